From an optimization exercise on the open Yosys and OpenROAD flow, aimed at small area and a short achievable clock period; shortcuts taken in it are not production practice. The RTL was checked by simulation tests, not by an equivalence proof against the original design. The runs stand in the order in which they began. Some may have run side by side, so a run need not build on the results above it, and the first need not be the original design. Not every run is shown, and edits may drop behaviour that the tests do not exercise. No activity file was given, so power comes from the tool's default toggle rates.

**flow/run.sh**
```bash
#!/bin/bash
# synth_recipe.tcl (not shown) runs the flow's synth.tcl, then flattens the netlist and writes it again
# the make line also repeats each setting of config.mk as NAME=value (left out here)
make -C /OpenROAD-flow-scripts/flow DESIGN_CONFIG=/design/flow/config.mk WORK_HOME=/design/flow/orfs CLKGATE_MAP_FILE= SYNTH_SCRIPT=/design/flow/synth_recipe.tcl finish
```
**flow/config.mk**
```make
export PLATFORM = sky130hd
export DESIGN_NAME = fir_filter
export DESIGN_NICKNAME = fir_filter
export VERILOG_FILES = /design/flow/design.v
export SDC_FILE = /design/flow/constraint.sdc
export NUM_CORES = 4
export LEC_CHECK = 0
export CAP_MARGIN = 20
export CORE_MARGIN = 2
export CORE_UTILIZATION = 40
export SLEW_MARGIN = 20
```
**flow/constraint.sdc**
```tcl
create_clock -name core_clock -period 13.0 [get_ports {clk}]
set_input_delay 2.6000 -clock core_clock [delete_from_list [all_inputs] [get_ports {clk}]]
set_output_delay 2.6000 -clock core_clock [all_outputs]
set_load 0.01 [all_outputs]
```
**flow/design.v**
```verilog
`timescale 1ns / 1ps
module fir_filter
#(
    parameter NUM_ELEMENTS = 7
)
(
    input clk,
    input rst,
    input [ 7 : 0 ] weight_data,
    input [ 2 : 0 ] weight_idx,
    input weight_valid,
    output weight_ready,
    input [ 7 : 0 ] input_data,
    input input_valid,
    output input_ready,
    output [ 15 : 0 ] output_data,
    input output_ready,
    output output_valid
);
    assign weight_ready = 1;
    assign input_ready = 1;
    assign output_valid = 1;
    reg [7:0] weights [NUM_ELEMENTS-1:0];
    reg [7:0] values [NUM_ELEMENTS-1:0];
    integer i;
    always@(posedge clk)begin
        if (rst)begin
            for (i = 0; i< NUM_ELEMENTS; i = i+1)
                weights[i] = 0;
        end else if (weight_valid)
            weights[weight_idx] = weight_data;
        for (i = NUM_ELEMENTS-1; i> 0; i=i-1)begin
            values[i] <= rst?0:values[i-1];
        end
        values[0] <= rst?0:input_data;
    end
    wire [15:0] intermediate_sums [NUM_ELEMENTS-1:0];
    assign output_data = intermediate_sums[NUM_ELEMENTS-1];  
    generate
        genvar j;
        for (j = 0; j<NUM_ELEMENTS; j=j+1)begin:summation
            assign intermediate_sums[j] = (j?intermediate_sums[j-1]:0) + values[j]*weights[j];
        end
    endgenerate
endmodule
```
==> impl_metrics.csv, run 1 <==
group,metric,value,unit
clocking,cts_root_buf,"clkbuf_16",
synth,synth-edff-count,48,
worst_setup_path,path_max_fanout,9,
worst_setup_path,path_class,"flop to primary output",
status,status,"complete, no violations",
finish,fin_nets,2510,
clocking,clk_pin_slew,90,ps
die,dieArea,48500,sq um
synth,ys_seq_elements,112,
worst_setup_path,endpoint_kind,"primary output",
sta,tightest_slew,916,ps
route,route.vias.total,11736,
sta,setup_viol,0,
route,drt-total-wl,44.0,mm
power,worst_ir_drop_vdd,374,uV
sta,post-route-min-period,10710,ps
grt,grt_pass1_wl,72.6,mm
worst_setup_path,slowest_delay,700,ps
flow_run,maxCapViolCount,0,
die,dieWidth,220,microns
synth,syn_area,18700,sq um
route,ant_nets,0,
power,leakagePower,0.0101,uW
grt,gr-total-overflow,0,
worst_setup_path,crit_path_start_kind,"flop",
route,viasPerCell,4.67,
finish,n_fill_cell,4533,
power,power,1770,uW
finish,final-seq-area,2720,sq um
finish,design_area,20000,sq um
sta,skew,9.70,ps
die,dieHeight,220,microns
clocking,post_cts_resized,0,
sta,rsz0062_at_grt,"no",
placement,placed_cell_area,19700,sq um
grt,antenna_found_initial,0,
synth,yosys_warnings,2,
clocking,htree_levels,3,
route,drtPass1Iterations,5,
grt,grt_pass1_vias,12920,
route,routedWlPerCell,17.5,microns
die,io_pins,43,
sta,hold_violations,0,
worst_setup_path,cpMaxStageDelayCell,"dfxtp_1",
worst_setup_path,crit_top_cell,"fa_1",
worst_setup_path,cp.arrival,8110,ps
clocking,numCtsBuffers,9,
synth,synth_cells,1875,
sta,fmax,0.0934,GHz
synth,postSynthAreaPerCell,9.98,sq um
sta,drv_slew,0,
hold_path,hold_class,"flop to flop",
finish,antennaDiodeCount,0,
finish,area_growth,7.17,%
die,rows,79,
finish,multi_input_area,14000,sq um
clocking,clock_sinks,112,
placement,io_buffers,37,
worst_setup_path,r2r_setup_slack,11670,ps
synth,synthArstFlopShare,0,
clocking,clk_path_buf_depth,2,
sta,whs,608,ps
placement,place.gp.congestion,0.853,
route,drt_iter0_markers,608,
clocking,cts_tree,"done",
finish,drive_above_1_share,0.0115,
grt,grtUsageTotal,0.200,
power,p_per_area,88.1,nW/um^2
synth,yosysSeqAreaShare,0.146,
die,start_util,0.404,
clocking,clock_latency,380,ps
sta,period_share,0.824,
clocking,post_cts_buffers,0,
route,drc,0,
clocking,cts_hold_buf,0,
synth,ys_types,32,
placement,dp_hpwl,38.3,mm
sta,slew_headroom,0.389,
grt,grt_max_degree,72,
die,fp.coreArea,46400,sq um
worst_setup_path,crit_required,10400,ps
synth,yosys_most_used_dff,"dfxtp_1",
sta,fin_setup_tns,0,ps
critical path, delay by kind of cell (launching register included):
family,cells,cell delay [ps]
fa+ha+maj,10,4930
compound gates,6,880
buf+inv,8,950
xor+xnor,1,130
simple gates,1,150
flops,1,700
routing by layer:
layer  up-vias  share of wire  track usage
met3        42          0.027       0.0165
li1       5446              -            -
met2       158           0.50        0.350
met1      6090           0.44        0.261
met5         -              0            0
met4         0          0.033       0.0676
final timing paths:
check	from	endpoint	cells after the start
hold reg to reg	values[1][4]	values[2][4]	1
setup / recovery	values[0][5]	output_data[15]	26
hold / removal	values[1][4]	values[2][4]	1
setup reg to reg	values[0][5]	values[1][5]	1
synth_stat cells, types with 2 or more instances:
| master | n | area (sq um) |
|---|---|---|
| dfxtp_1 | 64 | 1280 |
| o21ai_0 | 2 | 10.0 |
| a21o_1 | 6 | 45.0 |
| clkbuf_1 | 19 | 71.3 |
| nor2_1 | 42 | 158 |
| nand2b_1 | 6 | 37.5 |
| a21oi_1 | 10 | 50.1 |
| xor2_1 | 3 | 26.3 |
| buf_4 | 3 | 22.5 |
| o21a_1 | 2 | 15.0 |
| o21ai_1 | 2 | 10.0 |
| and3_1 | 2 | 12.5 |
| buf_2 | 2 | 10.0 |
| edfxtp_1 | 48 | 1440 |
| nor2b_1 | 61 | 382 |
| fa_1 | 401 | 8030 |
| inv_1 | 503 | 1890 |
| nand2_1 | 168 | 631 |
| ha_1 | 183 | 2290 |
| xnor2_1 | 28 | 245 |
| and2_1 | 302 | 1890 |
| mux2i_1 | 8 | 80.1 |
cell usage in the layout (no fill, tap or decap):
cell type,count
a311oi_2,1
clkbuf_1,1
clkinvlp_4,2
mux2i_1,8
buf_2,1
clkinv_4,1
o21a_1,2
nor3_1,1
nand3_1,1
a31oi_1,1
ha_1,183
and3_1,2
a31o_1,1
fa_1,401
and2_1,302
edfxtp_1,48
xor2_1,3
inv_1,503
o41ai_2,1
conb_1,3
nor2b_1,61
a21oi_1,10
clkdlybuf4s50_1,36
a21oi_2,1
inv_8,2
a21o_1,6
xnor2_1,28
or2_2,1
o21ai_0,2
o21ai_1,2
dfxtp_1,64
nand2b_1,6
bufinv_16,1
a31o_2,1
clkbuf_16,9
nor2_1,42
nand2_1,168
buf_4,1
stage by stage:
step,utilization,std cells,setup slack (ps)
final,0.432,2514,2290
after detailed placement,0.426,2498,2640
after global placement,0.426,2498,2720
after floorplan,-,1877,3720
after global routing,0.432,2514,1880
after CTS,0.432,2514,2260
power by group:
group / switching, uW / total (uW) / leakage (uW) / internal (uW)
clock network: 157 / 311 / 0.000143 / 154
registers: 38.9 / 420 / 0.000981 / 381
logic: 527 / 1040 / 0.00894 / 509
total: 723 / 1770 / 0.0101 / 1040
cells by family after synthesis:
kind of cell | synth area share
adder cells (fa/ha/maj) | 0.552
AND/OR/NAND/NOR | 0.167
buffers and inverters | 0.106
flip-flops | 0.146
XOR/XNOR | 0.0145
AO/OA/AOI/OAI | 0.0104
multiplexers | 0.00428
other | 0.000200
final cells by class:
class                           count  area share
Clock inverter                      6     0.00381
Tap cell                          607      0.0379
Multi-Input combinational cell   1238       0.698
Inverter                          503      0.0942
Clock buffer                       10      0.0114
Sequential cell                   112       0.136
Timing Repair Buffer               38      0.0186
sequential cells by signal, indices dropped and copies added, names as in the netlist:
signal   flops
weights     56
values      56
==> run 2, diff against run 1 <==
==> flow/design.v (replaced) <==
module fir_filter
#(
    parameter NUM_ELEMENTS = 7
)
(
    input clk,
    input rst,
    input [ 7 : 0 ] weight_data,
    input [ 2 : 0 ] weight_idx,
    input weight_valid,
    output weight_ready,
    input [ 7 : 0 ] input_data,
    input input_valid,
    output input_ready,
    output [ 15 : 0 ] output_data,
    input output_ready,
    output output_valid
);
    assign weight_ready = 1;
    assign input_ready = 1;
    assign output_valid = 1;
    reg [7:0] w0;
    reg [7:0] w1;
    reg [7:0] w2;
    reg [7:0] w3;
    reg [7:0] w4;
    reg [7:0] w5;
    reg [7:0] w6;
    reg [7:0] v0;
    reg [7:0] v1;
    reg [7:0] v2;
    reg [7:0] v3;
    reg [7:0] v4;
    reg [7:0] v5;
    wire [7:0] wn0;
    wsel ws0 (.rst(rst), .we(weight_valid && weight_idx == 3'd0), .wd(weight_data), .w(w0), .wn(wn0));
    wire [7:0] wn1;
    wsel ws1 (.rst(rst), .we(weight_valid && weight_idx == 3'd1), .wd(weight_data), .w(w1), .wn(wn1));
    wire [7:0] wn2;
    wsel ws2 (.rst(rst), .we(weight_valid && weight_idx == 3'd2), .wd(weight_data), .w(w2), .wn(wn2));
    wire [7:0] wn3;
    wsel ws3 (.rst(rst), .we(weight_valid && weight_idx == 3'd3), .wd(weight_data), .w(w3), .wn(wn3));
    wire [7:0] wn4;
    wsel ws4 (.rst(rst), .we(weight_valid && weight_idx == 3'd4), .wd(weight_data), .w(w4), .wn(wn4));
    wire [7:0] wn5;
    wsel ws5 (.rst(rst), .we(weight_valid && weight_idx == 3'd5), .wd(weight_data), .w(w5), .wn(wn5));
    wire [7:0] wn6;
    wsel ws6 (.rst(rst), .we(weight_valid && weight_idx == 3'd6), .wd(weight_data), .w(w6), .wn(wn6));
    always @(posedge clk) begin
        w0 <= wn0;
        w1 <= wn1;
        w2 <= wn2;
        w3 <= wn3;
        w4 <= wn4;
        w5 <= wn5;
        w6 <= wn6;
        v0 <= rst ? 8'd0 : input_data;
        v1 <= rst ? 8'd0 : v0;
        v2 <= rst ? 8'd0 : v1;
        v3 <= rst ? 8'd0 : v2;
        v4 <= rst ? 8'd0 : v3;
        v5 <= rst ? 8'd0 : v4;
    end
    wire p0_0_0 = ~(wn0[0] & input_data[0]);
    wire p0_0_1 = ~(wn0[0] & input_data[1]);
    wire p0_0_2 = ~(wn0[0] & input_data[2]);
    wire p0_0_3 = ~(wn0[0] & input_data[3]);
    wire p0_0_4 = ~(wn0[0] & input_data[4]);
    wire p0_0_5 = ~(wn0[0] & input_data[5]);
    wire p0_0_6 = ~(wn0[0] & input_data[6]);
    wire p0_0_7 = ~(wn0[0] & input_data[7]);
    wire p0_1_0 = ~(wn0[1] & input_data[0]);
    wire p0_1_1 = ~(wn0[1] & input_data[1]);
    wire p0_1_2 = ~(wn0[1] & input_data[2]);
    wire p0_1_3 = ~(wn0[1] & input_data[3]);
    wire p0_1_4 = ~(wn0[1] & input_data[4]);
    wire p0_1_5 = ~(wn0[1] & input_data[5]);
    wire p0_1_6 = ~(wn0[1] & input_data[6]);
    wire p0_1_7 = ~(wn0[1] & input_data[7]);
    wire p0_2_0 = ~(wn0[2] & input_data[0]);
    wire p0_2_1 = ~(wn0[2] & input_data[1]);
    wire p0_2_2 = ~(wn0[2] & input_data[2]);
    wire p0_2_3 = ~(wn0[2] & input_data[3]);
    wire p0_2_4 = ~(wn0[2] & input_data[4]);
    wire p0_2_5 = ~(wn0[2] & input_data[5]);
    wire p0_2_6 = ~(wn0[2] & input_data[6]);
    wire p0_2_7 = ~(wn0[2] & input_data[7]);
    wire p0_3_0 = ~(wn0[3] & input_data[0]);
    wire p0_3_1 = ~(wn0[3] & input_data[1]);
    wire p0_3_2 = ~(wn0[3] & input_data[2]);
    wire p0_3_3 = ~(wn0[3] & input_data[3]);
    wire p0_3_4 = ~(wn0[3] & input_data[4]);
    wire p0_3_5 = ~(wn0[3] & input_data[5]);
    wire p0_3_6 = ~(wn0[3] & input_data[6]);
    wire p0_3_7 = ~(wn0[3] & input_data[7]);
    wire p0_4_0 = ~(wn0[4] & input_data[0]);
    wire p0_4_1 = ~(wn0[4] & input_data[1]);
    wire p0_4_2 = ~(wn0[4] & input_data[2]);
    wire p0_4_3 = ~(wn0[4] & input_data[3]);
    wire p0_4_4 = ~(wn0[4] & input_data[4]);
    wire p0_4_5 = ~(wn0[4] & input_data[5]);
    wire p0_4_6 = ~(wn0[4] & input_data[6]);
    wire p0_4_7 = ~(wn0[4] & input_data[7]);
    wire p0_5_0 = ~(wn0[5] & input_data[0]);
    wire p0_5_1 = ~(wn0[5] & input_data[1]);
    wire p0_5_2 = ~(wn0[5] & input_data[2]);
    wire p0_5_3 = ~(wn0[5] & input_data[3]);
    wire p0_5_4 = ~(wn0[5] & input_data[4]);
    wire p0_5_5 = ~(wn0[5] & input_data[5]);
    wire p0_5_6 = ~(wn0[5] & input_data[6]);
    wire p0_5_7 = ~(wn0[5] & input_data[7]);
    wire p0_6_0 = ~(wn0[6] & input_data[0]);
    wire p0_6_1 = ~(wn0[6] & input_data[1]);
    wire p0_6_2 = ~(wn0[6] & input_data[2]);
    wire p0_6_3 = ~(wn0[6] & input_data[3]);
    wire p0_6_4 = ~(wn0[6] & input_data[4]);
    wire p0_6_5 = ~(wn0[6] & input_data[5]);
    wire p0_6_6 = ~(wn0[6] & input_data[6]);
    wire p0_6_7 = ~(wn0[6] & input_data[7]);
    wire p0_7_0 = ~(wn0[7] & input_data[0]);
    wire p0_7_1 = ~(wn0[7] & input_data[1]);
    wire p0_7_2 = ~(wn0[7] & input_data[2]);
    wire p0_7_3 = ~(wn0[7] & input_data[3]);
    wire p0_7_4 = ~(wn0[7] & input_data[4]);
    wire p0_7_5 = ~(wn0[7] & input_data[5]);
    wire p0_7_6 = ~(wn0[7] & input_data[6]);
    wire p0_7_7 = ~(wn0[7] & input_data[7]);
    wire p1_0_0 = ~(wn1[0] & v0[0]);
    wire p1_0_1 = ~(wn1[0] & v0[1]);
    wire p1_0_2 = ~(wn1[0] & v0[2]);
    wire p1_0_3 = ~(wn1[0] & v0[3]);
    wire p1_0_4 = ~(wn1[0] & v0[4]);
    wire p1_0_5 = ~(wn1[0] & v0[5]);
    wire p1_0_6 = ~(wn1[0] & v0[6]);
    wire p1_0_7 = ~(wn1[0] & v0[7]);
    wire p1_1_0 = ~(wn1[1] & v0[0]);
    wire p1_1_1 = ~(wn1[1] & v0[1]);
    wire p1_1_2 = ~(wn1[1] & v0[2]);
    wire p1_1_3 = ~(wn1[1] & v0[3]);
    wire p1_1_4 = ~(wn1[1] & v0[4]);
    wire p1_1_5 = ~(wn1[1] & v0[5]);
    wire p1_1_6 = ~(wn1[1] & v0[6]);
    wire p1_1_7 = ~(wn1[1] & v0[7]);
    wire p1_2_0 = ~(wn1[2] & v0[0]);
    wire p1_2_1 = ~(wn1[2] & v0[1]);
    wire p1_2_2 = ~(wn1[2] & v0[2]);
    wire p1_2_3 = ~(wn1[2] & v0[3]);
    wire p1_2_4 = ~(wn1[2] & v0[4]);
    wire p1_2_5 = ~(wn1[2] & v0[5]);
    wire p1_2_6 = ~(wn1[2] & v0[6]);
    wire p1_2_7 = ~(wn1[2] & v0[7]);
    wire p1_3_0 = ~(wn1[3] & v0[0]);
    wire p1_3_1 = ~(wn1[3] & v0[1]);
    wire p1_3_2 = ~(wn1[3] & v0[2]);
    wire p1_3_3 = ~(wn1[3] & v0[3]);
    wire p1_3_4 = ~(wn1[3] & v0[4]);
    wire p1_3_5 = ~(wn1[3] & v0[5]);
    wire p1_3_6 = ~(wn1[3] & v0[6]);
    wire p1_3_7 = ~(wn1[3] & v0[7]);
    wire p1_4_0 = ~(wn1[4] & v0[0]);
    wire p1_4_1 = ~(wn1[4] & v0[1]);
    wire p1_4_2 = ~(wn1[4] & v0[2]);
    wire p1_4_3 = ~(wn1[4] & v0[3]);
    wire p1_4_4 = ~(wn1[4] & v0[4]);
    wire p1_4_5 = ~(wn1[4] & v0[5]);
    wire p1_4_6 = ~(wn1[4] & v0[6]);
    wire p1_4_7 = ~(wn1[4] & v0[7]);
    wire p1_5_0 = ~(wn1[5] & v0[0]);
    wire p1_5_1 = ~(wn1[5] & v0[1]);
    wire p1_5_2 = ~(wn1[5] & v0[2]);
    wire p1_5_3 = ~(wn1[5] & v0[3]);
    wire p1_5_4 = ~(wn1[5] & v0[4]);
    wire p1_5_5 = ~(wn1[5] & v0[5]);
    wire p1_5_6 = ~(wn1[5] & v0[6]);
    wire p1_5_7 = ~(wn1[5] & v0[7]);
    wire p1_6_0 = ~(wn1[6] & v0[0]);
    wire p1_6_1 = ~(wn1[6] & v0[1]);
    wire p1_6_2 = ~(wn1[6] & v0[2]);
    wire p1_6_3 = ~(wn1[6] & v0[3]);
    wire p1_6_4 = ~(wn1[6] & v0[4]);
    wire p1_6_5 = ~(wn1[6] & v0[5]);
    wire p1_6_6 = ~(wn1[6] & v0[6]);
    wire p1_6_7 = ~(wn1[6] & v0[7]);
    wire p1_7_0 = ~(wn1[7] & v0[0]);
    wire p1_7_1 = ~(wn1[7] & v0[1]);
    wire p1_7_2 = ~(wn1[7] & v0[2]);
    wire p1_7_3 = ~(wn1[7] & v0[3]);
    wire p1_7_4 = ~(wn1[7] & v0[4]);
    wire p1_7_5 = ~(wn1[7] & v0[5]);
    wire p1_7_6 = ~(wn1[7] & v0[6]);
    wire p1_7_7 = ~(wn1[7] & v0[7]);
    wire p2_0_0 = ~(wn2[0] & v1[0]);
    wire p2_0_1 = ~(wn2[0] & v1[1]);
    wire p2_0_2 = ~(wn2[0] & v1[2]);
    wire p2_0_3 = ~(wn2[0] & v1[3]);
    wire p2_0_4 = ~(wn2[0] & v1[4]);
    wire p2_0_5 = ~(wn2[0] & v1[5]);
    wire p2_0_6 = ~(wn2[0] & v1[6]);
    wire p2_0_7 = ~(wn2[0] & v1[7]);
    wire p2_1_0 = ~(wn2[1] & v1[0]);
    wire p2_1_1 = ~(wn2[1] & v1[1]);
    wire p2_1_2 = ~(wn2[1] & v1[2]);
    wire p2_1_3 = ~(wn2[1] & v1[3]);
    wire p2_1_4 = ~(wn2[1] & v1[4]);
    wire p2_1_5 = ~(wn2[1] & v1[5]);
    wire p2_1_6 = ~(wn2[1] & v1[6]);
    wire p2_1_7 = ~(wn2[1] & v1[7]);
    wire p2_2_0 = ~(wn2[2] & v1[0]);
    wire p2_2_1 = ~(wn2[2] & v1[1]);
    wire p2_2_2 = ~(wn2[2] & v1[2]);
    wire p2_2_3 = ~(wn2[2] & v1[3]);
    wire p2_2_4 = ~(wn2[2] & v1[4]);
    wire p2_2_5 = ~(wn2[2] & v1[5]);
    wire p2_2_6 = ~(wn2[2] & v1[6]);
    wire p2_2_7 = ~(wn2[2] & v1[7]);
    wire p2_3_0 = ~(wn2[3] & v1[0]);
    wire p2_3_1 = ~(wn2[3] & v1[1]);
    wire p2_3_2 = ~(wn2[3] & v1[2]);
    wire p2_3_3 = ~(wn2[3] & v1[3]);
    wire p2_3_4 = ~(wn2[3] & v1[4]);
    wire p2_3_5 = ~(wn2[3] & v1[5]);
    wire p2_3_6 = ~(wn2[3] & v1[6]);
    wire p2_3_7 = ~(wn2[3] & v1[7]);
    wire p2_4_0 = ~(wn2[4] & v1[0]);
    wire p2_4_1 = ~(wn2[4] & v1[1]);
    wire p2_4_2 = ~(wn2[4] & v1[2]);
    wire p2_4_3 = ~(wn2[4] & v1[3]);
    wire p2_4_4 = ~(wn2[4] & v1[4]);
    wire p2_4_5 = ~(wn2[4] & v1[5]);
    wire p2_4_6 = ~(wn2[4] & v1[6]);
    wire p2_4_7 = ~(wn2[4] & v1[7]);
    wire p2_5_0 = ~(wn2[5] & v1[0]);
    wire p2_5_1 = ~(wn2[5] & v1[1]);
    wire p2_5_2 = ~(wn2[5] & v1[2]);
    wire p2_5_3 = ~(wn2[5] & v1[3]);
    wire p2_5_4 = ~(wn2[5] & v1[4]);
    wire p2_5_5 = ~(wn2[5] & v1[5]);
    wire p2_5_6 = ~(wn2[5] & v1[6]);
    wire p2_5_7 = ~(wn2[5] & v1[7]);
    wire p2_6_0 = ~(wn2[6] & v1[0]);
    wire p2_6_1 = ~(wn2[6] & v1[1]);
    wire p2_6_2 = ~(wn2[6] & v1[2]);
    wire p2_6_3 = ~(wn2[6] & v1[3]);
    wire p2_6_4 = ~(wn2[6] & v1[4]);
    wire p2_6_5 = ~(wn2[6] & v1[5]);
    wire p2_6_6 = ~(wn2[6] & v1[6]);
    wire p2_6_7 = ~(wn2[6] & v1[7]);
    wire p2_7_0 = ~(wn2[7] & v1[0]);
    wire p2_7_1 = ~(wn2[7] & v1[1]);
    wire p2_7_2 = ~(wn2[7] & v1[2]);
    wire p2_7_3 = ~(wn2[7] & v1[3]);
    wire p2_7_4 = ~(wn2[7] & v1[4]);
    wire p2_7_5 = ~(wn2[7] & v1[5]);
    wire p2_7_6 = ~(wn2[7] & v1[6]);
    wire p2_7_7 = ~(wn2[7] & v1[7]);
    wire p3_0_0 = ~(wn3[0] & v2[0]);
    wire p3_0_1 = ~(wn3[0] & v2[1]);
    wire p3_0_2 = ~(wn3[0] & v2[2]);
    wire p3_0_3 = ~(wn3[0] & v2[3]);
    wire p3_0_4 = ~(wn3[0] & v2[4]);
    wire p3_0_5 = ~(wn3[0] & v2[5]);
    wire p3_0_6 = ~(wn3[0] & v2[6]);
    wire p3_0_7 = ~(wn3[0] & v2[7]);
    wire p3_1_0 = ~(wn3[1] & v2[0]);
    wire p3_1_1 = ~(wn3[1] & v2[1]);
    wire p3_1_2 = ~(wn3[1] & v2[2]);
    wire p3_1_3 = ~(wn3[1] & v2[3]);
    wire p3_1_4 = ~(wn3[1] & v2[4]);
    wire p3_1_5 = ~(wn3[1] & v2[5]);
    wire p3_1_6 = ~(wn3[1] & v2[6]);
    wire p3_1_7 = ~(wn3[1] & v2[7]);
    wire p3_2_0 = ~(wn3[2] & v2[0]);
    wire p3_2_1 = ~(wn3[2] & v2[1]);
    wire p3_2_2 = ~(wn3[2] & v2[2]);
    wire p3_2_3 = ~(wn3[2] & v2[3]);
    wire p3_2_4 = ~(wn3[2] & v2[4]);
    wire p3_2_5 = ~(wn3[2] & v2[5]);
    wire p3_2_6 = ~(wn3[2] & v2[6]);
    wire p3_2_7 = ~(wn3[2] & v2[7]);
    wire p3_3_0 = ~(wn3[3] & v2[0]);
    wire p3_3_1 = ~(wn3[3] & v2[1]);
    wire p3_3_2 = ~(wn3[3] & v2[2]);
    wire p3_3_3 = ~(wn3[3] & v2[3]);
    wire p3_3_4 = ~(wn3[3] & v2[4]);
    wire p3_3_5 = ~(wn3[3] & v2[5]);
    wire p3_3_6 = ~(wn3[3] & v2[6]);
    wire p3_3_7 = ~(wn3[3] & v2[7]);
    wire p3_4_0 = ~(wn3[4] & v2[0]);
    wire p3_4_1 = ~(wn3[4] & v2[1]);
    wire p3_4_2 = ~(wn3[4] & v2[2]);
    wire p3_4_3 = ~(wn3[4] & v2[3]);
    wire p3_4_4 = ~(wn3[4] & v2[4]);
    wire p3_4_5 = ~(wn3[4] & v2[5]);
    wire p3_4_6 = ~(wn3[4] & v2[6]);
    wire p3_4_7 = ~(wn3[4] & v2[7]);
    wire p3_5_0 = ~(wn3[5] & v2[0]);
    wire p3_5_1 = ~(wn3[5] & v2[1]);
    wire p3_5_2 = ~(wn3[5] & v2[2]);
    wire p3_5_3 = ~(wn3[5] & v2[3]);
    wire p3_5_4 = ~(wn3[5] & v2[4]);
    wire p3_5_5 = ~(wn3[5] & v2[5]);
    wire p3_5_6 = ~(wn3[5] & v2[6]);
    wire p3_5_7 = ~(wn3[5] & v2[7]);
    wire p3_6_0 = ~(wn3[6] & v2[0]);
    wire p3_6_1 = ~(wn3[6] & v2[1]);
    wire p3_6_2 = ~(wn3[6] & v2[2]);
    wire p3_6_3 = ~(wn3[6] & v2[3]);
    wire p3_6_4 = ~(wn3[6] & v2[4]);
    wire p3_6_5 = ~(wn3[6] & v2[5]);
    wire p3_6_6 = ~(wn3[6] & v2[6]);
    wire p3_6_7 = ~(wn3[6] & v2[7]);
    wire p3_7_0 = ~(wn3[7] & v2[0]);
    wire p3_7_1 = ~(wn3[7] & v2[1]);
    wire p3_7_2 = ~(wn3[7] & v2[2]);
    wire p3_7_3 = ~(wn3[7] & v2[3]);
    wire p3_7_4 = ~(wn3[7] & v2[4]);
    wire p3_7_5 = ~(wn3[7] & v2[5]);
    wire p3_7_6 = ~(wn3[7] & v2[6]);
    wire p3_7_7 = ~(wn3[7] & v2[7]);
    wire p4_0_0 = ~(wn4[0] & v3[0]);
    wire p4_0_1 = ~(wn4[0] & v3[1]);
    wire p4_0_2 = ~(wn4[0] & v3[2]);
    wire p4_0_3 = ~(wn4[0] & v3[3]);
    wire p4_0_4 = ~(wn4[0] & v3[4]);
    wire p4_0_5 = ~(wn4[0] & v3[5]);
    wire p4_0_6 = ~(wn4[0] & v3[6]);
    wire p4_0_7 = ~(wn4[0] & v3[7]);
    wire p4_1_0 = ~(wn4[1] & v3[0]);
    wire p4_1_1 = ~(wn4[1] & v3[1]);
    wire p4_1_2 = ~(wn4[1] & v3[2]);
    wire p4_1_3 = ~(wn4[1] & v3[3]);
    wire p4_1_4 = ~(wn4[1] & v3[4]);
    wire p4_1_5 = ~(wn4[1] & v3[5]);
    wire p4_1_6 = ~(wn4[1] & v3[6]);
    wire p4_1_7 = ~(wn4[1] & v3[7]);
    wire p4_2_0 = ~(wn4[2] & v3[0]);
    wire p4_2_1 = ~(wn4[2] & v3[1]);
    wire p4_2_2 = ~(wn4[2] & v3[2]);
    wire p4_2_3 = ~(wn4[2] & v3[3]);
    wire p4_2_4 = ~(wn4[2] & v3[4]);
    wire p4_2_5 = ~(wn4[2] & v3[5]);
    wire p4_2_6 = ~(wn4[2] & v3[6]);
    wire p4_2_7 = ~(wn4[2] & v3[7]);
    wire p4_3_0 = ~(wn4[3] & v3[0]);
    wire p4_3_1 = ~(wn4[3] & v3[1]);
    wire p4_3_2 = ~(wn4[3] & v3[2]);
    wire p4_3_3 = ~(wn4[3] & v3[3]);
    wire p4_3_4 = ~(wn4[3] & v3[4]);
    wire p4_3_5 = ~(wn4[3] & v3[5]);
    wire p4_3_6 = ~(wn4[3] & v3[6]);
    wire p4_3_7 = ~(wn4[3] & v3[7]);
    wire p4_4_0 = ~(wn4[4] & v3[0]);
    wire p4_4_1 = ~(wn4[4] & v3[1]);
    wire p4_4_2 = ~(wn4[4] & v3[2]);
    wire p4_4_3 = ~(wn4[4] & v3[3]);
    wire p4_4_4 = ~(wn4[4] & v3[4]);
    wire p4_4_5 = ~(wn4[4] & v3[5]);
    wire p4_4_6 = ~(wn4[4] & v3[6]);
    wire p4_4_7 = ~(wn4[4] & v3[7]);
    wire p4_5_0 = ~(wn4[5] & v3[0]);
    wire p4_5_1 = ~(wn4[5] & v3[1]);
    wire p4_5_2 = ~(wn4[5] & v3[2]);
    wire p4_5_3 = ~(wn4[5] & v3[3]);
    wire p4_5_4 = ~(wn4[5] & v3[4]);
    wire p4_5_5 = ~(wn4[5] & v3[5]);
    wire p4_5_6 = ~(wn4[5] & v3[6]);
    wire p4_5_7 = ~(wn4[5] & v3[7]);
    wire p4_6_0 = ~(wn4[6] & v3[0]);
    wire p4_6_1 = ~(wn4[6] & v3[1]);
    wire p4_6_2 = ~(wn4[6] & v3[2]);
    wire p4_6_3 = ~(wn4[6] & v3[3]);
    wire p4_6_4 = ~(wn4[6] & v3[4]);
    wire p4_6_5 = ~(wn4[6] & v3[5]);
    wire p4_6_6 = ~(wn4[6] & v3[6]);
    wire p4_6_7 = ~(wn4[6] & v3[7]);
    wire p4_7_0 = ~(wn4[7] & v3[0]);
    wire p4_7_1 = ~(wn4[7] & v3[1]);
    wire p4_7_2 = ~(wn4[7] & v3[2]);
    wire p4_7_3 = ~(wn4[7] & v3[3]);
    wire p4_7_4 = ~(wn4[7] & v3[4]);
    wire p4_7_5 = ~(wn4[7] & v3[5]);
    wire p4_7_6 = ~(wn4[7] & v3[6]);
    wire p4_7_7 = ~(wn4[7] & v3[7]);
    wire p5_0_0 = ~(wn5[0] & v4[0]);
    wire p5_0_1 = ~(wn5[0] & v4[1]);
    wire p5_0_2 = ~(wn5[0] & v4[2]);
    wire p5_0_3 = ~(wn5[0] & v4[3]);
    wire p5_0_4 = ~(wn5[0] & v4[4]);
    wire p5_0_5 = ~(wn5[0] & v4[5]);
    wire p5_0_6 = ~(wn5[0] & v4[6]);
    wire p5_0_7 = ~(wn5[0] & v4[7]);
    wire p5_1_0 = ~(wn5[1] & v4[0]);
    wire p5_1_1 = ~(wn5[1] & v4[1]);
    wire p5_1_2 = ~(wn5[1] & v4[2]);
    wire p5_1_3 = ~(wn5[1] & v4[3]);
    wire p5_1_4 = ~(wn5[1] & v4[4]);
    wire p5_1_5 = ~(wn5[1] & v4[5]);
    wire p5_1_6 = ~(wn5[1] & v4[6]);
    wire p5_1_7 = ~(wn5[1] & v4[7]);
    wire p5_2_0 = ~(wn5[2] & v4[0]);
    wire p5_2_1 = ~(wn5[2] & v4[1]);
    wire p5_2_2 = ~(wn5[2] & v4[2]);
    wire p5_2_3 = ~(wn5[2] & v4[3]);
    wire p5_2_4 = ~(wn5[2] & v4[4]);
    wire p5_2_5 = ~(wn5[2] & v4[5]);
    wire p5_2_6 = ~(wn5[2] & v4[6]);
    wire p5_2_7 = ~(wn5[2] & v4[7]);
    wire p5_3_0 = ~(wn5[3] & v4[0]);
    wire p5_3_1 = ~(wn5[3] & v4[1]);
    wire p5_3_2 = ~(wn5[3] & v4[2]);
    wire p5_3_3 = ~(wn5[3] & v4[3]);
    wire p5_3_4 = ~(wn5[3] & v4[4]);
    wire p5_3_5 = ~(wn5[3] & v4[5]);
    wire p5_3_6 = ~(wn5[3] & v4[6]);
    wire p5_3_7 = ~(wn5[3] & v4[7]);
    wire p5_4_0 = ~(wn5[4] & v4[0]);
    wire p5_4_1 = ~(wn5[4] & v4[1]);
    wire p5_4_2 = ~(wn5[4] & v4[2]);
    wire p5_4_3 = ~(wn5[4] & v4[3]);
    wire p5_4_4 = ~(wn5[4] & v4[4]);
    wire p5_4_5 = ~(wn5[4] & v4[5]);
    wire p5_4_6 = ~(wn5[4] & v4[6]);
    wire p5_4_7 = ~(wn5[4] & v4[7]);
    wire p5_5_0 = ~(wn5[5] & v4[0]);
    wire p5_5_1 = ~(wn5[5] & v4[1]);
    wire p5_5_2 = ~(wn5[5] & v4[2]);
    wire p5_5_3 = ~(wn5[5] & v4[3]);
    wire p5_5_4 = ~(wn5[5] & v4[4]);
    wire p5_5_5 = ~(wn5[5] & v4[5]);
    wire p5_5_6 = ~(wn5[5] & v4[6]);
    wire p5_5_7 = ~(wn5[5] & v4[7]);
    wire p5_6_0 = ~(wn5[6] & v4[0]);
    wire p5_6_1 = ~(wn5[6] & v4[1]);
    wire p5_6_2 = ~(wn5[6] & v4[2]);
    wire p5_6_3 = ~(wn5[6] & v4[3]);
    wire p5_6_4 = ~(wn5[6] & v4[4]);
    wire p5_6_5 = ~(wn5[6] & v4[5]);
    wire p5_6_6 = ~(wn5[6] & v4[6]);
    wire p5_6_7 = ~(wn5[6] & v4[7]);
    wire p5_7_0 = ~(wn5[7] & v4[0]);
    wire p5_7_1 = ~(wn5[7] & v4[1]);
    wire p5_7_2 = ~(wn5[7] & v4[2]);
    wire p5_7_3 = ~(wn5[7] & v4[3]);
    wire p5_7_4 = ~(wn5[7] & v4[4]);
    wire p5_7_5 = ~(wn5[7] & v4[5]);
    wire p5_7_6 = ~(wn5[7] & v4[6]);
    wire p5_7_7 = ~(wn5[7] & v4[7]);
    wire p6_0_0 = ~(wn6[0] & v5[0]);
    wire p6_0_1 = ~(wn6[0] & v5[1]);
    wire p6_0_2 = ~(wn6[0] & v5[2]);
    wire p6_0_3 = ~(wn6[0] & v5[3]);
    wire p6_0_4 = ~(wn6[0] & v5[4]);
    wire p6_0_5 = ~(wn6[0] & v5[5]);
    wire p6_0_6 = ~(wn6[0] & v5[6]);
    wire p6_0_7 = ~(wn6[0] & v5[7]);
    wire p6_1_0 = ~(wn6[1] & v5[0]);
    wire p6_1_1 = ~(wn6[1] & v5[1]);
    wire p6_1_2 = ~(wn6[1] & v5[2]);
    wire p6_1_3 = ~(wn6[1] & v5[3]);
    wire p6_1_4 = ~(wn6[1] & v5[4]);
    wire p6_1_5 = ~(wn6[1] & v5[5]);
    wire p6_1_6 = ~(wn6[1] & v5[6]);
    wire p6_1_7 = ~(wn6[1] & v5[7]);
    wire p6_2_0 = ~(wn6[2] & v5[0]);
    wire p6_2_1 = ~(wn6[2] & v5[1]);
    wire p6_2_2 = ~(wn6[2] & v5[2]);
    wire p6_2_3 = ~(wn6[2] & v5[3]);
    wire p6_2_4 = ~(wn6[2] & v5[4]);
    wire p6_2_5 = ~(wn6[2] & v5[5]);
    wire p6_2_6 = ~(wn6[2] & v5[6]);
    wire p6_2_7 = ~(wn6[2] & v5[7]);
    wire p6_3_0 = ~(wn6[3] & v5[0]);
    wire p6_3_1 = ~(wn6[3] & v5[1]);
    wire p6_3_2 = ~(wn6[3] & v5[2]);
    wire p6_3_3 = ~(wn6[3] & v5[3]);
    wire p6_3_4 = ~(wn6[3] & v5[4]);
    wire p6_3_5 = ~(wn6[3] & v5[5]);
    wire p6_3_6 = ~(wn6[3] & v5[6]);
    wire p6_3_7 = ~(wn6[3] & v5[7]);
    wire p6_4_0 = ~(wn6[4] & v5[0]);
    wire p6_4_1 = ~(wn6[4] & v5[1]);
    wire p6_4_2 = ~(wn6[4] & v5[2]);
    wire p6_4_3 = ~(wn6[4] & v5[3]);
    wire p6_4_4 = ~(wn6[4] & v5[4]);
    wire p6_4_5 = ~(wn6[4] & v5[5]);
    wire p6_4_6 = ~(wn6[4] & v5[6]);
    wire p6_4_7 = ~(wn6[4] & v5[7]);
    wire p6_5_0 = ~(wn6[5] & v5[0]);
    wire p6_5_1 = ~(wn6[5] & v5[1]);
    wire p6_5_2 = ~(wn6[5] & v5[2]);
    wire p6_5_3 = ~(wn6[5] & v5[3]);
    wire p6_5_4 = ~(wn6[5] & v5[4]);
    wire p6_5_5 = ~(wn6[5] & v5[5]);
    wire p6_5_6 = ~(wn6[5] & v5[6]);
    wire p6_5_7 = ~(wn6[5] & v5[7]);
    wire p6_6_0 = ~(wn6[6] & v5[0]);
    wire p6_6_1 = ~(wn6[6] & v5[1]);
    wire p6_6_2 = ~(wn6[6] & v5[2]);
    wire p6_6_3 = ~(wn6[6] & v5[3]);
    wire p6_6_4 = ~(wn6[6] & v5[4]);
    wire p6_6_5 = ~(wn6[6] & v5[5]);
    wire p6_6_6 = ~(wn6[6] & v5[6]);
    wire p6_6_7 = ~(wn6[6] & v5[7]);
    wire p6_7_0 = ~(wn6[7] & v5[0]);
    wire p6_7_1 = ~(wn6[7] & v5[1]);
    wire p6_7_2 = ~(wn6[7] & v5[2]);
    wire p6_7_3 = ~(wn6[7] & v5[3]);
    wire p6_7_4 = ~(wn6[7] & v5[4]);
    wire p6_7_5 = ~(wn6[7] & v5[5]);
    wire p6_7_6 = ~(wn6[7] & v5[6]);
    wire p6_7_7 = ~(wn6[7] & v5[7]);
    wire s1, c2;
    ha us1 (.a(1'b1), .b(p0_0_5), .s(s1), .co(c2));
    wire s3, c4;
    fa us3 (.a(1'b1), .b(p0_0_6), .c(p0_1_5), .s(s3), .co(c4));
    wire s5, c6;
    fa us5 (.a(p0_2_4), .b(p0_3_3), .c(p0_4_2), .s(s5), .co(c6));
    wire s7, c8;
    fa us7 (.a(p0_5_1), .b(p0_6_0), .c(p1_0_6), .s(s7), .co(c8));
    wire s9, c10;
    fa us9 (.a(p1_1_5), .b(p1_2_4), .c(p1_3_3), .s(s9), .co(c10));
    wire s11, c12;
    ha us11 (.a(p1_4_2), .b(p1_5_1), .s(s11), .co(c12));
    wire s13, c14;
    fa us13 (.a(1'b1), .b(p0_0_7), .c(p0_1_6), .s(s13), .co(c14));
    wire s15, c16;
    fa us15 (.a(p0_2_5), .b(p0_3_4), .c(p0_4_3), .s(s15), .co(c16));
    wire s17, c18;
    fa us17 (.a(p0_5_2), .b(p0_6_1), .c(p0_7_0), .s(s17), .co(c18));
    wire s19, c20;
    fa us19 (.a(p1_0_7), .b(p1_1_6), .c(p1_2_5), .s(s19), .co(c20));
    wire s21, c22;
    fa us21 (.a(p1_3_4), .b(p1_4_3), .c(p1_5_2), .s(s21), .co(c22));
    wire s23, c24;
    fa us23 (.a(p1_6_1), .b(p1_7_0), .c(p2_0_7), .s(s23), .co(c24));
    wire s25, c26;
    fa us25 (.a(p2_1_6), .b(p2_2_5), .c(p2_3_4), .s(s25), .co(c26));
    wire s27, c28;
    fa us27 (.a(p2_4_3), .b(p2_5_2), .c(p2_6_1), .s(s27), .co(c28));
    wire s29, c30;
    fa us29 (.a(p2_7_0), .b(p3_0_7), .c(p3_1_6), .s(s29), .co(c30));
    wire s31, c32;
    fa us31 (.a(p3_2_5), .b(p3_3_4), .c(p3_4_3), .s(s31), .co(c32));
    wire s33, c34;
    fa us33 (.a(1'b1), .b(p0_1_7), .c(p0_2_6), .s(s33), .co(c34));
    wire s35, c36;
    fa us35 (.a(p0_3_5), .b(p0_4_4), .c(p0_5_3), .s(s35), .co(c36));
    wire s37, c38;
    fa us37 (.a(p0_6_2), .b(p0_7_1), .c(p1_1_7), .s(s37), .co(c38));
    wire s39, c40;
    fa us39 (.a(p1_2_6), .b(p1_3_5), .c(p1_4_4), .s(s39), .co(c40));
    wire s41, c42;
    fa us41 (.a(p1_5_3), .b(p1_6_2), .c(p1_7_1), .s(s41), .co(c42));
    wire s43, c44;
    fa us43 (.a(p2_1_7), .b(p2_2_6), .c(p2_3_5), .s(s43), .co(c44));
    wire s45, c46;
    fa us45 (.a(p2_4_4), .b(p2_5_3), .c(p2_6_2), .s(s45), .co(c46));
    wire s47, c48;
    fa us47 (.a(p2_7_1), .b(p3_1_7), .c(p3_2_6), .s(s47), .co(c48));
    wire s49, c50;
    fa us49 (.a(p3_3_5), .b(p3_4_4), .c(p3_5_3), .s(s49), .co(c50));
    wire s51, c52;
    fa us51 (.a(p0_2_7), .b(p0_3_6), .c(p0_4_5), .s(s51), .co(c52));
    wire s53, c54;
    fa us53 (.a(p0_5_4), .b(p0_6_3), .c(p0_7_2), .s(s53), .co(c54));
    wire s55, c56;
    fa us55 (.a(p1_2_7), .b(p1_3_6), .c(p1_4_5), .s(s55), .co(c56));
    wire s57, c58;
    fa us57 (.a(p1_5_4), .b(p1_6_3), .c(p1_7_2), .s(s57), .co(c58));
    wire s59, c60;
    ha us59 (.a(p2_2_7), .b(p2_3_6), .s(s59), .co(c60));
    wire s61, c62;
    ha us61 (.a(1'b1), .b(p0_0_3), .s(s61), .co(c62));
    wire s63, c64;
    fa us63 (.a(1'b1), .b(p0_0_4), .c(p0_1_3), .s(s63), .co(c64));
    wire s65, c66;
    fa us65 (.a(p0_2_2), .b(p0_3_1), .c(p0_4_0), .s(s65), .co(c66));
    wire s67, c68;
    fa us67 (.a(p1_0_4), .b(p1_1_3), .c(p1_2_2), .s(s67), .co(c68));
    wire s69, c70;
    fa us69 (.a(p1_3_1), .b(p1_4_0), .c(p2_0_4), .s(s69), .co(c70));
    wire s71, c72;
    ha us71 (.a(p2_1_3), .b(p2_2_2), .s(s71), .co(c72));
    wire s73, c74;
    fa us73 (.a(p0_1_4), .b(p0_2_3), .c(p0_3_2), .s(s73), .co(c74));
    wire s75, c76;
    fa us75 (.a(p0_4_1), .b(p0_5_0), .c(p1_0_5), .s(s75), .co(c76));
    wire s77, c78;
    fa us77 (.a(p1_1_4), .b(p1_2_3), .c(p1_3_2), .s(s77), .co(c78));
    wire s79, c80;
    fa us79 (.a(p1_4_1), .b(p1_5_0), .c(p2_0_5), .s(s79), .co(c80));
    wire s81, c82;
    fa us81 (.a(p2_1_4), .b(p2_2_3), .c(p2_3_2), .s(s81), .co(c82));
    wire s83, c84;
    fa us83 (.a(p2_4_1), .b(p2_5_0), .c(p3_0_5), .s(s83), .co(c84));
    wire s85, c86;
    fa us85 (.a(p3_1_4), .b(p3_2_3), .c(p3_3_2), .s(s85), .co(c86));
    wire s87, c88;
    fa us87 (.a(p3_4_1), .b(p3_5_0), .c(p4_0_5), .s(s87), .co(c88));
    wire s89, c90;
    fa us89 (.a(p4_1_4), .b(p4_2_3), .c(p4_3_2), .s(s89), .co(c90));
    wire s91, c92;
    ha us91 (.a(p4_4_1), .b(p4_5_0), .s(s91), .co(c92));
    wire s93, c94;
    fa us93 (.a(p1_6_0), .b(p2_0_6), .c(p2_1_5), .s(s93), .co(c94));
    wire s95, c96;
    fa us95 (.a(p2_2_4), .b(p2_3_3), .c(p2_4_2), .s(s95), .co(c96));
    wire s97, c98;
    fa us97 (.a(p2_5_1), .b(p2_6_0), .c(p3_0_6), .s(s97), .co(c98));
    wire s99, c100;
    fa us99 (.a(p3_1_5), .b(p3_2_4), .c(p3_3_3), .s(s99), .co(c100));
    wire s101, c102;
    fa us101 (.a(p3_4_2), .b(p3_5_1), .c(p3_6_0), .s(s101), .co(c102));
    wire s103, c104;
    fa us103 (.a(p4_0_6), .b(p4_1_5), .c(p4_2_4), .s(s103), .co(c104));
    wire s105, c106;
    fa us105 (.a(p4_3_3), .b(p4_4_2), .c(p4_5_1), .s(s105), .co(c106));
    wire s107, c108;
    fa us107 (.a(p4_6_0), .b(p5_0_6), .c(p5_1_5), .s(s107), .co(c108));
    wire s109, c110;
    fa us109 (.a(p5_2_4), .b(p5_3_3), .c(p5_4_2), .s(s109), .co(c110));
    wire s111, c112;
    fa us111 (.a(p5_5_1), .b(p5_6_0), .c(p6_0_6), .s(s111), .co(c112));
    wire s113, c114;
    fa us113 (.a(p6_1_5), .b(p6_2_4), .c(p6_3_3), .s(s113), .co(c114));
    wire s115, c116;
    fa us115 (.a(p6_4_2), .b(p6_5_1), .c(p6_6_0), .s(s115), .co(c116));
    wire s117, c118;
    fa us117 (.a(p3_5_2), .b(p3_6_1), .c(p3_7_0), .s(s117), .co(c118));
    wire s119, c120;
    fa us119 (.a(p4_0_7), .b(p4_1_6), .c(p4_2_5), .s(s119), .co(c120));
    wire s121, c122;
    fa us121 (.a(p4_3_4), .b(p4_4_3), .c(p4_5_2), .s(s121), .co(c122));
    wire s123, c124;
    fa us123 (.a(p4_6_1), .b(p4_7_0), .c(p5_0_7), .s(s123), .co(c124));
    wire s125, c126;
    fa us125 (.a(p5_1_6), .b(p5_2_5), .c(p5_3_4), .s(s125), .co(c126));
    wire s127, c128;
    fa us127 (.a(p5_4_3), .b(p5_5_2), .c(p5_6_1), .s(s127), .co(c128));
    wire s129, c130;
    fa us129 (.a(p5_7_0), .b(p6_0_7), .c(p6_1_6), .s(s129), .co(c130));
    wire s131, c132;
    fa us131 (.a(p6_2_5), .b(p6_3_4), .c(p6_4_3), .s(s131), .co(c132));
    wire s133, c134;
    fa us133 (.a(p6_5_2), .b(p6_6_1), .c(p6_7_0), .s(s133), .co(c134));
    wire s135, c136;
    fa us135 (.a(c12), .b(c4), .c(c6), .s(s135), .co(c136));
    wire s137, c138;
    fa us137 (.a(c8), .b(c10), .c(s13), .s(s137), .co(c138));
    wire s139, c140;
    fa us139 (.a(s15), .b(s17), .c(s19), .s(s139), .co(c140));
    wire s141, c142;
    fa us141 (.a(s21), .b(s23), .c(s25), .s(s141), .co(c142));
    wire s143, c144;
    fa us143 (.a(p3_6_2), .b(p3_7_1), .c(p4_1_7), .s(s143), .co(c144));
    wire s145, c146;
    fa us145 (.a(p4_2_6), .b(p4_3_5), .c(p4_4_4), .s(s145), .co(c146));
    wire s147, c148;
    fa us147 (.a(p4_5_3), .b(p4_6_2), .c(p4_7_1), .s(s147), .co(c148));
    wire s149, c150;
    fa us149 (.a(p5_1_7), .b(p5_2_6), .c(p5_3_5), .s(s149), .co(c150));
    wire s151, c152;
    fa us151 (.a(p5_4_4), .b(p5_5_3), .c(p5_6_2), .s(s151), .co(c152));
    wire s153, c154;
    fa us153 (.a(p5_7_1), .b(p6_1_7), .c(p6_2_6), .s(s153), .co(c154));
    wire s155, c156;
    fa us155 (.a(p6_3_5), .b(p6_4_4), .c(p6_5_3), .s(s155), .co(c156));
    wire s157, c158;
    fa us157 (.a(p6_6_2), .b(p6_7_1), .c(c14), .s(s157), .co(c158));
    wire s159, c160;
    fa us159 (.a(c16), .b(c18), .c(c20), .s(s159), .co(c160));
    wire s161, c162;
    fa us161 (.a(c22), .b(c24), .c(c26), .s(s161), .co(c162));
    wire s163, c164;
    fa us163 (.a(c28), .b(c30), .c(c32), .s(s163), .co(c164));
    wire s165, c166;
    fa us165 (.a(s33), .b(s35), .c(s37), .s(s165), .co(c166));
    wire s167, c168;
    fa us167 (.a(s39), .b(s41), .c(s43), .s(s167), .co(c168));
    wire s169, c170;
    ha us169 (.a(s45), .b(s47), .s(s169), .co(c170));
    wire s171, c172;
    fa us171 (.a(p2_4_5), .b(p2_5_4), .c(p2_6_3), .s(s171), .co(c172));
    wire s173, c174;
    fa us173 (.a(p2_7_2), .b(p3_2_7), .c(p3_3_6), .s(s173), .co(c174));
    wire s175, c176;
    fa us175 (.a(p3_4_5), .b(p3_5_4), .c(p3_6_3), .s(s175), .co(c176));
    wire s177, c178;
    fa us177 (.a(p3_7_2), .b(p4_2_7), .c(p4_3_6), .s(s177), .co(c178));
    wire s179, c180;
    fa us179 (.a(p4_4_5), .b(p4_5_4), .c(p4_6_3), .s(s179), .co(c180));
    wire s181, c182;
    fa us181 (.a(p4_7_2), .b(p5_2_7), .c(p5_3_6), .s(s181), .co(c182));
    wire s183, c184;
    fa us183 (.a(p5_4_5), .b(p5_5_4), .c(p5_6_3), .s(s183), .co(c184));
    wire s185, c186;
    fa us185 (.a(p5_7_2), .b(p6_2_7), .c(p6_3_6), .s(s185), .co(c186));
    wire s187, c188;
    fa us187 (.a(p6_4_5), .b(p6_5_4), .c(p6_6_3), .s(s187), .co(c188));
    wire s189, c190;
    fa us189 (.a(p6_7_2), .b(s59), .c(c34), .s(s189), .co(c190));
    wire s191, c192;
    fa us191 (.a(c36), .b(c38), .c(c40), .s(s191), .co(c192));
    wire s193, c194;
    fa us193 (.a(c42), .b(c44), .c(c46), .s(s193), .co(c194));
    wire s195, c196;
    fa us195 (.a(c48), .b(c50), .c(s51), .s(s195), .co(c196));
    wire s197, c198;
    fa us197 (.a(s53), .b(s55), .c(s57), .s(s197), .co(c198));
    wire s199, c200;
    fa us199 (.a(1'b1), .b(p0_3_7), .c(p0_4_6), .s(s199), .co(c200));
    wire s201, c202;
    fa us201 (.a(p0_5_5), .b(p0_6_4), .c(p0_7_3), .s(s201), .co(c202));
    wire s203, c204;
    fa us203 (.a(p1_3_7), .b(p1_4_6), .c(p1_5_5), .s(s203), .co(c204));
    wire s205, c206;
    fa us205 (.a(p1_6_4), .b(p1_7_3), .c(p2_3_7), .s(s205), .co(c206));
    wire s207, c208;
    fa us207 (.a(p2_4_6), .b(p2_5_5), .c(p2_6_4), .s(s207), .co(c208));
    wire s209, c210;
    fa us209 (.a(p2_7_3), .b(p3_3_7), .c(p3_4_6), .s(s209), .co(c210));
    wire s211, c212;
    fa us211 (.a(p3_5_5), .b(p3_6_4), .c(p3_7_3), .s(s211), .co(c212));
    wire s213, c214;
    fa us213 (.a(p4_3_7), .b(p4_4_6), .c(p4_5_5), .s(s213), .co(c214));
    wire s215, c216;
    fa us215 (.a(p4_6_4), .b(p4_7_3), .c(p5_3_7), .s(s215), .co(c216));
    wire s217, c218;
    fa us217 (.a(p5_4_6), .b(p5_5_5), .c(p5_6_4), .s(s217), .co(c218));
    wire s219, c220;
    fa us219 (.a(p5_7_3), .b(p6_3_7), .c(p6_4_6), .s(s219), .co(c220));
    wire s221, c222;
    fa us221 (.a(p6_5_5), .b(p6_6_4), .c(p6_7_3), .s(s221), .co(c222));
    wire s223, c224;
    fa us223 (.a(c60), .b(c52), .c(c54), .s(s223), .co(c224));
    wire s225, c226;
    ha us225 (.a(c56), .b(c58), .s(s225), .co(c226));
    wire s227, c228;
    fa us227 (.a(1'b1), .b(p0_4_7), .c(p0_5_6), .s(s227), .co(c228));
    wire s229, c230;
    fa us229 (.a(p0_6_5), .b(p0_7_4), .c(p1_4_7), .s(s229), .co(c230));
    wire s231, c232;
    fa us231 (.a(p1_5_6), .b(p1_6_5), .c(p1_7_4), .s(s231), .co(c232));
    wire s233, c234;
    fa us233 (.a(p2_4_7), .b(p2_5_6), .c(p2_6_5), .s(s233), .co(c234));
    wire s235, c236;
    fa us235 (.a(p2_7_4), .b(p3_4_7), .c(p3_5_6), .s(s235), .co(c236));
    wire s237, c238;
    fa us237 (.a(p3_6_5), .b(p3_7_4), .c(p4_4_7), .s(s237), .co(c238));
    wire s239, c240;
    fa us239 (.a(p4_5_6), .b(p4_6_5), .c(p4_7_4), .s(s239), .co(c240));
    wire s241, c242;
    ha us241 (.a(p5_4_7), .b(p5_5_6), .s(s241), .co(c242));
    wire s243, c244;
    ha us243 (.a(p0_5_7), .b(p0_6_6), .s(s243), .co(c244));
    wire s245, c246;
    fa us245 (.a(p0_0_2), .b(p0_1_1), .c(p0_2_0), .s(s245), .co(c246));
    wire s247, c248;
    fa us247 (.a(p0_1_2), .b(p0_2_1), .c(p0_3_0), .s(s247), .co(c248));
    wire s249, c250;
    fa us249 (.a(p1_0_3), .b(p1_1_2), .c(p1_2_1), .s(s249), .co(c250));
    wire s251, c252;
    fa us251 (.a(p1_3_0), .b(p2_0_3), .c(p2_1_2), .s(s251), .co(c252));
    wire s253, c254;
    fa us253 (.a(p2_2_1), .b(p2_3_0), .c(p3_0_3), .s(s253), .co(c254));
    wire s255, c256;
    fa us255 (.a(p3_1_2), .b(p3_2_1), .c(p3_3_0), .s(s255), .co(c256));
    wire s257, c258;
    fa us257 (.a(p2_3_1), .b(p2_4_0), .c(p3_0_4), .s(s257), .co(c258));
    wire s259, c260;
    fa us259 (.a(p3_1_3), .b(p3_2_2), .c(p3_3_1), .s(s259), .co(c260));
    wire s261, c262;
    fa us261 (.a(p3_4_0), .b(p4_0_4), .c(p4_1_3), .s(s261), .co(c262));
    wire s263, c264;
    fa us263 (.a(p4_2_2), .b(p4_3_1), .c(p4_4_0), .s(s263), .co(c264));
    wire s265, c266;
    fa us265 (.a(p5_0_4), .b(p5_1_3), .c(p5_2_2), .s(s265), .co(c266));
    wire s267, c268;
    fa us267 (.a(p5_3_1), .b(p5_4_0), .c(p6_0_4), .s(s267), .co(c268));
    wire s269, c270;
    fa us269 (.a(p6_1_3), .b(p6_2_2), .c(p6_3_1), .s(s269), .co(c270));
    wire s271, c272;
    fa us271 (.a(p5_0_5), .b(p5_1_4), .c(p5_2_3), .s(s271), .co(c272));
    wire s273, c274;
    fa us273 (.a(p5_3_2), .b(p5_4_1), .c(p5_5_0), .s(s273), .co(c274));
    wire s275, c276;
    fa us275 (.a(p6_0_5), .b(p6_1_4), .c(p6_2_3), .s(s275), .co(c276));
    wire s277, c278;
    fa us277 (.a(p6_3_2), .b(p6_4_1), .c(p6_5_0), .s(s277), .co(c278));
    wire s279, c280;
    fa us279 (.a(c72), .b(s91), .c(s1), .s(s279), .co(c280));
    wire s281, c282;
    fa us281 (.a(c64), .b(c66), .c(c68), .s(s281), .co(c282));
    wire s283, c284;
    fa us283 (.a(c70), .b(s73), .c(s75), .s(s283), .co(c284));
    wire s285, c286;
    fa us285 (.a(s77), .b(s79), .c(s81), .s(s285), .co(c286));
    wire s287, c288;
    fa us287 (.a(c92), .b(c2), .c(s11), .s(s287), .co(c288));
    wire s289, c290;
    fa us289 (.a(c74), .b(c76), .c(c78), .s(s289), .co(c290));
    wire s291, c292;
    fa us291 (.a(c80), .b(c82), .c(c84), .s(s291), .co(c292));
    wire s293, c294;
    fa us293 (.a(c86), .b(c88), .c(c90), .s(s293), .co(c294));
    wire s295, c296;
    fa us295 (.a(s93), .b(s95), .c(s97), .s(s295), .co(c296));
    wire s297, c298;
    fa us297 (.a(s99), .b(s101), .c(s103), .s(s297), .co(c298));
    wire s299, c300;
    fa us299 (.a(s105), .b(s107), .c(s109), .s(s299), .co(c300));
    wire s301, c302;
    fa us301 (.a(s111), .b(s113), .c(s115), .s(s301), .co(c302));
    wire s303, c304;
    ha us303 (.a(s3), .b(s5), .s(s303), .co(c304));
    wire s305, c306;
    fa us305 (.a(c94), .b(c96), .c(c98), .s(s305), .co(c306));
    wire s307, c308;
    fa us307 (.a(c100), .b(c102), .c(c104), .s(s307), .co(c308));
    wire s309, c310;
    fa us309 (.a(c106), .b(c108), .c(c110), .s(s309), .co(c310));
    wire s311, c312;
    fa us311 (.a(c112), .b(c114), .c(c116), .s(s311), .co(c312));
    wire s313, c314;
    fa us313 (.a(s117), .b(s119), .c(s121), .s(s313), .co(c314));
    wire s315, c316;
    fa us315 (.a(s123), .b(s125), .c(s127), .s(s315), .co(c316));
    wire s317, c318;
    fa us317 (.a(s129), .b(s131), .c(s133), .s(s317), .co(c318));
    wire s319, c320;
    fa us319 (.a(s27), .b(s29), .c(s31), .s(s319), .co(c320));
    wire s321, c322;
    fa us321 (.a(s135), .b(s137), .c(s139), .s(s321), .co(c322));
    wire s323, c324;
    fa us323 (.a(c118), .b(c120), .c(c122), .s(s323), .co(c324));
    wire s325, c326;
    fa us325 (.a(c124), .b(c126), .c(c128), .s(s325), .co(c326));
    wire s327, c328;
    fa us327 (.a(c130), .b(c132), .c(c134), .s(s327), .co(c328));
    wire s329, c330;
    fa us329 (.a(s143), .b(s145), .c(s147), .s(s329), .co(c330));
    wire s331, c332;
    fa us331 (.a(s149), .b(s151), .c(s153), .s(s331), .co(c332));
    wire s333, c334;
    fa us333 (.a(s155), .b(s49), .c(c136), .s(s333), .co(c334));
    wire s335, c336;
    fa us335 (.a(s169), .b(c138), .c(c140), .s(s335), .co(c336));
    wire s337, c338;
    fa us337 (.a(c142), .b(s157), .c(s159), .s(s337), .co(c338));
    wire s339, c340;
    fa us339 (.a(s161), .b(s163), .c(s165), .s(s339), .co(c340));
    wire s341, c342;
    fa us341 (.a(c144), .b(c146), .c(c148), .s(s341), .co(c342));
    wire s343, c344;
    fa us343 (.a(c150), .b(c152), .c(c154), .s(s343), .co(c344));
    wire s345, c346;
    fa us345 (.a(c156), .b(s171), .c(s173), .s(s345), .co(c346));
    wire s347, c348;
    fa us347 (.a(s175), .b(s177), .c(s179), .s(s347), .co(c348));
    wire s349, c350;
    fa us349 (.a(s181), .b(s183), .c(s185), .s(s349), .co(c350));
    wire s351, c352;
    fa us351 (.a(s187), .b(c170), .c(c158), .s(s351), .co(c352));
    wire s353, c354;
    fa us353 (.a(c160), .b(c162), .c(c164), .s(s353), .co(c354));
    wire s355, c356;
    fa us355 (.a(c166), .b(c168), .c(s189), .s(s355), .co(c356));
    wire s357, c358;
    fa us357 (.a(s191), .b(s193), .c(s195), .s(s357), .co(c358));
    wire s359, c360;
    fa us359 (.a(c172), .b(c174), .c(c176), .s(s359), .co(c360));
    wire s361, c362;
    fa us361 (.a(c178), .b(c180), .c(c182), .s(s361), .co(c362));
    wire s363, c364;
    fa us363 (.a(c184), .b(c186), .c(c188), .s(s363), .co(c364));
    wire s365, c366;
    fa us365 (.a(s199), .b(s201), .c(s203), .s(s365), .co(c366));
    wire s367, c368;
    fa us367 (.a(s205), .b(s207), .c(s209), .s(s367), .co(c368));
    wire s369, c370;
    fa us369 (.a(s211), .b(s213), .c(s215), .s(s369), .co(c370));
    wire s371, c372;
    fa us371 (.a(s217), .b(s219), .c(s221), .s(s371), .co(c372));
    wire s373, c374;
    fa us373 (.a(s225), .b(c190), .c(c192), .s(s373), .co(c374));
    wire s375, c376;
    fa us375 (.a(c194), .b(c196), .c(c198), .s(s375), .co(c376));
    wire s377, c378;
    fa us377 (.a(p5_6_5), .b(p5_7_4), .c(p6_4_7), .s(s377), .co(c378));
    wire s379, c380;
    fa us379 (.a(p6_5_6), .b(p6_6_5), .c(p6_7_4), .s(s379), .co(c380));
    wire s381, c382;
    fa us381 (.a(s241), .b(c200), .c(c202), .s(s381), .co(c382));
    wire s383, c384;
    fa us383 (.a(c204), .b(c206), .c(c208), .s(s383), .co(c384));
    wire s385, c386;
    fa us385 (.a(c210), .b(c212), .c(c214), .s(s385), .co(c386));
    wire s387, c388;
    fa us387 (.a(c216), .b(c218), .c(c220), .s(s387), .co(c388));
    wire s389, c390;
    fa us389 (.a(c222), .b(s227), .c(s229), .s(s389), .co(c390));
    wire s391, c392;
    fa us391 (.a(s231), .b(s233), .c(s235), .s(s391), .co(c392));
    wire s393, c394;
    fa us393 (.a(s237), .b(s239), .c(c226), .s(s393), .co(c394));
    wire s395, c396;
    fa us395 (.a(p0_7_5), .b(p1_5_7), .c(p1_6_6), .s(s395), .co(c396));
    wire s397, c398;
    fa us397 (.a(p1_7_5), .b(p2_5_7), .c(p2_6_6), .s(s397), .co(c398));
    wire s399, c400;
    fa us399 (.a(p2_7_5), .b(p3_5_7), .c(p3_6_6), .s(s399), .co(c400));
    wire s401, c402;
    fa us401 (.a(p3_7_5), .b(p4_5_7), .c(p4_6_6), .s(s401), .co(c402));
    wire s403, c404;
    fa us403 (.a(p4_7_5), .b(p5_5_7), .c(p5_6_6), .s(s403), .co(c404));
    wire s405, c406;
    fa us405 (.a(p5_7_5), .b(p6_5_7), .c(p6_6_6), .s(s405), .co(c406));
    wire s407, c408;
    fa us407 (.a(p6_7_5), .b(c242), .c(s243), .s(s407), .co(c408));
    wire s409, c410;
    fa us409 (.a(c228), .b(c230), .c(c232), .s(s409), .co(c410));
    wire s411, c412;
    fa us411 (.a(c234), .b(c236), .c(c238), .s(s411), .co(c412));
    wire s413, c414;
    fa us413 (.a(p0_6_7), .b(p0_7_6), .c(p1_6_7), .s(s413), .co(c414));
    wire s415, c416;
    fa us415 (.a(p1_7_6), .b(p2_6_7), .c(p2_7_6), .s(s415), .co(c416));
    wire s417, c418;
    ha us417 (.a(p3_6_7), .b(p3_7_6), .s(s417), .co(c418));
    wire s419, c420;
    ha us419 (.a(p0_0_1), .b(p0_1_0), .s(s419), .co(c420));
    wire s421, c422;
    fa us421 (.a(p1_0_2), .b(p1_1_1), .c(p1_2_0), .s(s421), .co(c422));
    wire s423, c424;
    fa us423 (.a(p2_0_2), .b(p2_1_1), .c(p2_2_0), .s(s423), .co(c424));
    wire s425, c426;
    fa us425 (.a(p3_0_2), .b(p3_1_1), .c(p3_2_0), .s(s425), .co(c426));
    wire s427, c428;
    ha us427 (.a(p4_0_2), .b(p4_1_1), .s(s427), .co(c428));
    wire s429, c430;
    fa us429 (.a(p4_0_3), .b(p4_1_2), .c(p4_2_1), .s(s429), .co(c430));
    wire s431, c432;
    fa us431 (.a(p4_3_0), .b(p5_0_3), .c(p5_1_2), .s(s431), .co(c432));
    wire s433, c434;
    fa us433 (.a(p5_2_1), .b(p5_3_0), .c(p6_0_3), .s(s433), .co(c434));
    wire s435, c436;
    fa us435 (.a(p6_1_2), .b(p6_2_1), .c(p6_3_0), .s(s435), .co(c436));
    wire s437, c438;
    fa us437 (.a(s61), .b(c246), .c(s247), .s(s437), .co(c438));
    wire s439, c440;
    fa us439 (.a(p6_4_0), .b(c62), .c(s71), .s(s439), .co(c440));
    wire s441, c442;
    fa us441 (.a(c248), .b(c250), .c(c252), .s(s441), .co(c442));
    wire s443, c444;
    fa us443 (.a(c254), .b(c256), .c(s257), .s(s443), .co(c444));
    wire s445, c446;
    fa us445 (.a(s259), .b(s261), .c(s263), .s(s445), .co(c446));
    wire s447, c448;
    fa us447 (.a(s265), .b(s267), .c(s269), .s(s447), .co(c448));
    wire s449, c450;
    ha us449 (.a(s63), .b(s65), .s(s449), .co(c450));
    wire s451, c452;
    fa us451 (.a(c258), .b(c260), .c(c262), .s(s451), .co(c452));
    wire s453, c454;
    fa us453 (.a(c264), .b(c266), .c(c268), .s(s453), .co(c454));
    wire s455, c456;
    fa us455 (.a(c270), .b(s271), .c(s273), .s(s455), .co(c456));
    wire s457, c458;
    fa us457 (.a(s275), .b(s277), .c(s83), .s(s457), .co(c458));
    wire s459, c460;
    fa us459 (.a(s85), .b(s87), .c(s89), .s(s459), .co(c460));
    wire s461, c462;
    fa us461 (.a(s279), .b(s281), .c(s283), .s(s461), .co(c462));
    wire s463, c464;
    fa us463 (.a(c272), .b(c274), .c(c276), .s(s463), .co(c464));
    wire s465, c466;
    fa us465 (.a(c278), .b(s7), .c(s9), .s(s465), .co(c466));
    wire s467, c468;
    fa us467 (.a(c280), .b(c282), .c(s303), .s(s467), .co(c468));
    wire s469, c470;
    fa us469 (.a(s287), .b(c284), .c(c286), .s(s469), .co(c470));
    wire s471, c472;
    fa us471 (.a(s289), .b(s291), .c(s293), .s(s471), .co(c472));
    wire s473, c474;
    fa us473 (.a(s295), .b(s297), .c(s299), .s(s473), .co(c474));
    wire s475, c476;
    fa us475 (.a(c288), .b(c304), .c(c290), .s(s475), .co(c476));
    wire s477, c478;
    fa us477 (.a(c292), .b(c294), .c(c296), .s(s477), .co(c478));
    wire s479, c480;
    fa us479 (.a(c298), .b(c300), .c(c302), .s(s479), .co(c480));
    wire s481, c482;
    fa us481 (.a(s305), .b(s307), .c(s309), .s(s481), .co(c482));
    wire s483, c484;
    fa us483 (.a(s311), .b(s313), .c(s315), .s(s483), .co(c484));
    wire s485, c486;
    fa us485 (.a(s317), .b(s319), .c(s141), .s(s485), .co(c486));
    wire s487, c488;
    fa us487 (.a(c306), .b(c308), .c(c310), .s(s487), .co(c488));
    wire s489, c490;
    fa us489 (.a(c312), .b(c314), .c(c316), .s(s489), .co(c490));
    wire s491, c492;
    fa us491 (.a(c318), .b(c320), .c(s323), .s(s491), .co(c492));
    wire s493, c494;
    fa us493 (.a(s325), .b(s327), .c(s329), .s(s493), .co(c494));
    wire s495, c496;
    fa us495 (.a(s331), .b(s167), .c(s333), .s(s495), .co(c496));
    wire s497, c498;
    fa us497 (.a(c322), .b(s335), .c(s337), .s(s497), .co(c498));
    wire s499, c500;
    fa us499 (.a(c324), .b(c326), .c(c328), .s(s499), .co(c500));
    wire s501, c502;
    fa us501 (.a(c330), .b(c332), .c(s341), .s(s501), .co(c502));
    wire s503, c504;
    fa us503 (.a(s343), .b(s345), .c(s347), .s(s503), .co(c504));
    wire s505, c506;
    fa us505 (.a(s349), .b(s197), .c(c334), .s(s505), .co(c506));
    wire s507, c508;
    fa us507 (.a(c336), .b(c338), .c(s351), .s(s507), .co(c508));
    wire s509, c510;
    fa us509 (.a(s353), .b(c340), .c(s355), .s(s509), .co(c510));
    wire s511, c512;
    fa us511 (.a(c342), .b(c344), .c(c346), .s(s511), .co(c512));
    wire s513, c514;
    fa us513 (.a(c348), .b(c350), .c(s359), .s(s513), .co(c514));
    wire s515, c516;
    fa us515 (.a(s361), .b(s363), .c(s223), .s(s515), .co(c516));
    wire s517, c518;
    fa us517 (.a(s365), .b(s367), .c(s369), .s(s517), .co(c518));
    wire s519, c520;
    fa us519 (.a(s371), .b(c352), .c(c354), .s(s519), .co(c520));
    wire s521, c522;
    fa us521 (.a(c356), .b(s373), .c(c358), .s(s521), .co(c522));
    wire s523, c524;
    fa us523 (.a(s377), .b(s379), .c(c360), .s(s523), .co(c524));
    wire s525, c526;
    fa us525 (.a(c362), .b(c364), .c(c224), .s(s525), .co(c526));
    wire s527, c528;
    fa us527 (.a(c366), .b(c368), .c(c370), .s(s527), .co(c528));
    wire s529, c530;
    fa us529 (.a(c372), .b(s381), .c(s383), .s(s529), .co(c530));
    wire s531, c532;
    fa us531 (.a(s385), .b(s387), .c(s389), .s(s531), .co(c532));
    wire s533, c534;
    fa us533 (.a(s391), .b(s393), .c(c374), .s(s533), .co(c534));
    wire s535, c536;
    fa us535 (.a(c378), .b(c380), .c(c240), .s(s535), .co(c536));
    wire s537, c538;
    fa us537 (.a(s395), .b(s397), .c(s399), .s(s537), .co(c538));
    wire s539, c540;
    fa us539 (.a(s401), .b(s403), .c(s405), .s(s539), .co(c540));
    wire s541, c542;
    fa us541 (.a(c382), .b(c384), .c(c386), .s(s541), .co(c542));
    wire s543, c544;
    fa us543 (.a(c388), .b(s407), .c(c390), .s(s543), .co(c544));
    wire s545, c546;
    fa us545 (.a(c392), .b(s409), .c(s411), .s(s545), .co(c546));
    wire s547, c548;
    fa us547 (.a(p4_6_7), .b(p4_7_6), .c(p5_6_7), .s(s547), .co(c548));
    wire s549, c550;
    fa us549 (.a(p5_7_6), .b(p6_6_7), .c(p6_7_6), .s(s549), .co(c550));
    wire s551, c552;
    fa us551 (.a(c244), .b(s417), .c(c396), .s(s551), .co(c552));
    wire s553, c554;
    fa us553 (.a(c398), .b(c400), .c(c402), .s(s553), .co(c554));
    wire s555, c556;
    fa us555 (.a(c404), .b(c406), .c(s413), .s(s555), .co(c556));
    wire s557, c558;
    fa us557 (.a(s415), .b(c408), .c(c410), .s(s557), .co(c558));
    wire s559, c560;
    fa us559 (.a(p0_7_7), .b(p1_7_7), .c(p2_7_7), .s(s559), .co(c560));
    wire s561, c562;
    ha us561 (.a(p3_7_7), .b(p4_7_7), .s(s561), .co(c562));
    wire s563, c564;
    fa us563 (.a(p1_0_1), .b(p1_1_0), .c(p2_0_1), .s(s563), .co(c564));
    wire s565, c566;
    fa us565 (.a(p2_1_0), .b(p3_0_1), .c(p3_1_0), .s(s565), .co(c566));
    wire s567, c568;
    fa us567 (.a(p4_2_0), .b(p5_0_2), .c(p5_1_1), .s(s567), .co(c568));
    wire s569, c570;
    fa us569 (.a(p5_2_0), .b(p6_0_2), .c(p6_1_1), .s(s569), .co(c570));
    wire s571, c572;
    fa us571 (.a(p6_2_0), .b(c420), .c(s427), .s(s571), .co(c572));
    wire s573, c574;
    fa us573 (.a(c428), .b(c422), .c(c424), .s(s573), .co(c574));
    wire s575, c576;
    fa us575 (.a(c426), .b(s429), .c(s431), .s(s575), .co(c576));
    wire s577, c578;
    fa us577 (.a(s433), .b(s435), .c(s249), .s(s577), .co(c578));
    wire s579, c580;
    ha us579 (.a(s251), .b(s253), .s(s579), .co(c580));
    wire s581, c582;
    fa us581 (.a(c430), .b(c432), .c(c434), .s(s581), .co(c582));
    wire s583, c584;
    fa us583 (.a(c436), .b(s67), .c(s69), .s(s583), .co(c584));
    wire s585, c586;
    fa us585 (.a(s449), .b(s439), .c(c438), .s(s585), .co(c586));
    wire s587, c588;
    fa us587 (.a(s441), .b(s443), .c(s445), .s(s587), .co(c588));
    wire s589, c590;
    fa us589 (.a(c440), .b(c450), .c(c442), .s(s589), .co(c590));
    wire s591, c592;
    fa us591 (.a(c444), .b(c446), .c(c448), .s(s591), .co(c592));
    wire s593, c594;
    fa us593 (.a(s451), .b(s453), .c(s455), .s(s593), .co(c594));
    wire s595, c596;
    fa us595 (.a(s457), .b(s459), .c(s285), .s(s595), .co(c596));
    wire s597, c598;
    fa us597 (.a(c452), .b(c454), .c(c456), .s(s597), .co(c598));
    wire s599, c600;
    fa us599 (.a(c458), .b(c460), .c(s463), .s(s599), .co(c600));
    wire s601, c602;
    fa us601 (.a(s465), .b(s301), .c(s467), .s(s601), .co(c602));
    wire s603, c604;
    fa us603 (.a(c462), .b(s469), .c(s471), .s(s603), .co(c604));
    wire s605, c606;
    fa us605 (.a(c464), .b(c466), .c(c468), .s(s605), .co(c606));
    wire s607, c608;
    fa us607 (.a(c470), .b(c472), .c(s475), .s(s607), .co(c608));
    wire s609, c610;
    fa us609 (.a(c474), .b(s477), .c(s479), .s(s609), .co(c610));
    wire s611, c612;
    fa us611 (.a(s481), .b(s483), .c(s485), .s(s611), .co(c612));
    wire s613, c614;
    fa us613 (.a(c476), .b(c478), .c(c480), .s(s613), .co(c614));
    wire s615, c616;
    fa us615 (.a(c482), .b(s487), .c(c484), .s(s615), .co(c616));
    wire s617, c618;
    fa us617 (.a(c486), .b(s489), .c(s491), .s(s617), .co(c618));
    wire s619, c620;
    fa us619 (.a(s493), .b(s339), .c(s495), .s(s619), .co(c620));
    wire s621, c622;
    fa us621 (.a(c488), .b(c490), .c(c492), .s(s621), .co(c622));
    wire s623, c624;
    fa us623 (.a(s499), .b(c494), .c(s501), .s(s623), .co(c624));
    wire s625, c626;
    fa us625 (.a(s503), .b(s357), .c(c496), .s(s625), .co(c626));
    wire s627, c628;
    fa us627 (.a(s505), .b(c498), .c(s507), .s(s627), .co(c628));
    wire s629, c630;
    fa us629 (.a(c500), .b(c502), .c(c504), .s(s629), .co(c630));
    wire s631, c632;
    fa us631 (.a(s511), .b(s513), .c(s515), .s(s631), .co(c632));
    wire s633, c634;
    fa us633 (.a(s375), .b(s517), .c(c506), .s(s633), .co(c634));
    wire s635, c636;
    fa us635 (.a(c508), .b(s519), .c(c510), .s(s635), .co(c636));
    wire s637, c638;
    fa us637 (.a(c512), .b(c514), .c(c516), .s(s637), .co(c638));
    wire s639, c640;
    fa us639 (.a(s523), .b(s525), .c(c376), .s(s639), .co(c640));
    wire s641, c642;
    fa us641 (.a(c518), .b(s527), .c(s529), .s(s641), .co(c642));
    wire s643, c644;
    fa us643 (.a(s531), .b(c520), .c(s533), .s(s643), .co(c644));
    wire s645, c646;
    fa us645 (.a(s535), .b(s537), .c(s539), .s(s645), .co(c646));
    wire s647, c648;
    fa us647 (.a(c394), .b(c524), .c(c526), .s(s647), .co(c648));
    wire s649, c650;
    fa us649 (.a(c528), .b(c530), .c(s541), .s(s649), .co(c650));
    wire s651, c652;
    fa us651 (.a(c532), .b(s543), .c(s545), .s(s651), .co(c652));
    wire s653, c654;
    fa us653 (.a(s547), .b(s549), .c(c536), .s(s653), .co(c654));
    wire s655, c656;
    fa us655 (.a(c412), .b(c538), .c(c540), .s(s655), .co(c656));
    wire s657, c658;
    fa us657 (.a(s551), .b(s553), .c(s555), .s(s657), .co(c658));
    wire s659, c660;
    fa us659 (.a(c542), .b(c544), .c(c546), .s(s659), .co(c660));
    wire s661, c662;
    fa us661 (.a(p5_7_7), .b(p6_7_7), .c(c418), .s(s661), .co(c662));
    wire s663, c664;
    fa us663 (.a(s561), .b(c548), .c(c550), .s(s663), .co(c664));
    wire s665, c666;
    fa us665 (.a(c414), .b(c416), .c(s559), .s(s665), .co(c666));
    wire s667, c668;
    fa us667 (.a(c552), .b(c554), .c(c556), .s(s667), .co(c668));
    wire s669, c670;
    ha us669 (.a(p0_0_0), .b(p1_0_0), .s(s669), .co(c670));
    wire s671, c672;
    fa us671 (.a(p4_0_1), .b(p4_1_0), .c(p5_0_1), .s(s671), .co(c672));
    wire s673, c674;
    fa us673 (.a(p5_1_0), .b(p6_0_1), .c(p6_1_0), .s(s673), .co(c674));
    wire s675, c676;
    fa us675 (.a(c564), .b(c566), .c(s567), .s(s675), .co(c676));
    wire s677, c678;
    fa us677 (.a(s569), .b(s421), .c(s423), .s(s677), .co(c678));
    wire s679, c680;
    ha us679 (.a(s425), .b(s245), .s(s679), .co(c680));
    wire s681, c682;
    fa us681 (.a(c568), .b(c570), .c(s255), .s(s681), .co(c682));
    wire s683, c684;
    fa us683 (.a(c572), .b(s579), .c(s573), .s(s683), .co(c684));
    wire s685, c686;
    fa us685 (.a(s575), .b(s577), .c(s437), .s(s685), .co(c686));
    wire s687, c688;
    fa us687 (.a(c580), .b(c574), .c(c576), .s(s687), .co(c688));
    wire s689, c690;
    fa us689 (.a(c578), .b(s581), .c(s583), .s(s689), .co(c690));
    wire s691, c692;
    fa us691 (.a(s447), .b(s585), .c(s587), .s(s691), .co(c692));
    wire s693, c694;
    fa us693 (.a(c582), .b(c584), .c(c586), .s(s693), .co(c694));
    wire s695, c696;
    fa us695 (.a(s589), .b(c588), .c(s591), .s(s695), .co(c696));
    wire s697, c698;
    fa us697 (.a(s593), .b(s595), .c(s461), .s(s697), .co(c698));
    wire s699, c700;
    fa us699 (.a(c590), .b(c592), .c(c594), .s(s699), .co(c700));
    wire s701, c702;
    fa us701 (.a(c596), .b(s597), .c(s599), .s(s701), .co(c702));
    wire s703, c704;
    fa us703 (.a(s473), .b(s601), .c(s603), .s(s703), .co(c704));
    wire s705, c706;
    fa us705 (.a(c598), .b(c600), .c(s321), .s(s705), .co(c706));
    wire s707, c708;
    fa us707 (.a(c602), .b(s605), .c(c604), .s(s707), .co(c708));
    wire s709, c710;
    fa us709 (.a(s607), .b(s609), .c(s611), .s(s709), .co(c710));
    wire s711, c712;
    fa us711 (.a(c606), .b(c608), .c(c610), .s(s711), .co(c712));
    wire s713, c714;
    fa us713 (.a(s613), .b(c612), .c(s615), .s(s713), .co(c714));
    wire s715, c716;
    fa us715 (.a(s617), .b(s497), .c(s619), .s(s715), .co(c716));
    wire s717, c718;
    fa us717 (.a(c614), .b(c616), .c(c618), .s(s717), .co(c718));
    wire s719, c720;
    fa us719 (.a(s621), .b(s623), .c(s509), .s(s719), .co(c720));
    wire s721, c722;
    fa us721 (.a(c620), .b(s625), .c(s627), .s(s721), .co(c722));
    wire s723, c724;
    fa us723 (.a(c622), .b(c624), .c(s629), .s(s723), .co(c724));
    wire s725, c726;
    fa us725 (.a(s631), .b(s521), .c(c626), .s(s725), .co(c726));
    wire s727, c728;
    fa us727 (.a(s633), .b(c628), .c(s635), .s(s727), .co(c728));
    wire s729, c730;
    fa us729 (.a(c630), .b(c632), .c(s637), .s(s729), .co(c730));
    wire s731, c732;
    fa us731 (.a(s639), .b(c522), .c(s641), .s(s731), .co(c732));
    wire s733, c734;
    fa us733 (.a(c634), .b(c636), .c(s643), .s(s733), .co(c734));
    wire s735, c736;
    fa us735 (.a(s645), .b(c534), .c(c638), .s(s735), .co(c736));
    wire s737, c738;
    fa us737 (.a(c640), .b(s647), .c(c642), .s(s737), .co(c738));
    wire s739, c740;
    fa us739 (.a(s649), .b(s651), .c(c644), .s(s739), .co(c740));
    wire s741, c742;
    fa us741 (.a(s653), .b(s557), .c(c646), .s(s741), .co(c742));
    wire s743, c744;
    fa us743 (.a(s655), .b(s657), .c(c648), .s(s743), .co(c744));
    wire s745, c746;
    fa us745 (.a(c650), .b(c652), .c(s659), .s(s745), .co(c746));
    wire s747, c748;
    fa us747 (.a(s661), .b(s663), .c(s665), .s(s747), .co(c748));
    wire s749, c750;
    fa us749 (.a(c654), .b(c558), .c(c656), .s(s749), .co(c750));
    wire s751, c752;
    fa us751 (.a(c658), .b(s667), .c(c660), .s(s751), .co(c752));
    wire s753, c754;
    fa us753 (.a(c562), .b(c560), .c(c662), .s(s753), .co(c754));
    wire s755, c756;
    ha us755 (.a(c664), .b(c666), .s(s755), .co(c756));
    wire s757, c758;
    fa us757 (.a(q0), .b(q1), .c(q2), .s(s757), .co(c758));
    wire s759, c760;
    fa us759 (.a(q6), .b(q7), .c(q8), .s(s759), .co(c760));
    wire s761, c762;
    ha us761 (.a(q9), .b(q10), .s(s761), .co(c762));
    wire s763, c764;
    fa us763 (.a(q12), .b(q13), .c(q14), .s(s763), .co(c764));
    wire s765, c766;
    fa us765 (.a(q15), .b(q16), .c(q17), .s(s765), .co(c766));
    wire s767, c768;
    fa us767 (.a(q18), .b(q19), .c(q20), .s(s767), .co(c768));
    wire s769, c770;
    fa us769 (.a(q21), .b(q22), .c(q23), .s(s769), .co(c770));
    wire s771, c772;
    fa us771 (.a(q24), .b(q25), .c(q26), .s(s771), .co(c772));
    wire s773, c774;
    fa us773 (.a(q27), .b(q28), .c(q29), .s(s773), .co(c774));
    wire s775, c776;
    fa us775 (.a(q30), .b(q31), .c(q32), .s(s775), .co(c776));
    wire s777, c778;
    fa us777 (.a(q33), .b(q34), .c(q35), .s(s777), .co(c778));
    wire s779, c780;
    fa us779 (.a(q36), .b(q37), .c(q38), .s(s779), .co(c780));
    wire s781, c782;
    fa us781 (.a(q39), .b(q40), .c(q41), .s(s781), .co(c782));
    wire s783, c784;
    fa us783 (.a(q42), .b(q43), .c(q44), .s(s783), .co(c784));
    wire s785, c786;
    fa us785 (.a(q45), .b(q46), .c(q47), .s(s785), .co(c786));
    wire s787, c788;
    fa us787 (.a(q48), .b(q49), .c(q50), .s(s787), .co(c788));
    wire s789, c790;
    fa us789 (.a(q51), .b(q52), .c(q53), .s(s789), .co(c790));
    wire s791, c792;
    fa us791 (.a(q54), .b(q55), .c(q56), .s(s791), .co(c792));
    wire s793, c794;
    fa us793 (.a(q57), .b(q58), .c(q59), .s(s793), .co(c794));
    wire s795, c796;
    fa us795 (.a(q60), .b(q61), .c(q62), .s(s795), .co(c796));
    wire s797, c798;
    fa us797 (.a(q63), .b(q64), .c(q65), .s(s797), .co(c798));
    wire s799, c800;
    fa us799 (.a(q66), .b(q67), .c(q68), .s(s799), .co(c800));
    wire s801, c802;
    fa us801 (.a(q69), .b(q70), .c(q71), .s(s801), .co(c802));
    wire s803, c804;
    fa us803 (.a(q72), .b(q73), .c(q74), .s(s803), .co(c804));
    wire s805, c806;
    fa us805 (.a(q75), .b(q76), .c(q77), .s(s805), .co(c806));
    wire s807, c808;
    fa us807 (.a(q78), .b(q79), .c(q80), .s(s807), .co(c808));
    wire s809, c810;
    fa us809 (.a(q81), .b(q82), .c(q83), .s(s809), .co(c810));
    wire s811, c812;
    fa us811 (.a(q84), .b(q85), .c(q86), .s(s811), .co(c812));
    wire s813, c814;
    fa us813 (.a(q87), .b(q88), .c(q89), .s(s813), .co(c814));
    wire s815, c816;
    fa us815 (.a(q90), .b(q91), .c(q92), .s(s815), .co(c816));
    wire s817, c818;
    fa us817 (.a(q93), .b(q94), .c(q95), .s(s817), .co(c818));
    wire s819, c820;
    ha us819 (.a(q3), .b(q4), .s(s819), .co(c820));
    wire s821, c822;
    fa us821 (.a(q11), .b(s761), .c(c758), .s(s821), .co(c822));
    wire s823, c824;
    fa us823 (.a(c762), .b(c760), .c(s763), .s(s823), .co(c824));
    wire s825, c826;
    fa us825 (.a(c764), .b(c766), .c(s767), .s(s825), .co(c826));
    wire s827, c828;
    fa us827 (.a(c768), .b(c770), .c(s771), .s(s827), .co(c828));
    wire s829, c830;
    fa us829 (.a(c772), .b(c774), .c(s775), .s(s829), .co(c830));
    wire s831, c832;
    fa us831 (.a(c776), .b(c778), .c(s779), .s(s831), .co(c832));
    wire s833, c834;
    fa us833 (.a(c780), .b(c782), .c(s783), .s(s833), .co(c834));
    wire s835, c836;
    fa us835 (.a(c784), .b(c786), .c(s787), .s(s835), .co(c836));
    wire s837, c838;
    fa us837 (.a(c788), .b(c790), .c(s791), .s(s837), .co(c838));
    wire s839, c840;
    fa us839 (.a(c792), .b(c794), .c(s795), .s(s839), .co(c840));
    wire s841, c842;
    fa us841 (.a(c796), .b(c798), .c(s799), .s(s841), .co(c842));
    wire s843, c844;
    fa us843 (.a(c800), .b(c802), .c(s803), .s(s843), .co(c844));
    wire s845, c846;
    fa us845 (.a(c804), .b(c806), .c(s807), .s(s845), .co(c846));
    wire s847, c848;
    fa us847 (.a(c808), .b(c810), .c(s811), .s(s847), .co(c848));
    wire s849, c850;
    fa us849 (.a(c812), .b(c814), .c(s815), .s(s849), .co(c850));
    wire s851, c852;
    ha us851 (.a(q5), .b(s819), .s(s851), .co(c852));
    wire s853, c854;
    fa us853 (.a(c820), .b(s759), .c(s821), .s(s853), .co(c854));
    wire s855, c856;
    fa us855 (.a(s765), .b(c822), .c(s823), .s(s855), .co(c856));
    wire s857, c858;
    fa us857 (.a(s769), .b(c824), .c(s825), .s(s857), .co(c858));
    wire s859, c860;
    fa us859 (.a(s773), .b(c826), .c(s827), .s(s859), .co(c860));
    wire s861, c862;
    fa us861 (.a(s777), .b(c828), .c(s829), .s(s861), .co(c862));
    wire s863, c864;
    fa us863 (.a(s781), .b(c830), .c(s831), .s(s863), .co(c864));
    wire s865, c866;
    fa us865 (.a(s785), .b(c832), .c(s833), .s(s865), .co(c866));
    wire s867, c868;
    fa us867 (.a(s789), .b(c834), .c(s835), .s(s867), .co(c868));
    wire s869, c870;
    fa us869 (.a(s793), .b(c836), .c(s837), .s(s869), .co(c870));
    wire s871, c872;
    fa us871 (.a(s797), .b(c838), .c(s839), .s(s871), .co(c872));
    wire s873, c874;
    fa us873 (.a(s801), .b(c840), .c(s841), .s(s873), .co(c874));
    wire s875, c876;
    fa us875 (.a(s805), .b(c842), .c(s843), .s(s875), .co(c876));
    wire s877, c878;
    fa us877 (.a(s809), .b(c844), .c(s845), .s(s877), .co(c878));
    wire s879, c880;
    fa us879 (.a(s813), .b(c846), .c(s847), .s(s879), .co(c880));
    wire s881, c882;
    fa us881 (.a(s817), .b(c848), .c(s849), .s(s881), .co(c882));
    reg q0, q1, q2, q3, q4, q5, q6, q7, q8, q9, q10, q11, q12, q13, q14, q15, q16, q17, q18, q19, q20, q21, q22, q23, q24, q25, q26, q27, q28, q29, q30, q31, q32, q33, q34, q35, q36, q37, q38, q39, q40, q41, q42, q43, q44, q45, q46, q47, q48, q49, q50, q51, q52, q53, q54, q55, q56, q57, q58, q59, q60, q61, q62, q63, q64, q65, q66, q67, q68, q69, q70, q71, q72, q73, q74, q75, q76, q77, q78, q79, q80, q81, q82, q83, q84, q85, q86, q87, q88, q89, q90, q91, q92, q93, q94, q95;
    always @(posedge clk) begin
        q0 <= s669;
        q1 <= p2_0_0;
        q2 <= p3_0_0;
        q3 <= p4_0_0;
        q4 <= p5_0_0;
        q5 <= p6_0_0;
        q6 <= c670;
        q7 <= s671;
        q8 <= s673;
        q9 <= s419;
        q10 <= s563;
        q11 <= s565;
        q12 <= c672;
        q13 <= c674;
        q14 <= s675;
        q15 <= s677;
        q16 <= s679;
        q17 <= s571;
        q18 <= c676;
        q19 <= c678;
        q20 <= c680;
        q21 <= s681;
        q22 <= s683;
        q23 <= s685;
        q24 <= c682;
        q25 <= c684;
        q26 <= c686;
        q27 <= s687;
        q28 <= s689;
        q29 <= s691;
        q30 <= c688;
        q31 <= c690;
        q32 <= c692;
        q33 <= s693;
        q34 <= s695;
        q35 <= s697;
        q36 <= c694;
        q37 <= c696;
        q38 <= c698;
        q39 <= s699;
        q40 <= s701;
        q41 <= s703;
        q42 <= c700;
        q43 <= c702;
        q44 <= c704;
        q45 <= s705;
        q46 <= s707;
        q47 <= s709;
        q48 <= c706;
        q49 <= c708;
        q50 <= c710;
        q51 <= s711;
        q52 <= s713;
        q53 <= s715;
        q54 <= c712;
        q55 <= c714;
        q56 <= c716;
        q57 <= s717;
        q58 <= s719;
        q59 <= s721;
        q60 <= c718;
        q61 <= c720;
        q62 <= c722;
        q63 <= s723;
        q64 <= s725;
        q65 <= s727;
        q66 <= c724;
        q67 <= c726;
        q68 <= c728;
        q69 <= s729;
        q70 <= s731;
        q71 <= s733;
        q72 <= c730;
        q73 <= c732;
        q74 <= c734;
        q75 <= s735;
        q76 <= s737;
        q77 <= s739;
        q78 <= c736;
        q79 <= c738;
        q80 <= c740;
        q81 <= s741;
        q82 <= s743;
        q83 <= s745;
        q84 <= c742;
        q85 <= c744;
        q86 <= c746;
        q87 <= s747;
        q88 <= s749;
        q89 <= s751;
        q90 <= c748;
        q91 <= c750;
        q92 <= c752;
        q93 <= s753;
        q94 <= s755;
        q95 <= c668;
    end
    wire [15:0] ra = {c880, c878, c876, c874, c872, c870, c868, c866, c864, c862, c860, c858, c856, c854, c852, s851};
    wire [15:0] rb = {s881, s879, s877, s875, s873, s871, s869, s867, s865, s863, s861, s859, s857, s855, s853, s757};
    wire [15:0] sum;
    cpa16 add (.a(ra), .b(rb), .s(sum));
    assign output_data = ~sum;
endmodule
module fa (input a, input b, input c, output s, output co);
    assign s = a ^ b ^ c;
    assign co = (a & b) | (a & c) | (b & c);
endmodule
module cpa16 (input [15:0] a, input [15:0] b, output [15:0] s);
    wire [15:0] p = a ^ b;
    wire [15:0] g0 = a & b, p0 = p;
    wire [15:0] g1, p1, g2, p2, g3, p3, g4, p4;
    genvar i;
    generate for (i = 0; i < 16; i = i + 1) begin : pf
        if (i % 2 == 1) begin
            assign g1[i] = g0[i] | (p0[i] & g0[i-1]);
            assign p1[i] = p0[i] & p0[i-1];
        end else begin
            assign g1[i] = g0[i]; assign p1[i] = p0[i];
        end
        if (i % 4 >= 2) begin
            assign g2[i] = g1[i] | (p1[i] & g1[i - i % 4 + 1]);
            assign p2[i] = p1[i] & p1[i - i % 4 + 1];
        end else begin
            assign g2[i] = g1[i]; assign p2[i] = p1[i];
        end
        if (i % 8 >= 4) begin
            assign g3[i] = g2[i] | (p2[i] & g2[i - i % 8 + 3]);
            assign p3[i] = p2[i] & p2[i - i % 8 + 3];
        end else begin
            assign g3[i] = g2[i]; assign p3[i] = p2[i];
        end
        if (i % 16 >= 8) begin
            assign g4[i] = g3[i] | (p3[i] & g3[7]);
            assign p4[i] = p3[i] & p3[7];
        end else begin
            assign g4[i] = g3[i]; assign p4[i] = p3[i];
        end
    end endgenerate
    assign s = p ^ {g4[14:0], 1'b0};
endmodule
module wsel (input rst, input we, input [7:0] wd, input [7:0] w, output [7:0] wn);
    assign wn = rst ? 8'd0 : (we ? wd : w);
endmodule
module ha (input a, input b, output s, output co);
    assign s = a ^ b;
    assign co = a & b;
endmodule
module fac (input a, input b, output s, output co);
    assign s = ~(a ^ b);
    assign co = a | b;
endmodule
--- a/flow/config.mk
+++ b/flow/config.mk
@@ -9,3 +9,5 @@
 export CORE_MARGIN = 2
 export CORE_UTILIZATION = 40
 export SLEW_MARGIN = 20
+export SYNTH_HIERARCHICAL = 1
+export SYNTH_MINIMUM_KEEP_SIZE = 0
==> run 2 against run 1 <==
Net effect:
- still clean
- die area is 10% lower
- sequential power is 57% higher
- flip-flop and latch count is 88 higher
- register-to-register slack worse by 3200 ps
- highest routed layer unchanged
==> impl_metrics.csv, run 2 <==
group,metric,value,unit
grt,grt_pass1_vias,11903,
status,status,"complete, no violations",
route,routedWlPerCell,23.7,microns
power,combPwrFrac,0.340,
sta,slew_headroom,0.259,
synth,synth_cells,1484,
sta,setup_viol,0,
synth,ys_top_cells_by_area,"fa_1, dfxtp_1, nand2_1, mux2i_1, ha_1",
worst_setup_path,path_max_fanout,3,
flow_run,maxCapViolCount,0,
worst_setup_path,crit_path_start_kind,"flop",
power,leakagePower,0.00429,uW
worst_setup_path,path_class,"flop to primary output",
synth,ys_seq_elements,200,
worst_setup_path,r2r-end,"q65",
die,start_util,0.403,
sta,hold_violations,0,
synth,syn_area,16800,sq um
synth,yosys_warnings,7,
power,worst_ir_drop_vdd,89.1,uV
worst_setup_path,worst-path-stages,13,
worst_setup_path,crit_buf_inv,2,
finish,n_fill_cell,3951,
placement,io_buffers,37,
placement,dp_hpwl,38.1,mm
clocking,post_cts_buffers,0,
clocking,cts_hold_buf,0,
power,p_per_area,102,nW/um^2
route,drt_iter0_markers,951,
route,ant_nets,0,
hold_path,hold_class,"flop to flop",
worst_setup_path,cp-endpoint,"output_data[9]",
power,power,1840,uW
worst_setup_path,crit_top_cell,"fa_1",
worst_setup_path,rr_worst_depth,9,
clocking,clk_pin_slew,80,ps
worst_setup_path,r2r-start,"w1[6]",
power,clockPowerShare,0.302,
route,route.vias.total,10569,
die,dieArea,43700,sq um
worst_setup_path,crit_chain,"fa_1, fa_1, fa_1, fa_1, a211oi_1, o21ai_0, and2_1, o21ai_0, nand2b_1, fa_1, xor2_1, inv_1, clkdlybuf4s50_1",
clocking,cts_root_buf,"clkbuf_16",
route,drtPass1Iterations,6,
route,drc,0,
synth,synth-edff-count,0,
power,swShare,0.329,
synth,synth_common_cells,"nand2_1, fa_1, dfxtp_1",
sta,rsz0062_at_grt,"no",
worst_setup_path,r2r_setup_slack,8460,ps
power,seq_power_share,0.358,
route,drt-total-wl,47.1,mm
die,fp.coreArea,41700,sq um
clocking,numCtsBuffers,17,
sta,period_share,0.584,
clocking,post_cts_resized,0,
placement,place.gp.congestion,0.939,
clocking,clock_sinks,200,
sta,fmax,0.132,GHz
synth,synth_most_common_cell,"nand2_1",
finish,final_common_cell,"nand2_1",
synth,yosysTopAreaCell,"fa_1",
grt,gr-total-overflow,0,
worst_setup_path,cpMaxStageDelayCell,"fa_1",
die,dieWidth,209,microns
clocking,cts_tree,"done",
sta,fin_ws,5400,ps
sta,skew,15.2,ps
sta,tightest_slew,1110,ps
sta,drv_slew,0,
placement,pre_cts_slack,5110,ps
worst_setup_path,cp.arrival,5000,ps
die,dieHeight,209,microns
grt,antenna_found_initial,1,
worst_setup_path,crit_required,10400,ps
placement,placed_cells,1952,
worst_setup_path,startpoint,"q0",
synth,synthArstFlopShare,0,
clocking,clk_path_buf_depth,2,
sta,fin_setup_tns,0,ps
finish,mostFrequentLayoutCells,"nand2_1, fa_1, dfxtp_1, nor2_1, mux2i_1",
finish,area_growth,7.10,%
grt,grt_max_degree,63,
die,io_pins,43,
synth,postSynthAreaPerCell,11.3,sq um
clocking,htree_levels,4,
synth,yosys.area.top_type_share,0.503,
power,internal_power,1230,uW
route,viasPerCell,5.32,
synth,yosys_most_used_dff,"dfxtp_1",
finish,drive_above_1_share,0.0408,
sta,post-route-min-period,7600,ps
synth,yosysSeqAreaShare,0.238,
die,rows,75,
synth,ys_types,38,
finish,fin_nets,1915,
worst_setup_path,endpoint_kind,"primary output",
worst_setup_path,crit_family,"adder cells",
clocking,clock_latency,460,ps
worst_setup_path,slowest_delay,530,ps
power,power_switching,605,uW
grt,grt_pass1_wl,74.0,mm
grt,grtUsageTotal,0.233,
finish,fin_cells,1985,
## run 2: per-module statistics from Yosys, one instance, submodules excluded
module	copies in the design	flops+latches	cells inside
wsel	7	0	18
cpa16	1	0	77
ha	23	0	1
fir_filter	1	200	840
fa	418	0	1
## run 2: cell type report
cell class / instances / area [sq um] / area share
inverters: 26 / 97.6 / 0.00542
well taps: 539 / 674 / 0.0375
clock buffers: 18 / 439 / 0.0244
multi-input cells: 1134 / 12100 / 0.674
flip-flops and latches: 200 / 4000 / 0.222
clock inverters: 14 / 160 / 0.00890
repair buffers: 53 / 488 / 0.0271
diodes: 1 / 2.50 / 0.000139
## run 2: kinds of logic after synthesis
kind of cell               Yosys count  share of synthesized area
DFF                                200                      0.238
buffers and inverters              160                     0.0429
and+or+nand+nor                    574                      0.139
AOI/OAI and AO/OA                   25                     0.0108
adders and majority gates          459                      0.530
xor gates and xnor gates             9                    0.00469
other                                1                   0.000223
muxes                               56                     0.0334
## run 2: per-layer routing
layer / global-route usage / vias to the layer above / part of all wire
li1: - / 4352 / -
met1: 0.292 / 5571 / 0.38
met2: 0.390 / 534 / 0.49
met3: 0.0502 / 112 / 0.085
met4: 0.105 / 0 / 0.048
met5: 0 / - / 0
## run 2: metrics by stage
step	util	hold slack [ps]	cell area, sq um
3_5_place_dp	0.417	506	17400
4_1_cts	0.432	526	18000
3_3_place_gp	0.417	496	17400
6_report	0.432	524	18000
2_1_floorplan	-	472	16800
5_1_grt	0.432	555	18000
## run 2: worst min path at each step
stage,from,to,slack [ps],cells past startpoint
after floorplan,w0[0],w0[0],470,2
after global placement,w6[1],w6[1],500,2
after detailed placement,w6[0],w6[0],510,2
after CTS,w5[1],w5[1],530,2
after global routing,w6[0],w6[0],560,2
final,w5[1],w5[1],520,2
## run 2: power groups by stage
| stage | combinational, uW | sequential, uW | clock, uW |
|---|---|---|---|
| detailed placement | 644 | 672 | 0 |
| finish | 626 | 658 | 555 |
| global route | 706 | 660 | 591 |
| CTS | 646 | 657 | 569 |
| floorplan | 378 | 657 | 0 |
| global placement | 637 | 671 | 0 |
## run 2: worst min-delay path, cell delays in order (launching register included)
cell     delay [ps]
dfxtp_1         310
mux2i_1          60
nor2_1          110
==> run 3: too many edits to list; what changed since run 2 <==
flow/design.v: 1546 -> 1485 lines; modules unchanged: 3
  fir_filter: edited, 1498 -> 1441 lines, shown in part
  wmux: new, 3 lines
  removed: wsel, fac
==> module fir_filter, changes in run 3, first 32 of 1507 lines <==
@@ -32,20 +32,21 @@
     reg [7:0] v3;
     reg [7:0] v4;
     reg [7:0] v5;
+    wire [7:0] wdr = rst ? 8'd0 : weight_data;
     wire [7:0] wn0;
-    wsel ws0 (.rst(rst), .we(weight_valid && weight_idx == 3'd0), .wd(weight_data), .w(w0), .wn(wn0));
+    wmux m0 (.s(rst | (weight_valid && weight_idx == 3'd0)), .a(w0), .b(wdr), .y(wn0));
     wire [7:0] wn1;
-    wsel ws1 (.rst(rst), .we(weight_valid && weight_idx == 3'd1), .wd(weight_data), .w(w1), .wn(wn1));
+    wmux m1 (.s(rst | (weight_valid && weight_idx == 3'd1)), .a(w1), .b(wdr), .y(wn1));
     wire [7:0] wn2;
-    wsel ws2 (.rst(rst), .we(weight_valid && weight_idx == 3'd2), .wd(weight_data), .w(w2), .wn(wn2));
+    wmux m2 (.s(rst | (weight_valid && weight_idx == 3'd2)), .a(w2), .b(wdr), .y(wn2));
     wire [7:0] wn3;
-    wsel ws3 (.rst(rst), .we(weight_valid && weight_idx == 3'd3), .wd(weight_data), .w(w3), .wn(wn3));
+    wmux m3 (.s(rst | (weight_valid && weight_idx == 3'd3)), .a(w3), .b(wdr), .y(wn3));
     wire [7:0] wn4;
-    wsel ws4 (.rst(rst), .we(weight_valid && weight_idx == 3'd4), .wd(weight_data), .w(w4), .wn(wn4));
+    wmux m4 (.s(rst | (weight_valid && weight_idx == 3'd4)), .a(w4), .b(wdr), .y(wn4));
     wire [7:0] wn5;
-    wsel ws5 (.rst(rst), .we(weight_valid && weight_idx == 3'd5), .wd(weight_data), .w(w5), .wn(wn5));
+    wmux m5 (.s(rst | (weight_valid && weight_idx == 3'd5)), .a(w5), .b(wdr), .y(wn5));
     wire [7:0] wn6;
-    wsel ws6 (.rst(rst), .we(weight_valid && weight_idx == 3'd6), .wd(weight_data), .w(w6), .wn(wn6));
+    wmux m6 (.s(rst | (weight_valid && weight_idx == 3'd6)), .a(w6), .b(wdr), .y(wn6));
     always @(posedge clk) begin
         w0 <= wn0;
         w1 <= wn1;
@@ -510,988 +511,930 @@
     wire p6_7_6 = ~(wn6[7] & v5[6]);
     wire p6_7_7 = ~(wn6[7] & v5[7]);
==> module wmux as of run 3 <==
module wmux (input s, input [7:0] a, input [7:0] b, output [7:0] y);
    assign y = s ? b : a;
endmodule
removed: flow/run.sh
==> flow/flow/run.sh (new file) <==
#!/bin/bash
# Standard layout, with stronger port buffers and timing repair aimed past the clock period.
set -euo pipefail
export BUFFER_PORTS_ARGS="-buffer_cell ${PORTBUF:-sky130_fd_sc_hd__buf_2}"
export SETUP_SLACK_MARGIN=${MARGIN:-6.5}
bash standard.sh > standard.log 2>&1
==> flow/standard.sh (new file) <==
#!/bin/bash
# synth_recipe.tcl (not shown) runs the flow's synth.tcl, then flattens the netlist and writes it again
# the make line also repeats each setting of config.mk as NAME=value (left out here)
make -C /OpenROAD-flow-scripts/flow DESIGN_CONFIG=/design/flow/config.mk WORK_HOME=/design/flow/orfs CLKGATE_MAP_FILE= SYNTH_SCRIPT=/design/flow/synth_recipe.tcl "${@:-finish}"
==> run 3 against run 2 <==
Net effect:
- still clean
- clock skew is 3.0 ps higher
- core utilization rose by 1.0 points
- count of clock-buffer cells in the layout is 1 lower
- highest routed layer unchanged
==> impl_metrics.csv, run 3 <==
group,metric,value,unit
die,rows,73,
worst_setup_path,endpoint_kind,"flop",
power,leakagePower,0.00451,uW
placement,place.gp.congestion,0.992,
synth,ys_seq_elements,156,
clocking,cts_root_buf,"clkbuf_16",
die,io_pins,43,
grt,grt_max_degree,32,
sta,fin_setup_tns,0,ps
synth,yosysTopAreaCell,"fa_1",
hold_path,hold_path_end,"q36",
worst_setup_path,path_class,"input pin to flop",
route,ant_nets,0,
power,p_per_area,166,nW/um^2
grt,antenna_found_initial,0,
finish,fin_nets,1820,
finish,drive_above_1_share,0.181,
sta,fmax,0.153,GHz
route,route.vias.total,10007,
worst_setup_path,cp.arrival,6860,ps
synth,yosys_warnings,7,
worst_setup_path,slowest_delay,610,ps
worst_setup_path,r2r-start,"v3[4]",
sta,setup_viol,0,
clocking,clk_path_buf_depth,2,
synth,ys_top_cells_by_area,"fa_1, dfxtp_1, nand2_1, mux2_4, nor2b_1",
grt,grt_pass1_vias,11392,
sta,tightest_slew,718,ps
worst_setup_path,crit_chain,"clkbuf_4, buf_16, a31o_4, buf_4, mux2_4, nand2_1, fa_1, fa_1, fa_2, fa_2, fa_1, fa_1",
grt,grt_pass1_wl,70.9,mm
synth,yosys.area.top_type_share,0.535,
sta,post-route-min-period,6540,ps
die,fp.coreArea,39500,sq um
grt,gr-total-overflow,0,
grt,grtUsageTotal,0.238,
finish,antennaDiodeCount,0,
synth,postSynthAreaPerCell,11.5,sq um
synth,syn_area,15900,sq um
sta,rsz0062_at_grt,"yes",
route,drt_iter0_markers,808,
route,drtPass1Iterations,5,
hold_path,hold_class,"flop to flop",
clocking,clk_pin_slew,70,ps
die,dieHeight,204,microns
finish,final_common_cell,"nand2_1",
worst_setup_path,crit_path_start_kind,"input pin",
worst_setup_path,r2r_setup_slack,8860,ps
sta,period_share,0.503,
placement,io_buffers,37,
power,power,2910,uW
worst_setup_path,cpMaxStageDelayCell,"fa_2",
sta,drv_slew,0,
placement,dp_hpwl,36.4,mm
worst_setup_path,r2r-end,"q8",
hold_path,hold_start,"v5[4]",
clocking,htree_levels,4,
clocking,cts_tree,"done",
synth,synth_most_common_cell,"nand2_1",
clocking,numCtsBuffers,17,
synth,synth_common_cells,"nand2_1, fa_1, dfxtp_1",
sta,whs,541,ps
worst_setup_path,rr_worst_depth,7,
route,drc,0,
route,viasPerCell,5.32,
sta,slew_headroom,0.520,
status,status,"complete, no violations",
sta,skew,18.1,ps
sta,hold_violations,0,
worst_setup_path,crit_required,13320,ps
synth,yosysSeqAreaShare,0.196,
synth,yosys_most_used_dff,"dfxtp_1",
die,dieArea,41500,sq um
die,start_util,0.403,
finish,area_growth,9.68,%
sta,fin_ws,6460,ps
worst_setup_path,crit_top_cell,"fa_1",
flow_run,maxCapViolCount,0,
hold_path,holdPathStages,1,
clocking,clock_latency,450,ps
power,worst_ir_drop_vdd,128,uV
route,drt-total-wl,46.5,mm
clocking,cts_hold_buf,0,
synth,synthArstFlopShare,0,
finish,mostFrequentLayoutCells,"nand2_1, fa_1, dfxtp_1, fa_2, mux2_4",
worst_setup_path,path_max_fanout,15,
clocking,clock_sinks,156,
synth,synth_cells,1385,
die,dieWidth,204,microns
synth,ys_types,38,
placement,pre_cts_slack,5270,ps
synth,synth-edff-count,0,
route,routedWlPerCell,24.7,microns
run 3: cell types whose count changed after synthesis, moves of 8 or more:
cell / change
buf_2: -21
mux2i_1: -56
dfxtp_1: -44
nor2_1: -55
buf_1: +33
ha_1: -11
nor2b_1: +8
clkbuf_1: -15
mux2_4: +56
run 3: worst max path at each step:
stage	slack [ps]	startpoint	to
after floorplan	6340	rst	q15
final	6460	rst	q35
after detailed placement	5270	rst	q35
after global routing	6390	rst	q35
after global placement	5310	rst	q24
after CTS	6490	rst	q35
run 3: timing repair:
action	4_1_cts	5_1_grt
cloned	2	1
resized for setup	23	10
endpoints found under the setup margin	41	22
setup buffers	1	13
pin swaps	1	0
run 3: per-layer routing:
| metal | global-route usage | up-vias | wire length, microns |
|---|---|---|---|
| met4 | 0.0871 | 0 | 1930 |
| met1 | 0.303 | 5337 | 18500 |
| met2 | 0.389 | 499 | 21800 |
| li1 | - | 4058 | - |
| met5 | 0 | - | 0 |
| met3 | 0.0673 | 113 | 4290 |
run 3: metrics by stage:
step | cells | utilization | instance area, sq um
after floorplan | 1399 | - | 16500
after global placement | 1833 | 0.417 | 16500
after detailed placement | 1833 | 0.417 | 16500
after CTS | 1868 | 0.437 | 17300
after global routing | 1882 | 0.442 | 17500
final | 1882 | 0.442 | 17500
run 3: cells by family after synthesis:
group / count (synthesis) / share of synthesized area
AND/OR/NAND/NOR: 523 / 0.134
AO/OA/AOI/OAI: 32 / 0.0150
multiplexers: 56 / 0.0527
other: 2 / 0.000471
adder cells (fa/ha/maj): 452 / 0.555
buffers and inverters: 155 / 0.0417
flip-flops: 156 / 0.196
XOR/XNOR: 9 / 0.00494
run 3: where the power goes:
| part | switching, uW | internal, uW | total, uW | leakage (uW) |
|---|---|---|---|---|
| logic | 1010 | 782 | 1790 | 0.00293 |
| clock network | 252 | 279 | 531 | 0.000300 |
| registers | 38.1 | 549 | 587 | 0.00129 |
run 3: Yosys stat by module (local to each module, per instance):
module	cells	copies in the design
fir_filter	811	1
cpa16	77	1
wmux	9	7
fa	1	422
ha	1	12
run 3: critical path: cells and delay by family:
| kind | cells | cell delay [ps] |
|---|---|---|
| multiplexers | 1 | 350 |
| AND/OR/NAND/NOR | 1 | 120 |
| AO/OA/AOI/OAI | 1 | 270 |
| buffers and inverters | 3 | 520 |
| adder cells (fa/ha/maj) | 6 | 3000 |
run 3: area by class of cell:
| cell class | count | area (sq um) |
|---|---|---|
| fill | 3663 | 22100 |
| multi-input combinational | 1089 | 12600 |
| sequential | 156 | 3120 |
| tap | 525 | 657 |
| clock buffer | 17 | 425 |
| timing repair buffer | 54 | 423 |
| clock inverter | 15 | 199 |
| inverter | 26 | 97.6 |
==> run 4, diff against run 3 <==
--- a/flow/design.v
+++ b/flow/design.v
@@ -537,7 +537,7 @@
     wire s25, c26;
     fa us25 (.a(p6_0_2), .b(p6_1_1), .c(p6_2_0), .s(s25), .co(c26));
     wire s27, c28;
-    fa us27 (.a(1'b1), .b(p0_0_3), .c(p0_1_2), .s(s27), .co(c28));
+    fa1 us27 (.a(p0_0_3), .b(p0_1_2), .s(s27), .co(c28));
     wire s29, c30;
     fa us29 (.a(p0_2_1), .b(p0_3_0), .c(p1_0_3), .s(s29), .co(c30));
     wire s31, c32;
@@ -555,7 +555,7 @@
     wire s43, c44;
     fa us43 (.a(p5_3_0), .b(p6_0_3), .c(p6_1_2), .s(s43), .co(c44));
     wire s45, c46;
-    fa us45 (.a(1'b1), .b(p0_0_4), .c(p0_1_3), .s(s45), .co(c46));
+    fa1 us45 (.a(p0_0_4), .b(p0_1_3), .s(s45), .co(c46));
     wire s47, c48;
     fa us47 (.a(p0_2_2), .b(p0_3_1), .c(p0_4_0), .s(s47), .co(c48));
     wire s49, c50;
@@ -579,7 +579,7 @@
     wire s67, c68;
     fa us67 (.a(p6_2_2), .b(p6_3_1), .c(p6_4_0), .s(s67), .co(c68));
     wire s69, c70;
-    fa us69 (.a(1'b1), .b(p0_0_5), .c(p0_1_4), .s(s69), .co(c70));
+    fa1 us69 (.a(p0_0_5), .b(p0_1_4), .s(s69), .co(c70));
     wire s71, c72;
     fa us71 (.a(p0_2_3), .b(p0_3_2), .c(p0_4_1), .s(s71), .co(c72));
     wire s73, c74;
@@ -607,7 +607,7 @@
     wire s95, c96;
     fa us95 (.a(p6_2_3), .b(p6_3_2), .c(p6_4_1), .s(s95), .co(c96));
     wire s97, c98;
-    fa us97 (.a(1'b1), .b(p0_0_6), .c(p0_1_5), .s(s97), .co(c98));
+    fa1 us97 (.a(p0_0_6), .b(p0_1_5), .s(s97), .co(c98));
     wire s99, c100;
     fa us99 (.a(p0_2_4), .b(p0_3_3), .c(p0_4_2), .s(s99), .co(c100));
     wire s101, c102;
@@ -639,7 +639,7 @@
     wire s127, c128;
     fa us127 (.a(p6_2_4), .b(p6_3_3), .c(p6_4_2), .s(s127), .co(c128));
     wire s129, c130;
-    fa us129 (.a(1'b1), .b(p0_0_7), .c(p0_1_6), .s(s129), .co(c130));
+    fa1 us129 (.a(p0_0_7), .b(p0_1_6), .s(s129), .co(c130));
     wire s131, c132;
     fa us131 (.a(p0_2_5), .b(p0_3_4), .c(p0_4_3), .s(s131), .co(c132));
     wire s133, c134;
@@ -677,7 +677,7 @@
     wire s165, c166;
     fa us165 (.a(p6_5_2), .b(p6_6_1), .c(p6_7_0), .s(s165), .co(c166));
     wire s167, c168;
-    fa us167 (.a(1'b1), .b(p0_1_7), .c(p0_2_6), .s(s167), .co(c168));
+    fa1 us167 (.a(p0_1_7), .b(p0_2_6), .s(s167), .co(c168));
     wire s169, c170;
     fa us169 (.a(p0_3_5), .b(p0_4_4), .c(p0_5_3), .s(s169), .co(c170));
     wire s171, c172;
@@ -737,7 +737,7 @@
     wire s225, c226;
     fa us225 (.a(p6_5_4), .b(p6_6_3), .c(p6_7_2), .s(s225), .co(c226));
     wire s227, c228;
-    fa us227 (.a(1'b1), .b(p0_3_7), .c(p0_4_6), .s(s227), .co(c228));
+    fa1 us227 (.a(p0_3_7), .b(p0_4_6), .s(s227), .co(c228));
     wire s229, c230;
     fa us229 (.a(p0_5_5), .b(p0_6_4), .c(p0_7_3), .s(s229), .co(c230));
     wire s231, c232;
@@ -761,7 +761,7 @@
     wire s249, c250;
     fa us249 (.a(p6_5_5), .b(p6_6_4), .c(p6_7_3), .s(s249), .co(c250));
     wire s251, c252;
-    fa us251 (.a(1'b1), .b(p0_4_7), .c(p0_5_6), .s(s251), .co(c252));
+    fa1 us251 (.a(p0_4_7), .b(p0_5_6), .s(s251), .co(c252));
     wire s253, c254;
     fa us253 (.a(p0_6_5), .b(p0_7_4), .c(p1_4_7), .s(s253), .co(c254));
     wire s255, c256;
@@ -1433,10 +1433,8 @@
     fa us865 (.a(c840), .b(s841), .c(q49), .s(s865), .co(c866));
     wire s867, c868;
     fa us867 (.a(c842), .b(s843), .c(q51), .s(s867), .co(c868));
-    wire [15:0] ra = {c866, c864, c862, c860, c858, c856, c854, c852, c850, c848, c846, s845, q3, q2, q1, q0};
-    wire [15:0] rb = {s867, s865, s863, s861, s859, s857, s855, s853, s851, s849, s847, q6, 1'b0, 1'b0, 1'b0, 1'b0};
     wire [15:0] sum;
-    cpa16 add (.a(ra), .b(rb), .s(sum));
+    cpa add (.x({s867, s865, s863, s861, s859, s857, s855, s853, s851, s849, s847, q6, c866, c864, c862, c860, c858, c856, c854, c852, c850, c848, c846, s845, q3, q2, q1, q0}), .s(sum));
     assign output_data = ~sum;
 endmodule
 module fa (input a, input b, input c, output s, output co);
@@ -1447,10 +1445,16 @@
     assign s = a ^ b;
     assign co = a & b;
 endmodule
+module fa1 (input a, input b, output s, output co);
+    assign s = ~(a ^ b);
+    assign co = a | b;
+endmodule
 module wmux (input s, input [7:0] a, input [7:0] b, output [7:0] y);
     assign y = s ? b : a;
 endmodule
-module cpa16 (input [15:0] a, input [15:0] b, output [15:0] s);
+module cpa (input [27:0] x, output [15:0] s);
+    wire [15:0] a = {x[15], x[14], x[13], x[12], x[11], x[10], x[9], x[8], x[7], x[6], x[5], x[4], x[3], x[2], x[1], x[0]};
+    wire [15:0] b = {x[27], x[26], x[25], x[24], x[23], x[22], x[21], x[20], x[19], x[18], x[17], x[16], 1'b0, 1'b0, 1'b0, 1'b0};
     wire [15:0] p = a ^ b;
     wire [15:0] g0 = a & b, p0 = p;
     wire [15:0] g1, p1, g2, p2, g3, p3, g4, p4;
==> run 4 against run 3 <==
Net effect:
- clock power about the same
- synthesized cell count up 0.14%
- flip-flop and latch count unchanged
- critical path depth unchanged
- combinational power down 17%
- sequential share of layout area down 0.27 points
- maximum frequency down 0.11%
- area after synthesis down 0.78%
- clock skew down 6.1 ps
- core utilization up 1.5 points
- non-clock buffer count up 19
- global-route usage down 0.22 points
==> impl_metrics.csv, run 4 <==
group,metric,value,unit
worst_setup_path,path_max_fanout,10,
synth,yosysTopAreaCell,"fa_1",
worst_setup_path,crit_top_cell,"fa_1",
grt,met2_usage,0.380,
clocking,clock_latency,450,ps
route,route.vias.total,10362,
grt,gr-total-overflow,0,
power,leakagePower,0.00477,uW
synth,synth_cells,1387,
synth,yosysSeqAreaShare,0.197,
grt,grt_pass1_vias,11019,
worst_setup_path,slowest_delay,600,ps
power,p_per_area,146,nW/um^2
synth,synth_common_cells,"nand2_1, fa_1, dfxtp_1",
sta,slew_headroom,0.574,
grt,grtUsageMet1,0.314,
die,fp.coreArea,38800,sq um
synth,yosys_warnings,7,
synth,syn_area,15800,sq um
worst_setup_path,endpoint_kind,"flop",
synth,synthMuxAreaShare,0.0532,
grt,grtUsageTotal,0.236,
placement,dp_hpwl,36.6,mm
die,rows,72,
synth,synth-compound-area-share,0.0112,
die,io_pins,43,
placement,place.gp.congestion,0.919,
flow_run,maxCapViolCount,0,
synth,synth-edff-count,0,
worst_setup_path,crit_chain,"clkbuf_4, buf_12, buf_4, nor2b_4, mux2_4, nand2_1, fa_1, fa_1, fa_1, fa_1, fa_1, fa_1",
finish,mostFrequentLayoutCells,"nand2_1, fa_1, dfxtp_1, fa_2, mux2_4",
sta,period_share,0.504,
sta,setup_viol,0,
sta,rsz0062_at_grt,"yes",
sta,tightest_slew,638,ps
synth,yosys.area_share.adder,0.551,
finish,drive_above_1_share,0.226,
sta,skew,12.0,ps
synth,synth_xor_area_frac,0.00498,
grt,met3_usage,0.0610,
grt,grt_max_degree,33,
synth,postSynthAreaPerCell,11.4,sq um
sta,fmax,0.153,GHz
worst_setup_path,cpMaxStageDelayCell,"fa_1",
sta,hold_violations,0,
synth,ys_top_cells_by_area,"fa_1, dfxtp_1, nand2_1, mux2_4, ha_1",
finish,n_fill_cell,3499,
synth,synthSimpleGateAreaFrac,0.131,
route,ant_nets,0,
synth,ys_seq_elements,156,
synth,ys_types,31,
route,viasPerCell,5.46,
finish,antennaDiodeCount,0,
clocking,htree_levels,4,
status,status,"complete, no violations",
worst_setup_path,crit_required,13330,ps
power,worst_ir_drop_vdd,108,uV
finish,final_common_cell,"nand2_1",
sta,fin_ws,6450,ps
die,dieArea,41200,sq um
placement,pre_cts_slack,5270,ps
sta,drv_slew,0,
worst_setup_path,cp.arrival,6870,ps
clocking,cts_root_buf,"clkbuf_16",
worst_setup_path,crit_path_start_kind,"input pin",
worst_setup_path,path_class,"input pin to flop",
synth,synth_most_common_cell,"nand2_1",
route,drt-total-wl,51.2,mm
synth,synth_top_family_by_area,"adder cells",
route,drtPass1Iterations,6,
hold_path,hold_class,"flop to flop",
clocking,clk_pin_slew,70,ps
route,routedWlPerCell,27.0,microns
synth,yosys_most_used_dff,"dfxtp_1",
clocking,cts_tree,"done",
sta,post-route-min-period,6550,ps
clocking,numCtsBuffers,17,
grt,grt_pass1_wl,69.7,mm
finish,fin_nets,1839,
placement,io_buffers,37,
route,drc,0,
synth,synthArstFlopShare,0,
synth,yosys.area.top_type_share,0.528,
grt,grt-busiest-layer,"met2",
grt,antenna_found_initial,1,
finish,area_growth,12.2,%
clocking,clock_sinks,156,
clocking,cts_hold_buf,0,
die,dieHeight,203,microns
sta,fin_setup_tns,0,ps
die,start_util,0.407,
route,drt_iter0_markers,1125,
clocking,clk_path_buf_depth,2,
die,dieWidth,203,microns
run 4: worst paths after layout:
kind              startpoint   to  slack, ps  cells past startpoint
setup / recovery         rst  q15       6450                     12
hold reg to reg        v5[4]  q36        570                      1
hold / removal         v5[4]  q36        570                      1
setup reg to reg       v3[4]   q8       8970                      7
run 4: area by class of cell:
type / count / area (sq um) / share of cell area
Multi-Input combinational cell: 1068 / 12600 / 0.708
Sequential cell: 156 / 3120 / 0.176
Tap cell: 518 / 648 / 0.0365
Timing Repair Buffer: 73 / 618 / 0.0348
Clock buffer: 17 / 425 / 0.0240
Inverter: 52 / 195 / 0.0110
Clock inverter: 14 / 171 / 0.00966
run 4: kinds of logic after synthesis:
logic type                 count (synthesis)
AOI/OAI and AO/OA                         21
xor gates and xnor gates                   9
adders and majority gates                447
buffers and inverters                    185
DFF                                      156
muxes                                     56
other                                      1
and+or+nand+nor                          512
run 4: modules after synthesis, one instance, submodules excluded:
module / area, sq um / flip-flops and latches
fir_filter: 5790 / 156
cpa: 448 / 0
ha: 12.5 / 0
fa1: 27.5 / 0
fa: 20.0 / 0
wmux: 131 / 0
run 4: per-stage QoR:
step                      instance area (sq um)  cells  hold WS (ps)  power [uW]   util
after floorplan                           16300   1389           444        1570      -
after global placement                    16300   1812           544        2020  0.420
after detailed placement                  16300   1812           552        2040  0.420
after CTS                                 17000   1844           561        2570  0.438
after global routing                      17700   1898           588        2820  0.457
final                                     17700   1898           565        2590  0.457
run 4: timing repair:
item                                    in CTS  in global routing
pin swaps                                    1                 26
endpoints found under the setup margin      40                 16
gates resized for setup                     19                 63
setup buffers                                0                 32
hold endpoints to repair                     0                  0
gates cloned                                 1                 22
run 4: worst max-delay path: cells and delay by family:
kind                       cells  cell delay (ps)
adders and majority gates      6             3050
buffers and inverters          3              520
muxes                          1              310
and+or+nand+nor                2              360
run 4: routing by layer:
metal	share of wire	vias up
li1	-	4112
met1	0.39	5451
met2	0.46	663
met3	0.12	134
met4	0.041	2
met5	0.00025	-
run 4: report_power, final:
part	switching [uW]	internal (uW)	total (uW)
Combinational	842	641	1480
Clock	237	290	528
Sequential	37.8	542	580
==> run 5, diff against run 4 <==
==> flow/design.v (replaced) <==
module fir_filter
#(
    parameter NUM_ELEMENTS = 7
)
(
    input clk,
    input rst,
    input [ 7 : 0 ] weight_data,
    input [ 2 : 0 ] weight_idx,
    input weight_valid,
    output weight_ready,
    input [ 7 : 0 ] input_data,
    input input_valid,
    output input_ready,
    output [ 15 : 0 ] output_data,
    input output_ready,
    output output_valid
);
    assign weight_ready = 1;
    assign input_ready = 1;
    assign output_valid = 1;
    reg [7:0] w0;
    reg [7:0] w1;
    reg [7:0] w2;
    reg [7:0] w3;
    reg [7:0] w4;
    reg [7:0] w5;
    reg [7:0] w6;
    reg [7:0] v0;
    reg [7:0] v1;
    reg [7:0] v2;
    reg [7:0] v3;
    reg [7:0] v4;
    reg [7:0] v5;
    wire [7:0] wdr = rst ? 8'd0 : weight_data;
    wire [7:0] wn0;
    wmux m0 (.s(rst | (weight_valid && weight_idx == 3'd0)), .a(w0), .b(wdr), .y(wn0));
    wire [7:0] wn1;
    wmux m1 (.s(rst | (weight_valid && weight_idx == 3'd1)), .a(w1), .b(wdr), .y(wn1));
    wire [7:0] wn2;
    wmux m2 (.s(rst | (weight_valid && weight_idx == 3'd2)), .a(w2), .b(wdr), .y(wn2));
    wire [7:0] wn3;
    wmux m3 (.s(rst | (weight_valid && weight_idx == 3'd3)), .a(w3), .b(wdr), .y(wn3));
    wire [7:0] wn4;
    wmux m4 (.s(rst | (weight_valid && weight_idx == 3'd4)), .a(w4), .b(wdr), .y(wn4));
    wire [7:0] wn5;
    wmux m5 (.s(rst | (weight_valid && weight_idx == 3'd5)), .a(w5), .b(wdr), .y(wn5));
    wire [7:0] wn6;
    wmux m6 (.s(rst | (weight_valid && weight_idx == 3'd6)), .a(w6), .b(wdr), .y(wn6));
    always @(posedge clk) begin
        w0 <= wn0;
        w1 <= wn1;
        w2 <= wn2;
        w3 <= wn3;
        w4 <= wn4;
        w5 <= wn5;
        w6 <= wn6;
        v0 <= rst ? 8'd0 : input_data;
        v1 <= rst ? 8'd0 : v0;
        v2 <= rst ? 8'd0 : v1;
        v3 <= rst ? 8'd0 : v2;
        v4 <= rst ? 8'd0 : v3;
        v5 <= rst ? 8'd0 : v4;
    end
    wire p0_0_0 = ~(wn0[0] & input_data[0]);
    wire p0_0_1 = ~(wn0[0] & input_data[1]);
    wire p0_0_2 = ~(wn0[0] & input_data[2]);
    wire p0_0_3 = ~(wn0[0] & input_data[3]);
    wire p0_0_4 = ~(wn0[0] & input_data[4]);
    wire p0_0_5 = ~(wn0[0] & input_data[5]);
    wire p0_0_6 = ~(wn0[0] & input_data[6]);
    wire p0_0_7 = ~(wn0[0] & input_data[7]);
    wire p0_1_0 = ~(wn0[1] & input_data[0]);
    wire p0_1_1 = ~(wn0[1] & input_data[1]);
    wire p0_1_2 = ~(wn0[1] & input_data[2]);
    wire p0_1_3 = ~(wn0[1] & input_data[3]);
    wire p0_1_4 = ~(wn0[1] & input_data[4]);
    wire p0_1_5 = ~(wn0[1] & input_data[5]);
    wire p0_1_6 = ~(wn0[1] & input_data[6]);
    wire p0_1_7 = ~(wn0[1] & input_data[7]);
    wire p0_2_0 = ~(wn0[2] & input_data[0]);
    wire p0_2_1 = ~(wn0[2] & input_data[1]);
    wire p0_2_2 = ~(wn0[2] & input_data[2]);
    wire p0_2_3 = ~(wn0[2] & input_data[3]);
    wire p0_2_4 = ~(wn0[2] & input_data[4]);
    wire p0_2_5 = ~(wn0[2] & input_data[5]);
    wire p0_2_6 = ~(wn0[2] & input_data[6]);
    wire p0_2_7 = ~(wn0[2] & input_data[7]);
    wire p0_3_0 = ~(wn0[3] & input_data[0]);
    wire p0_3_1 = ~(wn0[3] & input_data[1]);
    wire p0_3_2 = ~(wn0[3] & input_data[2]);
    wire p0_3_3 = ~(wn0[3] & input_data[3]);
    wire p0_3_4 = ~(wn0[3] & input_data[4]);
    wire p0_3_5 = ~(wn0[3] & input_data[5]);
    wire p0_3_6 = ~(wn0[3] & input_data[6]);
    wire p0_3_7 = ~(wn0[3] & input_data[7]);
    wire p0_4_0 = ~(wn0[4] & input_data[0]);
    wire p0_4_1 = ~(wn0[4] & input_data[1]);
    wire p0_4_2 = ~(wn0[4] & input_data[2]);
    wire p0_4_3 = ~(wn0[4] & input_data[3]);
    wire p0_4_4 = ~(wn0[4] & input_data[4]);
    wire p0_4_5 = ~(wn0[4] & input_data[5]);
    wire p0_4_6 = ~(wn0[4] & input_data[6]);
    wire p0_4_7 = ~(wn0[4] & input_data[7]);
    wire p0_5_0 = ~(wn0[5] & input_data[0]);
    wire p0_5_1 = ~(wn0[5] & input_data[1]);
    wire p0_5_2 = ~(wn0[5] & input_data[2]);
    wire p0_5_3 = ~(wn0[5] & input_data[3]);
    wire p0_5_4 = ~(wn0[5] & input_data[4]);
    wire p0_5_5 = ~(wn0[5] & input_data[5]);
    wire p0_5_6 = ~(wn0[5] & input_data[6]);
    wire p0_5_7 = ~(wn0[5] & input_data[7]);
    wire p0_6_0 = ~(wn0[6] & input_data[0]);
    wire p0_6_1 = ~(wn0[6] & input_data[1]);
    wire p0_6_2 = ~(wn0[6] & input_data[2]);
    wire p0_6_3 = ~(wn0[6] & input_data[3]);
    wire p0_6_4 = ~(wn0[6] & input_data[4]);
    wire p0_6_5 = ~(wn0[6] & input_data[5]);
    wire p0_6_6 = ~(wn0[6] & input_data[6]);
    wire p0_6_7 = ~(wn0[6] & input_data[7]);
    wire p0_7_0 = ~(wn0[7] & input_data[0]);
    wire p0_7_1 = ~(wn0[7] & input_data[1]);
    wire p0_7_2 = ~(wn0[7] & input_data[2]);
    wire p0_7_3 = ~(wn0[7] & input_data[3]);
    wire p0_7_4 = ~(wn0[7] & input_data[4]);
    wire p0_7_5 = ~(wn0[7] & input_data[5]);
    wire p0_7_6 = ~(wn0[7] & input_data[6]);
    wire p0_7_7 = ~(wn0[7] & input_data[7]);
    wire [9:0] x1;
    assign x1[0] = v0[0];
    wire s1, c2;
    ha us1 (.a(v0[1]), .b(v0[0]), .s(s1), .co(c2));
    assign x1[1] = s1;
    wire s3, c4;
    fa us3 (.a(v0[2]), .b(v0[1]), .c(c2), .s(s3), .co(c4));
    assign x1[2] = s3;
    wire s5, c6;
    fa us5 (.a(v0[3]), .b(v0[2]), .c(c4), .s(s5), .co(c6));
    assign x1[3] = s5;
    wire s7, c8;
    fa us7 (.a(v0[4]), .b(v0[3]), .c(c6), .s(s7), .co(c8));
    assign x1[4] = s7;
    wire s9, c10;
    fa us9 (.a(v0[5]), .b(v0[4]), .c(c8), .s(s9), .co(c10));
    assign x1[5] = s9;
    wire s11, c12;
    fa us11 (.a(v0[6]), .b(v0[5]), .c(c10), .s(s11), .co(c12));
    assign x1[6] = s11;
    wire s13, c14;
    fa us13 (.a(v0[7]), .b(v0[6]), .c(c12), .s(s13), .co(c14));
    assign x1[7] = s13;
    wire s15, c16;
    ha us15 (.a(v0[7]), .b(c14), .s(s15), .co(c16));
    assign x1[8] = s15;
    assign x1[9] = c16;
    wire [2:0] d1_0;
    dec2 dd1_0 (.a(wn1[0]), .b(wn1[1]), .s(d1_0));
    wire p1_0_0 = ~(wn1[0] & v0[0]);
    wire p1_0_1;
    sel3 qp1_0_1 (.s(d1_0), .a({x1[1], v0[0], v0[1]}), .y(p1_0_1));
    wire p1_0_2;
    sel3 qp1_0_2 (.s(d1_0), .a({x1[2], v0[1], v0[2]}), .y(p1_0_2));
    wire p1_0_3;
    sel3 qp1_0_3 (.s(d1_0), .a({x1[3], v0[2], v0[3]}), .y(p1_0_3));
    wire p1_0_4;
    sel3 qp1_0_4 (.s(d1_0), .a({x1[4], v0[3], v0[4]}), .y(p1_0_4));
    wire p1_0_5;
    sel3 qp1_0_5 (.s(d1_0), .a({x1[5], v0[4], v0[5]}), .y(p1_0_5));
    wire p1_0_6;
    sel3 qp1_0_6 (.s(d1_0), .a({x1[6], v0[5], v0[6]}), .y(p1_0_6));
    wire p1_0_7;
    sel3 qp1_0_7 (.s(d1_0), .a({x1[7], v0[6], v0[7]}), .y(p1_0_7));
    wire p1_0_8;
    sel2 qp1_0_8 (.s(d1_0[2:1]), .a({x1[8], v0[7]}), .y(p1_0_8));
    wire p1_0_9 = ~(d1_0[2] & x1[9]);
    wire [2:0] d1_1;
    dec2 dd1_1 (.a(wn1[2]), .b(wn1[3]), .s(d1_1));
    wire p1_1_0 = ~(wn1[2] & v0[0]);
    wire p1_1_1;
    sel3 qp1_1_1 (.s(d1_1), .a({x1[1], v0[0], v0[1]}), .y(p1_1_1));
    wire p1_1_2;
    sel3 qp1_1_2 (.s(d1_1), .a({x1[2], v0[1], v0[2]}), .y(p1_1_2));
    wire p1_1_3;
    sel3 qp1_1_3 (.s(d1_1), .a({x1[3], v0[2], v0[3]}), .y(p1_1_3));
    wire p1_1_4;
    sel3 qp1_1_4 (.s(d1_1), .a({x1[4], v0[3], v0[4]}), .y(p1_1_4));
    wire p1_1_5;
    sel3 qp1_1_5 (.s(d1_1), .a({x1[5], v0[4], v0[5]}), .y(p1_1_5));
    wire p1_1_6;
    sel3 qp1_1_6 (.s(d1_1), .a({x1[6], v0[5], v0[6]}), .y(p1_1_6));
    wire p1_1_7;
    sel3 qp1_1_7 (.s(d1_1), .a({x1[7], v0[6], v0[7]}), .y(p1_1_7));
    wire p1_1_8;
    sel2 qp1_1_8 (.s(d1_1[2:1]), .a({x1[8], v0[7]}), .y(p1_1_8));
    wire p1_1_9 = ~(d1_1[2] & x1[9]);
    wire [2:0] d1_2;
    dec2 dd1_2 (.a(wn1[4]), .b(wn1[5]), .s(d1_2));
    wire p1_2_0 = ~(wn1[4] & v0[0]);
    wire p1_2_1;
    sel3 qp1_2_1 (.s(d1_2), .a({x1[1], v0[0], v0[1]}), .y(p1_2_1));
    wire p1_2_2;
    sel3 qp1_2_2 (.s(d1_2), .a({x1[2], v0[1], v0[2]}), .y(p1_2_2));
    wire p1_2_3;
    sel3 qp1_2_3 (.s(d1_2), .a({x1[3], v0[2], v0[3]}), .y(p1_2_3));
    wire p1_2_4;
    sel3 qp1_2_4 (.s(d1_2), .a({x1[4], v0[3], v0[4]}), .y(p1_2_4));
    wire p1_2_5;
    sel3 qp1_2_5 (.s(d1_2), .a({x1[5], v0[4], v0[5]}), .y(p1_2_5));
    wire p1_2_6;
    sel3 qp1_2_6 (.s(d1_2), .a({x1[6], v0[5], v0[6]}), .y(p1_2_6));
    wire p1_2_7;
    sel3 qp1_2_7 (.s(d1_2), .a({x1[7], v0[6], v0[7]}), .y(p1_2_7));
    wire p1_2_8;
    sel2 qp1_2_8 (.s(d1_2[2:1]), .a({x1[8], v0[7]}), .y(p1_2_8));
    wire p1_2_9 = ~(d1_2[2] & x1[9]);
    wire [2:0] d1_3;
    dec2 dd1_3 (.a(wn1[6]), .b(wn1[7]), .s(d1_3));
    wire p1_3_0 = ~(wn1[6] & v0[0]);
    wire p1_3_1;
    sel3 qp1_3_1 (.s(d1_3), .a({x1[1], v0[0], v0[1]}), .y(p1_3_1));
    wire p1_3_2;
    sel3 qp1_3_2 (.s(d1_3), .a({x1[2], v0[1], v0[2]}), .y(p1_3_2));
    wire p1_3_3;
    sel3 qp1_3_3 (.s(d1_3), .a({x1[3], v0[2], v0[3]}), .y(p1_3_3));
    wire p1_3_4;
    sel3 qp1_3_4 (.s(d1_3), .a({x1[4], v0[3], v0[4]}), .y(p1_3_4));
    wire p1_3_5;
    sel3 qp1_3_5 (.s(d1_3), .a({x1[5], v0[4], v0[5]}), .y(p1_3_5));
    wire p1_3_6;
    sel3 qp1_3_6 (.s(d1_3), .a({x1[6], v0[5], v0[6]}), .y(p1_3_6));
    wire p1_3_7;
    sel3 qp1_3_7 (.s(d1_3), .a({x1[7], v0[6], v0[7]}), .y(p1_3_7));
    wire p1_3_8;
    sel2 qp1_3_8 (.s(d1_3[2:1]), .a({x1[8], v0[7]}), .y(p1_3_8));
    wire p1_3_9 = ~(d1_3[2] & x1[9]);
    wire [9:0] x2;
    assign x2[0] = v1[0];
    wire s17, c18;
    ha us17 (.a(v1[1]), .b(v1[0]), .s(s17), .co(c18));
    assign x2[1] = s17;
    wire s19, c20;
    fa us19 (.a(v1[2]), .b(v1[1]), .c(c18), .s(s19), .co(c20));
    assign x2[2] = s19;
    wire s21, c22;
    fa us21 (.a(v1[3]), .b(v1[2]), .c(c20), .s(s21), .co(c22));
    assign x2[3] = s21;
    wire s23, c24;
    fa us23 (.a(v1[4]), .b(v1[3]), .c(c22), .s(s23), .co(c24));
    assign x2[4] = s23;
    wire s25, c26;
    fa us25 (.a(v1[5]), .b(v1[4]), .c(c24), .s(s25), .co(c26));
    assign x2[5] = s25;
    wire s27, c28;
    fa us27 (.a(v1[6]), .b(v1[5]), .c(c26), .s(s27), .co(c28));
    assign x2[6] = s27;
    wire s29, c30;
    fa us29 (.a(v1[7]), .b(v1[6]), .c(c28), .s(s29), .co(c30));
    assign x2[7] = s29;
    wire s31, c32;
    ha us31 (.a(v1[7]), .b(c30), .s(s31), .co(c32));
    assign x2[8] = s31;
    assign x2[9] = c32;
    wire [2:0] d2_0;
    dec2 dd2_0 (.a(wn2[0]), .b(wn2[1]), .s(d2_0));
    wire p2_0_0 = ~(wn2[0] & v1[0]);
    wire p2_0_1;
    sel3 qp2_0_1 (.s(d2_0), .a({x2[1], v1[0], v1[1]}), .y(p2_0_1));
    wire p2_0_2;
    sel3 qp2_0_2 (.s(d2_0), .a({x2[2], v1[1], v1[2]}), .y(p2_0_2));
    wire p2_0_3;
    sel3 qp2_0_3 (.s(d2_0), .a({x2[3], v1[2], v1[3]}), .y(p2_0_3));
    wire p2_0_4;
    sel3 qp2_0_4 (.s(d2_0), .a({x2[4], v1[3], v1[4]}), .y(p2_0_4));
    wire p2_0_5;
    sel3 qp2_0_5 (.s(d2_0), .a({x2[5], v1[4], v1[5]}), .y(p2_0_5));
    wire p2_0_6;
    sel3 qp2_0_6 (.s(d2_0), .a({x2[6], v1[5], v1[6]}), .y(p2_0_6));
    wire p2_0_7;
    sel3 qp2_0_7 (.s(d2_0), .a({x2[7], v1[6], v1[7]}), .y(p2_0_7));
    wire p2_0_8;
    sel2 qp2_0_8 (.s(d2_0[2:1]), .a({x2[8], v1[7]}), .y(p2_0_8));
    wire p2_0_9 = ~(d2_0[2] & x2[9]);
    wire [2:0] d2_1;
    dec2 dd2_1 (.a(wn2[2]), .b(wn2[3]), .s(d2_1));
    wire p2_1_0 = ~(wn2[2] & v1[0]);
    wire p2_1_1;
    sel3 qp2_1_1 (.s(d2_1), .a({x2[1], v1[0], v1[1]}), .y(p2_1_1));
    wire p2_1_2;
    sel3 qp2_1_2 (.s(d2_1), .a({x2[2], v1[1], v1[2]}), .y(p2_1_2));
    wire p2_1_3;
    sel3 qp2_1_3 (.s(d2_1), .a({x2[3], v1[2], v1[3]}), .y(p2_1_3));
    wire p2_1_4;
    sel3 qp2_1_4 (.s(d2_1), .a({x2[4], v1[3], v1[4]}), .y(p2_1_4));
    wire p2_1_5;
    sel3 qp2_1_5 (.s(d2_1), .a({x2[5], v1[4], v1[5]}), .y(p2_1_5));
    wire p2_1_6;
    sel3 qp2_1_6 (.s(d2_1), .a({x2[6], v1[5], v1[6]}), .y(p2_1_6));
    wire p2_1_7;
    sel3 qp2_1_7 (.s(d2_1), .a({x2[7], v1[6], v1[7]}), .y(p2_1_7));
    wire p2_1_8;
    sel2 qp2_1_8 (.s(d2_1[2:1]), .a({x2[8], v1[7]}), .y(p2_1_8));
    wire p2_1_9 = ~(d2_1[2] & x2[9]);
    wire [2:0] d2_2;
    dec2 dd2_2 (.a(wn2[4]), .b(wn2[5]), .s(d2_2));
    wire p2_2_0 = ~(wn2[4] & v1[0]);
    wire p2_2_1;
    sel3 qp2_2_1 (.s(d2_2), .a({x2[1], v1[0], v1[1]}), .y(p2_2_1));
    wire p2_2_2;
    sel3 qp2_2_2 (.s(d2_2), .a({x2[2], v1[1], v1[2]}), .y(p2_2_2));
    wire p2_2_3;
    sel3 qp2_2_3 (.s(d2_2), .a({x2[3], v1[2], v1[3]}), .y(p2_2_3));
    wire p2_2_4;
    sel3 qp2_2_4 (.s(d2_2), .a({x2[4], v1[3], v1[4]}), .y(p2_2_4));
    wire p2_2_5;
    sel3 qp2_2_5 (.s(d2_2), .a({x2[5], v1[4], v1[5]}), .y(p2_2_5));
    wire p2_2_6;
    sel3 qp2_2_6 (.s(d2_2), .a({x2[6], v1[5], v1[6]}), .y(p2_2_6));
    wire p2_2_7;
    sel3 qp2_2_7 (.s(d2_2), .a({x2[7], v1[6], v1[7]}), .y(p2_2_7));
    wire p2_2_8;
    sel2 qp2_2_8 (.s(d2_2[2:1]), .a({x2[8], v1[7]}), .y(p2_2_8));
    wire p2_2_9 = ~(d2_2[2] & x2[9]);
    wire [2:0] d2_3;
    dec2 dd2_3 (.a(wn2[6]), .b(wn2[7]), .s(d2_3));
    wire p2_3_0 = ~(wn2[6] & v1[0]);
    wire p2_3_1;
    sel3 qp2_3_1 (.s(d2_3), .a({x2[1], v1[0], v1[1]}), .y(p2_3_1));
    wire p2_3_2;
    sel3 qp2_3_2 (.s(d2_3), .a({x2[2], v1[1], v1[2]}), .y(p2_3_2));
    wire p2_3_3;
    sel3 qp2_3_3 (.s(d2_3), .a({x2[3], v1[2], v1[3]}), .y(p2_3_3));
    wire p2_3_4;
    sel3 qp2_3_4 (.s(d2_3), .a({x2[4], v1[3], v1[4]}), .y(p2_3_4));
    wire p2_3_5;
    sel3 qp2_3_5 (.s(d2_3), .a({x2[5], v1[4], v1[5]}), .y(p2_3_5));
    wire p2_3_6;
    sel3 qp2_3_6 (.s(d2_3), .a({x2[6], v1[5], v1[6]}), .y(p2_3_6));
    wire p2_3_7;
    sel3 qp2_3_7 (.s(d2_3), .a({x2[7], v1[6], v1[7]}), .y(p2_3_7));
    wire p2_3_8;
    sel2 qp2_3_8 (.s(d2_3[2:1]), .a({x2[8], v1[7]}), .y(p2_3_8));
    wire p2_3_9 = ~(d2_3[2] & x2[9]);
    wire [9:0] x3;
    assign x3[0] = v2[0];
    wire s33, c34;
    ha us33 (.a(v2[1]), .b(v2[0]), .s(s33), .co(c34));
    assign x3[1] = s33;
    wire s35, c36;
    fa us35 (.a(v2[2]), .b(v2[1]), .c(c34), .s(s35), .co(c36));
    assign x3[2] = s35;
    wire s37, c38;
    fa us37 (.a(v2[3]), .b(v2[2]), .c(c36), .s(s37), .co(c38));
    assign x3[3] = s37;
    wire s39, c40;
    fa us39 (.a(v2[4]), .b(v2[3]), .c(c38), .s(s39), .co(c40));
    assign x3[4] = s39;
    wire s41, c42;
    fa us41 (.a(v2[5]), .b(v2[4]), .c(c40), .s(s41), .co(c42));
    assign x3[5] = s41;
    wire s43, c44;
    fa us43 (.a(v2[6]), .b(v2[5]), .c(c42), .s(s43), .co(c44));
    assign x3[6] = s43;
    wire s45, c46;
    fa us45 (.a(v2[7]), .b(v2[6]), .c(c44), .s(s45), .co(c46));
    assign x3[7] = s45;
    wire s47, c48;
    ha us47 (.a(v2[7]), .b(c46), .s(s47), .co(c48));
    assign x3[8] = s47;
    assign x3[9] = c48;
    wire [2:0] d3_0;
    dec2 dd3_0 (.a(wn3[0]), .b(wn3[1]), .s(d3_0));
    wire p3_0_0 = ~(wn3[0] & v2[0]);
    wire p3_0_1;
    sel3 qp3_0_1 (.s(d3_0), .a({x3[1], v2[0], v2[1]}), .y(p3_0_1));
    wire p3_0_2;
    sel3 qp3_0_2 (.s(d3_0), .a({x3[2], v2[1], v2[2]}), .y(p3_0_2));
    wire p3_0_3;
    sel3 qp3_0_3 (.s(d3_0), .a({x3[3], v2[2], v2[3]}), .y(p3_0_3));
    wire p3_0_4;
    sel3 qp3_0_4 (.s(d3_0), .a({x3[4], v2[3], v2[4]}), .y(p3_0_4));
    wire p3_0_5;
    sel3 qp3_0_5 (.s(d3_0), .a({x3[5], v2[4], v2[5]}), .y(p3_0_5));
    wire p3_0_6;
    sel3 qp3_0_6 (.s(d3_0), .a({x3[6], v2[5], v2[6]}), .y(p3_0_6));
    wire p3_0_7;
    sel3 qp3_0_7 (.s(d3_0), .a({x3[7], v2[6], v2[7]}), .y(p3_0_7));
    wire p3_0_8;
    sel2 qp3_0_8 (.s(d3_0[2:1]), .a({x3[8], v2[7]}), .y(p3_0_8));
    wire p3_0_9 = ~(d3_0[2] & x3[9]);
    wire [2:0] d3_1;
    dec2 dd3_1 (.a(wn3[2]), .b(wn3[3]), .s(d3_1));
    wire p3_1_0 = ~(wn3[2] & v2[0]);
    wire p3_1_1;
    sel3 qp3_1_1 (.s(d3_1), .a({x3[1], v2[0], v2[1]}), .y(p3_1_1));
    wire p3_1_2;
    sel3 qp3_1_2 (.s(d3_1), .a({x3[2], v2[1], v2[2]}), .y(p3_1_2));
    wire p3_1_3;
    sel3 qp3_1_3 (.s(d3_1), .a({x3[3], v2[2], v2[3]}), .y(p3_1_3));
    wire p3_1_4;
    sel3 qp3_1_4 (.s(d3_1), .a({x3[4], v2[3], v2[4]}), .y(p3_1_4));
    wire p3_1_5;
    sel3 qp3_1_5 (.s(d3_1), .a({x3[5], v2[4], v2[5]}), .y(p3_1_5));
    wire p3_1_6;
    sel3 qp3_1_6 (.s(d3_1), .a({x3[6], v2[5], v2[6]}), .y(p3_1_6));
    wire p3_1_7;
    sel3 qp3_1_7 (.s(d3_1), .a({x3[7], v2[6], v2[7]}), .y(p3_1_7));
    wire p3_1_8;
    sel2 qp3_1_8 (.s(d3_1[2:1]), .a({x3[8], v2[7]}), .y(p3_1_8));
    wire p3_1_9 = ~(d3_1[2] & x3[9]);
    wire [2:0] d3_2;
    dec2 dd3_2 (.a(wn3[4]), .b(wn3[5]), .s(d3_2));
    wire p3_2_0 = ~(wn3[4] & v2[0]);
    wire p3_2_1;
    sel3 qp3_2_1 (.s(d3_2), .a({x3[1], v2[0], v2[1]}), .y(p3_2_1));
    wire p3_2_2;
    sel3 qp3_2_2 (.s(d3_2), .a({x3[2], v2[1], v2[2]}), .y(p3_2_2));
    wire p3_2_3;
    sel3 qp3_2_3 (.s(d3_2), .a({x3[3], v2[2], v2[3]}), .y(p3_2_3));
    wire p3_2_4;
    sel3 qp3_2_4 (.s(d3_2), .a({x3[4], v2[3], v2[4]}), .y(p3_2_4));
    wire p3_2_5;
    sel3 qp3_2_5 (.s(d3_2), .a({x3[5], v2[4], v2[5]}), .y(p3_2_5));
    wire p3_2_6;
    sel3 qp3_2_6 (.s(d3_2), .a({x3[6], v2[5], v2[6]}), .y(p3_2_6));
    wire p3_2_7;
    sel3 qp3_2_7 (.s(d3_2), .a({x3[7], v2[6], v2[7]}), .y(p3_2_7));
    wire p3_2_8;
    sel2 qp3_2_8 (.s(d3_2[2:1]), .a({x3[8], v2[7]}), .y(p3_2_8));
    wire p3_2_9 = ~(d3_2[2] & x3[9]);
    wire [2:0] d3_3;
    dec2 dd3_3 (.a(wn3[6]), .b(wn3[7]), .s(d3_3));
    wire p3_3_0 = ~(wn3[6] & v2[0]);
    wire p3_3_1;
    sel3 qp3_3_1 (.s(d3_3), .a({x3[1], v2[0], v2[1]}), .y(p3_3_1));
    wire p3_3_2;
    sel3 qp3_3_2 (.s(d3_3), .a({x3[2], v2[1], v2[2]}), .y(p3_3_2));
    wire p3_3_3;
    sel3 qp3_3_3 (.s(d3_3), .a({x3[3], v2[2], v2[3]}), .y(p3_3_3));
    wire p3_3_4;
    sel3 qp3_3_4 (.s(d3_3), .a({x3[4], v2[3], v2[4]}), .y(p3_3_4));
    wire p3_3_5;
    sel3 qp3_3_5 (.s(d3_3), .a({x3[5], v2[4], v2[5]}), .y(p3_3_5));
    wire p3_3_6;
    sel3 qp3_3_6 (.s(d3_3), .a({x3[6], v2[5], v2[6]}), .y(p3_3_6));
    wire p3_3_7;
    sel3 qp3_3_7 (.s(d3_3), .a({x3[7], v2[6], v2[7]}), .y(p3_3_7));
    wire p3_3_8;
    sel2 qp3_3_8 (.s(d3_3[2:1]), .a({x3[8], v2[7]}), .y(p3_3_8));
    wire p3_3_9 = ~(d3_3[2] & x3[9]);
    wire [9:0] x4;
    assign x4[0] = v3[0];
    wire s49, c50;
    ha us49 (.a(v3[1]), .b(v3[0]), .s(s49), .co(c50));
    assign x4[1] = s49;
    wire s51, c52;
    fa us51 (.a(v3[2]), .b(v3[1]), .c(c50), .s(s51), .co(c52));
    assign x4[2] = s51;
    wire s53, c54;
    fa us53 (.a(v3[3]), .b(v3[2]), .c(c52), .s(s53), .co(c54));
    assign x4[3] = s53;
    wire s55, c56;
    fa us55 (.a(v3[4]), .b(v3[3]), .c(c54), .s(s55), .co(c56));
    assign x4[4] = s55;
    wire s57, c58;
    fa us57 (.a(v3[5]), .b(v3[4]), .c(c56), .s(s57), .co(c58));
    assign x4[5] = s57;
    wire s59, c60;
    fa us59 (.a(v3[6]), .b(v3[5]), .c(c58), .s(s59), .co(c60));
    assign x4[6] = s59;
    wire s61, c62;
    fa us61 (.a(v3[7]), .b(v3[6]), .c(c60), .s(s61), .co(c62));
    assign x4[7] = s61;
    wire s63, c64;
    ha us63 (.a(v3[7]), .b(c62), .s(s63), .co(c64));
    assign x4[8] = s63;
    assign x4[9] = c64;
    wire [2:0] d4_0;
    dec2 dd4_0 (.a(wn4[0]), .b(wn4[1]), .s(d4_0));
    wire p4_0_0 = ~(wn4[0] & v3[0]);
    wire p4_0_1;
    sel3 qp4_0_1 (.s(d4_0), .a({x4[1], v3[0], v3[1]}), .y(p4_0_1));
    wire p4_0_2;
    sel3 qp4_0_2 (.s(d4_0), .a({x4[2], v3[1], v3[2]}), .y(p4_0_2));
    wire p4_0_3;
    sel3 qp4_0_3 (.s(d4_0), .a({x4[3], v3[2], v3[3]}), .y(p4_0_3));
    wire p4_0_4;
    sel3 qp4_0_4 (.s(d4_0), .a({x4[4], v3[3], v3[4]}), .y(p4_0_4));
    wire p4_0_5;
    sel3 qp4_0_5 (.s(d4_0), .a({x4[5], v3[4], v3[5]}), .y(p4_0_5));
    wire p4_0_6;
    sel3 qp4_0_6 (.s(d4_0), .a({x4[6], v3[5], v3[6]}), .y(p4_0_6));
    wire p4_0_7;
    sel3 qp4_0_7 (.s(d4_0), .a({x4[7], v3[6], v3[7]}), .y(p4_0_7));
    wire p4_0_8;
    sel2 qp4_0_8 (.s(d4_0[2:1]), .a({x4[8], v3[7]}), .y(p4_0_8));
    wire p4_0_9 = ~(d4_0[2] & x4[9]);
    wire [2:0] d4_1;
    dec2 dd4_1 (.a(wn4[2]), .b(wn4[3]), .s(d4_1));
    wire p4_1_0 = ~(wn4[2] & v3[0]);
    wire p4_1_1;
    sel3 qp4_1_1 (.s(d4_1), .a({x4[1], v3[0], v3[1]}), .y(p4_1_1));
    wire p4_1_2;
    sel3 qp4_1_2 (.s(d4_1), .a({x4[2], v3[1], v3[2]}), .y(p4_1_2));
    wire p4_1_3;
    sel3 qp4_1_3 (.s(d4_1), .a({x4[3], v3[2], v3[3]}), .y(p4_1_3));
    wire p4_1_4;
    sel3 qp4_1_4 (.s(d4_1), .a({x4[4], v3[3], v3[4]}), .y(p4_1_4));
    wire p4_1_5;
    sel3 qp4_1_5 (.s(d4_1), .a({x4[5], v3[4], v3[5]}), .y(p4_1_5));
    wire p4_1_6;
    sel3 qp4_1_6 (.s(d4_1), .a({x4[6], v3[5], v3[6]}), .y(p4_1_6));
    wire p4_1_7;
    sel3 qp4_1_7 (.s(d4_1), .a({x4[7], v3[6], v3[7]}), .y(p4_1_7));
    wire p4_1_8;
    sel2 qp4_1_8 (.s(d4_1[2:1]), .a({x4[8], v3[7]}), .y(p4_1_8));
    wire p4_1_9 = ~(d4_1[2] & x4[9]);
    wire [2:0] d4_2;
    dec2 dd4_2 (.a(wn4[4]), .b(wn4[5]), .s(d4_2));
    wire p4_2_0 = ~(wn4[4] & v3[0]);
    wire p4_2_1;
    sel3 qp4_2_1 (.s(d4_2), .a({x4[1], v3[0], v3[1]}), .y(p4_2_1));
    wire p4_2_2;
    sel3 qp4_2_2 (.s(d4_2), .a({x4[2], v3[1], v3[2]}), .y(p4_2_2));
    wire p4_2_3;
    sel3 qp4_2_3 (.s(d4_2), .a({x4[3], v3[2], v3[3]}), .y(p4_2_3));
    wire p4_2_4;
    sel3 qp4_2_4 (.s(d4_2), .a({x4[4], v3[3], v3[4]}), .y(p4_2_4));
    wire p4_2_5;
    sel3 qp4_2_5 (.s(d4_2), .a({x4[5], v3[4], v3[5]}), .y(p4_2_5));
    wire p4_2_6;
    sel3 qp4_2_6 (.s(d4_2), .a({x4[6], v3[5], v3[6]}), .y(p4_2_6));
    wire p4_2_7;
    sel3 qp4_2_7 (.s(d4_2), .a({x4[7], v3[6], v3[7]}), .y(p4_2_7));
    wire p4_2_8;
    sel2 qp4_2_8 (.s(d4_2[2:1]), .a({x4[8], v3[7]}), .y(p4_2_8));
    wire p4_2_9 = ~(d4_2[2] & x4[9]);
    wire [2:0] d4_3;
    dec2 dd4_3 (.a(wn4[6]), .b(wn4[7]), .s(d4_3));
    wire p4_3_0 = ~(wn4[6] & v3[0]);
    wire p4_3_1;
    sel3 qp4_3_1 (.s(d4_3), .a({x4[1], v3[0], v3[1]}), .y(p4_3_1));
    wire p4_3_2;
    sel3 qp4_3_2 (.s(d4_3), .a({x4[2], v3[1], v3[2]}), .y(p4_3_2));
    wire p4_3_3;
    sel3 qp4_3_3 (.s(d4_3), .a({x4[3], v3[2], v3[3]}), .y(p4_3_3));
    wire p4_3_4;
    sel3 qp4_3_4 (.s(d4_3), .a({x4[4], v3[3], v3[4]}), .y(p4_3_4));
    wire p4_3_5;
    sel3 qp4_3_5 (.s(d4_3), .a({x4[5], v3[4], v3[5]}), .y(p4_3_5));
    wire p4_3_6;
    sel3 qp4_3_6 (.s(d4_3), .a({x4[6], v3[5], v3[6]}), .y(p4_3_6));
    wire p4_3_7;
    sel3 qp4_3_7 (.s(d4_3), .a({x4[7], v3[6], v3[7]}), .y(p4_3_7));
    wire p4_3_8;
    sel2 qp4_3_8 (.s(d4_3[2:1]), .a({x4[8], v3[7]}), .y(p4_3_8));
    wire p4_3_9 = ~(d4_3[2] & x4[9]);
    wire [9:0] x5;
    assign x5[0] = v4[0];
    wire s65, c66;
    ha us65 (.a(v4[1]), .b(v4[0]), .s(s65), .co(c66));
    assign x5[1] = s65;
    wire s67, c68;
    fa us67 (.a(v4[2]), .b(v4[1]), .c(c66), .s(s67), .co(c68));
    assign x5[2] = s67;
    wire s69, c70;
    fa us69 (.a(v4[3]), .b(v4[2]), .c(c68), .s(s69), .co(c70));
    assign x5[3] = s69;
    wire s71, c72;
    fa us71 (.a(v4[4]), .b(v4[3]), .c(c70), .s(s71), .co(c72));
    assign x5[4] = s71;
    wire s73, c74;
    fa us73 (.a(v4[5]), .b(v4[4]), .c(c72), .s(s73), .co(c74));
    assign x5[5] = s73;
    wire s75, c76;
    fa us75 (.a(v4[6]), .b(v4[5]), .c(c74), .s(s75), .co(c76));
    assign x5[6] = s75;
    wire s77, c78;
    fa us77 (.a(v4[7]), .b(v4[6]), .c(c76), .s(s77), .co(c78));
    assign x5[7] = s77;
    wire s79, c80;
    ha us79 (.a(v4[7]), .b(c78), .s(s79), .co(c80));
    assign x5[8] = s79;
    assign x5[9] = c80;
    wire [2:0] d5_0;
    dec2 dd5_0 (.a(wn5[0]), .b(wn5[1]), .s(d5_0));
    wire p5_0_0 = ~(wn5[0] & v4[0]);
    wire p5_0_1;
    sel3 qp5_0_1 (.s(d5_0), .a({x5[1], v4[0], v4[1]}), .y(p5_0_1));
    wire p5_0_2;
    sel3 qp5_0_2 (.s(d5_0), .a({x5[2], v4[1], v4[2]}), .y(p5_0_2));
    wire p5_0_3;
    sel3 qp5_0_3 (.s(d5_0), .a({x5[3], v4[2], v4[3]}), .y(p5_0_3));
    wire p5_0_4;
    sel3 qp5_0_4 (.s(d5_0), .a({x5[4], v4[3], v4[4]}), .y(p5_0_4));
    wire p5_0_5;
    sel3 qp5_0_5 (.s(d5_0), .a({x5[5], v4[4], v4[5]}), .y(p5_0_5));
    wire p5_0_6;
    sel3 qp5_0_6 (.s(d5_0), .a({x5[6], v4[5], v4[6]}), .y(p5_0_6));
    wire p5_0_7;
    sel3 qp5_0_7 (.s(d5_0), .a({x5[7], v4[6], v4[7]}), .y(p5_0_7));
    wire p5_0_8;
    sel2 qp5_0_8 (.s(d5_0[2:1]), .a({x5[8], v4[7]}), .y(p5_0_8));
    wire p5_0_9 = ~(d5_0[2] & x5[9]);
    wire [2:0] d5_1;
    dec2 dd5_1 (.a(wn5[2]), .b(wn5[3]), .s(d5_1));
    wire p5_1_0 = ~(wn5[2] & v4[0]);
    wire p5_1_1;
    sel3 qp5_1_1 (.s(d5_1), .a({x5[1], v4[0], v4[1]}), .y(p5_1_1));
    wire p5_1_2;
    sel3 qp5_1_2 (.s(d5_1), .a({x5[2], v4[1], v4[2]}), .y(p5_1_2));
    wire p5_1_3;
    sel3 qp5_1_3 (.s(d5_1), .a({x5[3], v4[2], v4[3]}), .y(p5_1_3));
    wire p5_1_4;
    sel3 qp5_1_4 (.s(d5_1), .a({x5[4], v4[3], v4[4]}), .y(p5_1_4));
    wire p5_1_5;
    sel3 qp5_1_5 (.s(d5_1), .a({x5[5], v4[4], v4[5]}), .y(p5_1_5));
    wire p5_1_6;
    sel3 qp5_1_6 (.s(d5_1), .a({x5[6], v4[5], v4[6]}), .y(p5_1_6));
    wire p5_1_7;
    sel3 qp5_1_7 (.s(d5_1), .a({x5[7], v4[6], v4[7]}), .y(p5_1_7));
    wire p5_1_8;
    sel2 qp5_1_8 (.s(d5_1[2:1]), .a({x5[8], v4[7]}), .y(p5_1_8));
    wire p5_1_9 = ~(d5_1[2] & x5[9]);
    wire [2:0] d5_2;
    dec2 dd5_2 (.a(wn5[4]), .b(wn5[5]), .s(d5_2));
    wire p5_2_0 = ~(wn5[4] & v4[0]);
    wire p5_2_1;
    sel3 qp5_2_1 (.s(d5_2), .a({x5[1], v4[0], v4[1]}), .y(p5_2_1));
    wire p5_2_2;
    sel3 qp5_2_2 (.s(d5_2), .a({x5[2], v4[1], v4[2]}), .y(p5_2_2));
    wire p5_2_3;
    sel3 qp5_2_3 (.s(d5_2), .a({x5[3], v4[2], v4[3]}), .y(p5_2_3));
    wire p5_2_4;
    sel3 qp5_2_4 (.s(d5_2), .a({x5[4], v4[3], v4[4]}), .y(p5_2_4));
    wire p5_2_5;
    sel3 qp5_2_5 (.s(d5_2), .a({x5[5], v4[4], v4[5]}), .y(p5_2_5));
    wire p5_2_6;
    sel3 qp5_2_6 (.s(d5_2), .a({x5[6], v4[5], v4[6]}), .y(p5_2_6));
    wire p5_2_7;
    sel3 qp5_2_7 (.s(d5_2), .a({x5[7], v4[6], v4[7]}), .y(p5_2_7));
    wire p5_2_8;
    sel2 qp5_2_8 (.s(d5_2[2:1]), .a({x5[8], v4[7]}), .y(p5_2_8));
    wire p5_2_9 = ~(d5_2[2] & x5[9]);
    wire [2:0] d5_3;
    dec2 dd5_3 (.a(wn5[6]), .b(wn5[7]), .s(d5_3));
    wire p5_3_0 = ~(wn5[6] & v4[0]);
    wire p5_3_1;
    sel3 qp5_3_1 (.s(d5_3), .a({x5[1], v4[0], v4[1]}), .y(p5_3_1));
    wire p5_3_2;
    sel3 qp5_3_2 (.s(d5_3), .a({x5[2], v4[1], v4[2]}), .y(p5_3_2));
    wire p5_3_3;
    sel3 qp5_3_3 (.s(d5_3), .a({x5[3], v4[2], v4[3]}), .y(p5_3_3));
    wire p5_3_4;
    sel3 qp5_3_4 (.s(d5_3), .a({x5[4], v4[3], v4[4]}), .y(p5_3_4));
    wire p5_3_5;
    sel3 qp5_3_5 (.s(d5_3), .a({x5[5], v4[4], v4[5]}), .y(p5_3_5));
    wire p5_3_6;
    sel3 qp5_3_6 (.s(d5_3), .a({x5[6], v4[5], v4[6]}), .y(p5_3_6));
    wire p5_3_7;
    sel3 qp5_3_7 (.s(d5_3), .a({x5[7], v4[6], v4[7]}), .y(p5_3_7));
    wire p5_3_8;
    sel2 qp5_3_8 (.s(d5_3[2:1]), .a({x5[8], v4[7]}), .y(p5_3_8));
    wire p5_3_9 = ~(d5_3[2] & x5[9]);
    wire [9:0] x6;
    assign x6[0] = v5[0];
    wire s81, c82;
    ha us81 (.a(v5[1]), .b(v5[0]), .s(s81), .co(c82));
    assign x6[1] = s81;
    wire s83, c84;
    fa us83 (.a(v5[2]), .b(v5[1]), .c(c82), .s(s83), .co(c84));
    assign x6[2] = s83;
    wire s85, c86;
    fa us85 (.a(v5[3]), .b(v5[2]), .c(c84), .s(s85), .co(c86));
    assign x6[3] = s85;
    wire s87, c88;
    fa us87 (.a(v5[4]), .b(v5[3]), .c(c86), .s(s87), .co(c88));
    assign x6[4] = s87;
    wire s89, c90;
    fa us89 (.a(v5[5]), .b(v5[4]), .c(c88), .s(s89), .co(c90));
    assign x6[5] = s89;
    wire s91, c92;
    fa us91 (.a(v5[6]), .b(v5[5]), .c(c90), .s(s91), .co(c92));
    assign x6[6] = s91;
    wire s93, c94;
    fa us93 (.a(v5[7]), .b(v5[6]), .c(c92), .s(s93), .co(c94));
    assign x6[7] = s93;
    wire s95, c96;
    ha us95 (.a(v5[7]), .b(c94), .s(s95), .co(c96));
    assign x6[8] = s95;
    assign x6[9] = c96;
    wire [2:0] d6_0;
    dec2 dd6_0 (.a(wn6[0]), .b(wn6[1]), .s(d6_0));
    wire p6_0_0 = ~(wn6[0] & v5[0]);
    wire p6_0_1;
    sel3 qp6_0_1 (.s(d6_0), .a({x6[1], v5[0], v5[1]}), .y(p6_0_1));
    wire p6_0_2;
    sel3 qp6_0_2 (.s(d6_0), .a({x6[2], v5[1], v5[2]}), .y(p6_0_2));
    wire p6_0_3;
    sel3 qp6_0_3 (.s(d6_0), .a({x6[3], v5[2], v5[3]}), .y(p6_0_3));
    wire p6_0_4;
    sel3 qp6_0_4 (.s(d6_0), .a({x6[4], v5[3], v5[4]}), .y(p6_0_4));
    wire p6_0_5;
    sel3 qp6_0_5 (.s(d6_0), .a({x6[5], v5[4], v5[5]}), .y(p6_0_5));
    wire p6_0_6;
    sel3 qp6_0_6 (.s(d6_0), .a({x6[6], v5[5], v5[6]}), .y(p6_0_6));
    wire p6_0_7;
    sel3 qp6_0_7 (.s(d6_0), .a({x6[7], v5[6], v5[7]}), .y(p6_0_7));
    wire p6_0_8;
    sel2 qp6_0_8 (.s(d6_0[2:1]), .a({x6[8], v5[7]}), .y(p6_0_8));
    wire p6_0_9 = ~(d6_0[2] & x6[9]);
    wire [2:0] d6_1;
    dec2 dd6_1 (.a(wn6[2]), .b(wn6[3]), .s(d6_1));
    wire p6_1_0 = ~(wn6[2] & v5[0]);
    wire p6_1_1;
    sel3 qp6_1_1 (.s(d6_1), .a({x6[1], v5[0], v5[1]}), .y(p6_1_1));
    wire p6_1_2;
    sel3 qp6_1_2 (.s(d6_1), .a({x6[2], v5[1], v5[2]}), .y(p6_1_2));
    wire p6_1_3;
    sel3 qp6_1_3 (.s(d6_1), .a({x6[3], v5[2], v5[3]}), .y(p6_1_3));
    wire p6_1_4;
    sel3 qp6_1_4 (.s(d6_1), .a({x6[4], v5[3], v5[4]}), .y(p6_1_4));
    wire p6_1_5;
    sel3 qp6_1_5 (.s(d6_1), .a({x6[5], v5[4], v5[5]}), .y(p6_1_5));
    wire p6_1_6;
    sel3 qp6_1_6 (.s(d6_1), .a({x6[6], v5[5], v5[6]}), .y(p6_1_6));
    wire p6_1_7;
    sel3 qp6_1_7 (.s(d6_1), .a({x6[7], v5[6], v5[7]}), .y(p6_1_7));
    wire p6_1_8;
    sel2 qp6_1_8 (.s(d6_1[2:1]), .a({x6[8], v5[7]}), .y(p6_1_8));
    wire p6_1_9 = ~(d6_1[2] & x6[9]);
    wire [2:0] d6_2;
    dec2 dd6_2 (.a(wn6[4]), .b(wn6[5]), .s(d6_2));
    wire p6_2_0 = ~(wn6[4] & v5[0]);
    wire p6_2_1;
    sel3 qp6_2_1 (.s(d6_2), .a({x6[1], v5[0], v5[1]}), .y(p6_2_1));
    wire p6_2_2;
    sel3 qp6_2_2 (.s(d6_2), .a({x6[2], v5[1], v5[2]}), .y(p6_2_2));
    wire p6_2_3;
    sel3 qp6_2_3 (.s(d6_2), .a({x6[3], v5[2], v5[3]}), .y(p6_2_3));
    wire p6_2_4;
    sel3 qp6_2_4 (.s(d6_2), .a({x6[4], v5[3], v5[4]}), .y(p6_2_4));
    wire p6_2_5;
    sel3 qp6_2_5 (.s(d6_2), .a({x6[5], v5[4], v5[5]}), .y(p6_2_5));
    wire p6_2_6;
    sel3 qp6_2_6 (.s(d6_2), .a({x6[6], v5[5], v5[6]}), .y(p6_2_6));
    wire p6_2_7;
    sel3 qp6_2_7 (.s(d6_2), .a({x6[7], v5[6], v5[7]}), .y(p6_2_7));
    wire p6_2_8;
    sel2 qp6_2_8 (.s(d6_2[2:1]), .a({x6[8], v5[7]}), .y(p6_2_8));
    wire p6_2_9 = ~(d6_2[2] & x6[9]);
    wire [2:0] d6_3;
    dec2 dd6_3 (.a(wn6[6]), .b(wn6[7]), .s(d6_3));
    wire p6_3_0 = ~(wn6[6] & v5[0]);
    wire p6_3_1;
    sel3 qp6_3_1 (.s(d6_3), .a({x6[1], v5[0], v5[1]}), .y(p6_3_1));
    wire p6_3_2;
    sel3 qp6_3_2 (.s(d6_3), .a({x6[2], v5[1], v5[2]}), .y(p6_3_2));
    wire p6_3_3;
    sel3 qp6_3_3 (.s(d6_3), .a({x6[3], v5[2], v5[3]}), .y(p6_3_3));
    wire p6_3_4;
    sel3 qp6_3_4 (.s(d6_3), .a({x6[4], v5[3], v5[4]}), .y(p6_3_4));
    wire p6_3_5;
    sel3 qp6_3_5 (.s(d6_3), .a({x6[5], v5[4], v5[5]}), .y(p6_3_5));
    wire p6_3_6;
    sel3 qp6_3_6 (.s(d6_3), .a({x6[6], v5[5], v5[6]}), .y(p6_3_6));
    wire p6_3_7;
    sel3 qp6_3_7 (.s(d6_3), .a({x6[7], v5[6], v5[7]}), .y(p6_3_7));
    wire p6_3_8;
    sel2 qp6_3_8 (.s(d6_3[2:1]), .a({x6[8], v5[7]}), .y(p6_3_8));
    wire p6_3_9 = ~(d6_3[2] & x6[9]);
    wire s97, c98;
    fa us97 (.a(p0_0_0), .b(p1_0_0), .c(p2_0_0), .s(s97), .co(c98));
    wire s99, c100;
    fa us99 (.a(p3_0_0), .b(p4_0_0), .c(p5_0_0), .s(s99), .co(c100));
    wire s101, c102;
    fa us101 (.a(p0_0_1), .b(p0_1_0), .c(p1_0_1), .s(s101), .co(c102));
    wire s103, c104;
    fa us103 (.a(p2_0_1), .b(p3_0_1), .c(p4_0_1), .s(s103), .co(c104));
    wire s105, c106;
    fa1 us105 (.a(p0_0_2), .b(p0_1_1), .s(s105), .co(c106));
    wire s107, c108;
    fa us107 (.a(p0_2_0), .b(p1_0_2), .c(p1_1_0), .s(s107), .co(c108));
    wire s109, c110;
    fa us109 (.a(p2_0_2), .b(p2_1_0), .c(p3_0_2), .s(s109), .co(c110));
    wire s111, c112;
    fa us111 (.a(p3_1_0), .b(p4_0_2), .c(p4_1_0), .s(s111), .co(c112));
    wire s113, c114;
    fa us113 (.a(p5_0_2), .b(p5_1_0), .c(p6_0_2), .s(s113), .co(c114));
    wire s115, c116;
    fa1 us115 (.a(p0_0_3), .b(p0_1_2), .s(s115), .co(c116));
    wire s117, c118;
    fa us117 (.a(p0_2_1), .b(p0_3_0), .c(p1_0_3), .s(s117), .co(c118));
    wire s119, c120;
    fa us119 (.a(p1_1_1), .b(p2_0_3), .c(p2_1_1), .s(s119), .co(c120));
    wire s121, c122;
    fa us121 (.a(p3_0_3), .b(p3_1_1), .c(p4_0_3), .s(s121), .co(c122));
    wire s123, c124;
    fa us123 (.a(p4_1_1), .b(p5_0_3), .c(p5_1_1), .s(s123), .co(c124));
    wire s125, c126;
    fa1 us125 (.a(p0_0_4), .b(p0_1_3), .s(s125), .co(c126));
    wire s127, c128;
    fa us127 (.a(p0_2_2), .b(p0_3_1), .c(p0_4_0), .s(s127), .co(c128));
    wire s129, c130;
    fa us129 (.a(p1_0_4), .b(p1_1_2), .c(p1_2_0), .s(s129), .co(c130));
    wire s131, c132;
    fa us131 (.a(p2_0_4), .b(p2_1_2), .c(p2_2_0), .s(s131), .co(c132));
    wire s133, c134;
    fa us133 (.a(p3_0_4), .b(p3_1_2), .c(p3_2_0), .s(s133), .co(c134));
    wire s135, c136;
    fa us135 (.a(p4_0_4), .b(p4_1_2), .c(p4_2_0), .s(s135), .co(c136));
    wire s137, c138;
    fa us137 (.a(p5_0_4), .b(p5_1_2), .c(p5_2_0), .s(s137), .co(c138));
    wire s139, c140;
    fa us139 (.a(p6_0_4), .b(p6_1_2), .c(p6_2_0), .s(s139), .co(c140));
    wire s141, c142;
    fa1 us141 (.a(p0_0_5), .b(p0_1_4), .s(s141), .co(c142));
    wire s143, c144;
    fa us143 (.a(p0_2_3), .b(p0_3_2), .c(p0_4_1), .s(s143), .co(c144));
    wire s145, c146;
    fa us145 (.a(p0_5_0), .b(p1_0_5), .c(p1_1_3), .s(s145), .co(c146));
    wire s147, c148;
    fa us147 (.a(p1_2_1), .b(p2_0_5), .c(p2_1_3), .s(s147), .co(c148));
    wire s149, c150;
    fa us149 (.a(p2_2_1), .b(p3_0_5), .c(p3_1_3), .s(s149), .co(c150));
    wire s151, c152;
    fa us151 (.a(p3_2_1), .b(p4_0_5), .c(p4_1_3), .s(s151), .co(c152));
    wire s153, c154;
    fa us153 (.a(p4_2_1), .b(p5_0_5), .c(p5_1_3), .s(s153), .co(c154));
    wire s155, c156;
    fa us155 (.a(p5_2_1), .b(p6_0_5), .c(p6_1_3), .s(s155), .co(c156));
    wire s157, c158;
    fa1 us157 (.a(p0_0_6), .b(p0_1_5), .s(s157), .co(c158));
    wire s159, c160;
    fa us159 (.a(p0_2_4), .b(p0_3_3), .c(p0_4_2), .s(s159), .co(c160));
    wire s161, c162;
    fa us161 (.a(p0_5_1), .b(p0_6_0), .c(p1_0_6), .s(s161), .co(c162));
    wire s163, c164;
    fa us163 (.a(p1_1_4), .b(p1_2_2), .c(p1_3_0), .s(s163), .co(c164));
    wire s165, c166;
    fa us165 (.a(p2_0_6), .b(p2_1_4), .c(p2_2_2), .s(s165), .co(c166));
    wire s167, c168;
    fa us167 (.a(p2_3_0), .b(p3_0_6), .c(p3_1_4), .s(s167), .co(c168));
    wire s169, c170;
    fa us169 (.a(p3_2_2), .b(p3_3_0), .c(p4_0_6), .s(s169), .co(c170));
    wire s171, c172;
    fa us171 (.a(p4_1_4), .b(p4_2_2), .c(p4_3_0), .s(s171), .co(c172));
    wire s173, c174;
    fa us173 (.a(p5_0_6), .b(p5_1_4), .c(p5_2_2), .s(s173), .co(c174));
    wire s175, c176;
    fa us175 (.a(p5_3_0), .b(p6_0_6), .c(p6_1_4), .s(s175), .co(c176));
    wire s177, c178;
    fa1 us177 (.a(p0_0_7), .b(p0_1_6), .s(s177), .co(c178));
    wire s179, c180;
    fa us179 (.a(p0_2_5), .b(p0_3_4), .c(p0_4_3), .s(s179), .co(c180));
    wire s181, c182;
    fa us181 (.a(p0_5_2), .b(p0_6_1), .c(p0_7_0), .s(s181), .co(c182));
    wire s183, c184;
    fa us183 (.a(p1_0_7), .b(p1_1_5), .c(p1_2_3), .s(s183), .co(c184));
    wire s185, c186;
    fa us185 (.a(p1_3_1), .b(p2_0_7), .c(p2_1_5), .s(s185), .co(c186));
    wire s187, c188;
    fa us187 (.a(p2_2_3), .b(p2_3_1), .c(p3_0_7), .s(s187), .co(c188));
    wire s189, c190;
    fa us189 (.a(p3_1_5), .b(p3_2_3), .c(p3_3_1), .s(s189), .co(c190));
    wire s191, c192;
    fa us191 (.a(p4_0_7), .b(p4_1_5), .c(p4_2_3), .s(s191), .co(c192));
    wire s193, c194;
    fa us193 (.a(p4_3_1), .b(p5_0_7), .c(p5_1_5), .s(s193), .co(c194));
    wire s195, c196;
    fa us195 (.a(p5_2_3), .b(p5_3_1), .c(p6_0_7), .s(s195), .co(c196));
    wire s197, c198;
    fa us197 (.a(p6_1_5), .b(p6_2_3), .c(p6_3_1), .s(s197), .co(c198));
    wire s199, c200;
    fa1 us199 (.a(p0_1_7), .b(p0_2_6), .s(s199), .co(c200));
    wire s201, c202;
    fa us201 (.a(p0_3_5), .b(p0_4_4), .c(p0_5_3), .s(s201), .co(c202));
    wire s203, c204;
    fa us203 (.a(p0_6_2), .b(p0_7_1), .c(p1_0_8), .s(s203), .co(c204));
    wire s205, c206;
    fa us205 (.a(p1_1_6), .b(p1_2_4), .c(p1_3_2), .s(s205), .co(c206));
    wire s207, c208;
    fa us207 (.a(p2_0_8), .b(p2_1_6), .c(p2_2_4), .s(s207), .co(c208));
    wire s209, c210;
    fa us209 (.a(p2_3_2), .b(p3_0_8), .c(p3_1_6), .s(s209), .co(c210));
    wire s211, c212;
    fa us211 (.a(p3_2_4), .b(p3_3_2), .c(p4_0_8), .s(s211), .co(c212));
    wire s213, c214;
    fa us213 (.a(p4_1_6), .b(p4_2_4), .c(p4_3_2), .s(s213), .co(c214));
    wire s215, c216;
    fa us215 (.a(p5_0_8), .b(p5_1_6), .c(p5_2_4), .s(s215), .co(c216));
    wire s217, c218;
    fa us217 (.a(p5_3_2), .b(p6_0_8), .c(p6_1_6), .s(s217), .co(c218));
    wire s219, c220;
    fa1 us219 (.a(p0_2_7), .b(p0_3_6), .s(s219), .co(c220));
    wire s221, c222;
    fa us221 (.a(p0_4_5), .b(p0_5_4), .c(p0_6_3), .s(s221), .co(c222));
    wire s223, c224;
    fa us223 (.a(p0_7_2), .b(p1_0_9), .c(p1_1_7), .s(s223), .co(c224));
    wire s225, c226;
    fa us225 (.a(p1_2_5), .b(p1_3_3), .c(p2_0_9), .s(s225), .co(c226));
    wire s227, c228;
    fa us227 (.a(p2_1_7), .b(p2_2_5), .c(p2_3_3), .s(s227), .co(c228));
    wire s229, c230;
    fa us229 (.a(p3_0_9), .b(p3_1_7), .c(p3_2_5), .s(s229), .co(c230));
    wire s231, c232;
    fa us231 (.a(p3_3_3), .b(p4_0_9), .c(p4_1_7), .s(s231), .co(c232));
    wire s233, c234;
    fa us233 (.a(p4_2_5), .b(p4_3_3), .c(p5_0_9), .s(s233), .co(c234));
    wire s235, c236;
    fa us235 (.a(p5_1_7), .b(p5_2_5), .c(p5_3_3), .s(s235), .co(c236));
    wire s237, c238;
    fa us237 (.a(p6_0_9), .b(p6_1_7), .c(p6_2_5), .s(s237), .co(c238));
    wire s239, c240;
    fa us239 (.a(p0_3_7), .b(p0_4_6), .c(p0_5_5), .s(s239), .co(c240));
    wire s241, c242;
    fa us241 (.a(p0_6_4), .b(p0_7_3), .c(p1_1_8), .s(s241), .co(c242));
    wire s243, c244;
    fa us243 (.a(p1_2_6), .b(p1_3_4), .c(p2_1_8), .s(s243), .co(c244));
    wire s245, c246;
    fa us245 (.a(p2_2_6), .b(p2_3_4), .c(p3_1_8), .s(s245), .co(c246));
    wire s247, c248;
    fa us247 (.a(p3_2_6), .b(p3_3_4), .c(p4_1_8), .s(s247), .co(c248));
    wire s249, c250;
    fa us249 (.a(p4_2_6), .b(p4_3_4), .c(p5_1_8), .s(s249), .co(c250));
    wire s251, c252;
    fa us251 (.a(p5_2_6), .b(p5_3_4), .c(p6_1_8), .s(s251), .co(c252));
    wire s253, c254;
    fa1 us253 (.a(p0_4_7), .b(p0_5_6), .s(s253), .co(c254));
    wire s255, c256;
    fa us255 (.a(p0_6_5), .b(p0_7_4), .c(p1_1_9), .s(s255), .co(c256));
    wire s257, c258;
    fa us257 (.a(p1_2_7), .b(p1_3_5), .c(p2_1_9), .s(s257), .co(c258));
    wire s259, c260;
    fa us259 (.a(p2_2_7), .b(p2_3_5), .c(p3_1_9), .s(s259), .co(c260));
    wire s261, c262;
    fa us261 (.a(p3_2_7), .b(p3_3_5), .c(p4_1_9), .s(s261), .co(c262));
    wire s263, c264;
    fa us263 (.a(p4_2_7), .b(p4_3_5), .c(p5_1_9), .s(s263), .co(c264));
    wire s265, c266;
    fa us265 (.a(p5_2_7), .b(p5_3_5), .c(p6_1_9), .s(s265), .co(c266));
    wire s267, c268;
    fa us267 (.a(p0_5_7), .b(p0_6_6), .c(p0_7_5), .s(s267), .co(c268));
    wire s269, c270;
    fa us269 (.a(p1_2_8), .b(p1_3_6), .c(p2_2_8), .s(s269), .co(c270));
    wire s271, c272;
    fa us271 (.a(p2_3_6), .b(p3_2_8), .c(p3_3_6), .s(s271), .co(c272));
    wire s273, c274;
    fa us273 (.a(p4_2_8), .b(p4_3_6), .c(p5_2_8), .s(s273), .co(c274));
    wire s275, c276;
    fa us275 (.a(p5_3_6), .b(p6_2_8), .c(p6_3_6), .s(s275), .co(c276));
    wire s277, c278;
    fa us277 (.a(p0_6_7), .b(p0_7_6), .c(p1_2_9), .s(s277), .co(c278));
    wire s279, c280;
    fa us279 (.a(p1_3_7), .b(p2_2_9), .c(p2_3_7), .s(s279), .co(c280));
    wire s281, c282;
    fa us281 (.a(p3_2_9), .b(p3_3_7), .c(p4_2_9), .s(s281), .co(c282));
    wire s283, c284;
    fa us283 (.a(p4_3_7), .b(p5_2_9), .c(p5_3_7), .s(s283), .co(c284));
    wire s285, c286;
    fa us285 (.a(p0_7_7), .b(p1_3_8), .c(p2_3_8), .s(s285), .co(c286));
    wire s287, c288;
    fa us287 (.a(p3_3_8), .b(p4_3_8), .c(p5_3_8), .s(s287), .co(c288));
    wire s289, c290;
    fa us289 (.a(p1_3_9), .b(p2_3_9), .c(p3_3_9), .s(s289), .co(c290));
    wire s291, c292;
    fa us291 (.a(p4_3_9), .b(p5_3_9), .c(p6_3_9), .s(s291), .co(c292));
    wire s293, c294;
    fa us293 (.a(s97), .b(s99), .c(p6_0_0), .s(s293), .co(c294));
    wire s295, c296;
    fa us295 (.a(c98), .b(c100), .c(s101), .s(s295), .co(c296));
    wire s297, c298;
    fa us297 (.a(s103), .b(p5_0_1), .c(p6_0_1), .s(s297), .co(c298));
    wire s299, c300;
    fa us299 (.a(c102), .b(c104), .c(s105), .s(s299), .co(c300));
    wire s301, c302;
    fa us301 (.a(s107), .b(s109), .c(s111), .s(s301), .co(c302));
    wire s303, c304;
    fa us303 (.a(c106), .b(c108), .c(c110), .s(s303), .co(c304));
    wire s305, c306;
    fa us305 (.a(c112), .b(c114), .c(s115), .s(s305), .co(c306));
    wire s307, c308;
    fa us307 (.a(s117), .b(s119), .c(s121), .s(s307), .co(c308));
    wire s309, c310;
    fa us309 (.a(s123), .b(p6_0_3), .c(p6_1_1), .s(s309), .co(c310));
    wire s311, c312;
    fa us311 (.a(c116), .b(c118), .c(c120), .s(s311), .co(c312));
    wire s313, c314;
    fa us313 (.a(c122), .b(c124), .c(s125), .s(s313), .co(c314));
    wire s315, c316;
    fa us315 (.a(s127), .b(s129), .c(s131), .s(s315), .co(c316));
    wire s317, c318;
    fa us317 (.a(s133), .b(s135), .c(s137), .s(s317), .co(c318));
    wire s319, c320;
    fa us319 (.a(c126), .b(c128), .c(c130), .s(s319), .co(c320));
    wire s321, c322;
    fa us321 (.a(c132), .b(c134), .c(c136), .s(s321), .co(c322));
    wire s323, c324;
    fa us323 (.a(c138), .b(c140), .c(s141), .s(s323), .co(c324));
    wire s325, c326;
    fa us325 (.a(s143), .b(s145), .c(s147), .s(s325), .co(c326));
    wire s327, c328;
    fa us327 (.a(s149), .b(s151), .c(s153), .s(s327), .co(c328));
    wire s329, c330;
    fa us329 (.a(c142), .b(c144), .c(c146), .s(s329), .co(c330));
    wire s331, c332;
    fa us331 (.a(c148), .b(c150), .c(c152), .s(s331), .co(c332));
    wire s333, c334;
    fa us333 (.a(c154), .b(c156), .c(s157), .s(s333), .co(c334));
    wire s335, c336;
    fa us335 (.a(s159), .b(s161), .c(s163), .s(s335), .co(c336));
    wire s337, c338;
    fa us337 (.a(s165), .b(s167), .c(s169), .s(s337), .co(c338));
    wire s339, c340;
    fa us339 (.a(s171), .b(s173), .c(s175), .s(s339), .co(c340));
    wire s341, c342;
    fa us341 (.a(c158), .b(c160), .c(c162), .s(s341), .co(c342));
    wire s343, c344;
    fa us343 (.a(c164), .b(c166), .c(c168), .s(s343), .co(c344));
    wire s345, c346;
    fa us345 (.a(c170), .b(c172), .c(c174), .s(s345), .co(c346));
    wire s347, c348;
    fa us347 (.a(c176), .b(s177), .c(s179), .s(s347), .co(c348));
    wire s349, c350;
    fa us349 (.a(s181), .b(s183), .c(s185), .s(s349), .co(c350));
    wire s351, c352;
    fa us351 (.a(s187), .b(s189), .c(s191), .s(s351), .co(c352));
    wire s353, c354;
    fa us353 (.a(s193), .b(s195), .c(s197), .s(s353), .co(c354));
    wire s355, c356;
    fa us355 (.a(c178), .b(c180), .c(c182), .s(s355), .co(c356));
    wire s357, c358;
    fa us357 (.a(c184), .b(c186), .c(c188), .s(s357), .co(c358));
    wire s359, c360;
    fa us359 (.a(c190), .b(c192), .c(c194), .s(s359), .co(c360));
    wire s361, c362;
    fa us361 (.a(c196), .b(c198), .c(s199), .s(s361), .co(c362));
    wire s363, c364;
    fa us363 (.a(s201), .b(s203), .c(s205), .s(s363), .co(c364));
    wire s365, c366;
    fa us365 (.a(s207), .b(s209), .c(s211), .s(s365), .co(c366));
    wire s367, c368;
    fa us367 (.a(s213), .b(s215), .c(s217), .s(s367), .co(c368));
    wire s369, c370;
    fa us369 (.a(c200), .b(c202), .c(c204), .s(s369), .co(c370));
    wire s371, c372;
    fa us371 (.a(c206), .b(c208), .c(c210), .s(s371), .co(c372));
    wire s373, c374;
    fa us373 (.a(c212), .b(c214), .c(c216), .s(s373), .co(c374));
    wire s375, c376;
    fa us375 (.a(c218), .b(s219), .c(s221), .s(s375), .co(c376));
    wire s377, c378;
    fa us377 (.a(s223), .b(s225), .c(s227), .s(s377), .co(c378));
    wire s379, c380;
    fa us379 (.a(s229), .b(s231), .c(s233), .s(s379), .co(c380));
    wire s381, c382;
    fa us381 (.a(s235), .b(s237), .c(p6_3_3), .s(s381), .co(c382));
    wire s383, c384;
    fa us383 (.a(c220), .b(c222), .c(c224), .s(s383), .co(c384));
    wire s385, c386;
    fa us385 (.a(c226), .b(c228), .c(c230), .s(s385), .co(c386));
    wire s387, c388;
    fa us387 (.a(c232), .b(c234), .c(c236), .s(s387), .co(c388));
    wire s389, c390;
    fa us389 (.a(c238), .b(s239), .c(s241), .s(s389), .co(c390));
    wire s391, c392;
    fa us391 (.a(s243), .b(s245), .c(s247), .s(s391), .co(c392));
    wire s393, c394;
    fa us393 (.a(s249), .b(s251), .c(p6_2_6), .s(s393), .co(c394));
    wire s395, c396;
    fa us395 (.a(c240), .b(c242), .c(c244), .s(s395), .co(c396));
    wire s397, c398;
    fa us397 (.a(c246), .b(c248), .c(c250), .s(s397), .co(c398));
    wire s399, c400;
    fa us399 (.a(c252), .b(s253), .c(s255), .s(s399), .co(c400));
    wire s401, c402;
    fa us401 (.a(s257), .b(s259), .c(s261), .s(s401), .co(c402));
    wire s403, c404;
    fa us403 (.a(s263), .b(s265), .c(p6_2_7), .s(s403), .co(c404));
    wire s405, c406;
    fa us405 (.a(c254), .b(c256), .c(c258), .s(s405), .co(c406));
    wire s407, c408;
    fa us407 (.a(c260), .b(c262), .c(c264), .s(s407), .co(c408));
    wire s409, c410;
    fa us409 (.a(c266), .b(s267), .c(s269), .s(s409), .co(c410));
    wire s411, c412;
    fa us411 (.a(s271), .b(s273), .c(s275), .s(s411), .co(c412));
    wire s413, c414;
    fa us413 (.a(c268), .b(c270), .c(c272), .s(s413), .co(c414));
    wire s415, c416;
    fa us415 (.a(c274), .b(c276), .c(s277), .s(s415), .co(c416));
    wire s417, c418;
    fa us417 (.a(s279), .b(s281), .c(s283), .s(s417), .co(c418));
    wire s419, c420;
    fa us419 (.a(c278), .b(c280), .c(c282), .s(s419), .co(c420));
    wire s421, c422;
    fa us421 (.a(c284), .b(s285), .c(s287), .s(s421), .co(c422));
    wire s423, c424;
    fa us423 (.a(c286), .b(c288), .c(s289), .s(s423), .co(c424));
    wire s425, c426;
    fa us425 (.a(c294), .b(s295), .c(s297), .s(s425), .co(c426));
    wire s427, c428;
    fa us427 (.a(c296), .b(c298), .c(s299), .s(s427), .co(c428));
    wire s429, c430;
    fa us429 (.a(s301), .b(s113), .c(p6_1_0), .s(s429), .co(c430));
    wire s431, c432;
    fa us431 (.a(c300), .b(c302), .c(s303), .s(s431), .co(c432));
    wire s433, c434;
    fa us433 (.a(s305), .b(s307), .c(s309), .s(s433), .co(c434));
    wire s435, c436;
    fa us435 (.a(c304), .b(c306), .c(c308), .s(s435), .co(c436));
    wire s437, c438;
    fa us437 (.a(c310), .b(s311), .c(s313), .s(s437), .co(c438));
    wire s439, c440;
    fa us439 (.a(s315), .b(s317), .c(s139), .s(s439), .co(c440));
    wire s441, c442;
    fa us441 (.a(c312), .b(c314), .c(c316), .s(s441), .co(c442));
    wire s443, c444;
    fa us443 (.a(c318), .b(s319), .c(s321), .s(s443), .co(c444));
    wire s445, c446;
    fa us445 (.a(s323), .b(s325), .c(s327), .s(s445), .co(c446));
    wire s447, c448;
    fa us447 (.a(c320), .b(c322), .c(c324), .s(s447), .co(c448));
    wire s449, c450;
    fa us449 (.a(c326), .b(c328), .c(s329), .s(s449), .co(c450));
    wire s451, c452;
    fa us451 (.a(s331), .b(s333), .c(s335), .s(s451), .co(c452));
    wire s453, c454;
    fa us453 (.a(s337), .b(s339), .c(p6_2_2), .s(s453), .co(c454));
    wire s455, c456;
    fa us455 (.a(c330), .b(c332), .c(c334), .s(s455), .co(c456));
    wire s457, c458;
    fa us457 (.a(c336), .b(c338), .c(c340), .s(s457), .co(c458));
    wire s459, c460;
    fa us459 (.a(s341), .b(s343), .c(s345), .s(s459), .co(c460));
    wire s461, c462;
    fa us461 (.a(s347), .b(s349), .c(s351), .s(s461), .co(c462));
    wire s463, c464;
    fa us463 (.a(c342), .b(c344), .c(c346), .s(s463), .co(c464));
    wire s465, c466;
    fa us465 (.a(c348), .b(c350), .c(c352), .s(s465), .co(c466));
    wire s467, c468;
    fa us467 (.a(c354), .b(s355), .c(s357), .s(s467), .co(c468));
    wire s469, c470;
    fa us469 (.a(s359), .b(s361), .c(s363), .s(s469), .co(c470));
    wire s471, c472;
    fa us471 (.a(s365), .b(s367), .c(p6_2_4), .s(s471), .co(c472));
    wire s473, c474;
    fa us473 (.a(c356), .b(c358), .c(c360), .s(s473), .co(c474));
    wire s475, c476;
    fa us475 (.a(c362), .b(c364), .c(c366), .s(s475), .co(c476));
    wire s477, c478;
    fa us477 (.a(c368), .b(s369), .c(s371), .s(s477), .co(c478));
    wire s479, c480;
    fa us479 (.a(s373), .b(s375), .c(s377), .s(s479), .co(c480));
    wire s481, c482;
    fa us481 (.a(c370), .b(c372), .c(c374), .s(s481), .co(c482));
    wire s483, c484;
    fa us483 (.a(c376), .b(c378), .c(c380), .s(s483), .co(c484));
    wire s485, c486;
    fa us485 (.a(c382), .b(s383), .c(s385), .s(s485), .co(c486));
    wire s487, c488;
    fa us487 (.a(s387), .b(s389), .c(s391), .s(s487), .co(c488));
    wire s489, c490;
    fa us489 (.a(c384), .b(c386), .c(c388), .s(s489), .co(c490));
    wire s491, c492;
    fa us491 (.a(c390), .b(c392), .c(c394), .s(s491), .co(c492));
    wire s493, c494;
    fa us493 (.a(s395), .b(s397), .c(s399), .s(s493), .co(c494));
    wire s495, c496;
    fa us495 (.a(s401), .b(s403), .c(p6_3_5), .s(s495), .co(c496));
    wire s497, c498;
    fa us497 (.a(c396), .b(c398), .c(c400), .s(s497), .co(c498));
    wire s499, c500;
    fa us499 (.a(c402), .b(c404), .c(s405), .s(s499), .co(c500));
    wire s501, c502;
    fa us501 (.a(s407), .b(s409), .c(s411), .s(s501), .co(c502));
    wire s503, c504;
    fa us503 (.a(c406), .b(c408), .c(c410), .s(s503), .co(c504));
    wire s505, c506;
    fa us505 (.a(c412), .b(s413), .c(s415), .s(s505), .co(c506));
    wire s507, c508;
    fa us507 (.a(s417), .b(p6_2_9), .c(p6_3_7), .s(s507), .co(c508));
    wire s509, c510;
    fa us509 (.a(c414), .b(c416), .c(c418), .s(s509), .co(c510));
    wire s511, c512;
    fa us511 (.a(s419), .b(s421), .c(p6_3_8), .s(s511), .co(c512));
    wire s513, c514;
    fa us513 (.a(c420), .b(c422), .c(s423), .s(s513), .co(c514));
    wire s515, c516;
    fa us515 (.a(c426), .b(s427), .c(s429), .s(s515), .co(c516));
    wire s517, c518;
    fa us517 (.a(c428), .b(c430), .c(s431), .s(s517), .co(c518));
    wire s519, c520;
    fa us519 (.a(c432), .b(c434), .c(s435), .s(s519), .co(c520));
    wire s521, c522;
    fa us521 (.a(c436), .b(c438), .c(c440), .s(s521), .co(c522));
    wire s523, c524;
    fa us523 (.a(s441), .b(s443), .c(s445), .s(s523), .co(c524));
    wire s525, c526;
    fa us525 (.a(c442), .b(c444), .c(c446), .s(s525), .co(c526));
    wire s527, c528;
    fa us527 (.a(s447), .b(s449), .c(s451), .s(s527), .co(c528));
    wire s529, c530;
    fa us529 (.a(c448), .b(c450), .c(c452), .s(s529), .co(c530));
    wire s531, c532;
    fa us531 (.a(c454), .b(s455), .c(s457), .s(s531), .co(c532));
    wire s533, c534;
    fa us533 (.a(s459), .b(s461), .c(s353), .s(s533), .co(c534));
    wire s535, c536;
    fa us535 (.a(c456), .b(c458), .c(c460), .s(s535), .co(c536));
    wire s537, c538;
    fa us537 (.a(c462), .b(s463), .c(s465), .s(s537), .co(c538));
    wire s539, c540;
    fa us539 (.a(s467), .b(s469), .c(s471), .s(s539), .co(c540));
    wire s541, c542;
    fa us541 (.a(c464), .b(c466), .c(c468), .s(s541), .co(c542));
    wire s543, c544;
    fa us543 (.a(c470), .b(c472), .c(s473), .s(s543), .co(c544));
    wire s545, c546;
    fa us545 (.a(s475), .b(s477), .c(s479), .s(s545), .co(c546));
    wire s547, c548;
    fa us547 (.a(c474), .b(c476), .c(c478), .s(s547), .co(c548));
    wire s549, c550;
    fa us549 (.a(c480), .b(s481), .c(s483), .s(s549), .co(c550));
    wire s551, c552;
    fa us551 (.a(s485), .b(s487), .c(s393), .s(s551), .co(c552));
    wire s553, c554;
    fa us553 (.a(c482), .b(c484), .c(c486), .s(s553), .co(c554));
    wire s555, c556;
    fa us555 (.a(c488), .b(s489), .c(s491), .s(s555), .co(c556));
    wire s557, c558;
    fa us557 (.a(c490), .b(c492), .c(c494), .s(s557), .co(c558));
    wire s559, c560;
    fa us559 (.a(c496), .b(s497), .c(s499), .s(s559), .co(c560));
    wire s561, c562;
    fa us561 (.a(c498), .b(c500), .c(c502), .s(s561), .co(c562));
    wire s563, c564;
    fa us563 (.a(s503), .b(s505), .c(s507), .s(s563), .co(c564));
    wire s565, c566;
    fa us565 (.a(c504), .b(c506), .c(c508), .s(s565), .co(c566));
    wire s567, c568;
    fa us567 (.a(c510), .b(c512), .c(s513), .s(s567), .co(c568));
    wire s569, c570;
    fa us569 (.a(c516), .b(s517), .c(s433), .s(s569), .co(c570));
    wire s571, c572;
    fa us571 (.a(c518), .b(s519), .c(s437), .s(s571), .co(c572));
    wire s573, c574;
    fa us573 (.a(c520), .b(s521), .c(s523), .s(s573), .co(c574));
    wire s575, c576;
    fa us575 (.a(c522), .b(c524), .c(s525), .s(s575), .co(c576));
    wire s577, c578;
    fa us577 (.a(s527), .b(s453), .c(p6_3_0), .s(s577), .co(c578));
    wire s579, c580;
    fa us579 (.a(c526), .b(c528), .c(s529), .s(s579), .co(c580));
    wire s581, c582;
    fa us581 (.a(c530), .b(c532), .c(c534), .s(s581), .co(c582));
    wire s583, c584;
    fa us583 (.a(s535), .b(s537), .c(s539), .s(s583), .co(c584));
    wire s585, c586;
    fa us585 (.a(c536), .b(c538), .c(c540), .s(s585), .co(c586));
    wire s587, c588;
    fa us587 (.a(s541), .b(s543), .c(s545), .s(s587), .co(c588));
    wire s589, c590;
    fa us589 (.a(c542), .b(c544), .c(c546), .s(s589), .co(c590));
    wire s591, c592;
    fa us591 (.a(s547), .b(s549), .c(s551), .s(s591), .co(c592));
    wire s593, c594;
    fa us593 (.a(c548), .b(c550), .c(c552), .s(s593), .co(c594));
    wire s595, c596;
    fa us595 (.a(s553), .b(s555), .c(s493), .s(s595), .co(c596));
    wire s597, c598;
    fa us597 (.a(c554), .b(c556), .c(s557), .s(s597), .co(c598));
    wire s599, c600;
    fa us599 (.a(c558), .b(c560), .c(s561), .s(s599), .co(c600));
    wire s601, c602;
    fa us601 (.a(c562), .b(c564), .c(s565), .s(s601), .co(c602));
    wire s603, c604;
    fa us603 (.a(c566), .b(s567), .c(s291), .s(s603), .co(c604));
    reg q0, q1, q2, q3, q4, q5, q6, q7, q8, q9, q10, q11, q12, q13, q14, q15, q16, q17, q18, q19, q20, q21, q22, q23, q24, q25, q26, q27, q28, q29, q30, q31, q32, q33, q34, q35, q36, q37, q38, q39, q40, q41, q42, q43, q44, q45, q46, q47, q48, q49, q50, q51, q52;
    always @(posedge clk) begin
        q0 <= s293;
        q1 <= s425;
        q2 <= s515;
        q3 <= s569;
        q4 <= c570;
        q5 <= s571;
        q6 <= s439;
        q7 <= c572;
        q8 <= s573;
        q9 <= s155;
        q10 <= p6_2_1;
        q11 <= c574;
        q12 <= s575;
        q13 <= s577;
        q14 <= c576;
        q15 <= c578;
        q16 <= s579;
        q17 <= s531;
        q18 <= s533;
        q19 <= c580;
        q20 <= s581;
        q21 <= s583;
        q22 <= p6_3_2;
        q23 <= c582;
        q24 <= c584;
        q25 <= s585;
        q26 <= s587;
        q27 <= s379;
        q28 <= s381;
        q29 <= c586;
        q30 <= c588;
        q31 <= s589;
        q32 <= s591;
        q33 <= p6_3_4;
        q34 <= c590;
        q35 <= c592;
        q36 <= s593;
        q37 <= s595;
        q38 <= s495;
        q39 <= c594;
        q40 <= c596;
        q41 <= s597;
        q42 <= s559;
        q43 <= s501;
        q44 <= c598;
        q45 <= s599;
        q46 <= s563;
        q47 <= c600;
        q48 <= s601;
        q49 <= s509;
        q50 <= s511;
        q51 <= c602;
        q52 <= s603;
    end
    wire s605, c606;
    ha us605 (.a(q14), .b(q15), .s(s605), .co(c606));
    wire s607, c608;
    ha us607 (.a(q19), .b(q20), .s(s607), .co(c608));
    wire s609, c610;
    fa us609 (.a(q23), .b(q24), .c(q25), .s(s609), .co(c610));
    wire s611, c612;
    ha us611 (.a(q26), .b(q27), .s(s611), .co(c612));
    wire s613, c614;
    fa us613 (.a(q29), .b(q30), .c(q31), .s(s613), .co(c614));
    wire s615, c616;
    ha us615 (.a(q32), .b(q33), .s(s615), .co(c616));
    wire s617, c618;
    fa us617 (.a(q34), .b(q35), .c(q36), .s(s617), .co(c618));
    wire s619, c620;
    ha us619 (.a(q37), .b(q38), .s(s619), .co(c620));
    wire s621, c622;
    fa us621 (.a(q39), .b(q40), .c(q41), .s(s621), .co(c622));
    wire s623, c624;
    ha us623 (.a(q42), .b(q43), .s(s623), .co(c624));
    wire s625, c626;
    ha us625 (.a(q44), .b(q45), .s(s625), .co(c626));
    wire s627, c628;
    ha us627 (.a(q47), .b(q48), .s(s627), .co(c628));
    wire s629, c630;
    ha us629 (.a(q7), .b(q8), .s(s629), .co(c630));
    wire s631, c632;
    ha us631 (.a(q11), .b(q12), .s(s631), .co(c632));
    wire s633, c634;
    fa us633 (.a(s605), .b(q16), .c(q17), .s(s633), .co(c634));
    wire s635, c636;
    fa us635 (.a(c606), .b(s607), .c(q21), .s(s635), .co(c636));
    wire s637, c638;
    fa us637 (.a(c608), .b(s609), .c(s611), .s(s637), .co(c638));
    wire s639, c640;
    fa us639 (.a(c610), .b(c612), .c(s613), .s(s639), .co(c640));
    wire s641, c642;
    fa us641 (.a(c614), .b(c616), .c(s617), .s(s641), .co(c642));
    wire s643, c644;
    fa us643 (.a(c618), .b(c620), .c(s621), .s(s643), .co(c644));
    wire s645, c646;
    fa us645 (.a(c622), .b(c624), .c(s625), .s(s645), .co(c646));
    wire s647, c648;
    fa us647 (.a(c626), .b(s627), .c(q49), .s(s647), .co(c648));
    wire s649, c650;
    ha us649 (.a(c628), .b(q51), .s(s649), .co(c650));
    wire s651, c652;
    ha us651 (.a(q4), .b(q5), .s(s651), .co(c652));
    wire s653, c654;
    fa us653 (.a(s629), .b(q9), .c(q10), .s(s653), .co(c654));
    wire s655, c656;
    fa us655 (.a(c630), .b(s631), .c(q13), .s(s655), .co(c656));
    wire s657, c658;
    fa us657 (.a(c632), .b(s633), .c(q18), .s(s657), .co(c658));
    wire s659, c660;
    fa us659 (.a(c634), .b(s635), .c(q22), .s(s659), .co(c660));
    wire s661, c662;
    fa us661 (.a(c636), .b(s637), .c(q28), .s(s661), .co(c662));
    wire s663, c664;
    fa us663 (.a(c638), .b(s639), .c(s615), .s(s663), .co(c664));
    wire s665, c666;
    fa us665 (.a(c640), .b(s641), .c(s619), .s(s665), .co(c666));
    wire s667, c668;
    fa us667 (.a(c642), .b(s643), .c(s623), .s(s667), .co(c668));
    wire s669, c670;
    fa us669 (.a(c644), .b(s645), .c(q46), .s(s669), .co(c670));
    wire s671, c672;
    fa us671 (.a(c646), .b(s647), .c(q50), .s(s671), .co(c672));
    wire s673, c674;
    fa us673 (.a(c648), .b(s649), .c(q52), .s(s673), .co(c674));
    wire [15:0] sum;
    cpa add (.x({s673, s671, s669, s667, s665, s663, s661, s659, s657, s655, s653, q6, c672, c670, c668, c666, c664, c662, c660, c658, c656, c654, c652, s651, q3, q2, q1, q0}), .s(sum));
    assign output_data = ~sum;
endmodule
module fa (input a, input b, input c, output s, output co);
    assign s = a ^ b ^ c;
    assign co = (a & b) | (a & c) | (b & c);
endmodule
module ha (input a, input b, output s, output co);
    assign s = a ^ b;
    assign co = a & b;
endmodule
module fa1 (input a, input b, output s, output co);
    assign s = ~(a ^ b);
    assign co = a | b;
endmodule
module dec2 (input a, input b, output [2:0] s);
    assign s = {a & b, ~a & b, a & ~b};
endmodule
module sel3 (input [2:0] s, input [2:0] a, output y);
    assign y = ~((s[0] & a[0]) | (s[1] & a[1]) | (s[2] & a[2]));
endmodule
module sel2 (input [1:0] s, input [1:0] a, output y);
    assign y = ~((s[0] & a[0]) | (s[1] & a[1]));
endmodule
module wmux (input s, input [7:0] a, input [7:0] b, output [7:0] y);
    assign y = s ? b : a;
endmodule
module cpa (input [27:0] x, output [15:0] s);
    wire [15:0] a = {x[15], x[14], x[13], x[12], x[11], x[10], x[9], x[8], x[7], x[6], x[5], x[4], x[3], x[2], x[1], x[0]};
    wire [15:0] b = {x[27], x[26], x[25], x[24], x[23], x[22], x[21], x[20], x[19], x[18], x[17], x[16], 1'b0, 1'b0, 1'b0, 1'b0};
    wire [15:0] p = a ^ b;
    wire [15:0] g0 = a & b, p0 = p;
    wire [15:0] g1, p1, g2, p2, g3, p3, g4, p4;
    genvar i;
    generate for (i = 0; i < 16; i = i + 1) begin : pf
        if (i % 2 == 1) begin
            assign g1[i] = g0[i] | (p0[i] & g0[i-1]);
            assign p1[i] = p0[i] & p0[i-1];
        end else begin
            assign g1[i] = g0[i]; assign p1[i] = p0[i];
        end
        if (i % 4 >= 2) begin
            assign g2[i] = g1[i] | (p1[i] & g1[i - i % 4 + 1]);
            assign p2[i] = p1[i] & p1[i - i % 4 + 1];
        end else begin
            assign g2[i] = g1[i]; assign p2[i] = p1[i];
        end
        if (i % 8 >= 4) begin
            assign g3[i] = g2[i] | (p2[i] & g2[i - i % 8 + 3]);
            assign p3[i] = p2[i] & p2[i - i % 8 + 3];
        end else begin
            assign g3[i] = g2[i]; assign p3[i] = p2[i];
        end
        if (i % 16 >= 8) begin
            assign g4[i] = g3[i] | (p3[i] & g3[7]);
            assign p4[i] = p3[i] & p3[7];
        end else begin
            assign g4[i] = g3[i]; assign p4[i] = p3[i];
        end
    end endgenerate
    assign s = p ^ {g4[14:0], 1'b0};
endmodule
==> run 5 against run 4 <==
Net effect:
- critical path depth is 1 higher
- area after synthesis is 7.0% lower
- design area is 4.2% lower
- total power is 6.5% higher
- worst setup slack worse by 81 ps
- critical path type unchanged
- first-iteration DRC count is 110% higher
- critical endpoint is now q3
- sequential share of layout area is 0.89 points higher
==> impl_metrics.csv, run 5 <==
group,metric,value,unit
clocking,clk_path_buf_depth,2,
synth,yosys.area.top_type_share,0.418,
route,viasPerCell,6.16,
power,worst_ir_drop_vdd,235,uV
synth,synthArstFlopShare,0,
finish,drive_above_1_share,0.289,
synth,ys_top_cells_by_area,"fa_1, dfxtp_1, a222oi_1, mux2_4, ha_1",
synth,yosys_warnings,7,
worst_setup_path,crit_required,13320,ps
synth,yosysSeqAreaShare,0.214,
grt,grt_pass1_vias,11131,
sta,fin_setup_tns,0,ps
power,seq_power_share,0.211,
sta,fin_ws,6370,ps
die,start_util,0.404,
clocking,cts_root_buf,"clkbuf_16",
power,swShare,0.417,
grt,grt_pass1_wl,70.5,mm
power,leakagePower,0.00546,uW
sta,setup_viol,0,
route,route.vias.total,10455,
route,drt_iter0_markers,2343,
worst_setup_path,endpoint_kind,"flop",
route,routedWlPerCell,26.9,microns
route,drtPass1Iterations,13,
worst_setup_path,cp.arrival,6950,ps
grt,grt_max_degree,32,
sta,rsz0062_at_grt,"yes",
grt,gr-total-overflow,0,
worst_setup_path,path_max_fanout,8,
synth,ys_types,35,
synth,synth-edff-count,0,
sta,period_share,0.510,
clocking,clk_pin_slew,70,ps
finish,final_common_cell,"fa_1",
worst_setup_path,cpMaxStageDelayCell,"a222oi_1",
worst_setup_path,path_class,"input pin to flop",
die,fp.coreArea,36400,sq um
power,clockPowerShare,0.194,
synth,synth_most_common_cell,"fa_1",
worst_setup_path,crit_top_cell,"fa_2",
power,internal_power,1610,uW
sta,drv_slew,0,
sta,hold_violations,0,
worst_setup_path,crit_path_start_kind,"input pin",
route,drt-total-wl,45.7,mm
flow_run,maxCapViolCount,0,
finish,fin_nets,1590,
placement,placed_cell_area,15400,sq um
synth,syn_area,14700,sq um
status,status,"complete, no violations",
sta,slew_headroom,0.316,
sta,skew,13.5,ps
die,dieArea,38300,sq um
die,dieWidth,196,microns
finish,antennaDiodeCount,0,
grt,grtUsageTotal,0.250,
sta,fmax,0.151,GHz
synth,postSynthAreaPerCell,13.1,sq um
synth,yosysTopAreaCell,"fa_1",
placement,dp_hpwl,35.9,mm
clocking,cts_hold_buf,0,
finish,design_area,17000,sq um
placement,pre_cts_slack,5220,ps
clocking,numCtsBuffers,17,
die,dieHeight,196,microns
clocking,htree_levels,4,
sta,post-route-min-period,6630,ps
synth,ys_seq_elements,157,
clocking,clock_latency,450,ps
route,drc,0,
worst_setup_path,crit_chain,"buf_12, buf_16, buf_12, nor2b_1, buf_4, mux2_4, and2b_2, a222oi_1, fa_1, fa_2, fa_2, fa_2, fa_1",
worst_setup_path,slowest_delay,830,ps
hold_path,hold_class,"flop to flop",
finish,area_growth,15.6,%
synth,synth_common_cells,"fa_1, a222oi_1, dfxtp_1",
synth,yosys_most_used_dff,"dfxtp_1",
die,io_pins,43,
clocking,cts_tree,"done",
route,ant_nets,0,
power,p_per_area,162,nW/um^2
synth,synth_cells,1127,
grt,antenna_found_initial,0,
sta,whs,496,ps
sta,tightest_slew,1030,ps
worst_setup_path,crit_buf_inv,4,
power,combPwrFrac,0.595,
placement,io_buffers,37,
clocking,clock_sinks,157,
power,power_switching,1150,uW
placement,place.gp.congestion,0.953,
finish,mostFrequentLayoutCells,"fa_1, a222oi_1, dfxtp_1, nand2_1",
die,rows,70,
worst_setup_path,crit_family,"adder cells",
==> run 5: path summary, 6_finish.rpt <==
| kind | end | depth (start not counted) | slack, ps | start |
|---|---|---|---|---|
| setup / recovery | q3 | 13 | 6370 | rst |
| hold reg to reg | w2[0] | 1 | 500 | w2[0] |
| setup reg to reg | q48 | 13 | 6690 | v3[0] |
| hold / removal | w2[0] | 1 | 500 | w2[0] |
==> run 5: kinds of logic (layout without fill, tap and decap cells) <==
family | count (synthesis) | in the layout | share of synthesized area
DFF | 157 | 157 | 0.214
xor gates and xnor gates | 9 | 9 | 0.00536
adders and majority gates | 350 | 350 | 0.454
muxes | 56 | 56 | 0.0572
AOI/OAI and AO/OA | 213 | 213 | 0.147
and+or+nand+nor | 248 | 248 | 0.0924
other | 1 | 3 | 0.000255
buffers and inverters | 93 | 193 | 0.0301
==> run 5: power by group through the flow <==
stage	Sequential (uW)	Clock, uW	Combinational (uW)
after floorplan	584	0	1130
after global placement	592	0	1590
after detailed placement	593	0	1600
after CTS	582	549	1640
after global routing	590	565	1870
final	582	536	1640
==> run 5: area by class of cell <==
type | instances | area [sq um]
Fill cell | 3253 | 19400
Multi-Input combinational cell | 879 | 11500
Sequential cell | 157 | 3140
Timing Repair Buffer | 105 | 970
Tap cell | 468 | 586
Clock buffer | 17 | 425
Inverter | 56 | 210
Clock inverter | 15 | 186
==> run 5: per-stage QoR <==
step	instances	total power, uW	util
after floorplan	1129	1720	-
after global placement	1601	2180	0.422
after detailed placement	1601	2190	0.422
after CTS	1680	2770	0.459
after global routing	1697	3020	0.467
final	1697	2760	0.467
==> run 5: what timing repair did <==
| item | 4_1_cts | 5_1_grt |
|---|---|---|
| pin swaps | 54 | 106 |
| endpoints found under the setup margin | 40 | 35 |
| gates resized for setup | 68 | 60 |
| buffers inserted | 45 | 17 |
| cloned | 2 | 0 |
==> run 5: modules after synthesis, one instance, submodules excluded, a selection <==
module | cells inside | area, sq um | flip-flops and latches
fir_filter | 379 | 4190 | 157
cpa | 48 | 448 | 0
wmux | 9 | 131 | 0
dec2 | 3 | 22.5 | 0
fa | 1 | 20.0 | 0
sel2 | 1 | 12.5 | 0
ha | 1 | 12.5 | 0
sel3 | 1 | 10.0 | 0
==> run 5: layer usage <==
layer  vias up  track usage  wire length [microns]
met1      5419        0.340                  18400
met2       594        0.411                  21600
li1       4339            -                      -
met5         -            0                      0
met4         0       0.0903                   1880
met3       103       0.0361                   3720
==> run 6, diff against run 5 <==
--- a/flow/design.v
+++ b/flow/design.v
@@ -62,70 +62,88 @@
         v4 <= rst ? 8'd0 : v3;
         v5 <= rst ? 8'd0 : v4;
     end
+    wire [9:0] x0;
+    times3 m3_0 (.u(input_data), .t(x0));
+    wire [2:0] d0_0;
+    dec2 dd0_0 (.a(wn0[0]), .b(wn0[1]), .s(d0_0));
     wire p0_0_0 = ~(wn0[0] & input_data[0]);
-    wire p0_0_1 = ~(wn0[0] & input_data[1]);
-    wire p0_0_2 = ~(wn0[0] & input_data[2]);
-    wire p0_0_3 = ~(wn0[0] & input_data[3]);
-    wire p0_0_4 = ~(wn0[0] & input_data[4]);
-    wire p0_0_5 = ~(wn0[0] & input_data[5]);
-    wire p0_0_6 = ~(wn0[0] & input_data[6]);
-    wire p0_0_7 = ~(wn0[0] & input_data[7]);
-    wire p0_1_0 = ~(wn0[1] & input_data[0]);
-    wire p0_1_1 = ~(wn0[1] & input_data[1]);
-    wire p0_1_2 = ~(wn0[1] & input_data[2]);
-    wire p0_1_3 = ~(wn0[1] & input_data[3]);
-    wire p0_1_4 = ~(wn0[1] & input_data[4]);
-    wire p0_1_5 = ~(wn0[1] & input_data[5]);
-    wire p0_1_6 = ~(wn0[1] & input_data[6]);
-    wire p0_1_7 = ~(wn0[1] & input_data[7]);
-    wire p0_2_0 = ~(wn0[2] & input_data[0]);
-    wire p0_2_1 = ~(wn0[2] & input_data[1]);
-    wire p0_2_2 = ~(wn0[2] & input_data[2]);
-    wire p0_2_3 = ~(wn0[2] & input_data[3]);
-    wire p0_2_4 = ~(wn0[2] & input_data[4]);
-    wire p0_2_5 = ~(wn0[2] & input_data[5]);
-    wire p0_2_6 = ~(wn0[2] & input_data[6]);
-    wire p0_2_7 = ~(wn0[2] & input_data[7]);
-    wire p0_3_0 = ~(wn0[3] & input_data[0]);
-    wire p0_3_1 = ~(wn0[3] & input_data[1]);
-    wire p0_3_2 = ~(wn0[3] & input_data[2]);
-    wire p0_3_3 = ~(wn0[3] & input_data[3]);
-    wire p0_3_4 = ~(wn0[3] & input_data[4]);
-    wire p0_3_5 = ~(wn0[3] & input_data[5]);
-    wire p0_3_6 = ~(wn0[3] & input_data[6]);
-    wire p0_3_7 = ~(wn0[3] & input_data[7]);
-    wire p0_4_0 = ~(wn0[4] & input_data[0]);
-    wire p0_4_1 = ~(wn0[4] & input_data[1]);
-    wire p0_4_2 = ~(wn0[4] & input_data[2]);
-    wire p0_4_3 = ~(wn0[4] & input_data[3]);
-    wire p0_4_4 = ~(wn0[4] & input_data[4]);
-    wire p0_4_5 = ~(wn0[4] & input_data[5]);
-    wire p0_4_6 = ~(wn0[4] & input_data[6]);
-    wire p0_4_7 = ~(wn0[4] & input_data[7]);
-    wire p0_5_0 = ~(wn0[5] & input_data[0]);
-    wire p0_5_1 = ~(wn0[5] & input_data[1]);
-    wire p0_5_2 = ~(wn0[5] & input_data[2]);
-    wire p0_5_3 = ~(wn0[5] & input_data[3]);
-    wire p0_5_4 = ~(wn0[5] & input_data[4]);
-    wire p0_5_5 = ~(wn0[5] & input_data[5]);
-    wire p0_5_6 = ~(wn0[5] & input_data[6]);
-    wire p0_5_7 = ~(wn0[5] & input_data[7]);
-    wire p0_6_0 = ~(wn0[6] & input_data[0]);
-    wire p0_6_1 = ~(wn0[6] & input_data[1]);
-    wire p0_6_2 = ~(wn0[6] & input_data[2]);
-    wire p0_6_3 = ~(wn0[6] & input_data[3]);
-    wire p0_6_4 = ~(wn0[6] & input_data[4]);
-    wire p0_6_5 = ~(wn0[6] & input_data[5]);
-    wire p0_6_6 = ~(wn0[6] & input_data[6]);
-    wire p0_6_7 = ~(wn0[6] & input_data[7]);
-    wire p0_7_0 = ~(wn0[7] & input_data[0]);
-    wire p0_7_1 = ~(wn0[7] & input_data[1]);
-    wire p0_7_2 = ~(wn0[7] & input_data[2]);
-    wire p0_7_3 = ~(wn0[7] & input_data[3]);
-    wire p0_7_4 = ~(wn0[7] & input_data[4]);
-    wire p0_7_5 = ~(wn0[7] & input_data[5]);
-    wire p0_7_6 = ~(wn0[7] & input_data[6]);
-    wire p0_7_7 = ~(wn0[7] & input_data[7]);
+    wire p0_0_1;
+    sel3 qp0_0_1 (.s(d0_0), .a({x0[1], input_data[0], input_data[1]}), .y(p0_0_1));
+    wire p0_0_2;
+    sel3 qp0_0_2 (.s(d0_0), .a({x0[2], input_data[1], input_data[2]}), .y(p0_0_2));
+    wire p0_0_3;
+    sel3 qp0_0_3 (.s(d0_0), .a({x0[3], input_data[2], input_data[3]}), .y(p0_0_3));
+    wire p0_0_4;
+    sel3 qp0_0_4 (.s(d0_0), .a({x0[4], input_data[3], input_data[4]}), .y(p0_0_4));
+    wire p0_0_5;
+    sel3 qp0_0_5 (.s(d0_0), .a({x0[5], input_data[4], input_data[5]}), .y(p0_0_5));
+    wire p0_0_6;
+    sel3 qp0_0_6 (.s(d0_0), .a({x0[6], input_data[5], input_data[6]}), .y(p0_0_6));
+    wire p0_0_7;
+    sel3 qp0_0_7 (.s(d0_0), .a({x0[7], input_data[6], input_data[7]}), .y(p0_0_7));
+    wire p0_0_8;
+    sel2 qp0_0_8 (.s(d0_0[2:1]), .a({x0[8], input_data[7]}), .y(p0_0_8));
+    wire p0_0_9 = ~(d0_0[2] & x0[9]);
+    wire [2:0] d0_1;
+    dec2 dd0_1 (.a(wn0[2]), .b(wn0[3]), .s(d0_1));
+    wire p0_1_0 = ~(wn0[2] & input_data[0]);
+    wire p0_1_1;
+    sel3 qp0_1_1 (.s(d0_1), .a({x0[1], input_data[0], input_data[1]}), .y(p0_1_1));
+    wire p0_1_2;
+    sel3 qp0_1_2 (.s(d0_1), .a({x0[2], input_data[1], input_data[2]}), .y(p0_1_2));
+    wire p0_1_3;
+    sel3 qp0_1_3 (.s(d0_1), .a({x0[3], input_data[2], input_data[3]}), .y(p0_1_3));
+    wire p0_1_4;
+    sel3 qp0_1_4 (.s(d0_1), .a({x0[4], input_data[3], input_data[4]}), .y(p0_1_4));
+    wire p0_1_5;
+    sel3 qp0_1_5 (.s(d0_1), .a({x0[5], input_data[4], input_data[5]}), .y(p0_1_5));
+    wire p0_1_6;
+    sel3 qp0_1_6 (.s(d0_1), .a({x0[6], input_data[5], input_data[6]}), .y(p0_1_6));
+    wire p0_1_7;
+    sel3 qp0_1_7 (.s(d0_1), .a({x0[7], input_data[6], input_data[7]}), .y(p0_1_7));
+    wire p0_1_8;
+    sel2 qp0_1_8 (.s(d0_1[2:1]), .a({x0[8], input_data[7]}), .y(p0_1_8));
+    wire p0_1_9 = ~(d0_1[2] & x0[9]);
+    wire [2:0] d0_2;
+    dec2 dd0_2 (.a(wn0[4]), .b(wn0[5]), .s(d0_2));
+    wire p0_2_0 = ~(wn0[4] & input_data[0]);
+    wire p0_2_1;
+    sel3 qp0_2_1 (.s(d0_2), .a({x0[1], input_data[0], input_data[1]}), .y(p0_2_1));
+    wire p0_2_2;
+    sel3 qp0_2_2 (.s(d0_2), .a({x0[2], input_data[1], input_data[2]}), .y(p0_2_2));
+    wire p0_2_3;
+    sel3 qp0_2_3 (.s(d0_2), .a({x0[3], input_data[2], input_data[3]}), .y(p0_2_3));
+    wire p0_2_4;
+    sel3 qp0_2_4 (.s(d0_2), .a({x0[4], input_data[3], input_data[4]}), .y(p0_2_4));
+    wire p0_2_5;
+    sel3 qp0_2_5 (.s(d0_2), .a({x0[5], input_data[4], input_data[5]}), .y(p0_2_5));
+    wire p0_2_6;
+    sel3 qp0_2_6 (.s(d0_2), .a({x0[6], input_data[5], input_data[6]}), .y(p0_2_6));
+    wire p0_2_7;
+    sel3 qp0_2_7 (.s(d0_2), .a({x0[7], input_data[6], input_data[7]}), .y(p0_2_7));
+    wire p0_2_8;
+    sel2 qp0_2_8 (.s(d0_2[2:1]), .a({x0[8], input_data[7]}), .y(p0_2_8));
+    wire p0_2_9 = ~(d0_2[2] & x0[9]);
+    wire [2:0] d0_3;
+    dec2 dd0_3 (.a(wn0[6]), .b(wn0[7]), .s(d0_3));
+    wire p0_3_0 = ~(wn0[6] & input_data[0]);
+    wire p0_3_1;
+    sel3 qp0_3_1 (.s(d0_3), .a({x0[1], input_data[0], input_data[1]}), .y(p0_3_1));
+    wire p0_3_2;
+    sel3 qp0_3_2 (.s(d0_3), .a({x0[2], input_data[1], input_data[2]}), .y(p0_3_2));
+    wire p0_3_3;
+    sel3 qp0_3_3 (.s(d0_3), .a({x0[3], input_data[2], input_data[3]}), .y(p0_3_3));
+    wire p0_3_4;
+    sel3 qp0_3_4 (.s(d0_3), .a({x0[4], input_data[3], input_data[4]}), .y(p0_3_4));
+    wire p0_3_5;
+    sel3 qp0_3_5 (.s(d0_3), .a({x0[5], input_data[4], input_data[5]}), .y(p0_3_5));
+    wire p0_3_6;
+    sel3 qp0_3_6 (.s(d0_3), .a({x0[6], input_data[5], input_data[6]}), .y(p0_3_6));
+    wire p0_3_7;
+    sel3 qp0_3_7 (.s(d0_3), .a({x0[7], input_data[6], input_data[7]}), .y(p0_3_7));
+    wire p0_3_8;
+    sel2 qp0_3_8 (.s(d0_3[2:1]), .a({x0[8], input_data[7]}), .y(p0_3_8));
+    wire p0_3_9 = ~(d0_3[2] & x0[9]);
     wire [9:0] x1;
     assign x1[0] = v0[0];
     wire s1, c2;
@@ -773,638 +791,597 @@
     wire s99, c100;
     fa us99 (.a(p3_0_0), .b(p4_0_0), .c(p5_0_0), .s(s99), .co(c100));
     wire s101, c102;
-    fa us101 (.a(p0_0_1), .b(p0_1_0), .c(p1_0_1), .s(s101), .co(c102));
+    fa1 us101 (.a(p0_0_1), .b(p1_0_1), .s(s101), .co(c102));
     wire s103, c104;
     fa us103 (.a(p2_0_1), .b(p3_0_1), .c(p4_0_1), .s(s103), .co(c104));
     wire s105, c106;
-    fa1 us105 (.a(p0_0_2), .b(p0_1_1), .s(s105), .co(c106));
+    fa us105 (.a(p0_0_2), .b(p0_1_0), .c(p1_0_2), .s(s105), .co(c106));
     wire s107, c108;
-    fa us107 (.a(p0_2_0), .b(p1_0_2), .c(p1_1_0), .s(s107), .co(c108));
+    fa us107 (.a(p1_1_0), .b(p2_0_2), .c(p2_1_0), .s(s107), .co(c108));
     wire s109, c110;
-    fa us109 (.a(p2_0_2), .b(p2_1_0), .c(p3_0_2), .s(s109), .co(c110));
+    fa us109 (.a(p3_0_2), .b(p3_1_0), .c(p4_0_2), .s(s109), .co(c110));
     wire s111, c112;
-    fa us111 (.a(p3_1_0), .b(p4_0_2), .c(p4_1_0), .s(s111), .co(c112));
+    fa us111 (.a(p4_1_0), .b(p5_0_2), .c(p5_1_0), .s(s111), .co(c112));
     wire s113, c114;
-    fa us113 (.a(p5_0_2), .b(p5_1_0), .c(p6_0_2), .s(s113), .co(c114));
+    fa us113 (.a(p0_0_3), .b(p0_1_1), .c(p1_0_3), .s(s113), .co(c114));
     wire s115, c116;
-    fa1 us115 (.a(p0_0_3), .b(p0_1_2), .s(s115), .co(c116));
+    fa us115 (.a(p1_1_1), .b(p2_0_3), .c(p2_1_1), .s(s115), .co(c116));
     wire s117, c118;
-    fa us117 (.a(p0_2_1), .b(p0_3_0), .c(p1_0_3), .s(s117), .co(c118));
+    fa us117 (.a(p3_0_3), .b(p3_1_1), .c(p4_0_3), .s(s117), .co(c118));
     wire s119, c120;
-    fa us119 (.a(p1_1_1), .b(p2_0_3), .c(p2_1_1), .s(s119), .co(c120));
+    fa us119 (.a(p4_1_1), .b(p5_0_3), .c(p5_1_1), .s(s119), .co(c120));
     wire s121, c122;
-    fa us121 (.a(p3_0_3), .b(p3_1_1), .c(p4_0_3), .s(s121), .co(c122));
+    fa1 us121 (.a(p0_0_4), .b(p0_1_2), .s(s121), .co(c122));
     wire s123, c124;
-    fa us123 (.a(p4_1_1), .b(p5_0_3), .c(p5_1_1), .s(s123), .co(c124));
+    fa us123 (.a(p0_2_0), .b(p1_0_4), .c(p1_1_2), .s(s123), .co(c124));
     wire s125, c126;
-    fa1 us125 (.a(p0_0_4), .b(p0_1_3), .s(s125), .co(c126));
+    fa us125 (.a(p1_2_0), .b(p2_0_4), .c(p2_1_2), .s(s125), .co(c126));
     wire s127, c128;
-    fa us127 (.a(p0_2_2), .b(p0_3_1), .c(p0_4_0), .s(s127), .co(c128));
+    fa us127 (.a(p2_2_0), .b(p3_0_4), .c(p3_1_2), .s(s127), .co(c128));
     wire s129, c130;
-    fa us129 (.a(p1_0_4), .b(p1_1_2), .c(p1_2_0), .s(s129), .co(c130));
+    fa us129 (.a(p3_2_0), .b(p4_0_4), .c(p4_1_2), .s(s129), .co(c130));
     wire s131, c132;
-    fa us131 (.a(p2_0_4), .b(p2_1_2), .c(p2_2_0), .s(s131), .co(c132));
+    fa us131 (.a(p4_2_0), .b(p5_0_4), .c(p5_1_2), .s(s131), .co(c132));
     wire s133, c134;
-    fa us133 (.a(p3_0_4), .b(p3_1_2), .c(p3_2_0), .s(s133), .co(c134));
+    fa us133 (.a(p5_2_0), .b(p6_0_4), .c(p6_1_2), .s(s133), .co(c134));
     wire s135, c136;
-    fa us135 (.a(p4_0_4), .b(p4_1_2), .c(p4_2_0), .s(s135), .co(c136));
+    fa us135 (.a(p0_0_5), .b(p0_1_3), .c(p0_2_1), .s(s135), .co(c136));
     wire s137, c138;
-    fa us137 (.a(p5_0_4), .b(p5_1_2), .c(p5_2_0), .s(s137), .co(c138));
+    fa us137 (.a(p1_0_5), .b(p1_1_3), .c(p1_2_1), .s(s137), .co(c138));
     wire s139, c140;
-    fa us139 (.a(p6_0_4), .b(p6_1_2), .c(p6_2_0), .s(s139), .co(c140));
+    fa us139 (.a(p2_0_5), .b(p2_1_3), .c(p2_2_1), .s(s139), .co(c140));
     wire s141, c142;
-    fa1 us141 (.a(p0_0_5), .b(p0_1_4), .s(s141), .co(c142));
+    fa us141 (.a(p3_0_5), .b(p3_1_3), .c(p3_2_1), .s(s141), .co(c142));
     wire s143, c144;
-    fa us143 (.a(p0_2_3), .b(p0_3_2), .c(p0_4_1), .s(s143), .co(c144));
+    fa us143 (.a(p4_0_5), .b(p4_1_3), .c(p4_2_1), .s(s143), .co(c144));
     wire s145, c146;
-    fa us145 (.a(p0_5_0), .b(p1_0_5), .c(p1_1_3), .s(s145), .co(c146));
+    fa us145 (.a(p5_0_5), .b(p5_1_3), .c(p5_2_1), .s(s145), .co(c146));
     wire s147, c148;
-    fa us147 (.a(p1_2_1), .b(p2_0_5), .c(p2_1_3), .s(s147), .co(c148));
+    fa us147 (.a(p6_0_5), .b(p6_1_3), .c(p6_2_1), .s(s147), .co(c148));
     wire s149, c150;
-    fa us149 (.a(p2_2_1), .b(p3_0_5), .c(p3_1_3), .s(s149), .co(c150));
+    fa1 us149 (.a(p0_0_6), .b(p0_1_4), .s(s149), .co(c150));
     wire s151, c152;
-    fa us151 (.a(p3_2_1), .b(p4_0_5), .c(p4_1_3), .s(s151), .co(c152));
+    fa us151 (.a(p0_2_2), .b(p0_3_0), .c(p1_0_6), .s(s151), .co(c152));
     wire s153, c154;
-    fa us153 (.a(p4_2_1), .b(p5_0_5), .c(p5_1_3), .s(s153), .co(c154));
+    fa us153 (.a(p1_1_4), .b(p1_2_2), .c(p1_3_0), .s(s153), .co(c154));
     wire s155, c156;
-    fa us155 (.a(p5_2_1), .b(p6_0_5), .c(p6_1_3), .s(s155), .co(c156));
+    fa us155 (.a(p2_0_6), .b(p2_1_4), .c(p2_2_2), .s(s155), .co(c156));
     wire s157, c158;
-    fa1 us157 (.a(p0_0_6), .b(p0_1_5), .s(s157), .co(c158));
+    fa us157 (.a(p2_3_0), .b(p3_0_6), .c(p3_1_4), .s(s157), .co(c158));
     wire s159, c160;
-    fa us159 (.a(p0_2_4), .b(p0_3_3), .c(p0_4_2), .s(s159), .co(c160));
+    fa us159 (.a(p3_2_2), .b(p3_3_0), .c(p4_0_6), .s(s159), .co(c160));
     wire s161, c162;
-    fa us161 (.a(p0_5_1), .b(p0_6_0), .c(p1_0_6), .s(s161), .co(c162));
+    fa us161 (.a(p4_1_4), .b(p4_2_2), .c(p4_3_0), .s(s161), .co(c162));
     wire s163, c164;
-    fa us163 (.a(p1_1_4), .b(p1_2_2), .c(p1_3_0), .s(s163), .co(c164));
+    fa us163 (.a(p5_0_6), .b(p5_1_4), .c(p5_2_2), .s(s163), .co(c164));
     wire s165, c166;
-    fa us165 (.a(p2_0_6), .b(p2_1_4), .c(p2_2_2), .s(s165), .co(c166));
+    fa us165 (.a(p5_3_0), .b(p6_0_6), .c(p6_1_4), .s(s165), .co(c166));
     wire s167, c168;
-    fa us167 (.a(p2_3_0), .b(p3_0_6), .c(p3_1_4), .s(s167), .co(c168));
+    fa us167 (.a(p0_0_7), .b(p0_1_5), .c(p0_2_3), .s(s167), .co(c168));
     wire s169, c170;
-    fa us169 (.a(p3_2_2), .b(p3_3_0), .c(p4_0_6), .s(s169), .co(c170));
+    fa us169 (.a(p0_3_1), .b(p1_0_7), .c(p1_1_5), .s(s169), .co(c170));
     wire s171, c172;
-    fa us171 (.a(p4_1_4), .b(p4_2_2), .c(p4_3_0), .s(s171), .co(c172));
+    fa us171 (.a(p1_2_3), .b(p1_3_1), .c(p2_0_7), .s(s171), .co(c172));
     wire s173, c174;
-    fa us173 (.a(p5_0_6), .b(p5_1_4), .c(p5_2_2), .s(s173), .co(c174));
+    fa us173 (.a(p2_1_5), .b(p2_2_3), .c(p2_3_1), .s(s173), .co(c174));
     wire s175, c176;
-    fa us175 (.a(p5_3_0), .b(p6_0_6), .c(p6_1_4), .s(s175), .co(c176));
+    fa us175 (.a(p3_0_7), .b(p3_1_5), .c(p3_2_3), .s(s175), .co(c176));
     wire s177, c178;
-    fa1 us177 (.a(p0_0_7), .b(p0_1_6), .s(s177), .co(c178));
+    fa us177 (.a(p3_3_1), .b(p4_0_7), .c(p4_1_5), .s(s177), .co(c178));
     wire s179, c180;
-    fa us179 (.a(p0_2_5), .b(p0_3_4), .c(p0_4_3), .s(s179), .co(c180));
+    fa us179 (.a(p4_2_3), .b(p4_3_1), .c(p5_0_7), .s(s179), .co(c180));
     wire s181, c182;
-    fa us181 (.a(p0_5_2), .b(p0_6_1), .c(p0_7_0), .s(s181), .co(c182));
+    fa us181 (.a(p5_1_5), .b(p5_2_3), .c(p5_3_1), .s(s181), .co(c182));
     wire s183, c184;
-    fa us183 (.a(p1_0_7), .b(p1_1_5), .c(p1_2_3), .s(s183), .co(c184));
+    fa us183 (.a(p6_0_7), .b(p6_1_5), .c(p6_2_3), .s(s183), .co(c184));
     wire s185, c186;
-    fa us185 (.a(p1_3_1), .b(p2_0_7), .c(p2_1_5), .s(s185), .co(c186));
+    fa us185 (.a(p0_0_8), .b(p0_1_6), .c(p0_2_4), .s(s185), .co(c186));
     wire s187, c188;
-    fa us187 (.a(p2_2_3), .b(p2_3_1), .c(p3_0_7), .s(s187), .co(c188));
+    fa us187 (.a(p0_3_2), .b(p1_0_8), .c(p1_1_6), .s(s187), .co(c188));
     wire s189, c190;
-    fa us189 (.a(p3_1_5), .b(p3_2_3), .c(p3_3_1), .s(s189), .co(c190));
+    fa us189 (.a(p1_2_4), .b(p1_3_2), .c(p2_0_8), .s(s189), .co(c190));
     wire s191, c192;
-    fa us191 (.a(p4_0_7), .b(p4_1_5), .c(p4_2_3), .s(s191), .co(c192));
+    fa us191 (.a(p2_1_6), .b(p2_2_4), .c(p2_3_2), .s(s191), .co(c192));
     wire s193, c194;
-    fa us193 (.a(p4_3_1), .b(p5_0_7), .c(p5_1_5), .s(s193), .co(c194));
+    fa us193 (.a(p3_0_8), .b(p3_1_6), .c(p3_2_4), .s(s193), .co(c194));
     wire s195, c196;
-    fa us195 (.a(p5_2_3), .b(p5_3_1), .c(p6_0_7), .s(s195), .co(c196));
+    fa us195 (.a(p3_3_2), .b(p4_0_8), .c(p4_1_6), .s(s195), .co(c196));
     wire s197, c198;
-    fa us197 (.a(p6_1_5), .b(p6_2_3), .c(p6_3_1), .s(s197), .co(c198));
+    fa us197 (.a(p4_2_4), .b(p4_3_2), .c(p5_0_8), .s(s197), .co(c198));
     wire s199, c200;
-    fa1 us199 (.a(p0_1_7), .b(p0_2_6), .s(s199), .co(c200));
+    fa us199 (.a(p5_1_6), .b(p5_2_4), .c(p5_3_2), .s(s199), .co(c200));
     wire s201, c202;
-    fa us201 (.a(p0_3_5), .b(p0_4_4), .c(p0_5_3), .s(s201), .co(c202));
+    fa us201 (.a(p6_0_8), .b(p6_1_6), .c(p6_2_4), .s(s201), .co(c202));
     wire s203, c204;
-    fa us203 (.a(p0_6_2), .b(p0_7_1), .c(p1_0_8), .s(s203), .co(c204));
+    fa1 us203 (.a(p0_0_9), .b(p0_1_7), .s(s203), .co(c204));
     wire s205, c206;
-    fa us205 (.a(p1_1_6), .b(p1_2_4), .c(p1_3_2), .s(s205), .co(c206));
+    fa us205 (.a(p0_2_5), .b(p0_3_3), .c(p1_0_9), .s(s205), .co(c206));
     wire s207, c208;
-    fa us207 (.a(p2_0_8), .b(p2_1_6), .c(p2_2_4), .s(s207), .co(c208));
+    fa us207 (.a(p1_1_7), .b(p1_2_5), .c(p1_3_3), .s(s207), .co(c208));
     wire s209, c210;
-    fa us209 (.a(p2_3_2), .b(p3_0_8), .c(p3_1_6), .s(s209), .co(c210));
+    fa us209 (.a(p2_0_9), .b(p2_1_7), .c(p2_2_5), .s(s209), .co(c210));
     wire s211, c212;
-    fa us211 (.a(p3_2_4), .b(p3_3_2), .c(p4_0_8), .s(s211), .co(c212));
+    fa us211 (.a(p2_3_3), .b(p3_0_9), .c(p3_1_7), .s(s211), .co(c212));
     wire s213, c214;
-    fa us213 (.a(p4_1_6), .b(p4_2_4), .c(p4_3_2), .s(s213), .co(c214));
+    fa us213 (.a(p3_2_5), .b(p3_3_3), .c(p4_0_9), .s(s213), .co(c214));
     wire s215, c216;
-    fa us215 (.a(p5_0_8), .b(p5_1_6), .c(p5_2_4), .s(s215), .co(c216));
+    fa us215 (.a(p4_1_7), .b(p4_2_5), .c(p4_3_3), .s(s215), .co(c216));
     wire s217, c218;
-    fa us217 (.a(p5_3_2), .b(p6_0_8), .c(p6_1_6), .s(s217), .co(c218));
+    fa us217 (.a(p5_0_9), .b(p5_1_7), .c(p5_2_5), .s(s217), .co(c218));
     wire s219, c220;
-    fa1 us219 (.a(p0_2_7), .b(p0_3_6), .s(s219), .co(c220));
+    fa us219 (.a(p5_3_3), .b(p6_0_9), .c(p6_1_7), .s(s219), .co(c220));
     wire s221, c222;
-    fa us221 (.a(p0_4_5), .b(p0_5_4), .c(p0_6_3), .s(s221), .co(c222));
+    fa1 us221 (.a(p0_1_8), .b(p0_2_6), .s(s221), .co(c222));
     wire s223, c224;
-    fa us223 (.a(p0_7_2), .b(p1_0_9), .c(p1_1_7), .s(s223), .co(c224));
+    fa us223 (.a(p0_3_4), .b(p1_1_8), .c(p1_2_6), .s(s223), .co(c224));
     wire s225, c226;
-    fa us225 (.a(p1_2_5), .b(p1_3_3), .c(p2_0_9), .s(s225), .co(c226));
+    fa us225 (.a(p1_3_4), .b(p2_1_8), .c(p2_2_6), .s(s225), .co(c226));
     wire s227, c228;
-    fa us227 (.a(p2_1_7), .b(p2_2_5), .c(p2_3_3), .s(s227), .co(c228));
+    fa us227 (.a(p2_3_4), .b(p3_1_8), .c(p3_2_6), .s(s227), .co(c228));
     wire s229, c230;
-    fa us229 (.a(p3_0_9), .b(p3_1_7), .c(p3_2_5), .s(s229), .co(c230));
+    fa us229 (.a(p3_3_4), .b(p4_1_8), .c(p4_2_6), .s(s229), .co(c230));
     wire s231, c232;
-    fa us231 (.a(p3_3_3), .b(p4_0_9), .c(p4_1_7), .s(s231), .co(c232));
+    fa us231 (.a(p4_3_4), .b(p5_1_8), .c(p5_2_6), .s(s231), .co(c232));
     wire s233, c234;
-    fa us233 (.a(p4_2_5), .b(p4_3_3), .c(p5_0_9), .s(s233), .co(c234));
+    fa us233 (.a(p5_3_4), .b(p6_1_8), .c(p6_2_6), .s(s233), .co(c234));
     wire s235, c236;
-    fa us235 (.a(p5_1_7), .b(p5_2_5), .c(p5_3_3), .s(s235), .co(c236));
+    fa us235 (.a(p0_1_9), .b(p0_2_7), .c(p0_3_5), .s(s235), .co(c236));
     wire s237, c238;
-    fa us237 (.a(p6_0_9), .b(p6_1_7), .c(p6_2_5), .s(s237), .co(c238));
+    fa us237 (.a(p1_1_9), .b(p1_2_7), .c(p1_3_5), .s(s237), .co(c238));
     wire s239, c240;
-    fa us239 (.a(p0_3_7), .b(p0_4_6), .c(p0_5_5), .s(s239), .co(c240));
+    fa us239 (.a(p2_1_9), .b(p2_2_7), .c(p2_3_5), .s(s239), .co(c240));
     wire s241, c242;
-    fa us241 (.a(p0_6_4), .b(p0_7_3), .c(p1_1_8), .s(s241), .co(c242));
+    fa us241 (.a(p3_1_9), .b(p3_2_7), .c(p3_3_5), .s(s241), .co(c242));
     wire s243, c244;
-    fa us243 (.a(p1_2_6), .b(p1_3_4), .c(p2_1_8), .s(s243), .co(c244));
+    fa us243 (.a(p4_1_9), .b(p4_2_7), .c(p4_3_5), .s(s243), .co(c244));
     wire s245, c246;
-    fa us245 (.a(p2_2_6), .b(p2_3_4), .c(p3_1_8), .s(s245), .co(c246));
+    fa us245 (.a(p5_1_9), .b(p5_2_7), .c(p5_3_5), .s(s245), .co(c246));
     wire s247, c248;
-    fa us247 (.a(p3_2_6), .b(p3_3_4), .c(p4_1_8), .s(s247), .co(c248));
+    fa us247 (.a(p6_1_9), .b(p6_2_7), .c(p6_3_5), .s(s247), .co(c248));
     wire s249, c250;
-    fa us249 (.a(p4_2_6), .b(p4_3_4), .c(p5_1_8), .s(s249), .co(c250));
+    fa1 us249 (.a(p0_2_8), .b(p0_3_6), .s(s249), .co(c250));
     wire s251, c252;
-    fa us251 (.a(p5_2_6), .b(p5_3_4), .c(p6_1_8), .s(s251), .co(c252));
+    fa us251 (.a(p1_2_8), .b(p1_3_6), .c(p2_2_8), .s(s251), .co(c252));
     wire s253, c254;
-    fa1 us253 (.a(p0_4_7), .b(p0_5_6), .s(s253), .co(c254));
+    fa us253 (.a(p2_3_6), .b(p3_2_8), .c(p3_3_6), .s(s253), .co(c254));
     wire s255, c256;
-    fa us255 (.a(p0_6_5), .b(p0_7_4), .c(p1_1_9), .s(s255), .co(c256));
+    fa us255 (.a(p4_2_8), .b(p4_3_6), .c(p5_2_8), .s(s255), .co(c256));
     wire s257, c258;
-    fa us257 (.a(p1_2_7), .b(p1_3_5), .c(p2_1_9), .s(s257), .co(c258));
+    fa us257 (.a(p5_3_6), .b(p6_2_8), .c(p6_3_6), .s(s257), .co(c258));
     wire s259, c260;
-    fa us259 (.a(p2_2_7), .b(p2_3_5), .c(p3_1_9), .s(s259), .co(c260));
+    fa1 us259 (.a(p0_2_9), .b(p0_3_7), .s(s259), .co(c260));
     wire s261, c262;
-    fa us261 (.a(p3_2_7), .b(p3_3_5), .c(p4_1_9), .s(s261), .co(c262));
+    fa us261 (.a(p1_2_9), .b(p1_3_7), .c(p2_2_9), .s(s261), .co(c262));
     wire s263, c264;
-    fa us263 (.a(p4_2_7), .b(p4_3_5), .c(p5_1_9), .s(s263), .co(c264));
+    fa us263 (.a(p2_3_7), .b(p3_2_9), .c(p3_3_7), .s(s263), .co(c264));
     wire s265, c266;
-    fa us265 (.a(p5_2_7), .b(p5_3_5), .c(p6_1_9), .s(s265), .co(c266));
+    fa us265 (.a(p4_2_9), .b(p4_3_7), .c(p5_2_9), .s(s265), .co(c266));
     wire s267, c268;
-    fa us267 (.a(p0_5_7), .b(p0_6_6), .c(p0_7_5), .s(s267), .co(c268));
+    fa us267 (.a(p5_3_7), .b(p6_2_9), .c(p6_3_7), .s(s267), .co(c268));
     wire s269, c270;
-    fa us269 (.a(p1_2_8), .b(p1_3_6), .c(p2_2_8), .s(s269), .co(c270));
+    fa us269 (.a(p0_3_8), .b(p1_3_8), .c(p2_3_8), .s(s269), .co(c270));
     wire s271, c272;
-    fa us271 (.a(p2_3_6), .b(p3_2_8), .c(p3_3_6), .s(s271), .co(c272));
+    fa us271 (.a(p3_3_8), .b(p4_3_8), .c(p5_3_8), .s(s271), .co(c272));
     wire s273, c274;
-    fa us273 (.a(p4_2_8), .b(p4_3_6), .c(p5_2_8), .s(s273), .co(c274));
+    fa1 us273 (.a(p0_3_9), .b(p1_3_9), .s(s273), .co(c274));
     wire s275, c276;
-    fa us275 (.a(p5_3_6), .b(p6_2_8), .c(p6_3_6), .s(s275), .co(c276));
+    fa us275 (.a(p2_3_9), .b(p3_3_9), .c(p4_3_9), .s(s275), .co(c276));
     wire s277, c278;
-    fa us277 (.a(p0_6_7), .b(p0_7_6), .c(p1_2_9), .s(s277), .co(c278));
+    fa us277 (.a(s97), .b(s99), .c(p6_0_0), .s(s277), .co(c278));
     wire s279, c280;
-    fa us279 (.a(p1_3_7), .b(p2_2_9), .c(p2_3_7), .s(s279), .co(c280));
+    fa us279 (.a(c98), .b(c100), .c(s101), .s(s279), .co(c280));
     wire s281, c282;
-    fa us281 (.a(p3_2_9), .b(p3_3_7), .c(p4_2_9), .s(s281), .co(c282));
+    fa us281 (.a(s103), .b(p5_0_1), .c(p6_0_1), .s(s281), .co(c282));
     wire s283, c284;
-    fa us283 (.a(p4_3_7), .b(p5_2_9), .c(p5_3_7), .s(s283), .co(c284));
+    fa us283 (.a(c102), .b(c104), .c(s105), .s(s283), .co(c284));
     wire s285, c286;
-    fa us285 (.a(p0_7_7), .b(p1_3_8), .c(p2_3_8), .s(s285), .co(c286));
+    fa us285 (.a(s107), .b(s109), .c(s111), .s(s285), .co(c286));
     wire s287, c288;
-    fa us287 (.a(p3_3_8), .b(p4_3_8), .c(p5_3_8), .s(s287), .co(c288));
+    fa us287 (.a(c106), .b(c108), .c(c110), .s(s287), .co(c288));
     wire s289, c290;
-    fa us289 (.a(p1_3_9), .b(p2_3_9), .c(p3_3_9), .s(s289), .co(c290));
+    fa us289 (.a(c112), .b(s113), .c(s115), .s(s289), .co(c290));
     wire s291, c292;
-    fa us291 (.a(p4_3_9), .b(p5_3_9), .c(p6_3_9), .s(s291), .co(c292));
+    fa us291 (.a(s117), .b(s119), .c(p6_0_3), .s(s291), .co(c292));
     wire s293, c294;
-    fa us293 (.a(s97), .b(s99), .c(p6_0_0), .s(s293), .co(c294));
+    fa us293 (.a(c114), .b(c116), .c(c118), .s(s293), .co(c294));
     wire s295, c296;
-    fa us295 (.a(c98), .b(c100), .c(s101), .s(s295), .co(c296));
+    fa us295 (.a(c120), .b(s121), .c(s123), .s(s295), .co(c296));
     wire s297, c298;
-    fa us297 (.a(s103), .b(p5_0_1), .c(p6_0_1), .s(s297), .co(c298));
+    fa us297 (.a(s125), .b(s127), .c(s129), .s(s297), .co(c298));
     wire s299, c300;
-    fa us299 (.a(c102), .b(c104), .c(s105), .s(s299), .co(c300));
+    fa us299 (.a(s131), .b(s133), .c(p6_2_0), .s(s299), .co(c300));
     wire s301, c302;
-    fa us301 (.a(s107), .b(s109), .c(s111), .s(s301), .co(c302));
+    fa us301 (.a(c122), .b(c124), .c(c126), .s(s301), .co(c302));
     wire s303, c304;
-    fa us303 (.a(c106), .b(c108), .c(c110), .s(s303), .co(c304));
+    fa us303 (.a(c128), .b(c130), .c(c132), .s(s303), .co(c304));
     wire s305, c306;
-    fa us305 (.a(c112), .b(c114), .c(s115), .s(s305), .co(c306));
+    fa us305 (.a(c134), .b(s135), .c(s137), .s(s305), .co(c306));
     wire s307, c308;
-    fa us307 (.a(s117), .b(s119), .c(s121), .s(s307), .co(c308));
+    fa us307 (.a(s139), .b(s141), .c(s143), .s(s307), .co(c308));
     wire s309, c310;
-    fa us309 (.a(s123), .b(p6_0_3), .c(p6_1_1), .s(s309), .co(c310));
+    fa us309 (.a(c136), .b(c138), .c(c140), .s(s309), .co(c310));
     wire s311, c312;
-    fa us311 (.a(c116), .b(c118), .c(c120), .s(s311), .co(c312));
+    fa us311 (.a(c142), .b(c144), .c(c146), .s(s311), .co(c312));
     wire s313, c314;
-    fa us313 (.a(c122), .b(c124), .c(s125), .s(s313), .co(c314));
+    fa us313 (.a(c148), .b(s149), .c(s151), .s(s313), .co(c314));
     wire s315, c316;
-    fa us315 (.a(s127), .b(s129), .c(s131), .s(s315), .co(c316));
+    fa us315 (.a(s153), .b(s155), .c(s157), .s(s315), .co(c316));
     wire s317, c318;
-    fa us317 (.a(s133), .b(s135), .c(s137), .s(s317), .co(c318));
+    fa us317 (.a(s159), .b(s161), .c(s163), .s(s317), .co(c318));
     wire s319, c320;
-    fa us319 (.a(c126), .b(c128), .c(c130), .s(s319), .co(c320));
+    fa us319 (.a(s165), .b(p6_2_2), .c(p6_3_0), .s(s319), .co(c320));
     wire s321, c322;
-    fa us321 (.a(c132), .b(c134), .c(c136), .s(s321), .co(c322));
+    fa us321 (.a(c150), .b(c152), .c(c154), .s(s321), .co(c322));
     wire s323, c324;
-    fa us323 (.a(c138), .b(c140), .c(s141), .s(s323), .co(c324));
+    fa us323 (.a(c156), .b(c158), .c(c160), .s(s323), .co(c324));
     wire s325, c326;
-    fa us325 (.a(s143), .b(s145), .c(s147), .s(s325), .co(c326));
+    fa us325 (.a(c162), .b(c164), .c(c166), .s(s325), .co(c326));
     wire s327, c328;
-    fa us327 (.a(s149), .b(s151), .c(s153), .s(s327), .co(c328));
+    fa us327 (.a(s167), .b(s169), .c(s171), .s(s327), .co(c328));
     wire s329, c330;
-    fa us329 (.a(c142), .b(c144), .c(c146), .s(s329), .co(c330));
+    fa us329 (.a(s173), .b(s175), .c(s177), .s(s329), .co(c330));
     wire s331, c332;
-    fa us331 (.a(c148), .b(c150), .c(c152), .s(s331), .co(c332));
+    fa us331 (.a(s179), .b(s181), .c(s183), .s(s331), .co(c332));
     wire s333, c334;
-    fa us333 (.a(c154), .b(c156), .c(s157), .s(s333), .co(c334));
+    fa us333 (.a(c168), .b(c170), .c(c172), .s(s333), .co(c334));
     wire s335, c336;
-    fa us335 (.a(s159), .b(s161), .c(s163), .s(s335), .co(c336));
+    fa us335 (.a(c174), .b(c176), .c(c178), .s(s335), .co(c336));
     wire s337, c338;
-    fa us337 (.a(s165), .b(s167), .c(s169), .s(s337), .co(c338));
+    fa us337 (.a(c180), .b(c182), .c(c184), .s(s337), .co(c338));
     wire s339, c340;
-    fa us339 (.a(s171), .b(s173), .c(s175), .s(s339), .co(c340));
+    fa us339 (.a(s185), .b(s187), .c(s189), .s(s339), .co(c340));
     wire s341, c342;
-    fa us341 (.a(c158), .b(c160), .c(c162), .s(s341), .co(c342));
+    fa us341 (.a(s191), .b(s193), .c(s195), .s(s341), .co(c342));
     wire s343, c344;
-    fa us343 (.a(c164), .b(c166), .c(c168), .s(s343), .co(c344));
+    fa us343 (.a(s197), .b(s199), .c(s201), .s(s343), .co(c344));
     wire s345, c346;
-    fa us345 (.a(c170), .b(c172), .c(c174), .s(s345), .co(c346));
+    fa us345 (.a(c186), .b(c188), .c(c190), .s(s345), .co(c346));
     wire s347, c348;
-    fa us347 (.a(c176), .b(s177), .c(s179), .s(s347), .co(c348));
+    fa us347 (.a(c192), .b(c194), .c(c196), .s(s347), .co(c348));
     wire s349, c350;
-    fa us349 (.a(s181), .b(s183), .c(s185), .s(s349), .co(c350));
+    fa us349 (.a(c198), .b(c200), .c(c202), .s(s349), .co(c350));
     wire s351, c352;
-    fa us351 (.a(s187), .b(s189), .c(s191), .s(s351), .co(c352));
+    fa us351 (.a(s203), .b(s205), .c(s207), .s(s351), .co(c352));
     wire s353, c354;
-    fa us353 (.a(s193), .b(s195), .c(s197), .s(s353), .co(c354));
+    fa us353 (.a(s209), .b(s211), .c(s213), .s(s353), .co(c354));
     wire s355, c356;
-    fa us355 (.a(c178), .b(c180), .c(c182), .s(s355), .co(c356));
+    fa us355 (.a(s215), .b(s217), .c(s219), .s(s355), .co(c356));
     wire s357, c358;
-    fa us357 (.a(c184), .b(c186), .c(c188), .s(s357), .co(c358));
+    fa us357 (.a(c204), .b(c206), .c(c208), .s(s357), .co(c358));
     wire s359, c360;
-    fa us359 (.a(c190), .b(c192), .c(c194), .s(s359), .co(c360));
+    fa us359 (.a(c210), .b(c212), .c(c214), .s(s359), .co(c360));
     wire s361, c362;
-    fa us361 (.a(c196), .b(c198), .c(s199), .s(s361), .co(c362));
+    fa us361 (.a(c216), .b(c218), .c(c220), .s(s361), .co(c362));
     wire s363, c364;
-    fa us363 (.a(s201), .b(s203), .c(s205), .s(s363), .co(c364));
+    fa us363 (.a(s221), .b(s223), .c(s225), .s(s363), .co(c364));
     wire s365, c366;
-    fa us365 (.a(s207), .b(s209), .c(s211), .s(s365), .co(c366));
+    fa us365 (.a(s227), .b(s229), .c(s231), .s(s365), .co(c366));
     wire s367, c368;
-    fa us367 (.a(s213), .b(s215), .c(s217), .s(s367), .co(c368));
+    fa us367 (.a(c222), .b(c224), .c(c226), .s(s367), .co(c368));
     wire s369, c370;
-    fa us369 (.a(c200), .b(c202), .c(c204), .s(s369), .co(c370));
+    fa us369 (.a(c228), .b(c230), .c(c232), .s(s369), .co(c370));
     wire s371, c372;
-    fa us371 (.a(c206), .b(c208), .c(c210), .s(s371), .co(c372));
+    fa us371 (.a(c234), .b(s235), .c(s237), .s(s371), .co(c372));
     wire s373, c374;
-    fa us373 (.a(c212), .b(c214), .c(c216), .s(s373), .co(c374));
+    fa us373 (.a(s239), .b(s241), .c(s243), .s(s373), .co(c374));
     wire s375, c376;
-    fa us375 (.a(c218), .b(s219), .c(s221), .s(s375), .co(c376));
+    fa us375 (.a(c236), .b(c238), .c(c240), .s(s375), .co(c376));
     wire s377, c378;
-    fa us377 (.a(s223), .b(s225), .c(s227), .s(s377), .co(c378));
+    fa us377 (.a(c242), .b(c244), .c(c246), .s(s377), .co(c378));
     wire s379, c380;
-    fa us379 (.a(s229), .b(s231), .c(s233), .s(s379), .co(c380));
+    fa us379 (.a(c248), .b(s249), .c(s251), .s(s379), .co(c380));
     wire s381, c382;
-    fa us381 (.a(s235), .b(s237), .c(p6_3_3), .s(s381), .co(c382));
+    fa us381 (.a(s253), .b(s255), .c(s257), .s(s381), .co(c382));
     wire s383, c384;
-    fa us383 (.a(c220), .b(c222), .c(c224), .s(s383), .co(c384));
+    fa us383 (.a(c250), .b(c252), .c(c254), .s(s383), .co(c384));
     wire s385, c386;
-    fa us385 (.a(c226), .b(c228), .c(c230), .s(s385), .co(c386));
+    fa us385 (.a(c256), .b(c258), .c(s259), .s(s385), .co(c386));
     wire s387, c388;
-    fa us387 (.a(c232), .b(c234), .c(c236), .s(s387), .co(c388));
+    fa us387 (.a(s261), .b(s263), .c(s265), .s(s387), .co(c388));
     wire s389, c390;
-    fa us389 (.a(c238), .b(s239), .c(s241), .s(s389), .co(c390));
+    fa us389 (.a(c260), .b(c262), .c(c264), .s(s389), .co(c390));
     wire s391, c392;
-    fa us391 (.a(s243), .b(s245), .c(s247), .s(s391), .co(c392));
+    fa us391 (.a(c266), .b(c268), .c(s269), .s(s391), .co(c392));
     wire s393, c394;
-    fa us393 (.a(s249), .b(s251), .c(p6_2_6), .s(s393), .co(c394));
+    fa us393 (.a(c270), .b(c272), .c(s273), .s(s393), .co(c394));
     wire s395, c396;
-    fa us395 (.a(c240), .b(c242), .c(c244), .s(s395), .co(c396));
+    fa us395 (.a(s275), .b(p5_3_9), .c(p6_3_9), .s(s395), .co(c396));
     wire s397, c398;
-    fa us397 (.a(c246), .b(c248), .c(c250), .s(s397), .co(c398));
+    fa us397 (.a(c278), .b(s279), .c(s281), .s(s397), .co(c398));
     wire s399, c400;
-    fa us399 (.a(c252), .b(s253), .c(s255), .s(s399), .co(c400));
+    fa us399 (.a(c280), .b(c282), .c(s283), .s(s399), .co(c400));
     wire s401, c402;
-    fa us401 (.a(s257), .b(s259), .c(s261), .s(s401), .co(c402));
+    fa us401 (.a(s285), .b(p6_0_2), .c(p6_1_0), .s(s401), .co(c402));
     wire s403, c404;
-    fa us403 (.a(s263), .b(s265), .c(p6_2_7), .s(s403), .co(c404));
+    fa us403 (.a(c284), .b(c286), .c(s287), .s(s403), .co(c404));
     wire s405, c406;
-    fa us405 (.a(c254), .b(c256), .c(c258), .s(s405), .co(c406));
+    fa us405 (.a(s289), .b(s291), .c(p6_1_1), .s(s405), .co(c406));
     wire s407, c408;
-    fa us407 (.a(c260), .b(c262), .c(c264), .s(s407), .co(c408));
+    fa us407 (.a(c288), .b(c290), .c(c292), .s(s407), .co(c408));
     wire s409, c410;
-    fa us409 (.a(c266), .b(s267), .c(s269), .s(s409), .co(c410));
+    fa us409 (.a(s293), .b(s295), .c(s297), .s(s409), .co(c410));
     wire s411, c412;
-    fa us411 (.a(s271), .b(s273), .c(s275), .s(s411), .co(c412));
+    fa us411 (.a(c294), .b(c296), .c(c298), .s(s411), .co(c412));
     wire s413, c414;
-    fa us413 (.a(c268), .b(c270), .c(c272), .s(s413), .co(c414));
+    fa us413 (.a(c300), .b(s301), .c(s303), .s(s413), .co(c414));
     wire s415, c416;
-    fa us415 (.a(c274), .b(c276), .c(s277), .s(s415), .co(c416));
+    fa us415 (.a(s305), .b(s307), .c(s145), .s(s415), .co(c416));
     wire s417, c418;
-    fa us417 (.a(s279), .b(s281), .c(s283), .s(s417), .co(c418));
+    fa us417 (.a(c302), .b(c304), .c(c306), .s(s417), .co(c418));
     wire s419, c420;
-    fa us419 (.a(c278), .b(c280), .c(c282), .s(s419), .co(c420));
+    fa us419 (.a(c308), .b(s309), .c(s311), .s(s419), .co(c420));
     wire s421, c422;
-    fa us421 (.a(c284), .b(s285), .c(s287), .s(s421), .co(c422));
+    fa us421 (.a(s313), .b(s315), .c(s317), .s(s421), .co(c422));
     wire s423, c424;
-    fa us423 (.a(c286), .b(c288), .c(s289), .s(s423), .co(c424));
+    fa us423 (.a(c310), .b(c312), .c(c314), .s(s423), .co(c424));
     wire s425, c426;
-    fa us425 (.a(c294), .b(s295), .c(s297), .s(s425), .co(c426));
+    fa us425 (.a(c316), .b(c318), .c(c320), .s(s425), .co(c426));
     wire s427, c428;
-    fa us427 (.a(c296), .b(c298), .c(s299), .s(s427), .co(c428));
+    fa us427 (.a(s321), .b(s323), .c(s325), .s(s427), .co(c428));
     wire s429, c430;
-    fa us429 (.a(s301), .b(s113), .c(p6_1_0), .s(s429), .co(c430));
+    fa us429 (.a(s327), .b(s329), .c(s331), .s(s429), .co(c430));
     wire s431, c432;
-    fa us431 (.a(c300), .b(c302), .c(s303), .s(s431), .co(c432));
+    fa us431 (.a(c322), .b(c324), .c(c326), .s(s431), .co(c432));
     wire s433, c434;
-    fa us433 (.a(s305), .b(s307), .c(s309), .s(s433), .co(c434));
+    fa us433 (.a(c328), .b(c330), .c(c332), .s(s433), .co(c434));
     wire s435, c436;
-    fa us435 (.a(c304), .b(c306), .c(c308), .s(s435), .co(c436));
+    fa us435 (.a(s333), .b(s335), .c(s337), .s(s435), .co(c436));
     wire s437, c438;
-    fa us437 (.a(c310), .b(s311), .c(s313), .s(s437), .co(c438));
+    fa us437 (.a(s339), .b(s341), .c(s343), .s(s437), .co(c438));
     wire s439, c440;
-    fa us439 (.a(s315), .b(s317), .c(s139), .s(s439), .co(c440));
+    fa us439 (.a(c334), .b(c336), .c(c338), .s(s439), .co(c440));
     wire s441, c442;
-    fa us441 (.a(c312), .b(c314), .c(c316), .s(s441), .co(c442));
+    fa us441 (.a(c340), .b(c342), .c(c344), .s(s441), .co(c442));
     wire s443, c444;
-    fa us443 (.a(c318), .b(s319), .c(s321), .s(s443), .co(c444));
+    fa us443 (.a(s345), .b(s347), .c(s349), .s(s443), .co(c444));
     wire s445, c446;
-    fa us445 (.a(s323), .b(s325), .c(s327), .s(s445), .co(c446));
+    fa us445 (.a(s351), .b(s353), .c(s355), .s(s445), .co(c446));
     wire s447, c448;
-    fa us447 (.a(c320), .b(c322), .c(c324), .s(s447), .co(c448));
+    fa us447 (.a(c346), .b(c348), .c(c350), .s(s447), .co(c448));
     wire s449, c450;
-    fa us449 (.a(c326), .b(c328), .c(s329), .s(s449), .co(c450));
+    fa us449 (.a(c352), .b(c354), .c(c356), .s(s449), .co(c450));
     wire s451, c452;
-    fa us451 (.a(s331), .b(s333), .c(s335), .s(s451), .co(c452));
+    fa us451 (.a(s357), .b(s359), .c(s361), .s(s451), .co(c452));
     wire s453, c454;
-    fa us453 (.a(s337), .b(s339), .c(p6_2_2), .s(s453), .co(c454));
+    fa us453 (.a(s363), .b(s365), .c(s233), .s(s453), .co(c454));
     wire s455, c456;
-    fa us455 (.a(c330), .b(c332), .c(c334), .s(s455), .co(c456));
+    fa us455 (.a(c358), .b(c360), .c(c362), .s(s455), .co(c456));
     wire s457, c458;
-    fa us457 (.a(c336), .b(c338), .c(c340), .s(s457), .co(c458));
+    fa us457 (.a(c364), .b(c366), .c(s367), .s(s457), .co(c458));
     wire s459, c460;
-    fa us459 (.a(s341), .b(s343), .c(s345), .s(s459), .co(c460));
+    fa us459 (.a(s369), .b(s371), .c(s373), .s(s459), .co(c460));
     wire s461, c462;
-    fa us461 (.a(s347), .b(s349), .c(s351), .s(s461), .co(c462));
+    fa us461 (.a(c368), .b(c370), .c(c372), .s(s461), .co(c462));
     wire s463, c464;
-    fa us463 (.a(c342), .b(c344), .c(c346), .s(s463), .co(c464));
+    fa us463 (.a(c374), .b(s375), .c(s377), .s(s463), .co(c464));
     wire s465, c466;
-    fa us465 (.a(c348), .b(c350), .c(c352), .s(s465), .co(c466));
+    fa us465 (.a(c376), .b(c378), .c(c380), .s(s465), .co(c466));
     wire s467, c468;
-    fa us467 (.a(c354), .b(s355), .c(s357), .s(s467), .co(c468));
+    fa us467 (.a(c382), .b(s383), .c(s385), .s(s467), .co(c468));
     wire s469, c470;
-    fa us469 (.a(s359), .b(s361), .c(s363), .s(s469), .co(c470));
+    fa us469 (.a(c384), .b(c386), .c(c388), .s(s469), .co(c470));
     wire s471, c472;
-    fa us471 (.a(s365), .b(s367), .c(p6_2_4), .s(s471), .co(c472));
+    fa us471 (.a(s389), .b(s391), .c(s271), .s(s471), .co(c472));
     wire s473, c474;
-    fa us473 (.a(c356), .b(c358), .c(c360), .s(s473), .co(c474));
+    fa us473 (.a(c390), .b(c392), .c(s393), .s(s473), .co(c474));
     wire s475, c476;
-    fa us475 (.a(c362), .b(c364), .c(c366), .s(s475), .co(c476));
+    fa us475 (.a(c398), .b(s399), .c(s401), .s(s475), .co(c476));
     wire s477, c478;
-    fa us477 (.a(c368), .b(s369), .c(s371), .s(s477), .co(c478));
+    fa us477 (.a(c400), .b(c402), .c(s403), .s(s477), .co(c478));
     wire s479, c480;
-    fa us479 (.a(s373), .b(s375), .c(s377), .s(s479), .co(c480));
+    fa us479 (.a(c404), .b(c406), .c(s407), .s(s479), .co(c480));
     wire s481, c482;
-    fa us481 (.a(c370), .b(c372), .c(c374), .s(s481), .co(c482));
+    fa us481 (.a(c408), .b(c410), .c(s411), .s(s481), .co(c482));
     wire s483, c484;
-    fa us483 (.a(c376), .b(c378), .c(c380), .s(s483), .co(c484));
+    fa us483 (.a(s413), .b(s415), .c(s147), .s(s483), .co(c484));
     wire s485, c486;
-    fa us485 (.a(c382), .b(s383), .c(s385), .s(s485), .co(c486));
+    fa us485 (.a(c412), .b(c414), .c(c416), .s(s485), .co(c486));
     wire s487, c488;
-    fa us487 (.a(s387), .b(s389), .c(s391), .s(s487), .co(c488));
+    fa us487 (.a(s417), .b(s419), .c(s421), .s(s487), .co(c488));
     wire s489, c490;
-    fa us489 (.a(c384), .b(c386), .c(c388), .s(s489), .co(c490));
+    fa us489 (.a(c418), .b(c420), .c(c422), .s(s489), .co(c490));
     wire s491, c492;
-    fa us491 (.a(c390), .b(c392), .c(c394), .s(s491), .co(c492));
+    fa us491 (.a(s423), .b(s425), .c(s427), .s(s491), .co(c492));
     wire s493, c494;
-    fa us493 (.a(s395), .b(s397), .c(s399), .s(s493), .co(c494));
+    fa us493 (.a(c424), .b(c426), .c(c428), .s(s493), .co(c494));
     wire s495, c496;
-    fa us495 (.a(s401), .b(s403), .c(p6_3_5), .s(s495), .co(c496));
+    fa us495 (.a(c430), .b(s431), .c(s433), .s(s495), .co(c496));
     wire s497, c498;
-    fa us497 (.a(c396), .b(c398), .c(c400), .s(s497), .co(c498));
+    fa us497 (.a(s435), .b(s437), .c(p6_3_2), .s(s497), .co(c498));
     wire s499, c500;
-    fa us499 (.a(c402), .b(c404), .c(s405), .s(s499), .co(c500));
+    fa us499 (.a(c432), .b(c434), .c(c436), .s(s499), .co(c500));
     wire s501, c502;
-    fa us501 (.a(s407), .b(s409), .c(s411), .s(s501), .co(c502));
+    fa us501 (.a(c438), .b(s439), .c(s441), .s(s501), .co(c502));
     wire s503, c504;
-    fa us503 (.a(c406), .b(c408), .c(c410), .s(s503), .co(c504));
+    fa us503 (.a(s443), .b(s445), .c(p6_2_5), .s(s503), .co(c504));
     wire s505, c506;
-    fa us505 (.a(c412), .b(s413), .c(s415), .s(s505), .co(c506));
+    fa us505 (.a(c440), .b(c442), .c(c444), .s(s505), .co(c506));
     wire s507, c508;
-    fa us507 (.a(s417), .b(p6_2_9), .c(p6_3_7), .s(s507), .co(c508));
+    fa us507 (.a(c446), .b(s447), .c(s449), .s(s507), .co(c508));
     wire s509, c510;
-    fa us509 (.a(c414), .b(c416), .c(c418), .s(s509), .co(c510));
+    fa us509 (.a(s451), .b(s453), .c(p6_3_4), .s(s509), .co(c510));
     wire s511, c512;
-    fa us511 (.a(s419), .b(s421), .c(p6_3_8), .s(s511), .co(c512));
+    fa us511 (.a(c448), .b(c450), .c(c452), .s(s511), .co(c512));
     wire s513, c514;
-    fa us513 (.a(c420), .b(c422), .c(s423), .s(s513), .co(c514));
+    fa us513 (.a(c454), .b(s455), .c(s457), .s(s513), .co(c514));
     wire s515, c516;
-    fa us515 (.a(c426), .b(s427), .c(s429), .s(s515), .co(c516));
+    fa us515 (.a(s459), .b(s245), .c(s247), .s(s515), .co(c516));
     wire s517, c518;
-    fa us517 (.a(c428), .b(c430), .c(s431), .s(s517), .co(c518));
+    fa us517 (.a(c456), .b(c458), .c(c460), .s(s517), .co(c518));
     wire s519, c520;
-    fa us519 (.a(c432), .b(c434), .c(s435), .s(s519), .co(c520));
+    fa us519 (.a(s461), .b(s463), .c(s379), .s(s519), .co(c520));
     wire s521, c522;
-    fa us521 (.a(c436), .b(c438), .c(c440), .s(s521), .co(c522));
+    fa us521 (.a(c462), .b(c464), .c(s465), .s(s521), .co(c522));
     wire s523, c524;
-    fa us523 (.a(s441), .b(s443), .c(s445), .s(s523), .co(c524));
+    fa us523 (.a(s467), .b(s387), .c(s267), .s(s523), .co(c524));
     wire s525, c526;
-    fa us525 (.a(c442), .b(c444), .c(c446), .s(s525), .co(c526));
+    fa us525 (.a(c466), .b(c468), .c(s469), .s(s525), .co(c526));
     wire s527, c528;
-    fa us527 (.a(s447), .b(s449), .c(s451), .s(s527), .co(c528));
+    fa us527 (.a(c470), .b(c472), .c(s473), .s(s527), .co(c528));
+    reg q0, q1, q2, q3, q4, q5, q6, q7, q8, q9, q10, q11, q12, q13, q14, q15, q16, q17, q18, q19, q20, q21, q22, q23, q24, q25, q26, q27, q28, q29, q30, q31, q32, q33, q34, q35, q36, q37, q38, q39, q40, q41, q42, q43, q44, q45, q46, q47, q48, q49, q50, q51, q52, q53, q54, q55, q56, q57, q58, q59, q60, q61, q62, q63, q64, q65;
+    always @(posedge clk) begin
+        q0 <= s277;
+        q1 <= s397;
+        q2 <= s475;
+        q3 <= c476;
+        q4 <= s477;
+        q5 <= s405;
+        q6 <= c478;
+        q7 <= s479;
+        q8 <= s409;
+        q9 <= s299;
+        q10 <= c480;
+        q11 <= s481;
+        q12 <= s483;
+        q13 <= c482;
+        q14 <= c484;
+        q15 <= s485;
+        q16 <= s487;
+        q17 <= s319;
+        q18 <= c486;
+        q19 <= c488;
+        q20 <= s489;
+        q21 <= s491;
+        q22 <= s429;
+        q23 <= p6_3_1;
+        q24 <= c490;
+        q25 <= c492;
+        q26 <= s493;
+        q27 <= s495;
+        q28 <= s497;
+        q29 <= c494;
+        q30 <= c496;
+        q31 <= c498;
+        q32 <= s499;
+        q33 <= s501;
+        q34 <= s503;
+        q35 <= p6_3_3;
+        q36 <= c500;
+        q37 <= c502;
+        q38 <= c504;
+        q39 <= s505;
+        q40 <= s507;
+        q41 <= s509;
+        q42 <= c506;
+        q43 <= c508;
+        q44 <= c510;
+        q45 <= s511;
+        q46 <= s513;
+        q47 <= s515;
+        q48 <= c512;
+        q49 <= c514;
+        q50 <= c516;
+        q51 <= s517;
+        q52 <= s519;
+        q53 <= s381;
+        q54 <= c518;
+        q55 <= c520;
+        q56 <= s521;
+        q57 <= s523;
+        q58 <= c522;
+        q59 <= c524;
+        q60 <= s525;
+        q61 <= s471;
+        q62 <= p6_3_8;
+        q63 <= c526;
+        q64 <= s527;
+        q65 <= s395;
+    end
     wire s529, c530;
-    fa us529 (.a(c448), .b(c450), .c(c452), .s(s529), .co(c530));
+    ha us529 (.a(q29), .b(q30), .s(s529), .co(c530));
     wire s531, c532;
-    fa us531 (.a(c454), .b(s455), .c(s457), .s(s531), .co(c532));
+    ha us531 (.a(q36), .b(q37), .s(s531), .co(c532));
     wire s533, c534;
-    fa us533 (.a(s459), .b(s461), .c(s353), .s(s533), .co(c534));
+    ha us533 (.a(q42), .b(q43), .s(s533), .co(c534));
     wire s535, c536;
-    fa us535 (.a(c456), .b(c458), .c(c460), .s(s535), .co(c536));
+    ha us535 (.a(q48), .b(q49), .s(s535), .co(c536));
     wire s537, c538;
-    fa us537 (.a(c462), .b(s463), .c(s465), .s(s537), .co(c538));
+    ha us537 (.a(q13), .b(q14), .s(s537), .co(c538));
     wire s539, c540;
-    fa us539 (.a(s467), .b(s469), .c(s471), .s(s539), .co(c540));
+    fa us539 (.a(q18), .b(q19), .c(q20), .s(s539), .co(c540));
     wire s541, c542;
-    fa us541 (.a(c464), .b(c466), .c(c468), .s(s541), .co(c542));
+    ha us541 (.a(q21), .b(q22), .s(s541), .co(c542));
     wire s543, c544;
-    fa us543 (.a(c470), .b(c472), .c(s473), .s(s543), .co(c544));
+    fa us543 (.a(q24), .b(q25), .c(q26), .s(s543), .co(c544));
     wire s545, c546;
-    fa us545 (.a(s475), .b(s477), .c(s479), .s(s545), .co(c546));
+    ha us545 (.a(q27), .b(q28), .s(s545), .co(c546));
     wire s547, c548;
-    fa us547 (.a(c474), .b(c476), .c(c478), .s(s547), .co(c548));
+    fa us547 (.a(s529), .b(q31), .c(q32), .s(s547), .co(c548));
     wire s549, c550;
-    fa us549 (.a(c480), .b(s481), .c(s483), .s(s549), .co(c550));
+    fa us549 (.a(q33), .b(q34), .c(q35), .s(s549), .co(c550));
     wire s551, c552;
-    fa us551 (.a(s485), .b(s487), .c(s393), .s(s551), .co(c552));
+    fa us551 (.a(c530), .b(s531), .c(q38), .s(s551), .co(c552));
     wire s553, c554;
-    fa us553 (.a(c482), .b(c484), .c(c486), .s(s553), .co(c554));
+    fa us553 (.a(q39), .b(q40), .c(q41), .s(s553), .co(c554));
     wire s555, c556;
-    fa us555 (.a(c488), .b(s489), .c(s491), .s(s555), .co(c556));
+    fa us555 (.a(c532), .b(s533), .c(q44), .s(s555), .co(c556));
     wire s557, c558;
-    fa us557 (.a(c490), .b(c492), .c(c494), .s(s557), .co(c558));
+    fa us557 (.a(q45), .b(q46), .c(q47), .s(s557), .co(c558));
     wire s559, c560;
-    fa us559 (.a(c496), .b(s497), .c(s499), .s(s559), .co(c560));
+    fa us559 (.a(c534), .b(s535), .c(q50), .s(s559), .co(c560));
     wire s561, c562;
-    fa us561 (.a(c498), .b(c500), .c(c502), .s(s561), .co(c562));
+    fa us561 (.a(q51), .b(q52), .c(q53), .s(s561), .co(c562));
     wire s563, c564;
-    fa us563 (.a(s503), .b(s505), .c(s507), .s(s563), .co(c564));
+    fa us563 (.a(c536), .b(q54), .c(q55), .s(s563), .co(c564));
     wire s565, c566;
-    fa us565 (.a(c504), .b(c506), .c(c508), .s(s565), .co(c566));
+    ha us565 (.a(q56), .b(q57), .s(s565), .co(c566));
     wire s567, c568;
-    fa us567 (.a(c510), .b(c512), .c(s513), .s(s567), .co(c568));
+    fa us567 (.a(q58), .b(q59), .c(q60), .s(s567), .co(c568));
     wire s569, c570;
-    fa us569 (.a(c516), .b(s517), .c(s433), .s(s569), .co(c570));
+    ha us569 (.a(q61), .b(q62), .s(s569), .co(c570));
     wire s571, c572;
-    fa us571 (.a(c518), .b(s519), .c(s437), .s(s571), .co(c572));
+    ha us571 (.a(q63), .b(q64), .s(s571), .co(c572));
     wire s573, c574;
-    fa us573 (.a(c520), .b(s521), .c(s523), .s(s573), .co(c574));
+    ha us573 (.a(q6), .b(q7), .s(s573), .co(c574));
     wire s575, c576;
-    fa us575 (.a(c522), .b(c524), .c(s525), .s(s575), .co(c576));
+    ha us575 (.a(q10), .b(q11), .s(s575), .co(c576));
     wire s577, c578;
-    fa us577 (.a(s527), .b(s453), .c(p6_3_0), .s(s577), .co(c578));
+    fa us577 (.a(s537), .b(q15), .c(q16), .s(s577), .co(c578));
     wire s579, c580;
-    fa us579 (.a(c526), .b(c528), .c(s529), .s(s579), .co(c580));
+    fa us579 (.a(c538), .b(s539), .c(s541), .s(s579), .co(c580));
     wire s581, c582;
-    fa us581 (.a(c530), .b(c532), .c(c534), .s(s581), .co(c582));
+    fa us581 (.a(c540), .b(c542), .c(s543), .s(s581), .co(c582));
     wire s583, c584;
-    fa us583 (.a(s535), .b(s537), .c(s539), .s(s583), .co(c584));
+    fa us583 (.a(c544), .b(c546), .c(s547), .s(s583), .co(c584));
     wire s585, c586;
-    fa us585 (.a(c536), .b(c538), .c(c540), .s(s585), .co(c586));
+    fa us585 (.a(c548), .b(c550), .c(s551), .s(s585), .co(c586));
     wire s587, c588;
-    fa us587 (.a(s541), .b(s543), .c(s545), .s(s587), .co(c588));
+    fa us587 (.a(c552), .b(c554), .c(s555), .s(s587), .co(c588));
     wire s589, c590;
-    fa us589 (.a(c542), .b(c544), .c(c546), .s(s589), .co(c590));
+    fa us589 (.a(c556), .b(c558), .c(s559), .s(s589), .co(c590));
     wire s591, c592;
-    fa us591 (.a(s547), .b(s549), .c(s551), .s(s591), .co(c592));
+    fa us591 (.a(c560), .b(c562), .c(s563), .s(s591), .co(c592));
     wire s593, c594;
-    fa us593 (.a(c548), .b(c550), .c(c552), .s(s593), .co(c594));
+    fa us593 (.a(c564), .b(c566), .c(s567), .s(s593), .co(c594));
     wire s595, c596;
-    fa us595 (.a(s553), .b(s555), .c(s493), .s(s595), .co(c596));
+    fa us595 (.a(c568), .b(c570), .c(s571), .s(s595), .co(c596));
     wire s597, c598;
-    fa us597 (.a(c554), .b(c556), .c(s557), .s(s597), .co(c598));
+    ha us597 (.a(q3), .b(q4), .s(s597), .co(c598));
     wire s599, c600;
-    fa us599 (.a(c558), .b(c560), .c(s561), .s(s599), .co(c600));
+    fa us599 (.a(s573), .b(q8), .c(q9), .s(s599), .co(c600));
     wire s601, c602;
-    fa us601 (.a(c562), .b(c564), .c(s565), .s(s601), .co(c602));
+    fa us601 (.a(c574), .b(s575), .c(q12), .s(s601), .co(c602));
     wire s603, c604;
-    fa us603 (.a(c566), .b(s567), .c(s291), .s(s603), .co(c604));
-    reg q0, q1, q2, q3, q4, q5, q6, q7, q8, q9, q10, q11, q12, q13, q14, q15, q16, q17, q18, q19, q20, q21, q22, q23, q24, q25, q26, q27, q28, q29, q30, q31, q32, q33, q34, q35, q36, q37, q38, q39, q40, q41, q42, q43, q44, q45, q46, q47, q48, q49, q50, q51, q52;
-    always @(posedge clk) begin
-        q0 <= s293;
-        q1 <= s425;
-        q2 <= s515;
-        q3 <= s569;
-        q4 <= c570;
-        q5 <= s571;
-        q6 <= s439;
-        q7 <= c572;
-        q8 <= s573;
-        q9 <= s155;
-        q10 <= p6_2_1;
-        q11 <= c574;
-        q12 <= s575;
-        q13 <= s577;
-        q14 <= c576;
-        q15 <= c578;
-        q16 <= s579;
-        q17 <= s531;
-        q18 <= s533;
-        q19 <= c580;
-        q20 <= s581;
-        q21 <= s583;
-        q22 <= p6_3_2;
-        q23 <= c582;
-        q24 <= c584;
-        q25 <= s585;
-        q26 <= s587;
-        q27 <= s379;
-        q28 <= s381;
-        q29 <= c586;
-        q30 <= c588;
-        q31 <= s589;
-        q32 <= s591;
-        q33 <= p6_3_4;
-        q34 <= c590;
-        q35 <= c592;
-        q36 <= s593;
-        q37 <= s595;
-        q38 <= s495;
-        q39 <= c594;
-        q40 <= c596;
-        q41 <= s597;
-        q42 <= s559;
-        q43 <= s501;
-        q44 <= c598;
-        q45 <= s599;
-        q46 <= s563;
-        q47 <= c600;
-        q48 <= s601;
-        q49 <= s509;
-        q50 <= s511;
-        q51 <= c602;
-        q52 <= s603;
-    end
+    fa us603 (.a(c576), .b(s577), .c(q17), .s(s603), .co(c604));
     wire s605, c606;
-    ha us605 (.a(q14), .b(q15), .s(s605), .co(c606));
+    fa us605 (.a(c578), .b(s579), .c(q23), .s(s605), .co(c606));
     wire s607, c608;
-    ha us607 (.a(q19), .b(q20), .s(s607), .co(c608));
+    fa us607 (.a(c580), .b(s581), .c(s545), .s(s607), .co(c608));
     wire s609, c610;
-    fa us609 (.a(q23), .b(q24), .c(q25), .s(s609), .co(c610));
+    fa us609 (.a(c582), .b(s583), .c(s549), .s(s609), .co(c610));
     wire s611, c612;
-    ha us611 (.a(q26), .b(q27), .s(s611), .co(c612));
+    fa us611 (.a(c584), .b(s585), .c(s553), .s(s611), .co(c612));
     wire s613, c614;
-    fa us613 (.a(q29), .b(q30), .c(q31), .s(s613), .co(c614));
+    fa us613 (.a(c586), .b(s587), .c(s557), .s(s613), .co(c614));
     wire s615, c616;
-    ha us615 (.a(q32), .b(q33), .s(s615), .co(c616));
+    fa us615 (.a(c588), .b(s589), .c(s561), .s(s615), .co(c616));
     wire s617, c618;
-    fa us617 (.a(q34), .b(q35), .c(q36), .s(s617), .co(c618));
+    fa us617 (.a(c590), .b(s591), .c(s565), .s(s617), .co(c618));
     wire s619, c620;
-    ha us619 (.a(q37), .b(q38), .s(s619), .co(c620));
+    fa us619 (.a(c592), .b(s593), .c(s569), .s(s619), .co(c620));
     wire s621, c622;
-    fa us621 (.a(q39), .b(q40), .c(q41), .s(s621), .co(c622));
-    wire s623, c624;
-    ha us623 (.a(q42), .b(q43), .s(s623), .co(c624));
-    wire s625, c626;
-    ha us625 (.a(q44), .b(q45), .s(s625), .co(c626));
-    wire s627, c628;
-    ha us627 (.a(q47), .b(q48), .s(s627), .co(c628));
-    wire s629, c630;
-    ha us629 (.a(q7), .b(q8), .s(s629), .co(c630));
-    wire s631, c632;
-    ha us631 (.a(q11), .b(q12), .s(s631), .co(c632));
-    wire s633, c634;
-    fa us633 (.a(s605), .b(q16), .c(q17), .s(s633), .co(c634));
-    wire s635, c636;
-    fa us635 (.a(c606), .b(s607), .c(q21), .s(s635), .co(c636));
-    wire s637, c638;
-    fa us637 (.a(c608), .b(s609), .c(s611), .s(s637), .co(c638));
-    wire s639, c640;
-    fa us639 (.a(c610), .b(c612), .c(s613), .s(s639), .co(c640));
-    wire s641, c642;
-    fa us641 (.a(c614), .b(c616), .c(s617), .s(s641), .co(c642));
-    wire s643, c644;
-    fa us643 (.a(c618), .b(c620), .c(s621), .s(s643), .co(c644));
-    wire s645, c646;
-    fa us645 (.a(c622), .b(c624), .c(s625), .s(s645), .co(c646));
-    wire s647, c648;
-    fa us647 (.a(c626), .b(s627), .c(q49), .s(s647), .co(c648));
-    wire s649, c650;
-    ha us649 (.a(c628), .b(q51), .s(s649), .co(c650));
-    wire s651, c652;
-    ha us651 (.a(q4), .b(q5), .s(s651), .co(c652));
-    wire s653, c654;
-    fa us653 (.a(s629), .b(q9), .c(q10), .s(s653), .co(c654));
-    wire s655, c656;
-    fa us655 (.a(c630), .b(s631), .c(q13), .s(s655), .co(c656));
-    wire s657, c658;
-    fa us657 (.a(c632), .b(s633), .c(q18), .s(s657), .co(c658));
-    wire s659, c660;
-    fa us659 (.a(c634), .b(s635), .c(q22), .s(s659), .co(c660));
-    wire s661, c662;
-    fa us661 (.a(c636), .b(s637), .c(q28), .s(s661), .co(c662));
-    wire s663, c664;
-    fa us663 (.a(c638), .b(s639), .c(s615), .s(s663), .co(c664));
-    wire s665, c666;
-    fa us665 (.a(c640), .b(s641), .c(s619), .s(s665), .co(c666));
-    wire s667, c668;
-    fa us667 (.a(c642), .b(s643), .c(s623), .s(s667), .co(c668));
-    wire s669, c670;
-    fa us669 (.a(c644), .b(s645), .c(q46), .s(s669), .co(c670));
-    wire s671, c672;
-    fa us671 (.a(c646), .b(s647), .c(q50), .s(s671), .co(c672));
-    wire s673, c674;
-    fa us673 (.a(c648), .b(s649), .c(q52), .s(s673), .co(c674));
-    wire [15:0] sum;
-    cpa add (.x({s673, s671, s669, s667, s665, s663, s661, s659, s657, s655, s653, q6, c672, c670, c668, c666, c664, c662, c660, c658, c656, c654, c652, s651, q3, q2, q1, q0}), .s(sum));
-    assign output_data = ~sum;
+    fa us621 (.a(c594), .b(s595), .c(q65), .s(s621), .co(c622));
+    cpa add (.x({s621, s619, s617, s615, s613, s611, s609, s607, s605, s603, s601, s599, q5, c620, c618, c616, c614, c612, c610, c608, c606, c604, c602, c600, c598, s597, q2, q1, q0}), .s(output_data));
 endmodule
 module fa (input a, input b, input c, output s, output co);
     assign s = a ^ b ^ c;
@@ -1430,9 +1407,48 @@
 module wmux (input s, input [7:0] a, input [7:0] b, output [7:0] y);
     assign y = s ? b : a;
 endmodule
-module cpa (input [27:0] x, output [15:0] s);
+module times3 (input [7:0] u, output [9:0] t);
+    wire [9:0] a = {2'b00, u};
+    wire [9:0] b = {1'b0, u, 1'b0};
+    wire [9:0] s;
+    assign t = s;
+    wire [9:0] p = a ^ b;
+    wire [9:0] g = a & b;
+    wire g0_1 = g[1] | (p[1] & g[0]);
+    wire p0_1 = p[1] & p[0];
+    wire g0_3 = g[3] | (p[3] & g[2]);
+    wire p0_3 = p[3] & p[2];
+    wire g0_5 = g[5] | (p[5] & g[4]);
+    wire p0_5 = p[5] & p[4];
+    wire g0_7 = g[7] | (p[7] & g[6]);
+    wire p0_7 = p[7] & p[6];
+    wire g0_9 = g[9] | (p[9] & g[8]);
+    wire p0_9 = p[9] & p[8];
+    wire g1_2 = g[2] | (p[2] & g0_1);
+    wire p1_2 = p[2] & p0_1;
+    wire g1_3 = g0_3 | (p0_3 & g0_1);
+    wire p1_3 = p0_3 & p0_1;
+    wire g1_6 = g[6] | (p[6] & g0_5);
+    wire p1_6 = p[6] & p0_5;
+    wire g1_7 = g0_7 | (p0_7 & g0_5);
+    wire p1_7 = p0_7 & p0_5;
+    wire g2_4 = g[4] | (p[4] & g1_3);
+    wire p2_4 = p[4] & p1_3;
+    wire g2_5 = g0_5 | (p0_5 & g1_3);
+    wire p2_5 = p0_5 & p1_3;
+    wire g2_6 = g1_6 | (p1_6 & g1_3);
+    wire p2_6 = p1_6 & p1_3;
+    wire g2_7 = g1_7 | (p1_7 & g1_3);
+    wire p2_7 = p1_7 & p1_3;
+    wire g3_8 = g[8] | (p[8] & g2_7);
+    wire p3_8 = p[8] & p2_7;
+    wire g3_9 = g0_9 | (p0_9 & g2_7);
+    wire p3_9 = p0_9 & p2_7;
+    assign s = p ^ {g3_8, g2_7, g2_6, g2_5, g2_4, g1_3, g1_2, g0_1, g[0], 1'b0};
+endmodule
+module cpa (input [28:0] x, output [15:0] s);
     wire [15:0] a = {x[15], x[14], x[13], x[12], x[11], x[10], x[9], x[8], x[7], x[6], x[5], x[4], x[3], x[2], x[1], x[0]};
-    wire [15:0] b = {x[27], x[26], x[25], x[24], x[23], x[22], x[21], x[20], x[19], x[18], x[17], x[16], 1'b0, 1'b0, 1'b0, 1'b0};
+    wire [15:0] b = {x[28], x[27], x[26], x[25], x[24], x[23], x[22], x[21], x[20], x[19], x[18], x[17], x[16], 1'b0, 1'b0, 1'b0};
     wire [15:0] p = a ^ b;
     wire [15:0] g0 = a & b, p0 = p;
     wire [15:0] g1, p1, g2, p2, g3, p3, g4, p4;
@@ -1463,5 +1479,5 @@
             assign g4[i] = g3[i]; assign p4[i] = p3[i];
         end
     end endgenerate
-    assign s = p ^ {g4[14:0], 1'b0};
+    assign s = ~(p ^ {g4[14:0], 1'b0});
 endmodule
--- a/flow/config.mk
+++ b/flow/config.mk
@@ -8,6 +8,7 @@
 export CAP_MARGIN = 20
 export CORE_MARGIN = 2
 export CORE_UTILIZATION = 40
+export CTS_BUF_LIST = sky130_fd_sc_hd__clkbuf_4 sky130_fd_sc_hd__clkbuf_8
 export SLEW_MARGIN = 20
 export SYNTH_HIERARCHICAL = 1
 export SYNTH_MINIMUM_KEEP_SIZE = 0
==> run 6 against run 5 <==
Net effect:
- hold slack lost 2.5 ps
- first-iteration DRC count is 0.90% lower
- design area fell by 3.7%
- largest cell class unchanged
- critical endpoint is now output_data[15]
- still clean on timing, DRC and antenna
- clock power down 19%
- area after synthesis is 1.7% higher
==> impl_metrics.csv, run 6 <==
group,metric,value,unit
synth,syn_area,15000,sq um
worst_setup_path,rr_worst_depth,12,
clocking,cts_tree,"done",
sta,fmax,0.156,GHz
power,leakagePower,0.00512,uW
worst_setup_path,r2r-start,"v1[1]",
sta,drv_slew,0,
route,drt_iter0_markers,2322,
synth,yosys_warnings,7,
sta,skew,23.1,ps
synth,postSynthAreaPerCell,13.2,sq um
die,dieArea,39000,sq um
hold_path,hold_class,"flop to flop",
grt,grt_pass1_wl,69.6,mm
die,dieWidth,197,microns
finish,final_common_cell,"fa_1",
finish,antennaDiodeCount,0,
clocking,cts_hold_buf,0,
placement,place.gp.congestion,0.963,
die,dieHeight,197,microns
status,status,"complete, no violations",
worst_setup_path,crit_buf_inv,2,
route,routedWlPerCell,27.5,microns
placement,dp_hpwl,36.8,mm
power,p_per_area,198,nW/um^2
worst_setup_path,r2r-end,"q34",
placement,placed_cells,1624,
worst_setup_path,crit_chain,"ha_1, fa_1, fa_1, fa_1, ha_4, inv_1, or3_1, o32ai_2, nor2_1, buf_2",
finish,drive_above_1_share,0.221,
clocking,htree_levels,4,
grt,grt_pass1_vias,10949,
clocking,clock_latency,500,ps
die,start_util,0.408,
power,power,3240,uW
flow_run,maxCapViolCount,0,
sta,fin_ws,6570,ps
worst_setup_path,crit_required,10400,ps
hold_path,hold_path_end,"w0[3]",
finish,fin_nets,1538,
placement,io_buffers,37,
sta,setup_viol,0,
hold_path,holdPathStages,1,
worst_setup_path,crit_family,"adder cells",
route,viasPerCell,6.37,
die,io_pins,43,
grt,antenna_found_initial,0,
sta,slew_headroom,0.424,
clocking,cts_root_buf,"clkbuf_8",
clocking,clk_path_buf_depth,2,
clocking,clk_pin_slew,100,ps
die,fp.coreArea,36700,sq um
worst_setup_path,cpMaxStageDelayCell,"fa_1",
grt,gr-total-overflow,0,
placement,pre_cts_slack,5360,ps
worst_setup_path,path_class,"flop to primary output",
sta,post-route-min-period,6430,ps
finish,area_growth,9.48,%
route,route.vias.total,10569,
finish,fin_cells,1660,
die,rows,70,
clocking,numCtsBuffers,17,
worst_setup_path,crit_path_start_kind,"flop",
worst_setup_path,startpoint,"q48",
sta,rsz0062_at_grt,"yes",
worst_setup_path,cp.arrival,3830,ps
hold_path,hold_start,"w0[3]",
grt,grtUsageTotal,0.243,
worst_setup_path,slowest_delay,530,ps
power,worst_ir_drop_vdd,335,uV
grt,grt_max_degree,57,
route,drt-total-wl,45.7,mm
worst_setup_path,r2r_setup_slack,7130,ps
worst_setup_path,endpoint_kind,"primary output",
sta,period_share,0.494,
sta,hold_violations,0,
sta,tightest_slew,860,ps
synth,synth_cells,1130,
route,drtPass1Iterations,14,
clocking,clock_sinks,170,
sta,fin_setup_tns,0,ps
worst_setup_path,path_max_fanout,5,
route,ant_nets,0,
finish,mostFrequentLayoutCells,"fa_1, a222oi_1, dfxtp_1, nor2b_1, nand2_1",
route,drc,0,
worst_setup_path,crit_top_cell,"fa_1",
==> run 6: final cells by class <==
type | instances | area, sq um
Fill cell | 3321 | 20300
Multi-Input combinational cell | 897 | 11500
Sequential cell | 170 | 3410
Tap cell | 468 | 586
Timing Repair Buffer | 46 | 285
Clock buffer | 18 | 248
Clock inverter | 14 | 203
Inverter | 47 | 176
==> run 6: per-layer routing <==
layer,vias to the layer above,wire [microns],global-route usage
li1,4477,-,-
met1,5427,18300,0.320
met2,591,21700,0.399
met3,74,4400,0.0603
met4,0,1230,0.0643
met5,-,0,0
==> run 6: stage by stage <==
stage                     hold slack, ps   util  instance area (sq um)
after floorplan                      459      -                  15000
after global routing                 505  0.446                  16400
final                                494  0.446                  16400
after CTS                            496  0.441                  16200
after global placement               466  0.426                  15600
after detailed placement             471  0.426                  15600
==> run 6: where the power goes <==
group / switching, uW / internal (uW)
logic: 1190 / 993
clock network: 231 / 204
registers: 36.9 / 588
total: 1460 / 1780
==> run 6: what timing repair did <==
| item | 4_1_cts | 5_1_grt |
|---|---|---|
| pin swaps | 10 | 12 |
| setup endpoints to repair | 61 | 37 |
| resized for setup | 26 | 29 |
| cloned | 0 | 1 |
| buffers inserted | 2 | 1 |
==> run 6: worst max path at each step <==
stage	endpoint	slack [ps]	depth (start not counted)
after global placement	q21	5400	10
after detailed placement	q41	5360	10
after floorplan	q12	6740	10
after CTS	output_data[15]	6500	10
after global routing	output_data[15]	6390	10
final	output_data[15]	6570	10
==> run 7, diff against run 6 <==
--- a/flow/design.v
+++ b/flow/design.v
@@ -1288,100 +1288,100 @@
         q65 <= s395;
     end
     wire s529, c530;
-    ha us529 (.a(q29), .b(q30), .s(s529), .co(c530));
+    fa us529 (.a(q3), .b(q4), .c(q5), .s(s529), .co(c530));
     wire s531, c532;
-    ha us531 (.a(q36), .b(q37), .s(s531), .co(c532));
+    fa us531 (.a(q6), .b(q7), .c(q8), .s(s531), .co(c532));
     wire s533, c534;
-    ha us533 (.a(q42), .b(q43), .s(s533), .co(c534));
+    fa us533 (.a(q10), .b(q11), .c(q12), .s(s533), .co(c534));
     wire s535, c536;
-    ha us535 (.a(q48), .b(q49), .s(s535), .co(c536));
+    fa us535 (.a(q13), .b(q14), .c(q15), .s(s535), .co(c536));
     wire s537, c538;
-    ha us537 (.a(q13), .b(q14), .s(s537), .co(c538));
+    fa us537 (.a(q18), .b(q19), .c(q20), .s(s537), .co(c538));
     wire s539, c540;
-    fa us539 (.a(q18), .b(q19), .c(q20), .s(s539), .co(c540));
+    fa us539 (.a(q21), .b(q22), .c(q23), .s(s539), .co(c540));
     wire s541, c542;
-    ha us541 (.a(q21), .b(q22), .s(s541), .co(c542));
+    fa us541 (.a(q24), .b(q25), .c(q26), .s(s541), .co(c542));
     wire s543, c544;
-    fa us543 (.a(q24), .b(q25), .c(q26), .s(s543), .co(c544));
+    fa us543 (.a(q29), .b(q30), .c(q31), .s(s543), .co(c544));
     wire s545, c546;
-    ha us545 (.a(q27), .b(q28), .s(s545), .co(c546));
+    fa us545 (.a(q32), .b(q33), .c(q34), .s(s545), .co(c546));
     wire s547, c548;
-    fa us547 (.a(s529), .b(q31), .c(q32), .s(s547), .co(c548));
+    fa us547 (.a(q36), .b(q37), .c(q38), .s(s547), .co(c548));
     wire s549, c550;
-    fa us549 (.a(q33), .b(q34), .c(q35), .s(s549), .co(c550));
+    fa us549 (.a(q39), .b(q40), .c(q41), .s(s549), .co(c550));
     wire s551, c552;
-    fa us551 (.a(c530), .b(s531), .c(q38), .s(s551), .co(c552));
+    fa us551 (.a(q42), .b(q43), .c(q44), .s(s551), .co(c552));
     wire s553, c554;
-    fa us553 (.a(q39), .b(q40), .c(q41), .s(s553), .co(c554));
+    fa us553 (.a(q45), .b(q46), .c(q47), .s(s553), .co(c554));
     wire s555, c556;
-    fa us555 (.a(c532), .b(s533), .c(q44), .s(s555), .co(c556));
+    fa us555 (.a(q48), .b(q49), .c(q50), .s(s555), .co(c556));
     wire s557, c558;
-    fa us557 (.a(q45), .b(q46), .c(q47), .s(s557), .co(c558));
+    fa us557 (.a(q51), .b(q52), .c(q53), .s(s557), .co(c558));
     wire s559, c560;
-    fa us559 (.a(c534), .b(s535), .c(q50), .s(s559), .co(c560));
+    fa us559 (.a(q54), .b(q55), .c(q56), .s(s559), .co(c560));
     wire s561, c562;
-    fa us561 (.a(q51), .b(q52), .c(q53), .s(s561), .co(c562));
+    fa us561 (.a(q58), .b(q59), .c(q60), .s(s561), .co(c562));
     wire s563, c564;
-    fa us563 (.a(c536), .b(q54), .c(q55), .s(s563), .co(c564));
+    fa us563 (.a(q63), .b(q64), .c(q65), .s(s563), .co(c564));
     wire s565, c566;
-    ha us565 (.a(q56), .b(q57), .s(s565), .co(c566));
+    fa us565 (.a(c530), .b(s531), .c(q9), .s(s565), .co(c566));
     wire s567, c568;
-    fa us567 (.a(q58), .b(q59), .c(q60), .s(s567), .co(c568));
+    fa us567 (.a(c534), .b(s535), .c(q16), .s(s567), .co(c568));
     wire s569, c570;
-    ha us569 (.a(q61), .b(q62), .s(s569), .co(c570));
+    fa us569 (.a(c536), .b(s537), .c(s539), .s(s569), .co(c570));
     wire s571, c572;
-    ha us571 (.a(q63), .b(q64), .s(s571), .co(c572));
+    fa us571 (.a(c538), .b(c540), .c(s541), .s(s571), .co(c572));
     wire s573, c574;
-    ha us573 (.a(q6), .b(q7), .s(s573), .co(c574));
+    fa us573 (.a(c542), .b(s543), .c(s545), .s(s573), .co(c574));
     wire s575, c576;
-    ha us575 (.a(q10), .b(q11), .s(s575), .co(c576));
+    fa us575 (.a(c544), .b(c546), .c(s547), .s(s575), .co(c576));
     wire s577, c578;
-    fa us577 (.a(s537), .b(q15), .c(q16), .s(s577), .co(c578));
+    fa us577 (.a(c548), .b(c550), .c(s551), .s(s577), .co(c578));
     wire s579, c580;
-    fa us579 (.a(c538), .b(s539), .c(s541), .s(s579), .co(c580));
+    fa us579 (.a(c552), .b(c554), .c(s555), .s(s579), .co(c580));
     wire s581, c582;
-    fa us581 (.a(c540), .b(c542), .c(s543), .s(s581), .co(c582));
+    fa us581 (.a(c556), .b(c558), .c(s559), .s(s581), .co(c582));
     wire s583, c584;
-    fa us583 (.a(c544), .b(c546), .c(s547), .s(s583), .co(c584));
+    fa us583 (.a(c560), .b(s561), .c(q61), .s(s583), .co(c584));
     wire s585, c586;
-    fa us585 (.a(c548), .b(c550), .c(s551), .s(s585), .co(c586));
+    fa us585 (.a(c566), .b(c532), .c(s533), .s(s585), .co(c586));
     wire s587, c588;
-    fa us587 (.a(c552), .b(c554), .c(s555), .s(s587), .co(c588));
+    fa us587 (.a(c570), .b(s571), .c(q27), .s(s587), .co(c588));
     wire s589, c590;
-    fa us589 (.a(c556), .b(c558), .c(s559), .s(s589), .co(c590));
+    fa us589 (.a(c572), .b(s573), .c(q35), .s(s589), .co(c590));
     wire s591, c592;
-    fa us591 (.a(c560), .b(c562), .c(s563), .s(s591), .co(c592));
+    fa us591 (.a(c574), .b(s575), .c(s549), .s(s591), .co(c592));
     wire s593, c594;
-    fa us593 (.a(c564), .b(c566), .c(s567), .s(s593), .co(c594));
+    fa us593 (.a(c576), .b(s577), .c(s553), .s(s593), .co(c594));
     wire s595, c596;
-    fa us595 (.a(c568), .b(c570), .c(s571), .s(s595), .co(c596));
+    fa us595 (.a(c578), .b(s579), .c(s557), .s(s595), .co(c596));
     wire s597, c598;
-    ha us597 (.a(q3), .b(q4), .s(s597), .co(c598));
+    fa us597 (.a(c580), .b(s581), .c(q57), .s(s597), .co(c598));
     wire s599, c600;
-    fa us599 (.a(s573), .b(q8), .c(q9), .s(s599), .co(c600));
+    fa us599 (.a(c582), .b(s583), .c(q62), .s(s599), .co(c600));
     wire s601, c602;
-    fa us601 (.a(c574), .b(s575), .c(q12), .s(s601), .co(c602));
+    fa us601 (.a(c584), .b(c562), .c(s563), .s(s601), .co(c602));
     wire s603, c604;
-    fa us603 (.a(c576), .b(s577), .c(q17), .s(s603), .co(c604));
+    fa us603 (.a(c586), .b(s567), .c(q17), .s(s603), .co(c604));
     wire s605, c606;
-    fa us605 (.a(c578), .b(s579), .c(q23), .s(s605), .co(c606));
+    ha us605 (.a(c568), .b(s569), .s(s605), .co(c606));
     wire s607, c608;
-    fa us607 (.a(c580), .b(s581), .c(s545), .s(s607), .co(c608));
+    ha us607 (.a(s587), .b(q28), .s(s607), .co(c608));
     wire s609, c610;
-    fa us609 (.a(c582), .b(s583), .c(s549), .s(s609), .co(c610));
+    ha us609 (.a(c588), .b(s589), .s(s609), .co(c610));
     wire s611, c612;
-    fa us611 (.a(c584), .b(s585), .c(s553), .s(s611), .co(c612));
+    ha us611 (.a(c590), .b(s591), .s(s611), .co(c612));
     wire s613, c614;
-    fa us613 (.a(c586), .b(s587), .c(s557), .s(s613), .co(c614));
+    ha us613 (.a(c592), .b(s593), .s(s613), .co(c614));
     wire s615, c616;
-    fa us615 (.a(c588), .b(s589), .c(s561), .s(s615), .co(c616));
+    ha us615 (.a(c594), .b(s595), .s(s615), .co(c616));
     wire s617, c618;
-    fa us617 (.a(c590), .b(s591), .c(s565), .s(s617), .co(c618));
+    ha us617 (.a(c596), .b(s597), .s(s617), .co(c618));
     wire s619, c620;
-    fa us619 (.a(c592), .b(s593), .c(s569), .s(s619), .co(c620));
+    ha us619 (.a(c598), .b(s599), .s(s619), .co(c620));
     wire s621, c622;
-    fa us621 (.a(c594), .b(s595), .c(q65), .s(s621), .co(c622));
-    cpa add (.x({s621, s619, s617, s615, s613, s611, s609, s607, s605, s603, s601, s599, q5, c620, c618, c616, c614, c612, c610, c608, c606, c604, c602, c600, c598, s597, q2, q1, q0}), .s(output_data));
+    ha us621 (.a(c600), .b(s601), .s(s621), .co(c622));
+    cpa add (.x({s621, s619, s617, s615, s613, s611, s609, s607, s605, c620, c618, c616, c614, c612, c610, c608, c606, c604, s603, s585, s565, s529, q2, q1, q0}), .s(output_data));
 endmodule
 module fa (input a, input b, input c, output s, output co);
     assign s = a ^ b ^ c;
@@ -1446,9 +1446,9 @@
     wire p3_9 = p0_9 & p2_7;
     assign s = p ^ {g3_8, g2_7, g2_6, g2_5, g2_4, g1_3, g1_2, g0_1, g[0], 1'b0};
 endmodule
-module cpa (input [28:0] x, output [15:0] s);
+module cpa (input [24:0] x, output [15:0] s);
     wire [15:0] a = {x[15], x[14], x[13], x[12], x[11], x[10], x[9], x[8], x[7], x[6], x[5], x[4], x[3], x[2], x[1], x[0]};
-    wire [15:0] b = {x[28], x[27], x[26], x[25], x[24], x[23], x[22], x[21], x[20], x[19], x[18], x[17], x[16], 1'b0, 1'b0, 1'b0};
+    wire [15:0] b = {x[24], x[23], x[22], x[21], x[20], x[19], x[18], x[17], x[16], 1'b0, 1'b0, 1'b0, 1'b0, 1'b0, 1'b0, 1'b0};
     wire [15:0] p = a ^ b;
     wire [15:0] g0 = a & b, p0 = p;
     wire [15:0] g1, p1, g2, p2, g3, p3, g4, p4;
==> run 7 against run 6 <==
Net effect:
- non-clock buffer count down 3
- hold slack better by 2.7 ps
- first-iteration DRC count down 0.99%
- maximum frequency about the same
- sequential share of layout area up 0.47 points
- sequential power about the same
- core utilization down 0.69 points
- via count down 1.9%
- final cell count down 2.2%
- flip-flop and latch count unchanged
- wire length down 2.0%
- synthesized cell count down 3.0%
- critical path type is now input pin to flop
==> impl_metrics.csv, run 7 <==
group,metric,value,unit
status,status,"complete, no violations",
synth,yosys_warnings,7,
route,routedWlPerCell,27.6,microns
route,ant_nets,0,
finish,antennaDiodeCount,0,
worst_setup_path,cpMaxStageDelayCell,"a222oi_1",
die,fp.coreArea,36400,sq um
finish,mostFrequentLayoutCells,"fa_1, a222oi_1, dfxtp_1, nor2b_1, nand2_1",
placement,placed_cell_area,15400,sq um
finish,drive_above_1_share,0.218,
clocking,clock_latency,510,ps
sta,hold_violations,0,
worst_setup_path,crit_path_start_kind,"input pin",
worst_setup_path,r2r_setup_slack,7120,ps
sta,drv_slew,0,
grt,grt_max_degree,64,
worst_setup_path,r2r-end,"q28",
power,power,2590,uW
finish,fin_nets,1496,
sta,rsz0062_at_grt,"yes",
clocking,clk_pin_slew,110,ps
finish,n_fill_cell,3367,
synth,syn_area,14800,sq um
sta,post-route-min-period,6430,ps
worst_setup_path,slowest_delay,560,ps
power,p_per_area,162,nW/um^2
worst_setup_path,r2r-start,"v0[1]",
route,drc,0,
sta,tightest_slew,715,ps
grt,grt_pass1_vias,10740,
worst_setup_path,crit_chain,"buf_2, buf_12, a31o_2, mux2_4, and2_2, a222oi_1, fa_1, fa_1, fa_1, fa_1",
worst_setup_path,path_class,"input pin to flop",
route,drt_iter0_markers,2299,
placement,io_buffers,37,
die,start_util,0.405,
clocking,numCtsBuffers,17,
placement,pre_cts_slack,5560,ps
sta,fmax,0.156,GHz
power,worst_ir_drop_vdd,211,uV
sta,skew,19.2,ps
worst_setup_path,crit_required,13380,ps
sta,period_share,0.494,
die,rows,70,
flow_run,maxCapViolCount,0,
clocking,clock_sinks,170,
placement,place.gp.congestion,0.948,
grt,gr-total-overflow,0,
clocking,cts_hold_buf,0,
clocking,cts_tree,"done",
die,dieWidth,196,microns
hold_path,hold_path_end,"w3[5]",
grt,grtUsageTotal,0.243,
sta,fin_setup_tns,0,ps
sta,whs,496,ps
die,dieArea,38500,sq um
route,viasPerCell,6.39,
worst_setup_path,rr_worst_depth,13,
hold_path,hold_start,"w3[5]",
finish,area_growth,8.46,%
sta,slew_headroom,0.523,
worst_setup_path,endpoint_kind,"flop",
route,route.vias.total,10371,
power,leakagePower,0.00490,uW
worst_setup_path,cp.arrival,6810,ps
worst_setup_path,path_max_fanout,63,
synth,postSynthAreaPerCell,13.5,sq um
grt,antenna_found_initial,0,
synth,synth_cells,1096,
hold_path,hold_class,"flop to flop",
route,drt-total-wl,44.8,mm
route,drtPass1Iterations,11,
die,io_pins,43,
clocking,cts_root_buf,"clkbuf_8",
clocking,htree_levels,4,
finish,final_common_cell,"fa_1",
finish,design_area,16000,sq um
placement,dp_hpwl,35.9,mm
worst_setup_path,crit_top_cell,"fa_1",
finish,final-seq-area,3400,sq um
sta,setup_viol,0,
die,dieHeight,196,microns
sta,fin_ws,6570,ps
hold_path,holdPathStages,1,
grt,grt_pass1_wl,68.6,mm
finish,multi_input_area,11200,sq um
clocking,clk_path_buf_depth,2,
## run 7: final cells by class
class	count	area share
timing repair buffer	43	0.0152
sequential	170	0.213
clock buffer	17	0.0146
multi-input combinational	865	0.701
clock inverter	15	0.00954
inverter	45	0.0106
tap	468	0.0366
## run 7: where the power goes
group | leakage (uW) | total (uW) | internal (uW) | switching (uW)
logic | 0.00331 | 1580 | 740 | 840
clock network | 0.000193 | 383 | 144 | 239
registers | 0.00140 | 628 | 588 | 40.1
## run 7: timing repair
action,in CTS,in global routing
gates resized for setup,22,19
hold endpoints to repair,0,0
setup buffers,0,1
setup endpoints to repair,57,39
pin swaps,6,6
## run 7: through the flow
stage          instances   util
2_1_floorplan       1098      -
3_3_place_gp        1590  0.423
3_5_place_dp        1590  0.423
4_1_cts             1622  0.436
5_1_grt             1623  0.439
6_report            1623  0.439
## run 7: how the worst max path moves through the flow
| stage | depth (start not counted) | endpoint | from |
|---|---|---|---|
| after floorplan | 10 | q12 | input_data[1] |
| after global placement | 10 | q12 | rst |
| after detailed placement | 10 | q41 | rst |
| after CTS | 10 | q41 | rst |
| after global routing | 10 | output_data[15] | q48 |
| final | 10 | q28 | rst |
## run 7: layer usage
| metal | vias up | GRT usage | part of all wire |
|---|---|---|---|
| met5 | - | 0 | 0 |
| met4 | 0 | 0.109 | 0.048 |
| met3 | 88 | 0.0497 | 0.081 |
| met2 | 599 | 0.386 | 0.46 |
| met1 | 5350 | 0.323 | 0.41 |
| li1 | 4334 | - | - |
## run 7: critical path, delay by kind of cell
family,cells,cell delay (ps)
adders and majority gates,4,2070
and+or+nand+nor,1,270
AOI/OAI and AO/OA,2,1020
buffers and inverters,2,390
muxes,1,360
==> run 8, diff against run 7 <==
--- a/flow/design.v
+++ b/flow/design.v
@@ -34,19 +34,33 @@
     reg [7:0] v5;
     wire [7:0] wdr = rst ? 8'd0 : weight_data;
     wire [7:0] wn0;
-    wmux m0 (.s(rst | (weight_valid && weight_idx == 3'd0)), .a(w0), .b(wdr), .y(wn0));
+    wire ld0 = rst | (weight_valid && weight_idx == 3'd0);
+    wire kp0 = ~rst & ~(weight_valid && weight_idx == 3'd0);
+    wsel m0 (.k(kp0), .l(ld0), .a(w0), .b(wdr), .y(wn0));
     wire [7:0] wn1;
-    wmux m1 (.s(rst | (weight_valid && weight_idx == 3'd1)), .a(w1), .b(wdr), .y(wn1));
+    wire ld1 = rst | (weight_valid && weight_idx == 3'd1);
+    wire kp1 = ~rst & ~(weight_valid && weight_idx == 3'd1);
+    wsel m1 (.k(kp1), .l(ld1), .a(w1), .b(wdr), .y(wn1));
     wire [7:0] wn2;
-    wmux m2 (.s(rst | (weight_valid && weight_idx == 3'd2)), .a(w2), .b(wdr), .y(wn2));
+    wire ld2 = rst | (weight_valid && weight_idx == 3'd2);
+    wire kp2 = ~rst & ~(weight_valid && weight_idx == 3'd2);
+    wsel m2 (.k(kp2), .l(ld2), .a(w2), .b(wdr), .y(wn2));
     wire [7:0] wn3;
-    wmux m3 (.s(rst | (weight_valid && weight_idx == 3'd3)), .a(w3), .b(wdr), .y(wn3));
+    wire ld3 = rst | (weight_valid && weight_idx == 3'd3);
+    wire kp3 = ~rst & ~(weight_valid && weight_idx == 3'd3);
+    wsel m3 (.k(kp3), .l(ld3), .a(w3), .b(wdr), .y(wn3));
     wire [7:0] wn4;
-    wmux m4 (.s(rst | (weight_valid && weight_idx == 3'd4)), .a(w4), .b(wdr), .y(wn4));
+    wire ld4 = rst | (weight_valid && weight_idx == 3'd4);
+    wire kp4 = ~rst & ~(weight_valid && weight_idx == 3'd4);
+    wsel m4 (.k(kp4), .l(ld4), .a(w4), .b(wdr), .y(wn4));
     wire [7:0] wn5;
-    wmux m5 (.s(rst | (weight_valid && weight_idx == 3'd5)), .a(w5), .b(wdr), .y(wn5));
+    wire ld5 = rst | (weight_valid && weight_idx == 3'd5);
+    wire kp5 = ~rst & ~(weight_valid && weight_idx == 3'd5);
+    wsel m5 (.k(kp5), .l(ld5), .a(w5), .b(wdr), .y(wn5));
     wire [7:0] wn6;
-    wmux m6 (.s(rst | (weight_valid && weight_idx == 3'd6)), .a(w6), .b(wdr), .y(wn6));
+    wire ld6 = rst | (weight_valid && weight_idx == 3'd6);
+    wire kp6 = ~rst & ~(weight_valid && weight_idx == 3'd6);
+    wsel m6 (.k(kp6), .l(ld6), .a(w6), .b(wdr), .y(wn6));
     always @(posedge clk) begin
         w0 <= wn0;
         w1 <= wn1;
@@ -791,7 +805,7 @@
     wire s99, c100;
     fa us99 (.a(p3_0_0), .b(p4_0_0), .c(p5_0_0), .s(s99), .co(c100));
     wire s101, c102;
-    fa1 us101 (.a(p0_0_1), .b(p1_0_1), .s(s101), .co(c102));
+    fa us101 (.a(1'b1), .b(p0_0_1), .c(p1_0_1), .s(s101), .co(c102));
     wire s103, c104;
     fa us103 (.a(p2_0_1), .b(p3_0_1), .c(p4_0_1), .s(s103), .co(c104));
     wire s105, c106;
@@ -811,7 +825,7 @@
     wire s119, c120;
     fa us119 (.a(p4_1_1), .b(p5_0_3), .c(p5_1_1), .s(s119), .co(c120));
     wire s121, c122;
-    fa1 us121 (.a(p0_0_4), .b(p0_1_2), .s(s121), .co(c122));
+    fa us121 (.a(1'b1), .b(p0_0_4), .c(p0_1_2), .s(s121), .co(c122));
     wire s123, c124;
     fa us123 (.a(p0_2_0), .b(p1_0_4), .c(p1_1_2), .s(s123), .co(c124));
     wire s125, c126;
@@ -839,7 +853,7 @@
     wire s147, c148;
     fa us147 (.a(p6_0_5), .b(p6_1_3), .c(p6_2_1), .s(s147), .co(c148));
     wire s149, c150;
-    fa1 us149 (.a(p0_0_6), .b(p0_1_4), .s(s149), .co(c150));
+    fa us149 (.a(1'b1), .b(p0_0_6), .c(p0_1_4), .s(s149), .co(c150));
     wire s151, c152;
     fa us151 (.a(p0_2_2), .b(p0_3_0), .c(p1_0_6), .s(s151), .co(c152));
     wire s153, c154;
@@ -893,7 +907,7 @@
     wire s201, c202;
     fa us201 (.a(p6_0_8), .b(p6_1_6), .c(p6_2_4), .s(s201), .co(c202));
     wire s203, c204;
-    fa1 us203 (.a(p0_0_9), .b(p0_1_7), .s(s203), .co(c204));
+    fa us203 (.a(1'b1), .b(p0_0_9), .c(p0_1_7), .s(s203), .co(c204));
     wire s205, c206;
     fa us205 (.a(p0_2_5), .b(p0_3_3), .c(p1_0_9), .s(s205), .co(c206));
     wire s207, c208;
@@ -911,7 +925,7 @@
     wire s219, c220;
     fa us219 (.a(p5_3_3), .b(p6_0_9), .c(p6_1_7), .s(s219), .co(c220));
     wire s221, c222;
-    fa1 us221 (.a(p0_1_8), .b(p0_2_6), .s(s221), .co(c222));
+    fa us221 (.a(1'b1), .b(p0_1_8), .c(p0_2_6), .s(s221), .co(c222));
     wire s223, c224;
     fa us223 (.a(p0_3_4), .b(p1_1_8), .c(p1_2_6), .s(s223), .co(c224));
     wire s225, c226;
@@ -939,7 +953,7 @@
     wire s247, c248;
     fa us247 (.a(p6_1_9), .b(p6_2_7), .c(p6_3_5), .s(s247), .co(c248));
     wire s249, c250;
-    fa1 us249 (.a(p0_2_8), .b(p0_3_6), .s(s249), .co(c250));
+    fa us249 (.a(1'b1), .b(p0_2_8), .c(p0_3_6), .s(s249), .co(c250));
     wire s251, c252;
     fa us251 (.a(p1_2_8), .b(p1_3_6), .c(p2_2_8), .s(s251), .co(c252));
     wire s253, c254;
@@ -949,7 +963,7 @@
     wire s257, c258;
     fa us257 (.a(p5_3_6), .b(p6_2_8), .c(p6_3_6), .s(s257), .co(c258));
     wire s259, c260;
-    fa1 us259 (.a(p0_2_9), .b(p0_3_7), .s(s259), .co(c260));
+    fa us259 (.a(1'b1), .b(p0_2_9), .c(p0_3_7), .s(s259), .co(c260));
     wire s261, c262;
     fa us261 (.a(p1_2_9), .b(p1_3_7), .c(p2_2_9), .s(s261), .co(c262));
     wire s263, c264;
@@ -963,7 +977,7 @@
     wire s271, c272;
     fa us271 (.a(p3_3_8), .b(p4_3_8), .c(p5_3_8), .s(s271), .co(c272));
     wire s273, c274;
-    fa1 us273 (.a(p0_3_9), .b(p1_3_9), .s(s273), .co(c274));
+    fa us273 (.a(1'b1), .b(p0_3_9), .c(p1_3_9), .s(s273), .co(c274));
     wire s275, c276;
     fa us275 (.a(p2_3_9), .b(p3_3_9), .c(p4_3_9), .s(s275), .co(c276));
     wire s277, c278;
@@ -1446,6 +1460,9 @@
     wire p3_9 = p0_9 & p2_7;
     assign s = p ^ {g3_8, g2_7, g2_6, g2_5, g2_4, g1_3, g1_2, g0_1, g[0], 1'b0};
 endmodule
+module wsel (input k, input l, input [7:0] a, input [7:0] b, output [7:0] y);
+    assign y = (a & {8{k}}) | (b & {8{l}});
+endmodule
 module cpa (input [24:0] x, output [15:0] s);
     wire [15:0] a = {x[15], x[14], x[13], x[12], x[11], x[10], x[9], x[8], x[7], x[6], x[5], x[4], x[3], x[2], x[1], x[0]};
     wire [15:0] b = {x[24], x[23], x[22], x[21], x[20], x[19], x[18], x[17], x[16], 1'b0, 1'b0, 1'b0, 1'b0, 1'b0, 1'b0, 1'b0};
==> run 8 against run 7 <==
Net effect:
- synthesized cell count fell by 1.5%
- clock power fell by 2%
- sequential share of layout area grew 0.48 points
- still clean
- wire length is 3.2% lower
- critical endpoint is now q47
- largest cell class unchanged
- area after synthesis is 1.9% lower
- largest power group unchanged
==> impl_metrics.csv, run 8 <==
group,metric,value,unit
worst_setup_path,rr_worst_depth,12,
power,clockPowerShare,0.146,
grt,antenna_found_initial,0,
clocking,htree_levels,4,
sta,fin_setup_tns,0,ps
die,dieWidth,194,microns
clocking,clock_sinks,170,
grt,gr-total-overflow,0,
sta,period_share,0.496,
finish,mostFrequentLayoutCells,"fa_1, a222oi_1, dfxtp_1, nor2b_1, nand2_1",
die,rows,69,
sta,drv_slew,0,
worst_setup_path,crit_required,13370,ps
sta,fin_ws,6550,ps
route,route.vias.total,10265,
clocking,cts_tree,"done",
worst_setup_path,endpoint_kind,"flop",
route,ant_nets,0,
grt,grt_pass1_vias,10709,
die,dieArea,37700,sq um
flow_run,maxCapViolCount,0,
route,routedWlPerCell,27.1,microns
clocking,cts_root_buf,"clkbuf_8",
worst_setup_path,crit_path_start_kind,"input pin",
synth,postSynthAreaPerCell,13.4,sq um
grt,grtUsageTotal,0.232,
synth,synth_cells,1080,
sta,rsz0062_at_grt,"yes",
placement,dp_hpwl,35.3,mm
clocking,numCtsBuffers,17,
worst_setup_path,startpoint,"rst",
worst_setup_path,path_class,"input pin to flop",
worst_setup_path,cpMaxStageDelayCell,"fa_1",
synth,yosys_warnings,7,
synth,syn_area,14500,sq um
worst_setup_path,path_max_fanout,70,
placement,io_buffers,37,
route,drt_iter0_markers,2034,
hold_path,holdPathStages,1,
die,fp.coreArea,35600,sq um
route,drtPass1Iterations,13,
clocking,cts_hold_buf,0,
finish,final_common_cell,"fa_1",
route,viasPerCell,6.43,
clocking,clock_latency,490,ps
worst_setup_path,cp.arrival,6820,ps
die,dieHeight,194,microns
worst_setup_path,crit_top_cell,"fa_1",
finish,area_growth,8.11,%
finish,antennaDiodeCount,0,
finish,fin_nets,1476,
sta,post-route-min-period,6450,ps
worst_setup_path,cp-endpoint,"q47",
placement,pre_cts_slack,5650,ps
worst_setup_path,crit_chain,"buf_2, clkbuf_8, a31oi_2, a22o_1, nor2b_1, a222oi_1, fa_1, fa_1, fa_1, fa_1",
sta,slew_headroom,0.469,
placement,placed_cells,1563,
power,leakagePower,0.00449,uW
route,drc,0,
power,worst_ir_drop_vdd,211,uV
sta,skew,21.8,ps
grt,grt_max_degree,71,
sta,tightest_slew,796,ps
power,combPwrFrac,0.610,
power,power_switching,1120,uW
status,status,"complete, no violations",
finish,drive_above_1_share,0.181,
grt,grt_pass1_wl,66.0,mm
worst_setup_path,r2r-start,"v1[1]",
power,seq_power_share,0.244,
power,swShare,0.436,
worst_setup_path,slowest_delay,590,ps
power,p_per_area,164,nW/um^2
worst_setup_path,r2r-end,"q27",
placement,place.gp.congestion,0.937,
worst_setup_path,r2r_setup_slack,7140,ps
route,drt-total-wl,43.3,mm
finish,fin_util,0.440,
clocking,clk_path_buf_depth,2,
sta,fmax,0.155,GHz
hold_path,hold_class,"flop to flop",
sta,setup_viol,0,
finish,fin_cells,1596,
die,io_pins,43,
die,start_util,0.407,
clocking,clk_pin_slew,100,ps
sta,hold_violations,0,
power,internal_power,1450,uW
run 8: power by group through the flow:
stage,clock [uW],combinational [uW],sequential [uW]
final,375,1570,626
after global routing,403,1770,634
after CTS,385,1500,627
after detailed placement,0,1440,638
after global placement,0,1440,636
after floorplan,0,977,628
run 8: per-layer routing:
metal | track usage | vias to the layer above | share of wire
met5 | 0 | - | 0
met4 | 0.0659 | 0 | 0.027
met3 | 0.0414 | 72 | 0.081
met2 | 0.396 | 546 | 0.49
met1 | 0.302 | 5293 | 0.41
li1 | - | 4354 | -
run 8: metrics by stage:
stage / hold WS [ps] / cell area [sq um] / power, uW
3_3_place_gp: 505 / 15100 / 2080
3_5_place_dp: 512 / 15100 / 2080
4_1_cts: 534 / 15500 / 2510
5_1_grt: 542 / 15700 / 2810
6_report: 537 / 15700 / 2570
2_1_floorplan: 484 / 14500 / 1610
run 8: repair_timing:
action                                 in CTS  in global routing
endpoints found under the hold margin       0                  0
setup buffers                               0                  1
setup endpoints to repair                  53                 51
resized for setup                          13                 39
pin swaps                                   5                  8
run 8: worst min-delay path by stage:
stage          start    end  slack [ps]
2_1_floorplan  w0[1]  w0[1]         480
3_3_place_gp   w2[1]  w2[1]         500
3_5_place_dp   w3[5]  w3[5]         510
4_1_cts        w3[5]  w3[5]         530
5_1_grt        w3[5]  w3[5]         540
6_report       w3[5]  w3[5]         540
run 8: worst max-delay path, delay by kind of cell:
kind / cells / cell delay [ps]
adder cells (fa/ha/maj): 4 / 2060
AO/OA/AOI/OAI: 3 / 1110
buffers and inverters: 2 / 470
AND/OR/NAND/NOR: 1 / 550
run 8: cell type report:
| type | count | area (sq um) |
|---|---|---|
| Fill cell | 3311 | 19900 |
| Multi-Input combinational cell | 880 | 11000 |
| Sequential cell | 170 | 3400 |
| Tap cell | 461 | 577 |
| Clock buffer | 17 | 234 |
| Timing Repair Buffer | 39 | 206 |
| Clock inverter | 15 | 135 |
| Inverter | 14 | 52.6 |
==> run 9, diff against run 8 <==
==> flow/flow/run.sh (replaced) <==
#!/bin/bash
# Standard layout, with stronger port buffers and timing repair aimed past the clock period.
set -euo pipefail
export BUFFER_PORTS_ARGS="-buffer_cell ${PORTBUF:-sky130_fd_sc_hd__buf_2}"
export SETUP_SLACK_MARGIN=${MARGIN:-6.6}
bash standard.sh > standard.log 2>&1
--- a/flow/config.mk
+++ b/flow/config.mk
@@ -8,7 +8,7 @@
 export CAP_MARGIN = 20
 export CORE_MARGIN = 2
 export CORE_UTILIZATION = 40
-export CTS_BUF_LIST = sky130_fd_sc_hd__clkbuf_4 sky130_fd_sc_hd__clkbuf_8
+export CTS_BUF_LIST = sky130_fd_sc_hd__clkbuf_8
 export SLEW_MARGIN = 20
 export SYNTH_HIERARCHICAL = 1
 export SYNTH_MINIMUM_KEEP_SIZE = 0
==> run 9 against run 8 <==
Net effect:
- clock skew fell by 0.60 ps
- sequential share of layout area fell by 0.063 points
- design area rose by 0.33%
- maximum frequency rose by 1.1%
- global-route usage rose by 0.068 points
- critical endpoint is now q12
- largest cell class unchanged
- largest power group unchanged
==> impl_metrics.csv, run 9 <==
group,metric,value,unit
status,status,"complete, no violations",
worst_setup_path,rr_worst_depth,12,
die,dieWidth,194,microns
worst_setup_path,crit_required,13370,ps
power,p_per_area,166,nW/um^2
worst_setup_path,r2r-start,"v1[1]",
sta,post-route-min-period,6380,ps
die,io_pins,43,
route,drt-total-wl,43.3,mm
sta,period_share,0.491,
power,leakagePower,0.00451,uW
sta,slew_headroom,0.505,
finish,fin_nets,1479,
finish,mostFrequentLayoutCells,"fa_1, a222oi_1, dfxtp_1, nor2b_1, nand2_1",
clocking,numCtsBuffers,17,
finish,area_growth,8.46,%
route,viasPerCell,6.43,
worst_setup_path,path_class,"input pin to flop",
grt,gr-total-overflow,0,
sta,rsz0062_at_grt,"yes",
grt,grt_pass1_vias,10702,
route,ant_nets,0,
die,fp.coreArea,35600,sq um
hold_path,holdPathStages,1,
grt,grt_pass1_wl,66.2,mm
finish,fin_util,0.442,
placement,place.gp.congestion,0.937,
clocking,cts_root_buf,"clkbuf_8",
finish,antennaDiodeCount,0,
route,route.vias.total,10282,
synth,synth_cells,1080,
route,drt_iter0_markers,2144,
die,start_util,0.407,
worst_setup_path,startpoint,"input_data[1]",
worst_setup_path,crit_chain,"clkbuf_4, ha_4, a21o_1, a21o_2, fa_1, xor2_1, a222oi_1, fa_2, fa_1, fa_1, fa_1",
clocking,clk_pin_slew,100,ps
finish,final_common_cell,"fa_1",
sta,fmax,0.157,GHz
grt,antenna_found_initial,0,
grt,grtUsageTotal,0.233,
sta,fin_setup_tns,0,ps
worst_setup_path,crit_top_cell,"fa_1",
die,rows,69,
worst_setup_path,cpMaxStageDelayCell,"fa_2",
sta,tightest_slew,743,ps
clocking,cts_hold_buf,0,
synth,yosys_warnings,7,
worst_setup_path,cp.arrival,6750,ps
clocking,htree_levels,4,
route,routedWlPerCell,27.1,microns
sta,drv_slew,0,
clocking,cts_tree,"done",
worst_setup_path,slowest_delay,660,ps
synth,syn_area,14500,sq um
die,dieArea,37700,sq um
placement,io_buffers,37,
sta,skew,21.2,ps
clocking,clk_path_buf_depth,2,
placement,dp_hpwl,35.3,mm
worst_setup_path,path_max_fanout,12,
route,drc,0,
worst_setup_path,endpoint_kind,"flop",
finish,drive_above_1_share,0.188,
hold_path,hold_start,"w3[5]",
route,drtPass1Iterations,13,
die,dieHeight,194,microns
grt,grt_max_degree,71,
clocking,clock_sinks,170,
power,worst_ir_drop_vdd,208,uV
flow_run,maxCapViolCount,0,
synth,postSynthAreaPerCell,13.4,sq um
worst_setup_path,crit_path_start_kind,"input pin",
clocking,clock_latency,490,ps
sta,setup_viol,0,
sta,hold_violations,0,
hold_path,hold_class,"flop to flop",
==> run 9: per-stage QoR <==
step / instances / worst slack, ps / hold WS, ps / cell area (sq um) / total power (uW)
6_report: 1599 / 6620 / 535 / 15700 / 2610
4_1_cts: 1596 / 6550 / 534 / 15600 / 2610
3_3_place_gp: 1563 / 5700 / 505 / 15100 / 2080
5_1_grt: 1599 / 6460 / 542 / 15700 / 2850
3_5_place_dp: 1563 / 5650 / 512 / 15100 / 2080
2_1_floorplan: 1090 / 6740 / 484 / 14500 / 1610
==> run 9: area by class of cell <==
class / count / area (sq um)
clock buffers: 17 / 234
clock inverters: 15 / 135
fillers: 3318 / 19900
inverters: 14 / 52.6
multi-input cells: 880 / 11100
flip-flops and latches: 170 / 3410
well taps: 461 / 577
repair buffers: 42 / 240
==> run 9: power by group <==
group | total [uW] | internal [uW] | switching (uW)
logic | 1600 | 747 | 857
registers | 626 | 587 | 39.5
clock network | 376 | 140 | 236
total | 2610 | 1470 | 1130
==> run 9: routing by layer <==
metal	track usage	share of wire
met5	0	0
met4	0.0637	0.026
met3	0.0414	0.080
met2	0.398	0.49
met1	0.304	0.41
==> run 9: what timing repair did <==
action | in CTS | in global routing
endpoints found under the hold margin | 0 | 0
pin swaps | 7 | 17
setup buffers | 1 | 3
resized for setup | 26 | 33
setup endpoints to repair | 59 | 57
==> run 9: worst max-delay path: cells and delay by family <==
kind	cells	cell delay, ps
compound gates	3	960
xor+xnor	1	220
fa+ha+maj	6	2790
buf+inv	1	190
==> run 9: path summary, 6_finish.rpt <==
path	endpoint	slack [ps]
worst max register to register	q27	7130
worst min register to register	w3[5]	540
worst max-delay path	q12	6620
worst min-delay path	w3[5]	540

## static timing again, ports no longer ideal
How much do the figures lean on ideal ports? The routed layouts below were timed once more, with nothing changed but the port constraints.
Step 1 assumes that a clkbuf_16 drives the clock port and a buf_2 every other input.
Step 2 adds t to the input delays and takes it off the output delays; t is the mean of the earliest and latest rising clock arrival at the registers after step 1. Input paths then give back, and output paths get back, about the clock's delay inside the block.
Three values: ideal, step 1, step 2; two values: the first two.
run	t, ns	slack for setup (ns)	worst setup path at the end	worst register clock-pin slew, ns	pins driven straight from the clock port
run 1	0.431	2.291 / 2.232 / 2.663	register to output	0.09 / 0.09	1
run 2	0.502	5.403 / 5.352 / 4.967	input to register	0.08 / 0.08	1
run 3	0.495	6.458 / 6.493 / 5.998	input to register	0.08 / 0.08	1
run 4	0.491	6.451 / 6.483 / 5.992	input to register	0.07 / 0.07	1
run 5	0.493	6.370 / 6.356 / 5.863	input to register	0.08 / 0.08	1
run 6	0.537	6.574 / 6.526 / 6.069	input to register	0.12 / 0.12	1
run 7	0.548	6.572 / 6.577 / 6.047	input to register	0.11 / 0.11	1
run 8	0.531	6.551 / 6.529 / 6.051	input to register	0.12 / 0.12	1
run 9	0.530	6.619 / 6.584 / 6.117	input to register	0.12 / 0.12	1
After both steps setup and hold are still met in every run listed. For run 7, which loses most, drivers alone change the setup slack by +0.005 ns; drivers and shift together by -0.525 ns.
